What follows belongs to an exercise in optimizing a design on an open flow for small area and a short achievable clock period; a production flow would make more cautious choices. At most, simulation tests tie the RTL to the original design; equivalence was not proved. Runs are listed by start time; runs that overlapped did not see each other's results, and the first one shown may already differ from the original design. Some runs may be left out. An edit can pass the tests and still lose a function that they never use. Only the layout flow was run in runs 2 to 13, 16, 17, 24 to 27, 30, 32, 33 and 50; the RTL was not checked for function there. The flow treats the clock pin as an ideal source, which a real chip does not have.

--- flow/design.v ---
module MultiTop(
    input             clk,
    input      [31:0] a,
    input      [31:0] b,
    output reg [31:0] prod
);
    reg  [31:0] a_q;
    reg  [31:0] b_q;
    wire [31:0] p;
    Multi multi(
        .a(a_q),
        .b(b_q),
        .prod(p)
    );
    always @(posedge clk) begin
        a_q  <= a;
        b_q  <= b;
        prod <= p;
    end
endmodule

module FALayer(
    input  [31:0]               a,
    input  [31:0]               b,
    input  [31:0]              c,
    output  [31:0]              result,
    output  [31:0]              carry
);
    assign result = a ^ b ^ c;
    assign carry = (a & b) | (c & (a ^ b));
endmodule
module Multi(
    input  [31:0]               a,
    input  [31:0]               b,
    output  [31:0]          prod
);
    assign prod[0] = a[0] & b[0];
    wire [31:0] result [0:29];
    wire [31:0] carry [0:29];
    genvar i;
    generate
        for (i = 0; i < 30; i = i + 1) begin: FALayerLoop
            if (i == 0) begin
                FALayer fa0(
                        .a(b[0] ? {1'b0, a[31:1]} : 32'b0),
                        .b(b[1] ? a : 32'b0),
                        .c(b[2] ? {a[30:0], 1'b0} : 32'b0),
                        .result(result[0]),
                        .carry(carry[0])
                    );
            end else begin
                FALayer fa(
                        .a({b[i + 1] ? a[31] : 1'b0, result[i - 1][31:1]}),
                        .b(carry[i - 1]),
                        .c(b[i + 2] ? {a[30:0], 1'b0} : 32'b0),
                        .result(result[i]),
                        .carry(carry[i])
                    );
            end
            assign prod[i + 1] = result[i][0];
        end
    endgenerate
    assign prod[31] = result[29][1] ^ carry[29][0];
endmodule
--- flow/run.sh ---
#!/bin/bash
# synth_recipe.tcl (not shown) runs the flow's synth.tcl, then flattens the netlist and writes it again
# the make line also repeats each setting of config.mk as NAME=value (left out here)
make -C /OpenROAD-flow-scripts/flow DESIGN_CONFIG=/design/flow/config.mk WORK_HOME=/design/flow/orfs CLKGATE_MAP_FILE= SYNTH_SCRIPT=/design/flow/synth_recipe.tcl finish
--- flow/config.mk ---
export PLATFORM = sky130hd
export DESIGN_NAME = MultiTop
export DESIGN_NICKNAME = MultiTop
export VERILOG_FILES = /design/flow/design.v
export SDC_FILE = /design/flow/constraint.sdc
export NUM_CORES = 4
export LEC_CHECK = 0
export CAP_MARGIN = 20
export CORE_MARGIN = 2
export CORE_UTILIZATION = 40
export SLEW_MARGIN = 20
--- flow/constraint.sdc ---
create_clock -name core_clock -period 17.0 [get_ports {clk}]
set_input_delay 3.4000 -clock core_clock [delete_from_list [all_inputs] [get_ports {clk}]]
set_output_delay 3.4000 -clock core_clock [all_outputs]
set_load 0.01 [all_outputs]
==> results of run 1 <==
flip-flops by register name, indices dropped and copies added (netlist names):
name,flops
b_q,32
a_q,32
prod,32
kinds of logic after synthesis:
family                   count (synthesis)  synth area share (%)
XOR/XNOR                                60                  3.66
adder cells (fa/ha/maj)                465                  60.8
flip-flops                              96                  12.9
buffers and inverters                  136                  3.43
AND/OR/NAND/NOR                        528                  19.2
cells in the final DEF, fill, tap and decap left out, drive strengths merged:
cell type,n
nand2,174
clkdlybuf4s50,96
ha,30
clkinvlp,2
clkbuf,11
buf,5
dfxtp,96
xor2,11
xnor3,1
and2,354
xnor2,48
clkinv,1
fa,435
bufinv,1
inv,56
metal layers:
layer	part of all wire, %	GRT usage, %	vias to the layer above
met5	0	0	-
met4	0.75	2.76	0
met3	3.0	2.75	13
met2	52	27.2	89
met1	45	20.5	4695
li1	-	-	3822
worst register-to-register path, delay by kind of cell (launching register included):
| kind | cells | cell delay, ns |
|---|---|---|
| fa+ha+maj | 30 | 13.93 |
| xor+xnor | 6 | 1.21 |
| buf+inv | 3 | 0.42 |
| flops | 1 | 0.41 |
| simple gates | 1 | 0.21 |
stage by stage:
| step | utilization (%) | hold WS (ns) | worst slack (ns) | instances | cell area (µm²) |
|---|---|---|---|---|---|
| 6_report | 45.0 | 0.741 | 0.732 | 1789 | 16500 |
| 5_1_grt | 45.0 | 0.781 | 0.318 | 1789 | 16500 |
| 4_1_cts | 45.0 | 0.760 | 0.438 | 1789 | 16500 |
| 3_5_place_dp | 44.2 | 0.749 | 0.449 | 1773 | 16200 |
| 3_3_place_gp | 44.2 | 0.733 | 0.767 | 1773 | 16200 |
| 2_1_floorplan | - | 0.617 | 1.33 | 1285 | 14900 |
area by class of cell:
cell class | count | area [µm²]
clock buffer | 11 | 253
clock inverter | 5 | 62.6
fill | 3489 | 20200
inverter | 55 | 206
multi-input combinational | 1053 | 12500
sequential | 96 | 1920
tap | 468 | 586
timing repair buffer | 101 | 998
path summary, 6_finish.rpt:
path	startpoint	to	slack (ns)	cells after the start
worst max-delay path	b_q[0]	prod[31]	0.73	40
worst min-delay path	a_q[0]	prod[0]	0.74	2
worst max register to register	b_q[0]	prod[31]	0.73	40
worst min register to register	a_q[0]	prod[0]	0.74	2
==> results.cfg, run 1 <==
[logic_synthesis]
synth_most_common_cell = fa_1
async_flop_share_pct = 0
synthTopCellsByArea = fa_1, and2_1, dfxtp_1
syn_nets = 1815
synth_edf_count = 0
synth_top_cell_by_area = fa_1
syn_inst = 1285
ys_types = 13
netlist_area_um2 = 14900
yosysWarnings = 2
seq_area_frac_synth_pct = 12.9
ys_ff_latch = 96
synth_top_cell_area_share_pct = 58.3
avgSynthCellArea_um2 = 11.6
synthTopCellsByCount = fa_1, and2_1, nand2_1
synth_flop_cell = dfxtp_1

[global_routing]
grt_overflow = 0
antenna_found_initial = 0
grt_pass1_wl_mm = 48.3
track_usage_pct = 15.5
grt_max_degree = 33
grt_pass1_vias = 10005

[die]
dieArea_um2 = 38900
rows = 70
die_x_um = 197
die_h_um = 197
core_area_um2 = 36700
num_io_pins = 97
initial_core_util_pct = 40.7

[routing]
drtIter0Drc = 210
wl_per_cell_um = 14.9
ant_nets = 0
drc = 0
viasPerCell = 4.82
dr.pass1.iters = 4
vias = 8619
wirelength_mm = 26.7

[cts]
post_cts_resized = 0
clk_latency_ns = 0.38
htree_levels = 3
holdBufCountCts = 0
numCtsBuffers = 9
cts.sink_count = 96
clkTransAtPathRegs_ns = 0.07
clockBufferDepth = 2
cts_tree = yes
cts-root-buf = clkbuf_16
cts_setup_buffers = 0

[placement]
place.gp.congestion = 0.752
hpwl_mm = 23.7
port_buffers = 96

[setup_path]
crit_top_cell = fa_1
worst_ep_required_time_ns = 17.25
critPathMaxFanout = 29
critical_path_class = reg -> reg
critPathLaunchType = flop
critPathMaxStageDelay_ns = 0.53
crit_path_top_delay_cell = fa_1
cp_top_family = adder cells
worst_setup_path_end_kind = flop
crit_buf_inv = 3
critPathArrivalTime_ns = 16.52

[cells_and_area]
n_antenna_cell = 0
final_nets = 1846
syn_to_final_growth_pct = 10.7
drive_gt1_share_pct = 1.74

[timing]
hold_viol = 0
max_freq_mhz = 61.5
min_period_ns = 16.27
slew_headroom_pct = 30.2
slew_viol_final = 0
post-route-period-util_pct = 95.7
finalClockSkew_ns = 0.0106
rsz0062_at_grt = false
fin_setup_tns_ns = 0
finalSetupViolCount = 0
tightest_slew_ns = 1.04

[min_path]
hold_path_class = reg -> reg

[outcome]
status = complete, no violations

[run]
max_cap_viol_count = 0
Power of run 1 is not shown: default switching activity piles up to over one toggle a cycle in this logic, so the estimate is an artifact.
## Run 2: large edit since run 1, in outline
flow/design.v: 64 -> 795 lines; modules unchanged: 1
  FA: new, 4 lines
  HA: new, 4 lines
  Multi: edited, 33 -> 766 lines, shown in part
  removed: FALayer
==> module FA as of run 2 <==
module FA(input a, input b, input c, output s, output co);
    assign s = a ^ b ^ c;
    assign co = (a & b) | (c & (a ^ b));
endmodule
==> module HA as of run 2 <==
module HA(input a, input b, output s, output co);
    assign s = a ^ b;
    assign co = a & b;
endmodule
==> module Multi, changes in run 2, first 18 of 797 lines <==
@@ -1,33 +1,766 @@
 module Multi(
-    input  [31:0]               a,
-    input  [31:0]               b,
-    output  [31:0]          prod
+    input  [31:0] a,
+    input  [31:0] b,
+    output [31:0] prod
 );
-    assign prod[0] = a[0] & b[0];
-    wire [31:0] result [0:29];
-    wire [31:0] carry [0:29];
-    genvar i;
-    generate
-        for (i = 0; i < 30; i = i + 1) begin: FALayerLoop
-            if (i == 0) begin
-                FALayer fa0(
-                        .a(b[0] ? {1'b0, a[31:1]} : 32'b0),
==> run 2 against run 1 <==
Clock skew up 0.00094 ns. Global-route usage grew 10 points. Critical path depth shrank 1. Routed wire length up 85%. Cell count is 12% higher. Non-clock buffer count increased by 39. Sequential share of layout area is 0.34 points higher. Die area up 0.26%. Area after synthesis rose by 0.27%. Via count is 57% higher. Sequential cell count did not move. Final area shrank 2.2%. Largest cell class unchanged.
==> results.cfg, run 2 <==
[logic_synthesis]
synth_top_family_by_area = adder cells
syn_inst = 1653
synth_flop_cell = dfxtp_1
synth-xor-area-share_pct = 2.49
ys_ff_latch = 96
syn_nets = 1979
synth_edf_count = 0
synth_top_cell_area_share_pct = 30.1
netlist_area_um2 = 15000
synthTopCellsByCount = nand2_1, clkbuf_1, fa_1
yosysWarnings = 1
synthSimpleGateAreaFrac_pct = 11.6
synth_fa_ha_area_share_pct = 33.1
avgSynthCellArea_um2 = 9.06
synth_most_common_cell = nand2_1
async_flop_share_pct = 0
synth_top_cell_by_area = fa_1
ys_types = 42
synthTopCellsByArea = fa_1, a221o_1, dfxtp_1
seq_area_frac_synth_pct = 12.8
synthMuxAreaShare_pct = 2.21
synth_compound_area_share_pct = 29.9

[setup_path]
critPathLaunchType = flop
critPathArrivalTime_ns = 15.79
crit_path_top_delay_cell = dfxtp_2
crit_top_cell = fa_1
critical_path_class = reg -> reg
worst_ep_required_time_ns = 17.27
critPathMaxStageDelay_ns = 0.98
critPathMaxFanout = 62
worst_setup_path_end_kind = flop

[cells_and_area]
n_antenna_cell = 0
layout_commonest_cell = nand2_1
fin_cells = 2012
final-seq-area_um2 = 1940
syn_to_final_growth_pct = 7.91
reg_top3 = a_q (32), b_q (32), prod (32)
drive_gt1_share_pct = 5.57
fillCellCount = 3502
final_cell_mix = nand2_1, fa_1, a221o_1
final_nets = 1865
multi_input_area_um2 = 11900

[global_routing]
grt_pass1_wl_mm = 75.4
grt_max_degree = 63
grt_overflow = 0
track_usage_pct = 25.5
antenna_found_initial = 0
grt_pass1_vias = 12244

[cts]
cts_setup_buffers = 0
cts.sink_count = 96
numCtsBuffers = 9
htree_levels = 3
clkTransAtPathRegs_ns = 0.07
clk_latency_ns = 0.40
holdBufCountCts = 0
post_cts_resized = 0
cts_tree = yes
clockBufferDepth = 2
cts-root-buf = clkbuf_16

[die]
die_x_um = 197
rows = 70
dieArea_um2 = 39000
core_area_um2 = 36700
num_io_pins = 97
die_h_um = 197
initial_core_util_pct = 40.8

[placement]
numPlacedInstances = 1996
place.gp.congestion = 0.914
port_buffers = 96
post-place-ws_ns = 1.54
hpwl_mm = 35.7

[routing]
ant_nets = 0
wirelength_mm = 49.5
drtIter0Drc = 1850
dr.pass1.iters = 8
viasPerCell = 6.71
drc = 0
wl_per_cell_um = 24.6
vias = 13508

[timing]
hold_viol = 0
slew_headroom_pct = 31.1
setup_slack_ns = 1.48
rsz0062_at_grt = false
post-route-period-util_pct = 91.3
finalSetupViolCount = 0
tightest_slew_ns = 1.03
min_period_ns = 15.52
finalClockSkew_ns = 0.0115
fin_setup_tns_ns = 0
max_freq_mhz = 64.5
slew_viol_final = 0

[run]
max_cap_viol_count = 0

[outcome]
status = complete, no violations

[min_path]
hold_path_class = reg -> reg
==> run 2: metrics by stage <==
step                      util, %  area, µm²  hold WS (ns)
after floorplan                 -      15000         0.503
after global placement       43.2      15900         0.998
after detailed placement     43.2      15900         0.995
after CTS                    44.0      16200          1.01
after global routing         44.0      16200          1.06
final                        44.0      16200          1.03
==> run 2: per-layer routing <==
metal / GRT usage [%] / share of wire (%)
met1: 36.1 / 42
met2: 39.7 / 46
met4: 8.49 / 3.1
met3: 3.96 / 8.8
met5: 0 / 0
==> run 2: area by class of cell <==
cell class | instances | area share (%)
timing repair buffer | 140 | 7.99
sequential | 96 | 12.0
tap | 468 | 3.62
inverter | 45 | 1.05
clock buffer | 10 | 1.48
clock inverter | 6 | 0.325
multi-input combinational | 1247 | 73.6
==> run 2: worst max-delay path, delay by kind of cell, from the launching register on <==
family | cells | cell delay [ns]
AOI/OAI and AO/OA | 1 | 0.24
xor gates and xnor gates | 6 | 1.04
adders and majority gates | 29 | 12.08
buffers and inverters | 1 | 0.08
DFF | 1 | 0.98
and+or+nand+nor | 2 | 0.95
==> run 2: kinds of logic (layout without fill, tap and decap cells) <==
| family | Yosys count | after routing |
|---|---|---|
| flip-flops | 96 | 96 |
| adder cells (fa/ha/maj) | 261 | 261 |
| multiplexers | 33 | 33 |
| AO/OA/AOI/OAI | 517 | 517 |
| XOR/XNOR | 41 | 41 |
| AND/OR/NAND/NOR | 395 | 395 |
| buffers and inverters | 310 | 201 |
==> run 2: final timing paths <==
path              slack, ns   start        to  cells after the start
hold reg to reg        1.03  b_q[1]   prod[0]                      2
setup / recovery       1.48  b_q[3]  prod[31]                     39
setup reg to reg       1.48  b_q[3]  prod[31]                     39
hold / removal         1.03  b_q[1]   prod[0]                      2
Power of run 2 is not shown: the default activity estimate is doubtful for this run.
==> run 3: changes to the inputs <==
--- a/flow/design.v
+++ b/flow/design.v
@@ -689,53 +689,95 @@
     wire G9_8 = g9 | (p9 & g8);
+    wire G12_11 = g12 | (p12 & g11);
+    wire P12_11 = p12 & p11;
     wire G11_10 = g11 | (p11 & g10);
     wire P11_10 = p11 & p10;
-    wire G13_12 = g13 | (p13 & g12);
-    wire P13_12 = p13 & p12;
+    wire G12_10 = G12_11 | (P12_11 & g10);
+    wire P12_10 = P12_11 & p10;
+    wire G10_8 = g10 | (p10 & G9_8);
+    wire G11_8 = G11_10 | (P11_10 & G9_8);
+    wire G12_8 = G12_10 | (P12_10 & G9_8);
     wire G15_14 = g15 | (p15 & g14);
     wire P15_14 = p15 & p14;
+    wire G14_13 = g14 | (p14 & g13);
+    wire P14_13 = p14 & p13;
+    wire G15_13 = G15_14 | (P15_14 & g13);
+    wire P15_13 = P15_14 & p13;
+    wire G18_17 = g18 | (p18 & g17);
+    wire P18_17 = p18 & p17;
     wire G17_16 = g17 | (p17 & g16);
     wire P17_16 = p17 & p16;
-    wire G19_18 = g19 | (p19 & g18);
-    wire P19_18 = p19 & p18;
+    wire G18_16 = G18_17 | (P18_17 & g16);
+    wire P18_16 = P18_17 & p16;
+    wire G16_13 = g16 | (p16 & G15_13);
+    wire P16_13 = p16 & P15_13;
+    wire G17_13 = G17_16 | (P17_16 & G15_13);
+    wire P17_13 = P17_16 & P15_13;
+    wire G18_13 = G18_16 | (P18_16 & G15_13);
+    wire P18_13 = P18_16 & P15_13;
+    wire G13_8 = g13 | (p13 & G12_8);
+    wire G14_8 = G14_13 | (P14_13 & G12_8);
+    wire G15_8 = G15_13 | (P15_13 & G12_8);
+    wire G16_8 = G16_13 | (P16_13 & G12_8);
+    wire G17_8 = G17_13 | (P17_13 & G12_8);
+    wire G18_8 = G18_13 | (P18_13 & G12_8);
     wire G21_20 = g21 | (p21 & g20);
     wire P21_20 = p21 & p20;
+    wire G20_19 = g20 | (p20 & g19);
+    wire P20_19 = p20 & p19;
+    wire G21_19 = G21_20 | (P21_20 & g19);
+    wire P21_19 = P21_20 & p19;
+    wire G24_23 = g24 | (p24 & g23);
+    wire P24_23 = p24 & p23;
     wire G23_22 = g23 | (p23 & g22);
     wire P23_22 = p23 & p22;
-    wire G25_24 = g25 | (p25 & g24);
-    wire P25_24 = p25 & p24;
+    wire G24_22 = G24_23 | (P24_23 & g22);
+    wire P24_22 = P24_23 & p22;
+    wire G22_19 = g22 | (p22 & G21_19);
+    wire P22_19 = p22 & P21_19;
+    wire G23_19 = G23_22 | (P23_22 & G21_19);
+    wire P23_19 = P23_22 & P21_19;
+    wire G24_19 = G24_22 | (P24_22 & G21_19);
+    wire P24_19 = P24_22 & P21_19;
     wire G27_26 = g27 | (p27 & g26);
     wire P27_26 = p27 & p26;
+    wire G26_25 = g26 | (p26 & g25);
+    wire P26_25 = p26 & p25;
+    wire G27_25 = G27_26 | (P27_26 & g25);
+    wire P27_25 = P27_26 & p25;
+    wire G30_29 = g30 | (p30 & g29);
+    wire P30_29 = p30 & p29;
     wire G29_28 = g29 | (p29 & g28);
     wire P29_28 = p29 & p28;
-    wire G11_8 = G11_10 | (P11_10 & G9_8);
-    wire G15_12 = G15_14 | (P15_14 & G13_12);
-    wire P15_12 = P15_14 & P13_12;
-    wire G19_16 = G19_18 | (P19_18 & G17_16);
-    wire P19_16 = P19_18 & P17_16;
-    wire G23_20 = G23_22 | (P23_22 & G21_20);
-    wire P23_20 = P23_22 & P21_20;
-    wire G27_24 = G27_26 | (P27_26 & G25_24);
-    wire P27_24 = P27_26 & P25_24;
-    wire G15_8 = G15_12 | (P15_12 & G11_8);
-    wire G23_16 = G23_20 | (P23_20 & G19_16);
-    wire P23_16 = P23_20 & P19_16;
-    wire G23_8 = G23_16 | (P23_16 & G15_8);
-    wire G19_8 = G19_16 | (P19_16 & G15_8);
-    wire G27_8 = G27_24 | (P27_24 & G23_8);
-    wire G13_8 = G13_12 | (P13_12 & G11_8);
-    wire G17_8 = G17_16 | (P17_16 & G15_8);
-    wire G21_8 = G21_20 | (P21_20 & G19_8);
-    wire G25_8 = G25_24 | (P25_24 & G23_8);
-    wire G29_8 = G29_28 | (P29_28 & G27_8);
-    wire G10_8 = g10 | (p10 & G9_8);
-    wire G12_8 = g12 | (p12 & G11_8);
-    wire G14_8 = g14 | (p14 & G13_8);
-    wire G16_8 = g16 | (p16 & G15_8);
-    wire G18_8 = g18 | (p18 & G17_8);
-    wire G20_8 = g20 | (p20 & G19_8);
-    wire G22_8 = g22 | (p22 & G21_8);
-    wire G24_8 = g24 | (p24 & G23_8);
-    wire G26_8 = g26 | (p26 & G25_8);
-    wire G28_8 = g28 | (p28 & G27_8);
-    wire G30_8 = g30 | (p30 & G29_8);
+    wire G30_28 = G30_29 | (P30_29 & g28);
+    wire P30_28 = P30_29 & p28;
+    wire G28_25 = g28 | (p28 & G27_25);
+    wire P28_25 = p28 & P27_25;
+    wire G29_25 = G29_28 | (P29_28 & G27_25);
+    wire P29_25 = P29_28 & P27_25;
+    wire G30_25 = G30_28 | (P30_28 & G27_25);
+    wire P30_25 = P30_28 & P27_25;
+    wire G25_19 = g25 | (p25 & G24_19);
+    wire P25_19 = p25 & P24_19;
+    wire G26_19 = G26_25 | (P26_25 & G24_19);
+    wire P26_19 = P26_25 & P24_19;
+    wire G27_19 = G27_25 | (P27_25 & G24_19);
+    wire P27_19 = P27_25 & P24_19;
+    wire G28_19 = G28_25 | (P28_25 & G24_19);
+    wire P28_19 = P28_25 & P24_19;
+    wire G29_19 = G29_25 | (P29_25 & G24_19);
+    wire P29_19 = P29_25 & P24_19;
+    wire G30_19 = G30_25 | (P30_25 & G24_19);
+    wire P30_19 = P30_25 & P24_19;
+    wire G19_8 = g19 | (p19 & G18_8);
+    wire G20_8 = G20_19 | (P20_19 & G18_8);
+    wire G21_8 = G21_19 | (P21_19 & G18_8);
+    wire G22_8 = G22_19 | (P22_19 & G18_8);
+    wire G23_8 = G23_19 | (P23_19 & G18_8);
+    wire G24_8 = G24_19 | (P24_19 & G18_8);
+    wire G25_8 = G25_19 | (P25_19 & G18_8);
+    wire G26_8 = G26_19 | (P26_19 & G18_8);
+    wire G27_8 = G27_19 | (P27_19 & G18_8);
+    wire G28_8 = G28_19 | (P28_19 & G18_8);
+    wire G29_8 = G29_19 | (P29_19 & G18_8);
+    wire G30_8 = G30_19 | (P30_19 & G18_8);
     assign prod[8] = p8;
==> run 3 against run 2 <==
Still clean. Maximum frequency barely moved. Sequential cell count did not move. Final area about the same. Cell count unchanged. Critical path depth down 2. Core utilization is essentially flat. Worst setup slack worse by 0.0070 ns. Global-route usage increased by 0.67 points. Sequential share of layout area about the same. Hold slack got worse by 0.0037 ns. Count of clock-buffer cells in the layout decreased by 1. Critical endpoint unchanged.
==> results.cfg, run 3 <==
[die]
die_x_um = 197
rows = 70
initial_core_util_pct = 40.8
num_io_pins = 97
core_area_um2 = 36700
dieArea_um2 = 39000
die_h_um = 197

[cells_and_area]
fillCellCount = 3519
layout_commonest_cell = nand2_1
final-seq-area_um2 = 1940
final_cell_mix = nand2_1, fa_1, a221o_1
syn_to_final_growth_pct = 8.04
n_antenna_cell = 0
drive_gt1_share_pct = 5.25
final_nets = 1857
reg_top3 = a_q (32), b_q (32), prod (32)
multi_input_area_um2 = 11900

[cts]
cts_setup_buffers = 0
numCtsBuffers = 9
clkTransAtPathRegs_ns = 0.08
cts.sink_count = 96
cts-root-buf = clkbuf_16
clk_latency_ns = 0.39
holdBufCountCts = 0
post_cts_resized = 0
htree_levels = 3
cts_tree = yes
clockBufferDepth = 2

[routing]
drtIter0Drc = 1805
drc = 0
vias = 13568
dr.pass1.iters = 7
viasPerCell = 6.74
wl_per_cell_um = 24.9
ant_nets = 0
wirelength_mm = 50.0

[logic_synthesis]
avgSynthCellArea_um2 = 9.05
synth_top_cell_by_area = fa_1
synthSimpleGateAreaFrac_pct = 12.1
synth_edf_count = 0
yosysWarnings = 1
seq_area_frac_synth_pct = 12.8
synthMuxAreaShare_pct = 2.14
synth-xor-area-share_pct = 2.85
synth_top_family_by_area = adder cells
ys_types = 43
syn_inst = 1653
synthTopCellsByArea = fa_1, a221o_1, dfxtp_1
syn_nets = 1971
ys_ff_latch = 96
netlist_area_um2 = 15000
synth_most_common_cell = nand2_1
synth_top_cell_area_share_pct = 30.1
synth_fa_ha_area_share_pct = 32.5
synth_compound_area_share_pct = 30.1
synthTopCellsByCount = nand2_1, clkbuf_1, fa_1
synth_flop_cell = dfxtp_1
async_flop_share_pct = 0

[placement]
place.gp.congestion = 0.922
port_buffers = 96
hpwl_mm = 36.3

[setup_path]
critPathArrivalTime_ns = 15.80
reg2reg_from = b_q[3]
critPathMaxFanout = 62
worst_ep_required_time_ns = 17.28
crit_buf_inv = 0
crit_path_top_delay_cell = dfxtp_2
critPathMaxStageDelay_ns = 0.98
cp_top_family = adder cells
crit_top_cell = fa_1
critPathLaunchType = flop
startpoint = b_q[3]
critical_path_class = reg -> reg
worst_setup_path_end_kind = flop

[global_routing]
grt_pass1_vias = 12709
grt_overflow = 0
antenna_found_initial = 0
grt_pass1_wl_mm = 77.5
track_usage_pct = 26.2
grt_max_degree = 63

[timing]
finalSetupViolCount = 0
slew_viol_final = 0
max_freq_mhz = 64.4
slew_headroom_pct = 28.3
hold_viol = 0
rsz0062_at_grt = false
fin_setup_tns_ns = 0
tightest_slew_ns = 1.07
min_period_ns = 15.52
post-route-period-util_pct = 91.3
finalClockSkew_ns = 0.0130

[min_path]
hold_path_class = reg -> reg
hold_path.startpoint = b_q[1]

[outcome]
status = complete, no violations

[run]
max_cap_viol_count = 0
run 3: cell types whose count changed in the layout (fill, tap and decap cells not counted), sizes merged, moves of 3 or more:
| cell | change |
|---|---|
| clkinv | -4 |
| nor3 | +5 |
| ha | -8 |
| xnor2 | -5 |
| or3 | -3 |
| inv | -6 |
| o21ai | +3 |
| nand2 | +7 |
| nor2 | +3 |
| or4 | +6 |
| xor2 | +6 |
run 3: stage by stage:
stage / cells / cell area, µm² / utilization (%) / hold WS [ns] / setup WS, ns
2_1_floorplan: 1653 / 15000 / - / 0.560 / 3.07
6_report: 2012 / 16200 / 44.0 / 1.02 / 1.48
3_3_place_gp: 1996 / 15900 / 43.2 / 0.996 / 1.77
5_1_grt: 2012 / 16200 / 44.0 / 1.08 / 0.909
3_5_place_dp: 1996 / 15900 / 43.2 / 1.02 / 1.56
4_1_cts: 2012 / 16200 / 44.0 / 1.04 / 1.55
run 3: logic make-up (layout without fill, tap and decap cells):
logic type	Yosys count	count (layout)
fa+ha+maj	253	253
xor+xnor	44	44
simple gates	408	408
mux	32	32
buf+inv	300	191
compound gates	520	520
flops	96	96
run 3: final timing paths:
path / cells past startpoint / slack, ns / to
min: 3 / 1.02 / prod[0]
min reg2reg: 3 / 1.02 / prod[0]
max: 37 / 1.48 / prod[31]
max reg2reg: 37 / 1.48 / prod[31]
run 3: tightest hold or removal path, cell delays in order, from the launching register on:
cell	delay, ns
dfxtp_2	0.32
buf_4	0.30
xnor2_1	0.24
ha_1	0.12
run 3: cell type report:
class                   count  area share [%]
repair buffers            141            8.04
clock inverters             7           0.465
clock buffers               9            1.39
inverters                  34           0.790
multi-input cells        1257            73.7
well taps                 468            3.62
flip-flops and latches     96            12.0
run 3: routing by layer:
layer / GRT usage (%) / part of all wire [%] / vias up
met5: 0 / 0 / -
met4: 9.52 / 3.4 / 0
met3: 3.23 / 7.7 / 70
met2: 41.5 / 47 / 665
met1: 36.7 / 42 / 6875
li1: - / - / 5958
Power of run 3 is not shown: the default activity estimate is doubtful for this run.
--- run 4: outline of the changes from run 3 ---
flow/design.v: 837 -> 1095 lines; modules unchanged: 3
  BENC: new, 5 lines, not shown
  XNOR: new, 3 lines
  PPSEL: new, 3 lines
  Multi: edited, 808 -> 1055 lines, shown in part
==> module XNOR as of run 4 <==
module XNOR(input a, input b, output y);
    assign y = ~(a ^ b);
endmodule
==> module PPSEL as of run 4 <==
module PPSEL(input onen, input xn0, input twon, input xn1, output pp);
    assign pp = ~((onen | xn0) & (twon | xn1));
endmodule
==> module Multi as of run 4, first 8 of 1055 lines <==
module Multi(
    input  [31:0] a,
    input  [31:0] b,
    output [31:0] prod
);
    wire w1, w2, w3, w4, w5, w6, w7, w8, w9, w10, w11, w12, w13, w14, w15, w16;
    wire w17, w18, w19, w20, w21, w22, w23, w24, w25, w26, w27, w28, w29, w30, w31, w32;
    wire w33, w34, w35, w36, w37, w38, w39, w40, w41, w42, w43, w44, w45, w46, w47, w48;
--- a/flow/config.mk
+++ b/flow/config.mk
@@ -11 +11,3 @@
 export SLEW_MARGIN = 20
+export SYNTH_HIERARCHICAL = 1
+export SYNTH_MINIMUM_KEEP_SIZE = 0
==> run 4 against run 3 <==
Critical path type unchanged. Hold slack lost 0.093 ns. Sequential share of layout area is 1.6 points higher. Final area down 12%. First-iteration DRC count fell by 64%. Register-to-register slack improved by 6.0 ns.
==> results.cfg, run 4 <==
[timing]
slew_headroom_pct = 32.1
tightest_slew_ns = 1.02
max_freq_mhz = 105
slew_viol_final = 0
finalSetupViolCount = 0
rsz0062_at_grt = false
hold_viol = 0
finalClockSkew_ns = 0.0162
fin_setup_tns_ns = 0
min_period_ns = 9.55
post-route-period-util_pct = 56.2

[cts]
cts_setup_buffers = 0
htree_levels = 3
cts_tree = yes
cts.sink_count = 96
clockBufferDepth = 2
post_cts_resized = 0
numCtsBuffers = 9
clkTransAtPathRegs_ns = 0.08
holdBufCountCts = 0
cts-root-buf = clkbuf_16
clk_latency_ns = 0.38

[setup_path]
critPathLaunchType = flop
critPathMaxStageDelay_ns = 0.98
startpoint = b_q[1]
cp_top_family = adder cells
crit_path_top_delay_cell = dfxtp_2
critical_path_class = reg -> reg
crit_buf_inv = 2
worst_ep_required_time_ns = 17.31
reg2reg_from = b_q[1]
critPathArrivalTime_ns = 9.86
critPathMaxFanout = 36
crit_top_cell = fa_1
worst_setup_path_end_kind = flop

[logic_synthesis]
syn_inst = 1109
ys_ff_latch = 96
synthTopCellsByArea = fa_1, xnor2_1, dfxtp_1
netlist_area_um2 = 12300
seq_area_frac_synth_pct = 15.6
synth_flop_cell = dfxtp_1
async_flop_share_pct = 0
synth_edf_count = 0
yosysWarnings = 7
ys_types = 30
synth_most_common_cell = xnor2_1
avgSynthCellArea_um2 = 11.1
synth_top_cell_by_area = fa_1
syn_nets = 1455
synth_top_cell_area_share_pct = 35.0
synthTopCellsByCount = xnor2_1, o22ai_1, fa_1

[global_routing]
grt_pass1_vias = 9610
track_usage_pct = 22.0
grt_max_degree = 37
grt_overflow = 0
antenna_found_initial = 0
grt_pass1_wl_mm = 53.5

[placement]
port_buffers = 96
place.gp.congestion = 0.901
hpwl_mm = 26.5

[cells_and_area]
syn_to_final_growth_pct = 15.2
final_cell_mix = xnor2_1, o22ai_1, fa_1
drive_gt1_share_pct = 3.16
reg_top3 = a_q (32), b_q (32), prod (32)
layout_commonest_cell = xnor2_1
n_antenna_cell = 0
fillCellCount = 2908
final_nets = 1574

[min_path]
hold_path.startpoint = b_q[0]
hold_path_class = reg -> reg

[die]
die_h_um = 179
dieArea_um2 = 32200
die_x_um = 179
num_io_pins = 97
core_area_um2 = 30400
rows = 64
initial_core_util_pct = 40.4

[routing]
ant_nets = 0
dr.pass1.iters = 5
wirelength_mm = 33.5
drc = 0
wl_per_cell_um = 20.6
vias = 9244
drtIter0Drc = 649
viasPerCell = 5.67

[run]
max_cap_viol_count = 0

[outcome]
status = complete, no violations
==> run 4: cell types whose count changed in the layout (fill, tap and decap cells not counted), sizes merged, moves of 32 or more <==
cell | previous run | this run
o221ai | 206 | 0
a221o | 208 | 0
nor2 | 50 | 4
o22ai | 0 | 272
nand2 | 265 | 18
a21oi | 55 | 3
xnor2 | 31 | 304
mux2i | 32 | 0
ha | 28 | 66
==> run 4: per-layer routing <==
layer	up-vias	routed length, µm	track usage [%]
met5	-	0	0
met1	4648	14000	29.2
li1	4207	-	-
met4	0	753	5.65
met2	336	16500	37.2
met3	53	2210	3.86
==> run 4: kinds of logic (layout without fill, tap and decap cells) <==
group | Yosys count | in the layout | share of synthesized area (%)
compound gates | 296 | 296 | 15.2
xor+xnor | 328 | 328 | 23.4
fa+ha+maj | 281 | 281 | 41.7
buf+inv | 60 | 184 | 2.11
flops | 96 | 96 | 15.6
simple gates | 48 | 48 | 2.00
==> run 4: final timing paths <==
| kind | end | slack [ns] | cells after the start |
|---|---|---|---|
| min reg2reg | prod[1] | 0.93 | 4 |
| max reg2reg | prod[31] | 7.45 | 25 |
| max | prod[31] | 7.45 | 25 |
| min | prod[1] | 0.93 | 4 |
==> run 4: cell type report <==
cell class	instances	area (µm²)	area share (%)
clock buffer	10	229	1.62
clock inverter	6	91.3	0.645
inverter	51	191	1.35
multi-input combinational	953	10100	71.4
sequential	96	1920	13.6
tap	396	495	3.50
timing repair buffer	117	1120	7.89
==> run 4: modules after synthesis (local to each module, per instance) <==
| module | cells | flops+latches | copies in the design | cell area, µm² |
|---|---|---|---|---|
| BENC | 5 | 0 | 15 | 35.0 |
| FA | 1 | 0 | 203 | 20.0 |
| HA | 1 | 0 | 30 | 12.5 |
| Multi | 161 | 0 | 1 | 1330 |
| MultiTop | 96 | 96 | 1 | 1920 |
| PPSEL | 1 | 0 | 272 | 6.26 |
| XNOR | 1 | 0 | 272 | 8.76 |
==> run 4: through the flow <==
stage | util [%] | hold slack, ns | area, µm² | std cells | worst slack (ns)
floorplan | - | 1.04 | 12300 | 1109 | 8.87
detailed placement | 45.5 | 0.919 | 13800 | 1613 | 7.56
global placement | 45.5 | 0.902 | 13800 | 1613 | 7.85
CTS | 46.6 | 0.936 | 14200 | 1629 | 7.54
finish | 46.6 | 0.930 | 14200 | 1629 | 7.45
global route | 46.6 | 1.02 | 14200 | 1629 | 6.83
Power of run 4 is not shown: default switching activity piles up to over one toggle a cycle in this logic, so the estimate is an artifact.
## Run 5: large edit since run 4, in outline
flow/design.v: 1095 -> 1156 lines; modules unchanged: 6
  XOR2: new, 3 lines
  AND2: new, 3 lines
  AO21: new, 3 lines
  Multi: edited, 1055 -> 1107 lines, not shown
==> module XOR2 as of run 5 <==
module XOR2(input a, input b, output y);
    assign y = a ^ b;
endmodule
==> module AND2 as of run 5 <==
module AND2(input a, input b, output y);
    assign y = a & b;
endmodule
==> module AO21 as of run 5 <==
module AO21(input a1, input a2, input b1, output x);
    assign x = (a1 & a2) | b1;
endmodule
==> run 5 against run 4 <==
First-iteration DRC count decreased by 0.15%. Area after synthesis decreased by 0.55%. Synthesized cell count decreased by 0.54%. Final area decreased by 0.74%. Largest cell class unchanged. Still clean on timing, DRC and antenna.
==> results.cfg, run 5 <==
[timing]
max_freq_mhz = 126
post-route-period-util_pct = 46.7
hold_viol = 0
slew_viol_final = 0
slew_headroom_pct = 31.3
finalClockSkew_ns = 0.0123
min_period_ns = 7.94
fin_setup_tns_ns = 0
setup_slack_ns = 9.06
rsz0062_at_grt = false
finalSetupViolCount = 0
tightest_slew_ns = 1.03

[global_routing]
grt_max_degree = 37
grt_pass1_wl_mm = 52.4
antenna_found_initial = 0
grt_overflow = 0
grt_pass1_vias = 9385
track_usage_pct = 21.7

[routing]
wl_per_cell_um = 20.3
drc = 0
viasPerCell = 5.62
vias = 9102
wirelength_mm = 33.0
ant_nets = 0
drtIter0Drc = 648
dr.pass1.iters = 7

[cts]
holdBufCountCts = 0
cts.sink_count = 96
htree_levels = 3
numCtsBuffers = 9
post_cts_resized = 0
clkTransAtPathRegs_ns = 0.08
cts-root-buf = clkbuf_16
clockBufferDepth = 2
cts_tree = yes
clk_latency_ns = 0.38
cts_setup_buffers = 0

[logic_synthesis]
syn_nets = 1439
synth_flop_cell = dfxtp_1
seq_area_frac_synth_pct = 15.7
synthTopCellsByArea = fa_1, xnor2_1, dfxtp_1
netlist_area_um2 = 12200
syn_inst = 1103
yosysWarnings = 7
synth_edf_count = 0
synth_top_cell_area_share_pct = 33.2
ys_ff_latch = 96
async_flop_share_pct = 0
synth_top_cell_by_area = fa_1
avgSynthCellArea_um2 = 11.1
ys_types = 13
synthTopCellsByCount = o22ai_1, xnor2_1, fa_1

[cells_and_area]
n_antenna_cell = 0
syn_to_final_growth_pct = 15.0
post-route-util_pct = 46.3
reg_top3 = a_q (32), b_q (32), prod (32)
drive_gt1_share_pct = 3.02
final_cell_mix = o22ai_1, xnor2_1, fa_1
final_nets = 1556
fin_cells = 1621

[die]
core_area_um2 = 30300
die_h_um = 179
num_io_pins = 97
dieArea_um2 = 32000
initial_core_util_pct = 40.3
rows = 64
die_x_um = 179

[outcome]
status = complete, no violations

[setup_path]
critPathMaxFanout = 36
critPathArrivalTime_ns = 8.20
worst_ep_required_time_ns = 17.26
critPathLaunchType = flop
critical_path_class = reg -> reg
worst_setup_path_end_kind = flop

[placement]
hpwl_mm = 25.6
place.gp.congestion = 0.869
port_buffers = 96
numPlacedInstances = 1605
post-place-ws_ns = 9.06

[run]
max_cap_viol_count = 0

[min_path]
hold_path_class = reg -> reg
-- run 5: cell types whose count changed after synthesis, moves of 4 or more --
cell	before	now
xor2_1	24	68
a21o_1	5	37
xnor2_1	304	272
inv_1	51	32
and2_1	0	15
fa_1	215	203
nor2_1	4	0
o21a_1	4	0
-- run 5: path summary, 6_finish.rpt --
kind              startpoint  endpoint  slack (ns)  depth (start not counted)
setup / recovery      b_q[1]  prod[31]        9.06                         19
setup reg to reg      b_q[1]  prod[31]        9.06                         19
hold / removal        b_q[0]   prod[0]        0.98                          4
hold reg to reg       b_q[0]   prod[0]        0.98                          4
-- run 5: area by class of cell --
| type | count | area [µm²] |
|---|---|---|
| Fill cell | 2857 | 16300 |
| Timing Repair Buffer | 115 | 1100 |
| Clock inverter | 7 | 72.6 |
| Inverter | 32 | 120 |
| Clock buffer | 9 | 225 |
| Multi-Input combinational cell | 966 | 10100 |
| Sequential cell | 96 | 1920 |
| Tap cell | 396 | 495 |
-- run 5: metrics by stage --
step / hold WS [ns] / instance area (µm²)
4_1_cts: 0.965 / 14100
3_3_place_gp: 0.926 / 13800
5_1_grt: 1.04 / 14100
3_5_place_dp: 0.942 / 13800
2_1_floorplan: 1.04 / 12200
6_report: 0.981 / 14100
-- run 5: logic make-up after synthesis --
family	Yosys count	share of synthesized area (%)
AO/OA/AOI/OAI	309	16.2
XOR/XNOR	340	24.3
adder cells (fa/ha/maj)	271	40.2
buffers and inverters	41	1.53
flip-flops	96	15.7
AND/OR/NAND/NOR	46	2.05
-- run 5: modules after synthesis (local to each module, per instance), excerpt --
module / cells inside / flip-flops and latches
HA: 1 / 0
XNOR: 1 / 0
PPSEL: 1 / 0
XOR2: 1 / 0
Multi: 27 / 0
MultiTop: 96 / 96
FA: 1 / 0
BENC: 5 / 0
AO21: 1 / 0
-- run 5: worst max-delay path: stages (launching register included) --
cell and delay [ns]:
dfxtp_2 0.99, ha_1 0.38, inv_1 0.65, nand2_1 0.82
o22ai_1 0.38, fa_1 0.49, fa_1 0.42, fa_1 0.41
fa_1 0.39, fa_1 0.39, fa_1 0.39, ha_1 0.33
a21o_1 0.22, a21o_1 0.25, a21o_1 0.27, a21o_1 0.27
a21o_1 0.24, a21o_1 0.19, a21o_1 0.17, xor2_1 0.15
-- run 5: routing by layer --
metal,share of wire [%],track usage [%],vias up
met5,0,0,-
met4,2.7,7.22,0
met3,6.4,3.58,47
met2,47,35.7,350
met1,44,29.1,4496
li1,-,-,4209
Power of run 5 is left out for the same reason.
==> run 6: changes to the inputs <==
--- a/flow/config.mk
+++ b/flow/config.mk
@@ -10,3 +10,3 @@
 export CORE_UTILIZATION = 40
-export SLEW_MARGIN = 20
+export SLEW_MARGIN = 75
 export SYNTH_HIERARCHICAL = 1
==> run 6 against run 5 <==
Hold slack got worse by 0.41 ns. Die area did not move. Count of clock-buffer cells in the layout rose by 1. First-iteration DRC count up 6.5%. Final area increased by 2.5%. Via count increased by 0.80%. Worst setup slack improved by 1.5 ns. Clock skew shrank 0.0023 ns. Sequential share of layout area increased by 0.077 points. Sequential cell count did not move.
==> results.cfg, run 6 <==
[cts]
holdBufCountCts = 0
htree_levels = 3
post_cts_resized = 0
cts_setup_buffers = 0
clkTransAtPathRegs_ns = 0.08
cts-root-buf = clkbuf_16
cts_tree = yes
clk_latency_ns = 0.37
numCtsBuffers = 9
cts.sink_count = 96
clockBufferDepth = 2

[global_routing]
grt_pass1_wl_mm = 52.7
grt_max_degree = 33
grt_pass1_vias = 9444
antenna_found_initial = 0
grt_overflow = 0
track_usage_pct = 21.8

[logic_synthesis]
syn_nets = 1439
ys_ff_latch = 96
yosysWarnings = 7
avgSynthCellArea_um2 = 11.1
synth_edf_count = 0
async_flop_share_pct = 0
synth_top_cell_area_share_pct = 33.2
synthTopCellsByArea = fa_1, xnor2_1, dfxtp_1
netlist_area_um2 = 12200
ys_types = 13
synth_flop_cell = dfxtp_1
seq_area_frac_synth_pct = 15.7
synthTopCellsByCount = o22ai_1, xnor2_1, fa_1
syn_inst = 1103
synth_top_cell_by_area = fa_1

[routing]
ant_nets = 0
wl_per_cell_um = 20.5
drc = 0
viasPerCell = 5.63
wirelength_mm = 33.4
vias = 9175
drtIter0Drc = 690
dr.pass1.iters = 5

[cells_and_area]
reg_top3 = a_q (32), b_q (32), prod (32)
drive_gt1_share_pct = 7.70
n_antenna_cell = 0
final_cell_mix = xnor2_1, o22ai_1, fa_1
final_nets = 1564
syn_to_final_growth_pct = 17.8
layout_commonest_cell = xnor2_1

[setup_path]
worst_setup_path_end_kind = flop
crit_path_top_delay_cell = fa_1
critPathLaunchType = flop
timing.critical_path.cells = buf_8, ha_1, inv_4, nand2_4, o22ai_1, fa_1, fa_1, fa_1, fa_1, fa_1, fa_1, fa_1, ha_1, a21o_1, a21o_1, a21o_1, a21o_1, a21o_1, a21o_1, a21o_1, xor2_1
critical_path_class = reg -> reg
critPathMaxStageDelay_ns = 0.41
critPathMaxFanout = 31
critPathArrivalTime_ns = 6.68
worst_ep_required_time_ns = 17.25

[die]
dieArea_um2 = 32000
initial_core_util_pct = 40.3
die_h_um = 179
core_area_um2 = 30300
die_x_um = 179
rows = 64
num_io_pins = 97

[placement]
port_buffers = 96
hpwl_mm = 25.9
place.gp.congestion = 0.869

[run]
max_cap_viol_count = 0

[timing]
min_period_ns = 6.43
hold_viol = 0
fin_setup_tns_ns = 0
finalClockSkew_ns = 0.0101
max_freq_mhz = 156
post-route-period-util_pct = 37.8
slew_viol_final = 0
slew_headroom_pct = 72.3
rsz0062_at_grt = false
tightest_slew_ns = 0.415
finalSetupViolCount = 0

[min_path]
hold_path_class = reg -> reg

[outcome]
status = complete, no violations
-- run 6: cell types whose count changed in the layout (fill, tap and decap cells not counted), moves of 8 or more --
cell	before	now
dfxtp_1	94	71
dfxtp_4	0	12
buf_4	19	8
dfxtp_2	2	13
nand2_1	15	5
buf_6	0	9
inv_1	32	23
o22ai_1	272	264
o22ai_2	0	8
-- run 6: final timing paths --
path	startpoint	to	slack, ns	cells past startpoint
worst max register to register	b_q[1]	prod[31]	10.57	21
worst min register to register	b_q[1]	prod[0]	0.57	1
worst min-delay path	b_q[1]	prod[0]	0.57	1
worst max-delay path	b_q[1]	prod[31]	10.57	21
-- run 6: through the flow --
step	utilization, %	hold WS (ns)	instances	instance area, µm²	worst slack (ns)
2_1_floorplan	-	1.04	1103	12200	9.62
3_3_place_gp	45.4	0.926	1605	13800	9.22
3_5_place_dp	46.3	0.559	1612	14000	10.54
4_1_cts	47.3	0.580	1628	14400	10.56
5_1_grt	47.5	0.603	1629	14400	10.34
6_report	47.5	0.574	1629	14400	10.57
-- run 6: logic make-up (layout without fill, tap and decap cells) --
logic type	after synthesis	count (layout)	share of synthesized area (%)
simple gates	46	46	2.05
fa+ha+maj	271	271	40.2
buf+inv	41	171	1.53
compound gates	309	309	16.2
flops	96	96	15.7
xor+xnor	340	340	24.3
-- run 6: worst max-delay path: cells and delay by family, from the launching register on --
kind                       cells  cell delay [ns]
AOI/OAI and AO/OA              8             1.76
DFF                            1             0.38
xor gates and xnor gates       1             0.15
buffers and inverters          2             0.30
and+or+nand+nor                1             0.30
adders and majority gates      9             3.40
-- run 6: Yosys stat by module, one instance, submodules excluded, a selection --
module,cell area (µm²),flip-flops and latches,cells,times used
AO21,7.51,0,1,37
FA,20.0,0,1,203
HA,12.5,0,1,53
Multi,138,0,27,1
MultiTop,1920,96,96,1
PPSEL,6.26,0,1,272
XOR2,8.76,0,1,53
-- run 6: cell type report --
class	count	area, µm²
repair buffers	123	1260
flip-flops and latches	96	1980
inverters	32	133
well taps	396	495
clock inverters	6	58.8
fillers	2827	15900
multi-input cells	966	10200
clock buffers	10	250
-- run 6: per-layer routing --
layer	global-route usage, %	vias up	wire, µm
li1	-	4222	-
met1	29.4	4552	14700
met2	35.9	355	15800
met3	3.67	46	2070
met4	6.44	0	822
met5	0	-	0
Power of run 6 is not shown: the default activity estimate is doubtful for this run.
==> run 7: changes to the inputs <==
--- a/flow/design.v
+++ b/flow/design.v
@@ -30,6 +30,15 @@
 module BENC(input b2, input b1, input b0, output onen, output twon, output neg);
-    assign onen = ~(b1 ^ b0);
-    assign twon = ~((b2 ^ b1) & (b1 ^ b0 ^ 1'b1));
+    wire one, t;
+    XOR2 xone(.a(b1), .b(b0), .y(one));
+    INV ione(.a(one), .y(onen));
+    XOR2 xt(.a(b2), .b(b1), .y(t));
+    NAND2 ntwo(.a(t), .b(one), .y(twon));
     assign neg = b2 & ~(b1 & b0);
 endmodule
+module INV(input a, output y);
+    assign y = ~a;
+endmodule
+module NAND2(input a, input b, output y);
+    assign y = ~(a & b);
+endmodule
 module XOR2(input a, input b, output y);
@@ -713,3 +722,3 @@
     FA fa1(.a(neg1), .b(pp0[2]), .c(pp1[0]), .s(w5), .co(w6));
-    HA ha3(.a(w4), .b(w5), .s(w7), .co(w8));
+    HA ha3(.a(w5), .b(w4), .s(w7), .co(w8));
     FA fa2(.a(pp0[3]), .b(pp1[1]), .c(w6), .s(w9), .co(w10));
@@ -752,3 +761,3 @@
     FA fa31(.a(w70), .b(w77), .c(w79), .s(w83), .co(w84));
-    FA fa32(.a(w81), .b(w72), .c(w83), .s(w85), .co(w86));
+    FA fa32(.a(w72), .b(w81), .c(w83), .s(w85), .co(w86));
     HA ha12(.a(w74), .b(w85), .s(w87), .co(w88));
@@ -771,3 +780,3 @@
     FA fa47(.a(w104), .b(w106), .c(w115), .s(w121), .co(w122));
-    FA fa48(.a(w117), .b(w119), .c(w108), .s(w123), .co(w124));
+    FA fa48(.a(w117), .b(w108), .c(w119), .s(w123), .co(w124));
     FA fa49(.a(w121), .b(w110), .c(w123), .s(w125), .co(w126));
@@ -806,3 +815,3 @@
     FA fa78(.a(w185), .b(w187), .c(w172), .s(w191), .co(w192));
-    FA fa79(.a(w189), .b(w174), .c(w191), .s(w193), .co(w194));
+    FA fa79(.a(w174), .b(w189), .c(w191), .s(w193), .co(w194));
     HA ha19(.a(w176), .b(w178), .s(w195), .co(w196));
@@ -871,3 +880,3 @@
     FA fa137(.a(w313), .b(w315), .c(w317), .s(w321), .co(w322));
-    FA fa138(.a(w296), .b(w319), .c(w298), .s(w323), .co(w324));
+    FA fa138(.a(w296), .b(w298), .c(w319), .s(w323), .co(w324));
     FA fa139(.a(w321), .b(w300), .c(w323), .s(w325), .co(w326));
@@ -896,4 +905,4 @@
     FA fa160(.a(w363), .b(w342), .c(w344), .s(w371), .co(w372));
-    FA fa161(.a(w365), .b(w367), .c(w369), .s(w373), .co(w374));
-    FA fa162(.a(w346), .b(w348), .c(w371), .s(w375), .co(w376));
+    FA fa161(.a(w365), .b(w367), .c(w346), .s(w373), .co(w374));
+    FA fa162(.a(w369), .b(w348), .c(w371), .s(w375), .co(w376));
     FA fa163(.a(w373), .b(w350), .c(w375), .s(w377), .co(w378));
@@ -913,3 +922,3 @@
     FA fa176(.a(w401), .b(w376), .c(w403), .s(w405), .co(w406));
-    HA ha28(.a(w378), .b(w405), .s(w407), .co(w408));
+    HA ha28(.a(w378), .b(w380), .s(w407), .co(w408));
     FA fa177(.a(pp0[29]), .b(pp1[27]), .c(pp2[25]), .s(w409), .co(w410));
@@ -937,3 +946,3 @@
     FA fa198(.a(w441), .b(w443), .c(w445), .s(w453), .co(w454));
-    FA fa199(.a(w420), .b(w447), .c(w422), .s(w455), .co(w456));
+    FA fa199(.a(w420), .b(w422), .c(w447), .s(w455), .co(w456));
     FA fa200(.a(w424), .b(w449), .c(w451), .s(w457), .co(w458));
@@ -992,3 +1001,3 @@
     wire g28, p28;
-    HA hgp28(.a(w380), .b(w407), .s(p28), .co(g28));
+    HA hgp28(.a(w405), .b(w407), .s(p28), .co(g28));
     wire g29, p29;
@@ -1147,4 +1156,4 @@
     XOR2 txw489(.a(w486), .b(w487), .y(w489));
-    XOR2 txw490(.a(w456), .b(w488), .y(w490));
-    XOR2 txw491(.a(w458), .b(w489), .y(w491));
+    XOR2 txw490(.a(w456), .b(w458), .y(w490));
+    XOR2 txw491(.a(w488), .b(w489), .y(w491));
     XOR2 txw492(.a(w490), .b(w491), .y(w492));
==> run 7 against run 6 <==
Still clean on timing, DRC and antenna. Die area up 0.15%. Critical path depth unchanged. Sequential share of layout area down 0.14 points. Global-route usage increased by 0.29 points. Clock skew shrank 0.0018 ns. Largest cell class unchanged. Highest routed layer unchanged.
==> results.cfg, run 7 <==
[setup_path]
regToRegEndpoint = prod[31]
worst_ep_required_time_ns = 17.25
critPathMaxFanout = 30
critPathMaxStageDelay_ns = 0.40
crit_path_top_delay_cell = fa_1
r2r_slack_ns = 10.71
reg2reg_depth = 21
path_depth = 21
worst_setup_path_end_kind = flop
critPathLaunchType = flop
critical_path_class = reg -> reg
crit_buf_inv = 2
cp_top_family = adder cells
crit_end = prod[31]
timing.critical_path.cells = buf_8, buf_12, xor2_2, nand2_4, o22ai_1, fa_1, fa_1, fa_1, fa_1, fa_1, fa_1, fa_1, ha_1, a21o_1, a21o_1, a21o_1, a21o_1, a21o_1, a21o_1, a21o_1, xor2_1
startpoint = b_q[1]
critPathArrivalTime_ns = 6.53
reg2reg_from = b_q[1]

[logic_synthesis]
synthTopCellsByArea = fa_1, xnor2_1, dfxtp_1
avgSynthCellArea_um2 = 11.1
ys_ff_latch = 96
yosysWarnings = 7
ys_types = 13
syn_inst = 1103
seq_area_frac_synth_pct = 15.7
synthTopCellsByCount = o22ai_1, xnor2_1, fa_1
netlist_area_um2 = 12300
synth_flop_cell = dfxtp_1
async_flop_share_pct = 0
syn_nets = 1424
synth_top_cell_by_area = fa_1
synth_edf_count = 0
synth_top_cell_area_share_pct = 33.2

[routing]
drtIter0Drc = 615
wirelength_mm = 33.8
drc = 0
wl_per_cell_um = 20.8
dr.pass1.iters = 5
viasPerCell = 5.64
ant_nets = 0
vias = 9192

[die]
die_h_um = 179
initial_core_util_pct = 40.4
num_io_pins = 97
die_x_um = 179
rows = 64
core_area_um2 = 30300
dieArea_um2 = 32000

[global_routing]
grt_overflow = 0
grt_pass1_wl_mm = 53.2
grt_pass1_vias = 9447
track_usage_pct = 22.1
grt_max_degree = 38
antenna_found_initial = 0

[cts]
clk_latency_ns = 0.36
numCtsBuffers = 9
cts-root-buf = clkbuf_16
cts.sink_count = 96
clkTransAtPathRegs_ns = 0.08
post_cts_resized = 0
cts_setup_buffers = 0
clockBufferDepth = 2
cts_tree = yes
htree_levels = 3
holdBufCountCts = 0

[placement]
hpwl_mm = 26.4
place.gp.congestion = 0.860
port_buffers = 96
post-place-ws_ns = 10.73
numPlacedInstances = 1609

[outcome]
status = complete, no violations

[timing]
setup_slack_ns = 10.71
finalClockSkew_ns = 0.00826
slew_headroom_pct = 74.5
finalSetupViolCount = 0
max_freq_mhz = 159
rsz0062_at_grt = false
hold_viol = 0
slew_viol_final = 0
post-route-period-util_pct = 37.0
fin_setup_tns_ns = 0
whs_ns = 0.920
tightest_slew_ns = 0.382
min_period_ns = 6.29

[min_path]
hold_path_class = reg -> reg

[cells_and_area]
drive_gt1_share_pct = 9.40
final_cell_mix = xnor2_1, o22ai_1, fa_1
reg_top3 = a_q (32), b_q (32), prod (32)
final_nets = 1550
syn_to_final_growth_pct = 18.7
layout_commonest_cell = xnor2_1
fin_cells = 1630
n_antenna_cell = 0
fillCellCount = 2772

[run]
max_cap_viol_count = 0
==> run 7: logic make-up after synthesis <==
| family | count (synthesis) | synth area share, % |
|---|---|---|
| compound gates | 324 | 17.5 |
| xor+xnor | 355 | 25.4 |
| fa+ha+maj | 256 | 38.6 |
| buf+inv | 41 | 1.53 |
| flops | 96 | 15.7 |
| simple gates | 31 | 1.28 |
==> run 7: layout make-up <==
type | count | area, µm² | area share, %
Clock buffer | 9 | 225 | 1.55
Clock inverter | 7 | 97.6 | 0.671
Inverter | 32 | 133 | 0.912
Multi-Input combinational cell | 966 | 10300 | 70.8
Sequential cell | 96 | 1980 | 13.6
Tap cell | 396 | 495 | 3.41
Timing Repair Buffer | 124 | 1310 | 9.03
==> run 7: metal layers <==
metal  global-route usage (%)  vias to the layer above  part of all wire, %
met1                     30.3                     4549                   44
met5                        0                        -                    0
met4                     9.38                        0                  3.7
met3                     3.05                       62                  6.2
li1                         -                     4215                    -
met2                     34.9                      366                   46
==> run 7: worst reg2reg max path, cell delays in order, from the launching register on <==
cell and delay (ns):
dfxtp_2 0.33, buf_8 0.15, buf_12 0.18, xor2_2 0.22, nand2_4 0.29, o22ai_1 0.15, fa_1 0.40, fa_1 0.39
fa_1 0.39, fa_1 0.40, fa_1 0.39, fa_1 0.38, fa_1 0.39, ha_1 0.33, a21o_1 0.23, a21o_1 0.25
a21o_1 0.28, a21o_1 0.27, a21o_1 0.24, a21o_1 0.19, a21o_1 0.17, xor2_1 0.15
==> run 7: metrics by stage <==
step / utilization, % / instance area [µm²]
after detailed placement: 46.5 / 14100
final: 47.9 / 14500
after CTS: 47.5 / 14400
after global placement: 45.4 / 13800
after global routing: 47.9 / 14500
after floorplan: - / 12300
==> run 7: how the worst min path moves through the flow <==
stage          slack [ns]      end   start  cells past startpoint
4_1_cts              0.88  prod[0]  b_q[1]                      2
3_3_place_gp         0.91  prod[2]  b_q[2]                      3
5_1_grt              0.95  prod[0]  b_q[1]                      3
6_report             0.92  prod[0]  b_q[0]                      4
3_5_place_dp         0.86  prod[0]  b_q[1]                      2
2_1_floorplan        0.90  prod[2]  b_q[2]                      4
Power of run 7 is left out: the tool's default activity adds up to more than one toggle a clock period on the data nets, which glitch-free logic cannot reach.
--- run 8: outline of the changes from run 7 ---
flow/design.v: 1165 -> 1211 lines; modules unchanged: 11
  Multi: edited, 1107 -> 1153 lines, shown in part
==> module Multi, changes in run 8, first 13 of 874 lines <==
@@ -35,3 +35,3 @@
     wire w465, w466, w467, w468, w469, w470, w471, w472, w473, w474, w475, w476, w477, w478, w479, w480;
-    wire w481, w482, w483, w484, w485, w486, w487, w488, w489, w490, w491, w492, w493, w494, w495, w496;
+    wire w481, w482, w483, w484, w485, w486, w487, w488, w489, w490, w491, w492;
     wire onen0 = ~b[0];
@@ -676,220 +676,218 @@
     FA fa9(.a(w25), .b(w27), .c(w22), .s(w29), .co(w30));
-    HA ha7(.a(w24), .b(w29), .s(w31), .co(w32));
-    FA fa10(.a(pp0[7]), .b(pp1[5]), .c(pp2[3]), .s(w33), .co(w34));
-    FA fa11(.a(pp3[1]), .b(w26), .c(w33), .s(w35), .co(w36));
-    FA fa12(.a(w28), .b(w35), .c(w30), .s(w37), .co(w38));
-    HA ha8(.a(w32), .b(w37), .s(w39), .co(w40));
-    FA fa13(.a(neg4), .b(pp0[8]), .c(pp1[6]), .s(w41), .co(w42));
==> run 8 against run 7 <==
Register-to-register slack gained 0.68 ns. Via count grew 2.1%. Count of clock-buffer cells in the layout grew 1. Routed wire length grew 1.1%. First-iteration DRC count grew 19%. Worst setup slack gained 0.68 ns. Still clean on timing, DRC and antenna. Maximum frequency grew 12%. Synthesized cell count grew 2.0%.
==> results.cfg, run 8 <==
[cts]
cts_tree = yes
clk_latency_ns = 0.38
holdBufCountCts = 0
cts-root-buf = clkbuf_16
htree_levels = 3
cts_setup_buffers = 0
numCtsBuffers = 9
clkTransAtPathRegs_ns = 0.07
cts.sink_count = 96
clockBufferDepth = 2
post_cts_resized = 0

[cells_and_area]
final_cell_mix = xnor2_1, o22ai_1, fa_1
syn_to_final_growth_pct = 18.2
layout_commonest_cell = xnor2_1
fillCellCount = 2791
multi_input_area_um2 = 10500
final-seq-area_um2 = 1980
reg_top3 = a_q (32), b_q (32), prod (32)
drive_gt1_share_pct = 9.16
final_cell_area_um2 = 14600
final_nets = 1571
n_antenna_cell = 0
post-route-util_pct = 48.0

[routing]
wl_met1_mm = 15.2
ant_nets = 0
drc = 0
vias = 9389
highest_layer = met4
viasPerCell = 5.69
wl_per_cell_um = 20.7
drtIter0Drc = 732
dr_wl_met2_mm = 16.1
met3_length_mm = 2.03
wirelength_mm = 34.2
dr.pass1.iters = 5

[global_routing]
grt_overflow = 0
grt_pass1_vias = 9735
antenna_found_initial = 0
grt_max_degree = 38
track_usage_pct = 21.8
grt_pass1_wl_mm = 55.2

[setup_path]
reg2reg_depth = 18
reg2reg_from = b_q[5]
critPathLaunchType = flop
regToRegEndpoint = prod[30]
r2r_slack_ns = 11.40
worst_setup_path_end_kind = flop
critPathArrivalTime_ns = 5.87
critPathMaxFanout = 33
worst_ep_required_time_ns = 17.27
critical_path_class = reg -> reg

[logic_synthesis]
avgSynthCellArea_um2 = 11.0
ys_ff_latch = 96
synthTopCellsByArea = fa_1, xnor2_1, dfxtp_1
ys_types = 13
synth_top_cell_by_area = fa_1
synth_flop_cell = dfxtp_1
syn_inst = 1125
syn_nets = 1446
synthTopCellsByCount = o22ai_1, xnor2_1, fa_1
synth_edf_count = 0
netlist_area_um2 = 12400
synth_top_cell_area_share_pct = 32.5
async_flop_share_pct = 0
seq_area_frac_synth_pct = 15.5
yosysWarnings = 7

[die]
dieArea_um2 = 32400
initial_core_util_pct = 40.6
num_io_pins = 97
die_x_um = 180
core_area_um2 = 30500
rows = 64
die_h_um = 180

[timing]
max_freq_mhz = 178
slew_viol_final = 0
finalSetupViolCount = 0
finalClockSkew_ns = 0.00947
tightest_slew_ns = 0.391
post-route-period-util_pct = 33.0
min_period_ns = 5.60
fin_setup_tns_ns = 0
slew_headroom_pct = 73.9
hold_viol = 0
rsz0062_at_grt = false
whs_ns = 0.712

[placement]
port_buffers = 96
place.gp.congestion = 0.886
hpwl_mm = 26.2
dpl_cell_area_um2 = 14200

[min_path]
whs_path_depth = 2
hold_path_class = reg -> reg
hold_path.startpoint = b_q[1]
hold_path_end = prod[0]

[run]
max_cap_viol_count = 0

[outcome]
status = complete, no violations
-- run 8: cell count changes after synthesis, sizes merged --
cell  change
xor2      +2
and2     +10
buf       -2
ha        +2
fa        -2
a21o     +12
-- run 8: cell type report --
type                       count  area share, %
clock inverter                 6          0.393
tap                          396           3.38
timing repair buffer         121           8.53
inverter                      32          0.957
sequential                    96           13.5
multi-input combinational    990           71.6
clock buffer                  10           1.63
-- run 8: layer usage --
| metal | vias to the layer above | GRT usage [%] |
|---|---|---|
| met5 | - | 0 |
| met4 | 0 | 7.97 |
| met3 | 46 | 2.82 |
| met2 | 367 | 35.1 |
| met1 | 4660 | 30.0 |
| li1 | 4316 | - |
-- run 8: per-stage QoR --
step	setup slack [ns]	cells
CTS	11.37	1647
global route	11.15	1651
floorplan	10.47	1125
global placement	10.56	1628
finish	11.40	1651
detailed placement	11.39	1631
-- run 8: worst max-delay path by stage --
stage	from	endpoint	slack [ns]
after floorplan	b_q[1]	prod[31]	10.47
after global placement	b_q[3]	prod[31]	10.56
after detailed placement	b_q[9]	prod[30]	11.39
after CTS	b_q[9]	prod[30]	11.37
after global routing	b_q[7]	prod[30]	11.15
final	b_q[5]	prod[30]	11.40
-- run 8: cells by family after synthesis --
logic type | share of synthesized area, %
AOI/OAI and AO/OA | 18.1
xor gates and xnor gates | 25.2
adders and majority gates | 38.0
buffers and inverters | 1.39
DFF | 15.5
and+or+nand+nor | 1.77
-- run 8: modules after synthesis (local to each module, per instance), excerpt --
module,flip-flops and latches,cells,copies in the design
PPSEL,0,1,272
XNOR,0,1,272
Multi,0,25,1
XOR2,0,1,85
MultiTop,96,96,1
INV,0,1,15
HA,0,1,55
FA,0,1,201
NAND2,0,1,15
BENC,0,1,15
-- run 8: critical path: stages (launching register included) --
cell     delay [ns]
dfxtp_2        0.33
buf_8          0.29
xor2_1         0.20
nand2_2        0.23
buf_4          0.27
o22ai_1        0.26
fa_1           0.50
fa_1           0.46
fa_1           0.53
fa_1           0.41
ha_1           0.20
ha_1           0.28
ha_1           0.32
a21o_1         0.21
a21o_1         0.19
a21o_1         0.16
a21o_2         0.27
a21o_1         0.20
xor2_1         0.15
Power of run 8 is left out for the same reason.
==> run 9: changes to the inputs <==
--- a/flow/config.mk
+++ b/flow/config.mk
@@ -9,3 +9,3 @@
 export CORE_MARGIN = 2
-export CORE_UTILIZATION = 40
+export CORE_UTILIZATION = 60
 export SLEW_MARGIN = 75
==> run 9 against run 8 <==
Core utilization is 23 points higher. Global-route usage is 10 points higher. First-iteration DRC count is 20% higher. Sequential cell count stayed put. Highest routed layer unchanged.
==> results.cfg, run 9 <==
[logic_synthesis]
syn_nets = 1446
syn_inst = 1125
avgSynthCellArea_um2 = 11.0
async_flop_share_pct = 0
netlist_area_um2 = 12400
synthTopCellsByCount = o22ai_1, xnor2_1, fa_1
synth_fa_ha_area_share_pct = 38.0
synth-xor-area-share_pct = 25.2
synth_top_family_by_area = adder cells
seq_area_frac_synth_pct = 15.5
ys_ff_latch = 96
synth_edf_count = 0
yosysWarnings = 7
ys_types = 13
synthTopCellsByArea = fa_1, xnor2_1, dfxtp_1
synth_flop_cell = dfxtp_1
synth_top_cell_area_share_pct = 32.5
synthMuxAreaShare_pct = 0
synthSimpleGateAreaFrac_pct = 1.77
synth_compound_area_share_pct = 18.1
synth_top_cell_by_area = fa_1

[cts]
holdBufCountCts = 0
clockBufferDepth = 2
post_cts_resized = 0
numCtsBuffers = 9
cts.sink_count = 96
clkTransAtPathRegs_ns = 0.09
cts-root-buf = clkbuf_16
cts_setup_buffers = 0
htree_levels = 3
clk_latency_ns = 0.37
cts_tree = yes

[timing]
finalClockSkew_ns = 0.0153
slew_viol_final = 0
finalSetupViolCount = 0
tightest_slew_ns = 0.389
fin_setup_tns_ns = 0
hold_viol = 0
min_period_ns = 5.74
post-route-period-util_pct = 33.8
max_freq_mhz = 174
rsz0062_at_grt = false
slew_headroom_pct = 74.1

[placement]
place.gp.congestion = 0.945
hpwl_mm = 25.7
port_buffers = 96
dpl_cell_area_um2 = 14000

[die]
die_h_um = 148
rows = 52
core_area_um2 = 20200
initial_core_util_pct = 61.2
die_x_um = 148
num_io_pins = 97
dieArea_um2 = 21800

[run]
max_cap_viol_count = 0

[routing]
dr.pass1.iters = 5
viasPerCell = 6.36
wl_per_cell_um = 22.3
ant_nets = 0
drtIter0Drc = 876
wirelength_mm = 34.0
drc = 0
vias = 9691

[global_routing]
grt_pass1_vias = 9913
grt_max_degree = 38
grt_overflow = 0
antenna_found_initial = 0
grt_pass1_wl_mm = 53.9
track_usage_pct = 32.2

[setup_path]
reg2reg_from = b_q[3]
timing.critical_path.cells = buf_8, xor2_1, nand2_2, buf_4, o22ai_1, fa_1, fa_1, fa_1, fa_1, fa_1, ha_1, ha_1, a21o_1, a21o_1, a21o_1, a21o_1, a21o_1, xor2_1
worst_setup_path_end_kind = flop
critPathMaxFanout = 35
startpoint = b_q[3]
critPathArrivalTime_ns = 6.00
crit_path_top_delay_cell = fa_1
worst_ep_required_time_ns = 17.26
critPathLaunchType = flop
critical_path_class = reg -> reg
critPathMaxStageDelay_ns = 0.51

[cells_and_area]
final_cell_mix = xnor2_1, o22ai_1, fa_1
final_nets = 1570
reg_top3 = a_q (32), b_q (32), prod (32)
drive_gt1_share_pct = 9.09
final_cell_area_um2 = 14400
syn_to_final_growth_pct = 16.5
n_antenna_cell = 0
post-route-util_pct = 71.3
layout_commonest_cell = xnor2_1

[min_path]
hold_path_class = reg -> reg
hold_path.startpoint = b_q[1]

[outcome]
status = complete, no violations
[run 9: stage by stage]
step | hold slack [ns] | instances | setup WS, ns
after floorplan | 0.895 | 1125 | 10.47
after global placement | 0.848 | 1504 | 10.82
after detailed placement | 0.860 | 1507 | 11.19
after CTS | 0.887 | 1523 | 11.20
after global routing | 0.924 | 1524 | 11.02
final | 0.875 | 1524 | 11.26
[run 9: kinds of logic after synthesis]
group	after synthesis
AOI/OAI and AO/OA	336
and+or+nand+nor	41
xor gates and xnor gates	357
buffers and inverters	39
DFF	96
adders and majority gates	256
[run 9: critical path, delay by kind of cell, from the launching register on]
family,cells,cell delay [ns]
buf+inv,2,0.56
compound gates,6,1.21
fa+ha+maj,7,2.86
simple gates,1,0.21
flops,1,0.34
xor+xnor,2,0.43
[run 9: cell type report]
cell class              instances  area (µm²)
multi-input cells             990       10500
fillers                      1523        5800
flip-flops and latches         96        1980
repair buffers                120        1210
well taps                     270         338
clock buffers                   9         225
inverters                      32         134
clock inverters                 7        80.1
[run 9: metal layers]
metal	wire length, µm	part of all wire, %	GRT usage, %
met5	0	0	0
met1	14400	42	44.9
met2	15600	46	51.0
met4	1040	3.1	11.0
met3	3010	8.9	5.93
[run 9: path summary, 6_finish.rpt]
kind | endpoint | slack (ns) | depth (start not counted)
min reg2reg | prod[0] | 0.87 | 2
max reg2reg | prod[31] | 11.26 | 18
max | prod[31] | 11.26 | 18
min | prod[0] | 0.87 | 2
[run 9: Yosys stat by module (local to each module, per instance), a selection]
module | cells inside | times used | flops+latches | cell area, µm²
PPSEL | 1 | 272 | 0 | 6.26
AO21 | 1 | 49 | 0 | 7.51
XOR2 | 1 | 85 | 0 | 8.76
Multi | 25 | 1 | 0 | 123
FA | 1 | 201 | 0 | 20.0
HA | 1 | 55 | 0 | 12.5
BENC | 1 | 15 | 0 | 11.3
INV | 1 | 15 | 0 | 3.75
NAND2 | 1 | 15 | 0 | 3.75
XNOR | 1 | 272 | 0 | 8.76
Power of run 9 is left out for the same reason.
==> run 10: changes to the inputs <==
--- a/flow/config.mk
+++ b/flow/config.mk
@@ -9,4 +9,4 @@
 export CORE_MARGIN = 2
-export CORE_UTILIZATION = 60
-export SLEW_MARGIN = 75
+export CORE_UTILIZATION = 40
+export SLEW_MARGIN = 85
 export SYNTH_HIERARCHICAL = 1
==> run 10 against run 9 <==
Still clean on timing, DRC and antenna. Die area up 49%. Sequential cell count unchanged. Cell count up 38%. Maximum frequency down 18%. Non-clock buffer count up 455. Critical path depth up 4. Final area up 82%. Hold slack better by 0.14 ns. Count of clock-buffer cells in the layout unchanged. Via count up 59%. Core utilization up 15 points. Area after synthesis unchanged.
==> results.cfg, run 10 <==
[timing]
max_freq_mhz = 142
tightest_slew_ns = 0.728
min_period_ns = 7.03
slew_headroom_pct = 51.5
post-route-period-util_pct = 41.3
finalClockSkew_ns = 0.0187
slew_viol_final = 0
rsz0062_at_grt = false
hold_viol = 0
finalSetupViolCount = 0
fin_setup_tns_ns = 0

[placement]
port_buffers = 96
place.gp.congestion = 0.886
hpwl_mm = 47.4
numPlacedInstances = 2008

[die]
initial_core_util_pct = 40.6
dieArea_um2 = 32400
core_area_um2 = 30500
die_h_um = 180
die_x_um = 180
num_io_pins = 97
rows = 64

[cts]
htree_levels = 3
clkTransAtPathRegs_ns = 0.09
clockBufferDepth = 2
cts-root-buf = clkbuf_16
clk_latency_ns = 0.41
cts_setup_buffers = 0
cts_tree = yes
post_cts_resized = 0
numCtsBuffers = 9
holdBufCountCts = 0
cts.sink_count = 96

[routing]
wirelength_mm = 89.6
ant_nets = 0
drtIter0Drc = 2176
wl_per_cell_um = 42.5
dr.pass1.iters = 7
vias = 15456
viasPerCell = 7.34
drc = 0

[logic_synthesis]
synth_top_cell_by_area = fa_1
synth_fa_ha_area_share_pct = 38.0
synth_top_cell_area_share_pct = 32.5
synthSimpleGateAreaFrac_pct = 1.77
synthTopCellsByArea = fa_1, xnor2_1, dfxtp_1
synth_flop_cell = dfxtp_1
ys_types = 13
synth_edf_count = 0
ys_ff_latch = 96
seq_area_frac_synth_pct = 15.5
netlist_area_um2 = 12400
synth_top_family_by_area = adder cells
syn_nets = 1446
synth_compound_area_share_pct = 18.1
synthTopCellsByCount = o22ai_1, xnor2_1, fa_1
synth-xor-area-share_pct = 25.2
yosysWarnings = 7
synthMuxAreaShare_pct = 0
avgSynthCellArea_um2 = 11.0
syn_inst = 1125
async_flop_share_pct = 0

[setup_path]
crit_path_top_delay_cell = fa_4
worst_ep_required_time_ns = 17.31
timing.critical_path.cells = buf_8, buf_8, buf_16, xor2_4, clkbuf_2, nand2_4, buf_4, buf_4, o22ai_4, fa_4, fa_1, fa_1, fa_1, fa_1, ha_1, ha_1, and2_1, and2_1, and2_1, and2_1, a21o_1, xor2_1
r2r_slack_ns = 9.97
cp_top_family = adder cells
worst_setup_path_end_kind = flop
crit_buf_inv = 6
critPathMaxFanout = 10
critPathMaxStageDelay_ns = 0.91
critPathArrivalTime_ns = 7.34
critPathLaunchType = flop
critical_path_class = reg -> reg

[global_routing]
grt_pass1_wl_mm = 94.6
track_usage_pct = 39.7
grt_pass1_vias = 14854
grt_overflow = 0
antenna_found_initial = 1
grt_max_degree = 21

[cells_and_area]
final_nets = 2025
syn_to_final_growth_pct = 112
fin_cells = 2107
final_cell_mix = o22ai_4, buf_1, fa_1
reg_top3 = a_q (32), b_q (32), prod (32)
layout_commonest_cell = o22ai_4
drive_gt1_share_pct = 57.4

[min_path]
hold_path_class = reg -> reg

[run]
max_cap_viol_count = 0

[outcome]
status = complete, no violations
-- run 10: cell types whose count changed in the layout (fill, tap and decap cells not counted), moves of 47 or more --
cell / before / now
xnor2_1: 271 / 0
o22ai_1: 267 / 11
o22ai_4: 0 / 207
buf_1: 1 / 191
xnor2_4: 0 / 154
xnor2_2: 1 / 118
buf_8: 5 / 60
o22ai_2: 5 / 54
xor2_1: 78 / 29
buf_2: 0 / 47
-- run 10: logic make-up after synthesis --
| family | Yosys count |
|---|---|
| compound gates | 336 |
| xor+xnor | 357 |
| fa+ha+maj | 256 |
| buf+inv | 39 |
| flops | 96 |
| simple gates | 41 |
-- run 10: cell type report --
cell class	instances	area, µm²
clock inverter	7	77.6
clock buffer	9	225
antenna	2	5.00
sequential	96	2070
tap	396	495
timing repair buffer	575	4850
fill	921	4200
multi-input combinational	990	18400
inverter	32	205
-- run 10: Yosys stat by module (local to each module, per instance) --
module    flip-flops and latches  times used  cells
MultiTop                      96           1     96
Multi                          0           1     25
FA                             0         201      1
HA                             0          55      1
BENC                           0          15      1
XNOR                           0         272      1
XOR2                           0          85      1
AO21                           0          49      1
AND2                           0          25      1
PPSEL                          0         272      1
INV                            0          15      1
NAND2                          0          15      1
-- run 10: metrics by stage --
step / area [µm²] / utilization [%] / hold slack [ns] / setup slack, ns
after floorplan: 12400 / - / 0.895 / 10.47
after global placement: 13900 / 45.7 / 0.887 / 10.56
after detailed placement: 22300 / 73.2 / 0.832 / 10.85
after CTS: 22600 / 74.2 / 0.853 / 10.70
after global routing: 26300 / 86.2 / 1.02 / 10.06
final: 26300 / 86.2 / 1.02 / 9.97
-- run 10: layer usage --
| metal | global-route usage [%] | share of wire (%) | wire length, µm |
|---|---|---|---|
| met1 | 43.9 | 30 | 27100 |
| met2 | 64.1 | 41 | 37100 |
| met3 | 10.9 | 15 | 13800 |
| met4 | 32.7 | 13 | 11500 |
| met5 | 0 | 0.15 | 138 |
-- run 10: final timing paths --
check | start | to | cells after the start
max | b_q[7] | prod[31] | 22
min | b_q[1] | prod[0] | 3
max reg2reg | b_q[7] | prod[31] | 22
min reg2reg | b_q[1] | prod[0] | 3
Power of run 10 is not shown: the default activity estimate is doubtful for this run.
==> run 11: changes to the inputs <==
--- a/flow/config.mk
+++ b/flow/config.mk
@@ -10,3 +10,3 @@
 export CORE_UTILIZATION = 40
-export SLEW_MARGIN = 85
+export SLEW_MARGIN = 80
 export SYNTH_HIERARCHICAL = 1
==> run 11 against run 10 <==
Count of clock-buffer cells in the layout is 1 higher. Area after synthesis did not move. Core utilization shrank 32 points. Critical path type unchanged. Die area is the same. Hold slack worse by 0.060 ns. Final area down 37%. Maximum frequency up 23%. Critical path depth decreased by 3.
==> results.cfg, run 11 <==
[outcome]
status = complete, no violations

[logic_synthesis]
synth_edf_count = 0
syn_nets = 1446
ys_types = 13
netlist_area_um2 = 12400
ys_ff_latch = 96
synth_top_cell_by_area = fa_1
synthTopCellsByArea = fa_1, xnor2_1, dfxtp_1
seq_area_frac_synth_pct = 15.5
yosysWarnings = 7
synth_flop_cell = dfxtp_1
async_flop_share_pct = 0
avgSynthCellArea_um2 = 11.0
synth_top_cell_area_share_pct = 32.5
synthTopCellsByCount = o22ai_1, xnor2_1, fa_1
syn_inst = 1125

[cells_and_area]
drive_gt1_share_pct = 23.5
fillCellCount = 2555
layout_commonest_cell = xnor2_1
final-seq-area_um2 = 2010
reg_top3 = a_q (32), b_q (32), prod (32)
n_antenna_cell = 0
final_nets = 1610
final_cell_area_um2 = 16500
multi_input_area_um2 = 11800
final_cell_mix = xnor2_1, fa_1, o22ai_1
syn_to_final_growth_pct = 33.0

[placement]
port_buffers = 96
place.gp.congestion = 0.886
post-place-ws_ns = 11.34
hpwl_mm = 28.2
dpl_cell_area_um2 = 15700

[timing]
slew_headroom_pct = 79.4
rsz0062_at_grt = false
finalSetupViolCount = 0
min_period_ns = 5.71
max_freq_mhz = 175
whs_ns = 0.955
hold_viol = 0
slew_viol_final = 0
setup_slack_ns = 11.29
post-route-period-util_pct = 33.6
fin_setup_tns_ns = 0
tightest_slew_ns = 0.307
finalClockSkew_ns = 0.0125

[routing]
ant_nets = 0
drc = 0
viasPerCell = 5.81
wirelength_mm = 36.6
dr.pass1.iters = 5
vias = 9817
wl_per_cell_um = 21.7
drtIter0Drc = 640

[global_routing]
grt_pass1_vias = 10320
antenna_found_initial = 0
grt_overflow = 0
grt_pass1_wl_mm = 57.7
grt_max_degree = 33
track_usage_pct = 22.8

[cts]
cts.sink_count = 96
cts-root-buf = clkbuf_16
clk_latency_ns = 0.38
holdBufCountCts = 0
post_cts_resized = 0
clockBufferDepth = 2
clkTransAtPathRegs_ns = 0.07
cts_tree = yes
htree_levels = 3
numCtsBuffers = 9
cts_setup_buffers = 0

[setup_path]
worst_setup_path_end_kind = flop
critical_path_class = reg -> reg
startpoint = b_q[9]
critPathLaunchType = flop
critPathMaxFanout = 16
worst_ep_required_time_ns = 17.26
critPathArrivalTime_ns = 5.97
reg2reg_from = b_q[9]

[die]
initial_core_util_pct = 40.6
dieArea_um2 = 32400
die_h_um = 180
die_x_um = 180
core_area_um2 = 30500
rows = 64
num_io_pins = 97

[min_path]
hold_path.startpoint = b_q[2]
hold_path_class = reg -> reg

[run]
max_cap_viol_count = 0
## run 11: cell counts after synthesis
No cell type changed its count.
## run 11: cell families after synthesis
group / after synthesis / share of synthesized area (%)
and+or+nand+nor: 41 / 1.77
adders and majority gates: 256 / 38.0
AOI/OAI and AO/OA: 336 / 18.1
DFF: 96 / 15.5
xor gates and xnor gates: 357 / 25.2
buffers and inverters: 39 / 1.39
## run 11: worst max-delay path, stage by stage, from the launching register on
cell and delay, ns:
dfxtp_1 0.35, buf_8 0.23, buf_16 0.19, xor2_1 0.24, nand2_4 0.16, buf_8 0.20
o22ai_1 0.17, fa_1 0.52, fa_1 0.48, fa_1 0.43, fa_1 0.53, fa_1 0.41
ha_1 0.20, ha_1 0.28, ha_1 0.32, and2_1 0.18, a21o_1 0.20, a21o_1 0.16
a21o_1 0.16, xor2_1 0.16
## run 11: path summary, 6_finish.rpt
path,endpoint,slack [ns],cells past startpoint
setup reg to reg,prod[30],11.29,19
hold reg to reg,prod[2],0.96,3
hold / removal,prod[2],0.96,3
setup / recovery,prod[30],11.29,19
## run 11: per-layer routing
metal  up-vias  GRT usage (%)  routed length (µm)
li1       4418              -                   -
met1      4886           30.4               15300
met2       430           36.6               17500
met3        83           3.46                2320
met4         0           10.6                1450
met5         -              0                   0
## run 11: modules after synthesis (local to each module, per instance), a selection
module    cells inside  area [µm²]  flops+latches  times used
HA                   1        12.5              0          55
XNOR                 1        8.76              0         272
AO21                 1        7.51              0          49
FA                   1        20.0              0         201
MultiTop            96        1920             96           1
XOR2                 1        8.76              0          85
## run 11: final cells by class
class                   instances  area share [%]
repair buffers                160            10.2
clock buffers                  10            1.45
flip-flops and latches         96            12.2
inverters                      32           0.964
well taps                     396            3.01
clock inverters                 6           0.380
multi-input cells             990            71.8
## run 11: through the flow
step,util (%),cells
after floorplan,-,1125
after global placement,45.7,1628
after detailed placement,51.4,1668
after CTS,52.4,1684
after global routing,54.0,1690
final,54.0,1690
Power of run 11 is not shown: the default activity estimate is doubtful for this run.
==> run 12: changes to the inputs <==
--- a/flow/config.mk
+++ b/flow/config.mk
@@ -10,3 +10,3 @@
 export CORE_UTILIZATION = 40
-export SLEW_MARGIN = 80
+export SLEW_MARGIN = 70
 export SYNTH_HIERARCHICAL = 1
==> run 12 against run 11 <==
Still clean. Sequential cell count unchanged. Routed wire length decreased by 7.2%. Via count decreased by 4.6%. Area after synthesis unchanged. Maximum frequency decreased by 4.3%. Global-route usage decreased by 1.2 points. Count of clock-buffer cells in the layout unchanged. Synthesized cell count unchanged. Hold slack got worse by 0.059 ns. Die area unchanged. Cell count decreased by 2.7%. Core utilization decreased by 6.9 points. Critical path type unchanged. Critical endpoint unchanged. Largest cell class unchanged.
==> results.cfg, run 12 <==
[global_routing]
grt_pass1_wl_mm = 54.9
grt_max_degree = 38
antenna_found_initial = 0
grt_pass1_vias = 9795
grt_overflow = 0
track_usage_pct = 21.6

[setup_path]
critPathLaunchType = flop
crit_top_cell = a21o_1
worst_setup_path_end_kind = flop
reg2reg_from = b_q[3]
critical_path_class = reg -> reg
critPathMaxStageDelay_ns = 0.53
worst_ep_required_time_ns = 17.26
reg2reg_depth = 18
critPathMaxFanout = 20
critPathArrivalTime_ns = 6.23
r2r_slack_ns = 11.03
crit_path_top_delay_cell = dfxtp_4
timing.critical_path.cells = buf_16, xor2_1, nand2_2, buf_4, o22ai_1, fa_1, fa_1, fa_1, fa_1, ha_1, ha_1, ha_1, a21o_1, a21o_1, a21o_1, a21o_1, a21o_1, xor2_1
regToRegEndpoint = prod[30]

[cts]
cts_setup_buffers = 0
clkTransAtPathRegs_ns = 0.07
post_cts_resized = 0
numCtsBuffers = 9
cts.sink_count = 96
holdBufCountCts = 0
clk_latency_ns = 0.38
htree_levels = 3
cts-root-buf = clkbuf_16
cts_tree = yes
clockBufferDepth = 2

[min_path]
whs_path_depth = 2
hold_path_class = reg -> reg
hold_path.startpoint = b_q[1]
hold_path_end = prod[0]

[logic_synthesis]
async_flop_share_pct = 0
yosysWarnings = 7
synth_top_family_by_area = adder cells
seq_area_frac_synth_pct = 15.5
synth-xor-area-share_pct = 25.2
synth_fa_ha_area_share_pct = 38.0
synthTopCellsByCount = o22ai_1, xnor2_1, fa_1
synth_top_cell_by_area = fa_1
synth_top_cell_area_share_pct = 32.5
synth_edf_count = 0
netlist_area_um2 = 12400
syn_inst = 1125
syn_nets = 1446
synth_flop_cell = dfxtp_1
synth_compound_area_share_pct = 18.1
synthMuxAreaShare_pct = 0
ys_types = 13
ys_ff_latch = 96
synthTopCellsByArea = fa_1, xnor2_1, dfxtp_1
avgSynthCellArea_um2 = 11.0
synthSimpleGateAreaFrac_pct = 1.77

[cells_and_area]
final_cell_mix = o22ai_1, xnor2_1, fa_1
final_nets = 1565
fillCellCount = 2858
n_antenna_cell = 0
drive_gt1_share_pct = 7.29
reg_top3 = a_q (32), b_q (32), prod (32)
syn_to_final_growth_pct = 16.1

[routing]
dr_wl_met2_mm = 15.8
wirelength_mm = 34.0
viasPerCell = 5.70
dr.pass1.iters = 5
ant_nets = 0
highest_layer = met4
drtIter0Drc = 739
wl_met1_mm = 14.8
wl_per_cell_um = 20.6
drc = 0
met3_length_mm = 2.22
vias = 9370

[timing]
min_period_ns = 5.97
slew_headroom_pct = 70.7
tightest_slew_ns = 0.440
fin_setup_tns_ns = 0
hold_viol = 0
finalClockSkew_ns = 0.0107
slew_viol_final = 0
finalSetupViolCount = 0
post-route-period-util_pct = 35.1
max_freq_mhz = 167
rsz0062_at_grt = false

[die]
num_io_pins = 97
dieArea_um2 = 32400
core_area_um2 = 30500
rows = 64
die_h_um = 180
initial_core_util_pct = 40.6
die_x_um = 180

[placement]
port_buffers = 96
place.gp.congestion = 0.886
hpwl_mm = 26.1

[run]
max_cap_viol_count = 0

[outcome]
status = complete, no violations
[run 12: cell counts after synthesis]
Identical to the previous run, type by type.
[run 12: worst max path at each step]
stage	slack, ns	start	depth (start not counted)	endpoint
6_report	11.03	b_q[3]	18	prod[30]
5_1_grt	10.75	b_q[7]	17	prod[30]
4_1_cts	11.04	b_q[3]	18	prod[30]
3_5_place_dp	11.06	b_q[3]	18	prod[30]
3_3_place_gp	10.56	b_q[3]	16	prod[31]
2_1_floorplan	10.47	b_q[1]	15	prod[31]
[run 12: kinds of logic (layout without fill, tap and decap cells)]
| group | after synthesis | in the layout |
|---|---|---|
| buffers and inverters | 39 | 163 |
| xor gates and xnor gates | 357 | 357 |
| AOI/OAI and AO/OA | 336 | 336 |
| and+or+nand+nor | 41 | 41 |
| adders and majority gates | 256 | 256 |
| DFF | 96 | 96 |
[run 12: area by class of cell]
cell class	instances	area [µm²]	share of cell area, %
clock buffer	10	239	1.66
multi-input combinational	990	10400	71.9
tap	396	495	3.44
sequential	96	1970	13.7
timing repair buffer	115	1140	7.96
clock inverter	6	62.6	0.435
inverter	32	130	0.904
[run 12: critical path, delay by kind of cell (launching register included)]
kind	cells	cell delay, ns
adder cells (fa/ha/maj)	7	2.69
AO/OA/AOI/OAI	6	1.32
flip-flops	1	0.53
buffers and inverters	2	0.51
XOR/XNOR	2	0.48
AND/OR/NAND/NOR	1	0.29
[run 12: modules after synthesis (local to each module, per instance), a selection]
module,copies in the design,cell area [µm²],cells,flops+latches
XOR2,85,8.76,1,0
FA,201,20.0,1,0
PPSEL,272,6.26,1,0
XNOR,272,8.76,1,0
Multi,1,123,25,0
MultiTop,1,1920,96,96
[run 12: per-stage QoR]
stage / cell area (µm²) / util (%) / hold slack, ns / setup slack, ns / cells
final: 14400 / 47.2 / 0.897 / 11.03 / 1645
after global routing: 14400 / 47.2 / 0.948 / 10.75 / 1645
after CTS: 14400 / 47.1 / 0.907 / 11.04 / 1645
after detailed placement: 14100 / 46.1 / 0.880 / 11.06 / 1629
after global placement: 13900 / 45.7 / 0.887 / 10.56 / 1628
after floorplan: 12400 / - / 0.895 / 10.47 / 1125
[run 12: metal layers]
metal,vias up,track usage (%)
met5,-,0
met3,69,2.78
met2,415,34.8
li1,4301,-
met4,0,8.88
met1,4585,29.4
Power of run 12 is not shown: default switching activity piles up to over one toggle a cycle in this logic, so the estimate is an artifact.
==> run 13: changes to the inputs <==
--- a/flow/design.v
+++ b/flow/design.v
@@ -30,12 +30,8 @@
 module BENC(input b2, input b1, input b0, output onen, output twon, output neg);
-    wire one, t;
-    XOR2 xone(.a(b1), .b(b0), .y(one));
-    INV ione(.a(one), .y(onen));
+    wire t;
+    XNOR xone(.a(b1), .b(b0), .y(onen));
     XOR2 xt(.a(b2), .b(b1), .y(t));
-    NAND2 ntwo(.a(t), .b(one), .y(twon));
+    NAND2 ntwo(.a(t), .b(onen), .y(twon));
     assign neg = b2 & ~(b1 & b0);
 endmodule
-module INV(input a, output y);
-    assign y = ~a;
-endmodule
 module NAND2(input a, input b, output y);
--- a/flow/config.mk
+++ b/flow/config.mk
@@ -10,3 +10,3 @@
 export CORE_UTILIZATION = 40
-export SLEW_MARGIN = 70
+export SLEW_MARGIN = 75
 export SYNTH_HIERARCHICAL = 1
==> run 13 against run 12 <==
Still clean on timing, DRC and antenna. Count of clock-buffer cells in the layout decreased by 1. Final area increased by 2.5%. Via count decreased by 0.14%. Sequential share of layout area decreased by 0.20 points. Die area decreased by 0.44%. Global-route usage increased by 0.19 points. Clock skew increased by 0.0037 ns. Hold slack got worse by 0.0038 ns. Routed wire length increased by 0.94%. Worst setup slack improved by 0.11 ns. Register-to-register slack improved by 0.11 ns. Critical path type unchanged. Highest routed layer unchanged.
==> results.cfg, run 13 <==
[timing]
post-route-period-util_pct = 34.5
hold_viol = 0
slew_headroom_pct = 75.4
tightest_slew_ns = 0.369
fin_setup_tns_ns = 0
finalClockSkew_ns = 0.0143
finalSetupViolCount = 0
min_period_ns = 5.86
slew_viol_final = 0
rsz0062_at_grt = false
max_freq_mhz = 171

[setup_path]
regToRegEndpoint = prod[31]
reg2reg_depth = 19
startpoint = b_q[7]
critPathArrivalTime_ns = 6.12
critPathLaunchType = flop
critical_path_class = reg -> reg
worst_ep_required_time_ns = 17.26
worst_setup_path_end_kind = flop
r2r_slack_ns = 11.14
critPathMaxFanout = 25
reg2reg_from = b_q[7]

[routing]
wl_per_cell_um = 20.7
ant_nets = 0
drtIter0Drc = 759
viasPerCell = 5.65
wirelength_mm = 34.3
dr.pass1.iters = 5
drc = 0
vias = 9357

[cts]
htree_levels = 3
cts_tree = yes
holdBufCountCts = 0
numCtsBuffers = 9
cts_setup_buffers = 0
cts-root-buf = clkbuf_16
clockBufferDepth = 2
clkTransAtPathRegs_ns = 0.08
post_cts_resized = 0
clk_latency_ns = 0.38
cts.sink_count = 96

[min_path]
hold_path_class = reg -> reg
hold_path.startpoint = b_q[2]
whs_path_depth = 3
hold_path_end = prod[2]

[placement]
port_buffers = 96
place.gp.congestion = 0.863
hpwl_mm = 26.7

[cells_and_area]
final_cell_mix = xnor2_1, o22ai_1, fa_1
syn_to_final_growth_pct = 19.5
reg_top3 = a_q (32), b_q (32), prod (32)
fillCellCount = 2774
n_antenna_cell = 0
final_nets = 1575
layout_commonest_cell = xnor2_1
drive_gt1_share_pct = 10.1

[logic_synthesis]
synthTopCellsByArea = fa_1, xnor2_1, dfxtp_1
synth_top_cell_area_share_pct = 32.6
synth_most_common_cell = xnor2_1
syn_nets = 1431
yosysWarnings = 7
syn_inst = 1110
seq_area_frac_synth_pct = 15.6
synthTopCellsByCount = xnor2_1, o22ai_1, fa_1
synth_edf_count = 0
ys_ff_latch = 96
ys_types = 13
synth_top_cell_by_area = fa_1
synth_flop_cell = dfxtp_1
async_flop_share_pct = 0
netlist_area_um2 = 12300
avgSynthCellArea_um2 = 11.1

[global_routing]
grt_max_degree = 34
track_usage_pct = 21.8
grt_pass1_vias = 9649
antenna_found_initial = 0
grt_overflow = 0
grt_pass1_wl_mm = 54.7

[die]
die_h_um = 180
die_x_um = 180
core_area_um2 = 30500
initial_core_util_pct = 40.4
dieArea_um2 = 32300
num_io_pins = 97
rows = 64

[run]
max_cap_viol_count = 0

[outcome]
status = complete, no violations
==> run 13: cell types whose count changed after synthesis <==
cell     previous run  this run
inv_1              32        17
xnor2_1           272       287
xor2_1             85        70
==> run 13: through the flow <==
stage	instances	utilization [%]	setup slack, ns	cell area (µm²)	hold slack [ns]
after detailed placement	1637	47.0	11.14	14400	0.875
after floorplan	1110	-	9.47	12300	0.897
after CTS	1653	48.1	11.13	14700	0.906
after global routing	1655	48.3	10.87	14700	0.956
after global placement	1622	45.8	10.44	14000	0.890
final	1655	48.3	11.14	14700	0.893
==> run 13: worst max path at each step <==
stage / cells past startpoint / slack [ns] / end
after global placement: 16 / 10.44 / prod[31]
after CTS: 19 / 11.13 / prod[31]
after floorplan: 15 / 9.47 / prod[31]
after global routing: 19 / 10.87 / prod[31]
after detailed placement: 19 / 11.14 / prod[31]
final: 19 / 11.14 / prod[31]
==> run 13: final cells by class <==
cell class                 instances  area [µm²]  share of cell area, %
multi-input combinational        990       10500                   71.3
clock inverter                     7        83.8                  0.569
clock buffer                       9         225                   1.53
timing repair buffer             140        1380                   9.39
sequential                        96        1980                   13.5
inverter                          17        63.8                  0.433
tap                              396         495                   3.36
==> run 13: cells by family after synthesis <==
| logic type | count (synthesis) | share of synthesized area [%] |
|---|---|---|
| AND/OR/NAND/NOR | 41 | 1.78 |
| flip-flops | 96 | 15.6 |
| adder cells (fa/ha/maj) | 256 | 38.2 |
| XOR/XNOR | 357 | 25.3 |
| buffers and inverters | 24 | 0.943 |
| AO/OA/AOI/OAI | 336 | 18.1 |
==> run 13: worst max-delay path, cell delays in order, from the launching register on <==
cell and delay (ns):
dfxtp_4 0.41, buf_8 0.19, buf_16 0.18, xnor2_2 0.11, buf_4 0.32, nand2_4 0.25, o22ai_1 0.27, fa_1 0.53
fa_1 0.48, fa_1 0.42, fa_1 0.53, fa_1 0.41, ha_1 0.20, ha_1 0.27, ha_1 0.32, and2_1 0.18
a21o_1 0.21, a21o_1 0.16, a21o_1 0.15, xor2_1 0.15
==> run 13: layer usage <==
metal | up-vias | GRT usage (%) | part of all wire (%)
met3 | 45 | 4.78 | 7.5
met2 | 365 | 34.7 | 46
met1 | 4620 | 29.5 | 44
met4 | 0 | 7.25 | 2.3
li1 | 4327 | - | -
met5 | - | 0 | 0
Power of run 13 is left out for the same reason.
==> run 14: too many edits to list; what changed since run 13 <==
flow/design.v: 1207 -> 1203 lines; modules unchanged: 10
  Multi: edited, 1153 -> 1149 lines, not shown
==> run 14 against run 13 <==
Non-clock buffer count fell by 4. Synthesized cell count fell by 0.63%. Register-to-register slack improved by 0.11 ns.
==> results.cfg, run 14 <==
[outcome]
status = complete, no violations

[cts]
cts-root-buf = clkbuf_16
clockBufferDepth = 2
clkTransAtPathRegs_ns = 0.07
cts_tree = yes
htree_levels = 3
cts_setup_buffers = 0
post_cts_resized = 0
numCtsBuffers = 9
clk_latency_ns = 0.38
holdBufCountCts = 0
cts.sink_count = 96

[setup_path]
critPathMaxFanout = 29
critPathLaunchType = flop
critical_path_class = reg -> reg
regToRegEndpoint = prod[31]
worst_setup_path_end_kind = flop
r2r_slack_ns = 11.25
reg2reg_depth = 17
reg2reg_from = b_q[9]
worst_ep_required_time_ns = 17.26
critPathArrivalTime_ns = 6.01

[global_routing]
grt_pass1_vias = 9671
grt_pass1_wl_mm = 54.0
grt_overflow = 0
grt_max_degree = 38
antenna_found_initial = 0
track_usage_pct = 22.4

[cells_and_area]
layout_commonest_cell = xnor2_1
multi_input_area_um2 = 10400
syn_to_final_growth_pct = 19.1
fin_cells = 1644
fillCellCount = 2845
n_antenna_cell = 0
final_nets = 1558
final_cell_mix = xnor2_1, o22ai_1, fa_1
reg_top3 = a_q (32), b_q (32), prod (32)
final-seq-area_um2 = 1990
final_cell_area_um2 = 14600
drive_gt1_share_pct = 9.62

[timing]
max_freq_mhz = 174
fin_setup_tns_ns = 0
rsz0062_at_grt = false
min_period_ns = 5.75
finalClockSkew_ns = 0.0157
hold_viol = 0
post-route-period-util_pct = 33.8
slew_viol_final = 0
finalSetupViolCount = 0
whs_ns = 0.698

[logic_synthesis]
synth_edf_count = 0
synth_flop_cell = dfxtp_1
synth_most_common_cell = xnor2_1
syn_inst = 1103
synthTopCellsByArea = fa_1, xnor2_1, dfxtp_1
ys_types = 14
ys_ff_latch = 96
async_flop_share_pct = 0
yosysWarnings = 7
synth_top_cell_area_share_pct = 33.7
syn_nets = 1418
synth_top_cell_by_area = fa_1
synthTopCellsByCount = xnor2_1, o22ai_1, fa_1
avgSynthCellArea_um2 = 11.1
seq_area_frac_synth_pct = 15.6
netlist_area_um2 = 12300

[die]
die_h_um = 179
die_x_um = 179
core_area_um2 = 30400
num_io_pins = 97
rows = 64
initial_core_util_pct = 40.4
dieArea_um2 = 32100

[min_path]
hold_path_end = prod[0]
hold_path_class = reg -> reg
hold_path.startpoint = b_q[1]
whs_path_depth = 2

[routing]
wl_met1_mm = 14.9
viasPerCell = 5.68
vias = 9337
wl_per_cell_um = 20.8
dr.pass1.iters = 7
dr_wl_met2_mm = 15.9
wirelength_mm = 34.2
met3_length_mm = 2.16
drc = 0
ant_nets = 0
highest_layer = met4
drtIter0Drc = 728

[placement]
port_buffers = 96
place.gp.congestion = 0.903
dpl_cell_area_um2 = 14300
hpwl_mm = 26.2
numPlacedInstances = 1627

[run]
max_cap_viol_count = 0
run 14: cell types whose count changed in the layout (fill, tap and decap cells not counted), moves of 2 or more:
cell	before	now
o22ai_2	6	4
and2_1	25	30
inv_8	3	1
ha_1	55	43
buf_8	7	4
buf_4	18	14
clkinv_8	2	0
fa_1	201	207
a21o_1	48	41
clkinv_2	0	2
o22ai_1	266	268
run 14: logic make-up after synthesis:
| group | count (synthesis) | synth area share (%) |
|---|---|---|
| AOI/OAI and AO/OA | 329 | 17.8 |
| xor gates and xnor gates | 357 | 25.4 |
| adders and majority gates | 250 | 38.1 |
| buffers and inverters | 24 | 0.947 |
| DFF | 96 | 15.6 |
| other | 1 | 0.0305 |
| and+or+nand+nor | 46 | 2.04 |
run 14: worst max-delay path by stage:
stage                           to  cells after the start   start
final                     prod[31]                     17  b_q[9]
after global routing      prod[31]                     18  b_q[9]
after CTS                 prod[31]                     17  b_q[9]
after detailed placement  prod[31]                     17  b_q[9]
after global placement    prod[31]                     16  b_q[7]
after floorplan           prod[31]                     15  b_q[1]
run 14: final cells by class:
cell class | count | share of cell area, %
clock buffers | 9 | 1.54
clock inverters | 7 | 0.513
inverters | 17 | 0.436
multi-input cells | 983 | 71.2
flip-flops and latches | 96 | 13.6
well taps | 396 | 3.38
repair buffers | 136 | 9.33
run 14: routing by layer:
metal	vias to the layer above	global-route usage (%)
met4	0	9.21
met3	57	3.07
met2	400	35.6
li1	4265	-
met5	-	0
met1	4615	30.6
run 14: through the flow:
step           setup slack [ns]  util, %
6_report                  11.25     48.1
3_5_place_dp              11.25     46.9
3_3_place_gp              10.60     45.7
5_1_grt                   11.02     48.1
2_1_floorplan              9.42        -
4_1_cts                   11.25     47.9
run 14: worst max-delay path, cell delays in order, from the launching register on:
cell	delay, ns
dfxtp_1	0.32
buf_6	0.30
xnor2_1	0.16
buf_4	0.32
nand2_4	0.24
o22ai_1	0.23
fa_1	0.50
fa_1	0.46
fa_1	0.39
fa_1	0.39
fa_1	0.51
fa_1	0.42
fa_1	0.37
ha_1	0.35
and2_1	0.17
a21o_1	0.18
a21o_1	0.16
xor2_1	0.15
run 14: Yosys stat by module (local to each module, per instance), a selection:
module  cell area (µm²)  flip-flops and latches  cells  times used
HA                 12.5                       0      1          43
BENC               11.3                       0      1          15
XOR2               8.76                       0      1          70
XNOR               8.76                       0      1         287
PPSEL              6.26                       0      1         272
AND2               6.26                       0      1          30
NAND2              3.75                       0      1          15
Power of run 14 is left out for the same reason.
--- run 15: outline of the changes from run 14 ---
flow/design.v: 1203 -> 1208 lines; modules unchanged: 9
  BENC: edited, 7 -> 8 lines
  Multi: edited, 1149 -> 1153 lines, not shown
==> module BENC as of run 15 <==
module BENC(input b2, input b1, input b0, output onen, output twon, output neg);
    wire t, onen2;
    XNOR xone(.a(b1), .b(b0), .y(onen));
    XNOR xone2(.a(b1), .b(b0), .y(onen2));
    XOR2 xt(.a(b2), .b(b1), .y(t));
    NAND2 ntwo(.a(t), .b(onen2), .y(twon));
    assign neg = b2 & ~(b1 & b0);
endmodule
==> run 15 against run 14 <==
Die area up 1.4%. Largest cell class unchanged. Clock skew about the same. Still clean. Highest routed layer unchanged. Count of clock-buffer cells in the layout up 1. Final area up 2.1%.
==> results.cfg, run 15 <==
[setup_path]
startpoint = b_q[9]
critPathArrivalTime_ns = 5.85
r2r_slack_ns = 11.42
critPathLaunchType = flop
worst_ep_required_time_ns = 17.27
reg2reg_from = b_q[9]
reg2reg_depth = 18
regToRegEndpoint = prod[31]
worst_setup_path_end_kind = flop
crit_end = prod[31]
critPathMaxFanout = 24
critical_path_class = reg -> reg

[routing]
ant_nets = 0
dr.pass1.iters = 5
wl_per_cell_um = 20.8
wirelength_mm = 34.8
viasPerCell = 5.66
vias = 9468
drtIter0Drc = 749
drc = 0

[cells_and_area]
layout_commonest_cell = xnor2_1
final_cell_mix = xnor2_1, o22ai_1, fa_1
n_antenna_cell = 0
drive_gt1_share_pct = 10.2
syn_to_final_growth_pct = 19.9
final_cell_area_um2 = 15000
fin_cells = 1674
fillCellCount = 2842
reg_top3 = a_q (32), b_q (32), prod (32)
final_nets = 1594

[placement]
numPlacedInstances = 1650
dpl_cell_area_um2 = 14500
place.gp.congestion = 0.910
hpwl_mm = 26.9
port_buffers = 96

[timing]
hold_viol = 0
finalClockSkew_ns = 0.0155
rsz0062_at_grt = false
min_period_ns = 5.58
tightest_slew_ns = 0.402
slew_viol_final = 0
fin_setup_tns_ns = 0
finalSetupViolCount = 0
slew_headroom_pct = 73.0
whs_ns = 0.753
max_freq_mhz = 179
post-route-period-util_pct = 32.8

[logic_synthesis]
ys_ff_latch = 96
seq_area_frac_synth_pct = 15.4
syn_inst = 1125
synthTopCellsByCount = xnor2_1, o22ai_1, fa_1
synth_most_common_cell = xnor2_1
ys_types = 13
synth_top_cell_area_share_pct = 32.3
yosysWarnings = 7
synth_top_cell_by_area = fa_1
netlist_area_um2 = 12500
syn_nets = 1446
synth_edf_count = 0
synth_flop_cell = dfxtp_1
async_flop_share_pct = 0
synthTopCellsByArea = fa_1, xnor2_1, dfxtp_1
avgSynthCellArea_um2 = 11.1

[die]
die_x_um = 181
initial_core_util_pct = 40.6
dieArea_um2 = 32600
rows = 64
num_io_pins = 97
core_area_um2 = 30700
die_h_um = 181

[cts]
cts.sink_count = 96
htree_levels = 3
numCtsBuffers = 9
cts_tree = yes
clkTransAtPathRegs_ns = 0.07
clk_latency_ns = 0.38
post_cts_resized = 0
holdBufCountCts = 0
cts-root-buf = clkbuf_16
clockBufferDepth = 2
cts_setup_buffers = 0

[global_routing]
track_usage_pct = 21.9
grt_pass1_vias = 9794
grt_overflow = 0
grt_pass1_wl_mm = 55.6
grt_max_degree = 37
antenna_found_initial = 0

[run]
max_cap_viol_count = 0

[min_path]
hold_path_class = reg -> reg

[outcome]
status = complete, no violations
run 15: cell count changes in the layout (fill, tap and decap cells not counted), moves of 3 or more:
cell,delta
fa_1,-6
xnor2_1,+16
buf_8,+7
ha_1,+12
and2_1,-5
xnor2_2,-3
a21o_1,+7
run 15: logic make-up after synthesis:
| logic type | Yosys count | share of synthesized area [%] |
|---|---|---|
| DFF | 96 | 15.4 |
| and+or+nand+nor | 41 | 1.76 |
| adders and majority gates | 256 | 37.8 |
| AOI/OAI and AO/OA | 336 | 18.0 |
| xor gates and xnor gates | 372 | 26.1 |
| buffers and inverters | 24 | 0.933 |
run 15: layout make-up:
class	count	area, µm²	area share (%)
Inverter	17	66.3	0.444
Tap cell	396	495	3.31
Sequential cell	96	1990	13.3
Timing Repair Buffer	144	1490	9.96
Clock inverter	6	57.6	0.385
Multi-Input combinational cell	1005	10600	71.0
Clock buffer	10	229	1.53
run 15: routing by layer:
layer,vias up,wire length (µm),track usage [%]
li1,4374,-,-
met1,4694,15200,29.3
met2,361,16700,36.2
met3,39,2270,4.18
met4,0,575,6.19
met5,-,0,0
run 15: how the worst min path moves through the flow:
stage                 from  endpoint  slack [ns]  cells after the start
floorplan           b_q[2]   prod[2]        0.92                      4
finish              b_q[1]   prod[0]        0.75                      2
global route        b_q[1]   prod[0]        0.78                      2
CTS                 b_q[1]   prod[0]        0.75                      2
global placement    b_q[2]   prod[2]        0.92                      3
detailed placement  b_q[1]   prod[0]        0.73                      2
run 15: critical path, cell delays in order, from the launching register on:
cell     delay [ns]
dfxtp_1        0.33
buf_6          0.16
buf_12         0.20
xor2_1         0.25
nand2_4        0.23
o22ai_2        0.25
fa_1           0.48
fa_1           0.46
fa_1           0.39
fa_1           0.40
fa_1           0.47
fa_1           0.38
ha_1           0.30
ha_1           0.32
and2_1         0.19
and2_1         0.15
a21o_1         0.17
a21o_1         0.16
xor2_1         0.15
run 15: metrics by stage:
stage / util, % / setup slack (ns)
global placement: 45.9 / 10.71
detailed placement: 47.2 / 11.41
global route: 48.7 / 11.16
CTS: 48.1 / 11.40
floorplan: - / 10.39
finish: 48.7 / 11.42
Power of run 15 is left out for the same reason.
## Run 16: large edit since run 15, in outline
flow/design.v: 1208 -> 1204 lines; modules unchanged: 10
  Multi: edited, 1153 -> 1149 lines, not shown
==> run 16 against run 15 <==
Hold slack better by 0.19 ns. Sequential cell count unchanged. Final area down 0.76%. First-iteration DRC count down 2.1%. Routed wire length down 0.25%. Still clean on timing, DRC and antenna. Cell count down 0.96%. Non-clock buffer count down 8. Register-to-register slack worse by 0.16 ns. Count of clock-buffer cells in the layout down 1. Die area down 0.43%.
==> results.cfg, run 16 <==
[outcome]
status = complete, no violations

[die]
dieArea_um2 = 32500
core_area_um2 = 30600
num_io_pins = 97
die_h_um = 180
rows = 64
die_x_um = 180
initial_core_util_pct = 40.6

[logic_synthesis]
synthTopCellsByCount = xnor2_1, o22ai_1, fa_1
avgSynthCellArea_um2 = 11.1
synth_most_common_cell = xnor2_1
synth_top_cell_area_share_pct = 33.5
synthTopCellsByArea = fa_1, xnor2_1, dfxtp_1
ys_types = 14
synth_flop_cell = dfxtp_1
ys_ff_latch = 96
syn_inst = 1117
synth_top_cell_by_area = fa_1
syn_nets = 1431
async_flop_share_pct = 0
netlist_area_um2 = 12400
yosysWarnings = 7
seq_area_frac_synth_pct = 15.5
synth_edf_count = 0

[cells_and_area]
n_antenna_cell = 0
final_cell_mix = xnor2_1, o22ai_1, fa_1
layout_commonest_cell = xnor2_1
reg_top3 = a_q (32), b_q (32), prod (32)
final_nets = 1571
drive_gt1_share_pct = 10.2
syn_to_final_growth_pct = 19.5

[cts]
post_cts_resized = 0
cts_setup_buffers = 0
clkTransAtPathRegs_ns = 0.07
clockBufferDepth = 2
cts_tree = yes
holdBufCountCts = 0
cts-root-buf = clkbuf_16
numCtsBuffers = 9
clk_latency_ns = 0.38
htree_levels = 3
cts.sink_count = 96

[global_routing]
grt_overflow = 0
antenna_found_initial = 0
track_usage_pct = 21.8
grt_pass1_wl_mm = 55.8
grt_pass1_vias = 10033
grt_max_degree = 39

[min_path]
hold_path_class = reg -> reg

[timing]
hold_viol = 0
post-route-period-util_pct = 33.8
slew_viol_final = 0
fin_setup_tns_ns = 0
rsz0062_at_grt = false
finalClockSkew_ns = 0.00644
max_freq_mhz = 174
finalSetupViolCount = 0
min_period_ns = 5.74

[setup_path]
critPathMaxStageDelay_ns = 0.52
critPathArrivalTime_ns = 6.00
critical_path_class = reg -> reg
timing.critical_path.cells = buf_6, xnor2_4, buf_2, buf_2, o22ai_1, fa_1, fa_1, fa_1, fa_1, fa_1, fa_1, ha_1, ha_1, and2_1, and2_1, and2_1, a21o_1, xor2_1
crit_path_top_delay_cell = fa_1
critPathMaxFanout = 26
worst_ep_required_time_ns = 17.26
critPathLaunchType = flop
worst_setup_path_end_kind = flop
crit_top_cell = fa_1

[placement]
port_buffers = 96
hpwl_mm = 26.7
place.gp.congestion = 0.898

[routing]
drc = 0
wirelength_mm = 34.7
viasPerCell = 5.71
ant_nets = 0
vias = 9468
dr.pass1.iters = 5
drtIter0Drc = 733
wl_per_cell_um = 20.9

[run]
max_cap_viol_count = 0
[run 16: cells by family (layout without fill, tap and decap cells)]
logic type               count (synthesis)  count (layout)  share of synthesized area [%]
XOR/XNOR                               372             372                           26.3
AO/OA/AOI/OAI                          328             328                           17.6
adder cells (fa/ha/maj)                249             249                           37.7
flip-flops                              96              96                           15.5
AND/OR/NAND/NOR                         47              47                           2.07
buffers and inverters                   24             169                          0.937
other                                    1               1                         0.0302
[run 16: per-module statistics from Yosys, one instance, submodules excluded]
module,flip-flops and latches,cells,area (µm²),copies in the design
AND2,0,1,6.26,31
AO21,0,1,7.51,41
XOR2,0,1,8.76,70
HA,0,1,12.5,41
PPSEL,0,1,6.26,272
BENC,0,1,11.3,15
Multi,0,26,126,1
NAND2,0,1,3.75,15
XNOR,0,1,8.76,302
MultiTop,96,96,1920,1
FA,0,1,20.0,208
[run 16: cell type report]
class	instances	area, µm²
clock buffer	9	225
clock inverter	7	62.6
fill	2807	15800
inverter	17	63.8
multi-input combinational	997	10600
sequential	96	1990
tap	396	495
timing repair buffer	136	1380
[run 16: critical path: cells and delay by family, from the launching register on]
| family | cells | cell delay (ns) |
|---|---|---|
| AOI/OAI and AO/OA | 2 | 0.31 |
| xor gates and xnor gates | 2 | 0.34 |
| adders and majority gates | 8 | 3.33 |
| buffers and inverters | 3 | 0.83 |
| DFF | 1 | 0.34 |
| and+or+nand+nor | 3 | 0.47 |
[run 16: final timing paths]
| kind | startpoint | endpoint | slack (ns) | cells after the start |
|---|---|---|---|---|
| setup / recovery | b_q[13] | prod[31] | 11.26 | 18 |
| hold / removal | b_q[1] | prod[0] | 0.95 | 3 |
| setup reg to reg | b_q[13] | prod[31] | 11.26 | 18 |
| hold reg to reg | b_q[1] | prod[0] | 0.95 | 3 |
[run 16: metrics by stage]
stage	instance area, µm²	instances	utilization, %	hold WS [ns]	setup slack, ns
6_report	14800	1658	48.5	0.945	11.26
5_1_grt	14800	1658	48.5	0.984	11.05
4_1_cts	14700	1656	48.1	0.905	11.25
3_5_place_dp	14400	1640	47.2	0.884	11.28
3_3_place_gp	14000	1628	45.9	0.920	10.50
2_1_floorplan	12400	1117	-	0.920	10.33
[run 16: metal layers]
metal,global-route usage (%),vias to the layer above,part of all wire [%]
li1,-,4314,-
met1,29.9,4676,44
met2,35.4,419,47
met3,3.03,59,6.6
met4,7.87,0,2.7
met5,0,-,0
Power of run 16 is left out for the same reason.
--- run 17: outline of the changes from run 16 ---
flow/design.v: 1204 -> 1202 lines; modules unchanged: 10
  Multi: edited, 1149 -> 1147 lines, shown in part
==> module Multi as of run 17, first 13 of 1147 lines <==
module Multi(
    input  [31:0] a,
    input  [31:0] b,
    output [31:0] prod
);
    wire w1, w2, w3, w4, w5, w6, w7, w8, w9, w10, w11, w12, w13, w14, w15, w16;
    wire w17, w18, w19, w20, w21, w22, w23, w24, w25, w26, w27, w28, w29, w30, w31, w32;
    wire w33, w34, w35, w36, w37, w38, w39, w40, w41, w42, w43, w44, w45, w46, w47, w48;
    wire w49, w50, w51, w52, w53, w54, w55, w56, w57, w58, w59, w60, w61, w62, w63, w64;
    wire w65, w66, w67, w68, w69, w70, w71, w72, w73, w74, w75, w76, w77, w78, w79, w80;
    wire w81, w82, w83, w84, w85, w86, w87, w88, w89, w90, w91, w92, w93, w94, w95, w96;
    wire w97, w98, w99, w100, w101, w102, w103, w104, w105, w106, w107, w108, w109, w110, w111, w112;
    wire w113, w114, w115, w116, w117, w118, w119, w120, w121, w122, w123, w124, w125, w126, w127, w128;
==> run 17 against run 16 <==
Hold slack worse by 0.25 ns. Sequential share of layout area rose by 0.058 points. Core utilization grew 0.19 points. Register-to-register slack better by 0.03 ns. Maximum frequency rose by 0.57%. Sequential cell count unchanged. Global-route usage increased by 0.24 points. Critical path type unchanged. Critical endpoint unchanged.
==> results.cfg, run 17 <==
[outcome]
status = complete, no violations

[cells_and_area]
final-seq-area_um2 = 2000
syn_to_final_growth_pct = 20.0
multi_input_area_um2 = 10600
drive_gt1_share_pct = 10.3
final_cell_mix = xnor2_1, o22ai_1, fa_1
reg_top3 = a_q (32), b_q (32), prod (32)
fillCellCount = 2813
final_nets = 1570
n_antenna_cell = 0
layout_commonest_cell = xnor2_1

[global_routing]
grt_pass1_vias = 9881
grt_overflow = 0
track_usage_pct = 22.1
antenna_found_initial = 0
grt_max_degree = 33
grt_pass1_wl_mm = 55.7

[timing]
hold_viol = 0
finalClockSkew_ns = 0.0122
min_period_ns = 5.71
slew_viol_final = 0
slew_headroom_pct = 75.2
finalSetupViolCount = 0
post-route-period-util_pct = 33.6
rsz0062_at_grt = false
tightest_slew_ns = 0.371
max_freq_mhz = 175
fin_setup_tns_ns = 0

[placement]
hpwl_mm = 27.1
place.gp.congestion = 0.923
port_buffers = 96

[setup_path]
worst_ep_required_time_ns = 17.27
critPathMaxFanout = 26
critical_path_class = reg -> reg
r2r_slack_ns = 11.29
critPathMaxStageDelay_ns = 0.55
startpoint = b_q[13]
critPathLaunchType = flop
crit_path_top_delay_cell = fa_1
regToRegEndpoint = prod[31]
critPathArrivalTime_ns = 5.98
crit_end = prod[31]
crit_top_cell = fa_1
timing.critical_path.cells = buf_6, xnor2_4, buf_2, buf_2, o22ai_1, fa_1, fa_1, fa_1, fa_1, fa_1, ha_1, fa_1, ha_1, and2_1, a21o_1, a21o_1, a21o_1, xor2_1
worst_setup_path_end_kind = flop
reg2reg_depth = 18
reg2reg_from = b_q[13]

[routing]
drtIter0Drc = 646
wirelength_mm = 34.8
vias = 9515
wl_per_cell_um = 21.0
ant_nets = 0
dr.pass1.iters = 5
drc = 0
viasPerCell = 5.74

[min_path]
whs_path_depth = 2
hold_path_class = reg -> reg

[logic_synthesis]
ys_types = 13
netlist_area_um2 = 12400
avgSynthCellArea_um2 = 11.1
synth_flop_cell = dfxtp_1
seq_area_frac_synth_pct = 15.5
yosysWarnings = 7
synth_edf_count = 0
synthTopCellsByArea = fa_1, xnor2_1, dfxtp_1
syn_inst = 1113
ys_ff_latch = 96
synth_top_cell_area_share_pct = 33.5
synthTopCellsByCount = xnor2_1, o22ai_1, fa_1
synth_most_common_cell = xnor2_1
synth_top_cell_by_area = fa_1
syn_nets = 1426
async_flop_share_pct = 0

[die]
num_io_pins = 97
dieArea_um2 = 32400
core_area_um2 = 30500
die_x_um = 180
initial_core_util_pct = 40.6
rows = 64
die_h_um = 180

[cts]
holdBufCountCts = 0
htree_levels = 3
numCtsBuffers = 9
cts.sink_count = 96
clk_latency_ns = 0.38
clkTransAtPathRegs_ns = 0.08
post_cts_resized = 0
cts_tree = yes
cts-root-buf = clkbuf_16
cts_setup_buffers = 0
clockBufferDepth = 2

[run]
max_cap_viol_count = 0
==> run 17: per-layer routing <==
layer	up-vias	share of wire (%)	GRT usage (%)
met4	0	2.7	7.77
met1	4784	43	29.5
met2	370	48	36.4
li1	4303	-	-
met3	58	6.4	3.44
met5	-	0	0
==> run 17: through the flow <==
stage                     std cells  utilization, %  area, µm²  hold WS (ns)  setup slack (ns)
final                          1658            48.7      14900         0.695             11.29
after detailed placement       1640            47.4      14500         0.693             11.31
after CTS                      1656            48.4      14800         0.697             11.28
after global placement         1622            45.9      14000         0.919             10.70
after floorplan                1113               -      12400         0.920             10.30
after global routing           1658            48.7      14900         0.720             11.03
==> run 17: worst min-delay path by stage <==
stage                 from       to  slack [ns]
detailed placement  b_q[1]  prod[0]        0.69
finish              b_q[1]  prod[0]        0.69
floorplan           b_q[2]  prod[2]        0.92
CTS                 b_q[1]  prod[0]        0.70
global placement    b_q[2]  prod[2]        0.92
global route        b_q[1]  prod[0]        0.72
==> run 17: Yosys stat by module (local to each module, per instance) <==
| module | copies in the design | cells inside |
|---|---|---|
| HA | 41 | 1 |
| AO21 | 40 | 1 |
| FA | 207 | 1 |
| XOR2 | 72 | 1 |
| NAND2 | 15 | 1 |
| PPSEL | 272 | 1 |
| MultiTop | 1 | 96 |
| AND2 | 30 | 1 |
| XNOR | 302 | 1 |
| Multi | 1 | 23 |
| BENC | 15 | 1 |
==> run 17: cell type report <==
type,count,share of cell area (%)
clock buffers,10,1.68
clock inverters,6,0.379
inverters,17,0.463
multi-input cells,995,71.2
flip-flops and latches,96,13.4
well taps,396,3.34
repair buffers,138,9.46
==> run 17: logic make-up (layout without fill, tap and decap cells) <==
logic type / Yosys count / count (layout) / synth area share (%)
AOI/OAI and AO/OA: 327 / 327 / 17.5
buffers and inverters: 22 / 171 / 0.819
and+or+nand+nor: 46 / 46 / 2.02
DFF: 96 / 96 / 15.5
xor gates and xnor gates: 374 / 374 / 26.5
adders and majority gates: 248 / 248 / 37.6
==> run 17: worst max-delay path: cells and delay by family (launching register included) <==
kind | cells | cell delay (ns)
adder cells (fa/ha/maj) | 8 | 3.25
flip-flops | 1 | 0.33
XOR/XNOR | 2 | 0.32
AO/OA/AOI/OAI | 4 | 0.68
buffers and inverters | 3 | 0.83
AND/OR/NAND/NOR | 1 | 0.16
Power of run 17 is left out for the same reason.
==> run 18: changes to the inputs <==
==> flow/design.v: back to that of run 15 <==
==> flow/flow/run.sh (new file) <==
#!/bin/bash
# The standard layout (standard.sh, standard synthesis included), except that the
# buffers buffer_ports puts on every input and output port are buf_1 cells rather than the
# clkdlybuf4s50_1 delay cells it picks by default. The make output goes to standard.log;
# ORFS keeps each step's own log under orfs/logs/.
set -euo pipefail
bash standard.sh BUFFER_PORTS_ARGS="-buffer_cell sky130_fd_sc_hd__buf_1" finish > standard.log 2>&1
==> flow/standard.sh (new file) <==
#!/bin/bash
# synth_recipe.tcl (not shown) runs the flow's synth.tcl, then flattens the netlist and writes it again
# the make line also repeats each setting of config.mk as NAME=value (left out here)
make -C /OpenROAD-flow-scripts/flow DESIGN_CONFIG=/design/flow/config.mk WORK_HOME=/design/flow/orfs CLKGATE_MAP_FILE= SYNTH_SCRIPT=/design/flow/synth_recipe.tcl "${@:-finish}"
removed: flow/run.sh
==> run 18 against run 17 <==
Still clean. Die area grew 0.70%. Non-clock buffer count shrank 2. Area after synthesis grew 0.72%. Core utilization shrank 2.3 points. Hold slack gained 0.18 ns. Cell count grew 0.48%. Sequential cell count is the same. Critical path type unchanged. Critical endpoint unchanged.
==> results.cfg, run 18 <==
[cts]
cts.sink_count = 96
clockBufferDepth = 2
htree_levels = 3
post_cts_resized = 0
cts_setup_buffers = 0
cts_tree = yes
numCtsBuffers = 9
clkTransAtPathRegs_ns = 0.07
cts-root-buf = clkbuf_16
holdBufCountCts = 0
clk_latency_ns = 0.38

[timing]
whs_ns = 0.874
post-route-period-util_pct = 32.6
rsz0062_at_grt = false
slew_viol_final = 0
min_period_ns = 5.54
finalClockSkew_ns = 0.0151
tightest_slew_ns = 0.391
fin_setup_tns_ns = 0
finalSetupViolCount = 0
max_freq_mhz = 181
hold_viol = 0
slew_headroom_pct = 73.8

[setup_path]
critPathMaxStageDelay_ns = 0.50
critPathLaunchType = flop
critPathArrivalTime_ns = 5.80
timing.critical_path.cells = clkbuf_8, xor2_1, nand2_4, o22ai_1, fa_1, fa_1, fa_1, fa_1, fa_1, fa_1, ha_1, ha_1, and2_1, and2_1, and2_1, a21o_1, xor2_1
r2r_slack_ns = 11.46
crit_top_cell = fa_1
worst_setup_path_end_kind = flop
critical_path_class = reg -> reg
critPathMaxFanout = 30
worst_ep_required_time_ns = 17.27
crit_path_top_delay_cell = fa_1

[run]
max_cap_viol_count = 0

[global_routing]
grt_pass1_vias = 10021
grt_overflow = 0
grt.met2_usage_pct = 35.5
grt_max_degree = 39
grt_pass1_wl_mm = 55.8
track_usage_pct = 21.8
grt_busiest_layer = met2
grt_use_met1_pct = 29.5
antenna_found_initial = 0
gr-usage-met3_pct = 4.28

[die]
core_area_um2 = 30700
initial_core_util_pct = 40.6
die_h_um = 181
rows = 64
num_io_pins = 97
dieArea_um2 = 32600
die_x_um = 181

[logic_synthesis]
netlist_area_um2 = 12500
synth_most_common_cell = xnor2_1
avgSynthCellArea_um2 = 11.1
ys_ff_latch = 96
async_flop_share_pct = 0
synth_edf_count = 0
ys_types = 13
yosysWarnings = 7
synthTopCellsByArea = fa_1, xnor2_1, dfxtp_1
synth_flop_cell = dfxtp_1
synth_top_cell_area_share_pct = 32.3
seq_area_frac_synth_pct = 15.4
synthTopCellsByCount = xnor2_1, o22ai_1, fa_1
syn_inst = 1125
syn_nets = 1446
synth_top_cell_by_area = fa_1

[placement]
port_buffers = 96
hpwl_mm = 26.7
place.gp.congestion = 0.902

[routing]
ant_nets = 0
dr.pass1.iters = 5
vias = 9647
drc = 0
viasPerCell = 5.79
wirelength_mm = 34.7
drtIter0Drc = 719
wl_per_cell_um = 20.8

[cells_and_area]
final_nets = 1586
drive_gt1_share_pct = 9.37
syn_to_final_growth_pct = 14.1
reg_top3 = a_q (32), b_q (32), prod (32)
n_antenna_cell = 0
layout_commonest_cell = xnor2_1
final_cell_mix = xnor2_1, o22ai_1, fa_1

[min_path]
hold_path_class = reg -> reg

[outcome]
status = complete, no violations
-- run 18: routing by layer --
metal / vias to the layer above / share of wire (%)
met2: 430 / 47
li1: 4368 / -
met3: 46 / 7.7
met4: 0 / 2.0
met1: 4803 / 43
met5: - / 0
-- run 18: logic make-up after synthesis --
kind of cell | after synthesis | synth area share, %
buffers and inverters | 24 | 0.933
xor gates and xnor gates | 372 | 26.1
AOI/OAI and AO/OA | 336 | 18.0
DFF | 96 | 15.4
adders and majority gates | 256 | 37.8
and+or+nand+nor | 41 | 1.76
-- run 18: worst paths after layout --
check	to	cells past startpoint	start
worst max-delay path	prod[31]	17	b_q[9]
worst min-delay path	prod[0]	3	b_q[0]
worst max register to register	prod[31]	17	b_q[9]
worst min register to register	prod[0]	3	b_q[0]
-- run 18: metrics by stage --
step / cell area (µm²) / worst slack, ns / utilization (%) / std cells
2_1_floorplan: 12500 / 10.39 / - / 1125
3_3_place_gp: 13500 / 10.76 / 44.1 / 1639
3_5_place_dp: 13800 / 11.35 / 45.0 / 1647
4_1_cts: 14100 / 11.35 / 46.0 / 1663
5_1_grt: 14200 / 11.21 / 46.4 / 1666
6_report: 14200 / 11.46 / 46.4 / 1666
-- run 18: modules after synthesis, one instance, submodules excluded --
module    flops+latches  cell area (µm²)
PPSEL                 0             6.26
Multi                 0              123
BENC                  0             11.3
XNOR                  0             8.76
MultiTop             96             1920
HA                    0             12.5
AND2                  0             6.26
NAND2                 0             3.75
AO21                  0             7.51
FA                    0             20.0
XOR2                  0             8.76
-- run 18: layout make-up --
type                    count  area [µm²]
clock buffers              11         254
clock inverters             5        46.3
fillers                  2857       16500
inverters                  17        68.8
multi-input cells        1005       10600
flip-flops and latches     96        1980
well taps                 396         495
repair buffers            136         769
-- run 18: critical path: cells and delay by family, from the launching register on --
kind,cells,cell delay (ns)
XOR/XNOR,2,0.42
AO/OA/AOI/OAI,2,0.44
flip-flops,1,0.32
AND/OR/NAND/NOR,4,0.71
adder cells (fa/ha/maj),8,3.19
buffers and inverters,1,0.31
Power of run 18 is left out for the same reason.
==> run 19: changes to the inputs <==
--- a/flow/config.mk
+++ b/flow/config.mk
@@ -10,2 +10,3 @@
 export CORE_UTILIZATION = 40
+export CTS_BUF_LIST = sky130_fd_sc_hd__clkbuf_8
 export SLEW_MARGIN = 75
==> run 19 against run 18 <==
Critical path depth grew 2. Highest routed layer unchanged. Final area shrank 0.79%. Count of clock-buffer cells in the layout decreased by 2. Still clean on timing, DRC and antenna. Core utilization down 0.37 points. Sequential cell count stayed put. Register-to-register slack lost 0.05 ns. Routed wire length is essentially flat. Sequential share of layout area rose by 0.11 points.
==> results.cfg, run 19 <==
[outcome]
status = complete, no violations

[setup_path]
critPathMaxFanout = 25
crit_path_top_delay_cell = fa_1
critPathMaxStageDelay_ns = 0.54
critPathArrivalTime_ns = 5.91
r2r_slack_ns = 11.41
reg2reg_from = b_q[1]
worst_setup_path_end_kind = flop
critical_path_class = reg -> reg
reg2reg_depth = 19
regToRegEndpoint = prod[28]
crit_top_cell = a21o_1
worst_ep_required_time_ns = 17.32
timing.critical_path.cells = buf_8, buf_12, nand2b_2, buf_4, buf_4, o22ai_1, fa_1, fa_1, fa_1, fa_1, ha_1, ha_1, a21o_1, a21o_1, a21o_1, a21o_1, a21o_2, a21o_1, xor2_1
critPathLaunchType = flop

[placement]
post-place-ws_ns = 11.35
hpwl_mm = 26.7
port_buffers = 96
place.gp.congestion = 0.902
numPlacedInstances = 1647
dpl_cell_area_um2 = 13800

[cells_and_area]
final_nets = 1586
multi_input_area_um2 = 10600
fin_cells = 1666
n_antenna_cell = 0
final_cell_mix = xnor2_1, o22ai_1, fa_1
final_cell_area_um2 = 14100
syn_to_final_growth_pct = 13.2
layout_commonest_cell = xnor2_1
fillCellCount = 2879
drive_gt1_share_pct = 9.37
post-route-util_pct = 46.0
reg_top3 = a_q (32), b_q (32), prod (32)
final-seq-area_um2 = 1980

[logic_synthesis]
synth_edf_count = 0
ys_ff_latch = 96
ys_types = 13
avgSynthCellArea_um2 = 11.1
seq_area_frac_synth_pct = 15.4
synth_most_common_cell = xnor2_1
synthTopCellsByArea = fa_1, xnor2_1, dfxtp_1
netlist_area_um2 = 12500
yosysWarnings = 7
syn_nets = 1446
synth_top_cell_by_area = fa_1
async_flop_share_pct = 0
synth_top_cell_area_share_pct = 32.3
syn_inst = 1125
synthTopCellsByCount = xnor2_1, o22ai_1, fa_1
synth_flop_cell = dfxtp_1

[die]
initial_core_util_pct = 40.6
dieArea_um2 = 32600
die_x_um = 181
die_h_um = 181
num_io_pins = 97
rows = 64
core_area_um2 = 30700

[cts]
holdBufCountCts = 0
cts-root-buf = clkbuf_8
cts_setup_buffers = 0
htree_levels = 3
clockBufferDepth = 2
clk_latency_ns = 0.43
numCtsBuffers = 9
clkTransAtPathRegs_ns = 0.11
post_cts_resized = 0
cts_tree = yes
cts.sink_count = 96

[routing]
viasPerCell = 5.74
wirelength_mm = 34.7
wl_per_cell_um = 20.8
drc = 0
ant_nets = 0
drtIter0Drc = 730
vias = 9571
dr.pass1.iters = 5

[timing]
post-route-period-util_pct = 32.9
hold_viol = 0
slew_viol_final = 0
min_period_ns = 5.59
slew_headroom_pct = 75.0
whs_ns = 0.694
setup_slack_ns = 11.41
max_freq_mhz = 179
finalClockSkew_ns = 0.0172
tightest_slew_ns = 0.375
finalSetupViolCount = 0
fin_setup_tns_ns = 0
rsz0062_at_grt = false

[min_path]
hold_path_class = reg -> reg
whs_path_depth = 2
hold_path_end = prod[0]
hold_path.startpoint = b_q[1]

[global_routing]
antenna_found_initial = 0
grt_max_degree = 39
track_usage_pct = 21.8
grt_overflow = 0
grt_pass1_wl_mm = 55.9
grt_pass1_vias = 10029

[run]
max_cap_viol_count = 0
[run 19: cell types whose count changed in the layout (fill, tap and decap cells not counted), sizes merged]
cell	change
clkbuf	-2
bufinv	+1
inv	+1
dlymetal6s2s	-1
buf	+1
[run 19: cell families (layout without fill, tap and decap cells)]
group,Yosys count,count (layout),synth area share (%)
adder cells (fa/ha/maj),256,256,37.8
AND/OR/NAND/NOR,41,41,1.76
XOR/XNOR,372,372,26.1
buffers and inverters,24,169,0.933
flip-flops,96,96,15.4
AO/OA/AOI/OAI,336,336,18.0
[run 19: modules after synthesis, one instance, submodules excluded, excerpt]
module / area, µm² / times used / cells
HA: 12.5 / 55 / 1
NAND2: 3.75 / 15 / 1
XNOR: 8.76 / 302 / 1
XOR2: 8.76 / 70 / 1
Multi: 123 / 1 / 25
MultiTop: 1920 / 1 / 96
AO21: 7.51 / 49 / 1
[run 19: area by class of cell]
cell class	instances	area share, %
Timing Repair Buffer	136	5.42
Tap cell	396	3.51
Multi-Input combinational cell	1005	75.1
Sequential cell	96	14.0
Inverter	17	0.488
Clock buffer	9	0.878
Clock inverter	7	0.568
[run 19: worst max-delay path by stage]
stage	start	to	slack, ns
6_report	b_q[1]	prod[28]	11.41
5_1_grt	b_q[1]	prod[28]	11.19
4_1_cts	b_q[3]	prod[28]	11.35
3_5_place_dp	b_q[3]	prod[28]	11.35
3_3_place_gp	b_q[7]	prod[31]	10.76
2_1_floorplan	b_q[1]	prod[31]	10.39
[run 19: critical path: cells and delay by family, from the launching register on]
| kind | cells | cell delay (ns) |
|---|---|---|
| buffers and inverters | 4 | 0.83 |
| DFF | 1 | 0.34 |
| and+or+nand+nor | 1 | 0.13 |
| xor gates and xnor gates | 1 | 0.15 |
| AOI/OAI and AO/OA | 7 | 1.44 |
| adders and majority gates | 6 | 2.57 |
[run 19: per-layer routing]
layer | up-vias | routed length, µm | track usage (%)
li1 | 4367 | - | -
met1 | 4765 | 15100 | 29.9
met2 | 393 | 16400 | 35.7
met3 | 46 | 2550 | 3.70
met4 | 0 | 634 | 6.13
met5 | - | 0 | 0
Power of run 19 is left out for the same reason.
==> run 20: changes to the inputs <==
--- a/flow/config.mk
+++ b/flow/config.mk
@@ -10,4 +10,3 @@
 export CORE_UTILIZATION = 40
-export CTS_BUF_LIST = sky130_fd_sc_hd__clkbuf_8
-export SLEW_MARGIN = 75
+export SLEW_MARGIN = 78
 export SYNTH_HIERARCHICAL = 1
==> run 20 against run 19 <==
Still clean on timing, DRC and antenna. Routed wire length rose by 0.73%. Worst setup slack got worse by 0.019 ns. Area after synthesis is the same. First-iteration DRC count is 6.2% lower. Critical path type unchanged. Largest cell class unchanged.
==> results.cfg, run 20 <==
[outcome]
status = complete, no violations

[logic_synthesis]
seq_area_frac_synth_pct = 15.4
synthSimpleGateAreaFrac_pct = 1.76
ys_ff_latch = 96
synthTopCellsByCount = xnor2_1, o22ai_1, fa_1
yosysWarnings = 7
syn_inst = 1125
synthMuxAreaShare_pct = 0
synth_fa_ha_area_share_pct = 37.8
synth_compound_area_share_pct = 18.0
synth_flop_cell = dfxtp_1
synth_top_cell_by_area = fa_1
synth_top_cell_area_share_pct = 32.3
ys_types = 13
synth_edf_count = 0
syn_nets = 1446
synthTopCellsByArea = fa_1, xnor2_1, dfxtp_1
async_flop_share_pct = 0
netlist_area_um2 = 12500
synth_most_common_cell = xnor2_1
synth-xor-area-share_pct = 26.1
synth_top_family_by_area = adder cells
avgSynthCellArea_um2 = 11.1

[cells_and_area]
layout_commonest_cell = xnor2_1
post-route-util_pct = 47.0
drive_gt1_share_pct = 11.1
fillCellCount = 2875
reg_top3 = a_q (32), b_q (32), prod (32)
syn_to_final_growth_pct = 15.7
final_cell_area_um2 = 14400
final_nets = 1592
n_antenna_cell = 0
fin_cells = 1672
final_cell_mix = xnor2_1, o22ai_1, fa_1

[cts]
htree_levels = 3
clkTransAtPathRegs_ns = 0.08
numCtsBuffers = 9
clk_latency_ns = 0.38
cts-root-buf = clkbuf_16
cts_setup_buffers = 0
post_cts_resized = 0
cts_tree = yes
cts.sink_count = 96
clockBufferDepth = 2
holdBufCountCts = 0

[die]
rows = 64
initial_core_util_pct = 40.6
dieArea_um2 = 32600
die_x_um = 181
num_io_pins = 97
die_h_um = 181
core_area_um2 = 30700

[placement]
place.gp.congestion = 0.902
port_buffers = 96
numPlacedInstances = 1652
hpwl_mm = 26.8
post-place-ws_ns = 11.40
dpl_cell_area_um2 = 13900

[timing]
hold_viol = 0
min_period_ns = 5.61
finalClockSkew_ns = 0.0159
rsz0062_at_grt = false
slew_headroom_pct = 77.8
whs_ns = 0.736
max_freq_mhz = 178
slew_viol_final = 0
tightest_slew_ns = 0.332
fin_setup_tns_ns = 0
post-route-period-util_pct = 33.0
setup_slack_ns = 11.39
finalSetupViolCount = 0

[setup_path]
critPathArrivalTime_ns = 5.88
worst_setup_path_end_kind = flop
critPathLaunchType = flop
critical_path_class = reg -> reg
critPathMaxFanout = 23
worst_ep_required_time_ns = 17.27

[global_routing]
grt_overflow = 0
gr-usage-met3_pct = 3.17
grt_busiest_layer = met2
track_usage_pct = 21.9
grt_pass1_vias = 9997
antenna_found_initial = 0
grt_pass1_wl_mm = 56.0
grt.met2_usage_pct = 36.0
grt_use_met1_pct = 30.0
grt_max_degree = 35

[routing]
drtIter0Drc = 685
vias = 9633
wl_per_cell_um = 20.9
drc = 0
ant_nets = 0
wirelength_mm = 34.9
viasPerCell = 5.76
dr.pass1.iters = 5

[min_path]
hold_path_class = reg -> reg

[run]
max_cap_viol_count = 0
run 20: cell counts after synthesis:
Identical to the previous run, type by type.
run 20: worst paths after layout:
check                             from       end  slack [ns]  cells after the start
worst max-delay path            b_q[3]  prod[30]       11.39                     19
worst min-delay path            b_q[1]   prod[0]        0.74                      2
worst max register to register  b_q[3]  prod[30]       11.39                     19
worst min register to register  b_q[1]   prod[0]        0.74                      2
run 20: final cells by class:
class / count / area, µm² / share of cell area, %
Inverter: 17 / 68.8 / 0.477
Multi-Input combinational cell: 1005 / 10800 / 74.5
Clock inverter: 5 / 46.3 / 0.321
Clock buffer: 11 / 254 / 1.76
Timing Repair Buffer: 142 / 812 / 5.63
Tap cell: 396 / 495 / 3.43
Sequential cell: 96 / 2000 / 13.8
run 20: cell families (layout without fill, tap and decap cells):
logic type | count (synthesis) | count (layout)
AO/OA/AOI/OAI | 336 | 336
XOR/XNOR | 372 | 372
adder cells (fa/ha/maj) | 256 | 256
buffers and inverters | 24 | 175
flip-flops | 96 | 96
AND/OR/NAND/NOR | 41 | 41
run 20: routing by layer:
metal	up-vias	wire, µm
met2	419	16600
met3	45	2410
met4	0	704
li1	4381	-
met1	4788	15300
met5	-	0
run 20: worst max-delay path, cell delays in order, from the launching register on:
cell	delay [ns]
dfxtp_2	0.32
buf_8	0.16
buf_12	0.18
xnor2_4	0.30
buf_2	0.28
o22ai_1	0.11
buf_1	0.13
fa_1	0.45
fa_1	0.45
fa_1	0.49
fa_1	0.54
fa_1	0.41
ha_1	0.29
ha_1	0.31
a21o_1	0.20
a21o_1	0.18
a21o_1	0.22
a21o_1	0.18
a21o_1	0.16
xor2_1	0.15
run 20: per-module statistics from Yosys, one instance, submodules excluded, excerpt:
| module | cells | area (µm²) |
|---|---|---|
| AO21 | 1 | 7.51 |
| Multi | 25 | 123 |
| XNOR | 1 | 8.76 |
| MultiTop | 96 | 1920 |
| FA | 1 | 20.0 |
| NAND2 | 1 | 3.75 |
| AND2 | 1 | 6.26 |
| BENC | 1 | 11.3 |
Power of run 20 is left out for the same reason.
==> run 21: changes to the inputs <==
--- a/flow/config.mk
+++ b/flow/config.mk
@@ -10,3 +10,3 @@
 export CORE_UTILIZATION = 40
-export SLEW_MARGIN = 78
+export SLEW_MARGIN = 72
 export SYNTH_HIERARCHICAL = 1
==> run 21 against run 20 <==
Critical path type unchanged. Area after synthesis did not move. Via count shrank 1.1%. Maximum frequency shrank 0.35%. Clock skew up 0.00080 ns. Still clean.
==> results.cfg, run 21 <==
[cells_and_area]
final_cell_mix = xnor2_1, o22ai_1, fa_1
syn_to_final_growth_pct = 12.8
layout_commonest_cell = xnor2_1
n_antenna_cell = 0
final-seq-area_um2 = 1970
fillCellCount = 2901
reg_top3 = a_q (32), b_q (32), prod (32)
final_nets = 1581
multi_input_area_um2 = 10600
drive_gt1_share_pct = 8.77

[cts]
cts_tree = yes
cts-root-buf = clkbuf_16
holdBufCountCts = 0
clkTransAtPathRegs_ns = 0.07
htree_levels = 3
clk_latency_ns = 0.38
numCtsBuffers = 9
cts.sink_count = 96
clockBufferDepth = 2
cts_setup_buffers = 0
post_cts_resized = 0

[logic_synthesis]
synthTopCellsByCount = xnor2_1, o22ai_1, fa_1
synth_edf_count = 0
seq_area_frac_synth_pct = 15.4
synth_most_common_cell = xnor2_1
async_flop_share_pct = 0
avgSynthCellArea_um2 = 11.1
ys_ff_latch = 96
syn_inst = 1125
ys_types = 13
synth_flop_cell = dfxtp_1
syn_nets = 1446
synthTopCellsByArea = fa_1, xnor2_1, dfxtp_1
synth_top_cell_area_share_pct = 32.3
netlist_area_um2 = 12500
synth_top_cell_by_area = fa_1
yosysWarnings = 7

[placement]
place.gp.congestion = 0.902
hpwl_mm = 26.5
port_buffers = 96

[timing]
slew_viol_final = 0
fin_setup_tns_ns = 0
rsz0062_at_grt = false
max_freq_mhz = 178
finalSetupViolCount = 0
post-route-period-util_pct = 33.1
slew_headroom_pct = 71.6
min_period_ns = 5.63
hold_viol = 0
finalClockSkew_ns = 0.0167
tightest_slew_ns = 0.426

[routing]
ant_nets = 0
dr_wl_met2_mm = 16.4
drc = 0
wl_per_cell_um = 20.8
dr.pass1.iters = 5
highest_layer = met4
wl_met1_mm = 15.2
drtIter0Drc = 715
wirelength_mm = 34.6
vias = 9531
viasPerCell = 5.74
met3_length_mm = 2.32

[die]
dieArea_um2 = 32600
num_io_pins = 97
initial_core_util_pct = 40.6
die_x_um = 181
rows = 64
core_area_um2 = 30700
die_h_um = 181

[setup_path]
critPathLaunchType = flop
critPathArrivalTime_ns = 5.89
worst_setup_path_end_kind = flop
timing.critical_path.cells = buf_8, xor2_1, nand2_2, buf_4, o22ai_1, fa_1, fa_1, fa_1, fa_1, ha_1, ha_1, a21o_1, a21o_1, a21o_1, a21o_1, a21o_2, a21o_1, xor2_1
cp_top_family = adder cells
critPathMaxFanout = 36
crit_buf_inv = 2
reg2reg_depth = 18
critical_path_class = reg -> reg
r2r_slack_ns = 11.37
crit_top_cell = a21o_1
regToRegEndpoint = prod[24]
reg2reg_from = b_q[3]
critPathMaxStageDelay_ns = 0.54
crit_path_top_delay_cell = fa_1
worst_ep_required_time_ns = 17.26

[global_routing]
grt_max_degree = 39
track_usage_pct = 21.7
grt_overflow = 0
antenna_found_initial = 0
grt_pass1_wl_mm = 55.5
grt_pass1_vias = 9907

[run]
max_cap_viol_count = 0

[min_path]
hold_path.startpoint = b_q[1]
hold_path_class = reg -> reg
hold_path_end = prod[0]
whs_path_depth = 2

[outcome]
status = complete, no violations
## run 21: cell types whose count changed in the layout (fill, tap and decap cells not counted), moves of 7 or more
cell,before,now
buf_6,12,5
o22ai_2,11,2
xnor2_1,286,294
xnor2_2,13,5
o22ai_1,261,270
buf_4,14,23
## run 21: cell type report
class,instances,area share [%]
multi-input combinational,1005,75.2
clock inverter,6,0.374
timing repair buffer,131,4.75
sequential,96,14.0
inverter,17,0.471
tap,396,3.52
clock buffer,10,1.63
## run 21: modules after synthesis, one instance, submodules excluded
module / area, µm² / cells inside
AND2: 6.26 / 1
AO21: 7.51 / 1
BENC: 11.3 / 1
FA: 20.0 / 1
HA: 12.5 / 1
Multi: 123 / 25
MultiTop: 1920 / 96
NAND2: 3.75 / 1
PPSEL: 6.26 / 1
XNOR: 8.76 / 1
XOR2: 8.76 / 1
## run 21: per-layer routing
layer  global-route usage (%)  up-vias
met2                     35.5      385
met4                     6.32        0
met3                     3.78       42
met1                     29.5     4744
li1                         -     4360
met5                        0        -
## run 21: kinds of logic (layout without fill, tap and decap cells)
family,Yosys count,count (layout),share of synthesized area [%]
XOR/XNOR,372,372,26.1
AO/OA/AOI/OAI,336,336,18.0
adder cells (fa/ha/maj),256,256,37.8
flip-flops,96,96,15.4
AND/OR/NAND/NOR,41,41,1.76
buffers and inverters,24,164,0.933
## run 21: worst max path at each step
| stage | startpoint | slack, ns | depth (start not counted) | endpoint |
|---|---|---|---|---|
| 2_1_floorplan | b_q[1] | 10.39 | 15 | prod[31] |
| 3_3_place_gp | b_q[7] | 10.76 | 16 | prod[31] |
| 3_5_place_dp | b_q[3] | 11.35 | 18 | prod[31] |
| 4_1_cts | b_q[3] | 11.36 | 18 | prod[24] |
| 5_1_grt | b_q[3] | 11.18 | 18 | prod[28] |
| 6_report | b_q[3] | 11.37 | 18 | prod[24] |
## run 21: metrics by stage
| stage | setup slack (ns) | instance area [µm²] | util, % | hold slack (ns) | std cells |
|---|---|---|---|---|---|
| global placement | 10.76 | 13500 | 44.1 | 0.916 | 1639 |
| detailed placement | 11.35 | 13700 | 44.8 | 0.866 | 1644 |
| finish | 11.37 | 14100 | 45.9 | 0.889 | 1661 |
| CTS | 11.36 | 14000 | 45.7 | 0.886 | 1660 |
| global route | 11.18 | 14100 | 45.9 | 0.933 | 1661 |
| floorplan | 10.39 | 12500 | - | 0.920 | 1125 |
Power of run 21 is left out for the same reason.
==> run 22: changes to the inputs <==
--- a/flow/config.mk
+++ b/flow/config.mk
@@ -9,4 +9,4 @@
 export CORE_MARGIN = 2
-export CORE_UTILIZATION = 40
-export SLEW_MARGIN = 72
+export CORE_UTILIZATION = 55
+export SLEW_MARGIN = 75
 export SYNTH_HIERARCHICAL = 1
==> run 22 against run 21 <==
Via count shrank 0.19%. Highest routed layer unchanged. Critical path type unchanged. Sequential cell count stayed put. Final area up 0.26%. Synthesized cell count unchanged. Count of clock-buffer cells in the layout decreased by 1. First-iteration DRC count rose by 14%. Critical endpoint is now prod[31]. Still clean.
==> results.cfg, run 22 <==
[logic_synthesis]
netlist_area_um2 = 12500
synthMuxAreaShare_pct = 0
synthTopCellsByCount = xnor2_1, o22ai_1, fa_1
syn_inst = 1125
synth_edf_count = 0
seq_area_frac_synth_pct = 15.4
synth_top_family_by_area = adder cells
synth-xor-area-share_pct = 26.1
synthSimpleGateAreaFrac_pct = 1.76
synth_flop_cell = dfxtp_1
yosysWarnings = 7
async_flop_share_pct = 0
synth_most_common_cell = xnor2_1
synth_top_cell_area_share_pct = 32.3
synth_top_cell_by_area = fa_1
ys_ff_latch = 96
ys_types = 13
synth_fa_ha_area_share_pct = 37.8
avgSynthCellArea_um2 = 11.1
synth_compound_area_share_pct = 18.0
synthTopCellsByArea = fa_1, xnor2_1, dfxtp_1
syn_nets = 1446

[cells_and_area]
post-route-util_pct = 62.9
final-seq-area_um2 = 1980
syn_to_final_growth_pct = 13.1
final_cell_mix = xnor2_1, o22ai_1, fa_1
layout_commonest_cell = xnor2_1
multi_input_area_um2 = 10700
n_antenna_cell = 0
final_nets = 1583
drive_gt1_share_pct = 10.0
fillCellCount = 1880
reg_top3 = a_q (32), b_q (32), prod (32)

[timing]
min_period_ns = 5.65
post-route-period-util_pct = 33.2
slew_headroom_pct = 73.8
tightest_slew_ns = 0.393
rsz0062_at_grt = false
slew_viol_final = 0
max_freq_mhz = 177
whs_ns = 0.904
finalSetupViolCount = 0
finalClockSkew_ns = 0.00900
fin_setup_tns_ns = 0
hold_viol = 0

[die]
die_x_um = 155
initial_core_util_pct = 55.6
rows = 55
die_h_um = 155
dieArea_um2 = 23900
core_area_um2 = 22400
num_io_pins = 97

[global_routing]
grt_max_degree = 39
grt_use_met1_pct = 41.6
grt.met2_usage_pct = 47.5
grt_overflow = 0
grt_pass1_wl_mm = 54.8
gr-usage-met3_pct = 5.72
antenna_found_initial = 0
track_usage_pct = 30.0
grt_pass1_vias = 9882
grt_busiest_layer = met2

[setup_path]
cp_top_family = adder cells
crit_top_cell = fa_1
critPathArrivalTime_ns = 5.90
critical_path_class = reg -> reg
critPathLaunchType = flop
crit_path_top_delay_cell = fa_1
critPathMaxFanout = 24
worst_setup_path_end_kind = flop
crit_buf_inv = 2
worst_ep_required_time_ns = 17.25
critPathMaxStageDelay_ns = 0.52
timing.critical_path.cells = buf_8, buf_8, xnor2_1, nand2_4, o22ai_1, fa_1, fa_1, fa_1, fa_1, fa_1, fa_1, ha_1, ha_1, and2_1, and2_1, and2_1, a21o_1, xor2_1

[cts]
clockBufferDepth = 2
numCtsBuffers = 9
cts.sink_count = 96
cts_tree = yes
cts-root-buf = clkbuf_16
holdBufCountCts = 0
clkTransAtPathRegs_ns = 0.08
htree_levels = 3
post_cts_resized = 0
cts_setup_buffers = 0
clk_latency_ns = 0.37

[routing]
wirelength_mm = 34.3
dr.pass1.iters = 7
ant_nets = 0
wl_per_cell_um = 22.1
viasPerCell = 6.13
drc = 0
vias = 9513
drtIter0Drc = 818

[placement]
port_buffers = 96
hpwl_mm = 26.5
place.gp.congestion = 0.874

[run]
max_cap_viol_count = 0

[min_path]
hold_path_class = reg -> reg

[outcome]
status = complete, no violations
## run 22: cell counts after synthesis
Identical to the previous run, type by type.
## run 22: worst paths after layout
check,from,end,slack (ns),cells after the start
setup reg to reg,b_q[7],prod[31],11.35,18
hold / removal,b_q[2],prod[2],0.90,3
setup / recovery,b_q[7],prod[31],11.35,18
hold reg to reg,b_q[2],prod[2],0.90,3
## run 22: kinds of logic (layout without fill, tap and decap cells)
family                     count (synthesis)  in the layout
AOI/OAI and AO/OA                        336            336
xor gates and xnor gates                 372            372
adders and majority gates                256            256
buffers and inverters                     24            166
DFF                                       96             96
and+or+nand+nor                           41             41
## run 22: Yosys stat by module, one instance, submodules excluded, excerpt
module | area, µm² | flip-flops and latches | cells
HA | 12.5 | 0 | 1
XOR2 | 8.76 | 0 | 1
AND2 | 6.26 | 0 | 1
AO21 | 7.51 | 0 | 1
PPSEL | 6.26 | 0 | 1
MultiTop | 1920 | 96 | 96
## run 22: per-layer routing
| layer | part of all wire, % | routed length [µm] |
|---|---|---|
| met5 | 0 | 0 |
| met4 | 3.3 | 1120 |
| met3 | 7.9 | 2720 |
| met2 | 45 | 15500 |
| met1 | 44 | 15000 |
## run 22: cell type report
class / count / share of cell area (%)
Multi-Input combinational cell: 1005 / 75.6
Sequential cell: 96 / 14.1
Timing Repair Buffer: 133 / 5.21
Tap cell: 285 / 2.53
Clock buffer: 9 / 1.60
Clock inverter: 7 / 0.497
Inverter: 17 / 0.488
## run 22: tightest hold or removal path: stages (launching register included)
cell and delay, ns:
dfxtp_2 0.38, a21boi_2 0.17, fa_1 0.20, ha_1 0.13
## run 22: stage by stage
| step | cell area [µm²] | setup slack, ns | instances |
|---|---|---|---|
| 2_1_floorplan | 12500 | 10.39 | 1125 |
| 3_3_place_gp | 13400 | 10.52 | 1523 |
| 3_5_place_dp | 13700 | 11.36 | 1535 |
| 4_1_cts | 14000 | 11.35 | 1551 |
| 5_1_grt | 14100 | 11.09 | 1552 |
| 6_report | 14100 | 11.35 | 1552 |
Power of run 22 is left out for the same reason.
==> run 23: changes to the inputs <==
--- a/flow/config.mk
+++ b/flow/config.mk
@@ -7,5 +7,5 @@
 export LEC_CHECK = 0
-export CAP_MARGIN = 20
+export CAP_MARGIN = 50
 export CORE_MARGIN = 2
-export CORE_UTILIZATION = 55
+export CORE_UTILIZATION = 40
 export SLEW_MARGIN = 75
==> run 23 against run 22 <==
Maximum frequency increased by 2.0%. Area after synthesis unchanged. Cell count increased by 7.3%. Register-to-register slack improved by 0.11 ns. First-iteration DRC count decreased by 12%. Routed wire length increased by 1.1%. Critical path type unchanged. Core utilization decreased by 17 points.
==> results.cfg, run 23 <==
[outcome]
status = complete, no violations

[global_routing]
grt_pass1_wl_mm = 55.8
grt.met2_usage_pct = 35.5
grt_overflow = 0
antenna_found_initial = 0
track_usage_pct = 21.8
grt_use_met1_pct = 29.5
grt_pass1_vias = 10021
gr-usage-met3_pct = 4.28
grt_max_degree = 39
grt_busiest_layer = met2

[setup_path]
worst_ep_required_time_ns = 17.27
critPathMaxFanout = 30
critical_path_class = reg -> reg
critPathLaunchType = flop
critPathArrivalTime_ns = 5.80
worst_setup_path_end_kind = flop

[min_path]
hold_path_class = reg -> reg

[logic_synthesis]
synthTopCellsByArea = fa_1, xnor2_1, dfxtp_1
syn_nets = 1446
synth-xor-area-share_pct = 26.1
synth_fa_ha_area_share_pct = 37.8
yosysWarnings = 7
ys_ff_latch = 96
syn_inst = 1125
seq_area_frac_synth_pct = 15.4
synth_most_common_cell = xnor2_1
synthMuxAreaShare_pct = 0
synth_flop_cell = dfxtp_1
async_flop_share_pct = 0
netlist_area_um2 = 12500
synth_edf_count = 0
synth_top_family_by_area = adder cells
synth_top_cell_by_area = fa_1
ys_types = 13
synth_top_cell_area_share_pct = 32.3
synth_compound_area_share_pct = 18.0
synthSimpleGateAreaFrac_pct = 1.76
synthTopCellsByCount = xnor2_1, o22ai_1, fa_1
avgSynthCellArea_um2 = 11.1

[timing]
tightest_slew_ns = 0.391
rsz0062_at_grt = false
fin_setup_tns_ns = 0
finalSetupViolCount = 0
setup_slack_ns = 11.46
max_freq_mhz = 181
finalClockSkew_ns = 0.0151
slew_headroom_pct = 73.8
post-route-period-util_pct = 32.6
min_period_ns = 5.54
hold_viol = 0
slew_viol_final = 0

[cells_and_area]
final_nets = 1586
n_antenna_cell = 0
layout_commonest_cell = xnor2_1
final_cell_mix = xnor2_1, o22ai_1, fa_1
syn_to_final_growth_pct = 14.1
drive_gt1_share_pct = 9.37
reg_top3 = a_q (32), b_q (32), prod (32)

[die]
dieArea_um2 = 32600
rows = 64
num_io_pins = 97
core_area_um2 = 30700
initial_core_util_pct = 40.6
die_h_um = 181
die_x_um = 181

[routing]
drc = 0
dr.pass1.iters = 5
wirelength_mm = 34.7
wl_per_cell_um = 20.8
drtIter0Drc = 719
viasPerCell = 5.79
ant_nets = 0
vias = 9647

[cts]
clkTransAtPathRegs_ns = 0.07
holdBufCountCts = 0
clockBufferDepth = 2
clk_latency_ns = 0.38
cts-root-buf = clkbuf_16
htree_levels = 3
cts_tree = yes
cts_setup_buffers = 0
numCtsBuffers = 9
cts.sink_count = 96
post_cts_resized = 0

[placement]
port_buffers = 96
hpwl_mm = 26.7
place.gp.congestion = 0.902
post-place-ws_ns = 11.35

[run]
max_cap_viol_count = 0
==> run 23: cell counts after synthesis <==
No cell type changed its count.
==> run 23: metrics by stage <==
stage | hold WS, ns | utilization (%) | std cells | instance area [µm²]
finish | 0.874 | 46.4 | 1666 | 14200
global route | 0.957 | 46.4 | 1666 | 14200
CTS | 0.874 | 46.0 | 1663 | 14100
detailed placement | 0.864 | 45.0 | 1647 | 13800
global placement | 0.916 | 44.1 | 1639 | 13500
floorplan | 0.920 | - | 1125 | 12500
==> run 23: layout make-up <==
| class | instances | area [µm²] |
|---|---|---|
| repair buffers | 136 | 769 |
| flip-flops and latches | 96 | 1980 |
| inverters | 17 | 68.8 |
| multi-input cells | 1005 | 10600 |
| clock buffers | 11 | 254 |
| clock inverters | 5 | 46.3 |
| fillers | 2857 | 16500 |
| well taps | 396 | 495 |
==> run 23: routing by layer <==
metal,vias to the layer above,wire length (µm),part of all wire (%)
met4,0,704,2.0
met3,46,2660,7.7
li1,4368,-,-
met1,4803,15000,43
met5,-,0,0
met2,430,16400,47
==> run 23: worst paths after layout <==
| path | startpoint | endpoint | slack [ns] | cells after the start |
|---|---|---|---|---|
| max | b_q[9] | prod[31] | 11.46 | 17 |
| min | b_q[0] | prod[0] | 0.87 | 3 |
| max reg2reg | b_q[9] | prod[31] | 11.46 | 17 |
| min reg2reg | b_q[0] | prod[0] | 0.87 | 3 |
==> run 23: logic make-up after synthesis <==
family / Yosys count
compound gates: 336
xor+xnor: 372
fa+ha+maj: 256
buf+inv: 24
flops: 96
simple gates: 41
==> run 23: modules after synthesis, one instance, submodules excluded, a selection <==
module | area [µm²] | times used | cells inside | flip-flops and latches
MultiTop | 1920 | 1 | 96 | 96
Multi | 123 | 1 | 25 | 0
BENC | 11.3 | 15 | 1 | 0
XNOR | 8.76 | 302 | 1 | 0
XOR2 | 8.76 | 70 | 1 | 0
AO21 | 7.51 | 49 | 1 | 0
AND2 | 6.26 | 25 | 1 | 0
PPSEL | 6.26 | 272 | 1 | 0
NAND2 | 3.75 | 15 | 1 | 0
==> run 23: critical path, cell delays in order (launching register included) <==
cell and delay, ns:
dfxtp_1 0.32, clkbuf_8 0.31, xor2_1 0.27, nand2_4 0.22, o22ai_1 0.26, fa_1 0.50, fa_1 0.45, fa_1 0.38
fa_1 0.39, fa_1 0.40, fa_1 0.47, ha_1 0.29, ha_1 0.31, and2_1 0.19, and2_1 0.15, and2_1 0.15
a21o_1 0.18, xor2_1 0.15
Power of run 23 is left out for the same reason.
==> run 24: changes to the inputs <==
--- a/flow/design.v
+++ b/flow/design.v
@@ -1003,58 +1003,66 @@
     HA hgp30(.a(w432), .b(w461), .s(p30), .co(g30));
+    wire G8_7;
+    AO21 gao8_7(.a1(p8), .a2(g7), .b1(g8), .x(G8_7));
+    wire P8_7;
+    AND2 pand8_7(.a(p8), .b(p7), .y(P8_7));
     wire G7_6;
     AO21 gao7_6(.a1(p7), .a2(g6), .b1(g7), .x(G7_6));
-    wire G9_8;
-    AO21 gao9_8(.a1(p9), .a2(g8), .b1(g9), .x(G9_8));
-    wire P9_8;
-    AND2 pand9_8(.a(p9), .b(p8), .y(P9_8));
-    wire G10_8;
-    AO21 gao10_8(.a1(p10), .a2(G9_8), .b1(g10), .x(G10_8));
-    wire P10_8;
-    AND2 pand10_8(.a(p10), .b(P9_8), .y(P10_8));
-    wire G12_11;
-    AO21 gao12_11(.a1(p12), .a2(g11), .b1(g12), .x(G12_11));
-    wire P12_11;
-    AND2 pand12_11(.a(p12), .b(p11), .y(P12_11));
-    wire G11_8;
-    AO21 gao11_8(.a1(p11), .a2(G10_8), .b1(g11), .x(G11_8));
-    wire P11_8;
-    AND2 pand11_8(.a(p11), .b(P10_8), .y(P11_8));
-    wire G12_8;
-    AO21 gao12_8(.a1(P12_11), .a2(G10_8), .b1(G12_11), .x(G12_8));
-    wire P12_8;
-    AND2 pand12_8(.a(P12_11), .b(P10_8), .y(P12_8));
     wire G8_6;
-    AO21 gao8_6(.a1(p8), .a2(G7_6), .b1(g8), .x(G8_6));
+    AO21 gao8_6(.a1(P8_7), .a2(g6), .b1(G8_7), .x(G8_6));
+    wire G10_9;
+    AO21 gao10_9(.a1(p10), .a2(g9), .b1(g10), .x(G10_9));
+    wire P10_9;
+    AND2 pand10_9(.a(p10), .b(p9), .y(P10_9));
+    wire G11_9;
+    AO21 gao11_9(.a1(p11), .a2(G10_9), .b1(g11), .x(G11_9));
+    wire P11_9;
+    AND2 pand11_9(.a(p11), .b(P10_9), .y(P11_9));
+    wire G13_12;
+    AO21 gao13_12(.a1(p13), .a2(g12), .b1(g13), .x(G13_12));
+    wire P13_12;
+    AND2 pand13_12(.a(p13), .b(p12), .y(P13_12));
+    wire G12_9;
+    AO21 gao12_9(.a1(p12), .a2(G11_9), .b1(g12), .x(G12_9));
+    wire P12_9;
+    AND2 pand12_9(.a(p12), .b(P11_9), .y(P12_9));
+    wire G13_9;
+    AO21 gao13_9(.a1(P13_12), .a2(G11_9), .b1(G13_12), .x(G13_9));
+    wire P13_9;
+    AND2 pand13_9(.a(P13_12), .b(P11_9), .y(P13_9));
+    wire G15_14;
+    AO21 gao15_14(.a1(p15), .a2(g14), .b1(g15), .x(G15_14));
+    wire P15_14;
+    AND2 pand15_14(.a(p15), .b(p14), .y(P15_14));
+    wire G16_14;
+    AO21 gao16_14(.a1(p16), .a2(G15_14), .b1(g16), .x(G16_14));
+    wire P16_14;
+    AND2 pand16_14(.a(p16), .b(P15_14), .y(P16_14));
+    wire G14_9;
+    AO21 gao14_9(.a1(p14), .a2(G13_9), .b1(g14), .x(G14_9));
+    wire P14_9;
+    AND2 pand14_9(.a(p14), .b(P13_9), .y(P14_9));
+    wire G15_9;
+    AO21 gao15_9(.a1(P15_14), .a2(G13_9), .b1(G15_14), .x(G15_9));
+    wire P15_9;
+    AND2 pand15_9(.a(P15_14), .b(P13_9), .y(P15_9));
+    wire G16_9;
+    AO21 gao16_9(.a1(P16_14), .a2(G13_9), .b1(G16_14), .x(G16_9));
+    wire P16_9;
+    AND2 pand16_9(.a(P16_14), .b(P13_9), .y(P16_9));
     wire G9_6;
-    AO21 gao9_6(.a1(P9_8), .a2(G7_6), .b1(G9_8), .x(G9_6));
+    AO21 gao9_6(.a1(p9), .a2(G8_6), .b1(g9), .x(G9_6));
     wire G10_6;
-    AO21 gao10_6(.a1(P10_8), .a2(G7_6), .b1(G10_8), .x(G10_6));
+    AO21 gao10_6(.a1(P10_9), .a2(G8_6), .b1(G10_9), .x(G10_6));
     wire G11_6;
-    AO21 gao11_6(.a1(P11_8), .a2(G7_6), .b1(G11_8), .x(G11_6));
+    AO21 gao11_6(.a1(P11_9), .a2(G8_6), .b1(G11_9), .x(G11_6));
     wire G12_6;
-    AO21 gao12_6(.a1(P12_8), .a2(G7_6), .b1(G12_8), .x(G12_6));
-    wire G14_13;
-    AO21 gao14_13(.a1(p14), .a2(g13), .b1(g14), .x(G14_13));
-    wire P14_13;
-    AND2 pand14_13(.a(p14), .b(p13), .y(P14_13));
-    wire G16_15;
-    AO21 gao16_15(.a1(p16), .a2(g15), .b1(g16), .x(G16_15));
-    wire P16_15;
-    AND2 pand16_15(.a(p16), .b(p15), .y(P16_15));
-    wire G15_13;
-    AO21 gao15_13(.a1(p15), .a2(G14_13), .b1(g15), .x(G15_13));
-    wire P15_13;
-    AND2 pand15_13(.a(p15), .b(P14_13), .y(P15_13));
-    wire G16_13;
-    AO21 gao16_13(.a1(P16_15), .a2(G14_13), .b1(G16_15), .x(G16_13));
-    wire P16_13;
-    AND2 pand16_13(.a(P16_15), .b(P14_13), .y(P16_13));
+    AO21 gao12_6(.a1(P12_9), .a2(G8_6), .b1(G12_9), .x(G12_6));
     wire G13_6;
-    AO21 gao13_6(.a1(p13), .a2(G12_6), .b1(g13), .x(G13_6));
+    AO21 gao13_6(.a1(P13_9), .a2(G8_6), .b1(G13_9), .x(G13_6));
     wire G14_6;
-    AO21 gao14_6(.a1(P14_13), .a2(G12_6), .b1(G14_13), .x(G14_6));
+    AO21 gao14_6(.a1(P14_9), .a2(G8_6), .b1(G14_9), .x(G14_6));
     wire G15_6;
-    AO21 gao15_6(.a1(P15_13), .a2(G12_6), .b1(G15_13), .x(G15_6));
+    AO21 gao15_6(.a1(P15_9), .a2(G8_6), .b1(G15_9), .x(G15_6));
     wire G16_6;
-    AO21 gao16_6(.a1(P16_13), .a2(G12_6), .b1(G16_13), .x(G16_6));
+    AO21 gao16_6(.a1(P16_9), .a2(G8_6), .b1(G16_9), .x(G16_6));
     wire G18_17;
@@ -1075,2 +1083,14 @@
     AND2 pand22_21(.a(p22), .b(p21), .y(P22_21));
+    wire G24_23;
+    AO21 gao24_23(.a1(p24), .a2(g23), .b1(g24), .x(G24_23));
+    wire P24_23;
+    AND2 pand24_23(.a(p24), .b(p23), .y(P24_23));
+    wire G23_21;
+    AO21 gao23_21(.a1(p23), .a2(G22_21), .b1(g23), .x(G23_21));
+    wire P23_21;
+    AND2 pand23_21(.a(p23), .b(P22_21), .y(P23_21));
+    wire G24_21;
+    AO21 gao24_21(.a1(P24_23), .a2(G22_21), .b1(G24_23), .x(G24_21));
+    wire P24_21;
+    AND2 pand24_21(.a(P24_23), .b(P22_21), .y(P24_21));
     wire G21_17;
@@ -1083,2 +1103,58 @@
     AND2 pand22_17(.a(P22_21), .b(P20_17), .y(P22_17));
+    wire G23_17;
+    AO21 gao23_17(.a1(P23_21), .a2(G20_17), .b1(G23_21), .x(G23_17));
+    wire P23_17;
+    AND2 pand23_17(.a(P23_21), .b(P20_17), .y(P23_17));
+    wire G24_17;
+    AO21 gao24_17(.a1(P24_21), .a2(G20_17), .b1(G24_21), .x(G24_17));
+    wire P24_17;
+    AND2 pand24_17(.a(P24_21), .b(P20_17), .y(P24_17));
+    wire G26_25;
+    AO21 gao26_25(.a1(p26), .a2(g25), .b1(g26), .x(G26_25));
+    wire P26_25;
+    AND2 pand26_25(.a(p26), .b(p25), .y(P26_25));
+    wire G27_25;
+    AO21 gao27_25(.a1(p27), .a2(G26_25), .b1(g27), .x(G27_25));
+    wire P27_25;
+    AND2 pand27_25(.a(p27), .b(P26_25), .y(P27_25));
+    wire G28_25;
+    AO21 gao28_25(.a1(p28), .a2(G27_25), .b1(g28), .x(G28_25));
+    wire P28_25;
+    AND2 pand28_25(.a(p28), .b(P27_25), .y(P28_25));
+    wire G30_29;
+    AO21 gao30_29(.a1(p30), .a2(g29), .b1(g30), .x(G30_29));
+    wire P30_29;
+    AND2 pand30_29(.a(p30), .b(p29), .y(P30_29));
+    wire G29_25;
+    AO21 gao29_25(.a1(p29), .a2(G28_25), .b1(g29), .x(G29_25));
+    wire P29_25;
+    AND2 pand29_25(.a(p29), .b(P28_25), .y(P29_25));
+    wire G30_25;
+    AO21 gao30_25(.a1(P30_29), .a2(G28_25), .b1(G30_29), .x(G30_25));
+    wire P30_25;
+    AND2 pand30_25(.a(P30_29), .b(P28_25), .y(P30_25));
+    wire G25_17;
+    AO21 gao25_17(.a1(p25), .a2(G24_17), .b1(g25), .x(G25_17));
+    wire P25_17;
+    AND2 pand25_17(.a(p25), .b(P24_17), .y(P25_17));
+    wire G26_17;
+    AO21 gao26_17(.a1(P26_25), .a2(G24_17), .b1(G26_25), .x(G26_17));
+    wire P26_17;
+    AND2 pand26_17(.a(P26_25), .b(P24_17), .y(P26_17));
+    wire G27_17;
+    AO21 gao27_17(.a1(P27_25), .a2(G24_17), .b1(G27_25), .x(G27_17));
+    wire P27_17;
+    AND2 pand27_17(.a(P27_25), .b(P24_17), .y(P27_17));
+    wire G28_17;
+    AO21 gao28_17(.a1(P28_25), .a2(G24_17), .b1(G28_25), .x(G28_17));
+    wire P28_17;
+    AND2 pand28_17(.a(P28_25), .b(P24_17), .y(P28_17));
+    wire G29_17;
+    AO21 gao29_17(.a1(P29_25), .a2(G24_17), .b1(G29_25), .x(G29_17));
+    wire P29_17;
+    AND2 pand29_17(.a(P29_25), .b(P24_17), .y(P29_17));
+    wire G30_17;
+    AO21 gao30_17(.a1(P30_25), .a2(G24_17), .b1(G30_25), .x(G30_17));
+    wire P30_17;
+    AND2 pand30_17(.a(P30_25), .b(P24_17), .y(P30_17));
     wire G17_6;
@@ -1095,58 +1171,18 @@
     AO21 gao22_6(.a1(P22_17), .a2(G16_6), .b1(G22_17), .x(G22_6));
-    wire G24_23;
-    AO21 gao24_23(.a1(p24), .a2(g23), .b1(g24), .x(G24_23));
-    wire P24_23;
-    AND2 pand24_23(.a(p24), .b(p23), .y(P24_23));
-    wire G25_23;
-    AO21 gao25_23(.a1(p25), .a2(G24_23), .b1(g25), .x(G25_23));
-    wire P25_23;
-    AND2 pand25_23(.a(p25), .b(P24_23), .y(P25_23));
-    wire G27_26;
-    AO21 gao27_26(.a1(p27), .a2(g26), .b1(g27), .x(G27_26));
-    wire P27_26;
-    AND2 pand27_26(.a(p27), .b(p26), .y(P27_26));
-    wire G26_23;
-    AO21 gao26_23(.a1(p26), .a2(G25_23), .b1(g26), .x(G26_23));
-    wire P26_23;
-    AND2 pand26_23(.a(p26), .b(P25_23), .y(P26_23));
-    wire G27_23;
-    AO21 gao27_23(.a1(P27_26), .a2(G25_23), .b1(G27_26), .x(G27_23));
-    wire P27_23;
-    AND2 pand27_23(.a(P27_26), .b(P25_23), .y(P27_23));
-    wire G29_28;
-    AO21 gao29_28(.a1(p29), .a2(g28), .b1(g29), .x(G29_28));
-    wire P29_28;
-    AND2 pand29_28(.a(p29), .b(p28), .y(P29_28));
-    wire G30_28;
-    AO21 gao30_28(.a1(p30), .a2(G29_28), .b1(g30), .x(G30_28));
-    wire P30_28;
-    AND2 pand30_28(.a(p30), .b(P29_28), .y(P30_28));
-    wire G28_23;
-    AO21 gao28_23(.a1(p28), .a2(G27_23), .b1(g28), .x(G28_23));
-    wire P28_23;
-    AND2 pand28_23(.a(p28), .b(P27_23), .y(P28_23));
-    wire G29_23;
-    AO21 gao29_23(.a1(P29_28), .a2(G27_23), .b1(G29_28), .x(G29_23));
-    wire P29_23;
-    AND2 pand29_23(.a(P29_28), .b(P27_23), .y(P29_23));
-    wire G30_23;
-    AO21 gao30_23(.a1(P30_28), .a2(G27_23), .b1(G30_28), .x(G30_23));
-    wire P30_23;
-    AND2 pand30_23(.a(P30_28), .b(P27_23), .y(P30_23));
     wire G23_6;
-    AO21 gao23_6(.a1(p23), .a2(G22_6), .b1(g23), .x(G23_6));
+    AO21 gao23_6(.a1(P23_17), .a2(G16_6), .b1(G23_17), .x(G23_6));
     wire G24_6;
-    AO21 gao24_6(.a1(P24_23), .a2(G22_6), .b1(G24_23), .x(G24_6));
+    AO21 gao24_6(.a1(P24_17), .a2(G16_6), .b1(G24_17), .x(G24_6));
     wire G25_6;
-    AO21 gao25_6(.a1(P25_23), .a2(G22_6), .b1(G25_23), .x(G25_6));
+    AO21 gao25_6(.a1(P25_17), .a2(G16_6), .b1(G25_17), .x(G25_6));
     wire G26_6;
-    AO21 gao26_6(.a1(P26_23), .a2(G22_6), .b1(G26_23), .x(G26_6));
+    AO21 gao26_6(.a1(P26_17), .a2(G16_6), .b1(G26_17), .x(G26_6));
     wire G27_6;
-    AO21 gao27_6(.a1(P27_23), .a2(G22_6), .b1(G27_23), .x(G27_6));
+    AO21 gao27_6(.a1(P27_17), .a2(G16_6), .b1(G27_17), .x(G27_6));
     wire G28_6;
-    AO21 gao28_6(.a1(P28_23), .a2(G22_6), .b1(G28_23), .x(G28_6));
+    AO21 gao28_6(.a1(P28_17), .a2(G16_6), .b1(G28_17), .x(G28_6));
     wire G29_6;
-    AO21 gao29_6(.a1(P29_23), .a2(G22_6), .b1(G29_23), .x(G29_6));
+    AO21 gao29_6(.a1(P29_17), .a2(G16_6), .b1(G29_17), .x(G29_6));
     wire G30_6;
-    AO21 gao30_6(.a1(P30_23), .a2(G22_6), .b1(G30_23), .x(G30_6));
+    AO21 gao30_6(.a1(P30_17), .a2(G16_6), .b1(G30_17), .x(G30_6));
     assign prod[6] = p6;
--- a/flow/config.mk
+++ b/flow/config.mk
@@ -7,3 +7,3 @@
 export LEC_CHECK = 0
-export CAP_MARGIN = 50
+export CAP_MARGIN = 20
 export CORE_MARGIN = 2
==> run 24 against run 23 <==
Highest routed layer unchanged. Clock skew fell by 0.0032 ns. Final area rose by 1.3%. Die area rose by 0.97%. Area after synthesis rose by 0.99%. Routed wire length rose by 0.15%. Global-route usage rose by 0.053 points. First-iteration DRC count rose by 3.5%. Maximum frequency fell by 3.6%. Still clean.
==> results.cfg, run 24 <==
[global_routing]
grt_max_degree = 39
track_usage_pct = 21.8
grt_pass1_wl_mm = 55.8
grt_overflow = 0
grt_pass1_vias = 9888
antenna_found_initial = 0

[logic_synthesis]
seq_area_frac_synth_pct = 15.3
syn_inst = 1143
async_flop_share_pct = 0
synth_flop_cell = dfxtp_1
syn_nets = 1464
synthTopCellsByArea = fa_1, xnor2_1, dfxtp_1
avgSynthCellArea_um2 = 11.0
netlist_area_um2 = 12600
synth_top_cell_area_share_pct = 32.0
synth_most_common_cell = xnor2_1
yosysWarnings = 7
synth_top_cell_by_area = fa_1
ys_ff_latch = 96
synth_edf_count = 0
ys_types = 13
synthTopCellsByCount = xnor2_1, o22ai_1, fa_1

[die]
die_h_um = 181
core_area_um2 = 30800
num_io_pins = 97
rows = 64
initial_core_util_pct = 40.8
die_x_um = 181
dieArea_um2 = 32900

[min_path]
hold_path.startpoint = b_q[1]
whs_path_depth = 2
hold_path_class = reg -> reg

[setup_path]
critical_path_class = reg -> reg
reg2reg_depth = 18
startpoint = b_q[17]
worst_ep_required_time_ns = 17.26
worst_setup_path_end_kind = flop
critPathArrivalTime_ns = 6.00
critPathMaxFanout = 22
critPathLaunchType = flop
reg2reg_from = b_q[17]

[placement]
dpl_cell_area_um2 = 14000
post-place-ws_ns = 11.27
place.gp.congestion = 0.884
hpwl_mm = 27.1
numPlacedInstances = 1672
port_buffers = 96

[routing]
highest_layer = met4
dr_wl_met2_mm = 15.9
wl_per_cell_um = 20.6
viasPerCell = 5.72
drtIter0Drc = 744
wl_met1_mm = 15.4
met3_length_mm = 2.63
drc = 0
wirelength_mm = 34.8
dr.pass1.iters = 7
vias = 9675
ant_nets = 0

[timing]
max_freq_mhz = 174
setup_slack_ns = 11.25
finalSetupViolCount = 0
slew_viol_final = 0
tightest_slew_ns = 0.389
whs_ns = 0.674
rsz0062_at_grt = false
slew_headroom_pct = 74.1
hold_viol = 0
min_period_ns = 5.75
finalClockSkew_ns = 0.0119
post-route-period-util_pct = 33.8
fin_setup_tns_ns = 0

[cts]
post_cts_resized = 0
cts_tree = yes
clk_latency_ns = 0.38
holdBufCountCts = 0
clkTransAtPathRegs_ns = 0.07
clockBufferDepth = 2
cts-root-buf = clkbuf_16
cts.sink_count = 96
cts_setup_buffers = 0
numCtsBuffers = 9
htree_levels = 3

[cells_and_area]
fin_cells = 1691
n_antenna_cell = 0
syn_to_final_growth_pct = 14.4
final_cell_mix = xnor2_1, o22ai_1, fa_1
fillCellCount = 2876
reg_top3 = a_q (32), b_q (32), prod (32)
final_cell_area_um2 = 14400
final_nets = 1611
post-route-util_pct = 46.7
layout_commonest_cell = xnor2_1
drive_gt1_share_pct = 9.42

[outcome]
status = complete, no violations

[run]
max_cap_viol_count = 0
run 24: cell types whose count changed in the layout (fill, tap and decap cells not counted), sizes merged:
| cell | change |
|---|---|
| bufinv | +2 |
| clkdlybuf4s18 | +1 |
| clkinvlp | +1 |
| buf | +4 |
| a21o | +9 |
| clkdlybuf4s15 | +2 |
| and2 | +9 |
| clkbuf | -2 |
| inv | -1 |
run 24: routing by layer:
layer | up-vias | track usage (%)
met2 | 404 | 34.9
li1 | 4446 | -
met1 | 4779 | 30.2
met4 | 0 | 7.28
met3 | 46 | 3.75
met5 | - | 0
run 24: logic make-up after synthesis:
logic type | synth area share (%)
XOR/XNOR | 25.9
AO/OA/AOI/OAI | 18.3
adder cells (fa/ha/maj) | 37.4
flip-flops | 15.3
AND/OR/NAND/NOR | 2.19
buffers and inverters | 0.924
run 24: worst paths after layout:
check | endpoint | slack [ns]
worst min-delay path | prod[0] | 0.67
worst max register to register | prod[31] | 11.25
worst min register to register | prod[0] | 0.67
worst max-delay path | prod[31] | 11.25
run 24: per-module statistics from Yosys (local to each module, per instance):
| module | flops+latches | cells inside | area [µm²] |
|---|---|---|---|
| MultiTop | 96 | 96 | 1920 |
| Multi | 0 | 25 | 123 |
| FA | 0 | 1 | 20.0 |
| HA | 0 | 1 | 12.5 |
| BENC | 0 | 1 | 11.3 |
| XNOR | 0 | 1 | 8.76 |
| XOR2 | 0 | 1 | 8.76 |
| AO21 | 0 | 1 | 7.51 |
| AND2 | 0 | 1 | 6.26 |
| PPSEL | 0 | 1 | 6.26 |
| NAND2 | 0 | 1 | 3.75 |
run 24: worst max-delay path: stages (launching register included):
cell	delay, ns
dfxtp_1	0.34
buf_6	0.28
xnor2_2	0.21
clkdlybuf4s15_2	0.32
buf_2	0.18
o22ai_1	0.12
fa_1	0.48
fa_1	0.48
fa_1	0.41
fa_1	0.39
fa_1	0.52
fa_1	0.42
ha_1	0.32
ha_1	0.33
and2_1	0.18
and2_1	0.16
and2_1	0.15
a21o_1	0.19
xor2_1	0.15
run 24: layout make-up:
class	count	area [µm²]	area share, %
Multi-Input combinational cell	1023	10700	74.3
Sequential cell	96	1980	13.7
Timing Repair Buffer	143	838	5.82
Tap cell	396	495	3.44
Clock buffer	9	225	1.56
Clock inverter	7	100	0.695
Inverter	17	63.8	0.443
Power of run 24 is left out for the same reason.
==> run 25: changes to the inputs <==
--- a/flow/design.v
+++ b/flow/design.v
@@ -1003,66 +1003,42 @@
     HA hgp30(.a(w432), .b(w461), .s(p30), .co(g30));
-    wire G8_7;
-    AO21 gao8_7(.a1(p8), .a2(g7), .b1(g8), .x(G8_7));
-    wire P8_7;
-    AND2 pand8_7(.a(p8), .b(p7), .y(P8_7));
     wire G7_6;
     AO21 gao7_6(.a1(p7), .a2(g6), .b1(g7), .x(G7_6));
+    wire G9_8;
+    AO21 gao9_8(.a1(p9), .a2(g8), .b1(g9), .x(G9_8));
+    wire P9_8;
+    AND2 pand9_8(.a(p9), .b(p8), .y(P9_8));
+    wire G10_8;
+    AO21 gao10_8(.a1(p10), .a2(G9_8), .b1(g10), .x(G10_8));
+    wire P10_8;
+    AND2 pand10_8(.a(p10), .b(P9_8), .y(P10_8));
     wire G8_6;
-    AO21 gao8_6(.a1(P8_7), .a2(g6), .b1(G8_7), .x(G8_6));
-    wire G10_9;
-    AO21 gao10_9(.a1(p10), .a2(g9), .b1(g10), .x(G10_9));
-    wire P10_9;
-    AND2 pand10_9(.a(p10), .b(p9), .y(P10_9));
-    wire G11_9;
-    AO21 gao11_9(.a1(p11), .a2(G10_9), .b1(g11), .x(G11_9));
-    wire P11_9;
-    AND2 pand11_9(.a(p11), .b(P10_9), .y(P11_9));
-    wire G13_12;
-    AO21 gao13_12(.a1(p13), .a2(g12), .b1(g13), .x(G13_12));
-    wire P13_12;
-    AND2 pand13_12(.a(p13), .b(p12), .y(P13_12));
-    wire G12_9;
-    AO21 gao12_9(.a1(p12), .a2(G11_9), .b1(g12), .x(G12_9));
-    wire P12_9;
-    AND2 pand12_9(.a(p12), .b(P11_9), .y(P12_9));
-    wire G13_9;
-    AO21 gao13_9(.a1(P13_12), .a2(G11_9), .b1(G13_12), .x(G13_9));
-    wire P13_9;
-    AND2 pand13_9(.a(P13_12), .b(P11_9), .y(P13_9));
-    wire G15_14;
-    AO21 gao15_14(.a1(p15), .a2(g14), .b1(g15), .x(G15_14));
-    wire P15_14;
-    AND2 pand15_14(.a(p15), .b(p14), .y(P15_14));
-    wire G16_14;
-    AO21 gao16_14(.a1(p16), .a2(G15_14), .b1(g16), .x(G16_14));
-    wire P16_14;
-    AND2 pand16_14(.a(p16), .b(P15_14), .y(P16_14));
-    wire G14_9;
-    AO21 gao14_9(.a1(p14), .a2(G13_9), .b1(g14), .x(G14_9));
-    wire P14_9;
-    AND2 pand14_9(.a(p14), .b(P13_9), .y(P14_9));
-    wire G15_9;
-    AO21 gao15_9(.a1(P15_14), .a2(G13_9), .b1(G15_14), .x(G15_9));
-    wire P15_9;
-    AND2 pand15_9(.a(P15_14), .b(P13_9), .y(P15_9));
-    wire G16_9;
-    AO21 gao16_9(.a1(P16_14), .a2(G13_9), .b1(G16_14), .x(G16_9));
-    wire P16_9;
-    AND2 pand16_9(.a(P16_14), .b(P13_9), .y(P16_9));
+    AO21 gao8_6(.a1(p8), .a2(G7_6), .b1(g8), .x(G8_6));
     wire G9_6;
-    AO21 gao9_6(.a1(p9), .a2(G8_6), .b1(g9), .x(G9_6));
+    AO21 gao9_6(.a1(P9_8), .a2(G7_6), .b1(G9_8), .x(G9_6));
     wire G10_6;
-    AO21 gao10_6(.a1(P10_9), .a2(G8_6), .b1(G10_9), .x(G10_6));
+    AO21 gao10_6(.a1(P10_8), .a2(G7_6), .b1(G10_8), .x(G10_6));
+    wire G12_11;
+    AO21 gao12_11(.a1(p12), .a2(g11), .b1(g12), .x(G12_11));
+    wire P12_11;
+    AND2 pand12_11(.a(p12), .b(p11), .y(P12_11));
+    wire G13_11;
+    AO21 gao13_11(.a1(p13), .a2(G12_11), .b1(g13), .x(G13_11));
+    wire P13_11;
+    AND2 pand13_11(.a(p13), .b(P12_11), .y(P13_11));
+    wire G14_11;
+    AO21 gao14_11(.a1(p14), .a2(G13_11), .b1(g14), .x(G14_11));
+    wire P14_11;
+    AND2 pand14_11(.a(p14), .b(P13_11), .y(P14_11));
     wire G11_6;
-    AO21 gao11_6(.a1(P11_9), .a2(G8_6), .b1(G11_9), .x(G11_6));
+    AO21 gao11_6(.a1(p11), .a2(G10_6), .b1(g11), .x(G11_6));
     wire G12_6;
-    AO21 gao12_6(.a1(P12_9), .a2(G8_6), .b1(G12_9), .x(G12_6));
+    AO21 gao12_6(.a1(P12_11), .a2(G10_6), .b1(G12_11), .x(G12_6));
     wire G13_6;
-    AO21 gao13_6(.a1(P13_9), .a2(G8_6), .b1(G13_9), .x(G13_6));
+    AO21 gao13_6(.a1(P13_11), .a2(G10_6), .b1(G13_11), .x(G13_6));
     wire G14_6;
-    AO21 gao14_6(.a1(P14_9), .a2(G8_6), .b1(G14_9), .x(G14_6));
-    wire G15_6;
-    AO21 gao15_6(.a1(P15_9), .a2(G8_6), .b1(G15_9), .x(G15_6));
-    wire G16_6;
-    AO21 gao16_6(.a1(P16_9), .a2(G8_6), .b1(G16_9), .x(G16_6));
+    AO21 gao14_6(.a1(P14_11), .a2(G10_6), .b1(G14_11), .x(G14_6));
+    wire G16_15;
+    AO21 gao16_15(.a1(p16), .a2(g15), .b1(g16), .x(G16_15));
+    wire P16_15;
+    AND2 pand16_15(.a(p16), .b(p15), .y(P16_15));
     wire G18_17;
@@ -1071,14 +1047,32 @@
     AND2 pand18_17(.a(p18), .b(p17), .y(P18_17));
-    wire G19_17;
-    AO21 gao19_17(.a1(p19), .a2(G18_17), .b1(g19), .x(G19_17));
-    wire P19_17;
-    AND2 pand19_17(.a(p19), .b(P18_17), .y(P19_17));
-    wire G20_17;
-    AO21 gao20_17(.a1(p20), .a2(G19_17), .b1(g20), .x(G20_17));
-    wire P20_17;
-    AND2 pand20_17(.a(p20), .b(P19_17), .y(P20_17));
-    wire G22_21;
-    AO21 gao22_21(.a1(p22), .a2(g21), .b1(g22), .x(G22_21));
-    wire P22_21;
-    AND2 pand22_21(.a(p22), .b(p21), .y(P22_21));
+    wire G17_15;
+    AO21 gao17_15(.a1(p17), .a2(G16_15), .b1(g17), .x(G17_15));
+    wire P17_15;
+    AND2 pand17_15(.a(p17), .b(P16_15), .y(P17_15));
+    wire G18_15;
+    AO21 gao18_15(.a1(P18_17), .a2(G16_15), .b1(G18_17), .x(G18_15));
+    wire P18_15;
+    AND2 pand18_15(.a(P18_17), .b(P16_15), .y(P18_15));
+    wire G19_15;
+    AO21 gao19_15(.a1(p19), .a2(G18_15), .b1(g19), .x(G19_15));
+    wire P19_15;
+    AND2 pand19_15(.a(p19), .b(P18_15), .y(P19_15));
+    wire G15_6;
+    AO21 gao15_6(.a1(p15), .a2(G14_6), .b1(g15), .x(G15_6));
+    wire G16_6;
+    AO21 gao16_6(.a1(P16_15), .a2(G14_6), .b1(G16_15), .x(G16_6));
+    wire G17_6;
+    AO21 gao17_6(.a1(P17_15), .a2(G14_6), .b1(G17_15), .x(G17_6));
+    wire G18_6;
+    AO21 gao18_6(.a1(P18_15), .a2(G14_6), .b1(G18_15), .x(G18_6));
+    wire G19_6;
+    AO21 gao19_6(.a1(P19_15), .a2(G14_6), .b1(G19_15), .x(G19_6));
+    wire G21_20;
+    AO21 gao21_20(.a1(p21), .a2(g20), .b1(g21), .x(G21_20));
+    wire P21_20;
+    AND2 pand21_20(.a(p21), .b(p20), .y(P21_20));
+    wire G22_20;
+    AO21 gao22_20(.a1(p22), .a2(G21_20), .b1(g22), .x(G22_20));
+    wire P22_20;
+    AND2 pand22_20(.a(p22), .b(P21_20), .y(P22_20));
     wire G24_23;
@@ -1087,26 +1081,20 @@
     AND2 pand24_23(.a(p24), .b(p23), .y(P24_23));
-    wire G23_21;
-    AO21 gao23_21(.a1(p23), .a2(G22_21), .b1(g23), .x(G23_21));
-    wire P23_21;
-    AND2 pand23_21(.a(p23), .b(P22_21), .y(P23_21));
-    wire G24_21;
-    AO21 gao24_21(.a1(P24_23), .a2(G22_21), .b1(G24_23), .x(G24_21));
-    wire P24_21;
-    AND2 pand24_21(.a(P24_23), .b(P22_21), .y(P24_21));
-    wire G21_17;
-    AO21 gao21_17(.a1(p21), .a2(G20_17), .b1(g21), .x(G21_17));
-    wire P21_17;
-    AND2 pand21_17(.a(p21), .b(P20_17), .y(P21_17));
-    wire G22_17;
-    AO21 gao22_17(.a1(P22_21), .a2(G20_17), .b1(G22_21), .x(G22_17));
-    wire P22_17;
-    AND2 pand22_17(.a(P22_21), .b(P20_17), .y(P22_17));
-    wire G23_17;
-    AO21 gao23_17(.a1(P23_21), .a2(G20_17), .b1(G23_21), .x(G23_17));
-    wire P23_17;
-    AND2 pand23_17(.a(P23_21), .b(P20_17), .y(P23_17));
-    wire G24_17;
-    AO21 gao24_17(.a1(P24_21), .a2(G20_17), .b1(G24_21), .x(G24_17));
-    wire P24_17;
-    AND2 pand24_17(.a(P24_21), .b(P20_17), .y(P24_17));
+    wire G23_20;
+    AO21 gao23_20(.a1(p23), .a2(G22_20), .b1(g23), .x(G23_20));
+    wire P23_20;
+    AND2 pand23_20(.a(p23), .b(P22_20), .y(P23_20));
+    wire G24_20;
+    AO21 gao24_20(.a1(P24_23), .a2(G22_20), .b1(G24_23), .x(G24_20));
+    wire P24_20;
+    AND2 pand24_20(.a(P24_23), .b(P22_20), .y(P24_20));
+    wire G20_6;
+    AO21 gao20_6(.a1(p20), .a2(G19_6), .b1(g20), .x(G20_6));
+    wire G21_6;
+    AO21 gao21_6(.a1(P21_20), .a2(G19_6), .b1(G21_20), .x(G21_6));
+    wire G22_6;
+    AO21 gao22_6(.a1(P22_20), .a2(G19_6), .b1(G22_20), .x(G22_6));
+    wire G23_6;
+    AO21 gao23_6(.a1(P23_20), .a2(G19_6), .b1(G23_20), .x(G23_6));
+    wire G24_6;
+    AO21 gao24_6(.a1(P24_20), .a2(G19_6), .b1(G24_20), .x(G24_6));
     wire G26_25;
@@ -1135,54 +1123,14 @@
     AND2 pand30_25(.a(P30_29), .b(P28_25), .y(P30_25));
-    wire G25_17;
-    AO21 gao25_17(.a1(p25), .a2(G24_17), .b1(g25), .x(G25_17));
-    wire P25_17;
-    AND2 pand25_17(.a(p25), .b(P24_17), .y(P25_17));
-    wire G26_17;
-    AO21 gao26_17(.a1(P26_25), .a2(G24_17), .b1(G26_25), .x(G26_17));
-    wire P26_17;
-    AND2 pand26_17(.a(P26_25), .b(P24_17), .y(P26_17));
-    wire G27_17;
-    AO21 gao27_17(.a1(P27_25), .a2(G24_17), .b1(G27_25), .x(G27_17));
-    wire P27_17;
-    AND2 pand27_17(.a(P27_25), .b(P24_17), .y(P27_17));
-    wire G28_17;
-    AO21 gao28_17(.a1(P28_25), .a2(G24_17), .b1(G28_25), .x(G28_17));
-    wire P28_17;
-    AND2 pand28_17(.a(P28_25), .b(P24_17), .y(P28_17));
-    wire G29_17;
-    AO21 gao29_17(.a1(P29_25), .a2(G24_17), .b1(G29_25), .x(G29_17));
-    wire P29_17;
-    AND2 pand29_17(.a(P29_25), .b(P24_17), .y(P29_17));
-    wire G30_17;
-    AO21 gao30_17(.a1(P30_25), .a2(G24_17), .b1(G30_25), .x(G30_17));
-    wire P30_17;
-    AND2 pand30_17(.a(P30_25), .b(P24_17), .y(P30_17));
-    wire G17_6;
-    AO21 gao17_6(.a1(p17), .a2(G16_6), .b1(g17), .x(G17_6));
-    wire G18_6;
-    AO21 gao18_6(.a1(P18_17), .a2(G16_6), .b1(G18_17), .x(G18_6));
-    wire G19_6;
-    AO21 gao19_6(.a1(P19_17), .a2(G16_6), .b1(G19_17), .x(G19_6));
-    wire G20_6;
-    AO21 gao20_6(.a1(P20_17), .a2(G16_6), .b1(G20_17), .x(G20_6));
-    wire G21_6;
-    AO21 gao21_6(.a1(P21_17), .a2(G16_6), .b1(G21_17), .x(G21_6));
-    wire G22_6;
-    AO21 gao22_6(.a1(P22_17), .a2(G16_6), .b1(G22_17), .x(G22_6));
-    wire G23_6;
-    AO21 gao23_6(.a1(P23_17), .a2(G16_6), .b1(G23_17), .x(G23_6));
-    wire G24_6;
-    AO21 gao24_6(.a1(P24_17), .a2(G16_6), .b1(G24_17), .x(G24_6));
     wire G25_6;
-    AO21 gao25_6(.a1(P25_17), .a2(G16_6), .b1(G25_17), .x(G25_6));
+    AO21 gao25_6(.a1(p25), .a2(G24_6), .b1(g25), .x(G25_6));
     wire G26_6;
-    AO21 gao26_6(.a1(P26_17), .a2(G16_6), .b1(G26_17), .x(G26_6));
+    AO21 gao26_6(.a1(P26_25), .a2(G24_6), .b1(G26_25), .x(G26_6));
     wire G27_6;
-    AO21 gao27_6(.a1(P27_17), .a2(G16_6), .b1(G27_17), .x(G27_6));
+    AO21 gao27_6(.a1(P27_25), .a2(G24_6), .b1(G27_25), .x(G27_6));
     wire G28_6;
-    AO21 gao28_6(.a1(P28_17), .a2(G16_6), .b1(G28_17), .x(G28_6));
+    AO21 gao28_6(.a1(P28_25), .a2(G24_6), .b1(G28_25), .x(G28_6));
     wire G29_6;
-    AO21 gao29_6(.a1(P29_17), .a2(G16_6), .b1(G29_17), .x(G29_6));
+    AO21 gao29_6(.a1(P29_25), .a2(G24_6), .b1(G29_25), .x(G29_6));
     wire G30_6;
-    AO21 gao30_6(.a1(P30_17), .a2(G16_6), .b1(G30_17), .x(G30_6));
+    AO21 gao30_6(.a1(P30_25), .a2(G24_6), .b1(G30_25), .x(G30_6));
     assign prod[6] = p6;
==> run 25 against run 24 <==
Maximum frequency is 2.4% higher. Final area is 1.0% lower. Critical path depth stayed put. Via count is 1.1% lower. Register-to-register slack better by 0.13 ns. Die area fell by 1.4%. Critical endpoint is now prod[30]. Area after synthesis down 1.4%. Sequential cell count unchanged. Global-route usage decreased by 0.30 points. First-iteration DRC count decreased by 6.5%.
==> results.cfg, run 25 <==
[cts]
holdBufCountCts = 0
cts_setup_buffers = 0
cts.sink_count = 96
clk_latency_ns = 0.38
cts-root-buf = clkbuf_16
clockBufferDepth = 2
htree_levels = 3
cts_tree = yes
numCtsBuffers = 9
post_cts_resized = 0
clkTransAtPathRegs_ns = 0.07

[logic_synthesis]
synth_most_common_cell = xnor2_1
avgSynthCellArea_um2 = 11.1
synth_top_cell_by_area = fa_1
netlist_area_um2 = 12400
syn_inst = 1117
syn_nets = 1438
synthTopCellsByArea = fa_1, xnor2_1, dfxtp_1
seq_area_frac_synth_pct = 15.5
async_flop_share_pct = 0
synth_top_cell_area_share_pct = 32.4
synth_edf_count = 0
synth_flop_cell = dfxtp_1
ys_types = 13
ys_ff_latch = 96
yosysWarnings = 7
synthTopCellsByCount = xnor2_1, o22ai_1, fa_1

[die]
core_area_um2 = 30600
num_io_pins = 97
initial_core_util_pct = 40.6
die_h_um = 180
rows = 64
dieArea_um2 = 32500
die_x_um = 180

[global_routing]
track_usage_pct = 21.5
grt_overflow = 0
antenna_found_initial = 0
grt_pass1_vias = 9783
grt_max_degree = 35
grt_pass1_wl_mm = 54.8

[timing]
finalClockSkew_ns = 0.0104
min_period_ns = 5.61
slew_headroom_pct = 75.6
fin_setup_tns_ns = 0
rsz0062_at_grt = false
tightest_slew_ns = 0.364
slew_viol_final = 0
finalSetupViolCount = 0
max_freq_mhz = 178
post-route-period-util_pct = 33.0
hold_viol = 0

[cells_and_area]
multi_input_area_um2 = 10600
final_nets = 1584
layout_commonest_cell = xnor2_1
post-route-util_pct = 46.6
final_cell_mix = xnor2_1, o22ai_1, fa_1
final-seq-area_um2 = 1990
fillCellCount = 2918
drive_gt1_share_pct = 9.62
reg_top3 = a_q (32), b_q (32), prod (32)
syn_to_final_growth_pct = 14.8
n_antenna_cell = 0

[placement]
port_buffers = 96
hpwl_mm = 26.8
place.gp.congestion = 0.889

[routing]
drtIter0Drc = 696
viasPerCell = 5.75
vias = 9570
wirelength_mm = 34.5
wl_per_cell_um = 20.7
dr.pass1.iters = 7
ant_nets = 0
drc = 0

[setup_path]
startpoint = b_q[9]
crit_buf_inv = 2
critPathLaunchType = flop
critical_path_class = reg -> reg
critPathMaxStageDelay_ns = 0.54
timing.critical_path.cells = buf_6, buf_12, xor2_1, nand2_4, o22ai_1, fa_1, fa_1, fa_1, fa_1, fa_1, ha_1, ha_1, a21o_1, a21o_1, a21o_1, a21o_1, a21o_1, xor2_1
critPathArrivalTime_ns = 5.88
worst_setup_path_end_kind = flop
cp_top_family = adder cells
crit_path_top_delay_cell = fa_1
worst_ep_required_time_ns = 17.27
critPathMaxFanout = 24
reg2reg_from = b_q[9]

[outcome]
status = complete, no violations

[min_path]
hold_path.startpoint = b_q[1]
hold_path_class = reg -> reg

[run]
max_cap_viol_count = 0
==> run 25: cell count changes after synthesis <==
cell / previous run / this run
a21o_1: 58 / 45
and2_1: 34 / 21
==> run 25: final cells by class <==
type / instances / area share, %
Timing Repair Buffer: 142 / 5.86
Clock buffer: 12 / 1.96
Clock inverter: 4 / 0.228
Inverter: 17 / 0.465
Multi-Input combinational cell: 997 / 74.0
Tap cell: 396 / 3.48
Sequential cell: 96 / 14.0
==> run 25: final timing paths <==
path | end | slack, ns | depth (start not counted)
worst max register to register | prod[30] | 11.39 | 18
worst min-delay path | prod[0] | 0.69 | 1
worst min register to register | prod[0] | 0.69 | 1
worst max-delay path | prod[30] | 11.39 | 18
==> run 25: cells by family (layout without fill, tap and decap cells) <==
group                      Yosys count  after routing  share of synthesized area, %
AOI/OAI and AO/OA                  332            332                          17.8
xor gates and xnor gates           372            372                          26.3
adders and majority gates          256            256                          38.0
buffers and inverters               24            175                         0.938
DFF                                 96             96                          15.5
and+or+nand+nor                     37             37                          1.56
==> run 25: modules after synthesis, one instance, submodules excluded <==
module	flip-flops and latches	copies in the design	cells inside	cell area [µm²]
AND2	0	21	1	6.26
AO21	0	45	1	7.51
MultiTop	96	1	96	1920
XNOR	0	302	1	8.76
NAND2	0	15	1	3.75
PPSEL	0	272	1	6.26
FA	0	201	1	20.0
Multi	0	1	25	123
HA	0	55	1	12.5
BENC	0	15	1	11.3
XOR2	0	70	1	8.76
==> run 25: through the flow <==
step                std cells  cell area [µm²]  hold WS [ns]  worst slack [ns]
finish                   1664            14300         0.691             11.39
global route             1664            14300         0.717             11.20
CTS                      1661            14200         0.692             11.44
detailed placement       1645            13900         0.683             11.45
global placement         1625            13400         0.908             10.77
floorplan                1117            12400         0.920             10.42
==> run 25: routing by layer <==
metal	part of all wire, %	track usage (%)	up-vias
li1	-	-	4344
met1	43	28.4	4755
met2	47	35.3	404
met3	7.4	4.63	67
met4	2.7	7.19	0
met5	0	0	-
Power of run 25 is left out for the same reason.
--- run 26: outline of the changes from run 25 ---
flow/design.v: 1192 -> 1231 lines; modules unchanged: 10
  BENC2: new, 10 lines, not shown
  INV: new, 3 lines
  Multi: edited, 1137 -> 1163 lines, shown in part
==> module INV as of run 26 <==
module INV(input a, output y);
    assign y = ~a;
endmodule
==> module Multi, changes in run 26, first 14 of 609 lines <==
@@ -36,5 +36,8 @@
     wire w481, w482, w483, w484, w485, w486, w487, w488, w489, w490, w491, w492;
-    wire onen0 = ~b[0];
+    wire onen0, onen0b;
     wire twon0 = ~(b[1] & ~b[0]);
     wire neg0 = b[1];
+    INV ione0(.a(b[0]), .y(onen0));
+    INV ione0b(.a(b[0]), .y(onen0b));
+    wire twon0b = twon0;
     wire [31:0] xn0;
@@ -90,20 +93,20 @@
     PPSEL sel0_15(.onen(onen0), .xn0(xn0[15]), .twon(twon0), .xn1(xn0[14]), .pp(pp0[15]));
-    PPSEL sel0_16(.onen(onen0), .xn0(xn0[16]), .twon(twon0), .xn1(xn0[15]), .pp(pp0[16]));
-    PPSEL sel0_17(.onen(onen0), .xn0(xn0[17]), .twon(twon0), .xn1(xn0[16]), .pp(pp0[17]));
==> run 26 against run 25 <==
Register-to-register slack got worse by 0.03 ns. Die area grew 1.2%. Maximum frequency is 0.45% lower. Core utilization rose by 0.36 points. Final area is 1.3% higher. Critical endpoint is now prod[28]. Highest routed layer unchanged.
==> results.cfg, run 26 <==
[outcome]
status = complete, no violations

[cts]
holdBufCountCts = 0
cts-root-buf = clkbuf_16
cts.sink_count = 96
htree_levels = 3
post_cts_resized = 0
cts_setup_buffers = 0
clkTransAtPathRegs_ns = 0.08
cts_tree = yes
numCtsBuffers = 9
clockBufferDepth = 2
clk_latency_ns = 0.38

[logic_synthesis]
syn_nets = 1463
syn_inst = 1142
ys_types = 13
synthTopCellsByArea = fa_1, xnor2_1, dfxtp_1
synth_top_cell_by_area = fa_1
synthMuxAreaShare_pct = 0
yosysWarnings = 7
synth_top_family_by_area = adder cells
async_flop_share_pct = 0
seq_area_frac_synth_pct = 15.3
synth_most_common_cell = xnor2_1
netlist_area_um2 = 12600
synth_flop_cell = dfxtp_1
synth_compound_area_share_pct = 17.8
avgSynthCellArea_um2 = 11.0
synth-xor-area-share_pct = 26.5
synthSimpleGateAreaFrac_pct = 1.98
synth_edf_count = 0
ys_ff_latch = 96
synth_fa_ha_area_share_pct = 37.5
synthTopCellsByCount = xnor2_1, o22ai_1, fa_1
synth_top_cell_area_share_pct = 32.0

[timing]
min_period_ns = 5.64
finalSetupViolCount = 0
fin_setup_tns_ns = 0
hold_viol = 0
rsz0062_at_grt = false
slew_viol_final = 0
slew_headroom_pct = 73.4
max_freq_mhz = 177
finalClockSkew_ns = 0.0118
post-route-period-util_pct = 33.2
tightest_slew_ns = 0.398

[global_routing]
antenna_found_initial = 0
grt_pass1_vias = 10178
grt_pass1_wl_mm = 56.2
track_usage_pct = 22.2
grt_overflow = 0
grt_max_degree = 40

[die]
dieArea_um2 = 32900
rows = 64
die_h_um = 181
die_x_um = 181
initial_core_util_pct = 40.9
core_area_um2 = 30700
num_io_pins = 97

[routing]
wl_per_cell_um = 20.7
drc = 0
ant_nets = 0
drtIter0Drc = 709
vias = 9635
dr.pass1.iters = 5
wirelength_mm = 35.1
viasPerCell = 5.69

[cells_and_area]
final_cell_mix = xnor2_1, o22ai_1, fa_1
syn_to_final_growth_pct = 14.9
drive_gt1_share_pct = 11.2
layout_commonest_cell = xnor2_1
reg_top3 = a_q (32), b_q (32), prod (32)
final_nets = 1614
n_antenna_cell = 0

[setup_path]
crit_path_top_delay_cell = fa_1
timing.critical_path.cells = buf_8, xor2_1, nand2_2, o22ai_1, fa_1, fa_1, fa_1, fa_1, ha_1, ha_1, ha_1, a21o_1, a21o_1, a21o_1, a21o_2, a21o_1, xor2_1
critical_path_class = reg -> reg
critPathArrivalTime_ns = 5.90
critPathMaxFanout = 37
worst_ep_required_time_ns = 17.26
critPathMaxStageDelay_ns = 0.51
critPathLaunchType = flop
worst_setup_path_end_kind = flop

[min_path]
hold_path_class = reg -> reg

[placement]
port_buffers = 96
place.gp.congestion = 0.928
hpwl_mm = 27.5

[run]
max_cap_viol_count = 0
==> run 26: changes by cell type after synthesis, sizes merged <==
cell / delta
nand2: +8
and2: +4
a21o: +4
inv: +1
xnor2: +8
==> run 26: area by class of cell <==
class	count	area [µm²]
Fill cell	2914	16300
Sequential cell	96	1990
Inverter	18	68.8
Tap cell	396	495
Timing Repair Buffer	147	835
Clock buffer	9	225
Clock inverter	7	86.3
Multi-Input combinational cell	1021	10700
==> run 26: cells by family (layout without fill, tap and decap cells) <==
group | after synthesis | in the layout
AO/OA/AOI/OAI | 336 | 336
XOR/XNOR | 380 | 380
adder cells (fa/ha/maj) | 256 | 256
buffers and inverters | 25 | 181
flip-flops | 96 | 96
AND/OR/NAND/NOR | 49 | 49
==> run 26: path summary, 6_finish.rpt <==
check                                end  depth (start not counted)  slack, ns   start
worst max-delay path            prod[28]                         17      11.36  b_q[3]
worst max register to register  prod[28]                         17      11.36  b_q[3]
worst min-delay path             prod[0]                          3       0.89  b_q[0]
worst min register to register   prod[0]                          3       0.89  b_q[0]
==> run 26: through the flow <==
| step | instances | setup slack (ns) | hold slack [ns] | area (µm²) | util, % |
|---|---|---|---|---|---|
| final | 1694 | 11.36 | 0.890 | 14400 | 46.9 |
| after global routing | 1694 | 11.10 | 0.951 | 14400 | 46.9 |
| after CTS | 1691 | 11.33 | 0.878 | 14300 | 46.5 |
| after detailed placement | 1675 | 11.33 | 0.860 | 14000 | 45.5 |
| after global placement | 1650 | 11.04 | 0.914 | 13600 | 44.1 |
| after floorplan | 1142 | 10.41 | 0.899 | 12600 | - |
==> run 26: critical path: cells and delay by family (launching register included) <==
family                     cells  cell delay (ns)
AOI/OAI and AO/OA              6             1.40
xor gates and xnor gates       2             0.50
adders and majority gates      7             2.67
buffers and inverters          1             0.31
DFF                            1             0.34
and+or+nand+nor                1             0.29
==> run 26: modules after synthesis (local to each module, per instance), a selection <==
module,copies in the design,cells,cell area [µm²],flops+latches
BENC2,8,1,11.3,0
AO21,49,1,7.51,0
NAND2,23,1,3.75,0
HA,55,1,12.5,0
XNOR,310,1,8.76,0
INV,2,1,3.75,0
==> run 26: layer usage <==
layer	vias to the layer above	GRT usage, %	wire length [µm]
li1	4437	-	-
met1	4740	29.9	15300
met2	402	36.2	16400
met3	56	3.69	2560
met4	0	7.45	869
met5	-	0	0
Power of run 26 is left out for the same reason.
==> run 27: changes to the inputs <==
--- a/flow/design.v
+++ b/flow/design.v
@@ -585,5 +585,4 @@
     PPSEL sel8_15(.onen(onen8b), .xn0(xn8[15]), .twon(twon8b), .xn1(xn8[14]), .pp(pp8[15]));
-    wire onen9, twon9, neg9;
-    BENC benc9(.b2(b[19]), .b1(b[18]), .b0(b[17]), .onen(onen9), .twon(twon9), .neg(neg9));
-    wire onen9b = onen9, twon9b = twon9;
+    wire onen9, twon9, onen9b, twon9b, neg9;
+    BENC2 benc9(.b2(b[19]), .b1(b[18]), .b0(b[17]), .onen(onen9), .twon(twon9), .onenb(onen9b), .twonb(twon9b), .neg(neg9));
     wire [13:0] xn9;
@@ -619,5 +618,4 @@
     PPSEL sel9_13(.onen(onen9b), .xn0(xn9[13]), .twon(twon9b), .xn1(xn9[12]), .pp(pp9[13]));
-    wire onen10, twon10, neg10;
-    BENC benc10(.b2(b[21]), .b1(b[20]), .b0(b[19]), .onen(onen10), .twon(twon10), .neg(neg10));
-    wire onen10b = onen10, twon10b = twon10;
+    wire onen10, twon10, onen10b, twon10b, neg10;
+    BENC2 benc10(.b2(b[21]), .b1(b[20]), .b0(b[19]), .onen(onen10), .twon(twon10), .onenb(onen10b), .twonb(twon10b), .neg(neg10));
     wire [11:0] xn10;
@@ -649,5 +647,4 @@
     PPSEL sel10_11(.onen(onen10b), .xn0(xn10[11]), .twon(twon10b), .xn1(xn10[10]), .pp(pp10[11]));
-    wire onen11, twon11, neg11;
-    BENC benc11(.b2(b[23]), .b1(b[22]), .b0(b[21]), .onen(onen11), .twon(twon11), .neg(neg11));
-    wire onen11b = onen11, twon11b = twon11;
+    wire onen11, twon11, onen11b, twon11b, neg11;
+    BENC2 benc11(.b2(b[23]), .b1(b[22]), .b0(b[21]), .onen(onen11), .twon(twon11), .onenb(onen11b), .twonb(twon11b), .neg(neg11));
     wire [9:0] xn11;
@@ -675,5 +672,4 @@
     PPSEL sel11_9(.onen(onen11b), .xn0(xn11[9]), .twon(twon11b), .xn1(xn11[8]), .pp(pp11[9]));
-    wire onen12, twon12, neg12;
-    BENC benc12(.b2(b[25]), .b1(b[24]), .b0(b[23]), .onen(onen12), .twon(twon12), .neg(neg12));
-    wire onen12b = onen12, twon12b = twon12;
+    wire onen12, twon12, onen12b, twon12b, neg12;
+    BENC2 benc12(.b2(b[25]), .b1(b[24]), .b0(b[23]), .onen(onen12), .twon(twon12), .onenb(onen12b), .twonb(twon12b), .neg(neg12));
     wire [7:0] xn12;
==> run 27 against run 26 <==
Sequential cell count unchanged. Clock skew decreased by 0.0018 ns. Hold slack got worse by 0.18 ns. Area after synthesis increased by 0.40%. Still clean. Via count increased by 1.2%. Final area increased by 0.38%. Register-to-register slack got worse by 0.08 ns. Core utilization decreased by 0.67 points.
==> results.cfg, run 27 <==
[routing]
wirelength_mm = 35.7
ant_nets = 0
dr_wl_met2_mm = 16.9
highest_layer = met4
vias = 9747
dr.pass1.iters = 7
viasPerCell = 5.73
drc = 0
drtIter0Drc = 881
wl_per_cell_um = 21.0
met3_length_mm = 2.75
wl_met1_mm = 15.1

[logic_synthesis]
synth_most_common_cell = xnor2_1
synth_top_cell_area_share_pct = 31.9
avgSynthCellArea_um2 = 11.0
netlist_area_um2 = 12600
synth_edf_count = 0
ys_types = 13
synth_flop_cell = dfxtp_1
synthTopCellsByArea = fa_1, xnor2_1, dfxtp_1
async_flop_share_pct = 0
ys_ff_latch = 96
yosysWarnings = 7
synth_top_cell_by_area = fa_1
synthTopCellsByCount = xnor2_1, o22ai_1, fa_1
seq_area_frac_synth_pct = 15.2
syn_nets = 1471
syn_inst = 1150

[cells_and_area]
final_nets = 1614
reg_top3 = a_q (32), b_q (32), prod (32)
layout_commonest_cell = xnor2_1
drive_gt1_share_pct = 11.6
syn_to_final_growth_pct = 14.8
n_antenna_cell = 0
final_cell_mix = xnor2_1, o22ai_1, fa_1

[setup_path]
critical_path_class = reg -> reg
critPathArrivalTime_ns = 5.98
worst_setup_path_end_kind = flop
critPathMaxFanout = 37
worst_ep_required_time_ns = 17.26
critPathLaunchType = flop

[cts]
clockBufferDepth = 2
numCtsBuffers = 9
post_cts_resized = 0
cts_setup_buffers = 0
cts_tree = yes
holdBufCountCts = 0
cts.sink_count = 96
clkTransAtPathRegs_ns = 0.07
cts-root-buf = clkbuf_16
htree_levels = 3
clk_latency_ns = 0.38

[timing]
slew_headroom_pct = 73.9
post-route-period-util_pct = 33.6
slew_viol_final = 0
tightest_slew_ns = 0.388
max_freq_mhz = 175
rsz0062_at_grt = false
fin_setup_tns_ns = 0
min_period_ns = 5.71
finalSetupViolCount = 0
finalClockSkew_ns = 0.00999
hold_viol = 0

[die]
rows = 65
die_x_um = 182
initial_core_util_pct = 40.3
num_io_pins = 97
dieArea_um2 = 33000
die_h_um = 182
core_area_um2 = 31300

[global_routing]
grt_pass1_wl_mm = 55.8
track_usage_pct = 22.2
grt_pass1_vias = 9831
grt_overflow = 0
grt_max_degree = 40
antenna_found_initial = 0

[min_path]
hold_path_class = reg -> reg

[placement]
port_buffers = 96
place.gp.congestion = 0.909
hpwl_mm = 27.9

[outcome]
status = complete, no violations

[run]
max_cap_viol_count = 0
## run 27: changes by cell type after synthesis, sizes merged
| cell | change |
|---|---|
| nand2 | +4 |
| xnor2 | +4 |
## run 27: layout make-up
cell class | instances | area (µm²)
flip-flops and latches | 96 | 1990
clock inverters | 7 | 62.6
well taps | 402 | 503
multi-input cells | 1029 | 10900
inverters | 18 | 67.6
repair buffers | 139 | 785
fillers | 2908 | 16800
clock buffers | 9 | 225
## run 27: cell families after synthesis
group,synth area share (%)
xor gates and xnor gates,26.7
adders and majority gates,37.3
AOI/OAI and AO/OA,17.7
DFF,15.2
buffers and inverters,0.952
and+or+nand+nor,2.09
## run 27: worst paths after layout
path | from | depth (start not counted) | to | slack (ns)
setup / recovery | b_q[3] | 17 | prod[31] | 11.29
hold / removal | b_q[1] | 2 | prod[0] | 0.71
setup reg to reg | b_q[3] | 17 | prod[31] | 11.29
hold reg to reg | b_q[1] | 2 | prod[0] | 0.71
## run 27: stage by stage
| stage | hold WS [ns] | area (µm²) | std cells | worst slack [ns] | utilization [%] |
|---|---|---|---|---|---|
| final | 0.713 | 14500 | 1700 | 11.29 | 46.3 |
| after detailed placement | 0.868 | 14000 | 1681 | 11.26 | 44.7 |
| after global routing | 0.735 | 14500 | 1700 | 11.03 | 46.3 |
| after CTS | 0.892 | 14300 | 1697 | 11.26 | 45.7 |
| after floorplan | 0.899 | 12600 | 1150 | 10.41 | - |
| after global placement | 0.916 | 13600 | 1663 | 11.01 | 43.4 |
## run 27: worst max-delay path, stage by stage (launching register included)
cell and delay, ns:
dfxtp_2 0.33, buf_8 0.31, xor2_1 0.28, nand2_2 0.27, o22ai_1 0.38, fa_1 0.53
fa_1 0.51, fa_1 0.43, fa_1 0.54, fa_1 0.42, ha_1 0.19, ha_1 0.27
ha_1 0.32, and2_1 0.18, and2_1 0.15, and2_1 0.15, a21o_1 0.18, xor2_1 0.15
## run 27: per-layer routing
layer / up-vias / global-route usage (%)
met1: 4825 / 30.2
met5: - / 0
met4: 0 / 7.28
met3: 59 / 3.45
li1: 4448 / -
met2: 415 / 36.3
## run 27: per-module statistics from Yosys (local to each module, per instance), a selection
module    flops+latches  cell area (µm²)  cells  times used
BENC                  0             11.3      1           3
FA                    0             20.0      1         201
XNOR                  0             8.76      1         314
Multi                 0              119     24           1
XOR2                  0             8.76      1          70
BENC2                 0             11.3      1          12
AND2                  0             6.26      1          25
MultiTop             96             1920     96           1
INV                   0             3.75      1           2
Power of run 27 is left out for the same reason.
==> run 28: changes to the inputs <==
==> flow/design.v: back to that of run 15 <==
==> flow/flow/run.sh (replaced) <==
#!/bin/bash
# The standard layout (standard.sh, standard synthesis included), with two changes:
# - buffer_ports puts buf_1 cells on the ports rather than clkdlybuf4s50_1 delay cells;
# - before the placement-stage repair_design, flow/fanout.tcl sets a max fanout, so that
#   repair_design buffers the high-fanout select nets.
# The make output goes to standard.log; ORFS keeps each step's own log under orfs/logs/.
set -euo pipefail
bash standard.sh BUFFER_PORTS_ARGS="-buffer_cell sky130_fd_sc_hd__buf_1" PRE_RESIZE_TCL="$(pwd)/flow/fanout.tcl" finish > standard.log 2>&1
==> flow/flow/fanout.tcl (new file) <==
# Buffer high-fanout nets (the Booth select lines): repair_design splits any net above this fanout.
set_max_fanout 8 [current_design]
--- a/flow/config.mk
+++ b/flow/config.mk
@@ -10,3 +10,3 @@
 export CORE_UTILIZATION = 40
-export SLEW_MARGIN = 75
+export SLEW_MARGIN = 20
 export SYNTH_HIERARCHICAL = 1
==> run 28 against run 27 <==
Final area up 6.2%. Via count rose by 7.0%. Hold slack improved by 0.24 ns. Still clean. Critical path type unchanged.
==> results.cfg, run 28 <==
[outcome]
status = complete, no violations

[setup_path]
critPathMaxFanout = 8
crit_top_cell = clkdlybuf4s50_1
reg2reg_depth = 25
critical_path_class = reg -> reg
reg2reg_from = b_q[3]
r2r_slack_ns = 6.66
critPathArrivalTime_ns = 10.61
worst_ep_required_time_ns = 17.27
worst_setup_path_end_kind = flop
critPathMaxStageDelay_ns = 0.82
regToRegEndpoint = prod[28]
crit_path_top_delay_cell = clkdlybuf4s50_1
critPathLaunchType = flop

[global_routing]
antenna_found_initial = 0
track_usage_pct = 25.4
grt_pass1_wl_mm = 63.2
grt_pass1_vias = 11012
grt_max_degree = 19
grt_overflow = 0

[placement]
hpwl_mm = 34.2
place.gp.congestion = 0.902
port_buffers = 96

[die]
dieArea_um2 = 32600
num_io_pins = 97
die_x_um = 181
core_area_um2 = 30700
rows = 64
initial_core_util_pct = 40.6
die_h_um = 181

[min_path]
whs_path_depth = 3
hold_path_class = reg -> reg
hold_path_end = prod[2]
hold_path.startpoint = b_q[2]

[cts]
clockBufferDepth = 2
post_cts_resized = 0
clkTransAtPathRegs_ns = 0.07
cts.sink_count = 96
numCtsBuffers = 9
holdBufCountCts = 0
htree_levels = 3
cts_tree = yes
cts-root-buf = clkbuf_16
cts_setup_buffers = 0
clk_latency_ns = 0.38

[logic_synthesis]
synth_flop_cell = dfxtp_1
synthTopCellsByCount = xnor2_1, o22ai_1, fa_1
ys_types = 13
synth_most_common_cell = xnor2_1
synth_top_cell_area_share_pct = 32.3
syn_nets = 1446
ys_ff_latch = 96
synth_edf_count = 0
avgSynthCellArea_um2 = 11.1
netlist_area_um2 = 12500
synthTopCellsByArea = fa_1, xnor2_1, dfxtp_1
synth_top_cell_by_area = fa_1
syn_inst = 1125
async_flop_share_pct = 0
yosysWarnings = 7
seq_area_frac_synth_pct = 15.4

[timing]
finalClockSkew_ns = 0.0162
fin_setup_tns_ns = 0
slew_viol_final = 0
finalSetupViolCount = 0
post-route-period-util_pct = 60.8
max_freq_mhz = 96.7
rsz0062_at_grt = false
min_period_ns = 10.34
tightest_slew_ns = 0.882
slew_headroom_pct = 41.0
hold_viol = 0

[cells_and_area]
n_antenna_cell = 0
reg_top3 = a_q (32), b_q (32), prod (32)
final_cell_mix = xnor2_1, o22ai_1, fa_1
drive_gt1_share_pct = 4.80
fillCellCount = 2780
syn_to_final_growth_pct = 23.5
final_nets = 1733
layout_commonest_cell = xnor2_1

[routing]
drtIter0Drc = 961
wl_per_cell_um = 22.2
dr.pass1.iters = 5
wirelength_mm = 40.3
vias = 10430
drc = 0
viasPerCell = 5.75
ant_nets = 0

[run]
max_cap_viol_count = 0
[run 28: worst max-delay path: cells and delay by family, from the launching register on]
kind / cells / cell delay (ns)
AND/OR/NAND/NOR: 1 / 0.18
flip-flops: 1 / 0.32
buffers and inverters: 9 / 5.57
XOR/XNOR: 2 / 0.28
AO/OA/AOI/OAI: 6 / 1.15
adder cells (fa/ha/maj): 7 / 2.72
[run 28: per-module statistics from Yosys (local to each module, per instance), a selection]
module | copies in the design | flops+latches
FA | 201 | 0
HA | 55 | 0
XOR2 | 70 | 0
NAND2 | 15 | 0
PPSEL | 272 | 0
AND2 | 25 | 0
XNOR | 302 | 0
BENC | 15 | 0
[run 28: cell type report]
cell class | instances | area, µm² | share of cell area (%)
Clock buffer | 9 | 225 | 1.46
Clock inverter | 7 | 61.3 | 0.398
Inverter | 17 | 63.8 | 0.415
Multi-Input combinational cell | 1005 | 10500 | 68.0
Sequential cell | 96 | 1930 | 12.5
Tap cell | 396 | 495 | 3.22
Timing Repair Buffer | 283 | 2160 | 14.0
[run 28: worst max path at each step]
stage,slack [ns],cells after the start,from,endpoint
4_1_cts,6.76,25,b_q[3],prod[28]
6_report,6.66,25,b_q[3],prod[28]
2_1_floorplan,10.39,15,b_q[1],prod[31]
3_3_place_gp,10.76,16,b_q[7],prod[31]
3_5_place_dp,6.76,25,b_q[3],prod[31]
5_1_grt,6.36,24,b_q[3],prod[28]
[run 28: kinds of logic (layout without fill, tap and decap cells)]
kind of cell / after synthesis / after routing / synth area share [%]
AOI/OAI and AO/OA: 336 / 336 / 18.0
xor gates and xnor gates: 372 / 372 / 26.1
adders and majority gates: 256 / 256 / 37.8
DFF: 96 / 96 / 15.4
buffers and inverters: 24 / 316 / 0.933
and+or+nand+nor: 41 / 41 / 1.76
[run 28: routing by layer]
metal | up-vias | wire length [µm] | track usage [%]
met5 | - | 0 | 0
met4 | 0 | 2380 | 14.0
met3 | 125 | 3660 | 5.05
met2 | 567 | 17700 | 39.0
met1 | 5078 | 16500 | 33.6
li1 | 4660 | - | -
[run 28: per-stage QoR]
step	utilization (%)	std cells	instance area [µm²]	setup WS, ns	hold slack (ns)
2_1_floorplan	-	1125	12500	10.39	0.920
3_3_place_gp	44.1	1639	13500	10.76	0.916
3_5_place_dp	49.2	1797	15100	6.76	0.926
4_1_cts	50.2	1813	15400	6.76	0.958
5_1_grt	50.2	1813	15400	6.36	1.03
6_report	50.2	1813	15400	6.66	0.951
Power of run 28 is not shown: the default activity estimate is doubtful for this run.
==> run 29: changes to the inputs <==
==> flow/flow/fanout.tcl (replaced) <==
# Buffer high-fanout nets (the Booth select lines): repair_design splits any net above this fanout.
set_max_fanout 14 [current_design]
==> run 29 against run 28 <==
Register-to-register slack improved by 1.8 ns. Worst setup slack improved by 1.8 ns. Critical endpoint unchanged. Via count shrank 4.7%. Cell count decreased by 5.8%. Sequential share of layout area is 0.94 points higher. Routed wire length fell by 6.8%. Still clean. Critical path depth decreased by 4.
==> results.cfg, run 29 <==
[routing]
drtIter0Drc = 851
drc = 0
viasPerCell = 5.82
vias = 9935
ant_nets = 0
wl_per_cell_um = 22.0
dr.pass1.iters = 5
wirelength_mm = 37.6

[global_routing]
grt_pass1_wl_mm = 58.5
antenna_found_initial = 0
track_usage_pct = 23.4
grt_pass1_vias = 10344
grt_max_degree = 19
grt_overflow = 0

[die]
initial_core_util_pct = 40.6
die_h_um = 181
dieArea_um2 = 32600
rows = 64
core_area_um2 = 30700
num_io_pins = 97
die_x_um = 181

[cts]
clkTransAtPathRegs_ns = 0.07
clk_latency_ns = 0.38
cts_setup_buffers = 0
cts-root-buf = clkbuf_16
clockBufferDepth = 2
numCtsBuffers = 9
cts.sink_count = 96
holdBufCountCts = 0
post_cts_resized = 0
htree_levels = 3
cts_tree = yes

[timing]
rsz0062_at_grt = false
tightest_slew_ns = 1.16
slew_viol_final = 0
post-route-period-util_pct = 50.2
finalSetupViolCount = 0
max_freq_mhz = 117
hold_viol = 0
slew_headroom_pct = 22.8
fin_setup_tns_ns = 0
min_period_ns = 8.53
whs_ns = 0.941
finalClockSkew_ns = 0.0123

[setup_path]
critical_path_class = reg -> reg
timing.critical_path.cells = buf_4, clkdlybuf4s50_1, clkdlybuf4s50_1, xor2_1, nand2_1, buf_4, clkdlybuf4s50_1, o22ai_1, fa_1, fa_1, fa_1, fa_1, ha_1, ha_1, ha_1, a21o_1, a21o_1, a21o_1, a21o_1, a21o_1, xor2_1
worst_setup_path_end_kind = flop
critPathMaxFanout = 14
critPathArrivalTime_ns = 8.80
crit_path_top_delay_cell = clkdlybuf4s50_1
critPathLaunchType = flop
critPathMaxStageDelay_ns = 1.15
crit_top_cell = a21o_1
worst_ep_required_time_ns = 17.27
crit_buf_inv = 5
cp_top_family = buffers and inverters

[logic_synthesis]
synthTopCellsByCount = xnor2_1, o22ai_1, fa_1
synth_edf_count = 0
synth_flop_cell = dfxtp_1
syn_inst = 1125
synthTopCellsByArea = fa_1, xnor2_1, dfxtp_1
netlist_area_um2 = 12500
synth_top_cell_area_share_pct = 32.3
avgSynthCellArea_um2 = 11.1
ys_ff_latch = 96
ys_types = 13
async_flop_share_pct = 0
yosysWarnings = 7
synth_top_cell_by_area = fa_1
synth_most_common_cell = xnor2_1
syn_nets = 1446
seq_area_frac_synth_pct = 15.4

[cells_and_area]
layout_commonest_cell = xnor2_1
syn_to_final_growth_pct = 14.9
final_nets = 1628
n_antenna_cell = 0
drive_gt1_share_pct = 5.49
final_cell_mix = xnor2_1, o22ai_1, fa_1
fin_cells = 1708
reg_top3 = a_q (32), b_q (32), prod (32)

[run]
max_cap_viol_count = 0

[placement]
hpwl_mm = 30.0
port_buffers = 96
numPlacedInstances = 1692
place.gp.congestion = 0.902

[min_path]
hold_path_class = reg -> reg

[outcome]
status = complete, no violations
## run 29: layout make-up
type | count | area [µm²]
clock buffers | 9 | 225
clock inverters | 7 | 61.3
fillers | 2867 | 16400
inverters | 17 | 63.8
multi-input cells | 1005 | 10500
flip-flops and latches | 96 | 1930
well taps | 396 | 495
repair buffers | 178 | 1090
## run 29: worst reg2reg max path: cells and delay by family, from the launching register on
family | cells | cell delay (ns)
XOR/XNOR | 2 | 0.28
adder cells (fa/ha/maj) | 7 | 2.84
flip-flops | 1 | 0.32
AND/OR/NAND/NOR | 1 | 0.46
buffers and inverters | 5 | 3.24
AO/OA/AOI/OAI | 6 | 1.28
## run 29: kinds of logic after synthesis
family,after synthesis,share of synthesized area [%]
xor+xnor,372,26.1
compound gates,336,18.0
buf+inv,24,0.933
flops,96,15.4
simple gates,41,1.76
fa+ha+maj,256,37.8
## run 29: modules after synthesis (local to each module, per instance), excerpt
module	cells	copies in the design	area [µm²]
AND2	1	25	6.26
HA	1	55	12.5
PPSEL	1	272	6.26
BENC	1	15	11.3
XNOR	1	302	8.76
FA	1	201	20.0
Multi	25	1	123
NAND2	1	15	3.75
AO21	1	49	7.51
## run 29: path summary, 6_finish.rpt
check	start	end	slack, ns	cells after the start
worst min-delay path	b_q[2]	prod[2]	0.94	3
worst max register to register	b_q[3]	prod[28]	8.47	21
worst min register to register	b_q[2]	prod[2]	0.94	3
worst max-delay path	b_q[3]	prod[28]	8.47	21
## run 29: routing by layer
| metal | track usage (%) | vias to the layer above | wire length, µm |
|---|---|---|---|
| met5 | 0 | - | 0 |
| met4 | 9.10 | 0 | 1250 |
| met3 | 5.38 | 84 | 3200 |
| met2 | 37.4 | 485 | 17100 |
| met1 | 30.8 | 4907 | 16000 |
| li1 | - | 4459 | - |
## run 29: stage by stage
| stage | util [%] | worst slack (ns) | cell area (µm²) |
|---|---|---|---|
| 2_1_floorplan | - | 10.39 | 12500 |
| 3_3_place_gp | 44.1 | 10.76 | 13500 |
| 3_5_place_dp | 45.8 | 8.53 | 14000 |
| 4_1_cts | 46.7 | 8.54 | 14300 |
| 5_1_grt | 46.7 | 8.16 | 14300 |
| 6_report | 46.7 | 8.47 | 14300 |
Power of run 29 is not shown: default switching activity piles up to over one toggle a cycle in this logic, so the estimate is an artifact.
==> run 30: too many edits to list; what changed since run 29 <==
flow/design.v: 1208 -> 1268 lines; modules unchanged: 10
  BENC2: new, 10 lines, not shown
  INV: new, 3 lines
  NOR2: new, 3 lines, not shown
  ANDN: new, 3 lines, not shown
  Multi: edited, 1153 -> 1194 lines, not shown
==> module INV as of run 30 <==
module INV(input a, output y);
    assign y = ~a;
endmodule
removed: flow/flow/fanout.tcl
==> flow/flow/run.sh (replaced) <==
#!/bin/bash
# The standard layout (standard.sh, standard synthesis included), except that the
# buffers buffer_ports puts on every input and output port are buf_1 cells rather than the
# clkdlybuf4s50_1 delay cells it picks by default. The make output goes to standard.log;
# ORFS keeps each step's own log under orfs/logs/.
set -euo pipefail
bash standard.sh BUFFER_PORTS_ARGS="-buffer_cell sky130_fd_sc_hd__buf_1" finish > standard.log 2>&1
--- a/flow/config.mk
+++ b/flow/config.mk
@@ -10,3 +10,3 @@
 export CORE_UTILIZATION = 40
-export SLEW_MARGIN = 20
+export SLEW_MARGIN = 75
 export SYNTH_HIERARCHICAL = 1
==> run 30 against run 29 <==
Count of clock-buffer cells in the layout unchanged. Area after synthesis fell by 0.93%. Clock skew down 0.00059 ns. Worst setup slack better by 3.1 ns. Hold slack got worse by 0.16 ns. Cell count fell by 3.6%. Global-route usage fell by 2.0 points. Synthesized cell count is 1.8% lower. Sequential cell count stayed put. Maximum frequency rose by 57%. Critical endpoint is now prod[31]. Largest cell class unchanged.
==> results.cfg, run 30 <==
[timing]
tightest_slew_ns = 0.360
slew_headroom_pct = 76.0
whs_ns = 0.779
post-route-period-util_pct = 32.0
min_period_ns = 5.44
slew_viol_final = 0
finalSetupViolCount = 0
max_freq_mhz = 184
rsz0062_at_grt = false
fin_setup_tns_ns = 0
finalClockSkew_ns = 0.0117
hold_viol = 0

[die]
die_h_um = 180
dieArea_um2 = 32300
core_area_um2 = 30500
initial_core_util_pct = 40.5
rows = 64
die_x_um = 180
num_io_pins = 97

[global_routing]
antenna_found_initial = 0
grt_pass1_vias = 9626
grt_max_degree = 33
track_usage_pct = 21.4
grt_overflow = 0
grt_pass1_wl_mm = 54.3

[logic_synthesis]
synth_top_cell_area_share_pct = 32.3
ys_types = 15
synth_top_cell_by_area = fa_1
synthTopCellsByCount = xnor2_1, o22ai_1, fa_1
synthTopCellsByArea = fa_1, xnor2_1, dfxtp_1
synth_most_common_cell = xnor2_1
yosysWarnings = 7
async_flop_share_pct = 0
avgSynthCellArea_um2 = 11.2
synth_edf_count = 0
synth_flop_cell = dfxtp_1
syn_nets = 1411
ys_ff_latch = 96
netlist_area_um2 = 12300
syn_inst = 1105
seq_area_frac_synth_pct = 15.6

[routing]
vias = 9427
drc = 0
drtIter0Drc = 839
viasPerCell = 5.73
dr.pass1.iters = 5
wirelength_mm = 33.9
ant_nets = 0
wl_per_cell_um = 20.6

[placement]
place.gp.congestion = 0.904
port_buffers = 96
hpwl_mm = 26.5

[setup_path]
critPathMaxFanout = 27
worst_ep_required_time_ns = 17.25
critical_path_class = reg -> reg
worst_setup_path_end_kind = flop
timing.critical_path.cells = buf_6, xor2_1, nand2_4, o22ai_1, fa_1, fa_1, fa_1, fa_1, fa_1, ha_1, ha_1, and2_1, and2_1, and2_1, a21o_1, xor2_1
crit_top_cell = fa_1
critPathLaunchType = flop
critPathMaxStageDelay_ns = 0.52
critPathArrivalTime_ns = 5.70
crit_path_top_delay_cell = fa_1

[cells_and_area]
final-seq-area_um2 = 1990
reg_top3 = a_q (32), b_q (32), prod (32)
multi_input_area_um2 = 10600
fillCellCount = 2822
final_cell_mix = xnor2_1, o22ai_1, fa_1
n_antenna_cell = 0
syn_to_final_growth_pct = 14.6
layout_commonest_cell = xnor2_1
drive_gt1_share_pct = 11.8
final_nets = 1551

[cts]
post_cts_resized = 0
clkTransAtPathRegs_ns = 0.08
cts.sink_count = 96
numCtsBuffers = 9
clockBufferDepth = 2
clk_latency_ns = 0.37
cts-root-buf = clkbuf_16
cts_tree = yes
holdBufCountCts = 0
htree_levels = 3
cts_setup_buffers = 0

[outcome]
status = complete, no violations

[run]
max_cap_viol_count = 0

[min_path]
hold_path_class = reg -> reg
## run 30: cell count changes after synthesis, sizes merged, moves of 4 or more
cell | before | now
o22ai | 272 | 256
inv | 17 | 2
nor2 | 0 | 16
nor2b | 0 | 16
and2 | 25 | 21
ha | 55 | 42
## run 30: critical path, delay by kind of cell, from the launching register on
family,cells,cell delay (ns)
fa+ha+maj,7,3.04
flops,1,0.33
compound gates,2,0.51
xor+xnor,2,0.42
simple gates,4,0.70
buf+inv,1,0.30
## run 30: cell type report
type / count / area share [%]
multi-input combinational: 1002 / 74.9
sequential: 96 / 14.1
timing repair buffer: 134 / 5.47
tap: 396 / 3.50
clock buffer: 9 / 1.59
clock inverter: 7 / 0.398
inverter: 2 / 0.106
## run 30: final timing paths
path	startpoint	end	slack, ns	cells after the start
worst max-delay path	b_q[11]	prod[31]	11.56	16
worst min-delay path	b_q[0]	prod[0]	0.78	2
worst max register to register	b_q[11]	prod[31]	11.56	16
worst min register to register	b_q[0]	prod[0]	0.78	2
## run 30: stage by stage
step | instances | area (µm²) | util, % | setup slack, ns
finish | 1646 | 14100 | 46.4 | 11.56
global route | 1646 | 14100 | 46.4 | 11.33
CTS | 1646 | 14100 | 46.2 | 11.54
detailed placement | 1630 | 13800 | 45.3 | 11.55
global placement | 1614 | 13400 | 43.8 | 10.73
floorplan | 1105 | 12300 | - | 10.53
## run 30: routing by layer
| metal | wire length, µm | vias up | part of all wire, % | global-route usage [%] |
|---|---|---|---|---|
| met5 | 0 | - | 0 | 0 |
| met4 | 722 | 0 | 2.1 | 6.37 |
| met3 | 2550 | 38 | 7.5 | 4.15 |
| met2 | 15900 | 402 | 47 | 34.5 |
| met1 | 14700 | 4719 | 43 | 29.3 |
| li1 | - | 4268 | - | - |
## run 30: cell families after synthesis
kind of cell | count (synthesis) | synth area share, %
AO/OA/AOI/OAI | 318 | 17.2
XOR/XNOR | 374 | 26.5
adder cells (fa/ha/maj) | 241 | 36.5
buffers and inverters | 7 | 0.365
AND/OR/NAND/NOR | 69 | 3.84
flip-flops | 96 | 15.6
Power of run 30 is not shown: the default activity estimate is doubtful for this run.
==> run 31: too many edits to list; what changed since run 30 <==
flow/design.v: 1268 -> 1262 lines; modules unchanged: 14
  Multi: edited, 1194 -> 1188 lines, not shown
==> run 31 against run 30 <==
Global-route usage hardly changed. Core utilization is 0.12 points lower. Critical endpoint unchanged. Highest routed layer unchanged. Die area about the same. Critical path depth is 1 higher. Cell count down 0.12%.
==> results.cfg, run 31 <==
[outcome]
status = complete, no violations

[cts]
numCtsBuffers = 9
holdBufCountCts = 0
cts-root-buf = clkbuf_16
htree_levels = 3
cts.sink_count = 96
clkTransAtPathRegs_ns = 0.07
post_cts_resized = 0
cts_setup_buffers = 0
cts_tree = yes
clockBufferDepth = 2
clk_latency_ns = 0.37

[logic_synthesis]
async_flop_share_pct = 0
avgSynthCellArea_um2 = 11.2
synth_edf_count = 0
seq_area_frac_synth_pct = 15.6
ys_types = 15
synthTopCellsByArea = fa_1, xnor2_1, dfxtp_1
syn_inst = 1103
ys_ff_latch = 96
synth_most_common_cell = xnor2_1
synth_top_cell_area_share_pct = 32.6
synthTopCellsByCount = xnor2_1, o22ai_1, fa_1
syn_nets = 1409
netlist_area_um2 = 12300
synth_top_cell_by_area = fa_1
synth_flop_cell = dfxtp_1
yosysWarnings = 7

[cells_and_area]
final_cell_area_um2 = 14100
drive_gt1_share_pct = 11.6
reg_top3 = a_q (32), b_q (32), prod (32)
syn_to_final_growth_pct = 14.3
fin_cells = 1644
final_nets = 1549
n_antenna_cell = 0
layout_commonest_cell = xnor2_1
post-route-util_pct = 46.3
final_cell_mix = xnor2_1, o22ai_1, fa_1

[routing]
dr.pass1.iters = 5
wirelength_mm = 33.9
wl_per_cell_um = 20.6
drtIter0Drc = 732
drc = 0
vias = 9367
ant_nets = 0
viasPerCell = 5.70

[placement]
dpl_cell_area_um2 = 13800
hpwl_mm = 26.4
port_buffers = 96
place.gp.congestion = 0.899
numPlacedInstances = 1628
post-place-ws_ns = 11.55

[global_routing]
track_usage_pct = 21.4
antenna_found_initial = 0
grt_pass1_wl_mm = 54.0
grt_pass1_vias = 9599
grt_max_degree = 34
grt_overflow = 0

[timing]
fin_setup_tns_ns = 0
hold_viol = 0
finalClockSkew_ns = 0.00902
post-route-period-util_pct = 32.0
setup_slack_ns = 11.56
rsz0062_at_grt = false
slew_headroom_pct = 75.4
min_period_ns = 5.44
finalSetupViolCount = 0
slew_viol_final = 0
tightest_slew_ns = 0.369
whs_ns = 0.777
max_freq_mhz = 184

[setup_path]
worst_setup_path_end_kind = flop
critPathArrivalTime_ns = 5.69
regToRegEndpoint = prod[31]
critPathMaxFanout = 21
worst_ep_required_time_ns = 17.25
reg2reg_depth = 17
reg2reg_from = b_q[17]
r2r_slack_ns = 11.56
critical_path_class = reg -> reg
critPathLaunchType = flop

[run]
max_cap_viol_count = 0

[die]
rows = 64
initial_core_util_pct = 40.5
die_h_um = 180
die_x_um = 180
num_io_pins = 97
dieArea_um2 = 32300
core_area_um2 = 30500

[min_path]
hold_path_class = reg -> reg
hold_path.startpoint = b_q[0]
hold_path_end = prod[0]
whs_path_depth = 2
[run 31: cell types whose count changed after synthesis]
cell / change
ha_1: -2
fa_1: +2
xor2_1: -2
buf_4: +2
a21o_1: -2
[run 31: logic make-up (layout without fill, tap and decap cells)]
family,count (synthesis),count (layout),share of synthesized area [%]
xor gates and xnor gates,372,372,26.4
AOI/OAI and AO/OA,316,316,17.1
adders and majority gates,241,241,36.6
DFF,96,96,15.6
and+or+nand+nor,69,69,3.84
buffers and inverters,9,154,0.486
[run 31: layout make-up]
type	instances	area, µm²
multi-input combinational	998	10600
clock inverter	7	61.3
timing repair buffer	136	758
clock buffer	9	225
fill	2831	16400
tap	396	495
sequential	96	1990
inverter	2	15.0
[run 31: per-module statistics from Yosys, one instance, submodules excluded, a selection]
| module | flip-flops and latches | area, µm² | cells |
|---|---|---|---|
| INV | 0 | 3.75 | 1 |
| NAND2 | 0 | 3.75 | 1 |
| ANDN | 0 | 13.8 | 1 |
| MultiTop | 96 | 1920 | 96 |
| Multi | 0 | 58.8 | 8 |
| BENC | 0 | 11.3 | 1 |
| AND2 | 0 | 6.26 | 1 |
| XNOR | 0 | 8.76 | 1 |
| HA | 0 | 12.5 | 1 |
[run 31: per-layer routing]
metal | vias to the layer above | share of wire, % | GRT usage [%]
met2 | 418 | 46 | 34.4
met3 | 59 | 7.4 | 4.13
li1 | 4264 | - | -
met1 | 4626 | 43 | 28.9
met5 | - | 0 | 0
met4 | 0 | 3.0 | 7.74
[run 31: worst max-delay path, stage by stage, from the launching register on]
cell	delay [ns]
dfxtp_1	0.33
buf_6	0.27
xnor2_2	0.21
buf_2	0.23
clkdlybuf4s15_2	0.29
o22ai_1	0.14
fa_1	0.47
fa_1	0.46
fa_1	0.59
fa_1	0.44
fa_1	0.45
ha_1	0.29
ha_1	0.32
and2_1	0.19
and2_1	0.15
and2_1	0.15
a21o_1	0.18
xor2_1	0.15
[run 31: worst max path at each step]
stage            start       end  slack [ns]  cells after the start
3_3_place_gp    b_q[1]  prod[31]       10.72                     15
3_5_place_dp   b_q[17]  prod[31]       11.55                     17
2_1_floorplan   b_q[1]  prod[31]       10.53                     14
6_report       b_q[17]  prod[31]       11.56                     17
5_1_grt         b_q[5]  prod[31]       11.33                     16
4_1_cts        b_q[17]  prod[31]       11.51                     17
Power of run 31 is not shown: the default activity estimate is doubtful for this run.
--- run 32: outline of the changes from run 31 ---
flow/design.v: 1262 -> 1270 lines; modules unchanged: 14
  Multi: edited, 1188 -> 1196 lines, not shown
==> run 32 against run 31 <==
Still clean on timing, DRC and antenna. Synthesized cell count did not move. Count of clock-buffer cells in the layout did not move. Global-route usage rose by 0.73 points. Non-clock buffer count fell by 3. Sequential share of layout area fell by 0.15 points. Largest cell class unchanged.
==> results.cfg, run 32 <==
[global_routing]
track_usage_pct = 22.2
grt_overflow = 0
grt_pass1_wl_mm = 56.0
grt_max_degree = 38
grt_pass1_vias = 9896
antenna_found_initial = 0

[cts]
clockBufferDepth = 2
post_cts_resized = 0
clkTransAtPathRegs_ns = 0.08
numCtsBuffers = 9
clk_latency_ns = 0.38
cts_tree = yes
holdBufCountCts = 0
cts.sink_count = 96
htree_levels = 3
cts_setup_buffers = 0
cts-root-buf = clkbuf_16

[setup_path]
critPathMaxFanout = 35
critical_path_class = reg -> reg
crit_buf_inv = 2
critPathLaunchType = flop
worst_ep_required_time_ns = 17.26
crit_path_top_delay_cell = fa_1
cp_top_family = adder cells
critPathMaxStageDelay_ns = 0.50
worst_setup_path_end_kind = flop
timing.critical_path.cells = buf_8, xor2_1, nand2_4, buf_4, o22ai_1, fa_1, fa_1, fa_1, fa_1, fa_1, and2_1, a21o_1, a21o_1, a21o_1, a21o_1, a21o_1, xor2_1
critPathArrivalTime_ns = 5.76

[cells_and_area]
final_nets = 1542
drive_gt1_share_pct = 12.3
n_antenna_cell = 0
final_cell_mix = xnor2_1, o22ai_1, fa_1
fin_cells = 1641
syn_to_final_growth_pct = 14.9
reg_top3 = a_q (32), b_q (32), prod (32)
layout_commonest_cell = xnor2_1

[logic_synthesis]
synth_top_cell_by_area = fa_1
ys_types = 15
synth_edf_count = 0
synth_most_common_cell = xnor2_1
netlist_area_um2 = 12300
seq_area_frac_synth_pct = 15.6
synth_top_cell_area_share_pct = 33.2
synthTopCellsByArea = fa_1, xnor2_1, dfxtp_1
yosysWarnings = 7
ys_ff_latch = 96
avgSynthCellArea_um2 = 11.2
syn_nets = 1405
async_flop_share_pct = 0
syn_inst = 1103
synth_flop_cell = dfxtp_1
synthTopCellsByCount = xnor2_1, o22ai_1, fa_1

[die]
die_x_um = 180
num_io_pins = 97
die_h_um = 180
rows = 64
core_area_um2 = 30500
initial_core_util_pct = 40.5
dieArea_um2 = 32300

[outcome]
status = complete, no violations

[routing]
wirelength_mm = 34.4
wl_per_cell_um = 21.0
drc = 0
drtIter0Drc = 755
ant_nets = 0
vias = 9352
dr.pass1.iters = 7
viasPerCell = 5.70

[timing]
finalSetupViolCount = 0
slew_headroom_pct = 74.4
whs_ns = 0.783
fin_setup_tns_ns = 0
setup_slack_ns = 11.50
slew_viol_final = 0
min_period_ns = 5.50
tightest_slew_ns = 0.383
finalClockSkew_ns = 0.0114
max_freq_mhz = 182
post-route-period-util_pct = 32.3
rsz0062_at_grt = false
hold_viol = 0

[run]
max_cap_viol_count = 0

[placement]
port_buffers = 96
numPlacedInstances = 1622
post-place-ws_ns = 11.43
place.gp.congestion = 0.879
hpwl_mm = 26.4

[min_path]
hold_path_class = reg -> reg
## run 32: worst paths after layout
| kind | startpoint | to | slack [ns] | depth (start not counted) |
|---|---|---|---|---|
| worst max-delay path | b_q[3] | prod[25] | 11.50 | 17 |
| worst min-delay path | b_q[0] | prod[0] | 0.78 | 2 |
| worst max register to register | b_q[3] | prod[25] | 11.50 | 17 |
| worst min register to register | b_q[0] | prod[0] | 0.78 | 2 |
## run 32: Yosys stat by module, one instance, submodules excluded, excerpt
module / area (µm²) / cells inside / times used
BENC: 11.3 / 1 / 15
INV: 3.75 / 1 / 2
PPSEL: 6.26 / 1 / 256
XNOR: 8.76 / 1 / 302
NAND2: 3.75 / 1 / 15
AND2: 6.26 / 1 / 27
## run 32: routing by layer
metal	wire length [µm]	share of wire [%]	track usage (%)	vias up
met3	2580	7.5	4.64	63
met5	0	0	0	-
met2	16300	47	36.4	389
li1	-	-	-	4246
met1	14700	43	29.9	4654
met4	831	2.4	5.63	0
## run 32: worst min-delay path: cells and delay by family (launching register included)
kind / cells / cell delay [ns]
and+or+nand+nor: 1 / 0.12
DFF: 1 / 0.36
buffers and inverters: 1 / 0.23
## run 32: cell type report
cell class	count	area, µm²
Fill cell	2884	16300
Multi-Input combinational cell	998	10600
Sequential cell	96	1980
Timing Repair Buffer	133	748
Tap cell	396	495
Clock buffer	9	225
Clock inverter	7	75.1
Inverter	2	15.0
## run 32: cell families (layout without fill, tap and decap cells)
family / after synthesis / in the layout / synth area share, %
XOR/XNOR: 372 / 372 / 26.4
flip-flops: 96 / 96 / 15.6
adder cells (fa/ha/maj): 237 / 237 / 36.5
AND/OR/NAND/NOR: 75 / 75 / 4.14
buffers and inverters: 9 / 151 / 0.486
AO/OA/AOI/OAI: 314 / 314 / 17.0
## run 32: per-stage QoR
stage / area [µm²] / util, %
2_1_floorplan: 12300 / -
3_3_place_gp: 13400 / 43.9
3_5_place_dp: 13700 / 45.0
4_1_cts: 14000 / 46.0
5_1_grt: 14200 / 46.5
6_report: 14200 / 46.5
Power of run 32 is not shown: the default activity estimate is doubtful for this run.
==> run 33: too many edits to list; what changed since run 32 <==
flow/design.v: 1270 -> 1268 lines; modules unchanged: 14
  Multi: edited, 1196 -> 1194 lines, shown in part
==> module Multi, changes in run 33, first 14 of 788 lines <==
@@ -33,3 +33,3 @@
     wire w433, w434, w435, w436, w437, w438, w439, w440, w441, w442, w443, w444, w445, w446, w447, w448;
-    wire w449, w450, w451, w452, w453, w454, w455, w456, w457, w458, w459, w460, w461, w462;
+    wire w449, w450, w451, w452, w453, w454, w455, w456, w457, w458;
     wire a0n;
@@ -732,213 +732,211 @@
     FA fa3(.a(pp2[0]), .b(pp0[4]), .c(pp1[2]), .s(w9), .co(w10));
-    FA fa4(.a(w9), .b(w6), .c(w8), .s(w11), .co(w12));
-    FA fa5(.a(pp0[5]), .b(pp1[3]), .c(pp2[1]), .s(w13), .co(w14));
-    FA fa6(.a(fc2), .b(w10), .c(w13), .s(w15), .co(w16));
-    HA ha3(.a(w15), .b(w12), .s(w17), .co(w18));
-    FA fa7(.a(pp3[0]), .b(pp0[6]), .c(pp1[4]), .s(w19), .co(w20));
-    FA fa8(.a(pp2[2]), .b(w14), .c(w19), .s(w21), .co(w22));
-    HA ha4(.a(w16), .b(w21), .s(w23), .co(w24));
==> run 33 against run 32 <==
Clock skew rose by 0.0047 ns. Sequential share of layout area rose by 0.13 points. Critical path depth rose by 1. First-iteration DRC count rose by 7.9%. Worst setup slack got worse by 0.068 ns. Synthesized cell count did not move. Maximum frequency fell by 1.2%. Cell count rose by 0.55%. Core utilization fell by 0.20 points. Critical path type unchanged.
==> results.cfg, run 33 <==
[outcome]
status = complete, no violations

[logic_synthesis]
seq_area_frac_synth_pct = 15.6
synthMuxAreaShare_pct = 0
avgSynthCellArea_um2 = 11.2
synthTopCellsByArea = fa_1, xnor2_1, dfxtp_1
synth_edf_count = 0
synth_top_cell_area_share_pct = 32.8
synth_compound_area_share_pct = 17.0
synth_top_cell_by_area = fa_1
yosysWarnings = 7
netlist_area_um2 = 12300
synth_most_common_cell = xnor2_1
syn_nets = 1406
synth-xor-area-share_pct = 26.6
ys_types = 16
synthTopCellsByCount = xnor2_1, o22ai_1, fa_1
synth_top_family_by_area = adder cells
syn_inst = 1103
ys_ff_latch = 96
async_flop_share_pct = 0
synth_fa_ha_area_share_pct = 36.4
synthSimpleGateAreaFrac_pct = 4.00
synth_flop_cell = dfxtp_1

[timing]
fin_setup_tns_ns = 0
post-route-period-util_pct = 32.7
rsz0062_at_grt = false
max_freq_mhz = 180
finalSetupViolCount = 0
finalClockSkew_ns = 0.0161
hold_viol = 0
min_period_ns = 5.56
slew_viol_final = 0

[setup_path]
critical_path_class = reg -> reg
reg2reg_from = b_q[1]
worst_setup_path_end_kind = flop
regToRegEndpoint = prod[31]
critPathMaxFanout = 15
crit_path_top_delay_cell = fa_1
critPathLaunchType = flop
crit_top_cell = fa_1
r2r_slack_ns = 11.44
critPathArrivalTime_ns = 5.83
worst_ep_required_time_ns = 17.27
critPathMaxStageDelay_ns = 0.53
timing.critical_path.cells = buf_8, buf_8, xnor2_1, nand2_4, o22ai_1, dlymetal6s2s_1, fa_1, fa_1, fa_1, fa_1, fa_1, fa_1, ha_1, and2_1, and2_1, and2_1, a21o_1, xor2_1
reg2reg_depth = 18
crit_buf_inv = 3
cp_top_family = adder cells

[cts]
clkTransAtPathRegs_ns = 0.08
cts_setup_buffers = 0
numCtsBuffers = 9
clockBufferDepth = 2
holdBufCountCts = 0
htree_levels = 3
cts-root-buf = clkbuf_16
clk_latency_ns = 0.38
post_cts_resized = 0
cts.sink_count = 96
cts_tree = yes

[cells_and_area]
inv_count = 2
fillCellCount = 2855
multi_input_area_share_pct = 74.7
comb.multi_input.count = 1000
largest_cell_class = multi-input gates
reg_top3 = a_q (32), b_q (32), prod (32)
layout_commonest_cell = xnor2_1
fin_cells = 1650
multi_input_area_um2 = 10600
syn_to_final_growth_pct = 14.5
design.seq.count = 96
drive_gt1_share_pct = 11.7
final-seq-area_um2 = 1990
final_cell_mix = xnor2_1, o22ai_1, fa_1
clkCellAreaFrac_pct = 2.00
bufAreaShareNonClock_pct = 5.58
n_antenna_cell = 0
final_nets = 1552
clkbuf_count = 9
signal_buffers = 140
seq_share_pct = 14.1

[placement]
hpwl_mm = 26.3
place.gp.congestion = 0.901
port_buffers = 96
numPlacedInstances = 1631

[min_path]
whs_path_depth = 2
hold_path.startpoint = b_q[0]
hold_path_class = reg -> reg
hold_path_end = prod[0]

[die]
rows = 64
initial_core_util_pct = 40.4
die_h_um = 180
num_io_pins = 97
n_tap_cell = 396
dieArea_um2 = 32300
core_area_um2 = 30500
die_x_um = 180

[routing]
ant_nets = 0
drc = 0
wirelength_mm = 33.9
vias = 9329
wl_per_cell_um = 20.6
drtIter0Drc = 815
viasPerCell = 5.65
dr.pass1.iters = 5

[global_routing]
grt_overflow = 0
grt_pass1_wl_mm = 54.5
track_usage_pct = 21.5
antenna_found_initial = 0
grt_max_degree = 33
grt_pass1_vias = 9664

[run]
max_cap_viol_count = 0
==> run 33: cell types whose count changed after synthesis <==
cell,delta
and2_1,-3
conb_1,+1
a21o_1,+1
ha_1,+4
xor2_1,+2
buf_4,-2
fa_1,-3
==> run 33: per-module statistics from Yosys (local to each module, per instance), a selection <==
| module | copies in the design | area (µm²) |
|---|---|---|
| ANDN | 16 | 13.8 |
| XOR2 | 72 | 8.76 |
| XNOR | 302 | 8.76 |
| NOR2 | 16 | 3.75 |
| FA | 202 | 20.0 |
| NAND2 | 15 | 3.75 |
| AND2 | 24 | 6.26 |
| BENC | 15 | 11.3 |
| HA | 36 | 12.5 |
| MultiTop | 1 | 1920 |
| INV | 2 | 3.75 |
| Multi | 1 | 47.5 |
==> run 33: worst register-to-register path, cell delays in order (launching register included) <==
cell            delay, ns
dfxtp_4              0.40
buf_8                0.16
buf_8                0.15
xnor2_1              0.25
nand2_4              0.19
o22ai_1              0.16
dlymetal6s2s_1       0.19
fa_1                 0.50
fa_1                 0.48
fa_1                 0.53
fa_1                 0.43
fa_1                 0.40
fa_1                 0.47
ha_1                 0.34
and2_1               0.17
and2_1               0.15
and2_1               0.16
a21o_1               0.18
xor2_1               0.15
==> run 33: cells by family after synthesis <==
logic type      Yosys count
buf+inv                   7
simple gates             72
other cells               1
flops                    96
compound gates          315
fa+ha+maj               238
xor+xnor                374
==> run 33: worst max path at each step <==
stage | startpoint | end | slack [ns] | depth (start not counted)
after floorplan | b_q[1] | prod[31] | 10.53 | 14
after global placement | b_q[5] | prod[31] | 10.92 | 15
after detailed placement | b_q[1] | prod[31] | 11.41 | 17
after CTS | b_q[1] | prod[31] | 11.42 | 17
after global routing | b_q[1] | prod[31] | 11.13 | 18
final | b_q[1] | prod[31] | 11.44 | 18
==> run 33: routing by layer <==
| metal | wire length, µm | GRT usage [%] |
|---|---|---|
| met2 | 15900 | 34.9 |
| met5 | 0 | 0 |
| met1 | 14800 | 29.0 |
| met3 | 2670 | 5.37 |
| met4 | 538 | 4.88 |
==> run 33: per-stage QoR <==
stage / setup WS, ns / hold WS (ns) / area (µm²) / util (%)
finish: 11.44 / 0.831 / 14100 / 46.3
global route: 11.13 / 0.865 / 14100 / 46.3
floorplan: 10.53 / 1.00 / 12300 / -
CTS: 11.42 / 0.829 / 14000 / 46.0
detailed placement: 11.41 / 0.821 / 13800 / 45.1
global placement: 10.92 / 1.00 / 13400 / 43.8
Power of run 33 is not shown: the default activity estimate is doubtful for this run.
==> run 34: changes to the inputs <==
==> flow/design.v: back to that of run 31 <==
==> flow/flow/run.sh (replaced) <==
#!/bin/bash
# The standard layout (standard.sh), with two changes after the standard synthesis:
# - buffer_ports puts buf_1 cells on the ports rather than clkdlybuf4s50_1 delay cells;
# - the delay cells (clkdlybuf4s*, dlygate*, dlymetal*) are added to the platform's
#   don't-use list, so that repair_design buffers slow nets with ordinary buffers.
# Each run's output goes to its own log here; ORFS keeps each step's log under orfs/logs/.
set -euo pipefail
bash standard.sh synth > synth.log 2>&1
DU=$(make -s -C "$FLOW_HOME" DESIGN_CONFIG="$PWD/config.mk" WORK_HOME="$PWD/orfs" print-DONT_USE_CELLS | sed -n 's/^DONT_USE_CELLS: //p')
[[ -n "$DU" ]]
for c in clkdlybuf4s15_1 clkdlybuf4s15_2 clkdlybuf4s18_1 clkdlybuf4s18_2 clkdlybuf4s25_1 clkdlybuf4s25_2 \
         clkdlybuf4s50_1 clkdlybuf4s50_2 dlygate4sd1_1 dlygate4sd2_1 dlygate4sd3_1 \
         dlymetal6s2s_1 dlymetal6s4s_1 dlymetal6s6s_1; do
  DU="$DU sky130_fd_sc_hd__$c"
done
bash standard.sh BUFFER_PORTS_ARGS="-buffer_cell sky130_fd_sc_hd__buf_1" DONT_USE_CELLS="$DU" finish > standard.log 2>&1
==> run 34 against run 33 <==
Clock skew shrank 0.0058 ns. Hold slack lost 0.0064 ns. Maximum frequency is 1.9% lower. Core utilization up 0.37 points. Register-to-register slack worse by 0.11 ns. Count of clock-buffer cells in the layout is the same. Sequential share of layout area barely moved. Final area increased by 0.80%. Largest cell class unchanged. Still clean on timing, DRC and antenna. Routed wire length grew 3.0%. Sequential cell count unchanged. Critical path depth down 1. Die area up 0.10%.
==> results.cfg, run 34 <==
[cells_and_area]
syn_to_final_growth_pct = 15.3
drive_gt1_share_pct = 14.2
final_nets = 1562
layout_commonest_cell = xnor2_1
reg_top3 = a_q (32), b_q (32), prod (32)
fillCellCount = 2871
final_cell_mix = xnor2_1, o22ai_1, fa_1

[cts]
htree_levels = 3
cts_setup_buffers = 0
clk_latency_ns = 0.38
cts-root-buf = clkbuf_16
numCtsBuffers = 9
holdBufCountCts = 0
clkTransAtPathRegs_ns = 0.08
post_cts_resized = 0
cts.sink_count = 96
cts_tree = yes
clockBufferDepth = 2

[global_routing]
grt_pass1_wl_mm = 55.3
grt_pass1_vias = 10007
grt_max_degree = 30
antenna_found_initial = 0
grt_overflow = 0
track_usage_pct = 22.0

[setup_path]
critical_path_class = reg -> reg
crit_path_top_delay_cell = fa_1
timing.critical_path.cells = buf_6, xnor2_2, buf_2, buf_2, o22ai_1, fa_1, fa_1, fa_1, fa_1, fa_1, fa_1, ha_1, and2_1, a21o_1, a21o_1, a21o_1, xor2_1
crit_end = prod[31]
crit_top_cell = fa_1
crit_buf_inv = 3
reg2reg_depth = 17
critPathMaxFanout = 29
worst_setup_path_end_kind = flop
critPathArrivalTime_ns = 5.92
r2r_slack_ns = 11.33
regToRegEndpoint = prod[31]
worst_ep_required_time_ns = 17.25
reg2reg_from = b_q[9]
critPathLaunchType = flop
path_depth = 17
startpoint = b_q[9]
critPathMaxStageDelay_ns = 0.49
cp_top_family = adder cells

[logic_synthesis]
syn_nets = 1409
synth_top_cell_by_area = fa_1
synth_top_cell_area_share_pct = 32.6
synth_edf_count = 0
synthTopCellsByArea = fa_1, xnor2_1, dfxtp_1
yosysWarnings = 7
synthTopCellsByCount = xnor2_1, o22ai_1, fa_1
ys_ff_latch = 96
seq_area_frac_synth_pct = 15.6
netlist_area_um2 = 12300
avgSynthCellArea_um2 = 11.2
ys_types = 15
synth_most_common_cell = xnor2_1
synth_flop_cell = dfxtp_1
async_flop_share_pct = 0
syn_inst = 1103

[timing]
rsz0062_at_grt = false
max_freq_mhz = 176
finalClockSkew_ns = 0.0103
finalSetupViolCount = 0
tightest_slew_ns = 0.365
slew_headroom_pct = 75.6
hold_viol = 0
slew_viol_final = 0
min_period_ns = 5.67
post-route-period-util_pct = 33.4
fin_setup_tns_ns = 0

[run]
max_cap_viol_count = 0

[routing]
viasPerCell = 5.73
wl_per_cell_um = 21.1
dr.pass1.iters = 5
drc = 0
ant_nets = 0
drtIter0Drc = 835
wirelength_mm = 34.9
vias = 9493

[outcome]
status = complete, no violations

[die]
rows = 64
core_area_um2 = 30500
dieArea_um2 = 32300
initial_core_util_pct = 40.5
die_h_um = 180
num_io_pins = 97
die_x_um = 180

[placement]
port_buffers = 96
hpwl_mm = 27.7
place.gp.congestion = 0.903

[min_path]
hold_path_class = reg -> reg
## run 34: cell types whose count changed after synthesis
| cell | delta |
|---|---|
| conb_1 | -1 |
| fa_1 | -1 |
| a21o_1 | +1 |
| ha_1 | +4 |
| xor2_1 | -2 |
| buf_4 | +2 |
| and2_1 | -3 |
## run 34: tightest hold or removal path, stage by stage (launching register included)
cell,delay (ns)
dfxtp_4,0.49
nor2b_4,0.18
ha_1,0.12
## run 34: worst min-delay path by stage
stage	startpoint	depth (start not counted)	slack, ns	to
after floorplan	b_q[2]	5	1.00	prod[3]
after global placement	b_q[0]	3	0.98	prod[1]
after detailed placement	b_q[1]	2	0.80	prod[1]
after CTS	b_q[1]	2	0.82	prod[1]
after global routing	b_q[1]	2	0.87	prod[1]
final	b_q[1]	2	0.82	prod[1]
## run 34: cells by family (layout without fill, tap and decap cells)
kind of cell	Yosys count	count (layout)	share of synthesized area, %
compound gates	316	316	17.1
buf+inv	9	167	0.486
flops	96	96	15.6
simple gates	69	69	3.84
other cells	0	1	0
xor+xnor	372	372	26.4
fa+ha+maj	241	241	36.6
## run 34: final cells by class
class / count / area, µm² / share of cell area (%)
multi-input cells: 998 / 10600 / 74.5
flip-flops and latches: 96 / 2010 / 14.1
repair buffers: 149 / 818 / 5.75
well taps: 396 / 495 / 3.48
clock buffers: 9 / 225 / 1.58
clock inverters: 7 / 61.3 / 0.431
inverters: 2 / 12.5 / 0.0879
diodes: 1 / 2.50 / 0.0176
## run 34: metal layers
metal | share of wire, % | wire (µm) | global-route usage [%] | up-vias
met1 | 43 | 15100 | 29.3 | 4718
met2 | 47 | 16300 | 35.6 | 416
met4 | 2.6 | 919 | 8.07 | 0
met5 | 0 | 0 | 0 | -
li1 | - | - | - | 4301
met3 | 7.3 | 2550 | 4.50 | 58
## run 34: per-stage QoR
step | setup WS, ns | utilization, % | hold WS, ns | instance area [µm²] | cells
2_1_floorplan | 10.53 | - | 1.00 | 12300 | 1103
3_3_place_gp | 10.72 | 43.5 | 0.976 | 13300 | 1613
3_5_place_dp | 11.38 | 45.5 | 0.803 | 13900 | 1639
4_1_cts | 11.37 | 46.4 | 0.818 | 14200 | 1655
5_1_grt | 11.09 | 46.7 | 0.871 | 14200 | 1657
6_report | 11.33 | 46.7 | 0.824 | 14200 | 1658
Power of run 34 is not shown: the default activity estimate is doubtful for this run.
==> run 35: changes to the inputs <==
==> flow/flow/run.sh (replaced) <==
#!/bin/bash
# The standard layout (standard.sh, standard synthesis included), except that the
# buffers buffer_ports puts on every input and output port are buf_1 cells rather than the
# clkdlybuf4s50_1 delay cells it picks by default. The make output goes to standard.log;
# ORFS keeps each step's own log under orfs/logs/.
set -euo pipefail
bash standard.sh BUFFER_PORTS_ARGS="-buffer_cell sky130_fd_sc_hd__buf_1" finish > standard.log 2>&1
--- a/flow/config.mk
+++ b/flow/config.mk
@@ -10,3 +10,3 @@
 export CORE_UTILIZATION = 40
-export SLEW_MARGIN = 75
+export SLEW_MARGIN = 77
 export SYNTH_HIERARCHICAL = 1
==> run 35 against run 34 <==
Still clean. Cell count fell by 0.54%. Die area did not move. Core utilization rose by 0.31 points. Sequential share of layout area fell by 0.17 points. Register-to-register slack improved by 0.25 ns. Worst setup slack improved by 0.25 ns. Area after synthesis did not move. Clock skew rose by 0.0037 ns. Via count fell by 0.81%. Global-route usage fell by 0.36 points. Maximum frequency rose by 4.6%. Critical path depth did not move. Critical endpoint unchanged.
==> results.cfg, run 35 <==
[cts]
holdBufCountCts = 0
cts_setup_buffers = 0
cts_tree = yes
clockBufferDepth = 2
numCtsBuffers = 9
post_cts_resized = 0
clkTransAtPathRegs_ns = 0.08
clk_latency_ns = 0.39
cts-root-buf = clkbuf_16
htree_levels = 3
cts.sink_count = 96

[logic_synthesis]
synth_most_common_cell = xnor2_1
netlist_area_um2 = 12300
syn_inst = 1103
avgSynthCellArea_um2 = 11.2
synthMuxAreaShare_pct = 0
synth_compound_area_share_pct = 17.1
synth_fa_ha_area_share_pct = 36.6
synth_top_cell_by_area = fa_1
synthTopCellsByArea = fa_1, xnor2_1, dfxtp_1
synth_flop_cell = dfxtp_1
ys_ff_latch = 96
yosysWarnings = 7
synthTopCellsByCount = xnor2_1, o22ai_1, fa_1
synthSimpleGateAreaFrac_pct = 3.84
synth-xor-area-share_pct = 26.4
async_flop_share_pct = 0
synth_top_cell_area_share_pct = 32.6
synth_top_family_by_area = adder cells
ys_types = 15
synth_edf_count = 0
seq_area_frac_synth_pct = 15.6
syn_nets = 1409

[routing]
viasPerCell = 5.71
drtIter0Drc = 697
wl_per_cell_um = 21.0
ant_nets = 0
wirelength_mm = 34.6
vias = 9416
dr.pass1.iters = 6
drc = 0

[cells_and_area]
seq_share_pct = 14.0
reg_top3 = a_q (32), b_q (32), prod (32)
final_nets = 1554
fillCellCount = 2848
signal_buffers = 141
n_antenna_cell = 0
post-route-util_pct = 47.0
multi_input_area_um2 = 10700
drive_gt1_share_pct = 13.6
final_cell_mix = xnor2_1, o22ai_1, fa_1
multi_input_area_share_pct = 74.6
final-seq-area_um2 = 2000
syn_to_final_growth_pct = 16.1
clkbuf_count = 9
largest_cell_class = multi-input gates
clkCellAreaFrac_pct = 2.14
layout_commonest_cell = xnor2_1
bufAreaShareNonClock_pct = 5.71
comb.multi_input.count = 998
inv_count = 2
design.seq.count = 96

[die]
rows = 64
n_tap_cell = 396
die_x_um = 180
dieArea_um2 = 32300
initial_core_util_pct = 40.5
num_io_pins = 97
core_area_um2 = 30500
die_h_um = 180

[timing]
finalSetupViolCount = 0
post-route-period-util_pct = 31.9
hold_viol = 0
slew_viol_final = 0
max_freq_mhz = 185
slew_headroom_pct = 76.4
finalClockSkew_ns = 0.0140
tightest_slew_ns = 0.351
min_period_ns = 5.42
rsz0062_at_grt = false
whs_ns = 0.821
fin_setup_tns_ns = 0

[min_path]
whs_path_depth = 2
hold_path_class = reg -> reg

[global_routing]
grt_pass1_vias = 9646
grt_overflow = 0
grt_max_degree = 34
track_usage_pct = 21.7
antenna_found_initial = 0
grt_pass1_wl_mm = 54.7

[placement]
place.gp.congestion = 0.899
hpwl_mm = 26.7
port_buffers = 96

[setup_path]
worst_ep_required_time_ns = 17.27
worst_setup_path_end_kind = flop
timing.critical_path.cells = buf_8, xnor2_1, nand2_4, buf_8, o22ai_1, fa_1, fa_1, fa_1, fa_1, fa_1, ha_1, a21o_1, a21o_1, a21o_1, a21o_2, a21o_1, xor2_1
crit_path_top_delay_cell = dfxtp_4
critPathLaunchType = flop
critPathMaxStageDelay_ns = 0.52
critPathMaxFanout = 20
critPathArrivalTime_ns = 5.69
crit_top_cell = fa_1
critical_path_class = reg -> reg
reg2reg_depth = 17

[run]
max_cap_viol_count = 0

[outcome]
status = complete, no violations
run 35: changes by cell type in the layout (fill, tap and decap cells not counted), moves of 3 or more:
| cell | delta |
|---|---|
| dfxtp_1 | +7 |
| o22ai_2 | +9 |
| buf_4 | +6 |
| clkbuf_4 | -4 |
| buf_2 | -22 |
| buf_1 | +6 |
| buf_8 | +10 |
| o22ai_1 | -9 |
| nor2_1 | -3 |
| dfxtp_2 | -6 |
| buf_12 | -6 |
run 35: path summary, 6_finish.rpt:
| path | slack, ns | start | to |
|---|---|---|---|
| setup reg to reg | 11.58 | b_q[1] | prod[31] |
| hold reg to reg | 0.82 | b_q[0] | prod[0] |
| setup / recovery | 11.58 | b_q[1] | prod[31] |
| hold / removal | 0.82 | b_q[0] | prod[0] |
run 35: per-stage QoR:
| stage | setup WS (ns) | area [µm²] | instances |
|---|---|---|---|
| 3_3_place_gp | 10.72 | 13300 | 1609 |
| 5_1_grt | 11.37 | 14300 | 1649 |
| 3_5_place_dp | 11.61 | 13900 | 1629 |
| 4_1_cts | 11.59 | 14200 | 1645 |
| 6_report | 11.58 | 14300 | 1649 |
| 2_1_floorplan | 10.53 | 12300 | 1103 |
run 35: logic make-up (layout without fill, tap and decap cells):
| group | Yosys count | count (layout) |
|---|---|---|
| xor+xnor | 372 | 372 |
| compound gates | 316 | 316 |
| fa+ha+maj | 241 | 241 |
| flops | 96 | 96 |
| simple gates | 69 | 69 |
| buf+inv | 9 | 159 |
run 35: per-layer routing:
layer  part of all wire (%)  global-route usage, %  vias up  wire length, µm
met2                     47                   35.0      412            16300
li1                       -                      -     4260                -
met5                      0                      0        -                0
met1                     43                   29.3     4699            14800
met4                    2.2                   5.98        0              750
met3                    7.7                   4.92       45             2660
run 35: per-module statistics from Yosys (local to each module, per instance), excerpt:
module  cells  copies in the design  flip-flops and latches  area (µm²)
HA          1                    40                       0        12.5
NAND2       1                    15                       0        3.75
INV         1                     2                       0        3.75
AO21        1                    45                       0        7.51
Multi       8                     1                       0        58.8
AND2        1                    21                       0        6.26
NOR2        1                    16                       0        3.75
PPSEL       1                   256                       0        6.26
XOR2        1                    70                       0        8.76
XNOR        1                   302                       0        8.76
run 35: critical path: cells and delay by family, from the launching register on:
kind / cells / cell delay, ns
xor+xnor: 2 / 0.33
buf+inv: 2 / 0.42
simple gates: 1 / 0.16
flops: 1 / 0.52
compound gates: 6 / 1.25
fa+ha+maj: 6 / 2.59
Power of run 35 is not shown: the default activity estimate is doubtful for this run.
==> run 36: changes to the inputs <==
--- a/flow/config.mk
+++ b/flow/config.mk
@@ -10,3 +10,3 @@
 export CORE_UTILIZATION = 40
-export SLEW_MARGIN = 77
+export SLEW_MARGIN = 72
 export SYNTH_HIERARCHICAL = 1
==> run 36 against run 35 <==
Maximum frequency shrank 0.10%. Routed wire length shrank 1.7%. Global-route usage shrank 0.23 points. Register-to-register slack is essentially flat. Still clean on timing, DRC and antenna. Critical path depth shrank 1. Non-clock buffer count shrank 11. Cell count shrank 0.67%. Sequential cell count is the same.
==> results.cfg, run 36 <==
[cells_and_area]
drive_gt1_share_pct = 10.4
final_nets = 1543
reg_top3 = a_q (32), b_q (32), prod (32)
syn_to_final_growth_pct = 13.9
fillCellCount = 2859
final_cell_area_um2 = 14100
layout_commonest_cell = xnor2_1
n_antenna_cell = 0
final_cell_mix = xnor2_1, o22ai_1, fa_1

[routing]
drtIter0Drc = 815
viasPerCell = 5.76
ant_nets = 0
wl_per_cell_um = 20.7
wirelength_mm = 34.0
dr.pass1.iters = 6
vias = 9427
drc = 0

[cts]
cts_setup_buffers = 0
clockBufferDepth = 2
cts-root-buf = clkbuf_16
numCtsBuffers = 9
cts_tree = yes
cts.sink_count = 96
clk_latency_ns = 0.38
htree_levels = 3
holdBufCountCts = 0
clkTransAtPathRegs_ns = 0.07
post_cts_resized = 0

[placement]
port_buffers = 96
place.gp.congestion = 0.899
dpl_cell_area_um2 = 13700
hpwl_mm = 26.3

[logic_synthesis]
seq_area_frac_synth_pct = 15.6
synth_top_cell_area_share_pct = 32.6
syn_inst = 1103
synth_edf_count = 0
async_flop_share_pct = 0
ys_ff_latch = 96
ys_types = 15
synthTopCellsByCount = xnor2_1, o22ai_1, fa_1
netlist_area_um2 = 12300
avgSynthCellArea_um2 = 11.2
synthTopCellsByArea = fa_1, xnor2_1, dfxtp_1
yosysWarnings = 7
synth_flop_cell = dfxtp_1
synth_top_cell_by_area = fa_1
syn_nets = 1409
synth_most_common_cell = xnor2_1

[global_routing]
grt_pass1_vias = 9606
track_usage_pct = 21.4
antenna_found_initial = 0
grt_pass1_wl_mm = 54.2
grt_overflow = 0
grt_max_degree = 34

[timing]
rsz0062_at_grt = false
min_period_ns = 5.42
slew_viol_final = 0
finalClockSkew_ns = 0.00976
post-route-period-util_pct = 31.9
tightest_slew_ns = 0.422
whs_ns = 0.834
finalSetupViolCount = 0
max_freq_mhz = 184
slew_headroom_pct = 71.9
hold_viol = 0
fin_setup_tns_ns = 0

[setup_path]
worst_setup_path_end_kind = flop
crit_top_cell = fa_1
timing.critical_path.cells = clkbuf_8, xor2_1, nand2_4, o22ai_1, fa_1, fa_1, fa_1, fa_1, fa_1, fa_1, ha_1, and2_1, a21o_1, a21o_1, a21o_1, xor2_1
critPathMaxFanout = 33
r2r_slack_ns = 11.58
critPathLaunchType = flop
critPathArrivalTime_ns = 5.68
critPathMaxStageDelay_ns = 0.49
critical_path_class = reg -> reg
crit_path_top_delay_cell = fa_1
worst_ep_required_time_ns = 17.26

[die]
dieArea_um2 = 32300
die_x_um = 180
die_h_um = 180
initial_core_util_pct = 40.5
core_area_um2 = 30500
num_io_pins = 97
rows = 64

[run]
max_cap_viol_count = 0

[outcome]
status = complete, no violations

[min_path]
hold_path_class = reg -> reg
[run 36: cell types whose count changed in the layout (fill, tap and decap cells not counted), moves of 3 or more]
cell / change
nor2_2: -9
dfxtp_1: +7
o22ai_2: -13
buf_16: +3
xnor2_2: -3
dfxtp_4: -5
o22ai_1: +13
buf_8: -10
buf_4: +7
nor2_1: +10
xnor2_1: +3
buf_1: -6
buf_6: -3
[run 36: layout make-up]
cell class	count	area (µm²)	share of cell area, %
Tap cell	396	495	3.52
Timing Repair Buffer	130	733	5.22
Clock buffer	10	229	1.63
Multi-Input combinational cell	998	10500	74.9
Inverter	2	12.5	0.0890
Sequential cell	96	1980	14.1
Clock inverter	6	75.1	0.534
[run 36: path summary, 6_finish.rpt]
| kind | from | depth (start not counted) | endpoint |
|---|---|---|---|
| min | b_q[0] | 2 | prod[0] |
| max | b_q[5] | 16 | prod[31] |
| min reg2reg | b_q[0] | 2 | prod[0] |
| max reg2reg | b_q[5] | 16 | prod[31] |
[run 36: kinds of logic after synthesis]
kind of cell	after synthesis	synth area share, %
fa+ha+maj	241	36.6
compound gates	316	17.1
simple gates	69	3.84
buf+inv	9	0.486
flops	96	15.6
xor+xnor	372	26.4
[run 36: per-stage QoR]
step                setup WS, ns  util (%)  std cells
finish                     11.58      46.1       1638
global route               11.30      46.1       1638
global placement           10.72      43.7       1609
detailed placement         11.54      45.0       1622
floorplan                  10.53         -       1103
CTS                        11.52      46.0       1638
[run 36: modules after synthesis, one instance, submodules excluded, excerpt]
module,flops+latches,area (µm²),cells inside
INV,0,3.75,1
Multi,0,58.8,8
HA,0,12.5,1
MultiTop,96,1920,96
ANDN,0,13.8,1
PPSEL,0,6.26,1
AND2,0,6.26,1
BENC,0,11.3,1
AO21,0,7.51,1
NOR2,0,3.75,1
[run 36: critical path: cells and delay by family, from the launching register on]
kind                     cells  cell delay, ns
buffers and inverters        1            0.33
adder cells (fa/ha/maj)      7            3.00
XOR/XNOR                     2            0.43
AO/OA/AOI/OAI                4            0.80
AND/OR/NAND/NOR              2            0.39
flip-flops                   1            0.32
[run 36: per-layer routing]
metal	global-route usage, %	part of all wire, %	vias up
li1	-	-	4247
met1	29.5	43	4659
met2	34.5	46	458
met3	3.44	7.9	63
met4	7.41	2.6	0
met5	0	0	-
Power of run 36 is not shown: the default activity estimate is doubtful for this run.
==> run 37: changes to the inputs <==
--- a/flow/config.mk
+++ b/flow/config.mk
@@ -9,4 +9,4 @@
 export CORE_MARGIN = 2
-export CORE_UTILIZATION = 40
-export SLEW_MARGIN = 72
+export CORE_UTILIZATION = 45
+export SLEW_MARGIN = 75
 export SYNTH_HIERARCHICAL = 1
==> run 37 against run 36 <==
Clock skew up 0.0037 ns. Core utilization rose by 6.2 points. Synthesized cell count unchanged. Final area grew 0.13%. First-iteration DRC count fell by 1.5%. Largest cell class unchanged.
==> results.cfg, run 37 <==
[die]
die_h_um = 170
rows = 60
initial_core_util_pct = 45.8
num_io_pins = 97
die_x_um = 170
core_area_um2 = 27000
dieArea_um2 = 28800

[cts]
clockBufferDepth = 2
cts_tree = yes
cts_setup_buffers = 0
clk_latency_ns = 0.37
cts-root-buf = clkbuf_16
numCtsBuffers = 9
post_cts_resized = 0
cts.sink_count = 96
clkTransAtPathRegs_ns = 0.09
htree_levels = 3
holdBufCountCts = 0

[logic_synthesis]
netlist_area_um2 = 12300
synthTopCellsByArea = fa_1, xnor2_1, dfxtp_1
async_flop_share_pct = 0
synth_top_cell_by_area = fa_1
synth_edf_count = 0
synth_most_common_cell = xnor2_1
ys_ff_latch = 96
syn_nets = 1409
seq_area_frac_synth_pct = 15.6
avgSynthCellArea_um2 = 11.2
synthTopCellsByCount = xnor2_1, o22ai_1, fa_1
yosysWarnings = 7
synth_flop_cell = dfxtp_1
ys_types = 15
synth_top_cell_area_share_pct = 32.6
syn_inst = 1103

[routing]
wl_per_cell_um = 21.0
vias = 9269
viasPerCell = 5.84
drtIter0Drc = 803
wirelength_mm = 33.3
ant_nets = 0
dr.pass1.iters = 5
drc = 0

[timing]
post-route-period-util_pct = 32.2
slew_headroom_pct = 73.0
max_freq_mhz = 183
finalSetupViolCount = 0
tightest_slew_ns = 0.406
fin_setup_tns_ns = 0
finalClockSkew_ns = 0.0134
rsz0062_at_grt = false
slew_viol_final = 0
min_period_ns = 5.47
hold_viol = 0

[placement]
port_buffers = 96
hpwl_mm = 25.8
place.gp.congestion = 0.900

[setup_path]
critPathMaxStageDelay_ns = 0.52
crit_top_cell = fa_1
worst_setup_path_end_kind = flop
crit_path_top_delay_cell = fa_1
crit_buf_inv = 2
cp_top_family = adder cells
worst_ep_required_time_ns = 17.27
critPathLaunchType = flop
critPathArrivalTime_ns = 5.74
critPathMaxFanout = 29
r2r_slack_ns = 11.53
critical_path_class = reg -> reg
timing.critical_path.cells = buf_8, xor2_1, nand2_1, buf_4, o22ai_1, fa_1, fa_1, fa_1, fa_1, fa_1, fa_1, ha_1, and2_1, a21o_1, a21o_1, a21o_1, xor2_1

[global_routing]
grt_overflow = 0
grt_pass1_wl_mm = 53.1
grt_max_degree = 34
antenna_found_initial = 0
track_usage_pct = 24.1
grt_pass1_vias = 9490

[cells_and_area]
drive_gt1_share_pct = 11.7
syn_to_final_growth_pct = 14.0
final_cell_mix = xnor2_1, o22ai_1, fa_1
layout_commonest_cell = xnor2_1
n_antenna_cell = 0
post-route-util_pct = 52.2
reg_top3 = a_q (32), b_q (32), prod (32)
final_nets = 1548

[run]
max_cap_viol_count = 0

[outcome]
status = complete, no violations

[min_path]
hold_path_class = reg -> reg
run 37: cell families (layout without fill, tap and decap cells):
family / after synthesis / count (layout) / share of synthesized area (%)
xor+xnor: 372 / 372 / 26.4
compound gates: 316 / 316 / 17.1
fa+ha+maj: 241 / 241 / 36.6
flops: 96 / 96 / 15.6
simple gates: 69 / 69 / 3.84
buf+inv: 9 / 153 / 0.486
run 37: final cells by class:
type / count / area [µm²]
inverters: 2 / 12.5
fillers: 2403 / 12900
clock inverters: 7 / 91.3
well taps: 341 / 427
flip-flops and latches: 96 / 1990
clock buffers: 9 / 225
multi-input cells: 998 / 10600
repair buffers: 135 / 776
run 37: metal layers:
metal	track usage, %	vias to the layer above	part of all wire (%)
met2	39.8	370	47
met5	0	-	0
met4	6.65	0	2.1
li1	-	4249	-
met1	33.0	4602	44
met3	3.78	48	6.6
run 37: modules after synthesis (local to each module, per instance), a selection:
module,cell area (µm²),flops+latches
HA,12.5,0
PPSEL,6.26,0
ANDN,13.8,0
AO21,7.51,0
MultiTop,1920,96
Multi,58.8,0
run 37: per-stage QoR:
stage	setup slack [ns]	std cells	cell area [µm²]	hold WS, ns
after floorplan	10.53	1103	12300	1.00
after global placement	10.87	1556	13300	1.01
after detailed placement	11.57	1571	13700	0.799
after CTS	11.56	1587	14000	0.816
after global routing	11.28	1588	14100	0.851
final	11.53	1588	14100	0.816
run 37: final timing paths:
kind	startpoint	to	cells after the start
worst max-delay path	b_q[3]	prod[30]	17
worst min-delay path	b_q[1]	prod[1]	2
worst max register to register	b_q[3]	prod[30]	17
worst min register to register	b_q[1]	prod[1]	2
run 37: tightest hold or removal path: stages (launching register included):
cell and delay (ns):
dfxtp_4 0.50, nor2b_4 0.18, ha_1 0.12
Power of run 37 is not shown: the default activity estimate is doubtful for this run.
==> run 38: changes to the inputs <==
--- a/flow/config.mk
+++ b/flow/config.mk
@@ -9,3 +9,3 @@
 export CORE_MARGIN = 2
-export CORE_UTILIZATION = 45
+export CORE_UTILIZATION = 35
 export SLEW_MARGIN = 75
==> run 38 against run 37 <==
Worst setup slack worse by 0.048 ns. Area after synthesis unchanged. Register-to-register slack worse by 0.05 ns.
==> results.cfg, run 38 <==
[die]
num_io_pins = 97
dieArea_um2 = 36800
core_area_um2 = 34600
die_h_um = 192
rows = 68
initial_core_util_pct = 35.7
die_x_um = 192

[routing]
dr.pass1.iters = 5
ant_nets = 0
wl_per_cell_um = 20.4
wirelength_mm = 34.7
drc = 0
drtIter0Drc = 705
vias = 9277
viasPerCell = 5.46

[global_routing]
grt_use_met1_pct = 25.2
grt_max_degree = 34
track_usage_pct = 19.7
grt_pass1_wl_mm = 55.3
gr-usage-met3_pct = 5.02
grt.met2_usage_pct = 31.9
grt_pass1_vias = 9829
grt_overflow = 0
grt_busiest_layer = met2
antenna_found_initial = 0

[cts]
htree_levels = 3
clk_latency_ns = 0.39
clockBufferDepth = 2
post_cts_resized = 0
cts-root-buf = clkbuf_16
cts_tree = yes
numCtsBuffers = 9
cts_setup_buffers = 0
cts.sink_count = 96
clkTransAtPathRegs_ns = 0.07
holdBufCountCts = 0

[logic_synthesis]
syn_inst = 1103
seq_area_frac_synth_pct = 15.6
ys_ff_latch = 96
synth_top_cell_by_area = fa_1
avgSynthCellArea_um2 = 11.2
syn_nets = 1409
async_flop_share_pct = 0
synth_most_common_cell = xnor2_1
ys_types = 15
synth_edf_count = 0
yosysWarnings = 7
synthTopCellsByArea = fa_1, xnor2_1, dfxtp_1
synthTopCellsByCount = xnor2_1, o22ai_1, fa_1
synth_top_cell_area_share_pct = 32.6
synth_flop_cell = dfxtp_1
netlist_area_um2 = 12300

[timing]
finalSetupViolCount = 0
rsz0062_at_grt = false
max_freq_mhz = 181
min_period_ns = 5.52
tightest_slew_ns = 0.376
post-route-period-util_pct = 32.5
slew_viol_final = 0
setup_slack_ns = 11.48
hold_viol = 0
slew_headroom_pct = 74.9
finalClockSkew_ns = 0.0143
fin_setup_tns_ns = 0

[cells_and_area]
reg_top3 = a_q (32), b_q (32), prod (32)
layout_commonest_cell = xnor2_1
drive_gt1_share_pct = 11.6
final_cell_mix = xnor2_1, o22ai_1, fa_1
n_antenna_cell = 0
fillCellCount = 3322
final_nets = 1546
syn_to_final_growth_pct = 15.1
post-route-util_pct = 41.0

[setup_path]
crit_path_top_delay_cell = fa_1
worst_setup_path_end_kind = flop
critPathArrivalTime_ns = 5.77
critPathMaxFanout = 17
crit_buf_inv = 2
cp_top_family = adder cells
critPathMaxStageDelay_ns = 0.51
critPathLaunchType = flop
crit_top_cell = fa_1
critical_path_class = reg -> reg
timing.critical_path.cells = buf_8, xnor2_1, nand2_2, buf_4, o22ai_1, fa_1, fa_1, fa_1, fa_1, fa_1, ha_1, a21o_1, a21o_1, a21o_1, a21o_2, a21o_1, xor2_1
worst_ep_required_time_ns = 17.26

[placement]
port_buffers = 96
post-place-ws_ns = 11.48
hpwl_mm = 27.3
place.gp.congestion = 0.905

[run]
max_cap_viol_count = 0

[min_path]
hold_path_class = reg -> reg

[outcome]
status = complete, no violations
[run 38: cell counts after synthesis]
Identical to the previous run, type by type.
[run 38: kinds of logic after synthesis]
kind of cell	after synthesis	synth area share, %
AND/OR/NAND/NOR	69	3.84
buffers and inverters	9	0.486
AO/OA/AOI/OAI	316	17.1
XOR/XNOR	372	26.4
adder cells (fa/ha/maj)	241	36.6
flip-flops	96	15.6
[run 38: worst register-to-register path: stages, from the launching register on]
cell,delay (ns)
dfxtp_4,0.49
buf_8,0.21
xnor2_1,0.15
nand2_2,0.22
buf_4,0.28
o22ai_1,0.27
fa_1,0.50
fa_1,0.44
fa_1,0.43
fa_1,0.51
fa_1,0.41
ha_1,0.33
a21o_1,0.20
a21o_1,0.18
a21o_1,0.16
a21o_2,0.26
a21o_1,0.20
xor2_1,0.15
[run 38: path summary, 6_finish.rpt]
path,startpoint,endpoint,slack (ns),cells past startpoint
hold reg to reg,b_q[0],prod[0],0.80,2
hold / removal,b_q[0],prod[0],0.80,2
setup / recovery,b_q[1],prod[31],11.48,17
setup reg to reg,b_q[1],prod[31],11.48,17
[run 38: metrics by stage]
stage	hold WS [ns]	instances	cell area [µm²]
after floorplan	1.00	1103	12300
after global placement	0.985	1671	13400
after detailed placement	0.830	1684	13800
after CTS	0.846	1700	14200
after global routing	0.828	1700	14200
final	0.802	1700	14200
[run 38: per-module statistics from Yosys, one instance, submodules excluded, a selection]
module    copies in the design  cell area, µm²
MultiTop                     1            1920
Multi                        1            58.8
FA                         201            20.0
ANDN                        16            13.8
XOR2                        70            8.76
AO21                        45            7.51
AND2                        21            6.26
PPSEL                      256            6.26
NAND2                       15            3.75
[run 38: cell type report]
class                      count  area [µm²]  area share, %
tap                          455         569           4.01
clock buffer                   9         225           1.58
timing repair buffer         133         747           5.26
clock inverter                 7        95.1          0.669
multi-input combinational    998       10600           74.4
inverter                       2        15.0          0.106
sequential                    96        1990           14.0
[run 38: per-layer routing]
metal / up-vias / part of all wire, %
met4: 0 / 3.0
met1: 4588 / 43
met5: - / 0
met2: 370 / 46
met3: 61 / 8.0
li1: 4258 / -
Power of run 38 is not shown: the default activity estimate is doubtful for this run.
==> run 39: changes to the inputs <==
==> flow/flow/run.sh (replaced) <==
#!/bin/bash
set -euo pipefail
SKEW_CELLS="sky130_fd_sc_hd__clkdlybuf4s50_1" \
  bash standard.sh BUFFER_PORTS_ARGS="-buffer_cell sky130_fd_sc_hd__buf_1" PRE_CTS_TCL="$(pwd)/flow/skew.tcl" finish > standard.log 2>&1
==> flow/flow/skew.tcl (new file) <==
set block [ord::get_db_block]
set db [ord::get_db]
set clk [$block findNet clk]
set cells [split $::env(SKEW_CELLS) ","]
set flops {}
set sx 0.0
set sy 0.0
foreach i [$block getInsts] {
  if {[string match {prod\[*} [$i getName]]} {
    lappend flops $i
    set bb [$i getBBox]
    set sx [expr {$sx + [$bb xMin]}]
    set sy [expr {$sy + [$bb yMin]}]
  }
}
set nf [llength $flops]
puts "skew: $nf product registers"
if {$nf != 32} { error "skew: expected 32 product registers, found $nf" }
set cx [expr {int($sx / $nf)}]
set cy [expr {int($sy / $nf)}]
set prev $clk
set k 0
foreach c $cells {
  set m [$db findMaster $c]
  if {$m eq "NULL" || $m eq ""} { error "skew: no master $c" }
  set inst [odb::dbInst_create $block $m skew_dly_$k]
  set net [odb::dbNet_create $block clk_prod_$k]
  $net setSigType CLOCK
  [$inst findITerm A] connect $prev
  [$inst findITerm X] connect $net
  $inst setLocation $cx $cy
  $inst setPlacementStatus PLACED
  set prev $net
  incr k
}
foreach i $flops {
  set it [$i findITerm CLK]
  $it disconnect
  $it connect $prev
}
puts "skew: product registers now clocked from [$prev getName] through $k cells"
detailed_placement
--- a/flow/config.mk
+++ b/flow/config.mk
@@ -9,4 +9,4 @@
 export CORE_MARGIN = 2
-export CORE_UTILIZATION = 35
-export SLEW_MARGIN = 75
+export CORE_UTILIZATION = 40
+export SLEW_MARGIN = 72
 export SYNTH_HIERARCHICAL = 1
==> run 39 against run 38 <==
The flow now stops in clock tree synthesis (4_1_cts). Synthesized cell count is the same. Area after synthesis is the same.
==> results.cfg, run 39 <==
[die]
rows = 64
die_h_um = 180
num_io_pins = 97
initial_core_util_pct = 40.5
die_x_um = 180

[logic_synthesis]
avgSynthCellArea_um2 = 11.2
synth-xor-area-share_pct = 26.4
synth_top_cell_area_share_pct = 32.6
synth_flop_cell = dfxtp_1
synth_compound_area_share_pct = 17.1
syn_inst = 1103
syn_nets = 1409
ys_types = 15
synth_most_common_cell = xnor2_1
synthTopCellsByArea = fa_1, xnor2_1, dfxtp_1
netlist_area_um2 = 12300
yosysWarnings = 7
synthMuxAreaShare_pct = 0
synth_top_cell_by_area = fa_1
async_flop_share_pct = 0
synthTopCellsByCount = xnor2_1, o22ai_1, fa_1
synth_edf_count = 0
seq_area_frac_synth_pct = 15.6
synthSimpleGateAreaFrac_pct = 3.84
synth_fa_ha_area_share_pct = 36.6
ys_ff_latch = 96
synth_top_family_by_area = adder cells

[placement]
numPlacedInstances = 1622
place.gp.congestion = 0.899
hpwl_mm = 26.3
port_buffers = 96

[outcome]
stop_error = Error: cts.tcl, 6 skew: expected 32 product registers, found 0
status = aborted with a tool error
failing_step = clock tree synthesis (4_1_cts)
run 39: kinds of logic after synthesis:
group / Yosys count
XOR/XNOR: 372
AO/OA/AOI/OAI: 316
adder cells (fa/ha/maj): 241
flip-flops: 96
AND/OR/NAND/NOR: 69
buffers and inverters: 9
run 39: stage by stage:
stage / hold WS, ns / instance area, µm² / worst slack, ns / utilization (%)
2_1_floorplan: 1.00 / 12300 / 10.53 / -
3_5_place_dp: 0.802 / 13700 / 11.54 / 45.0
3_3_place_gp: 0.995 / 13300 / 10.72 / 43.7
run 39: worst min path at each step:
stage,start,endpoint,slack [ns],cells after the start
after detailed placement,b_q[0],prod[0],0.80,2
after floorplan,b_q[2],prod[3],1.00,5
after global placement,b_q[2],prod[3],0.99,4
run 39: per-module statistics from Yosys (local to each module, per instance):
module	times used	cells	area, µm²
MultiTop	1	96	1920
Multi	1	8	58.8
FA	201	1	20.0
ANDN	16	1	13.8
HA	40	1	12.5
BENC	15	1	11.3
XNOR	302	1	8.76
XOR2	70	1	8.76
AO21	45	1	7.51
AND2	21	1	6.26
PPSEL	256	1	6.26
INV	2	1	3.75
NAND2	15	1	3.75
NOR2	16	1	3.75
==> run 40: changes to the inputs <==
--- a/flow/flow/skew.tcl
+++ b/flow/flow/skew.tcl
@@ -8,3 +8,3 @@
 foreach i [$block getInsts] {
-  if {[string match {prod\[*} [$i getName]]} {
+  if {[string match "prod*" [$i getName]] && [string match "sky130_fd_sc_hd__df*" [[$i getMaster] getName]]} {
     lappend flops $i
==> run 40 against run 39 <==
Synthesized cell count unchanged. The run now finishes clean. Area after synthesis unchanged.
==> results.cfg, run 40 <==
[outcome]
status = complete, no violations

[min_path]
hold_path_end = prod[0]
hold_path.startpoint = b_q[0]
hold_path_class = reg -> reg
whs_path_depth = 2

[logic_synthesis]
synth_compound_area_share_pct = 17.1
ys_types = 15
syn_nets = 1409
synth_most_common_cell = xnor2_1
synth_flop_cell = dfxtp_1
synth_fa_ha_area_share_pct = 36.6
synth_top_family_by_area = adder cells
synth_top_cell_area_share_pct = 32.6
ys_ff_latch = 96
synthSimpleGateAreaFrac_pct = 3.84
syn_inst = 1103
yosysWarnings = 7
avgSynthCellArea_um2 = 11.2
synthTopCellsByArea = fa_1, xnor2_1, dfxtp_1
synth-xor-area-share_pct = 26.4
synthTopCellsByCount = xnor2_1, o22ai_1, fa_1
synthMuxAreaShare_pct = 0
netlist_area_um2 = 12300
seq_area_frac_synth_pct = 15.6
synth_edf_count = 0
async_flop_share_pct = 0
synth_top_cell_by_area = fa_1

[timing]
fin_setup_tns_ns = 0
tightest_slew_ns = 0.411
finalClockSkew_ns = 0.0601
slew_viol_final = 0
post-route-period-util_pct = 31.7
min_period_ns = 5.39
hold_viol = 0
rsz0062_at_grt = false
finalSetupViolCount = 0
max_freq_mhz = 185
slew_headroom_pct = 72.6

[global_routing]
grt_pass1_vias = 9810
grt_overflow = 0
grt_pass1_wl_mm = 55.4
track_usage_pct = 22.2
antenna_found_initial = 0
grt_max_degree = 34

[cells_and_area]
final-seq-area_um2 = 1980
drive_gt1_share_pct = 11.5
fillCellCount = 2805
syn_to_final_growth_pct = 16.9
reg_top3 = a_q (32), b_q (32), prod (32)
final_cell_mix = xnor2_1, o22ai_1, fa_1
final_nets = 1558
n_antenna_cell = 0
fin_cells = 1656
multi_input_area_um2 = 10500
layout_commonest_cell = xnor2_1

[cts]
clk_latency_ns = 1.10
post_cts_resized = 0
cts_tree = yes
clkTransAtPathRegs_ns = 0.07
cts_setup_buffers = 0
holdBufCountCts = 0

[placement]
hpwl_mm = 26.3
port_buffers = 96
place.gp.congestion = 0.899
numPlacedInstances = 1622

[routing]
vias = 9540
viasPerCell = 5.76
dr.pass1.iters = 7
highest_layer = met4
dr_wl_met2_mm = 16.4
wirelength_mm = 35.2
wl_per_cell_um = 21.3
met3_length_mm = 2.87
drtIter0Drc = 855
wl_met1_mm = 15.0
ant_nets = 0
drc = 0

[setup_path]
worst_setup_path_end_kind = flop
worst_ep_required_time_ns = 17.97
critPathArrivalTime_ns = 6.36
reg2reg_from = b_q[5]
critPathMaxFanout = 33
regToRegEndpoint = prod[31]
reg2reg_depth = 16
critPathLaunchType = flop
critical_path_class = reg -> reg
r2r_slack_ns = 11.61

[die]
num_io_pins = 97
rows = 64
core_area_um2 = 30500
dieArea_um2 = 32300
die_h_um = 180
die_x_um = 180
initial_core_util_pct = 40.5

[run]
max_cap_viol_count = 0
## run 40: worst max-delay path by stage
stage,start,endpoint,cells after the start
detailed placement,b_q[13],prod[31],16
finish,b_q[5],prod[31],16
global placement,b_q[1],prod[31],15
CTS,b_q[13],prod[31],16
floorplan,b_q[1],prod[31],14
global route,b_q[5],prod[31],16
## run 40: layer usage
metal	GRT usage [%]	vias to the layer above
li1	-	4273
met1	29.6	4676
met2	35.2	515
met3	4.96	76
met4	9.04	0
met5	0	-
## run 40: logic make-up (layout without fill, tap and decap cells)
group | Yosys count | after routing
AOI/OAI and AO/OA | 316 | 316
xor gates and xnor gates | 372 | 372
adders and majority gates | 241 | 241
buffers and inverters | 9 | 166
DFF | 96 | 96
and+or+nand+nor | 69 | 69
## run 40: modules after synthesis, one instance, submodules excluded
module	copies in the design	flops+latches	cell area [µm²]
PPSEL	256	0	6.26
AO21	45	0	7.51
XNOR	302	0	8.76
Multi	1	0	58.8
ANDN	16	0	13.8
BENC	15	0	11.3
NAND2	15	0	3.75
NOR2	16	0	3.75
MultiTop	1	96	1920
FA	201	0	20.0
AND2	21	0	6.26
HA	40	0	12.5
XOR2	70	0	8.76
INV	2	0	3.75
## run 40: layout make-up, without the clock buffers
class	instances	area share (%)
Tap cell	396	3.43
Inverter	2	0.0867
Multi-Input combinational cell	998	73.0
Buffer	1	0.0693
Clock inverter	7	0.659
Timing Repair Buffer	131	5.11
Sequential cell	96	13.7
## run 40: critical path, cell delays in order, from the launching register on
cell and delay [ns]:
dfxtp_2 0.32, clkbuf_8 0.34, xor2_1 0.28, nand2_4 0.23, o22ai_1 0.26, fa_1 0.48, fa_1 0.40, fa_1 0.45
fa_1 0.49, fa_1 0.40, fa_1 0.46, ha_1 0.33, and2_1 0.16, a21o_1 0.22, a21o_1 0.16, a21o_1 0.16
xor2_1 0.15
## run 40: stage by stage
step	worst slack, ns	utilization [%]	hold slack (ns)	cell area (µm²)
5_1_grt	11.33	47.3	0.838	14400
2_1_floorplan	10.53	-	1.00	12300
6_report	11.61	47.3	0.772	14400
3_5_place_dp	11.54	45.0	0.802	13700
4_1_cts	11.55	47.2	0.763	14400
3_3_place_gp	10.72	43.7	0.995	13300
Power of run 40 is not shown: the default activity estimate is doubtful for this run.
==> run 41: changes to the inputs <==
==> flow/flow/run.sh (replaced) <==
#!/bin/bash
set -euo pipefail
SKEW_CELLS="sky130_fd_sc_hd__clkdlybuf4s50_1" \
  bash standard.sh BUFFER_PORTS_ARGS="-buffer_cell sky130_fd_sc_hd__buf_1" PRE_CTS_TCL="$(pwd)/flow/skew.tcl" CTS_ARGS="-sink_clustering_enable -repair_clock_nets -delay_buffer_derate 0 -no_insertion_delay" finish > standard.log 2>&1
==> run 41 against run 40 <==
Highest routed layer unchanged. Synthesized cell count did not move. Via count fell by 1.1%. Sequential share of layout area rose by 0.20 points. First-iteration DRC count fell by 3.5%. Sequential cell count did not move. Area after synthesis did not move. Cell count fell by 0.42%. Clock skew rose by 0.87 ns. Die area did not move. Hold slack got worse by 0.73 ns. Largest cell class unchanged. Worst setup slack improved by 0.26 ns. Global-route usage fell by 0.12 points.
==> results.cfg, run 41 <==
[setup_path]
crit_path_top_delay_cell = dfxtp_1
reg2reg_depth = 16
cp_top_family = flip-flops
worst_ep_required_time_ns = 13.60
critical_path_class = reg -> out
crit_buf_inv = 1
critPathArrivalTime_ns = 1.73
worst_setup_path_end_kind = primary output
r2r_slack_ns = 12.43
reg2reg_from = b_q[0]
critPathMaxStageDelay_ns = 0.32
timing.critical_path.cells = buf_1
critPathMaxFanout = 1
regToRegEndpoint = prod[31]
critPathLaunchType = flop
startpoint = prod[0]

[placement]
port_buffers = 96
hpwl_mm = 26.3
place.gp.congestion = 0.899

[logic_synthesis]
synth_most_common_cell = xnor2_1
avgSynthCellArea_um2 = 11.2
syn_nets = 1409
async_flop_share_pct = 0
synth_top_cell_area_share_pct = 32.6
netlist_area_um2 = 12300
yosysWarnings = 7
synthTopCellsByArea = fa_1, xnor2_1, dfxtp_1
syn_inst = 1103
ys_types = 15
synth_top_cell_by_area = fa_1
ys_ff_latch = 96
seq_area_frac_synth_pct = 15.6
synth_edf_count = 0
synthTopCellsByCount = xnor2_1, o22ai_1, fa_1
synth_flop_cell = dfxtp_1

[global_routing]
track_usage_pct = 22.1
grt_busiest_layer = met2
antenna_found_initial = 0
grt_use_met1_pct = 30.1
grt.met2_usage_pct = 35.5
grt_pass1_wl_mm = 55.1
grt_pass1_vias = 9708
grt_max_degree = 34
grt_overflow = 0
gr-usage-met3_pct = 4.13

[timing]
finalClockSkew_ns = 0.927
max_freq_mhz = 195
fin_setup_tns_ns = 0
slew_headroom_pct = 71.7
post-route-period-util_pct = 30.2
slew_viol_final = 0
hold_viol = 0
rsz0062_at_grt = false
finalSetupViolCount = 0
min_period_ns = 5.14
tightest_slew_ns = 0.424
whs_ns = 0.0436

[die]
num_io_pins = 97
rows = 64
initial_core_util_pct = 40.5
dieArea_um2 = 32300
die_x_um = 180
die_h_um = 180
core_area_um2 = 30500

[cts]
clkTransAtPathRegs_ns = 0.07
post_cts_resized = 0
cts_tree = yes
cts_setup_buffers = 0
clk_latency_ns = 1.27
holdBufCountCts = 1

[routing]
dr.pass1.iters = 8
wl_per_cell_um = 21.1
vias = 9437
ant_nets = 0
viasPerCell = 5.72
wirelength_mm = 34.9
drtIter0Drc = 825
drc = 0

[min_path]
hold_path_class = reg -> reg
whs_path_depth = 3
hold_path.startpoint = b_q[1]
hold_path_end = prod[1]

[outcome]
status = complete, no violations

[cells_and_area]
n_antenna_cell = 0
reg_top3 = a_q (32), b_q (32), prod (32)
final_nets = 1551
drive_gt1_share_pct = 11.0
final_cell_mix = xnor2_1, o22ai_1, fa_1
layout_commonest_cell = xnor2_1
syn_to_final_growth_pct = 15.4

[run]
max_cap_viol_count = 0
[run 41: cell counts after synthesis]
Identical to the previous run, type by type.
[run 41: Yosys stat by module (local to each module, per instance)]
module | times used | cells inside | cell area, µm² | flip-flops and latches
BENC | 15 | 1 | 11.3 | 0
FA | 201 | 1 | 20.0 | 0
XNOR | 302 | 1 | 8.76 | 0
PPSEL | 256 | 1 | 6.26 | 0
Multi | 1 | 8 | 58.8 | 0
NOR2 | 16 | 1 | 3.75 | 0
INV | 2 | 1 | 3.75 | 0
HA | 40 | 1 | 12.5 | 0
ANDN | 16 | 1 | 13.8 | 0
AO21 | 45 | 1 | 7.51 | 0
MultiTop | 1 | 96 | 1920 | 96
AND2 | 21 | 1 | 6.26 | 0
XOR2 | 70 | 1 | 8.76 | 0
NAND2 | 15 | 1 | 3.75 | 0
[run 41: how the worst max path moves through the flow]
stage,end,slack [ns],cells after the start
finish,prod[0],11.87,1
detailed placement,prod[31],11.54,16
floorplan,prod[31],10.53,14
CTS,prod[26],11.83,1
global placement,prod[31],10.72,15
global route,prod[6],11.80,1
[run 41: logic make-up (layout without fill, tap and decap cells)]
family | after synthesis | count (layout) | share of synthesized area [%]
buffers and inverters | 9 | 159 | 0.486
xor gates and xnor gates | 372 | 372 | 26.4
adders and majority gates | 241 | 241 | 36.6
and+or+nand+nor | 69 | 69 | 3.84
DFF | 96 | 96 | 15.6
AOI/OAI and AO/OA | 316 | 316 | 17.1
[run 41: cell type report, without the clock buffers]
type	instances	area, µm²
Tap cell	396	495
Multi-Input combinational cell	998	10500
Inverter	2	12.5
Timing Repair Buffer	132	748
Clock inverter	9	108
Buffer	1	10.0
Sequential cell	96	1980
Fill cell	2815	16300
[run 41: per-stage QoR]
| step | worst slack [ns] | util, % | instance area, µm² | std cells |
|---|---|---|---|---|
| floorplan | 10.53 | - | 12300 | 1103 |
| global placement | 10.72 | 43.7 | 13300 | 1609 |
| detailed placement | 11.54 | 45.0 | 13700 | 1622 |
| CTS | 11.83 | 46.5 | 14200 | 1648 |
| global route | 11.80 | 46.7 | 14200 | 1649 |
| finish | 11.87 | 46.7 | 14200 | 1649 |
[run 41: metal layers]
layer,vias up,wire length (µm)
met4,0,989
met3,56,2880
met2,454,16200
met5,-,0
met1,4671,14800
li1,4256,-
Power of run 41 is not shown: the default activity estimate is doubtful for this run.
==> run 42: changes to the inputs <==
==> flow/flow/run.sh (replaced) <==
#!/bin/bash
set -euo pipefail
SKEW_CELLS="sky130_fd_sc_hd__clkbuf_2" \
  bash standard.sh BUFFER_PORTS_ARGS="-buffer_cell sky130_fd_sc_hd__buf_1" PRE_CTS_TCL="$(pwd)/flow/skew.tcl" CTS_ARGS="-sink_clustering_enable -repair_clock_nets -delay_buffer_derate 0 -no_insertion_delay" finish > standard.log 2>&1
==> run 42 against run 41 <==
Final area decreased by 0.16%. Routed wire length increased by 0.19%. Still clean on timing, DRC and antenna. Area after synthesis unchanged.
==> results.cfg, run 42 <==
[outcome]
status = complete, no violations

[cts]
post_cts_resized = 0
cts_tree = yes
holdBufCountCts = 0
clkTransAtPathRegs_ns = 0.07
cts_setup_buffers = 0
clk_latency_ns = 0.83

[global_routing]
antenna_found_initial = 0
grt_use_met1_pct = 30.3
grt_overflow = 0
track_usage_pct = 22.1
gr-usage-met3_pct = 3.69
grt_max_degree = 34
grt.met2_usage_pct = 35.9
grt_busiest_layer = met2
grt_pass1_vias = 9662
grt_pass1_wl_mm = 55.2

[logic_synthesis]
synth_top_cell_by_area = fa_1
ys_types = 15
ys_ff_latch = 96
synthTopCellsByArea = fa_1, xnor2_1, dfxtp_1
synthTopCellsByCount = xnor2_1, o22ai_1, fa_1
synth_flop_cell = dfxtp_1
avgSynthCellArea_um2 = 11.2
seq_area_frac_synth_pct = 15.6
syn_inst = 1103
synth_most_common_cell = xnor2_1
synth_top_cell_area_share_pct = 32.6
async_flop_share_pct = 0
netlist_area_um2 = 12300
syn_nets = 1409
yosysWarnings = 7
synth_edf_count = 0

[routing]
viasPerCell = 5.73
wl_per_cell_um = 21.2
wirelength_mm = 34.9
drtIter0Drc = 835
dr.pass1.iters = 6
vias = 9445
drc = 0
ant_nets = 0

[cells_and_area]
layout_commonest_cell = xnor2_1
final_cell_area_um2 = 14200
syn_to_final_growth_pct = 15.2
drive_gt1_share_pct = 11.0
final_cell_mix = xnor2_1, o22ai_1, fa_1
n_antenna_cell = 0
reg_top3 = a_q (32), b_q (32), prod (32)
final_nets = 1549

[setup_path]
crit_top_cell = fa_1
worst_setup_path_end_kind = flop
critPathLaunchType = flop
critical_path_class = reg -> reg
cp_top_family = adder cells
critPathArrivalTime_ns = 5.68
crit_path_top_delay_cell = fa_1
critPathMaxFanout = 29
crit_buf_inv = 1
reg2reg_from = b_q[1]
worst_ep_required_time_ns = 17.70
startpoint = b_q[1]
critPathMaxStageDelay_ns = 0.51
timing.critical_path.cells = buf_8, xnor2_1, nand2_4, o22ai_1, fa_1, fa_1, fa_1, fa_1, fa_1, fa_1, ha_1, and2_1, and2_1, and2_1, a21o_1, xor2_1

[die]
initial_core_util_pct = 40.5
core_area_um2 = 30500
rows = 64
dieArea_um2 = 32300
die_h_um = 180
die_x_um = 180
num_io_pins = 97

[min_path]
hold_path_class = reg -> reg
hold_path.startpoint = b_q[0]

[run]
max_cap_viol_count = 0

[timing]
hold_viol = 0
fin_setup_tns_ns = 0
slew_headroom_pct = 71.8
finalClockSkew_ns = 0.491
slew_viol_final = 0
min_period_ns = 4.97
post-route-period-util_pct = 29.2
tightest_slew_ns = 0.423
rsz0062_at_grt = false
finalSetupViolCount = 0
max_freq_mhz = 201

[placement]
port_buffers = 96
hpwl_mm = 26.3
place.gp.congestion = 0.899
dpl_cell_area_um2 = 13700
run 42: changes by cell type in the layout (fill, tap and decap cells not counted), sizes merged:
cell,delta
dlygate4sd3,-1
clkdlybuf4s50,-1
run 42: area by class of cell, without the clock buffers:
| cell class | instances | area (µm²) |
|---|---|---|
| well taps | 396 | 495 |
| flip-flops and latches | 96 | 1980 |
| inverters | 2 | 12.5 |
| fillers | 2816 | 16300 |
| multi-input cells | 998 | 10500 |
| clock inverters | 9 | 108 |
| repair buffers | 130 | 733 |
| plain buffers | 1 | 5.00 |
run 42: per-stage QoR:
step	std cells	hold WS [ns]	utilization [%]	setup slack, ns
after floorplan	1103	1.00	-	10.53
after global placement	1609	0.995	43.7	10.72
after detailed placement	1622	0.802	45.0	11.54
after CTS	1647	0.308	46.5	12.00
after global routing	1647	0.383	46.6	11.78
final	1647	0.332	46.6	12.03
run 42: metal layers:
layer | vias to the layer above | part of all wire (%) | routed length, µm
met4 | 0 | 2.3 | 803
met3 | 48 | 8.1 | 2830
li1 | 4250 | - | -
met2 | 459 | 47 | 16400
met5 | - | 0 | 0
met1 | 4688 | 43 | 15000
run 42: path summary, 6_finish.rpt:
check             cells past startpoint        to  slack (ns)
setup reg to reg                     16  prod[31]       12.03
hold / removal                        2   prod[0]        0.33
hold reg to reg                       2   prod[0]        0.33
setup / recovery                     16  prod[31]       12.03
run 42: kinds of logic after synthesis:
kind of cell | count (synthesis) | synth area share [%]
xor gates and xnor gates | 372 | 26.4
AOI/OAI and AO/OA | 316 | 17.1
adders and majority gates | 241 | 36.6
DFF | 96 | 15.6
and+or+nand+nor | 69 | 3.84
buffers and inverters | 9 | 0.486
run 42: modules after synthesis (local to each module, per instance), excerpt:
module / cell area, µm² / cells
XNOR: 8.76 / 1
AND2: 6.26 / 1
NAND2: 3.75 / 1
AO21: 7.51 / 1
Multi: 58.8 / 8
ANDN: 13.8 / 1
NOR2: 3.75 / 1
MultiTop: 1920 / 96
run 42: worst reg2reg max path: stages, from the launching register on:
cell and delay (ns):
dfxtp_4 0.39, buf_8 0.18, xnor2_1 0.30, nand2_4 0.28, o22ai_1 0.30, fa_1 0.48, fa_1 0.45, fa_1 0.51
fa_1 0.43, fa_1 0.40, fa_1 0.46, ha_1 0.34, and2_1 0.18, and2_1 0.15, and2_1 0.15, a21o_1 0.19
xor2_1 0.15
Power of run 42 is not shown: the default activity estimate is doubtful for this run.
==> run 43: changes to the inputs <==
==> flow/flow/run.sh (replaced) <==
#!/bin/bash
set -euo pipefail
SKEW_CELLS="sky130_fd_sc_hd__clkdlybuf4s15_1" \
  bash standard.sh BUFFER_PORTS_ARGS="-buffer_cell sky130_fd_sc_hd__buf_1" PRE_CTS_TCL="$(pwd)/flow/skew.tcl" CTS_ARGS="-sink_clustering_enable -repair_clock_nets -delay_buffer_derate 0 -no_insertion_delay" finish > standard.log 2>&1
==> run 43 against run 42 <==
Largest cell class unchanged. Hold slack got worse by 0.13 ns. Register-to-register slack improved by 0.11 ns. Clock skew increased by 0.14 ns. Via count about the same. First-iteration DRC count increased by 0.96%. Maximum frequency increased by 2.2%. Final area about the same. Sequential cell count unchanged. Critical path depth unchanged. Still clean. Synthesized cell count unchanged.
==> results.cfg, run 43 <==
[outcome]
status = complete, no violations

[die]
initial_core_util_pct = 40.5
dieArea_um2 = 32300
core_area_um2 = 30500
rows = 64
num_io_pins = 97
die_x_um = 180
die_h_um = 180

[placement]
hpwl_mm = 26.3
port_buffers = 96
place.gp.congestion = 0.899
post-place-ws_ns = 11.54

[routing]
ant_nets = 0
dr_wl_met2_mm = 16.2
drtIter0Drc = 843
wl_per_cell_um = 21.2
met3_length_mm = 3.01
wl_met1_mm = 14.8
highest_layer = met4
dr.pass1.iters = 7
wirelength_mm = 34.9
drc = 0
vias = 9453
viasPerCell = 5.74

[global_routing]
grt_max_degree = 34
grt_overflow = 0
track_usage_pct = 22.1
grt_pass1_wl_mm = 55.1
grt_pass1_vias = 9703
antenna_found_initial = 0

[timing]
tightest_slew_ns = 0.414
slew_viol_final = 0
min_period_ns = 4.86
slew_headroom_pct = 72.4
fin_setup_tns_ns = 0
setup_slack_ns = 12.14
max_freq_mhz = 206
finalSetupViolCount = 0
hold_viol = 0
post-route-period-util_pct = 28.6
rsz0062_at_grt = false
finalClockSkew_ns = 0.626

[cells_and_area]
reg_top3 = a_q (32), b_q (32), prod (32)
final_cell_mix = xnor2_1, o22ai_1, fa_1
final-seq-area_um2 = 1980
multi_input_area_um2 = 10500
layout_commonest_cell = xnor2_1
fillCellCount = 2816
syn_to_final_growth_pct = 15.3
n_antenna_cell = 0
drive_gt1_share_pct = 11.0
final_nets = 1550

[logic_synthesis]
synthTopCellsByArea = fa_1, xnor2_1, dfxtp_1
netlist_area_um2 = 12300
synthTopCellsByCount = xnor2_1, o22ai_1, fa_1
ys_types = 15
synth_top_cell_area_share_pct = 32.6
synth_flop_cell = dfxtp_1
async_flop_share_pct = 0
synth_top_cell_by_area = fa_1
synth_edf_count = 0
ys_ff_latch = 96
seq_area_frac_synth_pct = 15.6
avgSynthCellArea_um2 = 11.2
synth_most_common_cell = xnor2_1
syn_nets = 1409
yosysWarnings = 7
syn_inst = 1103

[cts]
cts_tree = yes
post_cts_resized = 0
holdBufCountCts = 0
clk_latency_ns = 0.97
clkTransAtPathRegs_ns = 0.07
cts_setup_buffers = 0

[setup_path]
critPathArrivalTime_ns = 5.70
worst_setup_path_end_kind = flop
worst_ep_required_time_ns = 17.84
critical_path_class = reg -> reg
critPathMaxFanout = 33
critPathLaunchType = flop

[run]
max_cap_viol_count = 0

[min_path]
hold_path_class = reg -> reg
[run 43: final cells by class, without the clock buffers]
| class | count | share of cell area, % |
|---|---|---|
| Multi-Input combinational cell | 998 | 74.0 |
| Sequential cell | 96 | 13.9 |
| Timing Repair Buffer | 131 | 5.19 |
| Tap cell | 396 | 3.48 |
| Clock inverter | 9 | 0.756 |
| Inverter | 2 | 0.0879 |
| Buffer | 1 | 0.0703 |
[run 43: final timing paths]
check / start / endpoint / slack (ns) / cells past startpoint
max reg2reg: b_q[5] / prod[31] / 12.14 / 16
max: b_q[5] / prod[31] / 12.14 / 16
min reg2reg: b_q[0] / prod[0] / 0.20 / 2
min: b_q[0] / prod[0] / 0.20 / 2
[run 43: cells by family after synthesis]
kind of cell	synth area share, %
buf+inv	0.486
compound gates	17.1
flops	15.6
fa+ha+maj	36.6
xor+xnor	26.4
simple gates	3.84
[run 43: per-stage QoR]
step                hold WS [ns]  cells  util [%]  cell area [µm²]
global placement           0.995   1609      43.7            13300
detailed placement         0.802   1622      45.0            13700
finish                     0.202   1648      46.7            14200
global route               0.252   1648      46.7            14200
CTS                        0.171   1647      46.5            14200
floorplan                   1.00   1103         -            12300
[run 43: critical path, stage by stage, from the launching register on]
cell	delay, ns
dfxtp_2	0.31
clkbuf_8	0.25
xnor2_1	0.32
nand2_4	0.24
o22ai_1	0.28
fa_1	0.49
fa_1	0.46
fa_1	0.42
fa_1	0.49
fa_1	0.40
fa_1	0.46
ha_1	0.33
and2_1	0.16
a21o_1	0.22
a21o_1	0.16
a21o_1	0.17
xor2_1	0.15
[run 43: modules after synthesis (local to each module, per instance), a selection]
| module | cells inside | flops+latches | times used |
|---|---|---|---|
| PPSEL | 1 | 0 | 256 |
| BENC | 1 | 0 | 15 |
| INV | 1 | 0 | 2 |
| FA | 1 | 0 | 201 |
| NAND2 | 1 | 0 | 15 |
| AND2 | 1 | 0 | 21 |
| NOR2 | 1 | 0 | 16 |
| ANDN | 1 | 0 | 16 |
[run 43: metal layers]
metal	GRT usage (%)	vias to the layer above
met5	0	-
met2	35.4	479
met3	4.13	54
li1	-	4264
met4	7.48	0
met1	30.1	4656
Power of run 43 is not shown: the default activity estimate is doubtful for this run.
==> run 44: changes to the inputs <==
--- a/flow/config.mk
+++ b/flow/config.mk
@@ -10,2 +10,3 @@
 export CORE_UTILIZATION = 40
+export CTS_BUF_LIST = sky130_fd_sc_hd__clkbuf_8
 export SLEW_MARGIN = 72
==> run 44 against run 43 <==
Still clean. Die area unchanged. Sequential cell count unchanged. Critical path depth unchanged. First-iteration DRC count unchanged. Register-to-register slack about the same. Sequential share of layout area unchanged. Synthesized cell count unchanged. Routed wire length unchanged. Clock skew unchanged. Global-route usage unchanged. Worst setup slack unchanged. Core utilization unchanged. Critical path type unchanged.
==> results.cfg, run 44 <==
[die]
initial_core_util_pct = 40.5
rows = 64
core_area_um2 = 30500
die_x_um = 180
dieArea_um2 = 32300
num_io_pins = 97
die_h_um = 180

[timing]
finalSetupViolCount = 0
hold_viol = 0
max_freq_mhz = 206
min_period_ns = 4.86
post-route-period-util_pct = 28.6
finalClockSkew_ns = 0.626
tightest_slew_ns = 0.414
slew_viol_final = 0
rsz0062_at_grt = false
slew_headroom_pct = 72.4
fin_setup_tns_ns = 0

[routing]
vias = 9453
viasPerCell = 5.74
drc = 0
drtIter0Drc = 843
wirelength_mm = 34.9
ant_nets = 0
wl_per_cell_um = 21.2
dr.pass1.iters = 7

[cells_and_area]
syn_to_final_growth_pct = 15.3
fin_cells = 1648
final_nets = 1550
layout_commonest_cell = xnor2_1
n_antenna_cell = 0
reg_top3 = a_q (32), b_q (32), prod (32)
drive_gt1_share_pct = 11.0
post-route-util_pct = 46.7
final-seq-area_um2 = 1980
fillCellCount = 2816
final_cell_mix = xnor2_1, o22ai_1, fa_1
multi_input_area_um2 = 10500

[setup_path]
startpoint = b_q[5]
critPathMaxFanout = 33
reg2reg_from = b_q[5]
crit_end = prod[31]
critical_path_class = reg -> reg
worst_setup_path_end_kind = flop
critPathLaunchType = flop
critPathArrivalTime_ns = 5.70
worst_ep_required_time_ns = 17.84
regToRegEndpoint = prod[31]
r2r_slack_ns = 12.14
reg2reg_depth = 16

[cts]
holdBufCountCts = 0
cts_setup_buffers = 0
cts_tree = yes
post_cts_resized = 0
clkTransAtPathRegs_ns = 0.07
clk_latency_ns = 0.97

[global_routing]
antenna_found_initial = 0
grt_max_degree = 34
grt_pass1_vias = 9703
grt_pass1_wl_mm = 55.1
grt_overflow = 0
track_usage_pct = 22.1

[logic_synthesis]
synthTopCellsByArea = fa_1, xnor2_1, dfxtp_1
synthTopCellsByCount = xnor2_1, o22ai_1, fa_1
async_flop_share_pct = 0
synth_edf_count = 0
yosysWarnings = 7
synth_flop_cell = dfxtp_1
syn_nets = 1409
synth_most_common_cell = xnor2_1
ys_types = 15
synth_top_cell_by_area = fa_1
seq_area_frac_synth_pct = 15.6
avgSynthCellArea_um2 = 11.2
synth_top_cell_area_share_pct = 32.6
ys_ff_latch = 96
netlist_area_um2 = 12300
syn_inst = 1103

[placement]
port_buffers = 96
numPlacedInstances = 1622
place.gp.congestion = 0.899
hpwl_mm = 26.3

[min_path]
hold_path_class = reg -> reg
whs_path_depth = 2

[outcome]
status = complete, no violations

[run]
max_cap_viol_count = 0
[run 44: cell counts in the layout (fill, tap and decap cells not counted)]
No cell type changed its count.
[run 44: stage by stage]
step / hold WS [ns] / instance area, µm² / setup slack, ns
finish: 0.202 / 14200 / 12.14
global route: 0.252 / 14200 / 11.91
CTS: 0.171 / 14200 / 12.13
detailed placement: 0.802 / 13700 / 11.54
global placement: 0.995 / 13300 / 10.72
floorplan: 1.00 / 12300 / 10.53
[run 44: cell families after synthesis]
family	count (synthesis)	synth area share, %
AO/OA/AOI/OAI	316	17.1
XOR/XNOR	372	26.4
adder cells (fa/ha/maj)	241	36.6
buffers and inverters	9	0.486
flip-flops	96	15.6
AND/OR/NAND/NOR	69	3.84
[run 44: worst min path at each step]
| stage | slack, ns | startpoint | to |
|---|---|---|---|
| floorplan | 1.00 | b_q[2] | prod[3] |
| global placement | 0.99 | b_q[2] | prod[3] |
| detailed placement | 0.80 | b_q[0] | prod[0] |
| CTS | 0.17 | b_q[0] | prod[0] |
| global route | 0.25 | b_q[0] | prod[0] |
| finish | 0.20 | b_q[0] | prod[0] |
[run 44: final cells by class, without the clock buffers]
cell class              count  area share (%)
plain buffers               1          0.0703
clock inverters             9           0.756
inverters                   2          0.0879
multi-input cells         998            74.0
flip-flops and latches     96            13.9
well taps                 396            3.48
repair buffers            131            5.19
[run 44: layer usage]
layer | routed length, µm | track usage [%]
met4 | 979 | 7.48
met2 | 16200 | 35.4
met5 | 0 | 0
met1 | 14800 | 30.1
met3 | 3010 | 4.13
[run 44: worst max-delay path: stages (launching register included)]
cell and delay (ns):
dfxtp_2 0.31, clkbuf_8 0.25, xnor2_1 0.32, nand2_4 0.24
o22ai_1 0.28, fa_1 0.49, fa_1 0.46, fa_1 0.42
fa_1 0.49, fa_1 0.40, fa_1 0.46, ha_1 0.33
and2_1 0.16, a21o_1 0.22, a21o_1 0.16, a21o_1 0.17
xor2_1 0.15
Power of run 44 is not shown: the default activity estimate is doubtful for this run.
==> run 45: changes to the inputs <==
==> flow/flow/run.sh (replaced) <==
#!/bin/bash
set -euo pipefail
SKEW_CELLS="sky130_fd_sc_hd__clkdlybuf4s18_1" \
  bash standard.sh BUFFER_PORTS_ARGS="-buffer_cell sky130_fd_sc_hd__buf_1" PRE_CTS_TCL="$(pwd)/flow/skew.tcl" CTS_ARGS="-sink_clustering_enable -repair_clock_nets -delay_buffer_derate 0 -no_insertion_delay" finish > standard.log 2>&1
--- a/flow/config.mk
+++ b/flow/config.mk
@@ -10,3 +10,2 @@
 export CORE_UTILIZATION = 40
-export CTS_BUF_LIST = sky130_fd_sc_hd__clkbuf_8
 export SLEW_MARGIN = 72
==> run 45 against run 44 <==
First-iteration DRC count unchanged. Hold slack worse by 0.012 ns. Maximum frequency up 0.27%. Global-route usage stayed put. Highest routed layer unchanged. Final area did not move. Routed wire length about the same. Synthesized cell count unchanged. Sequential cell count unchanged.
==> results.cfg, run 45 <==
[logic_synthesis]
seq_area_frac_synth_pct = 15.6
yosysWarnings = 7
synth_flop_cell = dfxtp_1
async_flop_share_pct = 0
syn_nets = 1409
ys_types = 15
synthTopCellsByArea = fa_1, xnor2_1, dfxtp_1
syn_inst = 1103
synth_top_cell_area_share_pct = 32.6
ys_ff_latch = 96
synth_most_common_cell = xnor2_1
netlist_area_um2 = 12300
avgSynthCellArea_um2 = 11.2
synthTopCellsByCount = xnor2_1, o22ai_1, fa_1
synth_top_cell_by_area = fa_1
synth_edf_count = 0

[min_path]
hold_path_class = reg -> reg

[routing]
dr.pass1.iters = 7
drc = 0
wirelength_mm = 34.9
drtIter0Drc = 843
vias = 9460
viasPerCell = 5.74
wl_per_cell_um = 21.2
ant_nets = 0

[timing]
finalSetupViolCount = 0
slew_viol_final = 0
tightest_slew_ns = 0.414
min_period_ns = 4.85
post-route-period-util_pct = 28.5
rsz0062_at_grt = false
hold_viol = 0
max_freq_mhz = 206
fin_setup_tns_ns = 0
slew_headroom_pct = 72.4
finalClockSkew_ns = 0.640

[setup_path]
crit_buf_inv = 1
cp_top_family = flip-flops
worst_setup_path_end_kind = primary output
timing.critical_path.cells = buf_1
crit_path_top_delay_cell = dfxtp_1
critPathMaxStageDelay_ns = 0.32
worst_ep_required_time_ns = 13.60
critPathArrivalTime_ns = 1.45
critPathLaunchType = flop
critical_path_class = reg -> out
critPathMaxFanout = 1

[die]
rows = 64
die_h_um = 180
dieArea_um2 = 32300
core_area_um2 = 30500
initial_core_util_pct = 40.5
die_x_um = 180
num_io_pins = 97

[cts]
holdBufCountCts = 0
clk_latency_ns = 0.98
cts_tree = yes
clkTransAtPathRegs_ns = 0.07
post_cts_resized = 0
cts_setup_buffers = 0

[outcome]
status = complete, no violations

[cells_and_area]
n_antenna_cell = 0
drive_gt1_share_pct = 11.0
syn_to_final_growth_pct = 15.3
final_nets = 1550
final_cell_mix = xnor2_1, o22ai_1, fa_1
layout_commonest_cell = xnor2_1
reg_top3 = a_q (32), b_q (32), prod (32)

[placement]
hpwl_mm = 26.3
port_buffers = 96
place.gp.congestion = 0.899

[global_routing]
grt_overflow = 0
grt_max_degree = 34
grt_pass1_vias = 9703
antenna_found_initial = 0
grt_pass1_wl_mm = 55.1
track_usage_pct = 22.1

[run]
max_cap_viol_count = 0
==> run 45: changes by cell type in the layout (fill, tap and decap cells not counted), sizes merged <==
cell,change
clkdlybuf4s18,+1
clkdlybuf4s15,-1
==> run 45: through the flow <==
| stage | std cells | instance area [µm²] | utilization (%) | setup slack [ns] | hold slack, ns |
|---|---|---|---|---|---|
| floorplan | 1103 | 12300 | - | 10.53 | 1.00 |
| global placement | 1609 | 13300 | 43.7 | 10.72 | 0.995 |
| detailed placement | 1622 | 13700 | 45.0 | 11.54 | 0.802 |
| CTS | 1647 | 14200 | 46.5 | 12.12 | 0.157 |
| global route | 1648 | 14200 | 46.7 | 11.92 | 0.238 |
| finish | 1648 | 14200 | 46.7 | 12.15 | 0.190 |
==> run 45: cells by family (layout without fill, tap and decap cells) <==
group | Yosys count | in the layout | synth area share [%]
buffers and inverters | 9 | 158 | 0.486
AO/OA/AOI/OAI | 316 | 316 | 17.1
AND/OR/NAND/NOR | 69 | 69 | 3.84
flip-flops | 96 | 96 | 15.6
adder cells (fa/ha/maj) | 241 | 241 | 36.6
XOR/XNOR | 372 | 372 | 26.4
==> run 45: routing by layer <==
| layer | global-route usage [%] | wire length (µm) |
|---|---|---|
| met5 | 0 | 0 |
| met2 | 35.4 | 16100 |
| met1 | 30.1 | 14700 |
| met4 | 7.48 | 982 |
| met3 | 4.13 | 3030 |
==> run 45: path summary, 6_finish.rpt <==
| kind | end | start | slack, ns | cells past startpoint |
|---|---|---|---|---|
| setup / recovery | prod[0] | prod[0] | 12.15 | 1 |
| hold / removal | prod[0] | b_q[0] | 0.19 | 2 |
| setup reg to reg | prod[31] | b_q[5] | 12.15 | 16 |
| hold reg to reg | prod[0] | b_q[0] | 0.19 | 2 |
==> run 45: per-module statistics from Yosys (local to each module, per instance), a selection <==
module / flip-flops and latches / cell area [µm²]
FA: 0 / 20.0
Multi: 0 / 58.8
NAND2: 0 / 3.75
INV: 0 / 3.75
ANDN: 0 / 13.8
XOR2: 0 / 8.76
NOR2: 0 / 3.75
XNOR: 0 / 8.76
AND2: 0 / 6.26
==> run 45: final cells by class, without the clock buffers <==
| cell class | count | area (µm²) |
|---|---|---|
| Multi-Input combinational cell | 998 | 10500 |
| Buffer | 1 | 10.0 |
| Timing Repair Buffer | 131 | 738 |
| Clock inverter | 9 | 108 |
| Fill cell | 2816 | 16300 |
| Inverter | 2 | 12.5 |
| Tap cell | 396 | 495 |
| Sequential cell | 96 | 1980 |
Power of run 45 is not shown: the default activity estimate is doubtful for this run.
==> run 46: changes to the inputs <==
--- a/flow/design.v
+++ b/flow/design.v
@@ -53,4 +53,10 @@
 endmodule
-module ANDN(input a, input b, output y);
-    assign y = a & ~b;
+module BENCN(input b2, input b1, input b0, output onen, output twon, output negn);
+    wire t, onen2, m;
+    XNOR xone(.a(b1), .b(b0), .y(onen));
+    XNOR xone2(.a(b1), .b(b0), .y(onen2));
+    XOR2 xt(.a(b2), .b(b1), .y(t));
+    NAND2 ntwo(.a(t), .b(onen2), .y(twon));
+    NAND2 nm(.a(b1), .b(b0), .y(m));
+    NAND2 nneg(.a(b2), .b(m), .y(negn));
 endmodule
@@ -112,3 +118,4 @@
     wire twon0 = ~(b[1] & ~b[0]);
-    wire neg0 = b[1];
+    wire negn0;
+    INV ineg0(.a(b[1]), .y(negn0));
     INV ione0(.a(b[0]), .y(onen0));
@@ -153,3 +160,3 @@
     NOR2 fmn0(.a(onen0), .b(a0n), .y(fm0));
-    ANDN fcn0(.a(neg0), .b(fm0), .y(fc0));
+    NOR2 fcn0(.a(fm0), .b(negn0), .y(fc0));
     assign pp0[0] = fm0;
@@ -186,4 +193,4 @@
     PPSEL sel0_31(.onen(onen0b), .xn0(xn0[31]), .twon(twon0b), .xn1(xn0[30]), .pp(pp0[31]));
-    wire onen1, twon1, neg1;
-    BENC benc1(.b2(b[3]), .b1(b[2]), .b0(b[1]), .onen(onen1), .twon(twon1), .neg(neg1));
+    wire onen1, twon1, negn1;
+    BENCN benc1(.b2(b[3]), .b1(b[2]), .b0(b[1]), .onen(onen1), .twon(twon1), .negn(negn1));
     wire onen1b = onen1, twon1b = twon1;
@@ -224,3 +231,3 @@
     NOR2 fmn1(.a(onen1), .b(a0n), .y(fm1));
-    ANDN fcn1(.a(neg1), .b(fm1), .y(fc1));
+    NOR2 fcn1(.a(fm1), .b(negn1), .y(fc1));
     assign pp1[0] = fm1;
@@ -255,4 +262,4 @@
     PPSEL sel1_29(.onen(onen1b), .xn0(xn1[29]), .twon(twon1b), .xn1(xn1[28]), .pp(pp1[29]));
-    wire onen2, twon2, neg2;
-    BENC benc2(.b2(b[5]), .b1(b[4]), .b0(b[3]), .onen(onen2), .twon(twon2), .neg(neg2));
+    wire onen2, twon2, negn2;
+    BENCN benc2(.b2(b[5]), .b1(b[4]), .b0(b[3]), .onen(onen2), .twon(twon2), .negn(negn2));
     wire onen2b = onen2, twon2b = twon2;
@@ -291,3 +298,3 @@
     NOR2 fmn2(.a(onen2), .b(a0n), .y(fm2));
-    ANDN fcn2(.a(neg2), .b(fm2), .y(fc2));
+    NOR2 fcn2(.a(fm2), .b(negn2), .y(fc2));
     assign pp2[0] = fm2;
@@ -320,4 +327,4 @@
     PPSEL sel2_27(.onen(onen2b), .xn0(xn2[27]), .twon(twon2b), .xn1(xn2[26]), .pp(pp2[27]));
-    wire onen3, twon3, neg3;
-    BENC benc3(.b2(b[7]), .b1(b[6]), .b0(b[5]), .onen(onen3), .twon(twon3), .neg(neg3));
+    wire onen3, twon3, negn3;
+    BENCN benc3(.b2(b[7]), .b1(b[6]), .b0(b[5]), .onen(onen3), .twon(twon3), .negn(negn3));
     wire onen3b = onen3, twon3b = twon3;
@@ -354,3 +361,3 @@
     NOR2 fmn3(.a(onen3), .b(a0n), .y(fm3));
-    ANDN fcn3(.a(neg3), .b(fm3), .y(fc3));
+    NOR2 fcn3(.a(fm3), .b(negn3), .y(fc3));
     assign pp3[0] = fm3;
@@ -381,4 +388,4 @@
     PPSEL sel3_25(.onen(onen3b), .xn0(xn3[25]), .twon(twon3b), .xn1(xn3[24]), .pp(pp3[25]));
-    wire onen4, twon4, neg4;
-    BENC benc4(.b2(b[9]), .b1(b[8]), .b0(b[7]), .onen(onen4), .twon(twon4), .neg(neg4));
+    wire onen4, twon4, negn4;
+    BENCN benc4(.b2(b[9]), .b1(b[8]), .b0(b[7]), .onen(onen4), .twon(twon4), .negn(negn4));
     wire onen4b = onen4, twon4b = twon4;
@@ -413,3 +420,3 @@
     NOR2 fmn4(.a(onen4), .b(a0n), .y(fm4));
-    ANDN fcn4(.a(neg4), .b(fm4), .y(fc4));
+    NOR2 fcn4(.a(fm4), .b(negn4), .y(fc4));
     assign pp4[0] = fm4;
@@ -438,4 +445,4 @@
     PPSEL sel4_23(.onen(onen4b), .xn0(xn4[23]), .twon(twon4b), .xn1(xn4[22]), .pp(pp4[23]));
-    wire onen5, twon5, neg5;
-    BENC benc5(.b2(b[11]), .b1(b[10]), .b0(b[9]), .onen(onen5), .twon(twon5), .neg(neg5));
+    wire onen5, twon5, negn5;
+    BENCN benc5(.b2(b[11]), .b1(b[10]), .b0(b[9]), .onen(onen5), .twon(twon5), .negn(negn5));
     wire onen5b = onen5, twon5b = twon5;
@@ -468,3 +475,3 @@
     NOR2 fmn5(.a(onen5), .b(a0n), .y(fm5));
-    ANDN fcn5(.a(neg5), .b(fm5), .y(fc5));
+    NOR2 fcn5(.a(fm5), .b(negn5), .y(fc5));
     assign pp5[0] = fm5;
@@ -491,4 +498,4 @@
     PPSEL sel5_21(.onen(onen5b), .xn0(xn5[21]), .twon(twon5b), .xn1(xn5[20]), .pp(pp5[21]));
-    wire onen6, twon6, neg6;
-    BENC benc6(.b2(b[13]), .b1(b[12]), .b0(b[11]), .onen(onen6), .twon(twon6), .neg(neg6));
+    wire onen6, twon6, negn6;
+    BENCN benc6(.b2(b[13]), .b1(b[12]), .b0(b[11]), .onen(onen6), .twon(twon6), .negn(negn6));
     wire onen6b = onen6, twon6b = twon6;
@@ -519,3 +526,3 @@
     NOR2 fmn6(.a(onen6), .b(a0n), .y(fm6));
-    ANDN fcn6(.a(neg6), .b(fm6), .y(fc6));
+    NOR2 fcn6(.a(fm6), .b(negn6), .y(fc6));
     assign pp6[0] = fm6;
@@ -540,4 +547,4 @@
     PPSEL sel6_19(.onen(onen6b), .xn0(xn6[19]), .twon(twon6b), .xn1(xn6[18]), .pp(pp6[19]));
-    wire onen7, twon7, neg7;
-    BENC benc7(.b2(b[15]), .b1(b[14]), .b0(b[13]), .onen(onen7), .twon(twon7), .neg(neg7));
+    wire onen7, twon7, negn7;
+    BENCN benc7(.b2(b[15]), .b1(b[14]), .b0(b[13]), .onen(onen7), .twon(twon7), .negn(negn7));
     wire onen7b = onen7, twon7b = twon7;
@@ -566,3 +573,3 @@
     NOR2 fmn7(.a(onen7), .b(a0n), .y(fm7));
-    ANDN fcn7(.a(neg7), .b(fm7), .y(fc7));
+    NOR2 fcn7(.a(fm7), .b(negn7), .y(fc7));
     assign pp7[0] = fm7;
@@ -585,4 +592,4 @@
     PPSEL sel7_17(.onen(onen7b), .xn0(xn7[17]), .twon(twon7b), .xn1(xn7[16]), .pp(pp7[17]));
-    wire onen8, twon8, neg8;
-    BENC benc8(.b2(b[17]), .b1(b[16]), .b0(b[15]), .onen(onen8), .twon(twon8), .neg(neg8));
+    wire onen8, twon8, negn8;
+    BENCN benc8(.b2(b[17]), .b1(b[16]), .b0(b[15]), .onen(onen8), .twon(twon8), .negn(negn8));
     wire onen8b = onen8, twon8b = twon8;
@@ -609,3 +616,3 @@
     NOR2 fmn8(.a(onen8), .b(a0n), .y(fm8));
-    ANDN fcn8(.a(neg8), .b(fm8), .y(fc8));
+    NOR2 fcn8(.a(fm8), .b(negn8), .y(fc8));
     assign pp8[0] = fm8;
@@ -626,4 +633,4 @@
     PPSEL sel8_15(.onen(onen8b), .xn0(xn8[15]), .twon(twon8b), .xn1(xn8[14]), .pp(pp8[15]));
-    wire onen9, twon9, neg9;
-    BENC benc9(.b2(b[19]), .b1(b[18]), .b0(b[17]), .onen(onen9), .twon(twon9), .neg(neg9));
+    wire onen9, twon9, negn9;
+    BENCN benc9(.b2(b[19]), .b1(b[18]), .b0(b[17]), .onen(onen9), .twon(twon9), .negn(negn9));
     wire onen9b = onen9, twon9b = twon9;
@@ -648,3 +655,3 @@
     NOR2 fmn9(.a(onen9), .b(a0n), .y(fm9));
-    ANDN fcn9(.a(neg9), .b(fm9), .y(fc9));
+    NOR2 fcn9(.a(fm9), .b(negn9), .y(fc9));
     assign pp9[0] = fm9;
@@ -663,4 +670,4 @@
     PPSEL sel9_13(.onen(onen9b), .xn0(xn9[13]), .twon(twon9b), .xn1(xn9[12]), .pp(pp9[13]));
-    wire onen10, twon10, neg10;
-    BENC benc10(.b2(b[21]), .b1(b[20]), .b0(b[19]), .onen(onen10), .twon(twon10), .neg(neg10));
+    wire onen10, twon10, negn10;
+    BENCN benc10(.b2(b[21]), .b1(b[20]), .b0(b[19]), .onen(onen10), .twon(twon10), .negn(negn10));
     wire onen10b = onen10, twon10b = twon10;
@@ -683,3 +690,3 @@
     NOR2 fmn10(.a(onen10), .b(a0n), .y(fm10));
-    ANDN fcn10(.a(neg10), .b(fm10), .y(fc10));
+    NOR2 fcn10(.a(fm10), .b(negn10), .y(fc10));
     assign pp10[0] = fm10;
@@ -696,4 +703,4 @@
     PPSEL sel10_11(.onen(onen10b), .xn0(xn10[11]), .twon(twon10b), .xn1(xn10[10]), .pp(pp10[11]));
-    wire onen11, twon11, neg11;
-    BENC benc11(.b2(b[23]), .b1(b[22]), .b0(b[21]), .onen(onen11), .twon(twon11), .neg(neg11));
+    wire onen11, twon11, negn11;
+    BENCN benc11(.b2(b[23]), .b1(b[22]), .b0(b[21]), .onen(onen11), .twon(twon11), .negn(negn11));
     wire onen11b = onen11, twon11b = twon11;
@@ -714,3 +721,3 @@
     NOR2 fmn11(.a(onen11), .b(a0n), .y(fm11));
-    ANDN fcn11(.a(neg11), .b(fm11), .y(fc11));
+    NOR2 fcn11(.a(fm11), .b(negn11), .y(fc11));
     assign pp11[0] = fm11;
@@ -725,4 +732,4 @@
     PPSEL sel11_9(.onen(onen11b), .xn0(xn11[9]), .twon(twon11b), .xn1(xn11[8]), .pp(pp11[9]));
-    wire onen12, twon12, neg12;
-    BENC benc12(.b2(b[25]), .b1(b[24]), .b0(b[23]), .onen(onen12), .twon(twon12), .neg(neg12));
+    wire onen12, twon12, negn12;
+    BENCN benc12(.b2(b[25]), .b1(b[24]), .b0(b[23]), .onen(onen12), .twon(twon12), .negn(negn12));
     wire onen12b = onen12, twon12b = twon12;
@@ -741,3 +748,3 @@
     NOR2 fmn12(.a(onen12), .b(a0n), .y(fm12));
-    ANDN fcn12(.a(neg12), .b(fm12), .y(fc12));
+    NOR2 fcn12(.a(fm12), .b(negn12), .y(fc12));
     assign pp12[0] = fm12;
@@ -750,4 +757,4 @@
     PPSEL sel12_7(.onen(onen12b), .xn0(xn12[7]), .twon(twon12b), .xn1(xn12[6]), .pp(pp12[7]));
-    wire onen13, twon13, neg13;
-    BENC benc13(.b2(b[27]), .b1(b[26]), .b0(b[25]), .onen(onen13), .twon(twon13), .neg(neg13));
+    wire onen13, twon13, negn13;
+    BENCN benc13(.b2(b[27]), .b1(b[26]), .b0(b[25]), .onen(onen13), .twon(twon13), .negn(negn13));
     wire onen13b = onen13, twon13b = twon13;
@@ -764,3 +771,3 @@
     NOR2 fmn13(.a(onen13), .b(a0n), .y(fm13));
-    ANDN fcn13(.a(neg13), .b(fm13), .y(fc13));
+    NOR2 fcn13(.a(fm13), .b(negn13), .y(fc13));
     assign pp13[0] = fm13;
@@ -771,4 +778,4 @@
     PPSEL sel13_5(.onen(onen13b), .xn0(xn13[5]), .twon(twon13b), .xn1(xn13[4]), .pp(pp13[5]));
-    wire onen14, twon14, neg14;
-    BENC benc14(.b2(b[29]), .b1(b[28]), .b0(b[27]), .onen(onen14), .twon(twon14), .neg(neg14));
+    wire onen14, twon14, negn14;
+    BENCN benc14(.b2(b[29]), .b1(b[28]), .b0(b[27]), .onen(onen14), .twon(twon14), .negn(negn14));
     wire onen14b = onen14, twon14b = twon14;
@@ -783,3 +790,3 @@
     NOR2 fmn14(.a(onen14), .b(a0n), .y(fm14));
-    ANDN fcn14(.a(neg14), .b(fm14), .y(fc14));
+    NOR2 fcn14(.a(fm14), .b(negn14), .y(fc14));
     assign pp14[0] = fm14;
@@ -788,4 +795,4 @@
     PPSEL sel14_3(.onen(onen14b), .xn0(xn14[3]), .twon(twon14b), .xn1(xn14[2]), .pp(pp14[3]));
-    wire onen15, twon15, neg15;
-    BENC benc15(.b2(b[31]), .b1(b[30]), .b0(b[29]), .onen(onen15), .twon(twon15), .neg(neg15));
+    wire onen15, twon15, negn15;
+    BENCN benc15(.b2(b[31]), .b1(b[30]), .b0(b[29]), .onen(onen15), .twon(twon15), .negn(negn15));
     wire onen15b = onen15, twon15b = twon15;
@@ -798,3 +805,3 @@
     NOR2 fmn15(.a(onen15), .b(a0n), .y(fm15));
-    ANDN fcn15(.a(neg15), .b(fm15), .y(fc15));
+    NOR2 fcn15(.a(fm15), .b(negn15), .y(fc15));
     assign pp15[0] = fm15;
==> flow/flow/run.sh (replaced) <==
#!/bin/bash
# The standard layout (standard.sh, standard synthesis included), with these changes:
# - buffer_ports puts buf_1 cells on the ports rather than clkdlybuf4s50_1 delay cells;
# - CTS runs without latency balancing between the two clock nets (-delay_buffer_derate 0
#   -no_insertion_delay), so that it keeps that skew rather than padding the other registers'
#   clock to match it.
# The make output goes to standard.log; ORFS keeps each step's own log under orfs/logs/.
set -euo pipefail
SKEW_CELLS="sky130_fd_sc_hd__clkdlybuf4s18_1" \
  bash standard.sh BUFFER_PORTS_ARGS="-buffer_cell sky130_fd_sc_hd__buf_1" \
    PRE_CTS_TCL="$(pwd)/flow/skew.tcl" \
    CTS_ARGS="-sink_clustering_enable -repair_clock_nets -delay_buffer_derate 0 -no_insertion_delay" \
    finish > standard.log 2>&1
==> run 46 against run 45 <==
Clock skew shrank 0.018 ns. Highest routed layer unchanged. Routed wire length decreased by 2.5%. Maximum frequency is 0.49% lower. Cell count is 0.61% higher. Worst setup slack worse by 0.024 ns. Critical path depth is 15 higher. Critical path type is now reg -> reg. Synthesized cell count grew 1.5%. Core utilization increased by 0.31 points. Area after synthesis shrank 1.7%. Final area down 1.9%.
==> results.cfg, run 46 <==
[outcome]
status = complete, no violations

[logic_synthesis]
syn_inst = 1119
synth_flop_cell = dfxtp_1
synthTopCellsByArea = fa_1, xnor2_1, dfxtp_1
synth_edf_count = 0
avgSynthCellArea_um2 = 10.8
netlist_area_um2 = 12100
synth_top_cell_area_share_pct = 33.2
yosysWarnings = 7
ys_types = 13
seq_area_frac_synth_pct = 15.8
synthTopCellsByCount = xnor2_1, o22ai_1, fa_1
async_flop_share_pct = 0
ys_ff_latch = 96
syn_nets = 1425
synth_most_common_cell = xnor2_1
synth_top_cell_by_area = fa_1

[die]
die_x_um = 178
core_area_um2 = 29700
initial_core_util_pct = 40.8
rows = 63
dieArea_um2 = 31700
die_h_um = 178
num_io_pins = 97

[cells_and_area]
multi_input_area_um2 = 10300
final_nets = 1566
drive_gt1_share_pct = 8.36
fin_cells = 1658
final_cell_mix = xnor2_1, o22ai_1, fa_1
syn_to_final_growth_pct = 15.0
reg_top3 = a_q (32), b_q (32), prod (32)
layout_commonest_cell = xnor2_1
final-seq-area_um2 = 1980
fillCellCount = 2796
n_antenna_cell = 0

[setup_path]
critPathArrivalTime_ns = 5.73
timing.critical_path.cells = buf_6, xor2_1, nand2_4, o22ai_1, fa_1, fa_1, fa_1, fa_1, fa_1, fa_1, ha_1, and2_1, and2_1, and2_1, a21o_1, xor2_1
critical_path_class = reg -> reg
r2r_slack_ns = 12.13
worst_ep_required_time_ns = 17.85
worst_setup_path_end_kind = flop
crit_top_cell = fa_1
reg2reg_from = b_q[7]
reg2reg_depth = 16
cp_top_family = adder cells
critPathLaunchType = flop
crit_path_top_delay_cell = fa_1
critPathMaxFanout = 31
regToRegEndpoint = prod[31]
crit_buf_inv = 1
critPathMaxStageDelay_ns = 0.52

[min_path]
hold_path_end = prod[0]
hold_path_class = reg -> reg
hold_path.startpoint = b_q[0]
whs_path_depth = 2

[timing]
finalClockSkew_ns = 0.622
rsz0062_at_grt = false
hold_viol = 0
post-route-period-util_pct = 28.7
fin_setup_tns_ns = 0
slew_headroom_pct = 71.4
slew_viol_final = 0
max_freq_mhz = 205
tightest_slew_ns = 0.429
min_period_ns = 4.87
finalSetupViolCount = 0

[cts]
clk_latency_ns = 0.98
cts_setup_buffers = 0
cts_tree = yes
clkTransAtPathRegs_ns = 0.07
holdBufCountCts = 0
post_cts_resized = 0

[placement]
hpwl_mm = 25.8
numPlacedInstances = 1631
place.gp.congestion = 0.897
port_buffers = 96

[routing]
drc = 0
ant_nets = 0
wirelength_mm = 34.0
dr.pass1.iters = 5
vias = 9471
viasPerCell = 5.71
drtIter0Drc = 776
wl_per_cell_um = 20.5

[run]
max_cap_viol_count = 0

[global_routing]
grt_pass1_vias = 9545
grt_max_degree = 34
antenna_found_initial = 0
grt_pass1_wl_mm = 53.8
track_usage_pct = 22.6
grt_overflow = 0
[run 46: cell types whose count changed after synthesis, sizes merged]
cell    previous run  this run
nor2b             16         0
inv                2         3
a21boi            15         0
nor2              16        32
nand2             15        45
[run 46: stage by stage]
| step | instance area, µm² | worst slack [ns] | hold slack, ns | util, % |
|---|---|---|---|---|
| 2_1_floorplan | 12100 | 10.55 | 0.914 | - |
| 4_1_cts | 13900 | 12.11 | 0.0786 | 46.8 |
| 6_report | 14000 | 12.13 | 0.123 | 47.0 |
| 3_3_place_gp | 13100 | 10.85 | 0.954 | 44.2 |
| 3_5_place_dp | 13400 | 11.53 | 0.695 | 45.2 |
| 5_1_grt | 14000 | 11.88 | 0.128 | 47.0 |
[run 46: cell families after synthesis]
| kind of cell | count (synthesis) | share of synthesized area [%] |
|---|---|---|
| flip-flops | 96 | 15.8 |
| adder cells (fa/ha/maj) | 241 | 37.3 |
| XOR/XNOR | 372 | 26.9 |
| AO/OA/AOI/OAI | 301 | 16.0 |
| AND/OR/NAND/NOR | 99 | 3.52 |
| buffers and inverters | 10 | 0.526 |
[run 46: how the worst max path moves through the flow]
stage | start | endpoint | cells past startpoint
after CTS | prod[0] | prod[0] | 1
after detailed placement | b_q[13] | prod[31] | 16
final | b_q[7] | prod[31] | 16
after floorplan | b_q[1] | prod[31] | 14
after global placement | b_q[3] | prod[31] | 15
after global routing | b_q[5] | prod[31] | 16
[run 46: Yosys stat by module, one instance, submodules excluded, excerpt]
module	copies in the design	cell area, µm²
MultiTop	1	1920
FA	201	20.0
HA	40	12.5
XNOR	302	8.76
XOR2	70	8.76
AO21	45	7.51
AND2	21	6.26
PPSEL	256	6.26
INV	3	3.75
NAND2	45	3.75
NOR2	32	3.75
[run 46: layout make-up, without the clock buffers]
cell class                      count  area share [%]
Tap cell                          390            3.50
Buffer                              1          0.0717
Timing Repair Buffer              131            4.95
Sequential cell                    96            14.2
Inverter                            3           0.117
Clock inverter                     10           0.905
Multi-Input combinational cell   1013            73.8
[run 46: per-layer routing]
layer / global-route usage (%) / share of wire (%)
met1: 30.5 / 42
met2: 35.9 / 46
met3: 4.90 / 9.1
met4: 8.30 / 3.1
met5: 0 / 0
Power of run 46 is not shown: the default activity estimate is doubtful for this run.
==> run 47: changes to the inputs <==
--- a/flow/flow/run.sh
+++ b/flow/flow/run.sh
@@ -11,3 +11,3 @@
     PRE_CTS_TCL="$(pwd)/flow/skew.tcl" \
-    CTS_ARGS="-sink_clustering_enable -repair_clock_nets -delay_buffer_derate 0 -no_insertion_delay" \
+    CTS_ARGS="-sink_clustering_enable -repair_clock_nets -delay_buffer_derate 0 -no_insertion_delay -buf_list sky130_fd_sc_hd__clkbuf_8" \
     finish > standard.log 2>&1
==> run 47 against run 46 <==
Synthesized cell count unchanged. Final area is 0.93% lower. Clock skew rose by 0.025 ns. Hold slack lost 0.024 ns. Global-route usage fell by 0.064 points. Sequential cell count unchanged. Core utilization fell by 0.44 points. Cell count about the same. Worst setup slack worse by 0.033 ns. Still clean.
==> results.cfg, run 47 <==
[outcome]
status = complete, no violations

[die]
num_io_pins = 97
die_x_um = 178
die_h_um = 178
dieArea_um2 = 31700
rows = 63
core_area_um2 = 29700
initial_core_util_pct = 40.8

[run]
max_cap_viol_count = 0

[global_routing]
grt_overflow = 0
grt_pass1_wl_mm = 53.8
track_usage_pct = 22.6
antenna_found_initial = 0
grt_max_degree = 34
grt_pass1_vias = 9555

[setup_path]
path_depth = 1
critical_path_class = reg -> out
worst_setup_path_end_kind = primary output
crit_buf_inv = 1
worst_ep_required_time_ns = 13.60
cp_top_family = flip-flops
critPathArrivalTime_ns = 1.51
critPathLaunchType = flop
timing.critical_path.cells = buf_1
critPathMaxFanout = 1
reg2reg_depth = 16
crit_path_top_delay_cell = dfxtp_1
critPathMaxStageDelay_ns = 0.33

[timing]
finalClockSkew_ns = 0.647
max_freq_mhz = 204
min_period_ns = 4.91
slew_headroom_pct = 72.6
rsz0062_at_grt = false
hold_viol = 0
fin_setup_tns_ns = 0
post-route-period-util_pct = 28.9
tightest_slew_ns = 0.412
finalSetupViolCount = 0
setup_slack_ns = 12.09
slew_viol_final = 0
whs_ns = 0.0986

[min_path]
hold_path_class = reg -> reg
whs_path_depth = 2

[placement]
place.gp.congestion = 0.897
numPlacedInstances = 1631
port_buffers = 96
post-place-ws_ns = 11.53
hpwl_mm = 25.8

[routing]
drc = 0
ant_nets = 0
wirelength_mm = 33.9
drtIter0Drc = 832
vias = 9491
wl_per_cell_um = 20.5
dr.pass1.iters = 5
viasPerCell = 5.72

[cells_and_area]
n_antenna_cell = 0
fillCellCount = 2820
final_nets = 1567
reg_top3 = a_q (32), b_q (32), prod (32)
layout_commonest_cell = xnor2_1
fin_cells = 1659
syn_to_final_growth_pct = 14.0
final_cell_mix = xnor2_1, o22ai_1, fa_1
drive_gt1_share_pct = 8.43

[cts]
clkTransAtPathRegs_ns = 0.09
clk_latency_ns = 1.03
holdBufCountCts = 0
cts_tree = yes
cts_setup_buffers = 0
post_cts_resized = 0

[logic_synthesis]
synthTopCellsByArea = fa_1, xnor2_1, dfxtp_1
synth_edf_count = 0
synthTopCellsByCount = xnor2_1, o22ai_1, fa_1
syn_inst = 1119
ys_ff_latch = 96
synth_top_cell_area_share_pct = 33.2
seq_area_frac_synth_pct = 15.8
yosysWarnings = 7
ys_types = 13
synth_flop_cell = dfxtp_1
avgSynthCellArea_um2 = 10.8
netlist_area_um2 = 12100
synth_top_cell_by_area = fa_1
async_flop_share_pct = 0
synth_most_common_cell = xnor2_1
syn_nets = 1425
## run 47: cell counts after synthesis
Identical to the previous run, type by type.
## run 47: per-stage QoR
step                      cell area, µm²  utilization [%]
after detailed placement           13400             45.2
after floorplan                    12100                -
after global placement             13100             44.2
after CTS                          13800             46.3
after global routing               13800             46.5
final                              13800             46.5
## run 47: kinds of logic (layout without fill, tap and decap cells)
family | count (synthesis) | count (layout) | synth area share (%)
xor+xnor | 372 | 372 | 26.9
buf+inv | 10 | 160 | 0.526
simple gates | 99 | 99 | 3.52
flops | 96 | 96 | 15.8
compound gates | 301 | 301 | 16.0
fa+ha+maj | 241 | 241 | 37.3
## run 47: path summary, 6_finish.rpt
| check | startpoint | end | slack, ns |
|---|---|---|---|
| worst min-delay path | b_q[0] | prod[0] | 0.1 |
| worst min register to register | b_q[0] | prod[0] | 0.1 |
| worst max register to register | b_q[7] | prod[31] | 12.15 |
| worst max-delay path | prod[3] | prod[3] | 12.09 |
## run 47: area by class of cell, without the clock buffers
type                       instances  area [µm²]  share of cell area, %
inverter                           3        16.3                  0.118
sequential                        96        1980                   14.3
timing repair buffer             132         718                   5.19
tap                              390         488                   3.53
buffer                             1        10.0                 0.0724
clock inverter                    10         126                  0.914
multi-input combinational       1013       10300                   74.5
## run 47: Yosys stat by module, one instance, submodules excluded, a selection
module / cells / area (µm²)
MultiTop: 96 / 1920
XOR2: 1 / 8.76
AND2: 1 / 6.26
NAND2: 1 / 3.75
INV: 1 / 3.75
XNOR: 1 / 8.76
NOR2: 1 / 3.75
FA: 1 / 20.0
AO21: 1 / 7.51
PPSEL: 1 / 6.26
Multi: 8 / 58.8
HA: 1 / 12.5
## run 47: metal layers
metal | track usage, % | up-vias | wire, µm
met1 | 30.4 | 4699 | 14600
met2 | 36.3 | 427 | 15600
li1 | - | 4291 | -
met3 | 4.77 | 74 | 2720
met5 | 0 | - | 0
met4 | 7.35 | 0 | 995
## run 47: worst reg2reg max path, cell delays in order, from the launching register on
cell and delay, ns:
dfxtp_1 0.33, buf_6 0.32, xor2_1 0.28, nand2_4 0.23, o22ai_1 0.30, fa_1 0.50, fa_1 0.46, fa_1 0.52
fa_1 0.43, fa_1 0.40, fa_1 0.46, ha_1 0.33, and2_1 0.18, and2_1 0.15, and2_1 0.15, a21o_1 0.18
xor2_1 0.15
Power of run 47 is not shown: the default activity estimate is doubtful for this run.
==> run 48: changes to the inputs <==
--- a/flow/config.mk
+++ b/flow/config.mk
@@ -10,3 +10,3 @@
 export CORE_UTILIZATION = 40
-export SLEW_MARGIN = 72
+export SLEW_MARGIN = 65
 export SYNTH_HIERARCHICAL = 1
==> run 48 against run 47 <==
Largest cell class unchanged. Clock skew is 0.0026 ns higher. Worst setup slack worse by 0.092 ns. Hold slack better by 0.090 ns. Register-to-register slack worse by 0.15 ns. Maximum frequency is 1.8% lower. Global-route usage is 0.057 points higher. Via count is 0.40% lower. Cell count is 0.42% lower.
==> results.cfg, run 48 <==
[min_path]
hold_path_class = reg -> reg

[global_routing]
track_usage_pct = 22.6
grt_overflow = 0
grt_pass1_vias = 9662
grt_pass1_wl_mm = 53.8
grt_use_met1_pct = 30.6
grt.met2_usage_pct = 35.2
antenna_found_initial = 0
grt_busiest_layer = met2
grt_max_degree = 34
gr-usage-met3_pct = 5.03

[setup_path]
r2r_slack_ns = 12.00
critPathMaxStageDelay_ns = 0.57
reg2reg_from = b_q[1]
reg2reg_depth = 17
critPathArrivalTime_ns = 5.91
critPathMaxFanout = 22
timing.critical_path.cells = buf_16, xnor2_1, nand2_2, buf_4, o22ai_1, fa_1, fa_1, fa_1, fa_1, fa_1, ha_1, a21o_1, a21o_1, a21o_1, a21o_1, a21o_1, xor2_1
critical_path_class = reg -> reg
crit_path_top_delay_cell = dfxtp_4
critPathLaunchType = flop
worst_ep_required_time_ns = 17.91
startpoint = b_q[1]
crit_end = prod[30]
regToRegEndpoint = prod[30]
worst_setup_path_end_kind = flop

[cells_and_area]
layout_commonest_cell = xnor2_1
final_nets = 1559
fillCellCount = 2886
reg_top3 = a_q (32), b_q (32), prod (32)
drive_gt1_share_pct = 7.14
post-route-util_pct = 45.9
syn_to_final_growth_pct = 12.5
final_cell_mix = xnor2_1, o22ai_1, fa_1
final_cell_area_um2 = 13700
fin_cells = 1652

[logic_synthesis]
avgSynthCellArea_um2 = 10.8
syn_inst = 1119
yosysWarnings = 7
seq_area_frac_synth_pct = 15.8
synth_edf_count = 0
netlist_area_um2 = 12100
synth_flop_cell = dfxtp_1
synth_most_common_cell = xnor2_1
syn_nets = 1425
synthTopCellsByCount = xnor2_1, o22ai_1, fa_1
ys_types = 13
async_flop_share_pct = 0
synthTopCellsByArea = fa_1, xnor2_1, dfxtp_1
synth_top_cell_by_area = fa_1
synth_top_cell_area_share_pct = 33.2
ys_ff_latch = 96

[cts]
cts_setup_buffers = 0
clk_latency_ns = 1.02
clkTransAtPathRegs_ns = 0.09
post_cts_resized = 0
cts_tree = yes
holdBufCountCts = 0

[timing]
fin_setup_tns_ns = 0
slew_viol_final = 0
finalClockSkew_ns = 0.649
hold_viol = 0
rsz0062_at_grt = false
tightest_slew_ns = 0.507
min_period_ns = 5.00
post-route-period-util_pct = 29.4
setup_slack_ns = 12.00
finalSetupViolCount = 0
slew_headroom_pct = 66.2
max_freq_mhz = 200
whs_ns = 0.189

[placement]
place.gp.congestion = 0.897
port_buffers = 96
numPlacedInstances = 1626
hpwl_mm = 25.8
dpl_cell_area_um2 = 13300
post-place-ws_ns = 11.21

[routing]
wl_met1_mm = 14.5
highest_layer = met4
dr_wl_met2_mm = 15.2
drc = 0
wirelength_mm = 34.1
ant_nets = 0
viasPerCell = 5.72
met3_length_mm = 2.95
wl_per_cell_um = 20.6
drtIter0Drc = 865
dr.pass1.iters = 5
vias = 9453

[die]
initial_core_util_pct = 40.8
num_io_pins = 97
die_h_um = 178
dieArea_um2 = 31700
rows = 63
die_x_um = 178
core_area_um2 = 29700

[outcome]
status = complete, no violations

[run]
max_cap_viol_count = 0
==> run 48: changes by cell type in the layout (fill, tap and decap cells not counted), moves of 2 or more <==
cell and delta:
dfxtp_4 -4, buf_4 +4, nand2_4 -3, buf_8 -2, dfxtp_1 +4, buf_6 -4, nand2_1 +2, buf_2 -2
xnor2_2 -2, inv_4 -2, clkinv_4 +2
==> run 48: cell families (layout without fill, tap and decap cells) <==
kind of cell             count (synthesis)  count (layout)  share of synthesized area, %
AO/OA/AOI/OAI                          301             301                          16.0
buffers and inverters                   10             152                         0.526
other                                    0               1                             0
XOR/XNOR                               372             372                          26.9
adder cells (fa/ha/maj)                241             241                          37.3
AND/OR/NAND/NOR                         99              99                          3.52
flip-flops                              96              96                          15.8
==> run 48: how the worst min path moves through the flow <==
stage	startpoint	to	slack [ns]	cells past startpoint
floorplan	b_q[0]	prod[0]	0.91	3
finish	b_q[0]	prod[0]	0.19	2
detailed placement	b_q[0]	prod[0]	0.77	2
CTS	b_q[0]	prod[0]	0.13	2
global route	b_q[0]	prod[0]	0.23	2
global placement	b_q[2]	prod[3]	0.95	5
==> run 48: layout make-up, without the clock buffers <==
| cell class | count | area (µm²) | share of cell area (%) |
|---|---|---|---|
| Buffer | 1 | 10.0 | 0.0733 |
| Clock inverter | 10 | 97.6 | 0.715 |
| Antenna cell | 1 | 2.50 | 0.0183 |
| Tap cell | 390 | 488 | 3.57 |
| Inverter | 3 | 12.5 | 0.0916 |
| Sequential cell | 96 | 1970 | 14.4 |
| Multi-Input combinational cell | 1013 | 10300 | 75.2 |
| Timing Repair Buffer | 124 | 613 | 4.49 |
==> run 48: worst max-delay path, delay by kind of cell (launching register included) <==
| kind | cells | cell delay (ns) |
|---|---|---|
| adders and majority gates | 6 | 2.60 |
| DFF | 1 | 0.57 |
| xor gates and xnor gates | 2 | 0.31 |
| and+or+nand+nor | 1 | 0.21 |
| AOI/OAI and AO/OA | 6 | 1.30 |
| buffers and inverters | 2 | 0.49 |
==> run 48: modules after synthesis, one instance, submodules excluded, excerpt <==
module | cells | copies in the design | flip-flops and latches | cell area, µm²
NAND2 | 1 | 45 | 0 | 3.75
Multi | 8 | 1 | 0 | 58.8
XOR2 | 1 | 70 | 0 | 8.76
PPSEL | 1 | 256 | 0 | 6.26
HA | 1 | 40 | 0 | 12.5
XNOR | 1 | 302 | 0 | 8.76
FA | 1 | 201 | 0 | 20.0
Power of run 48 is not shown: the default activity estimate is doubtful for this run.
==> run 49: too many edits to list; what changed since run 48 <==
flow/design.v: 1269 -> 1319 lines; modules unchanged: 14
  AOI21: new, 3 lines
  OAI21: new, 3 lines
  Multi: edited, 1189 -> 1233 lines, not shown
==> module AOI21 as of run 49 <==
module AOI21(input a1, input a2, input b1, output y);
    assign y = ~((a1 & a2) | b1);
endmodule
==> module OAI21 as of run 49 <==
module OAI21(input a1, input a2, input b1, output y);
    assign y = ~((a1 | a2) & b1);
endmodule
--- a/flow/config.mk
+++ b/flow/config.mk
@@ -10,3 +10,3 @@
 export CORE_UTILIZATION = 40
-export SLEW_MARGIN = 65
+export SLEW_MARGIN = 72
 export SYNTH_HIERARCHICAL = 1
==> run 49 against run 48 <==
Global-route usage increased by 0.37 points. Cell count rose by 1.8%. Area after synthesis up 0.15%. Synthesized cell count increased by 2.0%. Via count is 0.37% higher. Critical path type is now reg -> out. Highest routed layer unchanged.
==> results.cfg, run 49 <==
[cts]
cts_setup_buffers = 0
clk_latency_ns = 1.02
post_cts_resized = 0
cts_tree = yes
clkTransAtPathRegs_ns = 0.08
holdBufCountCts = 0

[setup_path]
cp_top_family = flip-flops
critPathArrivalTime_ns = 1.51
startpoint = prod[31]
reg2reg_from = b_q[1]
critPathMaxFanout = 1
worst_setup_path_end_kind = primary output
critPathLaunchType = flop
crit_path_top_delay_cell = dfxtp_1
critPathMaxStageDelay_ns = 0.34
worst_ep_required_time_ns = 13.60
timing.critical_path.cells = buf_1
critical_path_class = reg -> out
crit_buf_inv = 1

[die]
die_h_um = 178
dieArea_um2 = 31800
die_x_um = 178
initial_core_util_pct = 40.8
num_io_pins = 97
rows = 63
core_area_um2 = 29800

[timing]
fin_setup_tns_ns = 0
finalClockSkew_ns = 0.651
setup_slack_ns = 12.09
rsz0062_at_grt = false
slew_viol_final = 0
min_period_ns = 4.91
max_freq_mhz = 204
slew_headroom_pct = 72.7
finalSetupViolCount = 0
tightest_slew_ns = 0.409
post-route-period-util_pct = 28.9
hold_viol = 0

[logic_synthesis]
ys_ff_latch = 96
syn_nets = 1447
ys_types = 13
async_flop_share_pct = 0
synthTopCellsByArea = fa_1, xnor2_1, dfxtp_1
yosysWarnings = 7
synthTopCellsByCount = xnor2_1, o22ai_1, fa_1
synth_edf_count = 0
avgSynthCellArea_um2 = 10.7
synth_top_cell_area_share_pct = 33.1
syn_inst = 1141
synth_most_common_cell = xnor2_1
seq_area_frac_synth_pct = 15.8
synth_top_cell_by_area = fa_1
netlist_area_um2 = 12200
synth_flop_cell = dfxtp_1

[routing]
drtIter0Drc = 742
viasPerCell = 5.64
wirelength_mm = 34.8
ant_nets = 0
vias = 9488
dr.pass1.iters = 7
drc = 0
wl_per_cell_um = 20.7

[placement]
numPlacedInstances = 1655
post-place-ws_ns = 11.62
place.gp.congestion = 0.877
port_buffers = 96
hpwl_mm = 27.1

[cells_and_area]
drive_gt1_share_pct = 10.5
fillCellCount = 2847
layout_commonest_cell = xnor2_1
syn_to_final_growth_pct = 14.3
fin_cells = 1681
reg_top3 = a_q (32), b_q (32), prod (32)
final_nets = 1589
final_cell_mix = xnor2_1, o22ai_1, fa_1
n_antenna_cell = 0
post-route-util_pct = 46.6

[global_routing]
grt_pass1_wl_mm = 54.7
grt_overflow = 0
antenna_found_initial = 0
track_usage_pct = 23.0
grt_pass1_vias = 9940
grt_max_degree = 33

[min_path]
hold_path_class = reg -> reg
hold_path.startpoint = b_q[0]

[outcome]
status = complete, no violations

[run]
max_cap_viol_count = 0
## run 49: final timing paths
check,end,slack [ns],cells past startpoint
setup / recovery,prod[31],12.09,1
hold / removal,prod[0],0.18,3
setup reg to reg,prod[31],12.24,16
hold reg to reg,prod[0],0.18,3
## run 49: metal layers
layer  track usage [%]  up-vias  wire length, µm
li1                  -     4330                -
met1              29.3     4675            14400
met2              38.1      411            16600
met3              5.92       72             2850
met4              7.72        0              942
met5                 0        -                0
## run 49: modules after synthesis, one instance, submodules excluded, excerpt
module,copies in the design,cells inside
INV,25,1
HA,40,1
Multi,1,8
AOI21,27,1
XNOR,315,1
NAND2,59,1
MultiTop,1,96
OAI21,18,1
PPSEL,256,1
FA,201,1
## run 49: cell type report, without the clock buffers
cell class / instances / area [µm²] / area share (%)
clock inverters: 9 / 83.8 / 0.604
inverters: 25 / 96.3 / 0.694
flip-flops and latches: 96 / 1990 / 14.4
plain buffers: 1 / 10.0 / 0.0721
multi-input cells: 1013 / 10200 / 73.8
well taps: 390 / 488 / 3.51
repair buffers: 132 / 766 / 5.51
## run 49: worst register-to-register path, cell delays in order, from the launching register on
cell	delay, ns
dfxtp_4	0.50
buf_8	0.21
xnor2_1	0.19
nand2_4	0.26
o22ai_1	0.35
fa_1	0.53
fa_1	0.40
fa_1	0.51
fa_1	0.43
fa_1	0.40
fa_1	0.48
ha_1	0.35
nand2_1	0.09
nor2_1	0.25
nand2_1	0.08
o21ai_1	0.16
xor2_1	0.15
## run 49: cell families after synthesis
family | count (synthesis) | synth area share (%)
xor+xnor | 372 | 26.8
fa+ha+maj | 241 | 37.2
flops | 96 | 15.8
buf+inv | 32 | 1.20
simple gates | 99 | 3.08
compound gates | 301 | 15.9
## run 49: metrics by stage
| step | hold slack (ns) | area, µm² |
|---|---|---|
| floorplan | 0.914 | 12200 |
| global placement | 0.756 | 13100 |
| detailed placement | 0.811 | 13600 |
| CTS | 0.141 | 13900 |
| global route | 0.197 | 13900 |
| finish | 0.181 | 13900 |
Power of run 49 is left out: the tool's default activity adds up to more than one toggle a clock period on the data nets, which glitch-free logic cannot reach.
==> run 50: changes to the inputs <==
--- a/flow/design.v
+++ b/flow/design.v
@@ -1086,24 +1086,22 @@
     HA hgp30(.a(w404), .b(w431), .s(p30), .co(g30));
+    wire G8_7;
+    AOI21 gao8_7(.a1(p8), .a2(g7), .b1(g8), .y(G8_7));
+    wire P8_7;
+    NAND2 pnd8_7(.a(p8), .b(p7), .y(P8_7));
     wire G7_6;
     AOI21 gao7_6(.a1(p7), .a2(g6), .b1(g7), .y(G7_6));
-    wire G9_8;
-    AOI21 gao9_8(.a1(p9), .a2(g8), .b1(g9), .y(G9_8));
-    wire P9_8;
-    NAND2 pnd9_8(.a(p9), .b(p8), .y(P9_8));
-    wire G10_8;
-    wire inv_p10;
-    INV iinv_p10(.a(p10), .y(inv_p10));
-    wire inv_g10;
-    INV iinv_g10(.a(g10), .y(inv_g10));
-    OAI21 gao10_8(.a1(inv_p10), .a2(G9_8), .b1(inv_g10), .y(G10_8));
-    wire P10_8;
-    NOR2 pnd10_8(.a(inv_p10), .b(P9_8), .y(P10_8));
     wire G8_6;
-    wire inv_G7_6;
-    INV iinv_G7_6(.a(G7_6), .y(inv_G7_6));
-    AOI21 gao8_6(.a1(p8), .a2(inv_G7_6), .b1(g8), .y(G8_6));
+    wire inv_g6;
+    INV iinv_g6(.a(g6), .y(inv_g6));
+    OAI21 gao8_6(.a1(P8_7), .a2(inv_g6), .b1(G8_7), .y(G8_6));
+    wire G10_9;
+    AOI21 gao10_9(.a1(p10), .a2(g9), .b1(g10), .y(G10_9));
+    wire P10_9;
+    NAND2 pnd10_9(.a(p10), .b(p9), .y(P10_9));
     wire G9_6;
-    OAI21 gao9_6(.a1(P9_8), .a2(G7_6), .b1(G9_8), .y(G9_6));
+    AOI21 gao9_6(.a1(p9), .a2(G8_6), .b1(g9), .y(G9_6));
     wire G10_6;
-    AOI21 gao10_6(.a1(P10_8), .a2(inv_G7_6), .b1(G10_8), .y(G10_6));
+    wire inv_G8_6;
+    INV iinv_G8_6(.a(G8_6), .y(inv_G8_6));
+    OAI21 gao10_6(.a1(P10_9), .a2(inv_G8_6), .b1(G10_9), .y(G10_6));
     wire G12_11;
@@ -1113,7 +1111,7 @@
     wire G11_6;
+    AOI21 gao11_6(.a1(p11), .a2(G10_6), .b1(g11), .y(G11_6));
+    wire G12_6;
     wire inv_G10_6;
     INV iinv_G10_6(.a(G10_6), .y(inv_G10_6));
-    AOI21 gao11_6(.a1(p11), .a2(inv_G10_6), .b1(g11), .y(G11_6));
-    wire G12_6;
-    OAI21 gao12_6(.a1(P12_11), .a2(G10_6), .b1(G12_11), .y(G12_6));
+    OAI21 gao12_6(.a1(P12_11), .a2(inv_G10_6), .b1(G12_11), .y(G12_6));
     wire G14_13;
@@ -1265,5 +1263,5 @@
     XNOR sx8(.a(p8), .b(G7_6), .y(prod[8]));
-    XNOR sx9(.a(p9), .b(G8_6), .y(prod[9]));
-    XOR2 sx10(.a(p10), .b(G9_6), .y(prod[10]));
-    XNOR sx11(.a(p11), .b(G10_6), .y(prod[11]));
+    XOR2 sx9(.a(p9), .b(G8_6), .y(prod[9]));
+    XNOR sx10(.a(p10), .b(G9_6), .y(prod[10]));
+    XOR2 sx11(.a(p11), .b(G10_6), .y(prod[11]));
     XNOR sx12(.a(p12), .b(G11_6), .y(prod[12]));
==> run 50 against run 49 <==
Synthesized cell count about the same. Hold slack worse by 0.017 ns. Still clean on timing, DRC and antenna. Die area barely moved. Critical path depth up 16. Clock skew down 0.0081 ns. Area after synthesis about the same. Largest cell class unchanged. Core utilization about the same. Critical endpoint is now prod[30]. First-iteration DRC count is 13% lower. Global-route usage is 0.66 points lower. Worst setup slack got worse by 0.029 ns. Register-to-register slack worse by 0.18 ns.
==> results.cfg, run 50 <==
[placement]
port_buffers = 96
hpwl_mm = 26.5
place.gp.congestion = 0.879

[setup_path]
worst_setup_path_end_kind = flop
critical_path_class = reg -> reg
reg2reg_depth = 17
crit_path_top_delay_cell = fa_1
critPathArrivalTime_ns = 5.88
crit_top_cell = fa_1
timing.critical_path.cells = buf_8, buf_16, xnor2_4, buf_4, o22ai_1, fa_1, fa_1, fa_1, fa_1, fa_1, fa_1, ha_1, nand2_1, nor2_1, nand2_1, o21ai_1, xor2_1
critPathLaunchType = flop
crit_end = prod[30]
startpoint = b_q[1]
r2r_slack_ns = 12.06
reg2reg_from = b_q[1]
worst_ep_required_time_ns = 17.94
critPathMaxFanout = 17
regToRegEndpoint = prod[30]
critPathMaxStageDelay_ns = 0.55

[cts]
cts_setup_buffers = 0
clkTransAtPathRegs_ns = 0.08
post_cts_resized = 0
clk_latency_ns = 1.02
cts_tree = yes
holdBufCountCts = 0

[timing]
finalClockSkew_ns = 0.643
fin_setup_tns_ns = 0
min_period_ns = 4.94
rsz0062_at_grt = false
post-route-period-util_pct = 29.1
slew_viol_final = 0
finalSetupViolCount = 0
hold_viol = 0
slew_headroom_pct = 72.7
max_freq_mhz = 202
tightest_slew_ns = 0.409

[die]
num_io_pins = 97
die_h_um = 178
core_area_um2 = 29800
rows = 63
initial_core_util_pct = 40.8
dieArea_um2 = 31800
die_x_um = 178

[global_routing]
antenna_found_initial = 0
grt_pass1_vias = 9843
grt_pass1_wl_mm = 53.4
track_usage_pct = 22.3
grt_max_degree = 33
grt_overflow = 0

[cells_and_area]
syn_to_final_growth_pct = 14.4
final_nets = 1589
drive_gt1_share_pct = 10.5
layout_commonest_cell = xnor2_1
final_cell_mix = xnor2_1, o22ai_1, fa_1
n_antenna_cell = 0
reg_top3 = a_q (32), b_q (32), prod (32)
fillCellCount = 2845

[routing]
vias = 9467
drtIter0Drc = 648
wirelength_mm = 33.8
wl_per_cell_um = 20.1
viasPerCell = 5.63
drc = 0
ant_nets = 0
dr.pass1.iters = 7

[logic_synthesis]
synth_edf_count = 0
ys_types = 13
seq_area_frac_synth_pct = 15.8
synth_most_common_cell = xnor2_1
synth_flop_cell = dfxtp_1
synth_top_cell_by_area = fa_1
synthTopCellsByArea = fa_1, xnor2_1, dfxtp_1
synth_top_cell_area_share_pct = 33.1
yosysWarnings = 7
syn_inst = 1140
async_flop_share_pct = 0
avgSynthCellArea_um2 = 10.7
netlist_area_um2 = 12100
syn_nets = 1446
synthTopCellsByCount = xnor2_1, o22ai_1, fa_1
ys_ff_latch = 96

[outcome]
status = complete, no violations

[min_path]
whs_path_depth = 3
hold_path_end = prod[0]
hold_path_class = reg -> reg
hold_path.startpoint = b_q[0]

[run]
max_cap_viol_count = 0
-- run 50: kinds of logic after synthesis --
group,count (synthesis),share of synthesized area (%)
buffers and inverters,31,1.17
adder cells (fa/ha/maj),241,37.2
AO/OA/AOI/OAI,301,15.9
flip-flops,96,15.8
AND/OR/NAND/NOR,99,3.08
XOR/XNOR,372,26.8
-- run 50: metrics by stage --
| step | hold slack [ns] | setup WS, ns | util, % | area [µm²] | std cells |
|---|---|---|---|---|---|
| 2_1_floorplan | 0.914 | 10.64 | - | 12100 | 1140 |
| 3_3_place_gp | 0.778 | 10.42 | 44.2 | 13200 | 1643 |
| 3_5_place_dp | 0.794 | 11.48 | 45.5 | 13600 | 1656 |
| 4_1_cts | 0.131 | 12.05 | 46.5 | 13900 | 1681 |
| 5_1_grt | 0.184 | 11.89 | 46.7 | 13900 | 1681 |
| 6_report | 0.164 | 12.06 | 46.7 | 13900 | 1681 |
-- run 50: metal layers --
layer  global-route usage, %  wire [µm]
met4                    8.20       1030
met1                    29.0      14100
met2                    36.7      16200
met3                    4.84       2460
met5                       0          0
-- run 50: cell type report, without the clock buffers --
| class | instances | area, µm² | share of cell area (%) |
|---|---|---|---|
| Sequential cell | 96 | 1980 | 14.3 |
| Timing Repair Buffer | 133 | 757 | 5.45 |
| Buffer | 1 | 10.0 | 0.0720 |
| Tap cell | 390 | 488 | 3.51 |
| Clock inverter | 9 | 101 | 0.729 |
| Inverter | 24 | 92.6 | 0.666 |
| Multi-Input combinational cell | 1013 | 10300 | 73.8 |
-- run 50: per-module statistics from Yosys, one instance, submodules excluded, a selection --
| module | cells inside | copies in the design |
|---|---|---|
| Multi | 8 | 1 |
| HA | 1 | 40 |
| XNOR | 1 | 314 |
| XOR2 | 1 | 58 |
| PPSEL | 1 | 256 |
| OAI21 | 1 | 18 |
| INV | 1 | 24 |
| NOR2 | 1 | 38 |
| NAND2 | 1 | 60 |
-- run 50: critical path, delay by kind of cell, from the launching register on --
| kind | cells | cell delay, ns |
|---|---|---|
| adders and majority gates | 7 | 3.12 |
| buffers and inverters | 3 | 0.59 |
| AOI/OAI and AO/OA | 2 | 0.54 |
| DFF | 1 | 0.50 |
| and+or+nand+nor | 3 | 0.46 |
| xor gates and xnor gates | 2 | 0.28 |
Power of run 50 is left out for the same reason.
==> run 51: changes to the inputs <==
--- a/flow/design.v
+++ b/flow/design.v
@@ -1086,22 +1086,24 @@
     HA hgp30(.a(w404), .b(w431), .s(p30), .co(g30));
-    wire G8_7;
-    AOI21 gao8_7(.a1(p8), .a2(g7), .b1(g8), .y(G8_7));
-    wire P8_7;
-    NAND2 pnd8_7(.a(p8), .b(p7), .y(P8_7));
     wire G7_6;
     AOI21 gao7_6(.a1(p7), .a2(g6), .b1(g7), .y(G7_6));
+    wire G9_8;
+    AOI21 gao9_8(.a1(p9), .a2(g8), .b1(g9), .y(G9_8));
+    wire P9_8;
+    NAND2 pnd9_8(.a(p9), .b(p8), .y(P9_8));
+    wire G10_8;
+    wire inv_p10;
+    INV iinv_p10(.a(p10), .y(inv_p10));
+    wire inv_g10;
+    INV iinv_g10(.a(g10), .y(inv_g10));
+    OAI21 gao10_8(.a1(inv_p10), .a2(G9_8), .b1(inv_g10), .y(G10_8));
+    wire P10_8;
+    NOR2 pnd10_8(.a(inv_p10), .b(P9_8), .y(P10_8));
     wire G8_6;
-    wire inv_g6;
-    INV iinv_g6(.a(g6), .y(inv_g6));
-    OAI21 gao8_6(.a1(P8_7), .a2(inv_g6), .b1(G8_7), .y(G8_6));
-    wire G10_9;
-    AOI21 gao10_9(.a1(p10), .a2(g9), .b1(g10), .y(G10_9));
-    wire P10_9;
-    NAND2 pnd10_9(.a(p10), .b(p9), .y(P10_9));
+    wire inv_G7_6;
+    INV iinv_G7_6(.a(G7_6), .y(inv_G7_6));
+    AOI21 gao8_6(.a1(p8), .a2(inv_G7_6), .b1(g8), .y(G8_6));
     wire G9_6;
-    AOI21 gao9_6(.a1(p9), .a2(G8_6), .b1(g9), .y(G9_6));
+    OAI21 gao9_6(.a1(P9_8), .a2(G7_6), .b1(G9_8), .y(G9_6));
     wire G10_6;
-    wire inv_G8_6;
-    INV iinv_G8_6(.a(G8_6), .y(inv_G8_6));
-    OAI21 gao10_6(.a1(P10_9), .a2(inv_G8_6), .b1(G10_9), .y(G10_6));
+    AOI21 gao10_6(.a1(P10_8), .a2(inv_G7_6), .b1(G10_8), .y(G10_6));
     wire G12_11;
@@ -1111,7 +1113,7 @@
     wire G11_6;
-    AOI21 gao11_6(.a1(p11), .a2(G10_6), .b1(g11), .y(G11_6));
-    wire G12_6;
     wire inv_G10_6;
     INV iinv_G10_6(.a(G10_6), .y(inv_G10_6));
-    OAI21 gao12_6(.a1(P12_11), .a2(inv_G10_6), .b1(G12_11), .y(G12_6));
+    AOI21 gao11_6(.a1(p11), .a2(inv_G10_6), .b1(g11), .y(G11_6));
+    wire G12_6;
+    OAI21 gao12_6(.a1(P12_11), .a2(G10_6), .b1(G12_11), .y(G12_6));
     wire G14_13;
@@ -1263,5 +1265,5 @@
     XNOR sx8(.a(p8), .b(G7_6), .y(prod[8]));
-    XOR2 sx9(.a(p9), .b(G8_6), .y(prod[9]));
-    XNOR sx10(.a(p10), .b(G9_6), .y(prod[10]));
-    XOR2 sx11(.a(p11), .b(G10_6), .y(prod[11]));
+    XNOR sx9(.a(p9), .b(G8_6), .y(prod[9]));
+    XOR2 sx10(.a(p10), .b(G9_6), .y(prod[10]));
+    XNOR sx11(.a(p11), .b(G10_6), .y(prod[11]));
     XNOR sx12(.a(p12), .b(G11_6), .y(prod[12]));
--- a/flow/flow/run.sh
+++ b/flow/flow/run.sh
@@ -8,3 +8,3 @@
 set -euo pipefail
-SKEW_CELLS="sky130_fd_sc_hd__clkdlybuf4s18_1" \
+SKEW_CELLS="sky130_fd_sc_hd__clkbuf_2" \
   bash standard.sh BUFFER_PORTS_ARGS="-buffer_cell sky130_fd_sc_hd__buf_1" \
==> run 51 against run 50 <==
Cell count is the same. Hold slack better by 0.15 ns. Synthesized cell count about the same. First-iteration DRC count rose by 15%. Final area decreased by 0.14%. Clock skew decreased by 0.12 ns. Maximum frequency is 0.76% higher. Sequential cell count is the same. Largest cell class unchanged.
==> results.cfg, run 51 <==
[outcome]
status = complete, no violations

[cells_and_area]
final_cell_mix = xnor2_1, o22ai_1, fa_1
n_antenna_cell = 0
drive_gt1_share_pct = 10.6
layout_commonest_cell = xnor2_1
syn_to_final_growth_pct = 14.2
post-route-util_pct = 46.6
fin_cells = 1681
reg_top3 = a_q (32), b_q (32), prod (32)
final_nets = 1589

[routing]
drtIter0Drc = 748
viasPerCell = 5.66
wl_per_cell_um = 20.7
wirelength_mm = 34.8
drc = 0
ant_nets = 0
vias = 9516
dr.pass1.iters = 5

[logic_synthesis]
synth_most_common_cell = xnor2_1
ys_types = 13
synthMuxAreaShare_pct = 0
yosysWarnings = 7
synth_flop_cell = dfxtp_1
synth_top_cell_by_area = fa_1
netlist_area_um2 = 12200
synth_compound_area_share_pct = 15.9
seq_area_frac_synth_pct = 15.8
syn_inst = 1141
syn_nets = 1447
avgSynthCellArea_um2 = 10.7
synth-xor-area-share_pct = 26.8
ys_ff_latch = 96
synth_fa_ha_area_share_pct = 37.2
synthTopCellsByCount = xnor2_1, o22ai_1, fa_1
synth_top_family_by_area = adder cells
synth_top_cell_area_share_pct = 33.1
async_flop_share_pct = 0
synth_edf_count = 0
synthSimpleGateAreaFrac_pct = 3.08
synthTopCellsByArea = fa_1, xnor2_1, dfxtp_1

[min_path]
whs_path_depth = 3
hold_path_end = prod[0]
hold_path_class = reg -> reg
hold_path.startpoint = b_q[0]

[timing]
fin_setup_tns_ns = 0
finalClockSkew_ns = 0.520
hold_viol = 0
finalSetupViolCount = 0
slew_headroom_pct = 72.7
max_freq_mhz = 204
post-route-period-util_pct = 28.8
rsz0062_at_grt = false
slew_viol_final = 0
min_period_ns = 4.90
tightest_slew_ns = 0.410

[setup_path]
r2r_slack_ns = 12.10
worst_ep_required_time_ns = 17.82
reg2reg_depth = 16
critical_path_class = reg -> reg
reg2reg_from = b_q[1]
critPathLaunchType = flop
worst_setup_path_end_kind = flop
critPathArrivalTime_ns = 5.72
critPathMaxFanout = 29
regToRegEndpoint = prod[31]

[global_routing]
grt_pass1_wl_mm = 54.7
grt_max_degree = 33
grt_overflow = 0
antenna_found_initial = 0
grt_pass1_vias = 9940
track_usage_pct = 23.0

[die]
core_area_um2 = 29800
rows = 63
die_h_um = 178
initial_core_util_pct = 40.8
dieArea_um2 = 31800
num_io_pins = 97
die_x_um = 178

[cts]
cts_setup_buffers = 0
holdBufCountCts = 0
cts_tree = yes
clkTransAtPathRegs_ns = 0.08
clk_latency_ns = 0.89
post_cts_resized = 0

[run]
max_cap_viol_count = 0

[placement]
place.gp.congestion = 0.877
numPlacedInstances = 1655
port_buffers = 96
hpwl_mm = 27.1
==> run 51: changes by cell type after synthesis <==
cell,change
xnor2_1,+1
nor2_1,+1
xor2_1,-1
nand2_1,-1
inv_1,+1
==> run 51: layout make-up, without the clock buffers <==
type	instances	area (µm²)
multi-input combinational	1013	10200
inverter	25	96.3
buffer	1	5.00
fill	2848	15900
timing repair buffer	132	766
clock inverter	9	83.8
tap	390	488
sequential	96	1990
==> run 51: worst max-delay path by stage <==
stage                           to  depth (start not counted)  startpoint
final                     prod[31]                         16      b_q[1]
after CTS                 prod[30]                         16      b_q[1]
after global routing      prod[26]                         17      b_q[1]
after floorplan           prod[26]                         15      b_q[1]
after detailed placement  prod[31]                         16      b_q[1]
after global placement    prod[30]                         16      b_q[1]
==> run 51: per-stage QoR <==
| step | setup WS [ns] | hold slack, ns | cell area (µm²) |
|---|---|---|---|
| floorplan | 10.64 | 0.914 | 12200 |
| global placement | 10.62 | 0.756 | 13100 |
| detailed placement | 11.62 | 0.811 | 13600 |
| CTS | 12.15 | 0.274 | 13900 |
| global route | 11.81 | 0.328 | 13900 |
| finish | 12.10 | 0.313 | 13900 |
==> run 51: worst max-delay path: stages, from the launching register on <==
cell     delay [ns]
dfxtp_4        0.50
buf_8          0.20
xnor2_1        0.19
nand2_4        0.26
o22ai_1        0.35
fa_1           0.53
fa_1           0.40
fa_1           0.51
fa_1           0.43
fa_1           0.40
fa_1           0.48
ha_1           0.35
nand2_1        0.09
nor2_1         0.25
nand2_1        0.08
o21ai_1        0.16
xor2_1         0.15
==> run 51: per-layer routing <==
layer / track usage (%) / wire length [µm] / part of all wire [%] / up-vias
met5: 0 / 0 / 0 / -
met2: 38.1 / 16600 / 48 / 415
li1: - / - / - / 4330
met3: 5.92 / 2790 / 8.0 / 82
met1: 29.3 / 14400 / 41 / 4689
met4: 7.72 / 987 / 2.8 / 0
==> run 51: cell families (layout without fill, tap and decap cells) <==
logic type | Yosys count | after routing
compound gates | 301 | 301
fa+ha+maj | 241 | 241
xor+xnor | 372 | 372
simple gates | 99 | 99
buf+inv | 32 | 182
flops | 96 | 96
Power of run 51 is left out for the same reason.
==> run 52: changes to the inputs <==
--- a/flow/flow/run.sh
+++ b/flow/flow/run.sh
@@ -8,3 +8,3 @@
 set -euo pipefail
-SKEW_CELLS="sky130_fd_sc_hd__clkbuf_2" \
+SKEW_CELLS="sky130_fd_sc_hd__clkdlybuf4s15_1" \
   bash standard.sh BUFFER_PORTS_ARGS="-buffer_cell sky130_fd_sc_hd__buf_1" \
==> run 52 against run 51 <==
Die area stayed put. Final area hardly changed. Sequential share of layout area hardly changed. Clock skew rose by 0.12 ns. Register-to-register slack better by 0.12 ns. Critical path type is now reg -> out. Still clean on timing, DRC and antenna. Sequential cell count did not move. Area after synthesis stayed put. Maximum frequency up 0.13%. Hold slack got worse by 0.12 ns. Routed wire length about the same. Highest routed layer unchanged. Cell count stayed put. Core utilization about the same.
==> results.cfg, run 52 <==
[timing]
fin_setup_tns_ns = 0
rsz0062_at_grt = false
slew_headroom_pct = 72.7
post-route-period-util_pct = 28.8
slew_viol_final = 0
hold_viol = 0
tightest_slew_ns = 0.409
finalSetupViolCount = 0
min_period_ns = 4.90
max_freq_mhz = 204
finalClockSkew_ns = 0.637

[setup_path]
critPathArrivalTime_ns = 1.50
timing.critical_path.cells = buf_1
worst_setup_path_end_kind = primary output
cp_top_family = flip-flops
critical_path_class = reg -> out
worst_ep_required_time_ns = 13.60
reg2reg_depth = 16
critPathMaxStageDelay_ns = 0.34
path_depth = 1
crit_buf_inv = 1
crit_path_top_delay_cell = dfxtp_1
critPathLaunchType = flop
critPathMaxFanout = 1

[run]
max_cap_viol_count = 0

[die]
core_area_um2 = 29800
die_h_um = 178
dieArea_um2 = 31800
rows = 63
initial_core_util_pct = 40.8
die_x_um = 178
num_io_pins = 97
n_tap_cell = 390

[logic_synthesis]
synth_top_family_by_area = adder cells
synthMuxAreaShare_pct = 0
synth_fa_ha_area_share_pct = 37.2
avgSynthCellArea_um2 = 10.7
syn_nets = 1447
seq_area_frac_synth_pct = 15.8
synth_top_cell_by_area = fa_1
synthSimpleGateAreaFrac_pct = 3.08
synth_edf_count = 0
synth_flop_cell = dfxtp_1
async_flop_share_pct = 0
synthTopCellsByArea = fa_1, xnor2_1, dfxtp_1
ys_types = 13
synth_compound_area_share_pct = 15.9
synthTopCellsByCount = xnor2_1, o22ai_1, fa_1
yosysWarnings = 7
netlist_area_um2 = 12200
synth_most_common_cell = xnor2_1
syn_inst = 1141
synth_top_cell_area_share_pct = 33.1
ys_ff_latch = 96
synth-xor-area-share_pct = 26.8

[cells_and_area]
comb.multi_input.count = 1013
n_antenna_cell = 0
seq_share_pct = 14.4
syn_to_final_growth_pct = 14.3
multi_input_area_um2 = 10200
final_cell_mix = xnor2_1, o22ai_1, fa_1
fillCellCount = 2847
drive_gt1_share_pct = 10.5
inv_count = 25
layout_commonest_cell = xnor2_1
final-seq-area_um2 = 1990
final_nets = 1589
multi_input_area_share_pct = 73.8
design.seq.count = 96
reg_top3 = a_q (32), b_q (32), prod (32)
largest_cell_class = multi-input gates

[global_routing]
track_usage_pct = 23.0
grt_pass1_vias = 9940
grt_pass1_wl_mm = 54.7
grt_overflow = 0
antenna_found_initial = 0
grt_max_degree = 33

[cts]
holdBufCountCts = 0
clk_latency_ns = 1.01
cts_setup_buffers = 0
post_cts_resized = 0
clkTransAtPathRegs_ns = 0.08
cts_tree = yes

[routing]
dr.pass1.iters = 7
vias = 9488
drc = 0
drtIter0Drc = 742
ant_nets = 0
viasPerCell = 5.64
wirelength_mm = 34.8
wl_per_cell_um = 20.7

[min_path]
whs_path_depth = 3
hold_path_class = reg -> reg

[outcome]
status = complete, no violations

[placement]
place.gp.congestion = 0.877
hpwl_mm = 27.1
port_buffers = 96
==> run 52: cell count changes in the layout (fill, tap and decap cells not counted), sizes merged <==
| cell | before | now |
|---|---|---|
| clkbuf | 16 | 15 |
| clkdlybuf4s15 | 0 | 1 |
==> run 52: metal layers <==
metal | routed length, µm | vias up | part of all wire, % | track usage [%]
li1 | - | 4330 | - | -
met1 | 14400 | 4675 | 41 | 29.3
met2 | 16600 | 411 | 48 | 38.1
met3 | 2850 | 72 | 8.2 | 5.92
met4 | 942 | 0 | 2.7 | 7.72
met5 | 0 | - | 0 | 0
==> run 52: worst reg2reg max path: cells and delay by family (launching register included) <==
family	cells	cell delay, ns
AND/OR/NAND/NOR	4	0.68
buffers and inverters	1	0.21
AO/OA/AOI/OAI	2	0.51
adder cells (fa/ha/maj)	7	3.10
flip-flops	1	0.50
XOR/XNOR	2	0.34
==> run 52: stage by stage <==
step	cell area, µm²	setup slack [ns]	hold slack, ns	utilization, %	cells
global placement	13100	10.62	0.756	44.1	1642
global route	13900	11.93	0.212	46.6	1681
detailed placement	13600	11.62	0.811	45.5	1655
CTS	13900	12.03	0.156	46.5	1680
finish	13900	12.10	0.195	46.6	1681
floorplan	12200	10.64	0.914	-	1141
==> run 52: kinds of logic (layout without fill, tap and decap cells) <==
family,after synthesis,in the layout
compound gates,301,301
xor+xnor,372,372
buf+inv,32,182
flops,96,96
fa+ha+maj,241,241
simple gates,99,99
==> run 52: final timing paths <==
| kind | from | endpoint | slack [ns] |
|---|---|---|---|
| max | prod[31] | prod[31] | 12.10 |
| min | b_q[0] | prod[0] | 0.20 |
| max reg2reg | b_q[1] | prod[31] | 12.22 |
| min reg2reg | b_q[0] | prod[0] | 0.20 |
==> run 52: Yosys stat by module (local to each module, per instance), excerpt <==
module | cells inside | copies in the design | area (µm²)
AOI21 | 1 | 27 | 8.76
INV | 1 | 25 | 3.75
HA | 1 | 40 | 12.5
FA | 1 | 201 | 20.0
NOR2 | 1 | 39 | 3.75
XNOR | 1 | 315 | 8.76
MultiTop | 96 | 1 | 1920
Multi | 8 | 1 | 58.8
XOR2 | 1 | 57 | 8.76
Power of run 52 is left out for the same reason.
==> run 53: changes to the inputs <==
--- a/flow/flow/run.sh
+++ b/flow/flow/run.sh
@@ -11,3 +11,3 @@
     PRE_CTS_TCL="$(pwd)/flow/skew.tcl" \
-    CTS_ARGS="-sink_clustering_enable -repair_clock_nets -delay_buffer_derate 0 -no_insertion_delay -buf_list sky130_fd_sc_hd__clkbuf_8" \
+    CTS_ARGS="-sink_clustering_enable -repair_clock_nets -delay_buffer_derate 0 -no_insertion_delay -buf_list sky130_fd_sc_hd__clkbuf_8 sky130_fd_sc_hd__clkbuf_16" \
     finish > standard.log 2>&1
==> run 53 against run 52 <==
The run now fails in clock tree synthesis (4_1_cts). Area after synthesis is the same. Synthesized cell count unchanged.
==> results.cfg, run 53 <==
[logic_synthesis]
synth_edf_count = 0
ys_types = 13
async_flop_share_pct = 0
avgSynthCellArea_um2 = 10.7
synth_fa_ha_area_share_pct = 37.2
synth_flop_cell = dfxtp_1
synthTopCellsByArea = fa_1, xnor2_1, dfxtp_1
ys_ff_latch = 96
yosysWarnings = 7
synth_top_cell_by_area = fa_1
synth-xor-area-share_pct = 26.8
synth_most_common_cell = xnor2_1
synthTopCellsByCount = xnor2_1, o22ai_1, fa_1
syn_inst = 1141
synth_top_cell_area_share_pct = 33.1
synthSimpleGateAreaFrac_pct = 3.08
synthMuxAreaShare_pct = 0
syn_nets = 1447
netlist_area_um2 = 12200
synth_compound_area_share_pct = 15.9
synth_top_family_by_area = adder cells
seq_area_frac_synth_pct = 15.8

[placement]
hpwl_mm = 27.1
port_buffers = 96
place.gp.congestion = 0.877

[die]
die_h_um = 178
die_x_um = 178
rows = 63
initial_core_util_pct = 40.8
num_io_pins = 97

[outcome]
status = aborted with a tool error
failing_step = clock tree synthesis (4_1_cts)
stop_error = [ERROR STA-0564] clock_tree_synthesis positional arguments not supported.
-- run 53: cell counts after synthesis --
No cell type changed its count.
-- run 53: cell families after synthesis --
family                     Yosys count
AOI/OAI and AO/OA                  301
xor gates and xnor gates           372
adders and majority gates          241
buffers and inverters               32
DFF                                 96
and+or+nand+nor                     99
-- run 53: worst max path at each step --
stage / depth (start not counted) / slack (ns) / end / startpoint
after floorplan: 15 / 10.64 / prod[26] / b_q[1]
after global placement: 16 / 10.62 / prod[30] / b_q[1]
after detailed placement: 16 / 11.62 / prod[31] / b_q[1]
-- run 53: Yosys stat by module, one instance, submodules excluded, a selection --
| module | cells inside | copies in the design | cell area, µm² |
|---|---|---|---|
| AOI21 | 1 | 27 | 8.76 |
| FA | 1 | 201 | 20.0 |
| HA | 1 | 40 | 12.5 |
| INV | 1 | 25 | 3.75 |
| Multi | 8 | 1 | 58.8 |
| MultiTop | 96 | 1 | 1920 |
| NAND2 | 1 | 59 | 3.75 |
| NOR2 | 1 | 39 | 3.75 |
| OAI21 | 1 | 18 | 5.00 |
| PPSEL | 1 | 256 | 6.26 |
| XNOR | 1 | 315 | 8.76 |
| XOR2 | 1 | 57 | 8.76 |
-- run 53: through the flow --
step / util (%) / instances / hold WS (ns) / area (µm²) / setup slack, ns
2_1_floorplan: - / 1141 / 0.914 / 12200 / 10.64
3_3_place_gp: 44.1 / 1642 / 0.756 / 13100 / 10.62
3_5_place_dp: 45.5 / 1655 / 0.811 / 13600 / 11.62
==> run 54: changes to the inputs <==
--- a/flow/flow/run.sh
+++ b/flow/flow/run.sh
@@ -11,3 +11,3 @@
     PRE_CTS_TCL="$(pwd)/flow/skew.tcl" \
-    CTS_ARGS="-sink_clustering_enable -repair_clock_nets -delay_buffer_derate 0 -no_insertion_delay -buf_list sky130_fd_sc_hd__clkbuf_8 sky130_fd_sc_hd__clkbuf_16" \
+    CTS_ARGS="-sink_clustering_enable -repair_clock_nets -delay_buffer_derate 0 -no_insertion_delay -root_buf sky130_fd_sc_hd__clkbuf_16 -buf_list sky130_fd_sc_hd__clkbuf_8" \
     finish > standard.log 2>&1
==> run 54 against run 53 <==
Now clean on timing, DRC and antenna. Area after synthesis did not move. Synthesized cell count did not move.
==> results.cfg, run 54 <==
[logic_synthesis]
seq_area_frac_synth_pct = 15.8
synth_top_cell_area_share_pct = 33.1
syn_nets = 1447
netlist_area_um2 = 12200
synth_most_common_cell = xnor2_1
avgSynthCellArea_um2 = 10.7
async_flop_share_pct = 0
yosysWarnings = 7
synth_edf_count = 0
synthTopCellsByCount = xnor2_1, o22ai_1, fa_1
ys_types = 13
synth_flop_cell = dfxtp_1
synthTopCellsByArea = fa_1, xnor2_1, dfxtp_1
synth_top_cell_by_area = fa_1
ys_ff_latch = 96
syn_inst = 1141

[setup_path]
timing.critical_path.cells = buf_1
crit_path_top_delay_cell = dfxtp_1
worst_ep_required_time_ns = 13.60
r2r_slack_ns = 12.23
reg2reg_from = b_q[1]
worst_setup_path_end_kind = primary output
crit_buf_inv = 1
cp_top_family = flip-flops
critPathArrivalTime_ns = 1.46
path_depth = 1
reg2reg_depth = 17
critical_path_class = reg -> out
crit_end = prod[31]
critPathLaunchType = flop
startpoint = prod[31]
regToRegEndpoint = prod[31]
critPathMaxFanout = 1
critPathMaxStageDelay_ns = 0.33

[cells_and_area]
fin_cells = 1681
syn_to_final_growth_pct = 15.6
n_antenna_cell = 0
reg_top3 = a_q (32), b_q (32), prod (32)
final_nets = 1589
final_cell_mix = xnor2_1, o22ai_1, fa_1
drive_gt1_share_pct = 10.5
layout_commonest_cell = xnor2_1
final_cell_area_um2 = 14000

[cts]
post_cts_resized = 0
cts_setup_buffers = 0
clkTransAtPathRegs_ns = 0.06
clk_latency_ns = 0.97
holdBufCountCts = 0
cts_tree = yes

[global_routing]
grt_max_degree = 33
antenna_found_initial = 0
track_usage_pct = 23.1
grt_pass1_vias = 9946
grt_pass1_wl_mm = 54.8
grt_overflow = 0

[routing]
wirelength_mm = 35.0
ant_nets = 0
viasPerCell = 5.67
wl_per_cell_um = 20.8
vias = 9528
drtIter0Drc = 712
drc = 0
dr.pass1.iters = 5

[timing]
slew_headroom_pct = 72.2
post-route-period-util_pct = 28.6
slew_viol_final = 0
rsz0062_at_grt = false
tightest_slew_ns = 0.416
hold_viol = 0
min_period_ns = 4.86
fin_setup_tns_ns = 0
finalClockSkew_ns = 0.622
max_freq_mhz = 206
finalSetupViolCount = 0

[placement]
port_buffers = 96
dpl_cell_area_um2 = 13600
numPlacedInstances = 1655
hpwl_mm = 27.1
place.gp.congestion = 0.877

[die]
core_area_um2 = 29800
die_x_um = 178
initial_core_util_pct = 40.8
rows = 63
num_io_pins = 97
dieArea_um2 = 31800
die_h_um = 178

[min_path]
hold_path_class = reg -> reg

[outcome]
status = complete, no violations

[run]
max_cap_viol_count = 0
-- run 54: logic make-up after synthesis --
group | after synthesis | share of synthesized area, %
and+or+nand+nor | 99 | 3.08
xor gates and xnor gates | 372 | 26.8
AOI/OAI and AO/OA | 301 | 15.9
buffers and inverters | 32 | 1.20
adders and majority gates | 241 | 37.2
DFF | 96 | 15.8
-- run 54: tightest hold or removal path, stage by stage, from the launching register on --
cell and delay (ns):
dfxtp_1 0.32, inv_1 0.04, buf_4 0.23, nor2_1 0.18
-- run 54: layer usage --
layer	GRT usage, %	routed length [µm]
met3	6.27	2960
met1	28.9	14300
met4	7.99	1000
met2	38.5	16800
met5	0	0
-- run 54: modules after synthesis (local to each module, per instance), excerpt --
module,cell area [µm²],copies in the design,cells inside
MultiTop,1920,1,96
Multi,58.8,1,8
FA,20.0,201,1
HA,12.5,40,1
AOI21,8.76,27,1
XNOR,8.76,315,1
XOR2,8.76,57,1
PPSEL,6.26,256,1
OAI21,5.00,18,1
INV,3.75,25,1
NAND2,3.75,59,1
NOR2,3.75,39,1
-- run 54: worst min path at each step --
stage	start	end	depth (start not counted)	slack [ns]
finish	b_q[0]	prod[0]	3	0.20
global route	b_q[0]	prod[0]	3	0.23
global placement	b_q[0]	prod[0]	3	0.76
floorplan	b_q[0]	prod[0]	3	0.91
detailed placement	b_q[0]	prod[0]	3	0.81
CTS	b_q[0]	prod[0]	3	0.17
-- run 54: final cells by class, without the clock buffers --
cell class,count,area (µm²)
clock inverters,9,83.8
flip-flops and latches,96,1990
fillers,2826,15800
plain buffers,1,10.0
well taps,390,488
multi-input cells,1013,10200
inverters,25,96.3
repair buffers,132,766
-- run 54: metrics by stage --
stage               util [%]  hold slack (ns)  setup WS [ns]
floorplan                  -            0.914          10.64
global placement        44.1            0.756          10.62
detailed placement      45.5            0.811          11.62
CTS                     47.1            0.172          12.10
global route            47.1            0.226          11.91
finish                  47.1            0.199          12.14
Power of run 54 is left out for the same reason.

port drivers added, routing unchanged:
How much do the figures lean on ideal ports? The routed layouts below were timed once more, with nothing changed but the port constraints. Step 1 sets driving cells, clkbuf_16 on the clock port and buf_2 on the other inputs (assumed; they add their load-dependent delay and slew). Step 2, shift: input delay + t, output delay - t, t = (earliest + latest rising clock arrival at the registers) / 2. This alone moves slack from input paths to output paths. a / b / c = ideal / step 1 / step 2; a / b = the first two.
run | t (ns) | setup WS [ns] | hold slack, ns | latest minus earliest clock arrival (ns) | pins driven straight from the clock port
run 1 | 0.421 | 0.732 / 0.732 / 0.732 | 0.741 / 0.741 / 0.741 | 0.010 / 0.010 | 1
run 2 | 0.447 | 1.485 / 1.485 / 1.485 | 1.027 / 1.027 / 1.027 | 0.011 / 0.011 | 1
run 3 | 0.436 | 1.478 / 1.478 / 1.478 | 1.024 / 1.024 / 1.024 | 0.013 / 0.014 | 1
run 4 | 0.419 | 7.450 / 7.450 / 7.450 | 0.930 / 0.930 / 0.930 | 0.017 / 0.016 | 1
run 5 | 0.424 | 9.058 / 9.058 / 9.058 | 0.981 / 0.981 / 0.981 | 0.012 / 0.012 | 1
run 6 | 0.415 | 10.571 / 10.571 / 10.571 | 0.574 / 0.574 / 0.574 | 0.011 / 0.010 | 1
run 7 | 0.412 | 10.713 / 10.713 / 10.713 | 0.920 / 0.920 / 0.920 | 0.009 / 0.008 | 1
run 8 | 0.426 | 11.395 / 11.395 / 11.395 | 0.712 / 0.712 / 0.712 | 0.010 / 0.009 | 1
run 9 | 0.412 | 11.259 / 11.259 / 11.259 | 0.875 / 0.875 / 0.875 | 0.018 / 0.018 | 1
run 10 | 0.457 | 9.973 / 9.973 / 9.973 | 1.015 / 1.015 / 1.015 | 0.018 / 0.019 | 1
run 11 | 0.422 | 11.288 / 11.288 / 11.288 | 0.955 / 0.955 / 0.955 | 0.013 / 0.013 | 1
run 12 | 0.424 | 11.029 / 11.029 / 11.029 | 0.897 / 0.897 / 0.897 | 0.011 / 0.011 | 1
run 13 | 0.421 | 11.139 / 11.139 / 11.139 | 0.893 / 0.893 / 0.893 | 0.014 / 0.015 | 1
run 14 | 0.418 | 11.248 / 11.248 / 11.248 | 0.698 / 0.698 / 0.698 | 0.015 / 0.016 | 1
run 15 | 0.422 | 11.417 / 11.417 / 11.417 | 0.753 / 0.753 / 0.753 | 0.015 / 0.015 | 1
run 16 | 0.425 | 11.257 / 11.257 / 11.257 | 0.945 / 0.945 / 0.945 | 0.007 / 0.007 | 1
run 17 | 0.426 | 11.290 / 11.290 / 11.290 | 0.695 / 0.695 / 0.695 | 0.013 / 0.012 | 1
run 18 | 0.416 | 11.462 / 11.462 / 11.462 | 0.874 / 0.874 / 0.874 | 0.015 / 0.015 | 1
run 19 | 0.467 | 11.408 / 11.408 / 11.408 | 0.694 / 0.694 / 0.694 | 0.017 / 0.017 | 1
run 20 | 0.420 | 11.389 / 11.389 / 11.389 | 0.736 / 0.736 / 0.736 | 0.016 / 0.016 | 1
run 21 | 0.419 | 11.369 / 11.369 / 11.369 | 0.889 / 0.889 / 0.889 | 0.016 / 0.017 | 1
run 22 | 0.409 | 11.352 / 11.352 / 11.352 | 0.904 / 0.904 / 0.904 | 0.010 / 0.009 | 1
run 23 | 0.416 | 11.462 / 11.462 / 11.462 | 0.874 / 0.874 / 0.874 | 0.015 / 0.015 | 1
run 24 | 0.426 | 11.253 / 11.253 / 11.253 | 0.674 / 0.674 / 0.674 | 0.012 / 0.012 | 1
run 25 | 0.425 | 11.388 / 11.388 / 11.388 | 0.691 / 0.691 / 0.691 | 0.011 / 0.011 | 1
run 26 | 0.418 | 11.363 / 11.363 / 11.363 | 0.890 / 0.890 / 0.890 | 0.013 / 0.013 | 1
run 27 | 0.425 | 11.286 / 11.286 / 11.286 | 0.713 / 0.713 / 0.713 | 0.010 / 0.010 | 1
run 28 | 0.426 | 6.656 / 6.656 / 6.656 | 0.951 / 0.951 / 0.951 | 0.016 / 0.016 | 1
run 29 | 0.428 | 8.473 / 8.473 / 8.473 | 0.941 / 0.941 / 0.941 | 0.013 / 0.012 | 1
run 30 | 0.418 | 11.557 / 11.557 / 11.557 | 0.779 / 0.779 / 0.779 | 0.011 / 0.012 | 1
run 31 | 0.419 | 11.560 / 11.560 / 11.560 | 0.777 / 0.777 / 0.777 | 0.009 / 0.009 | 1
run 32 | 0.421 | 11.503 / 11.503 / 11.503 | 0.783 / 0.783 / 0.783 | 0.013 / 0.012 | 1
run 33 | 0.420 | 11.435 / 11.435 / 11.435 | 0.831 / 0.831 / 0.831 | 0.016 / 0.017 | 1
run 34 | 0.422 | 11.330 / 11.330 / 11.330 | 0.824 / 0.824 / 0.824 | 0.010 / 0.011 | 1
run 35 | 0.433 | 11.581 / 11.581 / 11.581 | 0.821 / 0.821 / 0.821 | 0.014 / 0.014 | 1
run 36 | 0.421 | 11.576 / 11.576 / 11.576 | 0.834 / 0.834 / 0.834 | 0.010 / 0.010 | 1
run 37 | 0.416 | 11.531 / 11.531 / 11.531 | 0.816 / 0.816 / 0.816 | 0.014 / 0.014 | 1
run 38 | 0.427 | 11.482 / 11.482 / 11.482 | 0.802 / 0.802 / 0.802 | 0.014 / 0.014 | 1
run 40 | 1.129 | 11.605 / 11.605 / 11.605 | 0.772 / 0.772 / 0.772 | 0.061 / 0.061 | 2
run 41 | 0.855 | 11.865 / 11.815 / 12.432 | 0.044 / 0.044 / 0.044 | 0.927 / 0.927 | 1
run 42 | 0.641 | 12.028 / 12.028 / 12.028 | 0.332 / 0.332 / 0.332 | 0.491 / 0.492 | 1
run 43 | 0.706 | 12.136 / 12.113 / 12.136 | 0.202 / 0.202 / 0.202 | 0.626 / 0.626 | 1
run 44 | 0.706 | 12.136 / 12.113 / 12.136 | 0.202 / 0.202 / 0.202 | 0.626 / 0.626 | 1
run 45 | 0.713 | 12.149 / 12.099 / 12.150 | 0.190 / 0.190 / 0.190 | 0.639 / 0.639 | 1
run 46 | 0.719 | 12.125 / 12.096 / 12.125 | 0.123 / 0.123 / 0.123 | 0.623 / 0.622 | 1
run 47 | 0.753 | 12.092 / 12.044 / 12.151 | 0.099 / 0.099 / 0.099 | 0.647 / 0.647 | 1
run 48 | 0.744 | 12.000 / 12.000 / 12.000 | 0.189 / 0.189 / 0.189 | 0.650 / 0.650 | 1
run 49 | 0.739 | 12.089 / 12.048 / 12.237 | 0.181 / 0.181 / 0.181 | 0.651 / 0.651 | 1
run 50 | 0.737 | 12.061 / 12.057 / 12.061 | 0.164 / 0.164 / 0.164 | 0.643 / 0.643 | 1
run 51 | 0.671 | 12.098 / 12.098 / 12.098 | 0.313 / 0.313 / 0.313 | 0.519 / 0.519 | 1
run 52 | 0.731 | 12.104 / 12.063 / 12.222 | 0.195 / 0.195 / 0.195 | 0.636 / 0.636 | 1
run 54 | 0.707 | 12.145 / 12.098 / 12.231 | 0.199 / 0.199 / 0.199 | 0.622 / 0.622 | 1
In 13 of these runs the clock reaches the registers at very different times; t lies between them, and the last value is a rough guide only.
